This is an optimization exercise on Yosys and OpenROAD, whose aim is small area, a short achievable clock period and few clock cycles, not a production implementation. RTL that was checked went through simulation tests only; none was proved equivalent to the original. Order is by start time. A run may have started before the one above it ended, and the first run may already hold edits. The series may have gaps, and a smaller design here may also do less where the tests do not look. Function not checked in runs 3, 4, 12 to 14 and 27 to 34: the RTL went through the layout flow alone.

==> design/flow/design.v <==
`timescale 1ns / 1ps
module dp_ram(
    input                         i_clk,
    input                         i_a_wr,
    input  [P_LOG2_RAM_DEPTH-1:0] i_a_addr,
    input          [P_DATA_W-1:0] i_a_data,
    output reg     [P_DATA_W-1:0] o_a_data,
    input                         i_b_wr,
    input  [P_LOG2_RAM_DEPTH-1:0] i_b_addr,
    input          [P_DATA_W-1:0] i_b_data,
    output reg     [P_DATA_W-1:0] o_b_data
    );
   function integer log2;
      input [31:0] value;
      begin
	 value = value-1;
	 for (log2=0; value>0; log2=log2+1)
	   value = value>>1;
      end
   endfunction
   parameter P_DATA_W    = 640;
   parameter P_LOG2_RAM_DEPTH = 9;
   reg [P_DATA_W-1:0] mem [0:2**P_LOG2_RAM_DEPTH-1];
   always @(posedge i_clk) 
   begin
      o_a_data         <= mem[i_a_addr];
      if(i_a_wr) begin
         o_a_data      <= i_a_data;
         mem[i_a_addr] <= i_a_data;
      end
   end
   always @(posedge i_clk) 
   begin
      o_b_data         <= mem[i_b_addr];
      if(i_b_wr) begin
         o_b_data      <= i_b_data;
         mem[i_b_addr] <= i_b_data;
      end
   end
endmodule
`timescale 1ns / 1ps
module fifo(
    input                 i_clk,
    input                 i_reset,
    input  [P_DATA_W-1:0] i_data,
    input                 i_read,
    input                 i_write,
    output [P_DATA_W-1:0] o_data,
    output                o_empty,
    output                o_full
    );
   parameter  P_DATA_W = 11;
   parameter  P_ADDR_W = 8;
   localparam P_DEPTH  = (1 << P_ADDR_W);
   reg  [P_ADDR_W-1:0] wr_addr;
   reg  [P_ADDR_W-1:0] rd_addr;
   reg  [P_DATA_W-1:0] output_data;
   wire [P_DATA_W-1:0] ram_data;
   reg  [P_ADDR_W-1:0] counter;
   assign o_full  = (counter == (P_DEPTH-1));
   assign o_empty = (counter == 0);
   assign o_data  = ram_data; 
   always @(posedge i_clk)
   begin
      if (i_reset) begin
         wr_addr <= 0;
      end else if (i_write) begin
         wr_addr <= wr_addr+1;
      end
   end
   always @(posedge i_clk)
   begin
      if (i_reset) begin
         rd_addr <= 0;
      end else if (i_read) begin
         rd_addr <= rd_addr+1;
      end
   end
   always @(posedge i_clk)
   begin
      if (i_reset) begin
         counter <= 0;
      end else if (i_read && !i_write) begin
         counter <= counter-1;
      end else if (i_write && !i_read) begin
         counter <= counter+1;
      end
   end
   dp_ram #(
      .P_DATA_W(P_DATA_W),
      .P_LOG2_RAM_DEPTH(P_ADDR_W)
      ) buffer (
         .i_clk(i_clk),
         .i_a_wr(i_write),
         .i_a_addr(wr_addr),
         .i_a_data(i_data),
         .o_a_data(),
         .i_b_wr(1'b0),
         .i_b_addr(rd_addr),
         .i_b_data(0),
         .o_b_data(ram_data)
    );
endmodule
`timescale 1ns / 1ps
module bresenham(
      input                        i_clk,
      input                        i_reset,
      input      [P_X_COORD_W-1:0] i_x0,
      input      [P_X_COORD_W-1:0] i_x1,
      input      [P_Y_COORD_W-1:0] i_y0,
      input      [P_Y_COORD_W-1:0] i_y1,
      input                        i_load_vals,
      output reg [P_X_COORD_W-1:0] o_x_val,
      output reg [P_Y_COORD_W-1:0] o_y_val,
      output                       o_vals_rdy,
      output                       o_waiting
    );
   parameter  P_X_COORD_W                 = 11;
   parameter  P_Y_COORD_W                 = 11;
   localparam P_ERROR_W                   = (P_X_COORD_W>P_Y_COORD_W) ? P_X_COORD_W : P_Y_COORD_W;
   localparam STATE__WAITING              = 0;
   localparam STATE__SETUP_IS_STEEP       = 1;
   localparam STATE__SETUP_REV_COORDS     = 2;
   localparam STATE__SETUP_ERROR_AND_STEP = 3;
   localparam STATE__DRAWING              = 4;
   reg                    [2:0] curr_state, next_state;
   reg signed [P_X_COORD_W-1:0] x, x0, x1;
   reg signed [P_Y_COORD_W-1:0] y, y0, y1;
   reg signed [P_X_COORD_W-1:0] delta_x;
   reg signed [P_X_COORD_W-1:0] delta_y;
   reg signed   [P_ERROR_W-1:0] error;
   reg signed             [1:0] ystep;
   reg                          steep;
   reg                          vals_rdy;
   reg                          waiting;
   assign o_vals_rdy   = vals_rdy;
   assign o_waiting    = (curr_state == STATE__WAITING) ? 1'b1 : 1'b0;
   always @(posedge i_clk)
   begin
      if (i_reset) begin
         x              <= 'b0;
         x0             <= 'b0;
         x1             <= 'b0;
         y              <= 'b0;
         y0             <= 'b0;
         y1             <= 'b0;
         error          <= 'b0;
         curr_state     <= STATE__WAITING;
      end else begin
         vals_rdy       <= 0;
         x0             <= x0;
         x1             <= x1;
         y0             <= y0;
         y1             <= y1;
         error          <= error;
         curr_state     <= next_state;
         case (curr_state)
            STATE__WAITING : begin
               if (i_load_vals) begin
                  x0    <= i_x0;
                  x1    <= i_x1;
                  y0    <= i_y0;
                  y1    <= i_y1;
                  error <= 'b0;
               end
            end
            STATE__SETUP_IS_STEEP : begin
               if (y1 > y0) begin
                  if (x1 > x0) begin 
                     steep <= (y1-y0) > (x1-x0);
                  end else begin
                     steep <= (y1-y0) > (x0-x1);
                  end
               end else begin
                  if (x1 > x0) begin 
                     steep <= (y0-y1) > (x1-x0);
                  end else begin
                     steep <= (y0-y1) > (x0-x1);
                  end
               end
            end
            STATE__SETUP_REV_COORDS : begin
               if (steep) begin
                  if (y0 > y1) begin
                     x0      <= y1;
                     x1      <= y0;
                     y0      <= x1;
                     y1      <= x0;
                     delta_x <= y0-y1;
                     delta_y <= (x1>x0 ? x1-x0 : x0-x1);
                  end else begin
                     x0      <= y0;
                     x1      <= y1;
                     y0      <= x0;
                     y1      <= x1;
                     delta_x <= y1-y0;
                     delta_y <= (x1>x0 ? x1-x0 : x0-x1);
                  end
               end else begin
                  if (x0 > x1) begin
                     x0      <= x1;
                     x1      <= x0;
                     y0      <= y1;
                     y1      <= y0;
                     delta_x <= x0-x1;
                     delta_y <= (y1>y0 ? y1-y0 : y0-y1);
                  end else begin
                     delta_x <= x1-x0;
                     delta_y <= (y1>y0 ? y1-y0 : y0-y1);
                  end
               end
            end
            STATE__SETUP_ERROR_AND_STEP : begin
               error <= delta_x >>> 1;
               ystep <= (y0<y1 ? 1 : -1);
               x     <= x0;
               y     <= y0;
            end
            STATE__DRAWING : begin
               if (steep) begin
                  o_x_val <= y;
                  o_y_val <= x;
               end else begin
                  o_x_val <= x;
                  o_y_val <= y;
               end
               x <= x+1;
               if (error-delta_y < 0) begin
                  error <= error-delta_y + delta_x;
                  y     <= y+ystep;
               end else begin
                  error <= error-delta_y;
               end
               vals_rdy <= 1;
            end
         endcase
      end
   end
   always @(curr_state, i_load_vals, x, x1)
   begin
      next_state = curr_state;
      case(curr_state)
         STATE__WAITING : begin
            if (i_load_vals) begin
               next_state = STATE__SETUP_IS_STEEP;
            end 
         end
         STATE__SETUP_IS_STEEP : begin
            next_state = STATE__SETUP_REV_COORDS;
         end
         STATE__SETUP_REV_COORDS : begin
            next_state = STATE__SETUP_ERROR_AND_STEP;
         end
         STATE__SETUP_ERROR_AND_STEP : begin
            next_state = STATE__DRAWING;
         end
         STATE__DRAWING : begin
            if (x == x1) begin
               next_state = STATE__WAITING;
            end 
         end         
      endcase
   end
endmodule
`timescale 1ns / 1ps
module draw_lines(
      input                                      i_clk,
      input                                      i_reset,
      input                    [P_X_COORD_W-1:0] i_x0,
      input                    [P_X_COORD_W-1:0] i_x1,
      input                    [P_Y_COORD_W-1:0] i_y0,
      input                    [P_Y_COORD_W-1:0] i_y1,
      input                                      i_start,
      input                                      i_load_fifo,
      output                                     o_waiting,
      output                                     o_fifo_full,
      output                                     o_wr,
      output                [P_LOG2_RAM_DEPTH-1:0] o_addr
    );
    parameter P_X_COORD_W = 11;
    parameter P_Y_COORD_W = 11;
    parameter P_SCREEN_W = 640;
    parameter P_SCREEN_H = 480;
    parameter P_DATA_W = 1;
    parameter P_LOG2_RAM_DEPTH = 19;
    parameter P_FIFO_ADDR_W = 4;
    localparam STATE__WAITING = 0;
    localparam STATE__CLEAR   = 1;
    localparam STATE__LOAD    = 2;
    localparam STATE__DRAW    = 3;
    reg [1:0] curr_state;
    reg [1:0] next_state;
    wire [P_LOG2_RAM_DEPTH-1:0] bres_addr;
    reg  [P_LOG2_RAM_DEPTH-1:0] buffer_addr;
    wire bres_wr;
    reg  buffer_wr;
    wire [P_DATA_W-1:0] bres_data;
    reg  [P_DATA_W-1:0] buffer_data;
    wire                   bres_waiting;
    wire                   load_vals;
    wire [P_X_COORD_W-1:0] fifo_x0;
    wire [P_X_COORD_W-1:0] fifo_x1;
    wire [P_Y_COORD_W-1:0] fifo_y0;
    wire [P_Y_COORD_W-1:0] fifo_y1;
    wire     [P_X_COORD_W-1:0] x_val;
    wire     [P_Y_COORD_W-1:0] y_val;
    wire fifo_empty;
    wire fifo_full;
    assign o_fifo_full = fifo_full;
    assign o_waiting  = (curr_state == STATE__WAITING) ? 1'b1 : 1'b0;
    fifo #(.P_DATA_W(P_X_COORD_W), .P_ADDR_W(P_FIFO_ADDR_W)) x0_in_buffer (
		.i_clk(i_clk), 
		.i_reset(i_reset), 
		.i_data(i_x0), 
		.i_read(load_vals), 
		.i_write(i_load_fifo), 
		.o_data(fifo_x0), 
		.o_empty(fifo_empty), 
		.o_full(fifo_full)
	 );
    fifo #(.P_DATA_W(P_X_COORD_W), .P_ADDR_W(P_FIFO_ADDR_W)) x1_in_buffer (
		.i_clk(i_clk), 
		.i_reset(i_reset), 
		.i_data(i_x1), 
		.i_read(load_vals), 
		.i_write(i_load_fifo), 
		.o_data(fifo_x1), 
		.o_empty(), 
		.o_full()
	 );
    fifo #(.P_DATA_W(P_Y_COORD_W), .P_ADDR_W(P_FIFO_ADDR_W)) y0_in_buffer (
		.i_clk(i_clk), 
		.i_reset(i_reset), 
		.i_data(i_y0), 
		.i_read(load_vals), 
		.i_write(i_load_fifo), 
		.o_data(fifo_y0), 
		.o_empty(), 
		.o_full()
	 );
    fifo #(.P_DATA_W(P_Y_COORD_W), .P_ADDR_W(P_FIFO_ADDR_W)) y1_in_buffer (
		.i_clk(i_clk), 
		.i_reset(i_reset), 
		.i_data(i_y1), 
		.i_read(load_vals), 
		.i_write(i_load_fifo), 
		.o_data(fifo_y1), 
		.o_empty(), 
		.o_full()
	 );
    always @(posedge i_clk) 
    begin
      if (i_reset) begin
         curr_state <= STATE__WAITING;
      end else begin
         curr_state <= next_state;
      end
    end
   always @(curr_state, i_start, bres_waiting, fifo_empty)
   begin
      next_state = curr_state;
      case(curr_state)
         STATE__WAITING : begin
            if (i_start == 1'b1) begin
               next_state = STATE__LOAD;
            end
         end
         STATE__LOAD : begin
            next_state = STATE__DRAW;
         end
         STATE__DRAW : begin
            if (bres_waiting && fifo_empty) begin
               next_state = STATE__WAITING;
            end else if (~fifo_empty && bres_waiting) begin
               next_state = STATE__LOAD;
            end
         end
      endcase
   end
	bresenham bres (
		.i_clk(i_clk), 
		.i_reset(i_reset), 
		.i_x0(fifo_x0), 
		.i_x1(fifo_x1), 
		.i_y0(fifo_y0), 
		.i_y1(fifo_y1), 
		.i_load_vals(load_vals), 
      .o_x_val(x_val),
      .o_y_val(y_val),
		.o_vals_rdy(bres_wr),
      .o_waiting(bres_waiting)
	);
   assign load_vals = (curr_state == STATE__LOAD) ? 1'b1 : 1'b0;
   assign o_wr   = buffer_wr;
   assign o_addr = buffer_addr;
   assign bres_addr  = P_SCREEN_W*y_val+x_val;
   assign bres_data  = 1;
   always @(bres_addr, 
            bres_wr, 
            bres_data, 
            curr_state)
   begin
      case (curr_state)
         STATE__DRAW : begin
            buffer_wr   = bres_wr;
            buffer_addr = bres_addr;
            buffer_data = bres_data;
         end
         default : begin
            buffer_wr   = 1'b0;
            buffer_addr = 0;
            buffer_data = 0;
         end
      endcase
   end
endmodule
==> design/flow/run.sh <==
#!/bin/bash
# synth_recipe.tcl (not shown) runs the flow's synth.tcl, then flattens the netlist and writes it again
# the make line also repeats each setting of config.mk as NAME=value (left out here)
make -C /OpenROAD-flow-scripts/flow DESIGN_CONFIG=/design/flow/config.mk WORK_HOME=/design/flow/orfs CLKGATE_MAP_FILE= SYNTH_SCRIPT=/design/flow/synth_recipe.tcl finish
==> design/flow/config.mk <==
export PLATFORM = sky130hd
export DESIGN_NAME = draw_lines
export DESIGN_NICKNAME = draw_lines
export VERILOG_FILES = /design/flow/design.v
export SDC_FILE = /design/flow/constraint.sdc
export NUM_CORES = 4
export LEC_CHECK = 0
export CAP_MARGIN = 20
export CORE_MARGIN = 2
export CORE_UTILIZATION = 40
export SLEW_MARGIN = 20
==> design/flow/constraint.sdc <==
create_clock -name core_clock -period 5.0 [get_ports {i_clk}]
set_input_delay 1.0000 -clock core_clock [delete_from_list [all_inputs] [get_ports {i_clk}]]
set_output_delay 1.0000 -clock core_clock [all_outputs]
set_load 0.01 [all_outputs]
==> results of run 1 <==
## cell families after synthesis
family                     after synthesis
DFF                                    913
and+or+nand+nor                        658
AOI/OAI and AO/OA                      489
buffers and inverters                  295
muxes                                  290
adders and majority gates              167
xor gates and xnor gates               109
## per-stage QoR
stage / instances / utilization (%) / hold WS [ps] / setup slack [ps] / cell area (um^2)
2_1_floorplan: 2921 / - / 436 / 1110 / 42000
3_3_place_gp: 4242 / 42.5 / 446 / 623 / 44100
3_5_place_dp: 4242 / 42.5 / 451 / 574 / 44100
4_1_cts: 4423 / 45.6 / 462 / 10.5 / 47300
5_1_grt: 4424 / 45.6 / 474 / 136 / 47300
6_report: 4424 / 45.6 / 440 / 330 / 47300
## synthesized netlist by cell type, drive strengths merged, types with 6 or more instances
library cell	count	share of area (%)
nand4	26	0.39
a31oi	56	0.87
fa	10	0.48
o21a	17	0.30
nand2b	7	0.10
nor3b	8	0.14
a21oi	132	1.6
a2111oi	12	0.25
a21o	23	0.42
dfxtp	162	7.7
a22oi	12	0.21
a221oi	7	0.15
o21ai	142	1.7
or3	11	0.18
nor2b	23	0.34
mux2i	39	0.93
clkbuf	101	0.90
nand3	102	1.2
xnor2	64	1.3
o31ai	6	0.11
xor2	45	0.94
and3	30	0.46
mux4	220	12
buf	58	0.62
nor4	6	0.089
inv	135	1.2
nor3	27	0.32
ha	156	4.6
a211oi	14	0.25
and2	71	1.1
mux2	31	0.84
edfxtp	751	54
o211ai	8	0.14
nand2	146	1.3
nor2	187	1.7
o21bai	6	0.11
## layer usage
| layer | routed length [um] | track usage [%] |
|---|---|---|
| met5 | 24 | 0 |
| met4 | 2830 | 6.53 |
| met3 | 5680 | 2.78 |
| met2 | 50700 | 32.0 |
| met1 | 44700 | 26.1 |
## registers in the layout (all words and copies together), names as in the netlist, 176 cells and up
| name | flops |
|---|---|
| x0_in_buffer.buffer.mem | 176 |
| x1_in_buffer.buffer.mem | 176 |
| y0_in_buffer.buffer.mem | 176 |
| y1_in_buffer.buffer.mem | 176 |
## final cells by class
cell class              count  area [um^2]
clock buffers             122         2620
fillers                  9038        56500
repair buffers            101          946
diodes                      1         2.50
flip-flops and latches    913        25800
well taps                1380         1730
inverters                 136          513
clock inverters            58          578
multi-input cells        1713        15100
## worst max-delay path, cell delays in order (launching register included)
cell,delay [ps]
edfxtp_1,410
ha_1,310
ha_1,150
inv_1,60
fa_1,450
nor2b_1,110
o21ai_0,100
a21boi_1,180
o21ai_0,110
nand2_1,130
xnor2_1,200
xnor2_1,110
nor2_1,100
clkdlybuf4s50_1,550
## final timing paths
check	from	endpoint	slack [ps]	depth (start not counted)
min reg2reg	y0_in_buffer.buffer.o_b_data[6]$_DFF_P_	bres.y0[6]$_SDFFE_PP0P_	440	2
max	bres.o_y_val[3]$_DFFE_PP_	o_addr[16]	330	13
min	y0_in_buffer.buffer.o_b_data[6]$_DFF_P_	bres.y0[6]$_SDFFE_PP0P_	440	2
max reg2reg	bres.x1[0]$_SDFFE_PP0P_	bres.steep$_DFFE_PP_	440	18
## what timing repair did
| item | 4_1_cts | 5_1_grt |
|---|---|---|
| pin swaps | 0 | 1 |
| setup endpoints to repair | 1 | 2 |
| buffers inserted | 1 | 0 |
| resized for setup | 1 | 6 |
==> out/qor.yml, run 1 <==
netlist_instances: 2921
cts_root_buf: "clkbuf_16"
async_flop_share_pct: 0
tightestPinTransition_ps: 1050
dp_hpwl_um: 67400
cp_max_fo: 2
finalHoldViolCount: 0
fp.dieW_um: 328
ios: 70
clk_latency_ps: 700
globalplace.congestion: 0.922
dr.first_iter.drc_count: 2402
die_h_um: 328
critPathCaptureType: "output port"
synth-warning-count: 5
relSlewSlack_pct: 29.7
synthFlopType: "edfxtp_1"
critPathLaunchType: "register"
synth-seq-cells: 913
clock_sinks: 913
cts_buffers: 95
grt_max_degree: 89
dieArea_um2: 108000
synth_cell_types: 85
final_layout_size_suffix_gt1_share_pct: 15.2
cp.required_ps: 4000
maxCapViolations: 0
critPathKind: "register to output port"
avgSynthCellArea_um2: 14.4
syn_nets: 3135
drc_errors: 0
cts_max_path_buffers: 3
h-tree-depth: 3
clk_pin_slew_ps: 60
overflow: 0
fp-row-count: 118
first_global_vias: 25300
synth_top_family_by_area: "multiplexers"
synth_edf_count: 751
synth.area.mux_share_pct: 13.6
ys_seq_area_share_pct: 61.4
synth_xor_area_share_pct: 2.27
drt_wl_total_um: 104000
wl_per_cell_um: 23.5
ant_nets: 0
outcome: "complete, no violations"
slew_violations: 0
core_area_um2: 104000
start_util_pct: 40.5
hold_buffers: 0
portBuffers: 69
synth_area_um2: 42000
layout_commonest_cell: "edfxtp_1"
fin_nets: 3174
grt_pass1_wl_um: 157000
clock_skew_ps: 43.0
synth_compound_area_share_pct: 7.33
vias: 25000
period_minus_slack_ps: 4670
viasPerCell: 5.66
setup_viol: 0
rsz0062_at_grt: "no"
antenna_found_initial: 5
synthAdderAreaFrac_pct: 5.15
period_share_pct: 93.4
final_cell_mix: "edfxtp_1, mux4_2, nor2_1, ha_1, dfxtp_1"
syn_to_final_growth_pct: 12.6
arrival_ps: 3670
synth-simple-area-share_pct: 7.55
fmax_ghz: 0.214
hold_path_class: "register to register"
grt_util_all_layers_pct: 19.3
setup_tns_ps: 0
first_pass_iters: 6
tritoncts: "built"
Testbench counts, summed over its fixed seeds: cycles 129,814.
Power of run 1 is not shown: the default activity estimate is doubtful for this run.
==> run 2: changes to the inputs <==
==> design/flow/design.v (replaced) <==
module draw_lines(
      input          i_clk,
      input          i_reset,
      input   [10:0] i_x0,
      input   [10:0] i_x1,
      input   [10:0] i_y0,
      input   [10:0] i_y1,
      input          i_start,
      input          i_load_fifo,
      output         o_waiting,
      output         o_fifo_full,
      output         o_wr,
      output  [18:0] o_addr
    );
   localparam NR = 12;           
   localparam RW = 38;           
   reg        drawing;           
   reg  [3:0] count;             
   reg        full;              
   reg  [NR-1:0] r_v;            
   reg           p1_v, p2_v, e_v;
   reg        e_last;            
   wire finish = drawing & e_v & e_last;       
   wire [NR+2:0] vall = {e_v, p2_v, p1_v, r_v};    
   wire [NR+2:0] take;
   genvar gi;
   generate
      for (gi = 1; gi <= NR+2; gi = gi + 1) begin : g_take
         assign take[gi] = vall[gi-1] & (~&vall[NR+2:gi] | finish);
      end
   endgenerate
   assign take[0] = i_load_fifo;
   always @(posedge i_clk) begin
      if (i_reset) begin
         drawing <= 1'b0;
         count   <= 4'd0;
         full    <= 1'b0;
         r_v     <= {NR{1'b0}};
         p1_v    <= 1'b0;
         p2_v    <= 1'b0;
         e_v     <= 1'b0;
      end else begin
         if (i_start & ~drawing)
            drawing <= 1'b1;
         else if (finish & (count == 4'd1))
            drawing <= 1'b0;
         count <= count + {3'd0, i_load_fifo} - {3'd0, finish};
         full  <= (count + {3'd0, i_load_fifo} - {3'd0, finish}) == 4'd15;
         r_v   <= (r_v & ~take[NR:1]) | take[NR-1:0];
         p1_v  <= (p1_v & ~take[NR+1]) | take[NR];
         p2_v  <= (p2_v & ~take[NR+2]) | take[NR+1];
         e_v   <= (e_v & ~finish) | take[NR+2];
      end
   end
   assign o_waiting   = ~drawing;
   assign o_fifo_full = full;
   reg [RW-1:0] r_d [0:NR-1];
   always @(posedge i_clk) begin
      if (take[0])
         r_d[0] <= {i_x0[9:0], i_y0[8:0], i_x1[9:0], i_y1[8:0]};
   end
   generate
      for (gi = 1; gi < NR; gi = gi + 1) begin : g_raw
         always @(posedge i_clk) begin
            if (take[gi])
               r_d[gi] <= r_d[gi-1];
         end
      end
   endgenerate
   wire [9:0] h_x0 = r_d[NR-1][37:28];
   wire [8:0] h_y0 = r_d[NR-1][27:19];
   wire [9:0] h_x1 = r_d[NR-1][18:9];
   wire [8:0] h_y1 = r_d[NR-1][8:0];
   wire [10:0] dxp = {1'b0, h_x1} - {1'b0, h_x0};
   wire [10:0] dxn = {1'b0, h_x0} - {1'b0, h_x1};
   wire  [9:0] dyp = {1'b0, h_y1} - {1'b0, h_y0};
   wire  [9:0] dyn = {1'b0, h_y0} - {1'b0, h_y1};
   wire [18:0] a0  = {h_y0, 9'd0} + {2'd0, h_y0, 7'd0} + {9'd0, h_x0};
   wire [18:0] a1  = {h_y1, 9'd0} + {2'd0, h_y1, 7'd0} + {9'd0, h_x1};
   reg  [9:0] p1_adx;
   reg  [8:0] p1_ady;
   reg        p1_sx, p1_sy;      
   reg [18:0] p1_a0, p1_a1;
   always @(posedge i_clk) begin
      if (take[NR]) begin
         p1_sx  <= dxp[10];
         p1_sy  <= dyp[9];
         p1_adx <= dxp[10] ? dxn[9:0] : dxp[9:0];
         p1_ady <= dyp[9]  ? dyn[8:0] : dyp[8:0];
         p1_a0  <= a0;
         p1_a1  <= a1;
      end
   end
   wire [10:0] t_xy  = {1'b0, p1_adx} - {2'b0, p1_ady};         
   wire [10:0] t_yx  = {2'b0, p1_ady} - {1'b0, p1_adx};         
   wire [10:0] e0_ns = {2'b0, p1_adx[9:1]} - {2'b0, p1_ady};    
   wire [10:0] e0_s  = {3'b0, p1_ady[8:1]} - {1'b0, p1_adx};    
   wire        steep = t_xy[10];
   wire        swap  = steep ? p1_sy : p1_sx;
   reg [18:0] p2_addr;
   reg [10:0] p2_e;
   reg  [9:0] p2_d1;             
   reg  [9:0] p2_db;
   reg  [9:0] p2_cnt;            
   reg        p2_last;           
   reg        p2_steep, p2_bpos;
   always @(posedge i_clk) begin
      if (take[NR+1]) begin
         p2_addr  <= swap ? p1_a1 : p1_a0;
         p2_e     <= steep ? e0_s : e0_ns;
         p2_d1    <= steep ? t_yx[9:0] : t_xy[9:0];
         p2_db    <= steep ? p1_adx : {1'b0, p1_ady};
         p2_cnt   <= steep ? {1'b0, p1_ady} : p1_adx;
         p2_last  <= steep ? 1'b0 : (p1_adx == 10'd0);
         p2_steep <= steep;
         p2_bpos  <= ~(p1_sx ^ p1_sy);
      end
   end
   reg [18:0] e_addr;
   reg [10:0] e_err;             
   reg  [9:0] e_d1;
   reg  [9:0] e_db;
   reg  [9:0] e_cnt;
   reg        e_steep, e_bpos;
   wire        e_step = e_err[10];
   wire [18:0] e_inc  = ~e_step ? (e_steep ? 19'd640 : 19'd1) :
                        e_steep ? (e_bpos ? 19'd641 : 19'd639) :
                                  (e_bpos ? 19'd641 : -19'd639);
   wire [10:0] e_err_s  = e_err + {1'b0, e_d1};
   wire [10:0] e_err_ns = e_err - {1'b0, e_db};
   always @(posedge i_clk) begin
      if (take[NR+2]) begin
         e_addr  <= p2_addr;
         e_err   <= p2_e;
         e_d1    <= p2_d1;
         e_db    <= p2_db;
         e_cnt   <= p2_cnt;
         e_last  <= p2_last;
         e_steep <= p2_steep;
         e_bpos  <= p2_bpos;
      end else if (drawing & e_v) begin
         e_addr  <= e_addr + e_inc;
         e_err   <= e_step ? e_err_s : e_err_ns;
         e_cnt   <= e_cnt - 10'd1;
         e_last  <= (e_cnt == 10'd1);
      end
   end
   assign o_wr   = drawing & e_v;
   assign o_addr = e_addr;
endmodule
==> out/qor.yml, run 2 <==
grt_max_degree: 64  # -28%
clock_skew_ps: 21.7  # -21.3 ps
overflow: 0  # unchanged
tritoncts: "built"
synth-seq-cells: 662  # -27%
dpl_worst_slack_ps: 1580  # +1010 ps
fp.dieW_um: 263  # -20%
async_flop_share_pct: 0  # unchanged
viasPerCell: 4.77  # -16%
synth_cell_types: 68  # -20%
synth-warning-count: 2  # -3
setup_tns_ps: 0  # unchanged
fp-row-count: 95  # -19%
hold_path_class: "register to register"
yosys-top-cells-area: "edfxtp_1, ha_1, xnor2_1"
netlist_instances: 1700  # -42%
fmax_ghz: 0.295  # +38%
clock_sinks: 662  # -27%
dieArea_um2: 69400  # -36%
period_minus_slack_ps: 3390  # -1280 ps
first_pass_iters: 5  # -1
cts_root_buf: "clkbuf_16"
finalHoldViolCount: 0  # unchanged
largest_reg_flops: 456
critPathCaptureType: "register"
ios: 70  # unchanged
outcome: "complete, no violations"
vias: 13100  # -48%
maxCapViolations: 0  # unchanged
hold_buffers: 0  # unchanged
critPathKind: "register to register"
cp.required_ps: 5340  # +1340 ps
diodes: 0  # -1
synth_top_cell_area_share_pct: 71.5  # +18 points
syn_nets: 1907  # -39%
slew_violations: 0  # unchanged
first_global_vias: 13000  # -49%
layout_commonest_cell: "edfxtp_1"
hold_ws_ps: 404  # -35.6 ps
ant_nets: 0  # unchanged
synth_edf_count: 641  # -15%
grt_pass1_wl_um: 65100  # -59%
final_cell_mix: "edfxtp_1, ha_1, nor2_1, inv_1, o21ai_0"
drc_errors: 0  # unchanged
synthTopCellsByCount: "edfxtp_1, ha_1, nor2_1"
cp_max_fo: 19  # +17
setup_viol: 0  # unchanged
yosys.area.top_type: "edfxtp_1"
clk_pin_slew_ps: 60  # about the same
globalplace.congestion: 0.821  # -11%
portBuffers: 63  # -8.7%
antenna_found_initial: 0  # -5
die_h_um: 263  # -20%
dr.first_iter.drc_count: 790  # -67%
h-tree-depth: 3  # unchanged
cts_buffers: 69  # -27%
final_layout_size_suffix_gt1_share_pct: 8.96  # -6.3 points
clk_latency_ps: 610  # -90 ps
tightestPinTransition_ps: 1000  # -50.3 ps
ys_seq_area_share_pct: 73.1  # +12 points
avgSynthCellArea_um2: 15.8  # +10%
synthFlopType: "edfxtp_1"
postCtsSetupBuffers: 0  # -1
top_register: "r_d"
period_share_pct: 67.9  # -26 points
synth.most_common_cell: "edfxtp_1"
core_area_um2: 66900  # -36%
setup_ws_ps: 1610  # +1280 ps
synth_area_um2: 26900  # -36%
grt_util_all_layers_pct: 11.6  # -7.7 points
relSlewSlack_pct: 33.0  # +3.3 points
final_util_pct: 46.6  # +1.0 points
start_util_pct: 40.2  # -0.25 points
syn_to_final_growth_pct: 15.8
fin_nets: 2026  # -36%
drt_wl_total_um: 39900  # -62%
dp_hpwl_um: 27700  # -59%
rsz0062_at_grt: "no"
postCtsResizedCells: 0  # -1
cts_max_path_buffers: 3  # unchanged
wl_per_cell_um: 14.5  # -38%
arrival_ps: 3740  # +70 ps
critPathLaunchType: "register"
run 2: changes by cell type in the layout (fill, tap and decap cells not counted), moves of 67 or more:
cell / previous run / this run
and2_1: 70 / 3
dfxtp_1: 154 / 21
edfxtp_1: 751 / 641
mux4_2: 220 / 0
nand3_1: 102 / 6
nor2_1: 185 / 100
run 2: stage by stage:
stage | cells | instance area [um^2]
floorplan | 1700 | 26900
detailed placement | 2616 | 28700
CTS | 2742 | 31000
global route | 2747 | 31200
finish | 2747 | 31200
global placement | 2615 | 28700
run 2: critical path, stage by stage, from the launching register on:
cell	delay (ps)
edfxtp_1	500
inv_1	180
fa_1	480
nor2b_1	150
o21a_1	190
o21ai_1	130
a21oi_4	250
mux2i_4	830
mux2_2	420
run 2: path summary, 6_finish.rpt:
kind                     endpoint  depth (start not counted)                start  slack (ps)
min           r_d[9][0]$_DFFE_PP_                          0  r_d[8][0]$_DFFE_PP_         400
max reg2reg  p2_addr[0]$_DFFE_PP_                          8  p1_adx[1]$_DFFE_PP_        1610
min reg2reg   r_d[9][0]$_DFFE_PP_                          0  r_d[8][0]$_DFFE_PP_         400
max          p2_addr[0]$_DFFE_PP_                          8  p1_adx[1]$_DFFE_PP_        1610
run 2: cell type report:
cell class,instances,area [um^2]
fill,5703,35700
sequential,662,19700
multi-input combinational,908,6860
clock buffer,87,1860
tap,873,1090
timing repair buffer,78,851
clock inverter,39,474
inverter,100,375
run 2: kinds of logic (layout without fill, tap and decap cells):
logic type	Yosys count	in the layout	share of synthesized area, %
flops	662	662	73.1
other cells	1	1	0.0139
compound gates	298	298	6.77
simple gates	317	317	5.59
xor+xnor	88	88	2.86
mux	45	45	1.99
fa+ha+maj	159	159	7.81
buf+inv	130	304	1.89
run 2: layer usage:
layer / global-route usage, % / vias up / wire [um]
met4: 4.09 / 0 / 1100
met3: 2.55 / 80 / 1500
met2: 19.9 / 218 / 19400
met5: 0 / - / 0
li1: - / 6594 / -
met1: 14.6 / 6218 / 17800
Testbench counts for the RTL of run 2, summed over its fixed seeds: cycles 117,814.
Power of run 2 is not shown: the default activity estimate is doubtful for this run.
==> run 3: changes to the inputs <==
==> design/flow/design.v (replaced) <==
module draw_lines(
      input          i_clk,
      input          i_reset,
      input   [10:0] i_x0,
      input   [10:0] i_x1,
      input   [10:0] i_y0,
      input   [10:0] i_y1,
      input          i_start,
      input          i_load_fifo,
      output         o_waiting,
      output         o_fifo_full,
      output         o_wr,
      output  [18:0] o_addr
    );
   localparam NR = 12;           
   localparam RW = 38;           
   reg        idle;              
   reg        wr;                
   reg  [3:0] count;             
   reg        full;              
   reg  [NR-1:0] r_v;            
   reg           x_v, y_v, e_v;
   reg        e_last;            
   wire finish = wr & e_last;    
   wire [NR+2:0] vall = {e_v, y_v, x_v, r_v};      
   wire [NR+2:0] take;
   genvar gi;
   generate
      for (gi = 1; gi <= NR+2; gi = gi + 1) begin : g_take
         assign take[gi] = vall[gi-1] & (~&vall[NR+2:gi] | finish);
      end
   endgenerate
   assign take[0] = i_load_fifo;
   wire       done       = finish & (count == 4'd1);
   wire       idle_nx    = idle ? ~i_start : done;
   wire       e_v_nx     = (e_v & ~finish) | take[NR+2];
   wire [3:0] count_nx   = count + {3'd0, i_load_fifo} - {3'd0, finish};
   always @(posedge i_clk) begin
      if (i_reset) begin
         idle    <= 1'b1;
         wr      <= 1'b0;
         count   <= 4'd0;
         full    <= 1'b0;
         r_v     <= {NR{1'b0}};
         x_v     <= 1'b0;
         y_v     <= 1'b0;
         e_v     <= 1'b0;
      end else begin
         idle  <= idle_nx;
         wr    <= ~idle_nx & e_v_nx;
         count <= count_nx;
         full  <= count_nx == 4'd15;
         r_v   <= (r_v & ~take[NR:1]) | take[NR-1:0];
         x_v   <= (x_v & ~take[NR+1]) | take[NR];
         y_v   <= (y_v & ~take[NR+2]) | take[NR+1];
         e_v   <= e_v_nx;
      end
   end
   assign o_waiting   = idle;
   assign o_fifo_full = full;
   assign o_wr        = wr;
   reg [RW-1:0] r_d [0:NR-1];
   always @(posedge i_clk) begin
      if (take[0])
         r_d[0] <= {i_x0[9:0], i_y0[8:0], i_x1[9:0], i_y1[8:0]};
   end
   generate
      for (gi = 1; gi < NR; gi = gi + 1) begin : g_raw
         always @(posedge i_clk) begin
            if (take[gi])
               r_d[gi] <= r_d[gi-1];
         end
      end
   endgenerate
   wire [9:0] h_x0 = r_d[NR-1][37:28];
   wire [8:0] h_y0 = r_d[NR-1][27:19];
   wire [9:0] h_x1 = r_d[NR-1][18:9];
   wire [8:0] h_y1 = r_d[NR-1][8:0];
   reg  [10:0] x_dx;             
   reg   [9:0] x_dy;             
   reg  [18:0] x_a0, x_a1;       
   always @(posedge i_clk) begin
      if (take[NR]) begin
         x_dx <= {1'b0, h_x1} - {1'b0, h_x0};
         x_dy <= {1'b0, h_y1} - {1'b0, h_y0};
         x_a0 <= {h_y0, 9'd0} + {2'd0, h_y0, 7'd0} + {9'd0, h_x0};
         x_a1 <= {h_y1, 9'd0} + {2'd0, h_y1, 7'd0} + {9'd0, h_x1};
      end
   end
   wire        sx  = x_dx[10];
   wire        sy  = x_dy[9];
   wire [11:0] dxe = {x_dx[10], x_dx};
   wire [11:0] dye = {{2{x_dy[9]}}, x_dy};
   wire [11:0] s1  = dye - dxe;
   wire [11:0] s2  = dye + dxe;
   wire        steep = (s1[11] & s2[11]) | (~s1[11] & ~s2[11] & (|s1) & (|s2));
   wire        swap  = steep ? sy : sx;
   wire [10:0] ndx   = -x_dx;
   wire  [9:0] ndy   = -x_dy;
   reg   [9:0] y_adx;
   reg   [8:0] y_ady;
   reg         y_steep, y_bpos;
   reg  [18:0] y_addr;
   always @(posedge i_clk) begin
      if (take[NR+1]) begin
         y_adx   <= sx ? ndx[9:0] : x_dx[9:0];
         y_ady   <= sy ? ndy[8:0] : x_dy[8:0];
         y_steep <= steep;
         y_bpos  <= ~(sx ^ sy);
         y_addr  <= swap ? x_a1 : x_a0;
      end
   end
   wire [10:0] t_xy  = {1'b0, y_adx} - {2'b0, y_ady};         
   wire [10:0] t_yx  = {2'b0, y_ady} - {1'b0, y_adx};         
   wire [10:0] e0_ns = {2'b0, y_adx[9:1]} - {2'b0, y_ady};    
   wire [10:0] e0_s  = {3'b0, y_ady[8:1]} - {1'b0, y_adx};    
   reg [18:0] e_addr;
   reg [10:0] e_err;             
   reg  [9:0] e_d1;              
   reg  [9:0] e_db;
   reg  [9:0] e_cnt;             
   reg        e_steep, e_bpos;
   wire        e_step = e_err[10];
   wire [18:0] e_inc  = ~e_step ? (e_steep ? 19'd640 : 19'd1) :
                        e_steep ? (e_bpos ? 19'd641 : 19'd639) :
                                  (e_bpos ? 19'd641 : -19'd639);
   wire [10:0] e_err_s  = e_err + {1'b0, e_d1};
   wire [10:0] e_err_ns = e_err - {1'b0, e_db};
   always @(posedge i_clk) begin
      if (take[NR+2]) begin
         e_addr  <= y_addr;
         e_err   <= y_steep ? e0_s : e0_ns;
         e_d1    <= y_steep ? t_yx[9:0] : t_xy[9:0];
         e_db    <= y_steep ? y_adx : {1'b0, y_ady};
         e_cnt   <= y_steep ? {1'b0, y_ady} : y_adx;
         e_last  <= y_steep ? 1'b0 : (y_adx == 10'd0);
         e_steep <= y_steep;
         e_bpos  <= y_bpos;
      end else if (wr) begin
         e_addr  <= e_addr + e_inc;
         e_err   <= e_step ? e_err_s : e_err_ns;
         e_cnt   <= e_cnt - 10'd1;
         e_last  <= (e_cnt == 10'd1);
      end
   end
   assign o_addr = e_addr;
endmodule
==> out/qor.yml, run 3 <==
yosys-top-cells-area: "edfxtp_1, ha_1, xnor2_1"
fp.dieW_um: 266  # +1.1%
first_global_vias: 15000  # +15%
synth_cell_types: 68  # unchanged
overflow: 0  # unchanged
synth_area_um2: 27500  # +2.2%
dr.first_iter.drc_count: 842  # +6.6%
syn_nets: 2089  # +9.5%
final_layout_size_suffix_gt1_share_pct: 6.81  # -2.1 points
antenna_found_initial: 0  # unchanged
fillCellCount: 5854  # +2.6%
critPathKind: "register to register"
die_h_um: 266  # +1.1%
top_register: "r_d"
dieArea_um2: 70900  # +2.2%
clk_pin_slew_ps: 60  # about the same
tightestPinTransition_ps: 981  # -21.9 ps
crit_buf_inv: 1  # unchanged
cts_buffers: 67  # -2.9%
synth_edf_count: 618  # -3.6%
viasPerCell: 5.06  # +6.1%
critPathLaunchType: "register"
fmax_ghz: 0.271  # -8.0%
grt_pass1_wl_um: 75000  # +15%
clock_sinks: 640  # -3.3%
period_share_pct: 73.8  # +5.9 points
rsz0062_at_grt: "no"
synthFlopType: "edfxtp_1"
cts_max_path_buffers: 3  # unchanged
grt_util_all_layers_pct: 13.2  # +1.6 points
hold_path_class: "register to register"
hold_buffers: 0  # unchanged
postCtsSetupBuffers: 0  # unchanged
layout_commonest_cell: "edfxtp_1"
finalHoldViolCount: 0  # unchanged
largest_reg_flops: 456  # unchanged
start_util_pct: 40.2  # about the same
slew_violations: 0  # unchanged
grt_max_degree: 60  # -6.3%
ant_nets: 0  # unchanged
final_cell_mix: "edfxtp_1, ha_1, inv_1, nor2_1, nand2_1"
critical_path.slowest_cell: "or4b_4"
hold_ws_ps: 402  # -1.71 ps
synth_top_cell_area_share_pct: 67.5  # -4.0 points
fp-row-count: 96  # +1.1%
yosys.area.top_type: "edfxtp_1"
vias: 14700  # +12%
async_flop_share_pct: 0  # unchanged
dp_hpwl_um: 32600  # +18%
ys_seq_area_share_pct: 69.1  # -4.0 points
globalplace.congestion: 0.811  # -1.3%
setup_tns_ps: 0  # unchanged
slowest_delay_ps: 770  # -60 ps
avgSynthCellArea_um2: 14.6  # -7.5%
setup_viol: 0  # unchanged
fin_nets: 2189  # +8.0%
synthTopCellsByCount: "edfxtp_1, ha_1, inv_1"
cts_root_buf: "clkbuf_16"
postCtsResizedCells: 0  # unchanged
period_minus_slack_ps: 3690  # +297 ps
maxCapViolations: 0  # unchanged
core_area_um2: 68300  # +2.1%
portBuffers: 63  # unchanged
cp.required_ps: 5310  # -30 ps
critPathCaptureType: "register"
h-tree-depth: 3  # unchanged
arrival_ps: 4000  # +260 ps
synth.most_common_cell: "edfxtp_1"
outcome: "complete, no violations"
crit_family: "compound AO/OA/AOI/OAI gates"
first_pass_iters: 5  # unchanged
syn_to_final_growth_pct: 14.1
diodes: 0  # unchanged
drt_wl_total_um: 46200  # +16%
relSlewSlack_pct: 34.4  # +1.5 points
ios: 70  # unchanged
synth-warning-count: 2  # unchanged
synth-seq-cells: 640  # -3.3%
tritoncts: "built"
clk_latency_ps: 600  # about the same
cp_max_fo: 38  # +19
wl_per_cell_um: 15.9  # +9.5%
clock_skew_ps: 30.3  # +8.57 ps
crit_chain: "inv_1, ha_1, fa_1, nand2b_1, a21oi_2, o2bb2ai_2, o311a_1, or4b_4, o2111ai_1, nand3_1"
drc_errors: 0  # unchanged
netlist_instances: 1878  # +10%
-- run 3: kinds of logic (layout without fill, tap and decap cells) --
kind of cell             count (synthesis)  in the layout  share of synthesized area [%]
AND/OR/NAND/NOR                        416            416                           7.68
XOR/XNOR                                93             93                           2.96
flip-flops                             640            640                           69.1
buffers and inverters                  176            323                           2.57
multiplexers                            19             19                          0.710
AO/OA/AOI/OAI                          371            371                           9.18
adder cells (fa/ha/maj)                163            163                           7.82
-- run 3: path summary, 6_finish.rpt --
kind,startpoint,end,slack (ps),cells past startpoint
worst max register to register,x_dy[0]$_DFFE_PP_,y_addr[10]$_DFFE_PP_,1310,10
worst min-delay path,r_d[9][15]$_DFFE_PP_,r_d[10][15]$_DFFE_PP_,400,0
worst min register to register,r_d[9][15]$_DFFE_PP_,r_d[10][15]$_DFFE_PP_,400,0
worst max-delay path,x_dy[0]$_DFFE_PP_,y_addr[10]$_DFFE_PP_,1310,10
-- run 3: stage by stage --
stage | cells | cell area [um^2] | setup WS, ps | utilization (%)
global route | 2907 | 31400 | 1070 | 45.9
detailed placement | 2786 | 29300 | 1350 | 42.8
floorplan | 1878 | 27500 | 533 | -
finish | 2907 | 31400 | 1310 | 45.9
CTS | 2902 | 31200 | 1330 | 45.7
global placement | 2786 | 29300 | 1330 | 42.8
-- run 3: layer usage --
layer,vias up,routed length [um],track usage (%)
met4,0,1310,4.98
met1,6994,20100,16.2
met5,-,0,0
met3,104,1840,2.74
met2,328,23000,23.0
li1,7294,-,-
-- run 3: final cells by class --
| type | instances | area (um^2) | share of cell area [%] |
|---|---|---|---|
| well taps | 882 | 1100 | 3.52 |
| inverters | 120 | 450 | 1.44 |
| clock inverters | 32 | 239 | 0.762 |
| multi-input cells | 1062 | 7950 | 25.3 |
| repair buffers | 87 | 898 | 2.86 |
| clock buffers | 84 | 1740 | 5.55 |
| flip-flops and latches | 640 | 19000 | 60.6 |
Power of run 3 is not shown: the default activity estimate is doubtful for this run.
==> run 4: changes to the inputs <==
--- a/design/flow/config.mk
+++ b/design/flow/config.mk
@@ -10,2 +10,3 @@
 export CORE_UTILIZATION = 40
+export SETUP_SLACK_MARGIN = 2.9
 export SLEW_MARGIN = 20
==> out/qor.yml, run 4 <==
outcome: "complete, no violations"
clk_latency_ps: 650  # +50 ps
h-tree-depth: 2  # -1
fillCellCount: 5551  # -5.2%
antenna_found_initial: 0  # unchanged
syn_nets: 2089  # unchanged
synth_top_cell_area_share_pct: 67.5  # unchanged
tritoncts: "built"
netlist_instances: 1878  # unchanged
synth_edf_count: 618  # unchanged
grt_util_all_layers_pct: 15.7  # +2.4 points
grt_pass1_wl_um: 86700  # +15%
globalplace.congestion: 0.924  # +14%
hp-start: "r_d[10][19]$_DFFE_PP_"
cp_max_fo: 6  # -84%
ys_seq_area_share_pct: 69.1  # unchanged
clk_pin_slew_ps: 70  # about the same
drc_errors: 0  # unchanged
grt_max_degree: 60  # unchanged
timing.critical_path.from: "x_dx[0]$_DFFE_PP_"
tightestPinTransition_ps: 884  # -97.7 ps
fp-row-count: 96  # unchanged
critical_path.slowest_cell: "or4b_4"
fp.dieW_um: 266  # unchanged
slew_violations: 0  # unchanged
overflow: 0  # unchanged
critPathKind: "register to register"
critPathLaunchType: "register"
fmax_ghz: 0.310  # +15%
setup_tns_ps: 0  # unchanged
first_pass_iters: 4  # -1
ios: 70  # unchanged
vias: 16100  # +9.4%
async_flop_share_pct: 0  # unchanged
largest_reg_flops: 456  # unchanged
cts_buffers: 59  # -12%
cts_root_buf: "clkbuf_16"
fin_nets: 2402  # +9.7%
diodes: 0  # unchanged
first_global_vias: 16300  # +8.7%
setup_viol: 0  # unchanged
synthTopCellsByCount: "edfxtp_1, ha_1, inv_1"
synth.most_common_cell: "edfxtp_1"
cts_max_path_buffers: 3  # unchanged
rrSetupSlack_ps: 1780  # +470 ps
syn_to_final_growth_pct: 27.3
portBuffers: 63  # unchanged
hold_path_class: "register to register"
maxCapViolations: 0  # unchanged
ant_nets: 0  # unchanged
arrival_ps: 3590  # -410 ps
clock_sinks: 640  # unchanged
synth-seq-cells: 640  # unchanged
final_cell_mix: "edfxtp_1, buf_4, ha_1, inv_1, nor2_1"
drt_wl_total_um: 57200  # +24%
slowest_delay_ps: 600  # -170 ps
yosys-top-cells-area: "edfxtp_1, ha_1, xnor2_1"
synth_area_um2: 27500  # unchanged
period_minus_slack_ps: 3220  # -469 ps
layout_commonest_cell: "edfxtp_1"
start_util_pct: 40.2  # unchanged
dieArea_um2: 70900  # unchanged
crit_chain: "buf_6, ha_4, fa_2, nand2b_4, a21oi_4, o2bb2ai_4, o21ai_2, mux2i_4, buf_6, or4b_4, o2111ai_1, nand3_1"
dp_hpwl_um: 34000  # +4.4%
hold_buffers: 0  # unchanged
synth-warning-count: 2  # unchanged
synth_cell_types: 68  # unchanged
critPathCaptureType: "register"
avgSynthCellArea_um2: 14.6  # unchanged
finalHoldViolCount: 0  # unchanged
core_area_um2: 68300  # unchanged
die_h_um: 266  # unchanged
final_layout_size_suffix_gt1_share_pct: 27.8  # +21 points
synthFlopType: "edfxtp_1"
path_common_cell: "buf_6"
top_register: "r_d"
viasPerCell: 5.16  # +1.8%
yosys.area.top_type: "edfxtp_1"
dr.first_iter.drc_count: 730  # -13%
wl_per_cell_um: 18.3  # +15%
rsz0062_at_grt: "yes"
relSlewSlack_pct: 40.9  # +6.5 points
worst_r2r_startpoint: "x_dx[0]$_DFFE_PP_"
cp.required_ps: 5360  # +50 ps
clock_skew_ps: 34.6  # +4.28 ps
period_share_pct: 64.5  # -9.4 points
==> run 4: cell counts after synthesis <==
No cell type changed its count.
==> run 4: worst max-delay path, delay by kind of cell, from the launching register on <==
kind	cells	cell delay (ps)
buffers and inverters	2	320
AND/OR/NAND/NOR	3	880
flip-flops	1	400
adder cells (fa/ha/maj)	2	510
multiplexers	1	160
AO/OA/AOI/OAI	4	680
==> run 4: kinds of logic (layout without fill, tap and decap cells) <==
kind of cell | Yosys count | in the layout | share of synthesized area [%]
simple gates | 416 | 435 | 7.68
xor+xnor | 93 | 93 | 2.96
buf+inv | 176 | 515 | 2.57
flops | 640 | 640 | 69.1
mux | 19 | 19 | 0.710
compound gates | 371 | 375 | 9.18
fa+ha+maj | 163 | 163 | 7.82
==> run 4: per-layer routing <==
| layer | routed length, um | vias up | global-route usage [%] |
|---|---|---|---|
| met5 | 0 | - | 0 |
| met4 | 2240 | 0 | 6.44 |
| met3 | 1800 | 120 | 2.20 |
| met2 | 31400 | 321 | 30.0 |
| met1 | 21700 | 7879 | 17.2 |
| li1 | - | 7779 | - |
==> run 4: area by class of cell <==
cell class                      instances  area, um^2  area share [%]
Clock inverter                         34         459            1.31
Timing Repair Buffer                  285        2690            7.68
Inverter                              120         462            1.32
Sequential cell                       640       19000            54.3
Multi-Input combinational cell       1085        9720            27.8
Tap cell                              882        1100            3.15
Clock buffer                           76        1570            4.49
==> run 4: worst paths after layout <==
kind,endpoint,cells past startpoint
worst max-delay path,y_addr[13]$_DFFE_PP_,12
worst min-delay path,r_d[11][19]$_DFFE_PP_,0
worst max register to register,y_addr[13]$_DFFE_PP_,12
worst min register to register,r_d[11][19]$_DFFE_PP_,0
==> run 4: metrics by stage <==
step	utilization, %	instance area [um^2]	worst slack [ps]	cells	hold slack [ps]
floorplan	-	27900	2020	1878	400
global placement	43.2	29500	1490	2781	400
detailed placement	43.2	29500	1430	2781	405
CTS	49.4	33800	1820	3068	396
global route	51.2	35000	1660	3122	404
finish	51.2	35000	1780	3122	399
==> run 4: timing repair <==
| action | CTS | global route |
|---|---|---|
| buffers inserted | 158 | 44 |
| resized for setup | 269 | 161 |
| pin swaps | 113 | 91 |
| endpoints found under the setup margin | 450 | 356 |
| cloned | 19 | 9 |
Power of run 4 is not shown: the default activity estimate is doubtful for this run.
==> run 5: changes to the inputs <==
--- a/design/flow/design.v
+++ b/design/flow/design.v
@@ -16,2 +16,21 @@
    localparam RW = 38;           
+   function [11:0] ks_add;
+      input [11:0] a, b;
+      input        ci;
+      reg   [11:0] p, g, pp, gg;
+      integer i, d;
+      begin
+         p = a ^ b;
+         g = a & b;
+         gg = {g[11:1], g[0] | (p[0] & ci)};
+         pp = p;
+         for (d = 1; d < 12; d = d * 2) begin
+            for (i = 11; i >= d; i = i - 1) begin
+               gg[i] = gg[i] | (pp[i] & gg[i-d]);
+               pp[i] = pp[i] & pp[i-d];
+            end
+         end
+         ks_add = p ^ {gg[10:0], ci};
+      end
+   endfunction
    reg        idle;              
@@ -23,3 +42,4 @@
    reg        e_last;            
-   wire finish = wr & e_last;    
+   wire emit   = ~idle & e_v;    
+   wire finish = emit & e_last;  
    wire [NR+2:0] vall = {e_v, y_v, x_v, r_v};      
@@ -33,6 +53,3 @@
    assign take[0] = i_load_fifo;
-   wire       done       = finish & (count == 4'd1);
-   wire       idle_nx    = idle ? ~i_start : done;
-   wire       e_v_nx     = (e_v & ~finish) | take[NR+2];
-   wire [3:0] count_nx   = count + {3'd0, i_load_fifo} - {3'd0, finish};
+   wire [3:0] count_nx = count + {3'd0, i_load_fifo} - {3'd0, finish};
    always @(posedge i_clk) begin
@@ -48,4 +65,4 @@
       end else begin
-         idle  <= idle_nx;
-         wr    <= ~idle_nx & e_v_nx;
+         idle  <= idle ? ~i_start : (count == 4'd0);
+         wr    <= emit;
          count <= count_nx;
@@ -55,3 +72,3 @@
          y_v   <= (y_v & ~take[NR+2]) | take[NR+1];
-         e_v   <= e_v_nx;
+         e_v   <= (e_v & ~finish) | take[NR+2];
       end
@@ -78,34 +95,32 @@
    wire [8:0] h_y1 = r_d[NR-1][8:0];
-   reg  [10:0] x_dx;             
-   reg   [9:0] x_dy;             
-   reg  [18:0] x_a0, x_a1;       
+   wire [10:0] dxp = {1'b0, h_x1} - {1'b0, h_x0};
+   wire [10:0] dxn = {1'b0, h_x0} - {1'b0, h_x1};
+   wire  [9:0] dyp = {1'b0, h_y1} - {1'b0, h_y0};
+   wire  [9:0] dyn = {1'b0, h_y0} - {1'b0, h_y1};
+   reg  [RW-1:0] x_pts;          
+   reg     [9:0] x_adx;
+   reg     [8:0] x_ady;
+   reg           x_sx, x_sy;     
    always @(posedge i_clk) begin
       if (take[NR]) begin
-         x_dx <= {1'b0, h_x1} - {1'b0, h_x0};
-         x_dy <= {1'b0, h_y1} - {1'b0, h_y0};
-         x_a0 <= {h_y0, 9'd0} + {2'd0, h_y0, 7'd0} + {9'd0, h_x0};
-         x_a1 <= {h_y1, 9'd0} + {2'd0, h_y1, 7'd0} + {9'd0, h_x1};
+         x_pts <= r_d[NR-1];
+         x_sx  <= dxp[10];
+         x_sy  <= dyp[9];
+         x_adx <= dxp[10] ? dxn[9:0] : dxp[9:0];
+         x_ady <= dyp[9]  ? dyn[8:0] : dyp[8:0];
       end
    end
-   wire        sx  = x_dx[10];
-   wire        sy  = x_dy[9];
-   wire [11:0] dxe = {x_dx[10], x_dx};
-   wire [11:0] dye = {{2{x_dy[9]}}, x_dy};
-   wire [11:0] s1  = dye - dxe;
-   wire [11:0] s2  = dye + dxe;
-   wire        steep = (s1[11] & s2[11]) | (~s1[11] & ~s2[11] & (|s1) & (|s2));
-   wire        swap  = steep ? sy : sx;
-   wire [10:0] ndx   = -x_dx;
-   wire  [9:0] ndy   = -x_dy;
-   reg   [9:0] y_adx;
-   reg   [8:0] y_ady;
-   reg         y_steep, y_bpos;
-   reg  [18:0] y_addr;
+   wire        steep = {1'b0, x_ady} > x_adx;
+   reg  [RW-1:0] y_pts;
+   reg     [9:0] y_adx;
+   reg     [8:0] y_ady;
+   reg           y_steep, y_bpos, y_swap;
    always @(posedge i_clk) begin
       if (take[NR+1]) begin
-         y_adx   <= sx ? ndx[9:0] : x_dx[9:0];
-         y_ady   <= sy ? ndy[8:0] : x_dy[8:0];
+         y_pts   <= x_pts;
+         y_adx   <= x_adx;
+         y_ady   <= x_ady;
          y_steep <= steep;
-         y_bpos  <= ~(sx ^ sy);
-         y_addr  <= swap ? x_a1 : x_a0;
+         y_bpos  <= ~(x_sx ^ x_sy);
+         y_swap  <= steep ? x_sy : x_sx;
       end
@@ -116,3 +131,4 @@
    wire [10:0] e0_s  = {3'b0, y_ady[8:1]} - {1'b0, y_adx};    
-   reg [18:0] e_addr;
+   reg  [9:0] e_x;
+   reg  [8:0] e_y;
    reg [10:0] e_err;             
@@ -122,11 +138,17 @@
    reg        e_steep, e_bpos;
-   wire        e_step = e_err[10];
-   wire [18:0] e_inc  = ~e_step ? (e_steep ? 19'd640 : 19'd1) :
-                        e_steep ? (e_bpos ? 19'd641 : 19'd639) :
-                                  (e_bpos ? 19'd641 : -19'd639);
-   wire [10:0] e_err_s  = e_err + {1'b0, e_d1};
-   wire [10:0] e_err_ns = e_err - {1'b0, e_db};
+   wire        e_step   = e_err[10];
+   wire [11:0] e_err_s_w  = ks_add({e_err[10], e_err}, {2'b0, e_d1}, 1'b0);
+   wire [11:0] e_err_ns_w = ks_add({e_err[10], e_err}, {2'b11, ~e_db}, 1'b1);
+   wire [10:0] e_err_s  = e_err_s_w[10:0];
+   wire [10:0] e_err_ns = e_err_ns_w[10:0];
+   wire        x_mv = ~e_steep | e_step;
+   wire        x_up = ~e_steep | e_bpos;
+   wire        y_mv =  e_steep | e_step;
+   wire        y_up =  e_steep | e_bpos;
+   wire  [9:0] e_x_nx = x_mv ? (x_up ? e_x + 10'd1 : e_x - 10'd1) : e_x;
+   wire  [8:0] e_y_nx = y_mv ? (y_up ? e_y + 9'd1 : e_y - 9'd1) : e_y;
    always @(posedge i_clk) begin
       if (take[NR+2]) begin
-         e_addr  <= y_addr;
+         e_x     <= y_swap ? y_pts[18:9] : y_pts[37:28];
+         e_y     <= y_swap ? y_pts[8:0]  : y_pts[27:19];
          e_err   <= y_steep ? e0_s : e0_ns;
@@ -138,4 +160,5 @@
          e_bpos  <= y_bpos;
-      end else if (wr) begin
-         e_addr  <= e_addr + e_inc;
+      end else if (emit) begin
+         e_x     <= e_x_nx;
+         e_y     <= e_y_nx;
          e_err   <= e_step ? e_err_s : e_err_ns;
@@ -145,3 +168,13 @@
    end
-   assign o_addr = e_addr;
+   reg [18:0] addr;
+   wire [11:0] s_a = {1'b0, e_y, 2'b0};
+   wire [11:0] s_b = {3'b0, e_y};
+   wire [11:0] s_c = {9'b0, e_x[9:7]};
+   wire [11:0] s_sum = s_a ^ s_b ^ s_c;
+   wire [11:0] s_cry = (s_a & s_b) | (s_a & s_c) | (s_b & s_c);
+   always @(posedge i_clk) begin
+      addr[6:0]  <= e_x[6:0];
+      addr[18:7] <= ks_add(s_sum, {s_cry[10:0], 1'b0}, 1'b0);
+   end
+   assign o_addr = addr;
 endmodule
--- a/design/flow/config.mk
+++ b/design/flow/config.mk
@@ -7,2 +7,3 @@
 export LEC_CHECK = 0
+export ABC_AREA = 1
 export CAP_MARGIN = 20
@@ -10,3 +11,3 @@
 export CORE_UTILIZATION = 40
-export SETUP_SLACK_MARGIN = 2.9
+export SETUP_SLACK_MARGIN = 3.5
 export SLEW_MARGIN = 20
==> out/qor.yml, run 5 <==
synth.most_common_cell: "edfxtp_1"
slew_violations: 0  # unchanged
synth_edf_count: 638  # +3.2%
critPathKind: "register to register"
wl_met2_um: 36800  # +17%
grt_util_all_layers_pct: 17.3  # +1.6 points
final_layout_size_suffix_gt1_share_pct: 36.8  # +9.0 points
dieArea_um2: 71300  # +0.53%
maxCapViolations: 0  # unchanged
layout_commonest_cell: "edfxtp_1"
final_util_pct: 56.9  # +5.7 points
slowest_delay_ps: 360  # -240 ps
critPathCaptureType: "register"
highest_layer: "met4"
antenna_found_initial: 0  # unchanged
viasPerCell: 4.87  # -5.5%
outcome: "complete, no violations"
grt_pass1_wl_um: 93300  # +7.7%
vias: 16700  # +3.7%
cp.required_ps: 5390  # +30 ps
synth_area_um2: 27700  # +0.54%
relSlewSlack_pct: 59.5  # +19 points
fmax_ghz: 0.427  # +38%
dp_hpwl_um: 32100  # -5.8%
overflow: 0  # unchanged
cts_max_path_buffers: 3  # unchanged
rsz0062_at_grt: "yes"
portBuffers: 63  # unchanged
synth-warning-count: 2  # unchanged
tightestPinTransition_ps: 608  # -276 ps
first_global_vias: 16900  # +3.9%
rrSetupSlack_ps: 2660  # +880 ps
synth_cell_types: 56  # -18%
synthTopCellsByCount: "edfxtp_1, nand2_1, inv_1"
drc_errors: 0  # unchanged
critical_path.slowest_cell: "dfxtp_4"
ys_seq_area_share_pct: 72.3  # +3.2 points
grt_max_degree: 43  # -28%
crit_chain: "buf_12, nand3_4, buf_6, buf_6, inv_8, buf_6, nor2_4, nand2_4, nor2_4, nand3_4, o21ai_4, clkinv_4, buf_12, buf_16"
cts_root_buf: "clkbuf_16"
cp_max_fo: 5  # -1
synthFlopType: "edfxtp_1"
setup_viol: 0  # unchanged
final_cell_mix: "edfxtp_1, nand2_1, inv_1, buf_4, buf_6"
top_register: "r_d"
fin_nets: 2681  # +12%
path_common_cell: "buf_6"
clk_latency_ps: 630  # -20 ps
syn_nets: 2207  # +5.6%
hold_buffers: 0  # unchanged
fp.dieW_um: 267  # +0.26%
fp-row-count: 96  # unchanged
placed_area_um2: 29900  # +1.2%
drt_wl_total_um: 65300  # +14%
ant_nets: 0  # unchanged
synth_top_cell_area_share_pct: 69.3  # +1.8 points
top_regs: "r_d: 456 flops, x_pts: 38 flops, y_pts: 38 flops"
arrival_ps: 2730  # -860 ps
wl_per_cell_um: 19.1  # +4.2%
design_area_um2: 39000  # +11%
clock_skew_ps: 40.3  # +5.75 ps
cts_buffers: 71  # +20%
finalHoldViolCount: 0  # unchanged
clk_pin_slew_ps: 70  # about the same
setup_tns_ps: 0  # unchanged
wl_met3_um: 2190  # +22%
yosys-top-cells-area: "edfxtp_1, ha_1, nand2_1"
period_share_pct: 46.8  # -18 points
tritoncts: "built"
ios: 70  # unchanged
largest_reg_flops: 456  # unchanged
h-tree-depth: 3  # +1
avgSynthCellArea_um2: 13.7  # -6.2%
synth-seq-cells: 679  # +6.1%
syn_to_final_growth_pct: 40.9
wl_met1_um: 24400  # +13%
clock_sinks: 679  # +6.1%
core_area_um2: 68500  # +0.18%
hold_path_class: "register to register"
netlist_instances: 2013  # +7.2%
async_flop_share_pct: 0  # unchanged
die_h_um: 267  # +0.26%
first_pass_iters: 5  # +1
critPathLaunchType: "register"
yosys.area.top_type: "edfxtp_1"
globalplace.congestion: 0.864  # -6.5%
start_util_pct: 40.4  # +0.15 points
dr.first_iter.drc_count: 882  # +21%
period_minus_slack_ps: 2340  # -880 ps
diodes: 0  # unchanged
run 5: metal layers:
layer	global-route usage (%)	up-vias
li1	-	8070
met1	18.9	8158
met2	32.9	351
met3	3.17	110
met4	6.80	0
met5	0	-
run 5: logic make-up after synthesis:
logic type | share of synthesized area, %
flops | 72.3
simple gates | 8.85
compound gates | 5.66
buf+inv | 3.89
fa+ha+maj | 6.99
xor+xnor | 2.28
mux | 0.0724
run 5: path summary, 6_finish.rpt:
| check | cells after the start | endpoint | from |
|---|---|---|---|
| worst max register to register | 14 | r_d[3][1]$_DFFE_PP_ | e_v$_SDFF_PP0_ |
| worst max-delay path | 14 | r_d[3][1]$_DFFE_PP_ | e_v$_SDFF_PP0_ |
| worst min-delay path | 0 | r_d[4][28]$_DFFE_PP_ | r_d[3][28]$_DFFE_PP_ |
| worst min register to register | 0 | r_d[4][28]$_DFFE_PP_ | r_d[3][28]$_DFFE_PP_ |
run 5: area by class of cell:
cell class,count,area (um^2)
Fill cell,5190,29500
Sequential cell,679,20000
Multi-Input combinational cell,1076,8820
Timing Repair Buffer,412,5480
Clock buffer,80,1810
Tap cell,882,1100
Inverter,231,986
Clock inverter,48,561
Timing Repair inverter,16,201
run 5: what timing repair did:
action | CTS | global route
endpoints found under the setup margin | 736 | 722
pin swaps | 132 | 118
gates resized for setup | 452 | 269
buffers inserted | 203 | 78
gates cloned | 55 | 34
run 5: stage by stage:
step	std cells	hold WS (ps)	setup slack (ps)
global placement	2926	401	2370
floorplan	2013	387	2910
detailed placement	2926	405	2350
CTS	3312	402	2770
global route	3424	417	2610
finish	3424	405	2660
run 5: critical path, delay by kind of cell (launching register included):
family,cells,cell delay [ps]
buf+inv,8,940
simple gates,5,550
flops,1,360
compound gates,1,240
Testbench counts for the RTL of run 5, summed over its fixed seeds: cycles 117,974.
Power of run 5 is not shown: the default activity estimate is doubtful for this run.
==> run 6: changes to the inputs <==
--- a/design/flow/config.mk
+++ b/design/flow/config.mk
@@ -11,3 +11,3 @@
 export CORE_UTILIZATION = 40
-export SETUP_SLACK_MARGIN = 3.5
+export SETUP_SLACK_MARGIN = 3.0
 export SLEW_MARGIN = 20
==> out/qor.yml, run 6 <==
outcome: "complete, no violations"
syn_nets: 2207  # unchanged
hp-start: "r_d[10][10]$_DFFE_PP_"
netlist_instances: 2013  # unchanged
tritoncts: "built"
layout_commonest_cell: "edfxtp_1"
antenna_found_initial: 1  # +1
setup_viol: 0  # unchanged
hold_path_class: "register to register"
ys_seq_area_share_pct: 72.3  # unchanged
grt_pass1_wl_um: 80700  # -14%
clk_latency_ps: 620  # about the same
first_pass_iters: 5  # unchanged
wl_per_cell_um: 15.9  # -17%
synth_top_cell_area_share_pct: 69.3  # unchanged
fin_nets: 2478  # -7.6%
dp.cells: 2932  # +0.21%
cts_root_buf: "clkbuf_16"
globalplace.congestion: 0.865  # +0.12%
wl_met1_um: 21200  # -13%
start_util_pct: 40.4  # unchanged
fillCellCount: 5698  # +9.8%
wl_met2_um: 26600  # -28%
period_minus_slack_ps: 2230  # -116 ps
clock_sinks: 679  # unchanged
final_layout_size_suffix_gt1_share_pct: 26.8  # -10 points
yosys.area.top_type: "edfxtp_1"
dieArea_um2: 71300  # unchanged
dr.first_iter.drc_count: 777  # -12%
tightestPinTransition_ps: 914  # +307 ps
ant_nets: 0  # unchanged
period_share_pct: 44.5  # -2.3 points
hold_ws_ps: 400  # -4.54 ps
critPathKind: "register to register"
r2r_cells: 11  # -3
synth_area_um2: 27700  # unchanged
h-tree-depth: 3  # unchanged
portBuffers: 63  # unchanged
core_area_um2: 68500  # unchanged
drc_errors: 0  # unchanged
final_cells: 3219  # -6.0%
rrSetupSlack_ps: 2770  # +120 ps
critPathCaptureType: "register"
synth_cell_types: 56  # unchanged
yosys-top-cells-area: "edfxtp_1, ha_1, nand2_1"
syn_to_final_growth_pct: 24.9
fmax_ghz: 0.449  # +5.2%
regArea_um2: 20000  # about the same
clock_skew_ps: 23.5  # -16.9 ps
cp.required_ps: 5340  # -50 ps
synthTopCellsByCount: "edfxtp_1, nand2_1, inv_1"
multi_input_area_um2: 8220  # -6.7%
timing.rr.end: "x_adx[8]$_DFFE_PP_"
finalHoldViolCount: 0  # unchanged
synthFlopType: "edfxtp_1"
async_flop_share_pct: 0  # unchanged
final_cell_mix: "edfxtp_1, nand2_1, inv_1, buf_4, ha_1"
avgSynthCellArea_um2: 13.7  # unchanged
overflow: 0  # unchanged
hold_buffers: 0  # unchanged
setup_tns_ps: 0  # unchanged
cts_max_path_buffers: 3  # unchanged
clk_pin_slew_ps: 60  # about the same
cp_max_fo: 9  # +4
relSlewSlack_pct: 38.9  # -21 points
fp-row-count: 96  # unchanged
largest_reg_flops: 456  # unchanged
worstHoldEndpoint: "r_d[11][10]$_DFFE_PP_"
dp_hpwl_um: 32200  # +0.44%
ios: 70  # unchanged
slew_violations: 0  # unchanged
first_global_vias: 15400  # -8.8%
vias: 15400  # -7.8%
top_regs: "r_d: 456 flops, x_pts: 38 flops, y_pts: 38 flops"
grt_max_degree: 71  # +65%
diodes: 0  # unchanged
wl_met3_um: 1910  # -13%
synth-seq-cells: 679  # unchanged
critPathLaunchType: "register"
arrival_ps: 2560  # -170 ps
synth-warning-count: 2  # unchanged
worst_r2r_startpoint: "r_d[11][28]$_DFFE_PP_"
drt_wl_total_um: 51100  # -22%
cts_buffers: 71  # unchanged
viasPerCell: 4.78  # -1.9%
holdPathStages: 0  # unchanged
rsz0062_at_grt: "yes"
fp.dieW_um: 267  # unchanged
synth_edf_count: 638  # unchanged
grt_util_all_layers_pct: 14.4  # -2.9 points
top_register: "r_d"
synth.most_common_cell: "edfxtp_1"
maxCapViolations: 0  # unchanged
die_h_um: 267  # unchanged
highest_layer: "met4"
## run 6: cell families (layout without fill, tap and decap cells)
logic type / Yosys count / count (layout) / share of synthesized area (%)
AOI/OAI and AO/OA: 271 / 273 / 5.66
buffers and inverters: 268 / 587 / 3.89
DFF: 679 / 679 / 72.3
and+or+nand+nor: 575 / 578 / 8.85
adders and majority gates: 146 / 146 / 6.99
xor gates and xnor gates: 72 / 72 / 2.28
muxes: 2 / 2 / 0.0724
## run 6: layout make-up
| type | count | share of cell area [%] |
|---|---|---|
| inverter | 231 | 2.68 |
| multi-input combinational | 1071 | 23.8 |
| timing repair buffer | 225 | 5.73 |
| sequential | 679 | 57.9 |
| clock buffer | 85 | 5.29 |
| timing repair inverter | 5 | 0.109 |
| clock inverter | 41 | 1.31 |
| tap | 882 | 3.19 |
## run 6: worst max-delay path by stage
stage / start / to / slack [ps] / depth (start not counted)
floorplan: e_x[9]$_DFFE_PP_ / addr[16]$_DFF_P_ / 2910 / 11
global placement: e_last$_DFFE_PP_ / e_err[0]$_DFFE_PP_ / 1990 / 6
detailed placement: e_last$_DFFE_PP_ / e_err[1]$_DFFE_PP_ / 1990 / 6
CTS: r_d[11][9]$_DFFE_PP_ / x_adx[8]$_DFFE_PP_ / 2760 / 12
global route: r_d[11][9]$_DFFE_PP_ / x_adx[8]$_DFFE_PP_ / 2660 / 12
finish: r_d[11][28]$_DFFE_PP_ / x_adx[8]$_DFFE_PP_ / 2770 / 11
## run 6: through the flow
| stage | setup slack [ps] | utilization, % | area [um^2] |
|---|---|---|---|
| 2_1_floorplan | 2910 | - | 27800 |
| 3_3_place_gp | 1990 | 43.0 | 29400 |
| 3_5_place_dp | 1990 | 43.0 | 29400 |
| 4_1_cts | 2760 | 48.1 | 32900 |
| 5_1_grt | 2660 | 50.5 | 34500 |
| 6_report | 2770 | 50.5 | 34500 |
## run 6: critical path, stage by stage (launching register included)
cell	delay (ps)
edfxtp_1	410
ha_2	210
fa_2	350
nand3b_1	180
nand2_2	130
a21oi_4	80
o21ai_2	160
nand2_2	80
nand2_4	120
inv_8	70
nand2_1	70
nand2_2	90
## run 6: what timing repair did
item	CTS	global route
endpoints found under the setup margin	517	362
hold endpoints to repair	0	0
buffers inserted	82	69
gates resized for setup	249	240
pin swaps	54	124
gates cloned	10	0
## run 6: per-layer routing
layer	vias to the layer above	track usage, %
li1	7636	-
met1	7362	17.3
met2	278	26.1
met3	108	2.80
met4	0	4.42
met5	-	0
Power of run 6 is not shown: the default activity estimate is doubtful for this run.
==> run 7: changes to the inputs <==
--- a/design/flow/design.v
+++ b/design/flow/design.v
@@ -113,20 +113,19 @@
    wire        steep = {1'b0, x_ady} > x_adx;
-   reg  [RW-1:0] y_pts;
-   reg     [9:0] y_adx;
-   reg     [8:0] y_ady;
-   reg           y_steep, y_bpos, y_swap;
+   wire        swap  = steep ? x_sy : x_sx;
+   reg   [9:0] y_xs;
+   reg   [8:0] y_ys;
+   reg   [9:0] y_da, y_db;
+   reg         y_steep, y_bpos;
    always @(posedge i_clk) begin
       if (take[NR+1]) begin
-         y_pts   <= x_pts;
-         y_adx   <= x_adx;
-         y_ady   <= x_ady;
+         y_xs    <= swap ? x_pts[18:9] : x_pts[37:28];
+         y_ys    <= swap ? x_pts[8:0]  : x_pts[27:19];
+         y_da    <= steep ? {1'b0, x_ady} : x_adx;
+         y_db    <= steep ? x_adx : {1'b0, x_ady};
          y_steep <= steep;
          y_bpos  <= ~(x_sx ^ x_sy);
-         y_swap  <= steep ? x_sy : x_sx;
       end
    end
-   wire [10:0] t_xy  = {1'b0, y_adx} - {2'b0, y_ady};         
-   wire [10:0] t_yx  = {2'b0, y_ady} - {1'b0, y_adx};         
-   wire [10:0] e0_ns = {2'b0, y_adx[9:1]} - {2'b0, y_ady};    
-   wire [10:0] e0_s  = {3'b0, y_ady[8:1]} - {1'b0, y_adx};    
+   wire [9:0]  d1 = y_da - y_db;                             
+   wire [10:0] e0 = {2'b0, y_da[9:1]} - {1'b0, y_db};        
    reg  [9:0] e_x;
@@ -151,9 +150,9 @@
       if (take[NR+2]) begin
-         e_x     <= y_swap ? y_pts[18:9] : y_pts[37:28];
-         e_y     <= y_swap ? y_pts[8:0]  : y_pts[27:19];
-         e_err   <= y_steep ? e0_s : e0_ns;
-         e_d1    <= y_steep ? t_yx[9:0] : t_xy[9:0];
-         e_db    <= y_steep ? y_adx : {1'b0, y_ady};
-         e_cnt   <= y_steep ? {1'b0, y_ady} : y_adx;
-         e_last  <= y_steep ? 1'b0 : (y_adx == 10'd0);
+         e_x     <= y_xs;
+         e_y     <= y_ys;
+         e_err   <= e0;
+         e_d1    <= d1;
+         e_db    <= y_db;
+         e_cnt   <= y_da;
+         e_last  <= (y_da == 10'd0);
          e_steep <= y_steep;
==> out/qor.yml, run 7 <==
outcome: "complete, no violations"
critPathKind: "register to register"
fmax_ghz: 0.463  # +3.2%
setup_tns_ps: 0  # unchanged
yosys.area.top_type: "edfxtp_1"
h-tree-depth: 3  # unchanged
period_share_pct: 43.2  # -1.4 points
drc_errors: 0  # unchanged
async_flop_share_pct: 0  # unchanged
dp_hpwl_um: 28700  # -11%
synth-warning-count: 2  # unchanged
top_regs: "r_d: 456 flops, x_pts: 38 flops, addr: 19 flops"
synth.most_common_cell: "edfxtp_1"
synth-seq-cells: 660  # -2.8%
cts_buffers: 68  # -4.2%
layout_commonest_cell: "edfxtp_1"
ant_nets: 0  # unchanged
slowest_delay_ps: 460  # +50 ps
first_global_vias: 14400  # -6.8%
clock_sinks: 660  # -2.8%
crit_family: "simple AND/OR/NAND/NOR gates"
fin_nets: 2316  # -6.5%
yosys-top-cells-area: "edfxtp_1, ha_1, nand2_1"
drt_wl_total_um: 48400  # -5.3%
highest_layer: "met4"
crit_chain: "ha_1, nand4_2, nor2_4, o21ai_2, nand3_4, buf_4, nand3_2, nand3_2, nand2_1"
maxCapViolations: 0  # unchanged
globalplace.congestion: 0.831  # -4.0%
start_util_pct: 40.2  # -0.21 points
wl_met3_um: 1590  # -17%
multi_input_area_um2: 8000  # -2.8%
fp.dieW_um: 261  # -2.4%
first_pass_iters: 5  # unchanged
fp-row-count: 94  # -2.1%
synth_edf_count: 619  # -3.0%
final_cell_mix: "edfxtp_1, nand2_1, inv_1, buf_4, clkbuf_16"
synthTopCellsByCount: "edfxtp_1, nand2_1, inv_1"
viasPerCell: 4.75  # -0.65%
fillCellCount: 5359  # -5.9%
clk_pin_slew_ps: 60  # about the same
top_register: "r_d"
slew_violations: 0  # unchanged
ys_seq_area_share_pct: 73.7  # +1.5 points
cts_root_buf: "clkbuf_16"
syn_nets: 2048  # -7.2%
final_layout_size_suffix_gt1_share_pct: 28.2  # +1.4 points
tritoncts: "built"
setup_viol: 0  # unchanged
dieArea_um2: 67900  # -4.7%
antenna_found_initial: 0  # -1
avgSynthCellArea_um2: 14.1  # +2.3%
cp.required_ps: 5340  # about the same
diodes: 0  # unchanged
synth_area_um2: 26300  # -4.8%
wl_met1_um: 18700  # -12%
period_minus_slack_ps: 2160  # -68.4 ps
cp_max_fo: 7  # -2
ios: 70  # unchanged
synth_top_cell_area_share_pct: 70.6  # +1.3 points
hold_path_class: "register to register"
finalHoldViolCount: 0  # unchanged
relSlewSlack_pct: 37.5  # -1.4 points
dr.first_iter.drc_count: 690  # -11%
critPathLaunchType: "register"
arrival_ps: 2500  # -60 ps
die_h_um: 261  # -2.4%
clock_skew_ps: 28.2  # +4.78 ps
tightestPinTransition_ps: 935  # +20.8 ps
regArea_um2: 19400  # -2.9%
largest_reg_flops: 456  # unchanged
vias: 14500  # -5.7%
grt_util_all_layers_pct: 13.8  # -0.63 points
wl_per_cell_um: 15.8  # -0.27%
rsz0062_at_grt: "yes"
portBuffers: 63  # unchanged
crit_buf_inv: 1  # unchanged
overflow: 0  # unchanged
hold_buffers: 0  # unchanged
grt_max_degree: 60  # -15%
core_area_um2: 65500  # -4.3%
critPathCaptureType: "register"
wl_met2_um: 26700  # +0.40%
synthFlopType: "edfxtp_1"
cts_max_path_buffers: 3  # unchanged
netlist_instances: 1873  # -7.0%
grt_pass1_wl_um: 73300  # -9.2%
syn_to_final_growth_pct: 27.3
critical_path.slowest_cell: "edfxtp_1"
clk_latency_ps: 610  # about the same
path_common_cell: "nand3_2"
synth_cell_types: 52  # -7.1%
## run 7: cell count changes in the layout (fill, tap and decap cells not counted), sizes merged, moves of 7 or more
cell and delta:
clkinv -7, ha -17, xor2 -9, clkinvlp -10
edfxtp -19, nand3 +35, buf -20, nand2 -43
nor2 +15, inv -18, a21oi -23
## run 7: cells by family after synthesis
| group | Yosys count | share of synthesized area, % |
|---|---|---|
| compound gates | 230 | 4.90 |
| xor+xnor | 60 | 2.00 |
| fa+ha+maj | 127 | 6.38 |
| buf+inv | 240 | 3.72 |
| flops | 660 | 73.7 |
| mux | 1 | 0.0380 |
| other cells | 1 | 0.0142 |
| simple gates | 554 | 9.22 |
## run 7: metal layers
layer	vias up	track usage [%]
li1	7197	-
met5	-	0
met1	6993	15.1
met4	0	5.35
met3	91	2.65
met2	229	26.1
## run 7: path summary, 6_finish.rpt
path,to,depth (start not counted),startpoint,slack [ps]
min reg2reg,r_d[4][36]$_DFFE_PP_,0,r_d[3][36]$_DFFE_PP_,410
max reg2reg,y_ys[3]$_DFFE_PP_,9,x_ady[6]$_DFFE_PP_,2840
max,y_ys[3]$_DFFE_PP_,9,x_ady[6]$_DFFE_PP_,2840
min,r_d[4][36]$_DFFE_PP_,0,r_d[3][36]$_DFFE_PP_,410
## run 7: per-stage QoR
step	cells	cell area, um^2	utilization, %	setup slack (ps)	hold slack (ps)
after global routing	3056	33500	51.1	2790	411
after floorplan	1873	26500	-	2920	371
final	3056	33500	51.1	2840	405
after CTS	2985	31800	48.5	2850	396
after global placement	2777	28000	42.8	2300	400
after detailed placement	2777	28000	42.8	2270	405
## run 7: area by class of cell
cell class / count / area share (%)
sequential: 660 / 58.0
multi-input combinational: 996 / 23.9
timing repair buffer: 206 / 5.79
clock buffer: 87 / 5.35
tap: 864 / 3.23
inverter: 208 / 2.48
clock inverter: 34 / 1.28
timing repair inverter: 1 / 0.0261
## run 7: worst register-to-register path: cells and delay by family (launching register included)
family	cells	cell delay, ps
buf+inv	1	170
flops	1	460
simple gates	6	840
fa+ha+maj	1	340
compound gates	1	90
## run 7: what timing repair did
| action | CTS | global route |
|---|---|---|
| buffers inserted | 69 | 61 |
| setup endpoints to repair | 402 | 306 |
| endpoints found under the hold margin | 0 | 0 |
| gates cloned | 18 | 8 |
| gates resized for setup | 294 | 247 |
| pin swaps | 42 | 82 |
Testbench counts for the RTL of run 7, summed over its fixed seeds: cycles 117,974.
Power of run 7 is not shown: the default activity estimate is doubtful for this run.
==> run 8: changes to the inputs <==
--- a/design/flow/config.mk
+++ b/design/flow/config.mk
@@ -11,2 +11,4 @@
 export CORE_UTILIZATION = 40
+export CTS_CLUSTER_DIAMETER = 100
+export CTS_CLUSTER_SIZE = 30
 export SETUP_SLACK_MARGIN = 3.0
==> out/qor.yml, run 8 <==
outcome: "complete, no violations"
synth_area_um2: 26300  # unchanged
slew_violations: 0  # unchanged
dr.first_iter.drc_count: 684  # -0.87%
grt_pass1_wl_um: 71800  # -2.0%
wl_per_cell_um: 15.4  # -2.5%
fillCellCount: 5531  # +3.2%
avgSynthCellArea_um2: 14.1  # unchanged
critPathKind: "register to register"
vias: 14300  # -1.4%
portBuffers: 63  # unchanged
layout_commonest_cell: "edfxtp_1"
synth-warning-count: 2  # unchanged
finalHoldViolCount: 0  # unchanged
core_area_um2: 65500  # unchanged
async_flop_share_pct: 0  # unchanged
ios: 70  # unchanged
cts_buffers: 27  # -60%
setup_viol: 0  # unchanged
first_pass_iters: 5  # unchanged
setup_tns_ps: 0  # unchanged
period_minus_slack_ps: 2200  # +42.7 ps
hold_path_class: "register to register"
final_layout_size_suffix_gt1_share_pct: 26.8  # -1.4 points
globalplace.congestion: 0.831  # unchanged
cts_root_buf: "clkbuf_16"
syn_to_final_growth_pct: 21.7
synth_edf_count: 619  # unchanged
antenna_found_initial: 0  # unchanged
arrival_ps: 2570  # +70 ps
synth-seq-cells: 660  # unchanged
final_cell_mix: "edfxtp_1, nand2_1, inv_1, buf_4, ha_1"
critPathCaptureType: "register"
viasPerCell: 4.76  # +0.26%
synthFlopType: "edfxtp_1"
netlist_instances: 1873  # unchanged
clock_sinks: 660  # unchanged
grt_util_all_layers_pct: 13.2  # -0.61 points
diodes: 0  # unchanged
rsz0062_at_grt: "yes"
grt_max_degree: 60  # unchanged
synth_top_cell_area_share_pct: 70.6  # unchanged
yosys.area.top_type: "edfxtp_1"
synth.most_common_cell: "edfxtp_1"
first_global_vias: 14000  # -2.3%
largest_reg_flops: 456  # unchanged
synth_cell_types: 52  # unchanged
fmax_ghz: 0.454  # -1.9%
fp-row-count: 94  # unchanged
critPathLaunchType: "register"
overflow: 0  # unchanged
clk_latency_ps: 610  # about the same
ys_seq_area_share_pct: 73.7  # unchanged
dieArea_um2: 67900  # unchanged
yosys-top-cells-area: "edfxtp_1, ha_1, nand2_1"
relSlewSlack_pct: 38.0  # +0.57 points
h-tree-depth: 1  # -2
dp_hpwl_um: 28700  # unchanged
drt_wl_total_um: 46400  # -4.2%
ant_nets: 0  # unchanged
top_regs: "r_d: 456 flops, x_pts: 38 flops, addr: 19 flops"
tritoncts: "built"
die_h_um: 261  # unchanged
cp_max_fo: 8  # +1
cts_max_path_buffers: 3  # unchanged
start_util_pct: 40.2  # unchanged
clock_skew_ps: 35.0  # +6.79 ps
drc_errors: 0  # unchanged
syn_nets: 2048  # unchanged
clk_pin_slew_ps: 110  # +50 ps
period_share_pct: 44.0  # +0.85 points
maxCapViolations: 0  # unchanged
fp.dieW_um: 261  # unchanged
tightestPinTransition_ps: 927  # -8.58 ps
fin_nets: 2295  # -0.91%
cp.required_ps: 5370  # +30 ps
synthTopCellsByCount: "edfxtp_1, nand2_1, inv_1"
top_register: "r_d"
==> run 8: cell counts after synthesis <==
No cell type changed its count.
==> run 8: kinds of logic after synthesis <==
group	share of synthesized area, %
other cells	0.0142
compound gates	4.90
flops	73.7
buf+inv	3.72
xor+xnor	2.00
simple gates	9.22
mux	0.0380
fa+ha+maj	6.38
==> run 8: layout make-up <==
| cell class | instances | area, um^2 | area share, % |
|---|---|---|---|
| timing repair buffer | 230 | 2100 | 6.56 |
| multi-input combinational | 990 | 7740 | 24.2 |
| clock buffer | 43 | 736 | 2.30 |
| tap | 864 | 1080 | 3.38 |
| inverter | 208 | 818 | 2.55 |
| clock inverter | 7 | 92.6 | 0.289 |
| timing repair inverter | 3 | 33.8 | 0.105 |
| sequential | 660 | 19400 | 60.7 |
==> run 8: critical path, cell delays in order (launching register included) <==
cell and delay (ps):
edfxtp_1 480, ha_4 290, nand2_1 80, inv_1 60, o21ai_2 110, a21o_1 200
nand3_4 160, nand2_8 180, buf_12 180, inv_12 50, nand2_1 70, o21ai_2 90
==> run 8: final timing paths <==
kind / slack, ps / depth (start not counted) / start / to
worst max-delay path: 2800 / 11 / x_ady[3]$_DFFE_PP_ / y_da[7]$_DFFE_PP_
worst min register to register: 400 / 0 / r_d[10][34]$_DFFE_PP_ / r_d[11][34]$_DFFE_PP_
worst min-delay path: 400 / 0 / r_d[10][34]$_DFFE_PP_ / r_d[11][34]$_DFFE_PP_
worst max register to register: 2800 / 11 / x_ady[3]$_DFFE_PP_ / y_da[7]$_DFFE_PP_
==> run 8: what timing repair did <==
| action | in CTS | in global routing |
|---|---|---|
| hold endpoints to repair | 0 | 0 |
| gates cloned | 19 | 2 |
| gates resized for setup | 301 | 212 |
| setup buffers | 87 | 68 |
| hold buffers | 0 | 0 |
| setup endpoints to repair | 387 | 347 |
| pin swaps | 55 | 103 |
==> run 8: routing by layer <==
metal | wire length (um) | part of all wire [%] | track usage [%] | vias up
met5 | 0 | 0 | 0 | -
met4 | 1360 | 2.9 | 3.75 | 0
met3 | 1270 | 2.7 | 1.55 | 85
met2 | 25400 | 55 | 25.2 | 223
met1 | 18300 | 39 | 15.4 | 6893
li1 | - | - | - | 7104
==> run 8: stage by stage <==
| stage | std cells | hold slack (ps) | worst slack, ps | area, um^2 | utilization, % |
|---|---|---|---|---|---|
| 2_1_floorplan | 1873 | 371 | 2920 | 26500 | - |
| 3_3_place_gp | 2777 | 400 | 2300 | 28000 | 42.8 |
| 3_5_place_dp | 2777 | 405 | 2270 | 28000 | 42.8 |
| 4_1_cts | 2933 | 398 | 2860 | 30400 | 46.5 |
| 5_1_grt | 3005 | 410 | 2760 | 32000 | 48.9 |
| 6_report | 3005 | 398 | 2800 | 32000 | 48.9 |
Power of run 8 is not shown: the default activity estimate is doubtful for this run.
==> run 9: changes to the inputs <==
--- a/design/flow/config.mk
+++ b/design/flow/config.mk
@@ -12,3 +12,3 @@
 export CTS_CLUSTER_DIAMETER = 100
-export CTS_CLUSTER_SIZE = 30
+export CTS_CLUSTER_SIZE = 20
 export SETUP_SLACK_MARGIN = 3.0
==> out/qor.yml, run 9 <==
outcome: "complete, no violations"
cts_max_path_buffers: 3  # unchanged
fillCellCount: 5507  # -0.43%
cts_buffers: 39  # +44%
synth-warning-count: 2  # unchanged
critPathLaunchType: "register"
finalHoldViolCount: 0  # unchanged
grt_util_all_layers_pct: 13.5  # +0.37 points
clock_sinks: 660  # unchanged
cts_root_buf: "clkbuf_16"
critPathKind: "register to register"
setup_viol: 0  # unchanged
synth_edf_count: 619  # unchanged
dp_hpwl_um: 28700  # unchanged
avgSynthCellArea_um2: 14.1  # unchanged
regArea_um2: 19400  # unchanged
slew_violations: 0  # unchanged
final_layout_size_suffix_gt1_share_pct: 25.8  # -0.97 points
final_cell_mix: "edfxtp_1, nand2_1, inv_1, buf_4, ha_1"
yosys.area.top_type: "edfxtp_1"
first_global_vias: 14000  # -0.42%
synthTopCellsByCount: "edfxtp_1, nand2_1, inv_1"
ys_seq_area_share_pct: 73.7  # unchanged
fp.dieW_um: 261  # unchanged
r2r_cells: 12  # +1
h-tree-depth: 2  # +1
critPathCaptureType: "register"
clock_skew_ps: 21.8  # -13.2 ps
setup_tns_ps: 0  # unchanged
yosys-top-cells-area: "edfxtp_1, ha_1, nand2_1"
drc_errors: 0  # unchanged
rrSetupSlack_ps: 2860  # +60 ps
hold_ws_ps: 409  # +10.7 ps
synth_area_um2: 26300  # unchanged
fin_nets: 2278  # -0.74%
synthFlopType: "edfxtp_1"
drt_wl_total_um: 47500  # +2.4%
die_h_um: 261  # unchanged
hold_path_class: "register to register"
timing.rr.end: "y_xs[2]$_DFFE_PP_"
grt_max_degree: 60  # unchanged
layout_commonest_cell: "edfxtp_1"
fmax_ghz: 0.468  # +2.9%
cp.required_ps: 5350  # -20 ps
dieArea_um2: 67900  # unchanged
slowest_delay_ps: 380  # -100 ps
wl_per_cell_um: 15.9  # +3.0%
worst_r2r_startpoint: "x_adx[3]$_DFFE_PP_"
crit_chain: "inv_2, ha_4, nand2_1, inv_1, o21ai_2, a21o_1, nand3_4, nand2_8, buf_12, nand2_8, nand3_2, nand2_2"
synth.most_common_cell: "edfxtp_1"
tightestPinTransition_ps: 944  # +17.3 ps
fp-row-count: 94  # unchanged
cp_max_fo: 6  # -2
overflow: 0  # unchanged
period_share_pct: 42.8  # -1.3 points
syn_nets: 2048  # unchanged
rsz0062_at_grt: "yes"
ant_nets: 0  # unchanged
relSlewSlack_pct: 37.0  # -1.1 points
timing.critical_path.from: "x_adx[3]$_DFFE_PP_"
design_area_um2: 32200  # +0.41%
placed_area_um2: 28000  # unchanged
dr.first_iter.drc_count: 617  # -9.8%
grt_pass1_wl_um: 72300  # +0.77%
crit_end: "y_xs[2]$_DFFE_PP_"
netlist_instances: 1873  # unchanged
synth-seq-cells: 660  # unchanged
syn_to_final_growth_pct: 22.2
diodes: 0  # unchanged
antenna_found_initial: 0  # unchanged
critical_path.slowest_cell: "edfxtp_1"
largest_reg_flops: 456  # unchanged
top_regs: "r_d: 456 flops, x_pts: 38 flops, addr: 19 flops"
viasPerCell: 4.76  # about the same
first_pass_iters: 5  # unchanged
start_util_pct: 40.2  # unchanged
globalplace.congestion: 0.831  # unchanged
clk_latency_ps: 590  # -20 ps
synth_top_cell_area_share_pct: 70.6  # unchanged
period_minus_slack_ps: 2140  # -62.7 ps
core_area_um2: 65500  # unchanged
portBuffers: 63  # unchanged
async_flop_share_pct: 0  # unchanged
hp-start: "r_d[10][34]$_DFFE_PP_"
arrival_ps: 2480  # -90 ps
clk_pin_slew_ps: 90  # -20 ps
maxCapViolations: 0  # unchanged
multi_input_area_um2: 7880  # +1.9%
synth_cell_types: 52  # unchanged
tritoncts: "built"
vias: 14200  # -0.70%
path_common_cell: "nand2_8"
ios: 70  # unchanged
top_register: "r_d"
[run 9: how the worst min path moves through the flow]
stage | end | cells after the start
floorplan | addr[1]$_DFF_P_ | 0
global placement | r_d[10][2]$_DFFE_PP_ | 0
detailed placement | e_steep$_DFFE_PP_ | 0
CTS | r_d[7][6]$_DFFE_PP_ | 0
global route | r_d[9][24]$_DFFE_PP_ | 0
finish | r_d[11][34]$_DFFE_PP_ | 0
[run 9: per-stage QoR]
step / utilization (%) / cells / setup slack [ps]
6_report: 49.1 / 2985 / 2860
3_5_place_dp: 42.8 / 2777 / 2270
2_1_floorplan: - / 1873 / 2920
4_1_cts: 46.8 / 2924 / 2840
3_3_place_gp: 42.8 / 2777 / 2300
5_1_grt: 49.1 / 2985 / 2810
[run 9: area by class of cell]
class | count | share of cell area, %
multi-input combinational | 996 | 24.5
clock buffer | 52 | 3.19
tap | 864 | 3.36
timing repair buffer | 198 | 5.69
inverter | 208 | 2.54
sequential | 660 | 60.4
clock inverter | 7 | 0.303
[run 9: what timing repair did]
action,4_1_cts,5_1_grt
pin swaps,55,84
gates resized for setup,297,202
hold buffers,0,0
gates cloned,20,4
setup buffers,68,55
endpoints found under the setup margin,384,380
[run 9: logic make-up after synthesis]
kind of cell,count (synthesis),share of synthesized area [%]
DFF,660,73.7
and+or+nand+nor,554,9.22
buffers and inverters,240,3.72
AOI/OAI and AO/OA,230,4.90
adders and majority gates,127,6.38
xor gates and xnor gates,60,2.00
other,1,0.0142
muxes,1,0.0380
[run 9: worst max-delay path, delay by kind of cell, from the launching register on]
family	cells	cell delay, ps
AOI/OAI and AO/OA	2	330
DFF	1	380
adders and majority gates	1	220
and+or+nand+nor	6	630
buffers and inverters	3	330
[run 9: layer usage]
metal	track usage [%]	routed length, um	vias up
met5	0	0	-
met4	4.44	1190	0
met3	1.84	1420	75
met2	26.2	26700	217
met1	15.2	18200	6822
li1	-	-	7091
Power of run 9 is not shown: the default activity estimate is doubtful for this run.
==> run 10: changes to the inputs <==
--- a/design/flow/config.mk
+++ b/design/flow/config.mk
@@ -13,3 +13,3 @@
 export CTS_CLUSTER_SIZE = 20
-export SETUP_SLACK_MARGIN = 3.0
+export SETUP_SLACK_MARGIN = 2.9
 export SLEW_MARGIN = 20
==> out/qor.yml, run 10 <==
synth-seq-cells: 660  # unchanged
synth_top_cell_area_share_pct: 70.6  # unchanged
clock_sinks: 660  # unchanged
drc_errors: 0  # unchanged
drt_wl_total_um: 45700  # -3.8%
grt_pass1_wl_um: 70200  # -2.9%
dp.cells: 2777  # unchanged
critical_path.slowest_cell: "edfxtp_1"
netlist_instances: 1873  # unchanged
first_global_vias: 13600  # -2.5%
diodes: 0  # unchanged
finalHoldViolCount: 0  # unchanged
dieArea_um2: 67900  # unchanged
relSlewSlack_pct: 41.3  # +4.4 points
timing.rr.end: "y_ys[6]$_DFFE_PP_"
grt_max_degree: 63  # +5.0%
core_area_um2: 65500  # unchanged
cts_root_buf: "clkbuf_16"
synth_cell_types: 52  # unchanged
placed_area_um2: 28000  # -0.11%
critPathCaptureType: "register"
tightestPinTransition_ps: 878  # -66.5 ps
ant_nets: 0  # unchanged
synthFlopType: "edfxtp_1"
avgSynthCellArea_um2: 14.1  # unchanged
clk_pin_slew_ps: 80  # about the same
tritoncts: "built"
period_share_pct: 44.8  # +2.1 points
layout_commonest_cell: "edfxtp_1"
final_layout_size_suffix_gt1_share_pct: 20.2  # -5.6 points
yosys-top-cells-area: "edfxtp_1, ha_1, nand2_1"
setup_tns_ps: 0  # unchanged
worstHoldEndpoint: "r_d[9][23]$_DFFE_PP_"
regArea_um2: 19400  # about the same
rrSetupSlack_ps: 2760  # -100 ps
crit_chain: "inv_2, ha_4, nand2_2, inv_2, nand3_4, nor2_4, buf_6, nand3_4, nand2_8, buf_12, nand2_8, nand3_2, nand2_2"
slew_violations: 0  # unchanged
hold_ws_ps: 404  # -4.62 ps
maxCapViolations: 0  # unchanged
first_pass_iters: 7  # +2
arrival_ps: 2580  # +100 ps
synth-warning-count: 2  # unchanged
cp.required_ps: 5340  # about the same
grt_util_all_layers_pct: 13.1  # -0.43 points
r2r_cells: 13  # +1
cp_max_fo: 5  # -1
holdPathStages: 0  # unchanged
synth_edf_count: 619  # unchanged
fillCellCount: 5566  # +1.1%
final_cells: 2957  # -0.94%
wl_per_cell_um: 15.4  # -2.9%
top_regs: "r_d: 456 flops, x_pts: 38 flops, addr: 19 flops"
yosys.area.top_type: "edfxtp_1"
dp_hpwl_um: 28500  # -0.79%
syn_nets: 2048  # unchanged
syn_to_final_growth_pct: 18.5
hp-start: "r_d[8][23]$_DFFE_PP_"
cts_buffers: 39  # unchanged
fmax_ghz: 0.446  # -4.6%
ios: 70  # unchanged
critPathKind: "register to register"
top_register: "r_d"
fp.dieW_um: 261  # unchanged
dr.first_iter.drc_count: 634  # +2.8%
hold_buffers: 0  # unchanged
critPathLaunchType: "register"
die_h_um: 261  # unchanged
fin_nets: 2252  # -1.1%
multi_input_area_um2: 7230  # -8.2%
clock_skew_ps: 23.5  # +1.68 ps
vias: 14000  # -1.4%
setup_viol: 0  # unchanged
final_cell_mix: "edfxtp_1, nand2_1, inv_1, buf_4, ha_1"
largest_reg_flops: 456  # unchanged
synth.most_common_cell: "edfxtp_1"
viasPerCell: 4.74  # -0.46%
outcome: "complete, no violations"
fp-row-count: 94  # unchanged
period_minus_slack_ps: 2240  # +104 ps
cts_max_path_buffers: 3  # unchanged
worst_r2r_startpoint: "x_adx[5]$_DFFE_PP_"
hold_path_class: "register to register"
antenna_found_initial: 0  # unchanged
overflow: 0  # unchanged
ys_seq_area_share_pct: 73.7  # unchanged
synth_area_um2: 26300  # unchanged
design_area_um2: 31200  # -3.0%
globalplace.congestion: 0.848  # +2.0%
clk_latency_ps: 600  # about the same
portBuffers: 63  # unchanged
synthTopCellsByCount: "edfxtp_1, nand2_1, inv_1"
h-tree-depth: 2  # unchanged
async_flop_share_pct: 0  # unchanged
slowest_delay_ps: 480  # +100 ps
rsz0062_at_grt: "yes"
start_util_pct: 40.2  # unchanged
[run 10: cell counts after synthesis]
No cell type changed its count.
[run 10: metal layers]
| layer | share of wire [%] | vias up | GRT usage (%) |
|---|---|---|---|
| met2 | 54 | 231 | 24.3 |
| met5 | 0 | - | 0 |
| met1 | 39 | 6674 | 15.1 |
| met3 | 3.0 | 79 | 1.79 |
| li1 | - | 7023 | - |
| met4 | 3.5 | 0 | 5.52 |
[run 10: cell families after synthesis]
group           after synthesis  share of synthesized area [%]
fa+ha+maj                   127                           6.38
flops                       660                           73.7
simple gates                554                           9.22
other cells                   1                         0.0142
compound gates              230                           4.90
mux                           1                         0.0380
xor+xnor                     60                           2.00
buf+inv                     240                           3.72
[run 10: worst max-delay path by stage]
stage	startpoint	end	slack, ps	cells past startpoint
after global routing	x_adx[5]$_DFFE_PP_	y_ys[6]$_DFFE_PP_	2710	13
after global placement	i_load_fifo	full$_SDFF_PP0_	2280	7
final	x_adx[5]$_DFFE_PP_	y_ys[6]$_DFFE_PP_	2760	13
after floorplan	idle$_SDFF_PP1_	x_adx[0]$_DFFE_PP_	2900	5
after detailed placement	i_load_fifo	full$_SDFF_PP0_	2200	7
after CTS	idle$_SDFF_PP1_	r_d[2][27]$_DFFE_PP_	2790	7
[run 10: final cells by class]
cell class                      count  share of cell area [%]
Clock inverter                      7                   0.317
Inverter                          208                    2.56
Tap cell                          864                    3.47
Multi-Input combinational cell    992                    23.2
Clock buffer                       50                    3.26
Timing Repair Buffer              176                    4.95
Sequential cell                   660                    62.3
[run 10: what timing repair did]
| item | 4_1_cts | 5_1_grt |
|---|---|---|
| pin swaps | 32 | 45 |
| hold endpoints to repair | 0 | 0 |
| gates cloned | 17 | 3 |
| resized for setup | 207 | 157 |
| setup buffers | 46 | 55 |
| endpoints found under the setup margin | 328 | 310 |
[run 10: stage by stage]
step,utilization (%),worst slack [ps]
detailed placement,42.8,2200
global route,47.6,2710
CTS,45.9,2790
global placement,42.8,2280
finish,47.6,2760
floorplan,-,2900
[run 10: worst max-delay path, delay by kind of cell (launching register included)]
family	cells	cell delay [ps]
and+or+nand+nor	8	770
DFF	1	480
buffers and inverters	4	460
adders and majority gates	1	280
Power of run 10 is not shown: the default activity estimate is doubtful for this run.
==> run 11: changes to the inputs <==
--- a/design/flow/config.mk
+++ b/design/flow/config.mk
@@ -13,3 +13,3 @@
 export CTS_CLUSTER_SIZE = 20
-export SETUP_SLACK_MARGIN = 2.9
+export SETUP_SLACK_MARGIN = 3.2
 export SLEW_MARGIN = 20
==> out/qor.yml, run 11 <==
outcome: "complete, no violations"
rsz0062_at_grt: "yes"
fmax_ghz: 0.443  # -0.80%
relSlewSlack_pct: 35.3  # -6.1 points
synth_edf_count: 619  # unchanged
largest_reg_flops: 456  # unchanged
cts_max_path_buffers: 3  # unchanged
period_share_pct: 45.2  # +0.36 points
ys_seq_area_share_pct: 73.7  # unchanged
critPathCaptureType: "register"
cts_root_buf: "clkbuf_16"
dieArea_um2: 67900  # unchanged
fp.dieW_um: 261  # unchanged
die_h_um: 261  # unchanged
wl_per_cell_um: 16.8  # +8.8%
period_minus_slack_ps: 2260  # +18.2 ps
top_register: "r_d"
cp.required_ps: 5340  # about the same
tightestPinTransition_ps: 969  # +92.0 ps
critPathLaunchType: "register"
cp_max_fo: 5  # unchanged
synth_area_um2: 26300  # unchanged
diodes: 0  # unchanged
dr.first_iter.drc_count: 653  # +3.0%
top_regs: "r_d: 456 flops, x_pts: 38 flops, addr: 19 flops"
yosys.area.top_type: "edfxtp_1"
hold_path_class: "register to register"
crit_chain: "ha_4, a21oi_2, nor2_1, a21oi_2, nand3_4, nand2_8, buf_12, buf_12, clkinv_8, nand2_2, o21ai_1"
setup_ws_ps: 2740  # -18.2 ps
yosys-top-cells-area: "edfxtp_1, ha_1, nand2_1"
synth_cell_types: 52  # unchanged
setup_viol: 0  # unchanged
fin_nets: 2384  # +5.9%
setup_tns_ps: 0  # unchanged
async_flop_share_pct: 0  # unchanged
synthTopCellsByCount: "edfxtp_1, nand2_1, inv_1"
synth-warning-count: 2  # unchanged
slew_violations: 0  # unchanged
drc_errors: 0  # unchanged
clock_sinks: 660  # unchanged
final_cell_mix: "edfxtp_1, nand2_1, inv_1, buf_4, nand2_2"
crit_buf_inv: 3  # -1
clk_pin_slew_ps: 80  # about the same
hold_buffers: 0  # unchanged
cts_buffers: 39  # unchanged
crit_family: "flip-flops"
synth.most_common_cell: "edfxtp_1"
overflow: 0  # unchanged
start_util_pct: 40.2  # unchanged
portBuffers: 63  # unchanged
globalplace.congestion: 0.849  # +0.11%
holdPathStages: 0  # unchanged
crit_cells: 11  # -2
final_layout_size_suffix_gt1_share_pct: 37.6  # +17 points
synth_top_cell_area_share_pct: 70.6  # unchanged
r2r_cells: 11  # -2
placed_area_um2: 28400  # +1.3%
avgSynthCellArea_um2: 14.1  # unchanged
ios: 70  # unchanged
grt_util_all_layers_pct: 14.8  # +1.7 points
first_global_vias: 15100  # +11%
fp-row-count: 94  # unchanged
h-tree-depth: 2  # unchanged
arrival_ps: 2600  # +20 ps
maxCapViolations: 0  # unchanged
dp_hpwl_um: 29300  # +2.8%
viasPerCell: 4.82  # +1.9%
dpl_worst_slack_ps: 2300  # +102 ps
finalHoldViolCount: 0  # unchanged
netlist_instances: 1873  # unchanged
critical_path.slowest_cell: "edfxtp_1"
core_area_um2: 65500  # unchanged
hold_ws_ps: 401  # -3.13 ps
antenna_found_initial: 0  # unchanged
drt_wl_total_um: 52000  # +14%
tritoncts: "built"
ant_nets: 0  # unchanged
synthFlopType: "edfxtp_1"
clk_latency_ps: 590  # about the same
design_area_um2: 34700  # +11%
slowest_delay_ps: 480  # about the same
grt_pass1_wl_um: 78700  # +12%
grt_max_degree: 60  # -4.8%
vias: 14900  # +6.5%
syn_to_final_growth_pct: 31.8
layout_commonest_cell: "edfxtp_1"
first_pass_iters: 5  # -2
critPathKind: "register to register"
synth-seq-cells: 660  # unchanged
syn_nets: 2048  # unchanged
clock_skew_ps: 31.2  # +7.73 ps
run 11: cell type report:
cell class	count	area, um^2
clock buffers	54	1030
clock inverters	7	100
flip-flops and latches	660	19400
inverters	208	856
fillers	5105	30800
repair inverters	5	65.1
multi-input cells	992	8880
well taps	864	1080
repair buffers	303	3240
run 11: path summary, 6_finish.rpt:
path / startpoint / endpoint / slack, ps
worst max-delay path: x_ady[7]$_DFFE_PP_ / y_da[1]$_DFFE_PP_ / 2740
worst min-delay path: r_d[10][3]$_DFFE_PP_ / r_d[11][3]$_DFFE_PP_ / 400
worst max register to register: x_ady[7]$_DFFE_PP_ / y_da[1]$_DFFE_PP_ / 2740
worst min register to register: r_d[10][3]$_DFFE_PP_ / r_d[11][3]$_DFFE_PP_ / 400
run 11: per-layer routing:
metal  global-route usage (%)  up-vias  part of all wire [%]  wire length [um]
met3                     2.28      142                   3.3              1740
met5                        0        -                     0                 0
li1                         -     7288                     -                 -
met4                     7.06        0                   4.5              2360
met1                     16.3     7194                    37             19500
met2                     27.9      299                    55             28400
run 11: cells by family (layout without fill, tap and decap cells):
kind of cell             count (synthesis)  after routing  synth area share, %
flip-flops                             660            660                 73.7
XOR/XNOR                                60             60                 2.00
AO/OA/AOI/OAI                          230            233                 4.90
multiplexers                             1              1               0.0380
adder cells (fa/ha/maj)                127            127                 6.38
other                                    1              1               0.0142
buffers and inverters                  240            577                 3.72
AND/OR/NAND/NOR                        554            570                 9.22
run 11: timing repair:
action	4_1_cts	5_1_grt
pin swaps	123	170
resized for setup	457	304
gates cloned	28	7
buffers inserted	146	77
endpoints found under the setup margin	629	517
run 11: stage by stage:
step | std cells | util (%)
2_1_floorplan | 1873 | -
6_report | 3093 | 53.0
4_1_cts | 3009 | 49.9
5_1_grt | 3093 | 53.0
3_5_place_dp | 2774 | 43.3
3_3_place_gp | 2774 | 43.3
run 11: worst reg2reg max path, cell delays in order, from the launching register on:
cell      delay, ps
edfxtp_1        480
ha_4            300
a21oi_2         160
nor2_1           80
a21oi_2         190
nand3_4         190
nand2_8         130
buf_12          170
buf_12          130
clkinv_8         70
nand2_2          60
o21ai_1          60
Power of run 11 is not shown: the default activity estimate is doubtful for this run.
==> run 12: changes to the inputs <==
--- a/design/flow/design.v
+++ b/design/flow/design.v
@@ -42,4 +42,4 @@
    reg        e_last;            
-   wire emit   = ~idle & e_v;    
-   wire finish = emit & e_last;  
+   wire emit   = e_v & (~idle | (i_start & ~e_last));
+   wire finish = ~idle & e_v & e_last;    
    wire [NR+2:0] vall = {e_v, y_v, x_v, r_v};      
--- a/design/flow/config.mk
+++ b/design/flow/config.mk
@@ -13,3 +13,3 @@
 export CTS_CLUSTER_SIZE = 20
-export SETUP_SLACK_MARGIN = 3.2
+export SETUP_SLACK_MARGIN = 3.0
 export SLEW_MARGIN = 20
==> out/qor.yml, run 12 <==
rsz0062_at_grt: "yes"
clk_pin_slew_ps: 90  # about the same
hold_buffers: 0  # unchanged
hold_path_class: "register to register"
ios: 70  # unchanged
ant_nets: 0  # unchanged
dp_hpwl_um: 28700  # -2.1%
clock_sinks: 660  # unchanged
critPathKind: "register to register"
synth_area_um2: 26300  # -0.15%
fin_nets: 2352  # -1.3%
grt_max_degree: 69  # +15%
critPathCaptureType: "register"
period_share_pct: 44.8  # -0.35 points
die_h_um: 260  # about the same
avgSynthCellArea_um2: 14.0  # about the same
portBuffers: 63  # unchanged
dr.first_iter.drc_count: 716  # +9.6%
final_cell_mix: "edfxtp_1, nand2_1, inv_1, buf_4, nand2_2"
top_regs: "r_d: 456 flops, x_pts: 38 flops, addr: 19 flops"
largest_reg_flops: 456  # unchanged
synth-warning-count: 2  # unchanged
cp_max_fo: 6  # +1
slew_violations: 0  # unchanged
fp.dieW_um: 260  # about the same
synth-seq-cells: 660  # unchanged
clk_latency_ps: 600  # about the same
finalHoldViolCount: 0  # unchanged
grt_pass1_wl_um: 75900  # -3.6%
synth.most_common_cell: "edfxtp_1"
synthFlopType: "edfxtp_1"
core_area_um2: 64700  # -1.2%
fillCellCount: 5291  # +3.6%
yosys-top-cells-area: "edfxtp_1, ha_1, nand2_1"
outcome: "complete, no violations"
tightestPinTransition_ps: 849  # -120 ps
overflow: 0  # unchanged
clock_skew_ps: 26.0  # -5.22 ps
fmax_ghz: 0.446  # +0.79%
globalplace.congestion: 0.856  # +0.81%
final_util_pct: 52.0  # -1.0 points
yosys.area.top_type: "edfxtp_1"
setup_tns_ps: 0  # unchanged
h-tree-depth: 2  # unchanged
vias: 14800  # -0.74%
cp.required_ps: 5340  # about the same
top_register: "r_d"
syn_nets: 2047  # -0.049%
grt_util_all_layers_pct: 14.3  # -0.55 points
drt_wl_total_um: 51700  # -0.63%
netlist_instances: 1872  # -0.053%
final_layout_size_suffix_gt1_share_pct: 30.9  # -6.6 points
viasPerCell: 4.86  # +0.69%
drc_errors: 0  # unchanged
setup_viol: 0  # unchanged
period_minus_slack_ps: 2240  # -17.7 ps
synth_edf_count: 619  # unchanged
synthTopCellsByCount: "edfxtp_1, nand2_1, inv_1"
syn_to_final_growth_pct: 27.9
first_global_vias: 14700  # -2.7%
antenna_found_initial: 0  # unchanged
fp-row-count: 93  # -1.1%
cts_buffers: 39  # unchanged
relSlewSlack_pct: 43.4  # +8.1 points
synth_cell_types: 56  # +7.7%
maxCapViolations: 0  # unchanged
tritoncts: "built"
dieArea_um2: 67800  # -0.15%
diodes: 0  # unchanged
layout_commonest_cell: "edfxtp_1"
synth_top_cell_area_share_pct: 70.7  # +0.11 points
holdPathStages: 0  # unchanged
cts_root_buf: "clkbuf_16"
arrival_ps: 2580  # -20 ps
start_util_pct: 40.6  # +0.44 points
r2r_cells: 11  # unchanged
ys_seq_area_share_pct: 73.8  # +0.11 points
async_flop_share_pct: 0  # unchanged
cts_max_path_buffers: 3  # unchanged
wl_per_cell_um: 16.9  # +0.80%
first_pass_iters: 8  # +3
critPathLaunchType: "register"
==> run 12: layout make-up <==
class | instances | area, um^2 | share of cell area [%]
multi-input cells | 1013 | 8370 | 24.9
flip-flops and latches | 660 | 19400 | 57.8
repair buffers | 261 | 2780 | 8.28
well taps | 855 | 1070 | 3.18
clock buffers | 51 | 1020 | 3.04
clock inverters | 7 | 131 | 0.391
inverters | 200 | 792 | 2.36
repair inverters | 2 | 18.8 | 0.0558
==> run 12: cells by family after synthesis <==
group | Yosys count | share of synthesized area, %
other | 1 | 0.0143
multiplexers | 1 | 0.0381
flip-flops | 660 | 73.8
AO/OA/AOI/OAI | 233 | 4.93
AND/OR/NAND/NOR | 561 | 9.20
buffers and inverters | 231 | 3.64
adder cells (fa/ha/maj) | 127 | 6.39
XOR/XNOR | 58 | 1.93
==> run 12: final timing paths <==
kind / from / end / slack [ps]
min: r_d[9][4]$_DFFE_PP_ / r_d[10][4]$_DFFE_PP_ / 400
max reg2reg: x_adx[1]$_DFFE_PP_ / y_xs[0]$_DFFE_PP_ / 2760
max: x_adx[1]$_DFFE_PP_ / y_xs[0]$_DFFE_PP_ / 2760
min reg2reg: r_d[9][4]$_DFFE_PP_ / r_d[10][4]$_DFFE_PP_ / 400
==> run 12: worst max-delay path, stage by stage, from the launching register on <==
cell	delay [ps]
edfxtp_1	440
inv_2	140
ha_4	230
inv_1	60
nor2_1	50
o21ai_2	220
nand3_4	240
buf_12	220
nand2_8	90
nand2_8	90
nand3_2	120
nand2_2	80
==> run 12: repair_timing <==
item	in CTS	in global routing
endpoints found under the setup margin	604	519
gates cloned	36	8
gates resized for setup	335	315
pin swaps	76	113
setup buffers	101	80
==> run 12: routing by layer <==
layer  GRT usage [%]  vias to the layer above  share of wire [%]
met2            27.5                      285                 55
met3            1.73                       99                3.1
li1                -                     7257                  -
met5               0                        -                  0
met4            5.16                        0                3.3
met1            16.0                     7171                 38
==> run 12: through the flow <==
step / std cells / hold slack (ps) / setup slack, ps / instance area, um^2
6_report: 3049 / 401 / 2760 / 33600
5_1_grt: 3049 / 414 / 2730 / 33600
4_1_cts: 2959 / 404 / 2730 / 31400
3_5_place_dp: 2764 / 405 / 1880 / 28000
3_3_place_gp: 2764 / 400 / 1920 / 28000
2_1_floorplan: 1872 / 371 / 2870 / 26400
Power of run 12 is not shown: the default activity estimate is doubtful for this run.
==> run 13: changes to the inputs <==
--- a/design/flow/design.v
+++ b/design/flow/design.v
@@ -46,2 +46,3 @@
    wire [NR+2:0] take;
+   reg  [NR+2:1] sfull;
    genvar gi;
@@ -49,3 +50,3 @@
       for (gi = 1; gi <= NR+2; gi = gi + 1) begin : g_take
-         assign take[gi] = vall[gi-1] & (~&vall[NR+2:gi] | finish);
+         assign take[gi] = vall[gi-1] & (~sfull[gi] | finish);
       end
@@ -54,2 +55,9 @@
    wire [3:0] count_nx = count + {3'd0, i_load_fifo} - {3'd0, finish};
+   wire [NR+2:0] vall_nx = (vall & ~{finish, take[NR+2:1]}) | take;
+   wire [NR+2:1] sfull_nx;
+   generate
+      for (gi = 1; gi <= NR+2; gi = gi + 1) begin : g_sfull
+         assign sfull_nx[gi] = &vall_nx[NR+2:gi];
+      end
+   endgenerate
    always @(posedge i_clk) begin
@@ -64,2 +72,3 @@
          e_v     <= 1'b0;
+         sfull   <= {(NR+2){1'b0}};
       end else begin
@@ -69,6 +78,7 @@
          full  <= count_nx == 4'd15;
-         r_v   <= (r_v & ~take[NR:1]) | take[NR-1:0];
-         x_v   <= (x_v & ~take[NR+1]) | take[NR];
-         y_v   <= (y_v & ~take[NR+2]) | take[NR+1];
-         e_v   <= (e_v & ~finish) | take[NR+2];
+         r_v   <= vall_nx[NR-1:0];
+         x_v   <= vall_nx[NR];
+         y_v   <= vall_nx[NR+1];
+         e_v   <= vall_nx[NR+2];
+         sfull <= sfull_nx;
       end
==> out/qor.yml, run 13 <==
h-tree-depth: 2  # unchanged
grt_max_degree: 60  # -13%
critPathCaptureType: "register"
dr.first_iter.drc_count: 627  # -12%
hold_path_class: "register to register"
viasPerCell: 4.77  # -1.8%
drt_wl_total_um: 47100  # -8.8%
vias: 14700  # -1.1%
synth_cell_types: 52  # -7.1%
synthTopCellsByCount: "edfxtp_1, nand2_1, inv_1"
globalplace.congestion: 0.852  # -0.40%
finalHoldViolCount: 0  # unchanged
clk_latency_ps: 590  # about the same
rsz0062_at_grt: "yes"
outcome: "complete, no violations"
synth_top_cell_area_share_pct: 69.4  # -1.4 points
slew_violations: 0  # unchanged
dieArea_um2: 69100  # +1.9%
critPathLaunchType: "register"
netlist_instances: 1947  # +4.0%
top_register: "r_d"
clk_pin_slew_ps: 80  # about the same
met3_usage_pct: 1.88  # +0.15 points
syn_to_final_growth_pct: 21.7
synth_area_um2: 26800  # +2.0%
design_area_um2: 32600  # -2.9%
use_met2_pct: 24.6  # -2.9 points
tightestPinTransition_ps: 812  # -37.0 ps
maxCapViolations: 0  # unchanged
final_cell_mix: "edfxtp_1, nand2_1, inv_1, buf_4, nand3_1"
period_share_pct: 43.7  # -1.1 points
slowest_delay_ps: 470  # +30 ps
diodes: 0  # unchanged
async_flop_share_pct: 0  # unchanged
gr-usage-met1_pct: 15.0  # -1.0 points
largest_reg_flops: 456  # unchanged
synth-seq-cells: 673  # +2.0%
synth_edf_count: 619  # unchanged
first_pass_iters: 4  # -4
core_area_um2: 66100  # +2.2%
synth-warning-count: 2  # unchanged
ios: 70  # unchanged
first_global_vias: 14500  # -0.99%
fin_nets: 2362  # +0.43%
clock_skew_ps: 19.4  # -6.58 ps
clock_sinks: 673  # +2.0%
synth.most_common_cell: "edfxtp_1"
period_minus_slack_ps: 2190  # -55.2 ps
die_h_um: 263  # +0.96%
start_util_pct: 40.5  # -0.083 points
crit_buf_inv: 2  # -1
cts_max_path_buffers: 3  # unchanged
final_util_pct: 49.4  # -2.6 points
cp.required_ps: 5340  # about the same
hold_ws_ps: 409  # +7.66 ps
wl_per_cell_um: 15.3  # -9.5%
synthFlopType: "edfxtp_1"
fmax_ghz: 0.457  # +2.5%
critical_path.slowest_cell: "edfxtp_1"
fp-row-count: 94  # +1.1%
crit_family: "simple AND/OR/NAND/NOR gates"
cp_max_fo: 8  # +2
yosys.area.top_type: "edfxtp_1"
placed_area_um2: 28500  # +1.8%
top_regs: "r_d: 456 flops, x_pts: 38 flops, addr: 19 flops"
fillCellCount: 5608  # +6.0%
setup_viol: 0  # unchanged
drc_errors: 0  # unchanged
final_layout_size_suffix_gt1_share_pct: 24.3  # -6.6 points
ys_seq_area_share_pct: 73.4  # -0.45 points
cts_buffers: 40  # +2.6%
ant_nets: 0  # unchanged
layout_commonest_cell: "edfxtp_1"
syn_nets: 2122  # +3.7%
grt_util_all_layers_pct: 13.2  # -1.1 points
critPathKind: "register to register"
portBuffers: 63  # unchanged
dp_hpwl_um: 30200  # +5.3%
overflow: 0  # unchanged
crit_chain: "ha_4, nand2_4, nor2_4, nand4_1, nand3_4, buf_6, nand3b_4, buf_12, nand3_2, nand2_2"
fp.dieW_um: 263  # +0.96%
relSlewSlack_pct: 45.9  # +2.5 points
grt_pass1_wl_um: 73500  # -3.1%
top_usage_layer: "met2"
antenna_found_initial: 0  # unchanged
avgSynthCellArea_um2: 13.8  # -2.0%
setup_tns_ps: 0  # unchanged
cts_root_buf: "clkbuf_16"
tritoncts: "built"
arrival_ps: 2530  # -50 ps
yosys-top-cells-area: "edfxtp_1, ha_1, nand2_1"
==> run 13: cell families (layout without fill, tap and decap cells) <==
logic type / count (synthesis) / after routing / synth area share (%)
AO/OA/AOI/OAI: 218 / 218 / 4.58
XOR/XNOR: 60 / 60 / 1.96
adder cells (fa/ha/maj): 127 / 127 / 6.27
buffers and inverters: 254 / 504 / 3.84
flip-flops: 673 / 673 / 73.4
multiplexers: 1 / 1 / 0.0374
other: 1 / 1 / 0.0140
AND/OR/NAND/NOR: 613 / 625 / 9.90
==> run 13: through the flow <==
step                cells  setup slack, ps
detailed placement   2857             1720
CTS                  3008             2860
finish               3073             2810
global placement     2857             1740
floorplan            1947             2870
global route         3073             2730
==> run 13: layout make-up <==
class / instances / area [um^2] / share of cell area (%)
Tap cell: 864 / 1080 / 3.31
Timing Repair Buffer: 218 / 2000 / 6.13
Multi-Input combinational cell: 1032 / 7800 / 23.9
Sequential cell: 673 / 19700 / 60.3
Inverter: 222 / 876 / 2.68
Clock buffer: 60 / 1110 / 3.39
Clock inverter: 4 / 75.1 / 0.230
==> run 13: final timing paths <==
| kind | startpoint | endpoint | slack, ps | cells after the start |
|---|---|---|---|---|
| worst max-delay path | x_ady[7]$_DFFE_PP_ | y_xs[1]$_DFFE_PP_ | 2810 | 10 |
| worst min register to register | r_d[6][18]$_DFFE_PP_ | r_d[7][18]$_DFFE_PP_ | 410 | 0 |
| worst max register to register | x_ady[7]$_DFFE_PP_ | y_xs[1]$_DFFE_PP_ | 2810 | 10 |
| worst min-delay path | r_d[6][18]$_DFFE_PP_ | r_d[7][18]$_DFFE_PP_ | 410 | 0 |
==> run 13: repair_timing <==
item	in CTS	in global routing
resized for setup	304	228
setup buffers	76	63
hold buffers	0	0
setup endpoints to repair	297	227
gates cloned	11	2
pin swaps	52	87
==> run 13: layer usage <==
| layer | routed length [um] | share of wire, % |
|---|---|---|
| met5 | 0 | 0 |
| met4 | 1890 | 4.0 |
| met3 | 1430 | 3.0 |
| met2 | 25100 | 53 |
| met1 | 18700 | 40 |
Power of run 13 is not shown: the default activity estimate is doubtful for this run.
==> run 14: changes to the inputs <==
--- a/design/flow/design.v
+++ b/design/flow/design.v
@@ -42,4 +42,4 @@
    reg        e_last;            
-   wire emit   = e_v & (~idle | (i_start & ~e_last));
-   wire finish = ~idle & e_v & e_last;    
+   wire emit   = ~idle & e_v;    
+   wire finish = emit & e_last;  
    wire [NR+2:0] vall = {e_v, y_v, x_v, r_v};      
==> out/qor.yml, run 14 <==
outcome: "complete, no violations"
crit_buf_inv: 5  # +3
netlist_instances: 1951  # +0.21%
arrival_ps: 2550  # +20 ps
synth-warning-count: 2  # unchanged
yosys.area.top_type: "edfxtp_1"
dieArea_um2: 69100  # about the same
synth-seq-cells: 673  # unchanged
start_util_pct: 40.6  # about the same
die_h_um: 263  # about the same
synth_compound_area_share_pct: 4.78  # +0.20 points
critPathKind: "register to register"
vias: 14700  # +0.096%
slowest_delay_ps: 440  # -30 ps
synth_cell_types: 50  # -3.8%
setup_viol: 0  # unchanged
fmax_ghz: 0.450  # -1.7%
ios: 70  # unchanged
fp-row-count: 94  # unchanged
ys_seq_area_share_pct: 73.4  # about the same
overflow: 0  # unchanged
top_regs: "r_d: 456 flops, x_pts: 38 flops, addr: 19 flops"
wl_per_cell_um: 15.6  # +1.8%
tightestPinTransition_ps: 841  # +29.1 ps
final_cell_mix: "edfxtp_1, nand2_1, inv_1, buf_4, ha_1"
core_area_um2: 66100  # unchanged
grt_pass1_wl_um: 74100  # +0.75%
top_register: "r_d"
cts_root_buf: "clkbuf_16"
synth-simple-area-share_pct: 9.55  # -0.35 points
critical_path.slowest_cell: "edfxtp_1"
hold_buffers: 0  # unchanged
synthTopCellsByCount: "edfxtp_1, nand2_1, inv_1"
synth_edf_count: 619  # unchanged
clock_skew_ps: 15.6  # -3.88 ps
relSlewSlack_pct: 43.9  # -1.9 points
cp_max_fo: 5  # -3
avgSynthCellArea_um2: 13.7  # -0.17%
drt_wl_total_um: 48100  # +2.1%
tritoncts: "built"
critPathLaunchType: "register"
fin_nets: 2372  # +0.42%
globalplace.congestion: 0.839  # -1.5%
synth.area.mux_share_pct: 0.0373  # about the same
viasPerCell: 4.76  # -0.23%
grt_util_all_layers_pct: 13.4  # +0.20 points
hold_path_class: "register to register"
synth_top_cell_area_share_pct: 69.3  # about the same
diodes: 0  # unchanged
clock_sinks: 673  # unchanged
dr.first_iter.drc_count: 766  # +22%
layout_commonest_cell: "edfxtp_1"
ant_nets: 0  # unchanged
h-tree-depth: 2  # unchanged
slew_violations: 0  # unchanged
first_pass_iters: 5  # +1
fp.dieW_um: 263  # about the same
largest_reg_flops: 456  # unchanged
yosys-top-cells-area: "edfxtp_1, ha_1, nand2_1"
period_minus_slack_ps: 2220  # +36.8 ps
critPathCaptureType: "register"
cp.required_ps: 5330  # about the same
crit_family: "buffers and inverters"
first_global_vias: 14400  # -0.75%
drc_errors: 0  # unchanged
synthFlopType: "edfxtp_1"
setup_tns_ps: 0  # unchanged
rsz0062_at_grt: "yes"
crit_chain: "buf_6, nor2_4, buf_6, ha_4, a21oi_4, nand2_2, buf_4, buf_6, buf_6, xnor2_2, o21ai_1"
synth.most_common_cell: "edfxtp_1"
maxCapViolations: 0  # unchanged
period_share_pct: 44.5  # +0.74 points
grt_max_degree: 60  # unchanged
path_common_cell: "buf_6"
async_flop_share_pct: 0  # unchanged
synth_area_um2: 26800  # about the same
syn_nets: 2126  # +0.19%
synthAdderAreaFrac_pct: 6.26  # about the same
antenna_found_initial: 0  # unchanged
finalHoldViolCount: 0  # unchanged
synth_xor_area_share_pct: 1.93  # -0.033 points
cts_max_path_buffers: 3  # unchanged
clk_latency_ps: 570  # -20 ps
dp_hpwl_um: 29400  # -2.6%
portBuffers: 63  # unchanged
clk_pin_slew_ps: 90  # about the same
syn_to_final_growth_pct: 21.3
cts_buffers: 39  # -2.5%
synth_top_family_by_area: "simple AND/OR/NAND/NOR gates"
final_layout_size_suffix_gt1_share_pct: 24.2  # -0.064 points
run 14: changes by cell type after synthesis, moves of 2 or more:
cell	change
a21oi_1	-5
o22ai_1	+4
inv_1	+16
nand2_2	-3
nand3_1	-8
nand2_1	-12
o21bai_1	-2
o211ai_1	+3
a211oi_1	+2
a21o_1	-2
o21ai_0	+3
o21ai_2	+3
o21ai_1	+5
run 14: what timing repair did:
action | 4_1_cts | 5_1_grt
endpoints found under the hold margin | 0 | 0
gates resized for setup | 319 | 208
buffers inserted | 69 | 71
pin swaps | 64 | 78
gates cloned | 22 | 2
endpoints found under the setup margin | 620 | 302
run 14: kinds of logic after synthesis:
group,count (synthesis)
other cells,1
mux,1
compound gates,228
flops,673
fa+ha+maj,127
xor+xnor,59
buf+inv,270
simple gates,592
run 14: path summary, 6_finish.rpt:
kind                                           start              endpoint  slack [ps]  depth (start not counted)
worst max-delay path                e_bpos$_DFFE_PP_      e_y[4]$_DFFE_PP_        2780                         11
worst min register to register  r_d[8][24]$_DFFE_PP_  r_d[9][24]$_DFFE_PP_         410                          0
worst min-delay path            r_d[8][24]$_DFFE_PP_  r_d[9][24]$_DFFE_PP_         410                          0
worst max register to register      e_bpos$_DFFE_PP_      e_y[4]$_DFFE_PP_        2780                         11
run 14: routing by layer:
metal	vias up	global-route usage, %	share of wire (%)
met2	250	25.3	54
met4	0	5.16	3.1
met1	7005	15.1	40
met3	79	1.88	3.0
met5	-	0	0
li1	7333	-	-
run 14: final cells by class:
| class | count | area [um^2] |
|---|---|---|
| Timing Repair Buffer | 213 | 2040 |
| Tap cell | 864 | 1080 |
| Multi-Input combinational cell | 1029 | 7650 |
| Clock inverter | 4 | 67.6 |
| Fill cell | 5642 | 33600 |
| Sequential cell | 673 | 19700 |
| Inverter | 239 | 921 |
| Timing Repair inverter | 2 | 20.0 |
| Clock buffer | 59 | 1050 |
run 14: per-stage QoR:
stage	utilization, %	area (um^2)	instances	hold WS, ps	setup WS [ps]
finish	49.2	32500	3083	414	2780
global route	49.2	32500	3083	423	2690
CTS	47.1	31100	3010	417	2820
detailed placement	43.1	28500	2856	405	1990
global placement	43.1	28500	2855	401	2070
floorplan	-	26900	1951	371	2970
Power of run 14 is not shown: the default activity estimate is doubtful for this run.
==> run 15: changes to the inputs <==
--- a/design/flow/design.v
+++ b/design/flow/design.v
@@ -46,3 +46,2 @@
    wire [NR+2:0] take;
-   reg  [NR+2:1] sfull;
    genvar gi;
@@ -50,3 +49,3 @@
       for (gi = 1; gi <= NR+2; gi = gi + 1) begin : g_take
-         assign take[gi] = vall[gi-1] & (~sfull[gi] | finish);
+         assign take[gi] = vall[gi-1] & (~&vall[NR+2:gi] | finish);
       end
@@ -55,9 +54,2 @@
    wire [3:0] count_nx = count + {3'd0, i_load_fifo} - {3'd0, finish};
-   wire [NR+2:0] vall_nx = (vall & ~{finish, take[NR+2:1]}) | take;
-   wire [NR+2:1] sfull_nx;
-   generate
-      for (gi = 1; gi <= NR+2; gi = gi + 1) begin : g_sfull
-         assign sfull_nx[gi] = &vall_nx[NR+2:gi];
-      end
-   endgenerate
    always @(posedge i_clk) begin
@@ -72,3 +64,2 @@
          e_v     <= 1'b0;
-         sfull   <= {(NR+2){1'b0}};
       end else begin
@@ -78,7 +69,6 @@
          full  <= count_nx == 4'd15;
-         r_v   <= vall_nx[NR-1:0];
-         x_v   <= vall_nx[NR];
-         y_v   <= vall_nx[NR+1];
-         e_v   <= vall_nx[NR+2];
-         sfull <= sfull_nx;
+         r_v   <= (r_v & ~take[NR:1]) | take[NR-1:0];
+         x_v   <= (x_v & ~take[NR+1]) | take[NR];
+         y_v   <= (y_v & ~take[NR+2]) | take[NR+1];
+         e_v   <= (e_v & ~finish) | take[NR+2];
       end
--- a/design/flow/config.mk
+++ b/design/flow/config.mk
@@ -11,4 +11,5 @@
 export CORE_UTILIZATION = 40
+export CTS_BUF_LIST = sky130_fd_sc_hd__clkbuf_8
 export CTS_CLUSTER_DIAMETER = 100
-export CTS_CLUSTER_SIZE = 20
+export CTS_CLUSTER_SIZE = 15
 export SETUP_SLACK_MARGIN = 3.0
==> out/qor.yml, run 15 <==
outcome: "complete, no violations"
fmax_ghz: 0.461  # +2.5%
synth-simple-area-share_pct: 9.22  # -0.33 points
overflow: 0  # unchanged
clock_sinks: 660  # -1.9%
crit_cells: 11  # unchanged
critical_path.slowest_cell: "edfxtp_1"
critPathKind: "register to register"
clock_skew_ps: 31.2  # +15.6 ps
grt_util_all_layers_pct: 13.6  # +0.20 points
dr.first_iter.drc_count: 662  # -14%
relSlewSlack_pct: 38.0  # -5.9 points
async_flop_share_pct: 0  # unchanged
first_pass_iters: 4  # -1
rrSetupSlack_ps: 2830  # +50 ps
largest_reg_flops: 456  # unchanged
crit_buf_inv: 3  # -2
period_minus_slack_ps: 2170  # -54.7 ps
synth_compound_area_share_pct: 4.90  # +0.12 points
portBuffers: 63  # unchanged
syn_nets: 2048  # -3.7%
wl_per_cell_um: 15.9  # +1.9%
ant_nets: 0  # unchanged
vias: 14400  # -1.7%
fp.dieW_um: 261  # -0.89%
synth.most_common_cell: "edfxtp_1"
netlist_instances: 1873  # -4.0%
setup_ws_ps: 2830  # +54.7 ps
slew_violations: 0  # unchanged
setup_viol: 0  # unchanged
synth-warning-count: 2  # unchanged
gr-usage-met1_pct: 15.0  # -0.096 points
rsz0062_at_grt: "yes"
first_global_vias: 14300  # -1.0%
met3_usage_pct: 2.10  # +0.21 points
fin_nets: 2319  # -2.2%
core_area_um2: 65500  # -0.89%
fp-row-count: 94  # unchanged
yosys-top-cells-area: "edfxtp_1, ha_1, nand2_1"
critPathLaunchType: "register"
cts_root_buf: "clkbuf_8"
drc_errors: 0  # unchanged
grt_pass1_wl_um: 72600  # -2.0%
final_layout_size_suffix_gt1_share_pct: 28.7  # +4.4 points
synthAdderAreaFrac_pct: 6.38  # +0.12 points
crit_chain: "inv_2, ha_4, nand4_4, nor2_4, o21ai_2, nand3_4, buf_12, buf_6, nand3b_4, nand3_2, nand2_2"
globalplace.congestion: 0.831  # -1.0%
synth-seq-cells: 660  # -1.9%
crit_family: "simple AND/OR/NAND/NOR gates"
arrival_ps: 2570  # +20 ps
finalHoldViolCount: 0  # unchanged
synth_xor_area_share_pct: 2.00  # +0.069 points
final_util_pct: 49.5  # +0.30 points
final_cell_mix: "edfxtp_1, nand2_1, inv_1, buf_4, nor2_1"
grt_max_degree: 60  # unchanged
cp_max_fo: 5  # unchanged
synthTopCellsByCount: "edfxtp_1, nand2_1, inv_1"
avgSynthCellArea_um2: 14.1  # +2.3%
synth_top_family_by_area: "simple AND/OR/NAND/NOR gates"
cts_max_path_buffers: 3  # unchanged
ys_seq_area_share_pct: 73.7  # +0.36 points
dpl_worst_slack_ps: 2270  # +279 ps
holdPathStages: 0  # unchanged
synthFlopType: "edfxtp_1"
yosys.area.top_type: "edfxtp_1"
tightestPinTransition_ps: 927  # +86.2 ps
die_h_um: 261  # -0.89%
dieArea_um2: 67900  # -1.8%
period_share_pct: 43.4  # -1.1 points
start_util_pct: 40.2  # -0.38 points
antenna_found_initial: 1  # +1
synth_cell_types: 52  # +4.0%
layout_commonest_cell: "edfxtp_1"
hold_path_class: "register to register"
dp_hpwl_um: 28700  # -2.4%
syn_to_final_growth_pct: 23.2
synth.area.mux_share_pct: 0.0380  # +0.00069 points
clk_pin_slew_ps: 110  # +20 ps
synth_top_cell_area_share_pct: 70.6  # +1.3 points
tritoncts: "built"
setup_tns_ps: 0  # unchanged
viasPerCell: 4.75  # -0.16%
cp.required_ps: 5410  # +80 ps
use_met2_pct: 25.9  # +0.58 points
top_register: "r_d"
r2r_cells: 11  # unchanged
maxCapViolations: 0  # unchanged
synth_edf_count: 619  # unchanged
cts_buffers: 49  # +26%
drt_wl_total_um: 48300  # +0.31%
slowest_delay_ps: 440  # about the same
critPathCaptureType: "register"
top_usage_layer: "met2"
synth_area_um2: 26300  # -1.8%
ios: 70  # unchanged
h-tree-depth: 2  # unchanged
top_regs: "r_d: 456 flops, x_pts: 38 flops, addr: 19 flops"
clk_latency_ps: 660  # +90 ps
run 15: cell types whose count changed after synthesis, moves of 5 or more:
cell | before | now
nor2_1 | 87 | 80
nor3_1 | 5 | 10
dfxtp_1 | 54 | 41
inv_1 | 232 | 199
nand3_1 | 117 | 99
o22ai_1 | 6 | 1
a21oi_1 | 79 | 85
nand2_1 | 339 | 320
o21ai_2 | 7 | 1
run 15: timing repair:
action                                  CTS  global route
resized for setup                       311           253
hold buffers                              0             0
pin swaps                                69           107
endpoints found under the setup margin  386           321
gates cloned                             17             8
setup buffers                            82            70
run 15: worst paths after layout:
path                                           start                    to
worst max-delay path              x_adx[8]$_DFFE_PP_     y_ys[2]$_DFFE_PP_
worst min-delay path            r_d[5][23]$_DFFE_PP_  r_d[6][23]$_DFFE_PP_
worst max register to register    x_adx[8]$_DFFE_PP_     y_ys[2]$_DFFE_PP_
worst min register to register  r_d[5][23]$_DFFE_PP_  r_d[6][23]$_DFFE_PP_
run 15: kinds of logic (layout without fill, tap and decap cells):
kind of cell / after synthesis / after routing
buffers and inverters: 240 / 518
DFF: 660 / 660
AOI/OAI and AO/OA: 230 / 231
adders and majority gates: 127 / 127
muxes: 1 / 1
and+or+nand+nor: 554 / 573
xor gates and xnor gates: 60 / 60
other: 1 / 2
run 15: final cells by class:
cell class              instances  area, um^2
fillers                      5493       33100
flip-flops and latches        660       19400
multi-input cells             993        8060
repair buffers                229        2200
well taps                     864        1080
inverters                     208         813
clock buffers                  49         674
clock inverters                29         141
repair inverters                3        36.3
diodes                          1        2.50
run 15: metal layers:
metal / vias to the layer above / routed length [um]
met5: - / 0
met4: 0 / 1470
met3: 90 / 1650
met2: 244 / 26700
met1: 6927 / 18500
li1: 7160 / -
run 15: through the flow:
step | hold WS (ps) | cells | instance area, um^2
after floorplan | 371 | 1873 | 26500
after global placement | 400 | 2777 | 28000
after detailed placement | 405 | 2777 | 28000
after CTS | 403 | 2954 | 30500
after global routing | 411 | 3036 | 32400
final | 409 | 3036 | 32400
run 15: worst register-to-register path, stage by stage, from the launching register on:
cell,delay (ps)
edfxtp_1,440
inv_2,90
ha_4,280
nand4_4,120
nor2_4,150
o21ai_2,90
nand3_4,160
buf_12,160
buf_6,100
nand3b_4,150
nand3_2,110
nand2_2,70
Testbench counts for the RTL of run 15, summed over its fixed seeds: cycles 117,974.
Power of run 15 is not shown: the default activity estimate is doubtful for this run.
==> run 16: changes to the inputs <==
--- a/design/flow/config.mk
+++ b/design/flow/config.mk
@@ -11,5 +11,5 @@
 export CORE_UTILIZATION = 40
-export CTS_BUF_LIST = sky130_fd_sc_hd__clkbuf_8
+export CTS_BUF_LIST = sky130_fd_sc_hd__clkbuf_8 sky130_fd_sc_hd__clkbuf_16
 export CTS_CLUSTER_DIAMETER = 100
-export CTS_CLUSTER_SIZE = 15
+export CTS_CLUSTER_SIZE = 20
 export SETUP_SLACK_MARGIN = 3.0
==> out/qor.yml, run 16 <==
portBuffers: 63  # unchanged
synthFlopType: "edfxtp_1"
hold_path_class: "register to register"
ys_seq_area_share_pct: 73.7  # unchanged
period_minus_slack_ps: 2120  # -47.3 ps
first_pass_iters: 6  # +2
arrival_ps: 2510  # -60 ps
top_regs: "r_d: 456 flops, x_pts: 38 flops, addr: 19 flops"
clk_latency_ps: 590  # -70 ps
hold_buffers: 0  # unchanged
final_layout_size_suffix_gt1_share_pct: 25.0  # -3.6 points
layout_commonest_cell: "edfxtp_1"
maxCapViolations: 0  # unchanged
synth-seq-cells: 660  # unchanged
globalplace.congestion: 0.831  # unchanged
top_register: "r_d"
core_area_um2: 65500  # unchanged
syn_nets: 2048  # unchanged
cp_max_fo: 9  # +4
synth.most_common_cell: "edfxtp_1"
critPathCaptureType: "register"
netlist_instances: 1873  # unchanged
rsz0062_at_grt: "yes"
antenna_found_initial: 0  # -1
finalHoldViolCount: 0  # unchanged
async_flop_share_pct: 0  # unchanged
synth-warning-count: 2  # unchanged
first_global_vias: 13900  # -2.6%
drc_errors: 0  # unchanged
final_cells: 2984  # -1.7%
cp.required_ps: 5390  # -20 ps
grt_pass1_wl_um: 71500  # -1.5%
synthTopCellsByCount: "edfxtp_1, nand2_1, inv_1"
setup_viol: 0  # unchanged
yosys.area.top_type: "edfxtp_1"
fin_nets: 2277  # -1.8%
diodes: 0  # -1
vias: 14200  # -1.4%
die_h_um: 261  # unchanged
drt_wl_total_um: 47200  # -2.1%
start_util_pct: 40.2  # unchanged
grt_max_degree: 60  # unchanged
clock_skew_ps: 20.1  # -11.1 ps
worstHoldEndpoint: "r_d[11][34]$_DFFE_PP_"
clk_pin_slew_ps: 90  # -20 ps
syn_to_final_growth_pct: 21.7
rrSetupSlack_ps: 2880  # +50 ps
fmax_ghz: 0.471  # +2.2%
yosys-top-cells-area: "edfxtp_1, ha_1, nand2_1"
wl_per_cell_um: 15.8  # -0.38%
hp-start: "r_d[10][34]$_DFFE_PP_"
synth_edf_count: 619  # unchanged
viasPerCell: 4.77  # +0.36%
setup_tns_ps: 0  # unchanged
dp_hpwl_um: 28700  # unchanged
dieArea_um2: 67900  # unchanged
outcome: "complete, no violations"
avgSynthCellArea_um2: 14.1  # unchanged
cts_buffers: 39  # -20%
tritoncts: "built"
clock_sinks: 660  # unchanged
relSlewSlack_pct: 38.0  # about the same
dp.cells: 2777  # unchanged
cts_max_path_buffers: 3  # unchanged
period_share_pct: 42.4  # -0.94 points
overflow: 0  # unchanged
ios: 70  # unchanged
timing.rr.end: "y_da[7]$_DFFE_PP_"
tightestPinTransition_ps: 928  # +0.854 ps
dr.first_iter.drc_count: 673  # +1.7%
synth_area_um2: 26300  # unchanged
final_cell_mix: "edfxtp_1, nand2_1, inv_1, buf_4"
critPathLaunchType: "register"
fp.dieW_um: 261  # unchanged
largest_reg_flops: 456  # unchanged
grt_util_all_layers_pct: 13.4  # -0.20 points
slew_violations: 0  # unchanged
synth_top_cell_area_share_pct: 70.6  # unchanged
synth_cell_types: 52  # unchanged
r2r_cells: 10  # -1
critPathKind: "register to register"
cts_root_buf: "clkbuf_16"
fp-row-count: 94  # unchanged
h-tree-depth: 2  # unchanged
holdPathStages: 0  # unchanged
ant_nets: 0  # unchanged
worst_r2r_startpoint: "x_adx[1]$_DFFE_PP_"
[run 16: worst max-delay path, stage by stage (launching register included)]
cell and delay, ps:
edfxtp_1 380, inv_1 140, ha_1 300, inv_1 90, nor2_1 60, o21ai_2 180, nand3_4 150, nand2_8 170
buf_12 170, inv_6 70, o21ai_2 210
[run 16: logic make-up (layout without fill, tap and decap cells)]
family / count (synthesis) / in the layout / synth area share (%)
flip-flops: 660 / 660 / 73.7
AND/OR/NAND/NOR: 554 / 573 / 9.22
buffers and inverters: 240 / 466 / 3.72
AO/OA/AOI/OAI: 230 / 232 / 4.90
adder cells (fa/ha/maj): 127 / 127 / 6.38
XOR/XNOR: 60 / 60 / 2.00
other: 1 / 1 / 0.0142
multiplexers: 1 / 1 / 0.0380
[run 16: area by class of cell]
class	instances	area, um^2
Clock buffer	39	976
Clock inverter	20	146
Fill cell	5534	33500
Inverter	208	820
Multi-Input combinational cell	994	7770
Sequential cell	660	19400
Tap cell	864	1080
Timing Repair Buffer	197	1800
Timing Repair inverter	2	17.5
[run 16: worst max-delay path by stage]
stage | slack (ps) | start | endpoint | cells after the start
after global placement | 2300 | i_load_fifo | full$_SDFF_PP0_ | 5
after detailed placement | 2270 | i_load_fifo | full$_SDFF_PP0_ | 7
after CTS | 2850 | r_d[11][28]$_DFFE_PP_ | x_adx[5]$_DFFE_PP_ | 10
final | 2880 | x_adx[1]$_DFFE_PP_ | y_da[7]$_DFFE_PP_ | 10
after floorplan | 2920 | idle$_SDFF_PP1_ | x_adx[0]$_DFFE_PP_ | 5
after global routing | 2820 | x_adx[7]$_DFFE_PP_ | y_xs[5]$_DFFE_PP_ | 11
[run 16: per-layer routing]
layer | vias up | share of wire, % | track usage (%)
met5 | - | 0 | 0
met4 | 0 | 2.7 | 4.60
li1 | 7085 | - | -
met3 | 75 | 2.9 | 1.75
met1 | 6829 | 39 | 14.9
met2 | 236 | 56 | 25.8
[run 16: per-stage QoR]
| step | area [um^2] | setup WS (ps) | hold WS, ps | utilization (%) |
|---|---|---|---|---|
| 2_1_floorplan | 26500 | 2920 | 371 | - |
| 3_3_place_gp | 28000 | 2300 | 400 | 42.8 |
| 3_5_place_dp | 28000 | 2270 | 405 | 42.8 |
| 4_1_cts | 30400 | 2850 | 407 | 46.4 |
| 5_1_grt | 32000 | 2820 | 420 | 48.9 |
| 6_report | 32000 | 2880 | 410 | 48.9 |
[run 16: what timing repair did]
item                                    CTS  global route
buffers inserted                         66            56
pin swaps                                43            83
endpoints found under the setup margin  384           380
cloned                                   15             9
resized for setup                       268           223
Power of run 16 is not shown: the default activity estimate is doubtful for this run.
==> run 17: changes to the inputs <==
--- a/design/flow/config.mk
+++ b/design/flow/config.mk
@@ -10,3 +10,3 @@
 export CORE_MARGIN = 2
-export CORE_UTILIZATION = 40
+export CORE_UTILIZATION = 55
 export CTS_BUF_LIST = sky130_fd_sc_hd__clkbuf_8 sky130_fd_sc_hd__clkbuf_16
==> out/qor.yml, run 17 <==
clk_pin_slew_ps: 90  # about the same
arrival_ps: 2600  # +90 ps
setup_viol: 0  # unchanged
rsz0062_at_grt: "yes"
cts_root_buf: "clkbuf_16"
dp_hpwl_um: 28200  # -1.8%
start_util_pct: 55.5  # +15 points
synth_edf_count: 619  # unchanged
antenna_found_initial: 0  # unchanged
hold_buffers: 0  # unchanged
diodes: 0  # unchanged
ant_nets: 0  # unchanged
async_flop_share_pct: 0  # unchanged
finalHoldViolCount: 0  # unchanged
tightestPinTransition_ps: 1010  # +81.6 ps
wl_per_cell_um: 17.3  # +9.4%
core_area_um2: 47400  # -28%
period_minus_slack_ps: 2280  # +155 ps
ios: 70  # unchanged
overflow: 0  # unchanged
vias: 14500  # +1.8%
regArea_um2: 19400  # about the same
cts_max_path_buffers: 3  # unchanged
syn_to_final_growth_pct: 22.7
critPathLaunchType: "register"
h-tree-depth: 2  # unchanged
synth_top_cell_area_share_pct: 70.6  # unchanged
clk_latency_ps: 580  # about the same
fp.dieW_um: 223  # -14%
hold_path_class: "register to register"
multi_input_area_um2: 7990  # +2.8%
drt_wl_total_um: 47900  # +1.5%
viasPerCell: 5.23  # +9.7%
cp.required_ps: 5320  # -70 ps
critical_path.slowest_cell: "edfxtp_1"
netlist_instances: 1873  # unchanged
largest_reg_flops: 456  # unchanged
dr.first_iter.drc_count: 831  # +23%
grt_pass1_wl_um: 72700  # +1.7%
ys_seq_area_share_pct: 73.7  # unchanged
final_layout_size_suffix_gt1_share_pct: 27.5  # +2.4 points
synth_cell_types: 52  # unchanged
yosys.area.top_type: "edfxtp_1"
grt_max_degree: 68  # +13%
first_global_vias: 14100  # +1.3%
fin_nets: 2306  # +1.3%
clock_skew_ps: 33.5  # +13.5 ps
critPathKind: "register to register"
globalplace.congestion: 0.899  # +8.1%
synth-seq-cells: 660  # unchanged
fillCellCount: 3307  # -40%
slowest_delay_ps: 460  # +80 ps
outcome: "complete, no violations"
die_h_um: 223  # -14%
synth_area_um2: 26300  # unchanged
maxCapViolations: 0  # unchanged
drc_errors: 0  # unchanged
top_regs: "r_d: 456 flops, x_pts: 38 flops, addr: 19 flops"
synthFlopType: "edfxtp_1"
cp_max_fo: 10  # +1
setup_tns_ps: 0  # unchanged
grt_util_all_layers_pct: 18.7  # +5.4 points
synth-warning-count: 2  # unchanged
relSlewSlack_pct: 32.5  # -5.5 points
top_register: "r_d"
syn_nets: 2048  # unchanged
slew_violations: 0  # unchanged
first_pass_iters: 5  # -1
avgSynthCellArea_um2: 14.1  # unchanged
tritoncts: "built"
fp-row-count: 80  # -15%
dieArea_um2: 49600  # -27%
crit_chain: "inv_2, ha_4, nand2_4, inv_2, o21ai_2, a21o_1, buf_6, nand3_4, buf_4, buf_6, nand2_8, o21ai_0"
final_cell_mix: "edfxtp_1, nand2_1, inv_1, buf_4, nor2_1"
portBuffers: 63  # unchanged
synth.most_common_cell: "edfxtp_1"
fmax_ghz: 0.439  # -6.8%
critPathCaptureType: "register"
period_share_pct: 45.5  # +3.1 points
cts_buffers: 39  # unchanged
clock_sinks: 660  # unchanged
yosys-top-cells-area: "edfxtp_1, ha_1, nand2_1"
layout_commonest_cell: "edfxtp_1"
synthTopCellsByCount: "edfxtp_1, nand2_1, inv_1"
-- run 17: cell count changes in the layout (fill, tap and decap cells not counted), sizes merged, moves of 2 or more --
cell | previous run | this run
buf | 156 | 184
clkbuf | 39 | 41
clkinv | 4 | 2
inv | 226 | 230
nand2 | 333 | 337
nor2 | 96 | 94
-- run 17: cell families (layout without fill, tap and decap cells) --
logic type / after synthesis / after routing / share of synthesized area [%]
AND/OR/NAND/NOR: 554 / 576 / 9.22
buffers and inverters: 240 / 497 / 3.72
flip-flops: 660 / 660 / 73.7
AO/OA/AOI/OAI: 230 / 231 / 4.90
XOR/XNOR: 60 / 60 / 2.00
other: 1 / 1 / 0.0142
multiplexers: 1 / 1 / 0.0380
adder cells (fa/ha/maj): 127 / 127 / 6.38
-- run 17: final cells by class --
type                    count  share of cell area, %
flip-flops and latches    660                   60.2
multi-input cells         996                   24.7
repair buffers            224                   6.57
clock buffers              41                   3.18
inverters                 208                   2.52
well taps                 615                   2.38
clock inverters            22                  0.414
repair inverters            2                 0.0697
-- run 17: worst max-delay path: cells and delay by family (launching register included) --
kind	cells	cell delay [ps]
DFF	1	460
and+or+nand+nor	3	300
buffers and inverters	5	630
AOI/OAI and AO/OA	3	400
adders and majority gates	1	230
-- run 17: final timing paths --
check | depth (start not counted) | endpoint | slack [ps] | from
max | 12 | y_db[4]$_DFFE_PP_ | 2720 | x_adx[3]$_DFFE_PP_
min reg2reg | 0 | r_d[1][12]$_DFFE_PP_ | 410 | r_d[0][12]$_DFFE_PP_
min | 0 | r_d[1][12]$_DFFE_PP_ | 410 | r_d[0][12]$_DFFE_PP_
max reg2reg | 12 | y_db[4]$_DFFE_PP_ | 2720 | x_adx[3]$_DFFE_PP_
-- run 17: through the flow --
| step | utilization [%] | setup slack (ps) | hold slack [ps] | std cells | instance area, um^2 |
|---|---|---|---|---|---|
| 5_1_grt | 68.1 | 2680 | 412 | 2768 | 32300 |
| 4_1_cts | 64.4 | 2830 | 405 | 2697 | 30600 |
| 3_5_place_dp | 58.5 | 2220 | 405 | 2529 | 27700 |
| 2_1_floorplan | - | 2920 | 371 | 1873 | 26500 |
| 6_report | 68.1 | 2720 | 406 | 2768 | 32300 |
| 3_3_place_gp | 58.4 | 2290 | 400 | 2528 | 27700 |
-- run 17: layer usage --
| metal | vias up | global-route usage (%) | routed length [um] |
|---|---|---|---|
| li1 | 7134 | - | - |
| met5 | - | 0 | 0 |
| met3 | 105 | 2.95 | 1820 |
| met4 | 0 | 7.06 | 1740 |
| met1 | 6962 | 20.7 | 17600 |
| met2 | 279 | 36.0 | 26800 |
-- run 17: what timing repair did --
item | 4_1_cts | 5_1_grt
resized for setup | 302 | 247
buffers inserted | 79 | 69
gates cloned | 26 | 1
pin swaps | 61 | 93
setup endpoints to repair | 347 | 339
Power of run 17 is not shown: the default activity estimate is doubtful for this run.
==> run 18: changes to the inputs <==
--- a/design/flow/config.mk
+++ b/design/flow/config.mk
@@ -10,3 +10,3 @@
 export CORE_MARGIN = 2
-export CORE_UTILIZATION = 55
+export CORE_UTILIZATION = 40
 export CTS_BUF_LIST = sky130_fd_sc_hd__clkbuf_8 sky130_fd_sc_hd__clkbuf_16
@@ -14,2 +14,3 @@
 export CTS_CLUSTER_SIZE = 20
+export PLACE_DENSITY = 0.7
 export SETUP_SLACK_MARGIN = 3.0
==> out/qor.yml, run 18 <==
syn_nets: 2048  # unchanged
ys_seq_area_share_pct: 73.7  # unchanged
avgSynthCellArea_um2: 14.1  # unchanged
regArea_um2: 19400  # about the same
clock_sinks: 660  # unchanged
slew_violations: 0  # unchanged
synth_xor_area_share_pct: 2.00  # unchanged
holdPathStages: 0  # unchanged
die_h_um: 261  # +17%
dr.first_iter.drc_count: 845  # +1.7%
fin_nets: 2307  # +0.043%
first_global_vias: 14400  # +2.5%
final_cell_mix: "edfxtp_1, nand2_1, inv_1, buf_4, nor2_1"
critical_path.slowest_cell: "edfxtp_1"
cts_buffers: 39  # unchanged
finalHoldViolCount: 0  # unchanged
globalplace.congestion: 0.884  # -1.6%
wl_per_cell_um: 16.2  # -6.4%
cts_root_buf: "clkbuf_16"
hold_path_class: "register to register"
slowest_delay_ps: 460  # about the same
period_share_pct: 47.0  # +1.4 points
first_pass_iters: 5  # unchanged
clk_pin_slew_ps: 80  # about the same
synth-warning-count: 2  # unchanged
cp.required_ps: 5320  # about the same
largest_reg_flops: 456  # unchanged
final_layout_size_suffix_gt1_share_pct: 26.8  # -0.65 points
setup_viol: 0  # unchanged
synth_compound_area_share_pct: 4.90  # unchanged
cts_max_path_buffers: 3  # unchanged
rsz0062_at_grt: "yes"
core_area_um2: 65500  # +38%
synthTopCellsByCount: "edfxtp_1, nand2_1, inv_1"
layout_commonest_cell: "edfxtp_1"
critPathKind: "register to register"
vias: 14600  # +1.0%
cp_max_fo: 6  # -4
synth_edf_count: 619  # unchanged
outcome: "complete, no violations"
maxCapViolations: 0  # unchanged
overflow: 0  # unchanged
placed_area_um2: 28000  # +1.1%
synthAdderAreaFrac_pct: 6.38  # unchanged
design_area_um2: 32400  # +0.44%
top_regs: "r_d: 456 flops, x_pts: 38 flops, addr: 19 flops"
grt_max_degree: 41  # -40%
final_util_pct: 49.5  # -19 points
viasPerCell: 4.86  # -7.2%
hold_buffers: 0  # unchanged
drt_wl_total_um: 48800  # +1.9%
synth_top_cell_area_share_pct: 70.6  # unchanged
antenna_found_initial: 0  # unchanged
ant_nets: 0  # unchanged
clock_skew_ps: 20.8  # -12.7 ps
portBuffers: 63  # unchanged
relSlewSlack_pct: 36.7  # +4.2 points
critPathLaunchType: "register"
synth-simple-area-share_pct: 9.22  # unchanged
clk_latency_ps: 570  # about the same
syn_to_final_growth_pct: 23.3
top_register: "r_d"
start_util_pct: 40.2  # -15 points
ios: 70  # unchanged
h-tree-depth: 2  # unchanged
diodes: 0  # unchanged
synth_cell_types: 52  # unchanged
synth-seq-cells: 660  # unchanged
synth.most_common_cell: "edfxtp_1"
fp.dieW_um: 261  # +17%
arrival_ps: 2670  # +70 ps
yosys-top-cells-area: "edfxtp_1, ha_1, nand2_1"
grt_util_all_layers_pct: 13.6  # -5.2 points
fmax_ghz: 0.426  # -3.0%
grt_pass1_wl_um: 73400  # +0.91%
fp-row-count: 94  # +18%
tritoncts: "built"
async_flop_share_pct: 0  # unchanged
hold_ws_ps: 403  # -2.67 ps
tightestPinTransition_ps: 946  # -63.2 ps
synthFlopType: "edfxtp_1"
critPathCaptureType: "register"
setup_tns_ps: 0  # unchanged
r2r_cells: 11  # -1
synth_top_family_by_area: "simple AND/OR/NAND/NOR gates"
multi_input_area_um2: 7780  # -2.6%
synth_area_um2: 26300  # unchanged
yosys.area.top_type: "edfxtp_1"
dieArea_um2: 67900  # +37%
crit_chain: "ha_4, a21oi_2, nor2_1, a21oi_2, nand3_4, buf_12, nand2_8, buf_12, inv_8, nand2_1, o21ai_1"
synth.area.mux_share_pct: 0.0380  # unchanged
drc_errors: 0  # unchanged
period_minus_slack_ps: 2350  # +71.4 ps
fillCellCount: 5340  # +61%
netlist_instances: 1873  # unchanged
dp_hpwl_um: 28300  # +0.21%
-- run 18: layer usage --
layer	share of wire (%)	routed length, um	global-route usage, %
met4	4.0	1970	5.25
met2	54	26300	25.4
met3	3.9	1910	2.26
met5	0	0	0
met1	38	18600	15.3
-- run 18: what timing repair did --
item                       CTS  global route
pin swaps                   65            90
gates resized for setup    297           222
setup endpoints to repair  456           369
setup buffers               73            78
cloned                      18             8
-- run 18: worst paths after layout --
| kind | start | endpoint | slack (ps) |
|---|---|---|---|
| worst min-delay path | r_d[5][36]$_DFFE_PP_ | r_d[6][36]$_DFFE_PP_ | 400 |
| worst max-delay path | x_ady[7]$_DFFE_PP_ | y_da[4]$_DFFE_PP_ | 2650 |
| worst min register to register | r_d[5][36]$_DFFE_PP_ | r_d[6][36]$_DFFE_PP_ | 400 |
| worst max register to register | x_ady[7]$_DFFE_PP_ | y_da[4]$_DFFE_PP_ | 2650 |
-- run 18: final cells by class --
cell class                 count  area share (%)
tap                          864            3.33
timing repair buffer         230            6.85
clock buffer                  39            3.01
sequential                   660            59.9
clock inverter                19           0.382
multi-input combinational    991            24.0
timing repair inverter         2          0.0617
inverter                     208            2.49
-- run 18: worst max-delay path: cells and delay by family, from the launching register on --
family                     cells  cell delay [ps]
AOI/OAI and AO/OA              3              450
adders and majority gates      1              290
buffers and inverters          3              370
DFF                            1              460
and+or+nand+nor                4              510
-- run 18: cell families after synthesis --
kind of cell,Yosys count
adder cells (fa/ha/maj),127
flip-flops,660
AND/OR/NAND/NOR,554
other,1
multiplexers,1
buffers and inverters,240
XOR/XNOR,60
AO/OA/AOI/OAI,230
-- run 18: metrics by stage --
step	setup slack (ps)	std cells
floorplan	2920	1873
global placement	2310	2777
detailed placement	2270	2777
CTS	2710	2926
global route	2600	3013
finish	2650	3013
Power of run 18 is not shown: the default activity estimate is doubtful for this run.
==> run 19: changes to the inputs <==
--- a/design/flow/design.v
+++ b/design/flow/design.v
@@ -14,3 +14,3 @@
     );
-   localparam NR = 12;           
+   localparam NR = 11;           
    localparam RW = 38;           
@@ -40,3 +40,3 @@
    reg  [NR-1:0] r_v;            
-   reg           x_v, y_v, e_v;
+   reg           x_v, y_v, z_v, e_v;
    reg        e_last;            
@@ -44,8 +44,8 @@
    wire finish = emit & e_last;  
-   wire [NR+2:0] vall = {e_v, y_v, x_v, r_v};      
-   wire [NR+2:0] take;
+   wire [NR+3:0] vall = {e_v, z_v, y_v, x_v, r_v};      
+   wire [NR+3:0] take;
    genvar gi;
    generate
-      for (gi = 1; gi <= NR+2; gi = gi + 1) begin : g_take
-         assign take[gi] = vall[gi-1] & (~&vall[NR+2:gi] | finish);
+      for (gi = 1; gi <= NR+3; gi = gi + 1) begin : g_take
+         assign take[gi] = vall[gi-1] & (~&vall[NR+3:gi] | finish);
       end
@@ -63,2 +63,3 @@
          y_v     <= 1'b0;
+         z_v     <= 1'b0;
          e_v     <= 1'b0;
@@ -72,3 +73,4 @@
          y_v   <= (y_v & ~take[NR+2]) | take[NR+1];
-         e_v   <= (e_v & ~finish) | take[NR+2];
+         z_v   <= (z_v & ~take[NR+3]) | take[NR+2];
+         e_v   <= (e_v & ~finish) | take[NR+3];
       end
@@ -112,20 +114,33 @@
    end
-   wire        steep = {1'b0, x_ady} > x_adx;
-   wire        swap  = steep ? x_sy : x_sx;
-   reg   [9:0] y_xs;
-   reg   [8:0] y_ys;
-   reg   [9:0] y_da, y_db;
-   reg         y_steep, y_bpos;
+   reg  [RW-1:0] y_pts;
+   reg     [9:0] y_adx;
+   reg     [8:0] y_ady;
+   reg           y_sx, y_sy, y_steep;
    always @(posedge i_clk) begin
       if (take[NR+1]) begin
-         y_xs    <= swap ? x_pts[18:9] : x_pts[37:28];
-         y_ys    <= swap ? x_pts[8:0]  : x_pts[27:19];
-         y_da    <= steep ? {1'b0, x_ady} : x_adx;
-         y_db    <= steep ? x_adx : {1'b0, x_ady};
-         y_steep <= steep;
-         y_bpos  <= ~(x_sx ^ x_sy);
+         y_pts   <= x_pts;
+         y_adx   <= x_adx;
+         y_ady   <= x_ady;
+         y_sx    <= x_sx;
+         y_sy    <= x_sy;
+         y_steep <= {1'b0, x_ady} > x_adx;
       end
    end
-   wire [9:0]  d1 = y_da - y_db;                             
-   wire [10:0] e0 = {2'b0, y_da[9:1]} - {1'b0, y_db};        
+   wire        swap  = y_steep ? y_sy : y_sx;
+   reg   [9:0] z_xs;
+   reg   [8:0] z_ys;
+   reg   [9:0] z_da, z_db;
+   reg         z_steep, z_bpos;
+   always @(posedge i_clk) begin
+      if (take[NR+2]) begin
+         z_xs    <= swap ? y_pts[18:9] : y_pts[37:28];
+         z_ys    <= swap ? y_pts[8:0]  : y_pts[27:19];
+         z_da    <= y_steep ? {1'b0, y_ady} : y_adx;
+         z_db    <= y_steep ? y_adx : {1'b0, y_ady};
+         z_steep <= y_steep;
+         z_bpos  <= ~(y_sx ^ y_sy);
+      end
+   end
+   wire [9:0]  d1 = z_da - z_db;                             
+   wire [10:0] e0 = {2'b0, z_da[9:1]} - {1'b0, z_db};        
    reg  [9:0] e_x;
@@ -149,12 +164,12 @@
    always @(posedge i_clk) begin
-      if (take[NR+2]) begin
-         e_x     <= y_xs;
-         e_y     <= y_ys;
+      if (take[NR+3]) begin
+         e_x     <= z_xs;
+         e_y     <= z_ys;
          e_err   <= e0;
          e_d1    <= d1;
-         e_db    <= y_db;
-         e_cnt   <= y_da;
-         e_last  <= (y_da == 10'd0);
-         e_steep <= y_steep;
-         e_bpos  <= y_bpos;
+         e_db    <= z_db;
+         e_cnt   <= z_da;
+         e_last  <= (z_da == 10'd0);
+         e_steep <= z_steep;
+         e_bpos  <= z_bpos;
       end else if (emit) begin
--- a/design/flow/config.mk
+++ b/design/flow/config.mk
@@ -14,3 +14,2 @@
 export CTS_CLUSTER_SIZE = 20
-export PLACE_DENSITY = 0.7
 export SETUP_SLACK_MARGIN = 3.0
==> out/qor.yml, run 19 <==
outcome: "complete, no violations"
diodes: 0  # unchanged
clock_sinks: 682  # +3.3%
top_register: "r_d"
rsz0062_at_grt: "yes"
setup_tns_ps: 0  # unchanged
met3_usage_pct: 1.92  # -0.34 points
grt_pass1_wl_um: 70800  # -3.6%
synth_top_cell_area_share_pct: 71.3  # +0.73 points
ios: 70  # unchanged
yosys.area.top_type: "edfxtp_1"
yosys-top-cells-area: "edfxtp_1, ha_1, nand2_1"
use_met2_pct: 24.7  # -0.76 points
synth_edf_count: 641  # +3.6%
fmax_ghz: 0.487  # +14%
synth-warning-count: 2  # unchanged
layout_commonest_cell: "edfxtp_1"
fp-row-count: 95  # +1.1%
ant_nets: 0  # unchanged
portBuffers: 63  # unchanged
grt_max_degree: 47  # +15%
arrival_ps: 2520  # -150 ps
largest_reg_flops: 418  # -8.3%
dieArea_um2: 69500  # +2.5%
synth_cell_types: 49  # -5.8%
critPathCaptureType: "register"
relSlewSlack_pct: 42.3  # +5.6 points
finalHoldViolCount: 0  # unchanged
cts_root_buf: "clkbuf_16"
h-tree-depth: 2  # unchanged
tightestPinTransition_ps: 862  # -84.2 ps
wl_per_cell_um: 15.0  # -7.5%
first_pass_iters: 5  # unchanged
hold_path_class: "register to register"
synth-seq-cells: 682  # +3.3%
critPathLaunchType: "register"
period_share_pct: 41.1  # -5.9 points
drc_errors: 0  # unchanged
dp_hpwl_um: 28900  # +2.3%
cp_max_fo: 3  # -3
synth.most_common_cell: "edfxtp_1"
placed_area_um2: 28800  # +2.6%
maxCapViolations: 0  # unchanged
setup_viol: 0  # unchanged
clk_latency_ps: 580  # about the same
gr-usage-met1_pct: 14.1  # -1.2 points
design_area_um2: 32100  # -1.1%
syn_nets: 2073  # +1.2%
core_area_um2: 66900  # +2.2%
critical_path.slowest_cell: "fa_1"
cts_max_path_buffers: 3  # unchanged
synthTopCellsByCount: "edfxtp_1, nand2_1, inv_1"
avgSynthCellArea_um2: 14.2  # +1.1%
crit_chain: "inv_2, fa_1, inv_2, fa_2, nand2_1, nand2_1, o21ai_2, o221ai_2, a21oi_2, nor2_1"
final_util_pct: 47.9  # -1.6 points
antenna_found_initial: 1  # +1
slew_violations: 0  # unchanged
netlist_instances: 1898  # +1.3%
cp.required_ps: 5470  # +150 ps
tritoncts: "built"
synthFlopType: "edfxtp_1"
syn_to_final_growth_pct: 18.9
vias: 14100  # -3.7%
viasPerCell: 4.69  # -3.4%
start_util_pct: 40.3  # +0.13 points
top_regs: "r_d: 418 flops, x_pts: 38 flops, y_pts: 38 flops"
fp.dieW_um: 264  # +1.2%
slowest_delay_ps: 520  # +60 ps
synth_area_um2: 27000  # +2.5%
dr.first_iter.drc_count: 589  # -30%
final_layout_size_suffix_gt1_share_pct: 21.1  # -5.8 points
overflow: 0  # unchanged
final_cell_mix: "edfxtp_1, nand2_1, inv_1, buf_4, ha_1"
globalplace.congestion: 0.809  # -8.4%
clk_pin_slew_ps: 90  # about the same
drt_wl_total_um: 45100  # -7.7%
timing.critical_path.from: "e_y[0]$_DFFE_PP_"
critPathKind: "register to register"
async_flop_share_pct: 0  # unchanged
top_usage_layer: "met2"
ys_seq_area_share_pct: 74.4  # +0.65 points
worst_r2r_startpoint: "e_y[0]$_DFFE_PP_"
die_h_um: 264  # +1.2%
clock_skew_ps: 23.2  # +2.41 ps
hp-start: "r_d[9][7]$_DFFE_PP_"
first_global_vias: 14100  # -2.3%
cts_buffers: 40  # +2.6%
period_minus_slack_ps: 2050  # -294 ps
grt_util_all_layers_pct: 12.7  # -0.85 points
fin_nets: 2287  # -0.87%
-- run 19: cell types whose count changed after synthesis, moves of 5 or more --
cell and delta:
nand3b_1 +6, nand3_2 -5, nor2_1 -5, clkbuf_2 +5, o21ai_0 -6, nand2_1 +18, mux2_2 +19, a21oi_1 +12
o211ai_1 -8, edfxtp_1 +22, nor3_1 -5, inv_1 +18, nand3_1 -25
-- run 19: through the flow --
step | instances | setup slack, ps | hold slack [ps]
finish | 3006 | 2950 | 413
global route | 3006 | 2850 | 424
CTS | 2952 | 2910 | 417
detailed placement | 2818 | 2260 | 405
global placement | 2818 | 2310 | 400
floorplan | 1898 | 2710 | 370
-- run 19: final cells by class --
| cell class | instances | area, um^2 |
|---|---|---|
| Clock inverter | 23 | 139 |
| Inverter | 223 | 870 |
| Multi-Input combinational cell | 976 | 7110 |
| Tap cell | 873 | 1090 |
| Sequential cell | 682 | 20100 |
| Clock buffer | 40 | 1000 |
| Fill cell | 5718 | 34800 |
| Timing Repair inverter | 3 | 21.3 |
| Timing Repair Buffer | 186 | 1750 |
-- run 19: worst max-delay path: cells and delay by family (launching register included) --
kind / cells / cell delay (ps)
AO/OA/AOI/OAI: 3 / 380
flip-flops: 1 / 400
adder cells (fa/ha/maj): 2 / 860
AND/OR/NAND/NOR: 3 / 180
buffers and inverters: 2 / 120
-- run 19: layer usage --
layer	share of wire (%)	vias to the layer above
met1	40	6709
met2	54	222
met5	0.029	-
met4	2.7	2
li1	-	7086
met3	3.0	74
-- run 19: cells by family (layout without fill, tap and decap cells) --
| group | after synthesis | after routing | synth area share, % |
|---|---|---|---|
| muxes | 19 | 19 | 0.793 |
| and+or+nand+nor | 534 | 538 | 8.32 |
| xor gates and xnor gates | 65 | 65 | 2.11 |
| DFF | 682 | 682 | 74.4 |
| adders and majority gates | 127 | 127 | 6.22 |
| buffers and inverters | 249 | 475 | 3.59 |
| AOI/OAI and AO/OA | 222 | 227 | 4.57 |
-- run 19: worst paths after layout --
check / endpoint / slack [ps] / cells after the start
setup / recovery: addr[18]$_DFF_P_ / 2950 / 10
hold / removal: r_d[10][7]$_DFFE_PP_ / 410 / 0
setup reg to reg: addr[18]$_DFF_P_ / 2950 / 10
hold reg to reg: r_d[10][7]$_DFFE_PP_ / 410 / 0
-- run 19: repair_timing --
item                                    in CTS  in global routing
setup buffers                               59                 53
endpoints found under the hold margin        0                  0
gates resized for setup                    209                168
cloned                                      12                  1
hold buffers                                 0                  0
pin swaps                                   35                 70
endpoints found under the setup margin     692                437
Testbench counts for the RTL of run 19, summed over its fixed seeds: cycles 117,974.
Power of run 19 is not shown: the default activity estimate is doubtful for this run.
==> run 20: changes to the inputs <==
--- a/design/flow/config.mk
+++ b/design/flow/config.mk
@@ -11,3 +11,2 @@
 export CORE_UTILIZATION = 40
-export CTS_BUF_LIST = sky130_fd_sc_hd__clkbuf_8 sky130_fd_sc_hd__clkbuf_16
 export CTS_CLUSTER_DIAMETER = 100
==> out/qor.yml, run 20 <==
ys_seq_area_share_pct: 74.4  # unchanged
final_layout_size_suffix_gt1_share_pct: 21.1  # +0.037 points
largest_reg_flops: 418  # unchanged
cp.required_ps: 5470  # about the same
arrival_ps: 2510  # about the same
synth_top_cell_area_share_pct: 71.3  # unchanged
worst_r2r_startpoint: "e_y[0]$_DFFE_PP_"
dieArea_um2: 69500  # unchanged
clk_pin_slew_ps: 90  # about the same
critPathKind: "register to register"
yosys.area.top_type: "edfxtp_1"
start_util_pct: 40.3  # unchanged
r2r_cells: 10  # unchanged
antenna_found_initial: 1  # unchanged
top_register: "r_d"
dp_hpwl_um: 28900  # unchanged
fmax_ghz: 0.489  # +0.32%
portBuffers: 63  # unchanged
overflow: 0  # unchanged
critPathLaunchType: "register"
synth_cell_types: 49  # unchanged
top_regs: "r_d: 418 flops, x_pts: 38 flops, y_pts: 38 flops"
critical_path.slowest_cell: "fa_1"
crit_buf_inv: 2  # unchanged
ant_nets: 0  # unchanged
hp-start: "r_d[9][7]$_DFFE_PP_"
synthFlopType: "edfxtp_1"
fp-row-count: 95  # unchanged
synth_area_um2: 27000  # unchanged
timing.rr.end: "addr[18]$_DFF_P_"
crit_family: "adder cells"
rsz0062_at_grt: "yes"
holdPathStages: 0  # unchanged
grt_pass1_wl_um: 70700  # about the same
cts_root_buf: "clkbuf_16"
cts_max_path_buffers: 3  # unchanged
drt_wl_total_um: 45200  # +0.14%
globalplace.congestion: 0.809  # unchanged
relSlewSlack_pct: 42.5  # +0.12 points
hold_path_class: "register to register"
drc_errors: 0  # unchanged
synth.most_common_cell: "edfxtp_1"
wl_per_cell_um: 15.0  # +0.11%
clock_skew_ps: 24.7  # +1.54 ps
slew_violations: 0  # unchanged
period_minus_slack_ps: 2050  # -6.56 ps
finalHoldViolCount: 0  # unchanged
dr.first_iter.drc_count: 613  # +4.1%
layout_commonest_cell: "edfxtp_1"
synth-seq-cells: 682  # unchanged
outcome: "complete, no violations"
synth-warning-count: 2  # unchanged
syn_to_final_growth_pct: 18.9  # about the same
tightestPinTransition_ps: 860  # -1.85 ps
h-tree-depth: 2  # unchanged
viasPerCell: 4.69  # about the same
synth_edf_count: 641  # unchanged
syn_nets: 2073  # unchanged
slowest_delay_ps: 520  # about the same
critPathCaptureType: "register"
clk_latency_ps: 580  # about the same
yosys-top-cells-area: "edfxtp_1, ha_1, nand2_1"
maxCapViolations: 0  # unchanged
synthTopCellsByCount: "edfxtp_1, nand2_1, inv_1"
final_cell_mix: "edfxtp_1, nand2_1, inv_1, buf_4, ha_1"
avgSynthCellArea_um2: 14.2  # unchanged
setup_viol: 0  # unchanged
tritoncts: "built"
vias: 14100  # +0.043%
rrSetupSlack_ps: 2950  # about the same
core_area_um2: 66900  # unchanged
fin_nets: 2288  # +0.044%
async_flop_share_pct: 0  # unchanged
cts_buffers: 40  # unchanged
period_share_pct: 40.9  # -0.13 points
worstHoldEndpoint: "r_d[10][7]$_DFFE_PP_"
crit_chain: "inv_2, fa_1, inv_2, fa_2, nand2_1, nand2_1, o21ai_2, o221ai_2, a21oi_2, nor2_1"
fp.dieW_um: 264  # unchanged
cp_max_fo: 3  # unchanged
grt_max_degree: 47  # unchanged
setup_tns_ps: 0  # unchanged
ios: 70  # unchanged
diodes: 0  # unchanged
fillCellCount: 5715  # -0.052%
die_h_um: 264  # unchanged
first_global_vias: 14100  # +0.014%
netlist_instances: 1898  # unchanged
clock_sinks: 682  # unchanged
grt_util_all_layers_pct: 12.7  # about the same
first_pass_iters: 5  # unchanged
-- run 20: cell counts after synthesis --
Identical to the previous run, type by type.
-- run 20: kinds of logic (layout without fill, tap and decap cells) --
logic type	count (synthesis)	after routing	share of synthesized area [%]
XOR/XNOR	65	65	2.11
AND/OR/NAND/NOR	534	538	8.32
AO/OA/AOI/OAI	222	227	4.57
multiplexers	19	19	0.793
adder cells (fa/ha/maj)	127	127	6.22
flip-flops	682	682	74.4
buffers and inverters	249	476	3.59
-- run 20: layout make-up --
type | instances | area (um^2) | area share [%]
flip-flops and latches | 682 | 20100 | 62.6
multi-input cells | 976 | 7110 | 22.2
repair buffers | 187 | 1750 | 5.47
well taps | 873 | 1090 | 3.40
clock buffers | 56 | 1060 | 3.31
inverters | 223 | 870 | 2.71
clock inverters | 7 | 78.8 | 0.246
repair inverters | 3 | 21.3 | 0.0663
-- run 20: metrics by stage --
stage	area (um^2)	util (%)	cells	hold WS [ps]	setup WS [ps]
final	32100	47.9	3007	413	2950
after global routing	32100	47.9	3007	424	2860
after CTS	30900	46.2	2952	417	2910
after detailed placement	28800	43.0	2818	405	2260
after global placement	28800	43.0	2818	400	2310
after floorplan	27100	-	1898	370	2710
-- run 20: worst max path at each step --
stage	start	end	cells past startpoint
2_1_floorplan	e_v$_SDFF_PP0_	r_d[1][0]$_DFFE_PP_	6
3_3_place_gp	i_load_fifo	full$_SDFF_PP0_	8
3_5_place_dp	idle$_SDFF_PP1_	r_d[2][33]$_DFFE_PP_	7
4_1_cts	idle$_SDFF_PP1_	o_waiting	1
5_1_grt	e_y[0]$_DFFE_PP_	addr[18]$_DFF_P_	10
6_report	e_y[0]$_DFFE_PP_	addr[18]$_DFF_P_	10
-- run 20: worst register-to-register path: stages (launching register included) --
cell and delay, ps:
edfxtp_1 390, inv_2 60, fa_1 520, inv_2 60
fa_2 340, nand2_1 70, nand2_1 70, o21ai_2 90
o221ai_2 150, a21oi_2 140, nor2_1 40
-- run 20: timing repair --
action	CTS	global route
endpoints found under the setup margin	692	437
buffers inserted	59	54
pin swaps	35	70
gates cloned	12	1
hold buffers	0	0
resized for setup	209	168
-- run 20: layer usage --
metal,vias up,global-route usage (%),wire length [um]
met4,2,4.05,1190
li1,7090,-,-
met1,6720,14.1,18000
met5,-,0,13
met3,72,1.92,1380
met2,215,24.7,24600
Power of run 20 is not shown: the default activity estimate is doubtful for this run.
==> run 21: changes to the inputs <==
--- a/design/flow/config.mk
+++ b/design/flow/config.mk
@@ -13,3 +13,3 @@
 export CTS_CLUSTER_SIZE = 20
-export SETUP_SLACK_MARGIN = 3.0
+export SETUP_SLACK_MARGIN = 3.1
 export SLEW_MARGIN = 20
==> out/qor.yml, run 21 <==
vias: 14600  # +3.7%
fp-row-count: 95  # unchanged
grt_max_degree: 61  # +30%
avgSynthCellArea_um2: 14.2  # unchanged
slowest_delay_ps: 370  # -150 ps
clk_latency_ps: 600  # +20 ps
first_pass_iters: 5  # unchanged
syn_nets: 2073  # unchanged
crit_buf_inv: 1  # -1
crit_family: "flip-flops"
globalplace.congestion: 0.852  # +5.3%
ant_nets: 0  # unchanged
dieArea_um2: 69500  # unchanged
async_flop_share_pct: 0  # unchanged
first_global_vias: 14600  # +3.3%
period_minus_slack_ps: 2070  # +26.0 ps
grt_pass1_wl_um: 75000  # +6.0%
synth_area_um2: 27000  # unchanged
setup_viol: 0  # unchanged
critPathKind: "register to output port"
hold_path_class: "register to register"
tritoncts: "built"
outcome: "complete, no violations"
finalHoldViolCount: 0  # unchanged
syn_to_final_growth_pct: 25.4
core_area_um2: 66900  # unchanged
ios: 70  # unchanged
top_register: "r_d"
clock_skew_ps: 40.7  # +16.0 ps
die_h_um: 264  # unchanged
wl_per_cell_um: 16.2  # +7.7%
yosys-top-cells-area: "edfxtp_1, ha_1, nand2_1"
final_layout_size_suffix_gt1_share_pct: 29.0  # +7.9 points
synth_cell_types: 49  # unchanged
yosys.area.top_type: "edfxtp_1"
maxCapViolations: 0  # unchanged
fin_nets: 2374  # +3.8%
fillCellCount: 5564  # -2.6%
fmax_ghz: 0.482  # -1.3%
cp.required_ps: 4000  # -1470 ps
ys_seq_area_share_pct: 74.4  # unchanged
rsz0062_at_grt: "yes"
drc_errors: 0  # unchanged
placed_area_um2: 28800  # +0.19%
dp_hpwl_um: 28800  # -0.61%
largest_reg_flops: 418  # unchanged
relSlewSlack_pct: 42.4  # -0.091 points
fp.dieW_um: 264  # unchanged
final_cell_mix: "edfxtp_1, nand2_1, inv_1, buf_4, a21oi_1"
diodes: 0  # unchanged
clk_pin_slew_ps: 80  # about the same
drt_wl_total_um: 50000  # +11%
synthFlopType: "edfxtp_1"
crit_chain: "buf_6"
clock_sinks: 682  # unchanged
cts_buffers: 40  # unchanged
antenna_found_initial: 0  # -1
layout_commonest_cell: "edfxtp_1"
grt_util_all_layers_pct: 13.6  # +0.93 points
synth-warning-count: 2  # unchanged
slew_violations: 0  # unchanged
arrival_ps: 1070  # -1440 ps
tightestPinTransition_ps: 862  # +1.36 ps
setup_tns_ps: 0  # unchanged
critical_path.slowest_cell: "dfxtp_4"
synthTopCellsByCount: "edfxtp_1, nand2_1, inv_1"
top_regs: "r_d: 418 flops, x_pts: 38 flops, y_pts: 38 flops"
cp_max_fo: 4  # +1
cts_max_path_buffers: 3  # unchanged
period_share_pct: 41.5  # +0.52 points
critPathLaunchType: "register"
synth_top_cell_area_share_pct: 71.3  # unchanged
viasPerCell: 4.73  # +0.86%
start_util_pct: 40.3  # unchanged
critPathCaptureType: "output port"
hold_buffers: 0  # unchanged
synth-seq-cells: 682  # unchanged
portBuffers: 63  # unchanged
dr.first_iter.drc_count: 711  # +16%
cts_root_buf: "clkbuf_16"
h-tree-depth: 2  # unchanged
design_area_um2: 33800  # +5.4%
netlist_instances: 1898  # unchanged
synth.most_common_cell: "edfxtp_1"
synth_edf_count: 641  # unchanged
overflow: 0  # unchanged
-- run 21: cell counts after synthesis --
No cell type changed its count.
-- run 21: through the flow --
step / hold WS (ps) / worst slack [ps] / util (%) / instances
after floorplan: 370 / 2830 / - / 1898
after global routing: 394 / 2860 / 50.5 / 3093
final: 405 / 2930 / 50.5 / 3093
after global placement: 400 / 2360 / 43.1 / 2816
after detailed placement: 405 / 2300 / 43.1 / 2816
after CTS: 394 / 2880 / 47.6 / 3005
-- run 21: cell families (layout without fill, tap and decap cells) --
group           count (synthesis)  after routing  synth area share, %
buf+inv                       249            563                 3.59
fa+ha+maj                     127            127                 6.22
xor+xnor                       65             65                 2.11
compound gates                222            226                 4.57
flops                         682            682                 74.4
mux                            19             19                0.793
simple gates                  534            538                 8.32
-- run 21: final timing paths --
path / depth (start not counted) / slack, ps / endpoint / startpoint
min reg2reg: 0 / 410 / y_pts[21]$_DFFE_PP_ / x_pts[21]$_DFFE_PP_
max reg2reg: 10 / 2950 / addr[18]$_DFF_P_ / e_y[0]$_DFFE_PP_
max: 1 / 2930 / o_waiting / idle$_SDFF_PP1_
min: 0 / 410 / y_pts[21]$_DFFE_PP_ / x_pts[21]$_DFFE_PP_
-- run 21: metal layers --
| metal | part of all wire [%] | global-route usage, % | up-vias |
|---|---|---|---|
| li1 | - | - | 7250 |
| met1 | 38 | 14.6 | 7113 |
| met2 | 57 | 27.3 | 195 |
| met3 | 2.6 | 1.91 | 69 |
| met4 | 2.2 | 4.20 | 0 |
| met5 | 0 | 0 | - |
-- run 21: final cells by class --
cell class | count | area (um^2) | share of cell area, %
Inverter | 223 | 913 | 2.70
Clock inverter | 4 | 96.3 | 0.285
Timing Repair inverter | 5 | 38.8 | 0.115
Timing Repair Buffer | 272 | 2770 | 8.18
Multi-Input combinational cell | 975 | 7720 | 22.8
Sequential cell | 682 | 20100 | 59.4
Clock buffer | 59 | 1090 | 3.23
Tap cell | 873 | 1090 | 3.23
-- run 21: timing repair --
| item | 4_1_cts | 5_1_grt |
|---|---|---|
| setup endpoints to repair | 712 | 460 |
| cloned | 13 | 15 |
| buffers inserted | 113 | 73 |
| pin swaps | 70 | 121 |
| resized for setup | 277 | 258 |
Power of run 21 is not shown: the default activity estimate is doubtful for this run.
==> run 22: changes to the inputs <==
--- a/design/flow/config.mk
+++ b/design/flow/config.mk
@@ -13,3 +13,3 @@
 export CTS_CLUSTER_SIZE = 20
-export SETUP_SLACK_MARGIN = 3.1
+export SETUP_SLACK_MARGIN = 2.9
 export SLEW_MARGIN = 20
==> out/qor.yml, run 22 <==
outcome: "complete, no violations"
drt_wl_total_um: 44100  # -12%
critPathCaptureType: "register"
clk_pin_slew_ps: 80  # about the same
fillCellCount: 5845  # +5.1%
dieArea_um2: 69500  # unchanged
dr.first_iter.drc_count: 714  # +0.42%
tightestPinTransition_ps: 990  # +129 ps
slew_violations: 0  # unchanged
cts_max_path_buffers: 3  # unchanged
multi_input_area_um2: 6560  # -15%
fmax_ghz: 0.482  # about the same
rsz0062_at_grt: "yes"
core_area_um2: 66900  # unchanged
final_cell_mix: "edfxtp_1, nand2_1, inv_1, ha_1, a21oi_1"
synthTopCellsByCount: "edfxtp_1, nand2_1, inv_1"
setup_tns_ps: 0  # unchanged
avgSynthCellArea_um2: 14.2  # unchanged
relSlewSlack_pct: 34.0  # -8.4 points
ys_seq_area_share_pct: 74.4  # unchanged
critPathKind: "register to register"
yosys.area.top_type: "edfxtp_1"
layout_commonest_cell: "edfxtp_1"
netlist_instances: 1898  # unchanged
cts_root_buf: "clkbuf_16"
crit_buf_inv: 2  # +1
ant_nets: 0  # unchanged
cts_buffers: 40  # unchanged
synth_cell_types: 49  # unchanged
cp_max_fo: 19  # +15
start_util_pct: 40.3  # unchanged
clock_skew_ps: 41.9  # +1.16 ps
critical_path.slowest_cell: "a21oi_2"
slowest_delay_ps: 750  # +380 ps
crit_family: "compound AO/OA/AOI/OAI gates"
fp.dieW_um: 264  # unchanged
critPathLaunchType: "register"
fp-row-count: 95  # unchanged
final_layout_size_suffix_gt1_share_pct: 14.7  # -14 points
viasPerCell: 4.68  # -1.1%
first_global_vias: 13800  # -5.5%
diodes: 0  # unchanged
setup_viol: 0  # unchanged
die_h_um: 264  # unchanged
syn_nets: 2073  # unchanged
maxCapViolations: 0  # unchanged
drc_errors: 0  # unchanged
cp.required_ps: 5230  # +1230 ps
syn_to_final_growth_pct: 15.0
vias: 13800  # -5.6%
antenna_found_initial: 0  # unchanged
async_flop_share_pct: 0  # unchanged
synth-warning-count: 2  # unchanged
ios: 70  # unchanged
grt_pass1_wl_um: 70500  # -5.9%
clk_latency_ps: 610  # about the same
synth.most_common_cell: "edfxtp_1"
regArea_um2: 20100  # about the same
synthFlopType: "edfxtp_1"
synth_top_cell_area_share_pct: 71.3  # unchanged
grt_util_all_layers_pct: 12.7  # -0.90 points
clock_sinks: 682  # unchanged
fin_nets: 2232  # -6.0%
crit_chain: "inv_2, nor2_4, nand2_4, nand2_2, nor4_4, buf_12, a21oi_2"
synth_area_um2: 27000  # unchanged
portBuffers: 63  # unchanged
synth-seq-cells: 682  # unchanged
largest_reg_flops: 418  # unchanged
yosys-top-cells-area: "edfxtp_1, ha_1, nand2_1"
globalplace.congestion: 0.872  # +2.4%
first_pass_iters: 5  # unchanged
tritoncts: "built"
period_minus_slack_ps: 2070  # +0.0600 ps
hold_path_class: "register to register"
top_regs: "r_d: 418 flops, x_pts: 38 flops, y_pts: 38 flops"
grt_max_degree: 61  # unchanged
finalHoldViolCount: 0  # unchanged
period_share_pct: 41.5  # about the same
h-tree-depth: 2  # unchanged
wl_per_cell_um: 15.0  # -7.5%
synth_edf_count: 641  # unchanged
top_register: "r_d"
dp_hpwl_um: 28700  # -0.20%
arrival_ps: 2300  # +1230 ps
overflow: 0  # unchanged
==> run 22: cell count changes in the layout (fill, tap and decap cells not counted), sizes merged <==
| cell | change |
|---|---|
| buf | -128 |
| clkbuf | -13 |
| inv | +2 |
| clkinv | -1 |
| clkinvlp | -1 |
| nor2 | -1 |
==> run 22: metal layers <==
| layer | part of all wire, % | global-route usage [%] | vias to the layer above |
|---|---|---|---|
| li1 | - | - | 6981 |
| met2 | 54 | 24.3 | 182 |
| met5 | 0 | 0 | - |
| met3 | 2.8 | 1.89 | 68 |
| met4 | 2.5 | 3.94 | 0 |
| met1 | 41 | 14.5 | 6573 |
==> run 22: final timing paths <==
check | endpoint | cells after the start | from | slack, ps
min | r_d[10][22]$_DFFE_PP_ | 0 | r_d[9][22]$_DFFE_PP_ | 410
max reg2reg | r_d[1][18]$_DFFE_PP_ | 7 | e_v$_SDFF_PP0_ | 2930
max | r_d[1][18]$_DFFE_PP_ | 7 | e_v$_SDFF_PP0_ | 2930
min reg2reg | r_d[10][22]$_DFFE_PP_ | 0 | r_d[9][22]$_DFFE_PP_ | 410
==> run 22: kinds of logic (layout without fill, tap and decap cells) <==
family          count (synthesis)  after routing  synth area share (%)
flops                         682            682                  74.4
fa+ha+maj                     127            127                  6.22
mux                            19             19                 0.793
simple gates                  534            537                  8.32
xor+xnor                       65             65                  2.11
buf+inv                       249            422                  3.59
compound gates                222            226                  4.57
==> run 22: through the flow <==
step | setup WS, ps | hold WS, ps | cell area [um^2] | std cells | util, %
final | 2930 | 407 | 31000 | 2951 | 46.4
after global routing | 2800 | 422 | 31000 | 2951 | 46.4
after CTS | 2810 | 407 | 30400 | 2920 | 45.4
after detailed placement | 2200 | 405 | 28700 | 2817 | 43.0
after global placement | 2240 | 400 | 28700 | 2817 | 43.0
after floorplan | 2680 | 370 | 27100 | 1898 | -
==> run 22: layout make-up <==
class	count	area share (%)
clock inverter	7	0.335
inverter	223	2.79
sequential	682	64.7
timing repair buffer	134	3.98
multi-input combinational	974	21.1
timing repair inverter	2	0.0484
tap	873	3.52
clock buffer	56	3.45
==> run 22: repair_timing <==
action | CTS | global route
pin swaps | 19 | 35
resized for setup | 144 | 93
endpoints found under the setup margin | 621 | 382
gates cloned | 9 | 0
endpoints found under the hold margin | 0 | 0
hold buffers | 0 | 0
setup buffers | 31 | 30
==> run 22: worst register-to-register path, stage by stage, from the launching register on <==
cell and delay (ps):
dfxtp_2 350, inv_2 40, nor2_4 130, nand2_4 70, nand2_2 160, nor4_4 60, buf_12 160, a21oi_2 760
Power of run 22 is not shown: the default activity estimate is doubtful for this run.
==> run 23: changes to the inputs <==
--- a/design/flow/config.mk
+++ b/design/flow/config.mk
@@ -13,3 +13,3 @@
 export CTS_CLUSTER_SIZE = 20
-export SETUP_SLACK_MARGIN = 2.9
+export SETUP_SLACK_MARGIN = 2.7
 export SLEW_MARGIN = 20
==> out/qor.yml, run 23 <==
outcome: "complete, no violations"
die_h_um: 264  # unchanged
period_minus_slack_ps: 2230  # +155 ps
ant_nets: 0  # unchanged
final_util_pct: 45.4  # -0.99 points
first_pass_iters: 5  # unchanged
cp.required_ps: 4000  # -1230 ps
yosys.area.top_type: "edfxtp_1"
cts_max_path_buffers: 3  # unchanged
clk_pin_slew_ps: 80  # about the same
dpl_worst_slack_ps: 2060  # -145 ps
highest_layer: "met5"
syn_nets: 2073  # unchanged
layout_commonest_cell: "edfxtp_1"
hold_ws_ps: 412  # +5.35 ps
final_cell_mix: "edfxtp_1, nand2_1, inv_1, ha_1, a21oi_1"
fp-row-count: 95  # unchanged
clk_latency_ps: 590  # -20 ps
hold_path_class: "register to register"
crit_buf_inv: 1  # -1
grt_pass1_wl_um: 67300  # -4.6%
overflow: 0  # unchanged
fmax_ghz: 0.449  # -7.0%
async_flop_share_pct: 0  # unchanged
fp.dieW_um: 264  # unchanged
syn_to_final_growth_pct: 12.5
portBuffers: 63  # unchanged
largest_reg_flops: 418  # unchanged
critPathCaptureType: "output port"
antenna_found_initial: 2  # +2
slew_violations: 0  # unchanged
wl_met1_um: 16900  # -5.4%
wl_met3_um: 1360  # +8.5%
maxCapViolations: 0  # unchanged
synth_top_cell_area_share_pct: 71.3  # unchanged
globalplace.congestion: 0.835  # -4.3%
critPathLaunchType: "register"
ios: 70  # unchanged
top_register: "r_d"
first_global_vias: 13800  # -0.19%
setup_tns_ps: 0  # unchanged
avgSynthCellArea_um2: 14.2  # unchanged
critPathKind: "register to output port"
dr.first_iter.drc_count: 655  # -8.3%
tightestPinTransition_ps: 974  # -16.2 ps
core_area_um2: 66900  # unchanged
synth_cell_types: 49  # unchanged
grt_max_degree: 61  # unchanged
dieArea_um2: 69500  # unchanged
cp_max_fo: 4  # -15
synthTopCellsByCount: "edfxtp_1, nand2_1, inv_1"
crit_chain: "clkdlybuf4s15_1"
synth-warning-count: 2  # unchanged
top_regs: "r_d: 418 flops, x_pts: 38 flops, y_pts: 38 flops"
setup_viol: 0  # unchanged
slowest_delay_ps: 380  # -370 ps
synth.most_common_cell: "edfxtp_1"
viasPerCell: 4.67  # -0.22%
tritoncts: "built"
grt_util_all_layers_pct: 12.0  # -0.75 points
critical_path.slowest_cell: "dfxtp_2"
synth-seq-cells: 682  # unchanged
drt_wl_total_um: 41400  # -6.2%
h-tree-depth: 2  # unchanged
synthFlopType: "edfxtp_1"
synth_area_um2: 27000  # unchanged
netlist_instances: 1898  # unchanged
start_util_pct: 40.3  # unchanged
period_share_pct: 44.6  # +3.1 points
dp_hpwl_um: 27800  # -3.1%
setup_ws_ps: 2770  # -155 ps
vias: 13600  # -1.6%
cts_buffers: 40  # unchanged
yosys-top-cells-area: "edfxtp_1, ha_1, nand2_1"
ys_seq_area_share_pct: 74.4  # unchanged
finalHoldViolCount: 0  # unchanged
relSlewSlack_pct: 34.9  # +0.92 points
wl_met2_um: 22000  # -7.9%
crit_family: "flip-flops"
clock_sinks: 682  # unchanged
arrival_ps: 1230  # -1070 ps
synth_edf_count: 641  # unchanged
diodes: 0  # unchanged
cts_root_buf: "clkbuf_16"
fin_nets: 2193  # -1.7%
clock_skew_ps: 23.4  # -18.5 ps
hold_buffers: 0  # unchanged
final_layout_size_suffix_gt1_share_pct: 7.85  # -6.9 points
drc_errors: 0  # unchanged
wl_per_cell_um: 14.2  # -4.9%
rsz0062_at_grt: "yes"
## run 23: cell types whose count changed in the layout (fill, tap and decap cells not counted), moves of 10 or more
cell,change
a21oi_1,+12
a21oi_2,-12
buf_2,-21
buf_4,-34
dlygate4sd2_1,+21
ha_1,+15
ha_4,-10
inv_1,+12
nand2_1,+14
nand2_2,-10
o21ai_0,+10
## run 23: routing by layer
| layer | vias to the layer above | track usage [%] |
|---|---|---|
| li1 | 6873 | - |
| met1 | 6427 | 13.5 |
| met2 | 209 | 22.8 |
| met3 | 69 | 1.91 |
| met4 | 4 | 4.22 |
| met5 | - | 0 |
## run 23: metrics by stage
stage                     instances  area [um^2]
after floorplan                1898        27000
after global placement         2818        28700
after detailed placement       2818        28700
after CTS                      2900        30200
after global routing           2910        30400
final                          2910        30400
## run 23: final timing paths
check	startpoint	endpoint	slack [ps]	depth (start not counted)
setup / recovery	idle$_SDFF_PP1_	o_waiting	2770	1
hold / removal	r_d[6][1]$_DFFE_PP_	r_d[7][1]$_DFFE_PP_	410	0
setup reg to reg	e_v$_SDFF_PP0_	r_d[6][31]$_DFFE_PP_	2800	10
hold reg to reg	r_d[6][1]$_DFFE_PP_	r_d[7][1]$_DFFE_PP_	410	0
## run 23: repair_timing
action,4_1_cts,5_1_grt
gates resized for setup,50,16
buffers inserted,15,8
setup endpoints to repair,589,144
cloned,6,1
pin swaps,12,3
## run 23: cell type report
type	instances	area, um^2
Inverter	223	850
Clock inverter	7	92.6
Fill cell	5811	36600
Multi-Input combinational cell	974	6180
Clock buffer	54	1060
Tap cell	873	1090
Sequential cell	682	20100
Timing Repair Buffer	97	1010
## run 23: cells by family (layout without fill, tap and decap cells)
kind of cell    Yosys count  count (layout)  synth area share (%)
fa+ha+maj               127             127                  6.22
simple gates            534             537                  8.32
mux                      19              19                 0.793
buf+inv                 249             381                  3.59
flops                   682             682                  74.4
compound gates          222             226                  4.57
xor+xnor                 65              65                  2.11
Power of run 23 is not shown: the default activity estimate is doubtful for this run.
==> run 24: changes to the inputs <==
--- a/design/flow/config.mk
+++ b/design/flow/config.mk
@@ -13,3 +13,3 @@
 export CTS_CLUSTER_SIZE = 20
-export SETUP_SLACK_MARGIN = 2.7
+export SETUP_SLACK_MARGIN = 2.8
 export SLEW_MARGIN = 20
==> out/qor.yml, run 24 <==
outcome: "complete, no violations"
antenna_found_initial: 0  # -2
met3_usage_pct: 1.84  # -0.075 points
vias: 13700  # +1.1%
cts_root_buf: "clkbuf_16"
synth_edf_count: 641  # unchanged
ys_seq_area_share_pct: 74.4  # unchanged
rsz0062_at_grt: "yes"
clk_pin_slew_ps: 80  # about the same
yosys-top-cells-area: "edfxtp_1, ha_1, nand2_1"
synthFlopType: "edfxtp_1"
netlist_instances: 1898  # unchanged
use_met2_pct: 24.3  # +1.4 points
arrival_ps: 1140  # -90 ps
worstHoldEndpoint: "r_d[9][7]$_DFFE_PP_"
synth_area_um2: 27000  # unchanged
yosys.area.top_type: "edfxtp_1"
critPathKind: "register to output port"
crit_chain: "dlygate4sd2_1"
holdPathStages: 0  # unchanged
grt_util_all_layers_pct: 12.5  # +0.55 points
timing.rr.end: "e_err[8]$_DFFE_PP_"
largest_reg_flops: 418  # unchanged
top_usage_layer: "met2"
synth_top_cell_area_share_pct: 71.3  # unchanged
dp_hpwl_um: 28600  # +2.7%
viasPerCell: 4.68  # +0.26%
syn_nets: 2073  # unchanged
fmax_ghz: 0.468  # +4.3%
cts_buffers: 40  # unchanged
setup_viol: 0  # unchanged
drt_wl_total_um: 43700  # +5.7%
drc_errors: 0  # unchanged
r2r_cells: 8  # -2
hold_ws_ps: 414  # +1.92 ps
period_minus_slack_ps: 2140  # -91.5 ps
setup_tns_ps: 0  # unchanged
slew_violations: 0  # unchanged
start_util_pct: 40.3  # unchanged
crit_family: "flip-flops"
clock_sinks: 682  # unchanged
cts_max_path_buffers: 3  # unchanged
grt_pass1_wl_um: 69900  # +3.9%
finalHoldViolCount: 0  # unchanged
layout_commonest_cell: "edfxtp_1"
first_pass_iters: 7  # +2
first_global_vias: 13700  # -0.43%
slowest_delay_ps: 300  # -80 ps
portBuffers: 63  # unchanged
final_layout_size_suffix_gt1_share_pct: 10.8  # +2.9 points
ios: 70  # unchanged
h-tree-depth: 2  # unchanged
rrSetupSlack_ps: 2880  # +80 ps
worst_r2r_startpoint: "z_da[6]$_DFFE_PP_"
critPathLaunchType: "register"
syn_to_final_growth_pct: 13.6
overflow: 0  # unchanged
core_area_um2: 66900  # unchanged
hp-start: "r_d[8][7]$_DFFE_PP_"
critical_path.slowest_cell: "dfxtp_1"
maxCapViolations: 0  # unchanged
cp.required_ps: 4000  # about the same
synth-seq-cells: 682  # unchanged
fp.dieW_um: 264  # unchanged
tritoncts: "built"
synth.most_common_cell: "edfxtp_1"
hold_path_class: "register to register"
gr-usage-met1_pct: 14.1  # +0.60 points
ant_nets: 0  # unchanged
final_cell_mix: "edfxtp_1, nand2_1, inv_1, ha_1, a21oi_1"
top_register: "r_d"
synth-warning-count: 2  # unchanged
grt_max_degree: 50  # -18%
die_h_um: 264  # unchanged
fp-row-count: 95  # unchanged
synth_cell_types: 49  # unchanged
period_share_pct: 42.7  # -1.8 points
globalplace.congestion: 0.823  # -1.4%
wl_per_cell_um: 14.9  # +4.9%
async_flop_share_pct: 0  # unchanged
clock_skew_ps: 17.6  # -5.80 ps
diodes: 0  # unchanged
crit_buf_inv: 1  # unchanged
dr.first_iter.drc_count: 751  # +15%
avgSynthCellArea_um2: 14.2  # unchanged
clk_latency_ps: 590  # about the same
relSlewSlack_pct: 38.4  # +3.5 points
critPathCaptureType: "output port"
fin_nets: 2213  # +0.91%
tightestPinTransition_ps: 921  # -52.9 ps
cp_max_fo: 1  # -3
dieArea_um2: 69500  # unchanged
hold_buffers: 0  # unchanged
top_regs: "r_d: 418 flops, x_pts: 38 flops, y_pts: 38 flops"
synthTopCellsByCount: "edfxtp_1, nand2_1, inv_1"
-- run 24: logic make-up after synthesis --
logic type | synth area share, %
fa+ha+maj | 6.22
compound gates | 4.57
simple gates | 8.32
buf+inv | 3.59
xor+xnor | 2.11
flops | 74.4
mux | 0.793
-- run 24: worst max-delay path by stage --
stage	startpoint	end	cells past startpoint
global placement	e_v$_SDFF_PP0_	x_pts[14]$_DFFE_PP_	7
detailed placement	e_v$_SDFF_PP0_	x_pts[13]$_DFFE_PP_	7
floorplan	idle$_SDFF_PP1_	r_d[1][0]$_DFFE_PP_	5
global route	e_y[0]$_DFFE_PP_	addr[15]$_DFF_P_	10
CTS	e_y[0]$_DFFE_PP_	addr[18]$_DFF_P_	10
finish	addr[18]$_DFF_P_	o_addr[18]	1
-- run 24: metrics by stage --
| stage | setup WS, ps | area [um^2] | cells | util, % |
|---|---|---|---|---|
| after CTS | 2800 | 30300 | 2912 | 45.3 |
| after floorplan | 2620 | 27000 | 1898 | - |
| final | 2860 | 30600 | 2933 | 45.8 |
| after global placement | 2120 | 28700 | 2818 | 42.9 |
| after detailed placement | 2040 | 28700 | 2818 | 42.9 |
| after global routing | 2720 | 30600 | 2933 | 45.8 |
-- run 24: per-layer routing --
layer | part of all wire [%] | up-vias
li1 | - | 6942
met1 | 40 | 6545
met2 | 55 | 172
met3 | 2.8 | 66
met4 | 2.2 | 0
met5 | 0 | -
-- run 24: final cells by class --
type / count / area, um^2
Fill cell: 5857 / 36300
Inverter: 223 / 855
Clock inverter: 6 / 90.1
Tap cell: 873 / 1090
Timing Repair Buffer: 116 / 1130
Multi-Input combinational cell: 974 / 6310
Timing Repair inverter: 1 / 7.51
Clock buffer: 58 / 1080
Sequential cell: 682 / 20100
-- run 24: what timing repair did --
item                       in CTS  in global routing
setup endpoints to repair     650                441
setup buffers                  23                 19
pin swaps                      14                 12
resized for setup              80                 58
gates cloned                    7                  1
Power of run 24 is not shown: the default activity estimate is doubtful for this run.
==> run 25: changes to the inputs <==
--- a/design/flow/config.mk
+++ b/design/flow/config.mk
@@ -11,5 +11,6 @@
 export CORE_UTILIZATION = 40
+export CTS_BUF_LIST = sky130_fd_sc_hd__clkbuf_8 sky130_fd_sc_hd__clkbuf_16
 export CTS_CLUSTER_DIAMETER = 100
 export CTS_CLUSTER_SIZE = 20
-export SETUP_SLACK_MARGIN = 2.8
+export SETUP_SLACK_MARGIN = 2.9
 export SLEW_MARGIN = 20
==> out/qor.yml, run 25 <==
wl_per_cell_um: 14.9  # +0.28%
diodes: 0  # unchanged
hold_path_class: "register to register"
dr.first_iter.drc_count: 693  # -7.7%
clock_skew_ps: 41.9  # +24.3 ps
critPathKind: "register to register"
fp.dieW_um: 264  # unchanged
synth-warning-count: 2  # unchanged
yosys-top-cells-area: "edfxtp_1, ha_1, nand2_1"
final_cell_mix: "edfxtp_1, nand2_1, inv_1, ha_1, a21oi_1"
fp-row-count: 95  # unchanged
yosys.area.top_type: "edfxtp_1"
globalplace.congestion: 0.872  # +6.0%
largest_reg_flops: 418  # unchanged
avgSynthCellArea_um2: 14.2  # unchanged
drc_errors: 0  # unchanged
fin_nets: 2232  # +0.86%
cts_root_buf: "clkbuf_16"
syn_to_final_growth_pct: 15.0
drt_wl_total_um: 44100  # +0.89%
synth-seq-cells: 682  # unchanged
tightestPinTransition_ps: 979  # +58.0 ps
synth_top_cell_area_share_pct: 71.3  # unchanged
critPathCaptureType: "register"
critPathLaunchType: "register"
async_flop_share_pct: 0  # unchanged
first_pass_iters: 5  # -2
top_register: "r_d"
viasPerCell: 4.67  # -0.18%
clk_pin_slew_ps: 80  # about the same
hold_buffers: 0  # unchanged
design_area_um2: 31000  # +1.2%
h-tree-depth: 2  # unchanged
synth_cell_types: 49  # unchanged
start_util_pct: 40.3  # unchanged
cp.required_ps: 5230  # +1230 ps
synth.most_common_cell: "edfxtp_1"
ios: 70  # unchanged
clock_sinks: 682  # unchanged
setup_viol: 0  # unchanged
arrival_ps: 2300  # +1160 ps
slew_violations: 0  # unchanged
overflow: 0  # unchanged
fmax_ghz: 0.485  # +3.5%
netlist_instances: 1898  # unchanged
tritoncts: "built"
maxCapViolations: 0  # unchanged
first_global_vias: 13800  # +0.62%
cts_buffers: 40  # unchanged
cp_max_fo: 19  # +18
grt_util_all_layers_pct: 12.7  # +0.20 points
vias: 13800  # +0.43%
finalHoldViolCount: 0  # unchanged
period_share_pct: 41.3  # -1.5 points
final_layout_size_suffix_gt1_share_pct: 14.7  # +3.9 points
clk_latency_ps: 610  # +20 ps
die_h_um: 264  # unchanged
dp_hpwl_um: 28700  # +0.46%
portBuffers: 63  # unchanged
rsz0062_at_grt: "yes"
synth_edf_count: 641  # unchanged
placed_area_um2: 28700  # about the same
grt_pass1_wl_um: 70600  # +0.91%
outcome: "complete, no violations"
core_area_um2: 66900  # unchanged
cts_max_path_buffers: 3  # unchanged
relSlewSlack_pct: 34.7  # -3.7 points
final_cells: 2951  # +0.61%
dp.cells: 2817  # -0.035%
antenna_found_initial: 0  # unchanged
ant_nets: 0  # unchanged
top_regs: "r_d: 418 flops, x_pts: 38 flops, y_pts: 38 flops"
synthFlopType: "edfxtp_1"
synthTopCellsByCount: "edfxtp_1, nand2_1, inv_1"
setup_tns_ps: 0  # unchanged
grt_max_degree: 61  # +22%
dieArea_um2: 69500  # unchanged
syn_nets: 2073  # unchanged
period_minus_slack_ps: 2060  # -73.0 ps
layout_commonest_cell: "edfxtp_1"
final_util_pct: 46.4  # +0.57 points
ys_seq_area_share_pct: 74.4  # unchanged
synth_area_um2: 27000  # unchanged
[run 25: cell types whose count changed in the layout (fill, tap and decap cells not counted), moves of 9 or more]
cell / delta
buf_4: +15
ha_1: -10
clkbuf_1: -17
clkdlybuf4s15_1: -10
buf_2: +20
nand2_1: -9
ha_4: +9
[run 25: repair_timing]
action | CTS | global route
pin swaps | 19 | 35
setup endpoints to repair | 620 | 382
setup buffers | 31 | 30
gates cloned | 9 | 0
gates resized for setup | 144 | 93
[run 25: worst paths after layout]
| check | from | to | slack, ps | cells past startpoint |
|---|---|---|---|---|
| setup reg to reg | e_v$_SDFF_PP0_ | r_d[1][18]$_DFFE_PP_ | 2940 | 7 |
| hold / removal | r_d[9][22]$_DFFE_PP_ | r_d[10][22]$_DFFE_PP_ | 410 | 0 |
| hold reg to reg | r_d[9][22]$_DFFE_PP_ | r_d[10][22]$_DFFE_PP_ | 410 | 0 |
| setup / recovery | e_v$_SDFF_PP0_ | r_d[1][18]$_DFFE_PP_ | 2940 | 7 |
[run 25: layout make-up]
class,count,area [um^2]
clock buffer,41,1010
clock inverter,22,160
fill,5845,35900
timing repair buffer,134,1240
tap,873,1090
multi-input combinational,974,6560
sequential,682,20100
inverter,223,866
timing repair inverter,2,15.0
[run 25: kinds of logic (layout without fill, tap and decap cells)]
logic type | Yosys count | in the layout | share of synthesized area, %
AOI/OAI and AO/OA | 222 | 226 | 4.57
xor gates and xnor gates | 65 | 65 | 2.11
adders and majority gates | 127 | 127 | 6.22
buffers and inverters | 249 | 422 | 3.59
DFF | 682 | 682 | 74.4
muxes | 19 | 19 | 0.793
and+or+nand+nor | 534 | 537 | 8.32
[run 25: layer usage]
layer	up-vias	global-route usage, %	share of wire (%)
li1	6982	-	-
met1	6551	14.5	41
met2	185	24.4	54
met3	66	1.89	2.9
met4	0	3.94	2.4
met5	-	0	0
[run 25: critical path, cell delays in order, from the launching register on]
cell	delay [ps]
dfxtp_2	350
inv_2	40
nor2_4	130
nand2_4	70
nand2_2	160
nor4_4	60
buf_12	160
a21oi_2	740
[run 25: through the flow]
| stage | worst slack [ps] | hold slack, ps |
|---|---|---|
| after floorplan | 2680 | 370 |
| after global placement | 2240 | 400 |
| after detailed placement | 2200 | 405 |
| after CTS | 2810 | 407 |
| after global routing | 2800 | 422 |
| final | 2940 | 406 |
Power of run 25 is not shown: the default activity estimate is doubtful for this run.
==> run 26: changes to the inputs <==
--- a/design/flow/config.mk
+++ b/design/flow/config.mk
@@ -11,5 +11,4 @@
 export CORE_UTILIZATION = 40
-export CTS_BUF_LIST = sky130_fd_sc_hd__clkbuf_8 sky130_fd_sc_hd__clkbuf_16
 export CTS_CLUSTER_DIAMETER = 100
-export CTS_CLUSTER_SIZE = 20
+export CTS_CLUSTER_SIZE = 25
 export SETUP_SLACK_MARGIN = 2.9
==> out/qor.yml, run 26 <==
outcome: "complete, no violations"
r2r_cells: 10  # +3
synth_cell_types: 49  # unchanged
worst_r2r_startpoint: "e_x[9]$_DFFE_PP_"
relSlewSlack_pct: 41.2  # +6.4 points
clock_skew_ps: 13.6  # -28.3 ps
synth_edf_count: 641  # unchanged
cp.required_ps: 4000  # -1230 ps
avgSynthCellArea_um2: 14.2  # unchanged
grt_max_degree: 61  # unchanged
start_util_pct: 40.3  # unchanged
timing.critical_path.from: "idle$_SDFF_PP1_"
wl_per_cell_um: 14.3  # -4.1%
ios: 70  # unchanged
regArea_um2: 20100  # about the same
cts_max_path_buffers: 3  # unchanged
top_register: "r_d"
dp.cells: 2817  # unchanged
critPathKind: "register to output port"
hold_buffers: 0  # unchanged
antenna_found_initial: 0  # unchanged
viasPerCell: 4.65  # -0.48%
globalplace.congestion: 0.872  # unchanged
final_cells: 2955  # +0.14%
critPathLaunchType: "register"
worstHoldEndpoint: "r_d[9][3]$_DFFE_PP_"
rsz0062_at_grt: "yes"
hold_path_class: "register to register"
setup_tns_ps: 0  # unchanged
first_global_vias: 13600  # -1.1%
portBuffers: 63  # unchanged
syn_nets: 2073  # unchanged
synth-seq-cells: 682  # unchanged
final_layout_size_suffix_gt1_share_pct: 14.9  # +0.16 points
h-tree-depth: 1  # -1
clk_latency_ps: 630  # +20 ps
crit_family: "flip-flops"
hp-start: "r_d[8][3]$_DFFE_PP_"
fin_nets: 2232  # unchanged
dr.first_iter.drc_count: 652  # -5.9%
tightestPinTransition_ps: 882  # -97.7 ps
synth_top_cell_area_share_pct: 71.3  # unchanged
top_regs: "r_d: 418 flops, x_pts: 38 flops, y_pts: 38 flops"
yosys.area.top_type: "edfxtp_1"
timing.rr.end: "addr[18]$_DFF_P_"
tritoncts: "built"
core_area_um2: 66900  # unchanged
slew_violations: 0  # unchanged
maxCapViolations: 0  # unchanged
synthTopCellsByCount: "edfxtp_1, nand2_1, inv_1"
clk_pin_slew_ps: 100  # +20 ps
final_cell_mix: "edfxtp_1, nand2_1, inv_1, ha_1, a21oi_1"
synthFlopType: "edfxtp_1"
cp_max_fo: 2  # -17
fillCellCount: 5851  # +0.10%
largest_reg_flops: 418  # unchanged
critPathCaptureType: "output port"
arrival_ps: 1090  # -1210 ps
holdPathStages: 0  # unchanged
first_pass_iters: 5  # unchanged
netlist_instances: 1898  # unchanged
period_minus_slack_ps: 2090  # +30.1 ps
fmax_ghz: 0.478  # -1.4%
critical_path.slowest_cell: "dfxtp_4"
period_share_pct: 41.9  # +0.60 points
fp.dieW_um: 264  # unchanged
ant_nets: 0  # unchanged
synth.most_common_cell: "edfxtp_1"
final_util_pct: 46.2  # -0.14 points
overflow: 0  # unchanged
cts_buffers: 31  # -23%
fp-row-count: 95  # unchanged
clock_sinks: 682  # unchanged
hold_ws_ps: 414  # +7.20 ps
synth_area_um2: 27000  # unchanged
die_h_um: 264  # unchanged
grt_util_all_layers_pct: 12.1  # -0.62 points
dieArea_um2: 69500  # unchanged
rrSetupSlack_ps: 2950  # about the same
slowest_delay_ps: 360  # -380 ps
syn_to_final_growth_pct: 14.6
setup_viol: 0  # unchanged
synth-warning-count: 2  # unchanged
layout_commonest_cell: "edfxtp_1"
yosys-top-cells-area: "edfxtp_1, ha_1, nand2_1"
cts_root_buf: "clkbuf_16"
finalHoldViolCount: 0  # unchanged
crit_chain: "buf_6"
async_flop_share_pct: 0  # unchanged
drc_errors: 0  # unchanged
ys_seq_area_share_pct: 74.4  # unchanged
dp_hpwl_um: 28700  # unchanged
drt_wl_total_um: 42400  # -3.9%
crit_buf_inv: 1  # -1
multi_input_area_um2: 6590  # +0.40%
grt_pass1_wl_um: 68600  # -2.8%
diodes: 0  # unchanged
vias: 13700  # -0.34%
## run 26: cell families after synthesis
| kind of cell | count (synthesis) | synth area share (%) |
|---|---|---|
| flops | 682 | 74.4 |
| simple gates | 534 | 8.32 |
| buf+inv | 249 | 3.59 |
| compound gates | 222 | 4.57 |
| fa+ha+maj | 127 | 6.22 |
| xor+xnor | 65 | 2.11 |
| mux | 19 | 0.793 |
## run 26: repair_timing
item / CTS / global route
pin swaps: 24 / 31
buffers inserted: 35 / 35
cloned: 9 / 0
setup endpoints to repair: 668 / 405
resized for setup: 158 / 104
## run 26: stage by stage
| stage | cell area (um^2) | setup WS (ps) |
|---|---|---|
| finish | 30900 | 2910 |
| detailed placement | 28700 | 2200 |
| floorplan | 27100 | 2680 |
| CTS | 30200 | 2800 |
| global placement | 28700 | 2240 |
| global route | 30900 | 2840 |
## run 26: how the worst max path moves through the flow
stage                     slack [ps]  cells after the start                   end
after floorplan                 2680                      6   r_d[1][0]$_DFFE_PP_
after global placement          2240                      8       full$_SDFF_PP0_
after detailed placement        2200                      8       full$_SDFF_PP0_
after CTS                       2800                      7  r_d[4][27]$_DFFE_PP_
after global routing            2840                      1             o_waiting
final                           2910                      1             o_waiting
## run 26: layout make-up
cell class,instances,area share [%]
Clock buffer,55,2.90
Timing Repair Buffer,143,4.36
Timing Repair inverter,2,0.0485
Multi-Input combinational cell,974,21.3
Tap cell,873,3.53
Clock inverter,3,0.113
Inverter,223,2.80
Sequential cell,682,64.9
## run 26: per-layer routing
layer	part of all wire [%]	GRT usage, %	wire length (um)	vias up
met5	0	0	0	-
met4	2.1	2.75	874	0
met3	2.7	1.58	1150	62
met2	54	23.2	22800	172
met1	42	14.3	17600	6525
li1	-	-	-	6978
Power of run 26 is not shown: the default activity estimate is doubtful for this run.
==> run 27: changes to the inputs <==
--- a/design/flow/design.v
+++ b/design/flow/design.v
@@ -14,3 +14,3 @@
     );
-   localparam NR = 11;           
+   localparam NR = 12;           
    localparam RW = 38;           
@@ -40,3 +40,3 @@
    reg  [NR-1:0] r_v;            
-   reg           x_v, y_v, z_v, e_v;
+   reg           x_v, y_v, e_v;
    reg        e_last;            
@@ -44,8 +44,8 @@
    wire finish = emit & e_last;  
-   wire [NR+3:0] vall = {e_v, z_v, y_v, x_v, r_v};      
-   wire [NR+3:0] take;
+   wire [NR+2:0] vall = {e_v, y_v, x_v, r_v};      
+   wire [NR+2:0] take;
    genvar gi;
    generate
-      for (gi = 1; gi <= NR+3; gi = gi + 1) begin : g_take
-         assign take[gi] = vall[gi-1] & (~&vall[NR+3:gi] | finish);
+      for (gi = 1; gi <= NR+2; gi = gi + 1) begin : g_take
+         assign take[gi] = vall[gi-1] & (~&vall[NR+2:gi] | finish);
       end
@@ -63,3 +63,2 @@
          y_v     <= 1'b0;
-         z_v     <= 1'b0;
          e_v     <= 1'b0;
@@ -73,4 +72,3 @@
          y_v   <= (y_v & ~take[NR+2]) | take[NR+1];
-         z_v   <= (z_v & ~take[NR+3]) | take[NR+2];
-         e_v   <= (e_v & ~finish) | take[NR+3];
+         e_v   <= (e_v & ~finish) | take[NR+2];
       end
@@ -114,33 +112,23 @@
    end
-   reg  [RW-1:0] y_pts;
-   reg     [9:0] y_adx;
-   reg     [8:0] y_ady;
-   reg           y_sx, y_sy, y_steep;
+   wire        steep = {1'b0, x_ady} > x_adx;
+   wire  [9:0] xs_s = x_sy ? x_pts[18:9] : x_pts[37:28];
+   wire  [8:0] ys_s = x_sy ? x_pts[8:0]  : x_pts[27:19];
+   wire  [9:0] xs_n = x_sx ? x_pts[18:9] : x_pts[37:28];
+   wire  [8:0] ys_n = x_sx ? x_pts[8:0]  : x_pts[27:19];
+   reg   [9:0] y_xs;
+   reg   [8:0] y_ys;
+   reg   [9:0] y_da, y_db;
+   reg         y_steep, y_bpos;
    always @(posedge i_clk) begin
       if (take[NR+1]) begin
-         y_pts   <= x_pts;
-         y_adx   <= x_adx;
-         y_ady   <= x_ady;
-         y_sx    <= x_sx;
-         y_sy    <= x_sy;
-         y_steep <= {1'b0, x_ady} > x_adx;
+         y_xs    <= steep ? xs_s : xs_n;
+         y_ys    <= steep ? ys_s : ys_n;
+         y_da    <= steep ? {1'b0, x_ady} : x_adx;
+         y_db    <= steep ? x_adx : {1'b0, x_ady};
+         y_steep <= steep;
+         y_bpos  <= ~(x_sx ^ x_sy);
       end
    end
-   wire        swap  = y_steep ? y_sy : y_sx;
-   reg   [9:0] z_xs;
-   reg   [8:0] z_ys;
-   reg   [9:0] z_da, z_db;
-   reg         z_steep, z_bpos;
-   always @(posedge i_clk) begin
-      if (take[NR+2]) begin
-         z_xs    <= swap ? y_pts[18:9] : y_pts[37:28];
-         z_ys    <= swap ? y_pts[8:0]  : y_pts[27:19];
-         z_da    <= y_steep ? {1'b0, y_ady} : y_adx;
-         z_db    <= y_steep ? y_adx : {1'b0, y_ady};
-         z_steep <= y_steep;
-         z_bpos  <= ~(y_sx ^ y_sy);
-      end
-   end
-   wire [9:0]  d1 = z_da - z_db;                             
-   wire [10:0] e0 = {2'b0, z_da[9:1]} - {1'b0, z_db};        
+   wire [9:0]  d1 = y_da - y_db;                             
+   wire [10:0] e0 = {2'b0, y_da[9:1]} - {1'b0, y_db};        
    reg  [9:0] e_x;
@@ -164,12 +152,12 @@
    always @(posedge i_clk) begin
-      if (take[NR+3]) begin
-         e_x     <= z_xs;
-         e_y     <= z_ys;
+      if (take[NR+2]) begin
+         e_x     <= y_xs;
+         e_y     <= y_ys;
          e_err   <= e0;
          e_d1    <= d1;
-         e_db    <= z_db;
-         e_cnt   <= z_da;
-         e_last  <= (z_da == 10'd0);
-         e_steep <= z_steep;
-         e_bpos  <= z_bpos;
+         e_db    <= y_db;
+         e_cnt   <= y_da;
+         e_last  <= (y_da == 10'd0);
+         e_steep <= y_steep;
+         e_bpos  <= y_bpos;
       end else if (emit) begin
==> out/qor.yml, run 27 <==
viasPerCell: 4.70  # +1.1%
setup_ws_ps: 2760  # -146 ps
hold_path_class: "register to register"
synth-warning-count: 2  # unchanged
die_h_um: 262  # -0.58%
grt_util_all_layers_pct: 12.5  # +0.38 points
dieArea_um2: 68700  # -1.2%
clk_latency_ps: 620  # about the same
grt_pass1_wl_um: 69000  # +0.58%
crit_end: "y_db[2]$_DFFE_PP_"
dpl_worst_slack_ps: 2280  # +78.3 ps
ys_seq_area_share_pct: 72.8  # -1.6 points
grt_max_degree: 69  # +13%
clock_skew_ps: 15.8  # +2.25 ps
worst_r2r_startpoint: "x_adx[5]$_DFFE_PP_"
clock_sinks: 660  # -3.2%
antenna_found_initial: 0  # unchanged
top_register: "r_d"
synth.most_common_cell: "edfxtp_1"
async_flop_share_pct: 0  # unchanged
synth_cell_types: 52  # +6.1%
dp_hpwl_um: 29100  # +1.6%
overflow: 0  # unchanged
cp.required_ps: 5370  # +1370 ps
slew_violations: 0  # unchanged
setup_tns_ps: 0  # unchanged
drt_wl_total_um: 43600  # +3.0%
first_global_vias: 13900  # +2.1%
wl_per_cell_um: 14.5  # +1.1%
dr.first_iter.drc_count: 785  # +20%
yosys.area.top_type: "edfxtp_1"
portBuffers: 63  # unchanged
globalplace.congestion: 0.833  # -4.5%
finalHoldViolCount: 0  # unchanged
timing.rr.end: "y_db[2]$_DFFE_PP_"
r2r_cells: 10  # unchanged
critPathLaunchType: "register"
ios: 70  # unchanged
slowest_delay_ps: 450  # +90 ps
cp_max_fo: 18  # +16
synth-seq-cells: 660  # -3.2%
period_minus_slack_ps: 2240  # +146 ps
tightestPinTransition_ps: 948  # +65.9 ps
rsz0062_at_grt: "yes"
synth_top_cell_area_share_pct: 69.7  # -1.6 points
timing.critical_path.from: "x_adx[5]$_DFFE_PP_"
diodes: 0  # unchanged
rrSetupSlack_ps: 2760  # -190 ps
synthFlopType: "edfxtp_1"
fin_nets: 2301  # +3.1%
cts_buffers: 31  # unchanged
final_cell_mix: "edfxtp_1, nand2_1, inv_1, o21ai_0, ha_1"
setup_viol: 0  # unchanged
netlist_instances: 1968  # +3.7%
start_util_pct: 40.5  # +0.17 points
largest_reg_flops: 456  # +9.1%
cts_root_buf: "clkbuf_16"
synth_area_um2: 26700  # -1.2%
synthTopCellsByCount: "edfxtp_1, nand2_1, inv_1"
crit_chain: "inv_1, ha_1, nand2_1, nor3_2, o21ai_1, o211ai_1, nand2_4, bufbuf_16, nand2_1, o21ai_1"
use_met2_pct: 23.4  # +0.14 points
hold_buffers: 0  # unchanged
ant_nets: 0  # unchanged
critPathCaptureType: "register"
syn_to_final_growth_pct: 15.7
relSlewSlack_pct: 36.7  # -4.5 points
maxCapViolations: 0  # unchanged
arrival_ps: 2610  # +1520 ps
drc_errors: 0  # unchanged
fp.dieW_um: 262  # -0.58%
fmax_ghz: 0.446  # -6.5%
met3_usage_pct: 1.71  # +0.12 points
top_regs: "r_d: 456 flops, x_pts: 38 flops, addr: 19 flops"
core_area_um2: 65900  # -1.6%
syn_nets: 2143  # +3.4%
yosys-top-cells-area: "edfxtp_1, nand2_1, ha_1"
period_share_pct: 44.8  # +2.9 points
vias: 14100  # +3.0%
avgSynthCellArea_um2: 13.5  # -4.7%
tritoncts: "built"
top_usage_layer: "met2"
fp-row-count: 94  # -1.1%
synth_edf_count: 619  # -3.4%
layout_commonest_cell: "edfxtp_1"
critical_path.slowest_cell: "edfxtp_1"
first_pass_iters: 5  # unchanged
gr-usage-met1_pct: 14.6  # +0.23 points
critPathKind: "register to register"
clk_pin_slew_ps: 100  # about the same
cts_max_path_buffers: 3  # unchanged
final_layout_size_suffix_gt1_share_pct: 17.2  # +2.3 points
outcome: "complete, no violations"
h-tree-depth: 1  # unchanged
[run 27: cell count changes in the layout (fill, tap and decap cells not counted), moves of 9 or more]
| cell | change |
|---|---|
| a21oi_1 | -23 |
| a21oi_2 | +14 |
| buf_4 | +15 |
| edfxtp_1 | -22 |
| mux2_2 | -19 |
| nand2_1 | +29 |
| nand2_2 | +24 |
| nand3_1 | -13 |
| o211ai_1 | +9 |
| o21ai_0 | +27 |
| o21ai_1 | +12 |
[run 27: what timing repair did]
action                     CTS  global route
pin swaps                   24            43
resized for setup          178           142
cloned                       9             2
setup endpoints to repair  320           298
buffers inserted            29            48
[run 27: layer usage]
layer	wire length, um	vias to the layer above
li1	-	7167
met1	17800	6688
met2	23000	217
met3	1300	75
met4	1560	0
met5	0	-
[run 27: worst min path at each step]
stage                    startpoint                    end  slack, ps  cells after the start
4_1_cts        r_d[7][19]$_DFFE_PP_   r_d[8][19]$_DFFE_PP_        420                      0
3_5_place_dp   r_d[9][37]$_DFFE_PP_  r_d[10][37]$_DFFE_PP_        400                      0
5_1_grt        r_d[4][33]$_DFFE_PP_   r_d[5][33]$_DFFE_PP_        430                      0
2_1_floorplan      e_x[1]$_DFFE_PP_        addr[1]$_DFF_P_        370                      0
3_3_place_gp    r_d[6][3]$_DFFE_PP_    r_d[7][3]$_DFFE_PP_        400                      0
6_report       r_d[9][15]$_DFFE_PP_  r_d[10][15]$_DFFE_PP_        410                      0
[run 27: logic make-up after synthesis]
group / synth area share, %
simple gates: 9.41
compound gates: 5.61
xor+xnor: 1.91
fa+ha+maj: 6.30
flops: 72.8
mux: 0.0375
buf+inv: 3.93
other cells: 0.0141
[run 27: layout make-up]
type / count / area, um^2
clock buffer: 46 / 832
timing repair buffer: 158 / 1520
tap: 864 / 1080
multi-input combinational: 1051 / 7020
clock inverter: 6 / 68.8
inverter: 221 / 875
fill: 5702 / 35000
sequential: 660 / 19400
timing repair inverter: 3 / 26.3
[run 27: critical path: cells and delay by family, from the launching register on]
| family | cells | cell delay [ps] |
|---|---|---|
| DFF | 1 | 450 |
| AOI/OAI and AO/OA | 3 | 290 |
| adders and majority gates | 1 | 310 |
| buffers and inverters | 2 | 430 |
| and+or+nand+nor | 4 | 500 |
[run 27: through the flow]
stage          cells  hold slack, ps  util [%]  cell area (um^2)
6_report        3009             410      46.8             30900
5_1_grt         3009             425      46.8             30900
4_1_cts         2955             417      45.3             29800
3_5_place_dp    2865             405      43.0             28300
3_3_place_gp    2865             401      43.0             28300
2_1_floorplan   1968             371         -             26700
Power of run 27 is not shown: the default activity estimate is doubtful for this run.
==> run 28: changes to the inputs <==
--- a/design/flow/config.mk
+++ b/design/flow/config.mk
@@ -13,3 +13,3 @@
 export CTS_CLUSTER_SIZE = 25
-export SETUP_SLACK_MARGIN = 2.9
+export SETUP_SLACK_MARGIN = 3.0
 export SLEW_MARGIN = 20
==> out/qor.yml, run 28 <==
cts_root_buf: "clkbuf_16"
final_cell_mix: "edfxtp_1, nand2_1, inv_1, buf_4, ha_1"
die_h_um: 262  # unchanged
drc_errors: 0  # unchanged
wl_per_cell_um: 14.8  # +1.9%
vias: 14500  # +2.8%
fin_nets: 2337  # +1.6%
arrival_ps: 2570  # -40 ps
layout_commonest_cell: "edfxtp_1"
timing.rr.end: "x_adx[6]$_DFFE_PP_"
grt_max_degree: 69  # unchanged
dr.first_iter.drc_count: 777  # -1.0%
overflow: 0  # unchanged
portBuffers: 63  # unchanged
synth_xor_area_share_pct: 1.91  # unchanged
critPathKind: "register to register"
setup_viol: 0  # unchanged
async_flop_share_pct: 0  # unchanged
globalplace.congestion: 0.848  # +1.8%
avgSynthCellArea_um2: 13.5  # unchanged
synth_top_cell_area_share_pct: 69.7  # unchanged
syn_to_final_growth_pct: 19.6
synth_edf_count: 619  # unchanged
finalHoldViolCount: 0  # unchanged
core_area_um2: 65900  # unchanged
setup_tns_ps: 0  # unchanged
antenna_found_initial: 0  # unchanged
h-tree-depth: 1  # unchanged
worstHoldEndpoint: "r_d[11][9]$_DFFE_PP_"
top_register: "r_d"
synth-warning-count: 2  # unchanged
grt_pass1_wl_um: 70200  # +1.8%
largest_reg_flops: 456  # unchanged
synth_top_family_by_area: "simple AND/OR/NAND/NOR gates"
cp.required_ps: 5390  # +20 ps
first_global_vias: 14100  # +1.2%
maxCapViolations: 0  # unchanged
clk_latency_ps: 640  # +20 ps
ios: 70  # unchanged
cp_max_fo: 8  # -10
synth_compound_area_share_pct: 5.61  # unchanged
yosys.area.top_type: "edfxtp_1"
dieArea_um2: 68700  # unchanged
hp-start: "r_d[10][9]$_DFFE_PP_"
fmax_ghz: 0.458  # +2.6%
synthFlopType: "edfxtp_1"
drt_wl_total_um: 45100  # +3.4%
diodes: 0  # unchanged
top_regs: "r_d: 456 flops, x_pts: 38 flops, addr: 19 flops"
synthTopCellsByCount: "edfxtp_1, nand2_1, inv_1"
yosys-top-cells-area: "edfxtp_1, nand2_1, ha_1"
rsz0062_at_grt: "yes"
synth_cell_types: 52  # unchanged
tritoncts: "built"
synth.most_common_cell: "edfxtp_1"
synth-seq-cells: 660  # unchanged
synthAdderAreaFrac_pct: 6.30  # unchanged
synth-simple-area-share_pct: 9.41  # unchanged
cts_max_path_buffers: 3  # unchanged
cts_buffers: 31  # unchanged
period_minus_slack_ps: 2180  # -57.5 ps
holdPathStages: 0  # unchanged
ys_seq_area_share_pct: 72.8  # unchanged
clk_pin_slew_ps: 100  # about the same
syn_nets: 2143  # unchanged
hold_path_class: "register to register"
final_layout_size_suffix_gt1_share_pct: 21.8  # +4.6 points
slew_violations: 0  # unchanged
first_pass_iters: 5  # unchanged
netlist_instances: 1968  # unchanged
grt_util_all_layers_pct: 12.7  # +0.19 points
dp_hpwl_um: 28800  # -1.2%
worst_r2r_startpoint: "r_d[11][28]$_DFFE_PP_"
period_share_pct: 43.6  # -1.1 points
critPathCaptureType: "register"
synth.area.mux_share_pct: 0.0375  # unchanged
rrSetupSlack_ps: 2820  # +60 ps
outcome: "complete, no violations"
clock_sinks: 660  # unchanged
hold_buffers: 0  # unchanged
critPathLaunchType: "register"
fp.dieW_um: 262  # unchanged
synth_area_um2: 26700  # unchanged
relSlewSlack_pct: 38.6  # +2.0 points
clock_skew_ps: 30.3  # +14.4 ps
r2r_cells: 10  # unchanged
fp-row-count: 94  # unchanged
tightestPinTransition_ps: 918  # -29.9 ps
viasPerCell: 4.77  # +1.4%
start_util_pct: 40.5  # unchanged
ant_nets: 0  # unchanged
==> run 28: worst max-delay path: stages, from the launching register on <==
cell	delay, ps
edfxtp_1	440
ha_4	190
fa_2	370
o21ai_4	210
a21oi_4	90
o21ai_2	150
nand2_2	120
nand2_8	120
inv_8	60
nand2_1	80
nand2_2	90
==> run 28: worst max-delay path by stage <==
| stage | cells after the start | to | slack (ps) | from |
|---|---|---|---|---|
| 2_1_floorplan | 5 | r_d[8][0]$_DFFE_PP_ | 2820 | x_v$_SDFF_PP0_ |
| 3_3_place_gp | 6 | e_err[1]$_DFFE_PP_ | 2220 | e_last$_DFFE_PP_ |
| 3_5_place_dp | 6 | e_err[3]$_DFFE_PP_ | 2190 | e_last$_DFFE_PP_ |
| 4_1_cts | 10 | x_adx[6]$_DFFE_PP_ | 2790 | r_d[11][28]$_DFFE_PP_ |
| 5_1_grt | 11 | x_adx[8]$_DFFE_PP_ | 2770 | r_d[11][28]$_DFFE_PP_ |
| 6_report | 10 | x_adx[6]$_DFFE_PP_ | 2820 | r_d[11][28]$_DFFE_PP_ |
==> run 28: kinds of logic after synthesis <==
family                     after synthesis
DFF                                    660
and+or+nand+nor                        593
AOI/OAI and AO/OA                      267
buffers and inverters                  261
adders and majority gates              127
xor gates and xnor gates                58
other                                    1
muxes                                    1
==> run 28: stage by stage <==
stage / hold slack (ps) / worst slack, ps / cells / util [%] / area (um^2)
final: 403 / 2820 / 3051 / 48.4 / 31900
after global routing: 418 / 2770 / 3051 / 48.4 / 31900
after CTS: 415 / 2790 / 3001 / 46.3 / 30500
after detailed placement: 405 / 2190 / 2864 / 43.0 / 28400
after global placement: 401 / 2220 / 2864 / 43.0 / 28400
after floorplan: 371 / 2820 / 1968 / - / 26800
==> run 28: cell type report <==
class,instances,area (um^2)
Timing Repair Buffer,186,1770
Clock buffer,54,903
Multi-Input combinational cell,1056,7680
Clock inverter,4,61.3
Timing Repair inverter,6,85.1
Tap cell,864,1080
Sequential cell,660,19400
Fill cell,5574,34000
Inverter,221,883
==> run 28: what timing repair did <==
item / CTS / global route
cloned: 10 / 6
pin swaps: 53 / 81
resized for setup: 233 / 221
endpoints found under the setup margin: 406 / 345
buffers inserted: 69 / 40
==> run 28: layer usage <==
layer  global-route usage, %  up-vias  wire (um)  part of all wire [%]
li1                        -     7272          -                     -
met1                    14.9     6939      18400                    41
met2                    23.6      246      23800                    53
met3                    1.67       85       1360                   3.0
met4                    4.66        0       1580                   3.5
met5                       0        -          0                     0
Power of run 28 is not shown: the default activity estimate is doubtful for this run.
==> run 29: changes to the inputs <==
--- a/design/flow/design.v
+++ b/design/flow/design.v
@@ -14,3 +14,3 @@
     );
-   localparam NR = 12;           
+   localparam NR = 11;           
    localparam RW = 38;           
@@ -40,3 +40,3 @@
    reg  [NR-1:0] r_v;            
-   reg           x_v, y_v, e_v;
+   reg           x_v, y_v, z_v, e_v;
    reg        e_last;            
@@ -44,8 +44,8 @@
    wire finish = emit & e_last;  
-   wire [NR+2:0] vall = {e_v, y_v, x_v, r_v};      
-   wire [NR+2:0] take;
+   wire [NR+3:0] vall = {e_v, z_v, y_v, x_v, r_v};      
+   wire [NR+3:0] take;
    genvar gi;
    generate
-      for (gi = 1; gi <= NR+2; gi = gi + 1) begin : g_take
-         assign take[gi] = vall[gi-1] & (~&vall[NR+2:gi] | finish);
+      for (gi = 1; gi <= NR+3; gi = gi + 1) begin : g_take
+         assign take[gi] = vall[gi-1] & (~&vall[NR+3:gi] | finish);
       end
@@ -63,2 +63,3 @@
          y_v     <= 1'b0;
+         z_v     <= 1'b0;
          e_v     <= 1'b0;
@@ -72,3 +73,4 @@
          y_v   <= (y_v & ~take[NR+2]) | take[NR+1];
-         e_v   <= (e_v & ~finish) | take[NR+2];
+         z_v   <= (z_v & ~take[NR+3]) | take[NR+2];
+         e_v   <= (e_v & ~finish) | take[NR+3];
       end
@@ -99,3 +101,4 @@
    wire  [9:0] dyn = {1'b0, h_y0} - {1'b0, h_y1};
-   reg  [RW-1:0] x_pts;          
+   reg     [9:0] x_x0;           
+   reg     [8:0] x_y0;
    reg     [9:0] x_adx;
@@ -105,3 +108,4 @@
       if (take[NR]) begin
-         x_pts <= r_d[NR-1];
+         x_x0  <= h_x0;
+         x_y0  <= h_y0;
          x_sx  <= dxp[10];
@@ -112,23 +116,35 @@
    end
-   wire        steep = {1'b0, x_ady} > x_adx;
-   wire  [9:0] xs_s = x_sy ? x_pts[18:9] : x_pts[37:28];
-   wire  [8:0] ys_s = x_sy ? x_pts[8:0]  : x_pts[27:19];
-   wire  [9:0] xs_n = x_sx ? x_pts[18:9] : x_pts[37:28];
-   wire  [8:0] ys_n = x_sx ? x_pts[8:0]  : x_pts[27:19];
-   reg   [9:0] y_xs;
-   reg   [8:0] y_ys;
-   reg   [9:0] y_da, y_db;
-   reg         y_steep, y_bpos;
+   wire  [9:0] x_x1 = x_sx ? x_x0 - x_adx : x_x0 + x_adx;
+   wire  [8:0] x_y1 = x_sy ? x_y0 - x_ady : x_y0 + x_ady;
+   reg  [RW-1:0] y_pts;
+   reg     [9:0] y_adx;
+   reg     [8:0] y_ady;
+   reg           y_sx, y_sy, y_steep;
    always @(posedge i_clk) begin
       if (take[NR+1]) begin
-         y_xs    <= steep ? xs_s : xs_n;
-         y_ys    <= steep ? ys_s : ys_n;
-         y_da    <= steep ? {1'b0, x_ady} : x_adx;
-         y_db    <= steep ? x_adx : {1'b0, x_ady};
-         y_steep <= steep;
-         y_bpos  <= ~(x_sx ^ x_sy);
+         y_pts   <= {x_x0, x_y0, x_x1, x_y1};
+         y_adx   <= x_adx;
+         y_ady   <= x_ady;
+         y_sx    <= x_sx;
+         y_sy    <= x_sy;
+         y_steep <= {1'b0, x_ady} > x_adx;
       end
    end
-   wire [9:0]  d1 = y_da - y_db;                             
-   wire [10:0] e0 = {2'b0, y_da[9:1]} - {1'b0, y_db};        
+   wire        swap  = y_steep ? y_sy : y_sx;
+   reg   [9:0] z_xs;
+   reg   [8:0] z_ys;
+   reg   [9:0] z_da, z_db;
+   reg         z_steep, z_bpos;
+   always @(posedge i_clk) begin
+      if (take[NR+2]) begin
+         z_xs    <= swap ? y_pts[18:9] : y_pts[37:28];
+         z_ys    <= swap ? y_pts[8:0]  : y_pts[27:19];
+         z_da    <= y_steep ? {1'b0, y_ady} : y_adx;
+         z_db    <= y_steep ? y_adx : {1'b0, y_ady};
+         z_steep <= y_steep;
+         z_bpos  <= ~(y_sx ^ y_sy);
+      end
+   end
+   wire [9:0]  d1 = z_da - z_db;                             
+   wire [10:0] e0 = {2'b0, z_da[9:1]} - {1'b0, z_db};        
    reg  [9:0] e_x;
@@ -152,12 +168,12 @@
    always @(posedge i_clk) begin
-      if (take[NR+2]) begin
-         e_x     <= y_xs;
-         e_y     <= y_ys;
+      if (take[NR+3]) begin
+         e_x     <= z_xs;
+         e_y     <= z_ys;
          e_err   <= e0;
          e_d1    <= d1;
-         e_db    <= y_db;
-         e_cnt   <= y_da;
-         e_last  <= (y_da == 10'd0);
-         e_steep <= y_steep;
-         e_bpos  <= y_bpos;
+         e_db    <= z_db;
+         e_cnt   <= z_da;
+         e_last  <= (z_da == 10'd0);
+         e_steep <= z_steep;
+         e_bpos  <= z_bpos;
       end else if (emit) begin
--- a/design/flow/config.mk
+++ b/design/flow/config.mk
@@ -13,3 +13,3 @@
 export CTS_CLUSTER_SIZE = 25
-export SETUP_SLACK_MARGIN = 3.0
+export SETUP_SLACK_MARGIN = 2.9
 export SLEW_MARGIN = 20
==> out/qor.yml, run 29 <==
outcome: "complete, no violations"
r2r_cells: 14  # +4
synth_compound_area_share_pct: 5.41  # -0.20 points
path_common_cell: "nand2_1"
die_h_um: 266  # +1.6%
dr.first_iter.drc_count: 852  # +9.7%
fin_nets: 2432  # +4.1%
holdPathStages: 0  # unchanged
drc_errors: 0  # unchanged
synth-warning-count: 2  # unchanged
netlist_instances: 2041  # +3.7%
portBuffers: 63  # unchanged
placed_area_um2: 29400  # +3.8%
setup_tns_ps: 0  # unchanged
critPathLaunchType: "register"
setup_viol: 0  # unchanged
slowest_delay_ps: 440  # about the same
ys_seq_area_share_pct: 70.8  # -2.0 points
period_share_pct: 50.1  # +6.4 points
viasPerCell: 4.76  # -0.18%
design_area_um2: 32400  # +1.6%
grt_util_all_layers_pct: 12.9  # +0.19 points
hold_path_class: "register to register"
cp_max_fo: 5  # -3
synth_top_family_by_area: "simple AND/OR/NAND/NOR gates"
critical_path.slowest_cell: "edfxtp_1"
cts_root_buf: "clkbuf_16"
fp.dieW_um: 266  # +1.6%
fillCellCount: 5837  # +4.7%
largest_reg_flops: 418  # -8.3%
core_area_um2: 68300  # +3.8%
clk_pin_slew_ps: 100  # about the same
critPathCaptureType: "register"
synth_xor_area_share_pct: 2.96  # +1.1 points
h-tree-depth: 1  # unchanged
fmax_ghz: 0.399  # -13%
tritoncts: "built"
synth_top_cell_area_share_pct: 67.9  # -1.9 points
clock_sinks: 663  # +0.45%
antenna_found_initial: 0  # unchanged
synth.area.mux_share_pct: 0.777  # +0.74 points
synth_edf_count: 622  # +0.48%
drt_wl_total_um: 46400  # +3.0%
vias: 14900  # +2.6%
globalplace.congestion: 0.845  # -0.37%
arrival_ps: 2890  # +320 ps
final_cell_mix: "edfxtp_1, nand2_1, inv_1, ha_1, a21oi_1"
first_pass_iters: 6  # +1
slew_violations: 0  # unchanged
syn_nets: 2245  # +4.8%
yosys-top-cells-area: "edfxtp_1, ha_1, nand2_1"
diodes: 0  # unchanged
finalHoldViolCount: 0  # unchanged
synth-seq-cells: 663  # +0.45%
wl_per_cell_um: 14.8  # +0.22%
start_util_pct: 40.3  # -0.21 points
synthFlopType: "edfxtp_1"
synth-simple-area-share_pct: 8.53  # -0.88 points
layout_commonest_cell: "edfxtp_1"
avgSynthCellArea_um2: 13.5  # -0.46%
syn_to_final_growth_pct: 17.6
synthAdderAreaFrac_pct: 7.50  # +1.2 points
ios: 70  # unchanged
maxCapViolations: 0  # unchanged
dieArea_um2: 70900  # +3.2%
synth_area_um2: 27500  # +3.2%
ant_nets: 0  # unchanged
synthTopCellsByCount: "edfxtp_1, nand2_1, inv_1"
cp.required_ps: 5390  # about the same
crit_chain: "buf_4, nor3_4, nand2_2, nor2_2, a21oi_1, xor2_1, inv_1, ha_4, nand2_1, inv_2, a221oi_2, nand2_1, nand2_1, nand2_1"
synth.most_common_cell: "edfxtp_1"
regArea_um2: 19500  # +0.48%
yosys.area.top_type: "edfxtp_1"
dp_hpwl_um: 30600  # +6.1%
top_regs: "r_d: 418 flops, y_pts: 38 flops, addr: 19 flops"
synth_cell_types: 48  # -7.7%
relSlewSlack_pct: 42.4  # +3.7 points
rsz0062_at_grt: "yes"
clock_skew_ps: 19.2  # -11.1 ps
period_minus_slack_ps: 2500  # +322 ps
final_layout_size_suffix_gt1_share_pct: 19.0  # -2.7 points
fp-row-count: 96  # +2.1%
top_register: "r_d"
grt_max_degree: 71  # +2.9%
tightestPinTransition_ps: 862  # -55.9 ps
first_global_vias: 15100  # +6.9%
overflow: 0  # unchanged
async_flop_share_pct: 0  # unchanged
grt_pass1_wl_um: 74200  # +5.6%
clk_latency_ps: 630  # about the same
cts_max_path_buffers: 3  # unchanged
critPathKind: "register to register"
multi_input_area_um2: 8220  # +7.1%
cts_buffers: 31  # unchanged
[run 29: path summary, 6_finish.rpt]
check / startpoint / endpoint / slack (ps)
setup / recovery: x_adx[0]$_DFFE_PP_ / y_pts[17]$_DFFE_PP_ / 2500
hold / removal: r_d[5][30]$_DFFE_PP_ / r_d[6][30]$_DFFE_PP_ / 410
setup reg to reg: x_adx[0]$_DFFE_PP_ / y_pts[17]$_DFFE_PP_ / 2500
hold reg to reg: r_d[5][30]$_DFFE_PP_ / r_d[6][30]$_DFFE_PP_ / 410
[run 29: cell type report]
cell class                      instances  area share [%]
Tap cell                              882            3.41
Multi-Input combinational cell       1105            25.4
Sequential cell                       663            60.3
Clock inverter                          4           0.174
Clock buffer                           54            2.79
Inverter                              257            3.07
Timing Repair Buffer                  168            4.84
Timing Repair inverter                  2          0.0464
[run 29: kinds of logic after synthesis]
kind of cell,after synthesis
DFF,663
and+or+nand+nor,562
buffers and inverters,282
AOI/OAI and AO/OA,266
adders and majority gates,156
xor gates and xnor gates,93
muxes,19
[run 29: worst max-delay path, delay by kind of cell (launching register included)]
family | cells | cell delay (ps)
xor gates and xnor gates | 1 | 190
DFF | 1 | 440
AOI/OAI and AO/OA | 2 | 370
buffers and inverters | 3 | 320
adders and majority gates | 1 | 260
and+or+nand+nor | 7 | 690
[run 29: per-layer routing]
metal  vias to the layer above  track usage (%)  share of wire, %
li1                       7529                -                 -
met1                      7082             14.1                39
met2                       225             25.5                55
met3                        80             1.58               2.6
met4                         0             4.01               3.2
met5                         -                0                 0
[run 29: repair_timing]
item,in CTS,in global routing
gates resized for setup,200,181
gates cloned,10,1
hold buffers,0,0
pin swaps,49,73
setup endpoints to repair,505,189
hold endpoints to repair,0,0
setup buffers,57,39
[run 29: per-stage QoR]
stage                     setup WS (ps)  instances  util [%]  hold slack, ps
after CTS                          2550       3095      45.8             396
after detailed placement           2330       2970      43.0             369
after global routing               2380       3135      47.4             423
after floorplan                    2570       2041         -             355
final                              2500       3135      47.4             409
after global placement             2450       2970      43.0             372
Power of run 29 is not shown: the default activity estimate is doubtful for this run.
==> run 30: changes to the inputs <==
--- a/design/flow/design.v
+++ b/design/flow/design.v
@@ -116,5 +116,4 @@
    end
-   wire  [9:0] x_x1 = x_sx ? x_x0 - x_adx : x_x0 + x_adx;
-   wire  [8:0] x_y1 = x_sy ? x_y0 - x_ady : x_y0 + x_ady;
-   reg  [RW-1:0] y_pts;
+   reg     [9:0] y_x0;
+   reg     [8:0] y_y0;
    reg     [9:0] y_adx;
@@ -124,3 +123,4 @@
       if (take[NR+1]) begin
-         y_pts   <= {x_x0, x_y0, x_x1, x_y1};
+         y_x0    <= x_x0;
+         y_y0    <= x_y0;
          y_adx   <= x_adx;
@@ -133,2 +133,4 @@
    wire        swap  = y_steep ? y_sy : y_sx;
+   wire  [9:0] y_x1  = y_sx ? y_x0 - y_adx : y_x0 + y_adx;
+   wire  [8:0] y_y1  = y_sy ? y_y0 - y_ady : y_y0 + y_ady;
    reg   [9:0] z_xs;
@@ -139,4 +141,4 @@
       if (take[NR+2]) begin
-         z_xs    <= swap ? y_pts[18:9] : y_pts[37:28];
-         z_ys    <= swap ? y_pts[8:0]  : y_pts[27:19];
+         z_xs    <= swap ? y_x1 : y_x0;
+         z_ys    <= swap ? y_y1 : y_y0;
          z_da    <= y_steep ? {1'b0, y_ady} : y_adx;
==> out/qor.yml, run 30 <==
outcome: "complete, no violations"
slew_violations: 0  # unchanged
h-tree-depth: 1  # unchanged
synth_top_cell_area_share_pct: 67.3  # -0.55 points
critical_path.slowest_cell: "edfxtp_1"
synthFlopType: "edfxtp_1"
drc_errors: 0  # unchanged
relSlewSlack_pct: 40.4  # -2.0 points
vias: 14700  # -1.3%
final_layout_size_suffix_gt1_share_pct: 18.1  # -0.94 points
fillCellCount: 5812  # -0.43%
rrSetupSlack_ps: 2510  # +20 ps
layout_commonest_cell: "edfxtp_1"
fin_nets: 2428  # -0.16%
tightestPinTransition_ps: 892  # +30.2 ps
critPathCaptureType: "register"
grt_util_all_layers_pct: 12.8  # -0.11 points
avgSynthCellArea_um2: 13.1  # -2.6%
synth_edf_count: 603  # -3.1%
finalHoldViolCount: 0  # unchanged
hold_path_class: "register to register"
grt_pass1_wl_um: 72400  # -2.4%
fp-row-count: 95  # -1.0%
top_register: "r_d"
viasPerCell: 4.72  # -0.87%
crit_family: "simple AND/OR/NAND/NOR gates"
arrival_ps: 2880  # about the same
cp.required_ps: 5390  # about the same
synth_cell_types: 44  # -8.3%
critPathLaunchType: "register"
start_util_pct: 40.2  # -0.072 points
synth-seq-cells: 644  # -2.9%
cp_max_fo: 4  # -1
fp.dieW_um: 263  # -1.1%
cts_root_buf: "clkbuf_16"
async_flop_share_pct: 0  # unchanged
top_regs: "r_d: 418 flops, addr: 19 flops"
timing.rr.end: "z_xs[9]$_DFFE_PP_"
crit_chain: "inv_2, ha_4, nand2_4, nor3_4, a31oi_1, xor2_1, inv_1, ha_4, nand2_4, inv_1, a21oi_2, nand3_4, nand3_4, nand3_2, nand2_1, nand2_1"
clk_latency_ps: 630  # about the same
final_cell_mix: "edfxtp_1, nand2_1, inv_1, ha_1, a21oi_1"
portBuffers: 63  # unchanged
hold_buffers: 0  # unchanged
placed_area_um2: 28700  # -2.3%
crit_buf_inv: 3  # unchanged
hp-start: "r_d[7][7]$_DFFE_PP_"
setup_ws_ps: 2510  # +15.8 ps
wl_per_cell_um: 14.5  # -2.4%
synthTopCellsByCount: "edfxtp_1, nand2_1, inv_1"
tritoncts: "built"
design_area_um2: 31700  # -2.2%
largest_reg_flops: 418  # unchanged
yosys.area.top_type: "edfxtp_1"
setup_viol: 0  # unchanged
diodes: 0  # unchanged
first_global_vias: 14700  # -2.5%
drt_wl_total_um: 45100  # -2.8%
clock_sinks: 644  # -2.9%
die_h_um: 263  # -1.1%
setup_tns_ps: 0  # unchanged
dieArea_um2: 69300  # -2.2%
cts_buffers: 31  # unchanged
worstHoldEndpoint: "r_d[8][7]$_DFFE_PP_"
maxCapViolations: 0  # unchanged
first_pass_iters: 4  # -2
yosys-top-cells-area: "edfxtp_1, ha_1, nand2_1"
globalplace.congestion: 0.881  # +4.3%
synth.most_common_cell: "edfxtp_1"
period_minus_slack_ps: 2490  # -15.8 ps
clk_pin_slew_ps: 100  # about the same
rsz0062_at_grt: "yes"
slowest_delay_ps: 430  # about the same
worst_r2r_startpoint: "y_adx[0]$_DFFE_PP_"
clock_skew_ps: 31.5  # +12.4 ps
syn_nets: 2253  # +0.36%
dpl_worst_slack_ps: 2280  # -54.4 ps
dr.first_iter.drc_count: 674  # -21%
ant_nets: 0  # unchanged
cts_max_path_buffers: 3  # unchanged
antenna_found_initial: 0  # unchanged
hold_ws_ps: 398  # -10.3 ps
grt_max_degree: 52  # -27%
ios: 70  # unchanged
synth-warning-count: 2  # unchanged
netlist_instances: 2049  # +0.39%
holdPathStages: 0  # unchanged
fmax_ghz: 0.402  # +0.64%
core_area_um2: 66900  # -2.1%
syn_to_final_growth_pct: 17.8
synth_area_um2: 26900  # -2.3%
r2r_cells: 16  # +2
dp_hpwl_um: 30300  # -0.66%
overflow: 0  # unchanged
critPathKind: "register to register"
ys_seq_area_share_pct: 70.4  # -0.48 points
period_share_pct: 49.8  # -0.32 points
[run 30: kinds of logic (layout without fill, tap and decap cells)]
kind of cell	after synthesis	count (layout)	synth area share, %
adder cells (fa/ha/maj)	156	156	7.67
AND/OR/NAND/NOR	614	615	9.52
AO/OA/AOI/OAI	265	271	5.44
flip-flops	644	644	70.4
buffers and inverters	284	477	4.20
XOR/XNOR	86	86	2.80
[run 30: worst max-delay path by stage]
| stage | start | to | slack [ps] | cells after the start |
|---|---|---|---|---|
| floorplan | e_v$_SDFF_PP0_ | r_d[1][0]$_DFFE_PP_ | 2500 | 9 |
| global placement | i_load_fifo | full$_SDFF_PP0_ | 2380 | 8 |
| detailed placement | i_load_fifo | full$_SDFF_PP0_ | 2280 | 8 |
| CTS | y_adx[1]$_DFFE_PP_ | z_xs[9]$_DFFE_PP_ | 2590 | 17 |
| global route | y_adx[1]$_DFFE_PP_ | z_xs[9]$_DFFE_PP_ | 2370 | 17 |
| finish | y_adx[0]$_DFFE_PP_ | z_xs[9]$_DFFE_PP_ | 2510 | 16 |
[run 30: worst register-to-register path, cell delays in order (launching register included)]
cell,delay (ps)
edfxtp_1,430
inv_2,110
ha_4,160
nand2_4,60
nor3_4,200
a31oi_1,120
xor2_1,140
inv_1,90
ha_4,270
nand2_4,70
inv_1,50
a21oi_2,170
nand3_4,120
nand3_4,80
nand3_2,80
nand2_1,80
nand2_1,50
[run 30: area by class of cell]
cell class,instances,area (um^2),share of cell area [%]
Clock buffer,50,847,2.67
Tap cell,873,1090,3.45
Clock inverter,8,92.6,0.292
Timing Repair Buffer,168,1620,5.12
Inverter,251,963,3.04
Sequential cell,644,18900,59.8
Multi-Input combinational cell,1128,8120,25.6
[run 30: repair_timing]
| item | CTS | global route |
|---|---|---|
| cloned | 7 | 1 |
| resized for setup | 197 | 181 |
| buffers inserted | 59 | 35 |
| pin swaps | 49 | 85 |
| endpoints found under the hold margin | 0 | 0 |
| setup endpoints to repair | 476 | 330 |
[run 30: stage by stage]
| stage | utilization (%) | std cells |
|---|---|---|
| floorplan | - | 2049 |
| global placement | 42.9 | 2961 |
| detailed placement | 42.9 | 2961 |
| CTS | 45.9 | 3085 |
| global route | 47.3 | 3122 |
| finish | 47.3 | 3122 |
[run 30: per-layer routing]
metal	routed length, um	GRT usage (%)	vias up	share of wire, %
li1	-	-	7489	-
met1	18400	14.7	6976	41
met2	24200	24.6	191	54
met3	1150	1.55	69	2.5
met4	1350	3.91	0	3.0
met5	0	0	-	0
Power of run 30 is not shown: the default activity estimate is doubtful for this run.
==> run 31: changes to the inputs <==
--- a/design/flow/design.v
+++ b/design/flow/design.v
@@ -133,4 +133,6 @@
    wire        swap  = y_steep ? y_sy : y_sx;
-   wire  [9:0] y_x1  = y_sx ? y_x0 - y_adx : y_x0 + y_adx;
-   wire  [8:0] y_y1  = y_sy ? y_y0 - y_ady : y_y0 + y_ady;
+   wire [11:0] y_x1_w = ks_add({2'b0, y_x0}, {2'b0, y_adx ^ {10{y_sx}}}, y_sx);
+   wire [11:0] y_y1_w = ks_add({3'b0, y_y0}, {3'b0, y_ady ^ {9{y_sy}}}, y_sy);
+   wire  [9:0] y_x1  = y_x1_w[9:0];
+   wire  [8:0] y_y1  = y_y1_w[8:0];
    reg   [9:0] z_xs;
==> out/qor.yml, run 31 <==
setup_viol: 0  # unchanged
crit_chain: "buf_6, inv_2, o21ai_4, inv_2, fa_2, inv_2, nand3_2, nand2_2, nand3_2, nand2_2, a21oi_2, xnor2_1, nand2_1, nand2_1"
synthFlopType: "edfxtp_1"
arrival_ps: 2510  # -370 ps
first_global_vias: 14400  # -2.3%
largest_reg_flops: 418  # unchanged
grt_util_all_layers_pct: 12.7  # -0.063 points
diodes: 0  # unchanged
synth_edf_count: 603  # unchanged
synth-warning-count: 2  # unchanged
outcome: "complete, no violations"
yosys.area.top_type: "edfxtp_1"
wl_met1_um: 17300  # -5.9%
worstHoldEndpoint: "r_d[3][31]$_DFFE_PP_"
fp.dieW_um: 262  # -0.54%
slew_violations: 0  # unchanged
drc_errors: 0  # unchanged
synth.most_common_cell: "edfxtp_1"
cts_max_path_buffers: 3  # unchanged
netlist_instances: 1976  # -3.6%
fillCellCount: 5778  # -0.58%
globalplace.congestion: 0.859  # -2.5%
antenna_found_initial: 0  # unchanged
finalHoldViolCount: 0  # unchanged
clk_latency_ps: 620  # about the same
slowest_delay_ps: 420  # about the same
ios: 70  # unchanged
drt_wl_total_um: 43700  # -3.1%
portBuffers: 63  # unchanged
synth_cell_types: 51  # +16%
crit_cells: 14  # -2
fin_nets: 2333  # -3.9%
dp_hpwl_um: 29400  # -3.1%
highest_layer: "met4"
fp-row-count: 94  # -1.1%
clk_pin_slew_ps: 100  # about the same
period_share_pct: 42.5  # -7.2 points
critPathCaptureType: "register"
core_area_um2: 65900  # -1.6%
synth-seq-cells: 644  # unchanged
top_regs: "r_d: 418 flops, addr: 19 flops"
multi_input_area_um2: 7500  # -7.7%
critPathKind: "register to register"
syn_to_final_growth_pct: 16.2
ys_seq_area_share_pct: 71.1  # +0.77 points
critical_path.slowest_cell: "edfxtp_1"
final_cell_mix: "edfxtp_1, nand2_1, inv_1, ha_1, o21ai_0"
wl_met3_um: 1070  # -7.0%
rsz0062_at_grt: "yes"
wl_per_cell_um: 14.4  # about the same
crit_family: "simple AND/OR/NAND/NOR gates"
hold_buffers: 0  # unchanged
top_register: "r_d"
tightestPinTransition_ps: 831  # -60.6 ps
syn_nets: 2168  # -3.8%
cp_max_fo: 4  # unchanged
h-tree-depth: 1  # unchanged
grt_pass1_wl_um: 70000  # -3.4%
tritoncts: "built"
overflow: 0  # unchanged
clock_sinks: 644  # unchanged
r2r_cells: 14  # -2
async_flop_share_pct: 0  # unchanged
cts_buffers: 30  # -3.2%
critPathLaunchType: "register"
hp-start: "r_d[2][31]$_DFFE_PP_"
hold_path_class: "register to register"
dr.first_iter.drc_count: 651  # -3.4%
maxCapViolations: 0  # unchanged
grt_max_degree: 43  # -17%
path_common_cell: "inv_2"
holdPathStages: 0  # unchanged
fmax_ghz: 0.470  # +17%
yosys-top-cells-area: "edfxtp_1, ha_1, nand2_1"
crit_buf_inv: 4  # +1
worst_r2r_startpoint: "y_sx$_DFFE_PP_"
layout_commonest_cell: "edfxtp_1"
vias: 14200  # -3.5%
synth_area_um2: 26600  # -1.1%
relSlewSlack_pct: 44.4  # +4.1 points
rrSetupSlack_ps: 2870  # +360 ps
final_layout_size_suffix_gt1_share_pct: 17.0  # -1.1 points
cts_root_buf: "clkbuf_16"
regArea_um2: 18900  # unchanged
first_pass_iters: 5  # +1
viasPerCell: 4.69  # -0.47%
die_h_um: 262  # -0.54%
synth_top_cell_area_share_pct: 68.0  # +0.74 points
cp.required_ps: 5380  # about the same
timing.rr.end: "z_xs[8]$_DFFE_PP_"
synthTopCellsByCount: "edfxtp_1, nand2_1, inv_1"
avgSynthCellArea_um2: 13.5  # +2.6%
dieArea_um2: 68600  # -1.1%
ant_nets: 0  # unchanged
start_util_pct: 40.4  # +0.20 points
clock_skew_ps: 17.5  # -14.1 ps
setup_tns_ps: 0  # unchanged
period_minus_slack_ps: 2130  # -361 ps
wl_met2_um: 23800  # -1.8%
## run 31: changes by cell type in the layout (fill, tap and decap cells not counted), moves of 8 or more
cell      before  now
a21oi_1       88   71
a21oi_2       20   31
buf_4         73   63
buf_6         27   17
ha_4          24   15
inv_1        227  208
nand2_1      342  326
nand3_1       74   63
nand3_2       21    5
o211ai_1       4   12
o21ai_0       59   81
o21ai_1       27   18
## run 31: routing by layer
metal | GRT usage (%) | vias to the layer above
met1 | 13.8 | 6716
met5 | 0 | -
li1 | - | 7226
met3 | 1.48 | 75
met2 | 25.1 | 198
met4 | 4.57 | 0
## run 31: logic make-up after synthesis
family,Yosys count,share of synthesized area [%]
compound gates,279,5.86
xor+xnor,89,2.93
fa+ha+maj,144,7.17
buf+inv,266,4.02
flops,644,71.1
mux,1,0.0376
simple gates,553,8.86
## run 31: cell type report
class	count	share of cell area [%]
flip-flops and latches	644	61.3
multi-input cells	1073	24.3
repair buffers	152	4.95
well taps	864	3.50
inverters	235	3.00
clock buffers	49	2.66
clock inverters	6	0.219
repair inverters	5	0.125
## run 31: what timing repair did
item	4_1_cts	5_1_grt
setup endpoints to repair	571	102
gates cloned	11	1
setup buffers	54	28
pin swaps	36	46
hold endpoints to repair	0	0
gates resized for setup	182	144
## run 31: worst max path at each step
stage                          from  slack (ps)             endpoint
floorplan           idle$_SDFF_PP1_        2590  r_d[1][0]$_DFFE_PP_
global placement     y_sx$_DFFE_PP_        2210    z_xs[8]$_DFFE_PP_
detailed placement   y_sx$_DFFE_PP_        2190    z_xs[8]$_DFFE_PP_
CTS                  e_v$_SDFF_PP0_        2820     e_last$_DFFE_PP_
global route         y_sx$_DFFE_PP_        2740    z_xs[8]$_DFFE_PP_
finish               y_sx$_DFFE_PP_        2870    z_xs[8]$_DFFE_PP_
## run 31: through the flow
stage,hold slack [ps],cells,worst slack [ps],area (um^2),utilization [%]
floorplan,371,1976,2590,26700,-
global placement,400,2877,2210,28300,43.0
detailed placement,405,2877,2190,28300,43.0
CTS,403,2997,2820,30100,45.7
global route,406,3028,2740,30900,46.9
finish,409,3028,2870,30900,46.9
Power of run 31 is not shown: the default activity estimate is doubtful for this run.
==> run 32: changes to the inputs <==
--- a/design/flow/design.v
+++ b/design/flow/design.v
@@ -42,4 +42,4 @@
    reg        e_last;            
-   wire emit   = ~idle & e_v;    
-   wire finish = emit & e_last;  
+   wire emit   = e_v & (~idle | (i_start & ~e_last));
+   wire finish = ~idle & e_v & e_last;    
    wire [NR+3:0] vall = {e_v, z_v, y_v, x_v, r_v};      
@@ -101,4 +101,3 @@
    wire  [9:0] dyn = {1'b0, h_y0} - {1'b0, h_y1};
-   reg     [9:0] x_x0;           
-   reg     [8:0] x_y0;
+   reg  [RW-1:0] x_pts;          
    reg     [9:0] x_adx;
@@ -108,4 +107,3 @@
       if (take[NR]) begin
-         x_x0  <= h_x0;
-         x_y0  <= h_y0;
+         x_pts <= r_d[NR-1];
          x_sx  <= dxp[10];
@@ -116,4 +114,3 @@
    end
-   reg     [9:0] y_x0;
-   reg     [8:0] y_y0;
+   reg  [RW-1:0] y_pts;
    reg     [9:0] y_adx;
@@ -123,4 +120,3 @@
       if (take[NR+1]) begin
-         y_x0    <= x_x0;
-         y_y0    <= x_y0;
+         y_pts   <= x_pts;
          y_adx   <= x_adx;
@@ -133,6 +129,2 @@
    wire        swap  = y_steep ? y_sy : y_sx;
-   wire [11:0] y_x1_w = ks_add({2'b0, y_x0}, {2'b0, y_adx ^ {10{y_sx}}}, y_sx);
-   wire [11:0] y_y1_w = ks_add({3'b0, y_y0}, {3'b0, y_ady ^ {9{y_sy}}}, y_sy);
-   wire  [9:0] y_x1  = y_x1_w[9:0];
-   wire  [8:0] y_y1  = y_y1_w[8:0];
    reg   [9:0] z_xs;
@@ -143,4 +135,4 @@
       if (take[NR+2]) begin
-         z_xs    <= swap ? y_x1 : y_x0;
-         z_ys    <= swap ? y_y1 : y_y0;
+         z_xs    <= swap ? y_pts[18:9] : y_pts[37:28];
+         z_ys    <= swap ? y_pts[8:0]  : y_pts[27:19];
          z_da    <= y_steep ? {1'b0, y_ady} : y_adx;
==> out/qor.yml, run 32 <==
ys_seq_area_share_pct: 74.5  # +3.4 points
clk_pin_slew_ps: 100  # about the same
synth_area_um2: 26900  # +1.2%
yosys-top-cells-area: "edfxtp_1, ha_1, nand2_1"
grt_util_all_layers_pct: 12.1  # -0.56 points
portBuffers: 63  # unchanged
synth_edf_count: 641  # +6.3%
period_minus_slack_ps: 2140  # +12.7 ps
fmax_ghz: 0.467  # -0.59%
slew_violations: 0  # unchanged
synthFlopType: "edfxtp_1"
synth_top_cell_area_share_pct: 71.5  # +3.4 points
critPathCaptureType: "register"
clk_latency_ps: 630  # about the same
synth.most_common_cell: "edfxtp_1"
overflow: 0  # unchanged
holdPathStages: 0  # unchanged
hold_path_class: "register to register"
clock_sinks: 682  # +5.9%
synth_cell_types: 49  # -3.9%
period_share_pct: 42.8  # +0.25 points
largest_reg_flops: 418  # unchanged
final_cell_mix: "edfxtp_1, nand2_1, inv_1, ha_1, a21oi_1"
first_pass_iters: 5  # unchanged
drt_wl_total_um: 42700  # -2.3%
antenna_found_initial: 0  # unchanged
dp.cells: 2806  # -2.5%
fp.dieW_um: 263  # +0.58%
grt_pass1_wl_um: 69300  # -0.92%
final_layout_size_suffix_gt1_share_pct: 15.1  # -1.9 points
final_cells: 2947  # -2.7%
worstHoldEndpoint: "addr[6]$_DFF_P_"
netlist_instances: 1889  # -4.4%
synth-warning-count: 2  # unchanged
dp_hpwl_um: 28500  # -3.0%
diodes: 0  # unchanged
top_register: "r_d"
core_area_um2: 66900  # +1.6%
worst_r2r_startpoint: "e_steep$_DFFE_PP_"
grt_max_degree: 67  # +56%
fin_nets: 2224  # -4.7%
synthTopCellsByCount: "edfxtp_1, nand2_1, inv_1"
arrival_ps: 2510  # about the same
hold_buffers: 0  # unchanged
finalHoldViolCount: 0  # unchanged
tritoncts: "built"
critPathKind: "register to register"
start_util_pct: 40.2  # -0.17 points
top_regs: "r_d: 418 flops, x_pts: 38 flops, y_pts: 38 flops"
rrSetupSlack_ps: 2860  # about the same
timing.rr.end: "e_y[8]$_DFFE_PP_"
syn_to_final_growth_pct: 14.6
syn_nets: 2064  # -4.8%
setup_tns_ps: 0  # unchanged
cp.required_ps: 5370  # about the same
viasPerCell: 4.64  # -1.1%
clock_skew_ps: 25.0  # +7.55 ps
r2r_cells: 10  # -4
rsz0062_at_grt: "yes"
cts_root_buf: "clkbuf_16"
avgSynthCellArea_um2: 14.3  # +5.8%
cts_buffers: 31  # +3.3%
h-tree-depth: 1  # unchanged
fp-row-count: 95  # +1.1%
vias: 13700  # -3.7%
die_h_um: 263  # +0.58%
ant_nets: 0  # unchanged
fillCellCount: 5829  # +0.88%
dieArea_um2: 69400  # +1.2%
cts_max_path_buffers: 3  # unchanged
relSlewSlack_pct: 38.8  # -5.6 points
outcome: "complete, no violations"
hp-start: "e_x[6]$_DFFE_PP_"
async_flop_share_pct: 0  # unchanged
synth-seq-cells: 682  # +5.9%
layout_commonest_cell: "edfxtp_1"
dr.first_iter.drc_count: 702  # +7.8%
globalplace.congestion: 0.857  # -0.20%
drc_errors: 0  # unchanged
critPathLaunchType: "register"
first_global_vias: 14000  # -2.7%
multi_input_area_um2: 6590  # -12%
regArea_um2: 20100  # +6.0%
hold_ws_ps: 412  # +2.94 ps
setup_viol: 0  # unchanged
tightestPinTransition_ps: 917  # +86.0 ps
cp_max_fo: 5  # +1
yosys.area.top_type: "edfxtp_1"
maxCapViolations: 0  # unchanged
wl_per_cell_um: 14.5  # +0.37%
ios: 70  # unchanged
## run 32: cell types whose count changed in the layout (fill, tap and decap cells not counted), sizes merged, moves of 12 or more
cell / before / now
mux2: 0 / 19
inv: 232 / 212
xnor2: 27 / 15
ha: 130 / 115
o21ai: 118 / 88
a21oi: 112 / 98
edfxtp: 603 / 641
nand2: 365 / 334
## run 32: worst max path at each step
stage / startpoint / end / slack, ps / cells past startpoint
after floorplan: y_v$_SDFF_PP0_ / r_d[2][0]$_DFFE_PP_ / 2830 / 7
after global placement: i_start / e_x[6]$_DFFE_PP_ / 1770 / 4
after detailed placement: i_start / e_x[5]$_DFFE_PP_ / 1740 / 4
after CTS: r_v[6]$_SDFF_PP0_ / r_d[2][12]$_DFFE_PP_ / 2800 / 6
after global routing: e_steep$_DFFE_PP_ / e_y[8]$_DFFE_PP_ / 2780 / 10
final: e_steep$_DFFE_PP_ / e_y[8]$_DFFE_PP_ / 2860 / 10
## run 32: critical path, cell delays in order, from the launching register on
cell and delay [ps]:
edfxtp_1 510, nor2_4 250, inv_2 70, fa_2 360
nand3b_1 180, nand2_2 110, nand4_1 130, nand3_2 110
xor2_1 70, nand2_1 60, nand2_1 50
## run 32: layout make-up
class	instances	share of cell area, %
well taps	873	3.54
clock buffers	54	2.79
repair inverters	2	0.0487
flip-flops and latches	682	65.1
multi-input cells	972	21.4
repair buffers	147	4.36
inverters	213	2.65
clock inverters	4	0.142
## run 32: cell families (layout without fill, tap and decap cells)
| group | count (synthesis) | after routing | share of synthesized area (%) |
|---|---|---|---|
| buf+inv | 240 | 420 | 3.41 |
| fa+ha+maj | 127 | 127 | 6.24 |
| simple gates | 536 | 539 | 8.37 |
| mux | 19 | 19 | 0.795 |
| xor+xnor | 66 | 66 | 2.15 |
| flops | 682 | 682 | 74.5 |
| compound gates | 219 | 221 | 4.51 |
## run 32: stage by stage
step	worst slack, ps	instance area [um^2]	utilization [%]
2_1_floorplan	2830	27100	-
3_3_place_gp	1770	28700	42.9
3_5_place_dp	1740	28700	42.9
4_1_cts	2800	30000	44.8
5_1_grt	2780	30900	46.1
6_report	2860	30900	46.1
## run 32: timing repair
item,in CTS,in global routing
setup buffers,28,42
resized for setup,135,110
endpoints found under the setup margin,454,303
pin swaps,13,43
gates cloned,6,4
## run 32: layer usage
layer	GRT usage, %	part of all wire (%)
met4	3.41	2.6
met5	0	0
met3	1.67	2.5
met1	13.9	41
met2	23.4	54
Power of run 32 is not shown: the default activity estimate is doubtful for this run.
==> run 33: changes to the inputs <==
--- a/design/flow/design.v
+++ b/design/flow/design.v
@@ -161,4 +161,6 @@
    wire        y_up =  e_steep | e_bpos;
-   wire  [9:0] e_x_nx = x_mv ? (x_up ? e_x + 10'd1 : e_x - 10'd1) : e_x;
-   wire  [8:0] e_y_nx = y_mv ? (y_up ? e_y + 9'd1 : e_y - 9'd1) : e_y;
+   wire [11:0] e_x_nx_w = ks_add({2'b0, e_x}, {{11{x_mv & ~x_up}}, x_mv}, 1'b0);
+   wire [11:0] e_y_nx_w = ks_add({3'b0, e_y}, {{11{y_mv & ~y_up}}, y_mv}, 1'b0);
+   wire  [9:0] e_x_nx = e_x_nx_w[9:0];
+   wire  [8:0] e_y_nx = e_y_nx_w[8:0];
    always @(posedge i_clk) begin
==> out/qor.yml, run 33 <==
yosys-top-cells-area: "edfxtp_1, ha_1, nand2_1"
critical_path.slowest_cell: "edfxtp_1"
setup_viol: 0  # unchanged
grt_pass1_wl_um: 70500  # +1.7%
synthTopCellsByCount: "edfxtp_1, nand2_1, inv_1"
clk_latency_ps: 580  # -50 ps
fp.dieW_um: 263  # about the same
first_pass_iters: 5  # unchanged
clock_skew_ps: 18.4  # -6.60 ps
synth_edf_count: 641  # unchanged
cp.required_ps: 5340  # -30 ps
period_minus_slack_ps: 2240  # +97.3 ps
synth.most_common_cell: "edfxtp_1"
cp_max_fo: 3  # -2
synth_area_um2: 26900  # about the same
top_regs: "r_d: 418 flops, x_pts: 38 flops, y_pts: 38 flops"
dr.first_iter.drc_count: 702  # unchanged
finalHoldViolCount: 0  # unchanged
ios: 70  # unchanged
tightestPinTransition_ps: 791  # -126 ps
fin_nets: 2228  # +0.18%
hold_path_class: "register to register"
fillCellCount: 5785  # -0.75%
start_util_pct: 40.2  # about the same
core_area_um2: 66900  # unchanged
cts_max_path_buffers: 3  # unchanged
overflow: 0  # unchanged
period_share_pct: 44.7  # +1.9 points
holdPathStages: 0  # unchanged
final_cell_mix: "edfxtp_1, nand2_1, inv_1, buf_4, ha_1"
cts_root_buf: "clkbuf_16"
wl_met2_um: 23700  # +2.4%
antenna_found_initial: 0  # unchanged
grt_util_all_layers_pct: 12.6  # +0.42 points
tritoncts: "built"
viasPerCell: 4.65  # about the same
vias: 13700  # -0.13%
dpl_worst_slack_ps: 1820  # +74.2 ps
avgSynthCellArea_um2: 14.5  # +1.7%
portBuffers: 63  # unchanged
outcome: "complete, no violations"
ys_seq_area_share_pct: 74.5  # about the same
dieArea_um2: 69400  # about the same
slowest_delay_ps: 440  # -70 ps
yosys.area.top_type: "edfxtp_1"
h-tree-depth: 2  # +1
highest_layer: "met4"
largest_reg_flops: 418  # unchanged
grt_max_degree: 63  # -6.0%
clock_sinks: 682  # unchanged
drt_wl_total_um: 44000  # +3.1%
synth-warning-count: 2  # unchanged
rsz0062_at_grt: "yes"
regArea_um2: 20100  # about the same
syn_nets: 2034  # -1.5%
diodes: 0  # unchanged
netlist_instances: 1857  # -1.7%
crit_chain: "buf_8, or2_4, ha_4, fa_2, nand3_2, nand2_2, nand4_1, o211ai_1, or2_4, nand3_2, nand2_1"
ant_nets: 0  # unchanged
critPathKind: "register to register"
wl_met3_um: 1190  # +10%
synth-seq-cells: 682  # unchanged
globalplace.congestion: 0.849  # -1.0%
fp-row-count: 95  # unchanged
fmax_ghz: 0.447  # -4.3%
die_h_um: 263  # about the same
setup_ws_ps: 2760  # -97.3 ps
synth_top_cell_area_share_pct: 71.5  # about the same
synthFlopType: "edfxtp_1"
top_register: "r_d"
dp_hpwl_um: 28300  # -0.69%
drc_errors: 0  # unchanged
critPathCaptureType: "register"
layout_commonest_cell: "edfxtp_1"
r2r_cells: 11  # +1
maxCapViolations: 0  # unchanged
relSlewSlack_pct: 47.1  # +8.3 points
final_layout_size_suffix_gt1_share_pct: 19.9  # +4.8 points
multi_input_area_um2: 6770  # +2.6%
hold_ws_ps: 413  # +1.21 ps
syn_to_final_growth_pct: 16.8
critPathLaunchType: "register"
first_global_vias: 13800  # -0.95%
clk_pin_slew_ps: 100  # about the same
final_util_pct: 47.0  # +0.90 points
hp-start: "x_pts[17]$_DFFE_PP_"
async_flop_share_pct: 0  # unchanged
wl_per_cell_um: 15.0  # +3.2%
arrival_ps: 2580  # +70 ps
worst_r2r_startpoint: "e_err[10]$_DFFE_PP_"
slew_violations: 0  # unchanged
setup_tns_ps: 0  # unchanged
crit_family: "simple AND/OR/NAND/NOR gates"
crit_buf_inv: 1  # unchanged
timing.critical_path.from: "e_err[10]$_DFFE_PP_"
cts_buffers: 35  # +13%
crit_cells: 11  # +1
synth_cell_types: 55  # +12%
wl_met1_um: 18000  # +3.4%
-- run 33: changes by cell type after synthesis, sizes merged, moves of 4 or more --
| cell | previous run | this run |
|---|---|---|
| buf | 8 | 18 |
| clkbuf | 19 | 14 |
| inv | 211 | 215 |
| nand2 | 334 | 313 |
| nand3 | 75 | 57 |
| nand3b | 10 | 3 |
| nand4 | 12 | 16 |
| nor2 | 87 | 66 |
| nor3 | 5 | 11 |
| or2 | 11 | 4 |
-- run 33: final timing paths --
check                                           end  slack, ps
worst max register to register     e_y[8]$_DFFE_PP_       2760
worst max-delay path               e_y[8]$_DFFE_PP_       2760
worst min-delay path            y_pts[17]$_DFFE_PP_        410
worst min register to register  y_pts[17]$_DFFE_PP_        410
-- run 33: cell families (layout without fill, tap and decap cells) --
kind of cell,count (synthesis),after routing,share of synthesized area [%]
xor+xnor,69,69,2.27
mux,19,19,0.795
simple gates,476,479,7.51
buf+inv,249,455,3.68
compound gates,233,236,4.88
fa+ha+maj,129,129,6.33
flops,682,682,74.5
-- run 33: metal layers --
layer	vias up	GRT usage, %
met5	-	0
met4	0	3.91
met3	65	1.82
met2	161	24.1
met1	6527	14.3
li1	6916	-
-- run 33: metrics by stage --
step | cell area [um^2] | cells
after detailed placement | 28700 | 2769
after global placement | 28700 | 2769
final | 31500 | 2942
after CTS | 30700 | 2892
after global routing | 31500 | 2942
after floorplan | 27100 | 1857
-- run 33: what timing repair did --
action / CTS / global route
pin swaps: 52 / 67
hold buffers: 0 / 0
setup endpoints to repair: 395 / 203
gates resized for setup: 220 / 93
gates cloned: 7 / 1
setup buffers: 61 / 48
-- run 33: worst register-to-register path, delay by kind of cell, from the launching register on --
| family | cells | cell delay (ps) |
|---|---|---|
| AO/OA/AOI/OAI | 1 | 100 |
| adder cells (fa/ha/maj) | 2 | 530 |
| buffers and inverters | 1 | 150 |
| flip-flops | 1 | 440 |
| AND/OR/NAND/NOR | 7 | 790 |
-- run 33: layout make-up --
cell class                 instances  area share (%)
clock buffer                      43            2.88
clock inverter                    12           0.497
inverter                         217            2.65
multi-input combinational        932            21.5
sequential                       682            63.8
tap                              873            3.47
timing repair buffer             182            5.13
timing repair inverter             1          0.0239
Power of run 33 is not shown: the default activity estimate is doubtful for this run.
==> run 34: changes to the inputs <==
--- a/design/flow/design.v
+++ b/design/flow/design.v
@@ -42,4 +42,4 @@
    reg        e_last;            
-   wire emit   = e_v & (~idle | (i_start & ~e_last));
-   wire finish = ~idle & e_v & e_last;    
+   wire emit   = ~idle & e_v;    
+   wire finish = emit & e_last;  
    wire [NR+3:0] vall = {e_v, z_v, y_v, x_v, r_v};      
==> out/qor.yml, run 34 <==
ant_nets: 0  # unchanged
slew_violations: 0  # unchanged
critPathCaptureType: "register"
yosys-top-cells-area: "edfxtp_1, ha_1, nand2_1"
clock_sinks: 682  # unchanged
clock_skew_ps: 16.3  # -2.07 ps
h-tree-depth: 1  # -1
fp.dieW_um: 264  # about the same
cts_buffers: 31  # -11%
fmax_ghz: 0.435  # -2.6%
yosys.area.top_type: "edfxtp_1"
synth_edf_count: 641  # unchanged
clk_latency_ps: 620  # +40 ps
clk_pin_slew_ps: 110  # about the same
first_global_vias: 13700  # -0.88%
dr.first_iter.drc_count: 770  # +9.7%
synth-warning-count: 2  # unchanged
critPathKind: "register to register"
largest_reg_flops: 418  # unchanged
synth-simple-area-share_pct: 7.56  # +0.049 points
rsz0062_at_grt: "yes"
relSlewSlack_pct: 42.8  # -4.3 points
core_area_um2: 66900  # unchanged
viasPerCell: 4.65  # about the same
synth.most_common_cell: "edfxtp_1"
synthTopCellsByCount: "edfxtp_1, nand2_1, inv_1"
hold_buffers: 0  # unchanged
crit_chain: "buf_8, or2_4, ha_4, fa_2, nand3_2, nand2_2, nand4_1, o211ai_1, or2_4, nand3_2, nand2_1"
synth-seq-cells: 682  # unchanged
grt_max_degree: 61  # -3.2%
cp.required_ps: 5390  # +50 ps
period_share_pct: 45.9  # +1.2 points
critical_path.slowest_cell: "edfxtp_1"
vias: 13800  # +0.64%
portBuffers: 63  # unchanged
outcome: "complete, no violations"
finalHoldViolCount: 0  # unchanged
maxCapViolations: 0  # unchanged
avgSynthCellArea_um2: 14.5  # -0.12%
tightestPinTransition_ps: 855  # +64.0 ps
top_register: "r_d"
fin_nets: 2237  # +0.40%
syn_nets: 2038  # +0.20%
overflow: 0  # unchanged
globalplace.congestion: 0.847  # -0.21%
first_pass_iters: 5  # unchanged
synthAdderAreaFrac_pct: 6.32  # about the same
syn_to_final_growth_pct: 16.7
fillCellCount: 5802  # +0.29%
fp-row-count: 95  # unchanged
dp_hpwl_um: 28800  # +1.5%
synth_area_um2: 26900  # about the same
synth_xor_area_share_pct: 2.27  # about the same
arrival_ps: 2690  # +110 ps
die_h_um: 264  # about the same
netlist_instances: 1861  # +0.22%
top_regs: "r_d: 418 flops, x_pts: 38 flops, y_pts: 38 flops"
setup_viol: 0  # unchanged
diodes: 0  # unchanged
synth_top_cell_area_share_pct: 71.4  # about the same
hold_path_class: "register to register"
final_layout_size_suffix_gt1_share_pct: 18.7  # -1.2 points
tritoncts: "built"
synth.area.mux_share_pct: 0.794  # about the same
synth_top_family_by_area: "simple AND/OR/NAND/NOR gates"
drt_wl_total_um: 44100  # +0.14%
ios: 70  # unchanged
ys_seq_area_share_pct: 74.5  # about the same
period_minus_slack_ps: 2300  # +59.4 ps
hp-start: "r_d[2][14]$_DFFE_PP_"
final_cell_mix: "edfxtp_1, nand2_1, inv_1, buf_4, ha_1"
cts_root_buf: "clkbuf_16"
antenna_found_initial: 0  # unchanged
grt_pass1_wl_um: 69200  # -1.8%
worst_r2r_startpoint: "e_err[10]$_DFFE_PP_"
cts_max_path_buffers: 3  # unchanged
layout_commonest_cell: "edfxtp_1"
synthFlopType: "edfxtp_1"
grt_util_all_layers_pct: 12.3  # -0.23 points
drc_errors: 0  # unchanged
wl_per_cell_um: 14.9  # -0.40%
critPathLaunchType: "register"
async_flop_share_pct: 0  # unchanged
synth_cell_types: 56  # +1.8%
timing.critical_path.from: "e_err[10]$_DFFE_PP_"
setup_tns_ps: 0  # unchanged
cp_max_fo: 3  # unchanged
slowest_delay_ps: 440  # about the same
synth_compound_area_share_pct: 4.81  # -0.065 points
dieArea_um2: 69500  # about the same
start_util_pct: 40.3  # about the same
## run 34: cell count changes in the layout (fill, tap and decap cells not counted), sizes merged, moves of 2 or more
cell    previous run  this run
a31oi              6        11
buf              141       149
clkbuf            44        54
clkinv             8         2
inv              218       221
nand3             57        59
nor2              69        71
nor3              11        13
o21ai             90        86
## run 34: worst paths after layout
kind | to | slack [ps] | depth (start not counted)
setup / recovery | e_y[8]$_DFFE_PP_ | 2700 | 11
hold / removal | r_d[3][14]$_DFFE_PP_ | 410 | 0
setup reg to reg | e_y[8]$_DFFE_PP_ | 2700 | 11
hold reg to reg | r_d[3][14]$_DFFE_PP_ | 410 | 0
## run 34: critical path: cells and delay by family, from the launching register on
kind            cells  cell delay (ps)
simple gates        7              820
fa+ha+maj           2              520
buf+inv             1              150
compound gates      1              130
flops               1              440
## run 34: cell families (layout without fill, tap and decap cells)
group                    after synthesis  after routing
buffers and inverters                256            471
XOR/XNOR                              69             69
AND/OR/NAND/NOR                      476            481
adder cells (fa/ha/maj)              129            129
AO/OA/AOI/OAI                        230            234
flip-flops                           682            682
multiplexers                          19             19
## run 34: repair_timing
action | in CTS | in global routing
buffers inserted | 32 | 84
endpoints found under the hold margin | 0 | 0
cloned | 7 | 3
pin swaps | 34 | 57
gates resized for setup | 180 | 123
endpoints found under the setup margin | 426 | 224
## run 34: area by class of cell
type	count	area, um^2	share of cell area [%]
inverter	223	860	2.73
sequential	682	20100	63.9
clock buffer	54	862	2.74
tap	873	1090	3.47
timing repair buffer	189	1700	5.41
timing repair inverter	1	7.51	0.0239
clock inverter	4	66.3	0.211
multi-input combinational	932	6760	21.5
## run 34: metal layers
metal,vias up,global-route usage (%),share of wire (%)
met5,-,0,0
li1,6965,-,-
met2,142,24.3,56
met1,6599,14.0,40
met3,50,1.52,2.2
met4,0,3.17,2.2
## run 34: metrics by stage
step | util [%] | area, um^2 | hold WS (ps) | setup WS (ps) | instances
2_1_floorplan | - | 27100 | 355 | 2690 | 1861
3_3_place_gp | 42.9 | 28700 | 379 | 1720 | 2773
3_5_place_dp | 42.9 | 28700 | 377 | 1680 | 2774
4_1_cts | 45.2 | 30300 | 401 | 2700 | 2871
5_1_grt | 47.0 | 31400 | 417 | 2540 | 2958
6_report | 47.0 | 31400 | 407 | 2700 | 2958
Power of run 34 is not shown: the default activity estimate is doubtful for this run.

-- static timing again, ports no longer ideal --
How much do the figures lean on ideal ports? The routed layouts below were timed once more, with nothing changed but the port constraints.
Step 1, drivers: a clkbuf_16 drives i_clk and a buf_2 each remaining input, both assumed.
Step 2 also shifts input and output timing later by t, the mid clock arrival at the registers, as if the neighbouring blocks saw the same clock.
Three values: no drivers, after step 1, after step 2; two values: the first two.
| run | shift t [ns] | slack for setup (ns) | worst slew at a driven data input, ns |
|---|---|---|---|
| run 1 | 0.745 | 0.330 / 0.260 / 0.443 | 0.08 |
| run 2 | 0.661 | 1.605 / 1.605 / 1.605 | 0.04 |
| run 3 | 0.640 | 1.309 / 1.309 / 1.309 | 0.03 |
| run 4 | 0.685 | 1.777 / 1.777 / 1.777 | 0.05 |
| run 5 | 0.673 | 2.658 / 2.658 / 2.599 | 0.04 |
| run 6 | 0.669 | 2.774 / 2.774 / 2.470 | 0.06 |
| run 7 | 0.654 | 2.842 / 2.842 / 2.457 | 0.04 |
| run 8 | 0.662 | 2.800 / 2.800 / 2.470 | 0.04 |
| run 9 | 0.635 | 2.862 / 2.862 / 2.584 | 0.04 |
| run 10 | 0.639 | 2.758 / 2.758 / 2.497 | 0.04 |
| run 11 | 0.640 | 2.740 / 2.740 / 2.569 | 0.05 |
| run 12 | 0.639 | 2.758 / 2.758 / 2.408 | 0.05 |
| run 13 | 0.635 | 2.813 / 2.813 / 2.482 | 0.04 |
| run 14 | 0.619 | 2.777 / 2.777 / 2.476 | 0.03 |
| run 15 | 0.702 | 2.831 / 2.831 / 2.455 | 0.04 |
| run 16 | 0.632 | 2.878 / 2.878 / 2.586 | 0.04 |
| run 17 | 0.624 | 2.724 / 2.724 / 2.420 | 0.04 |
| run 18 | 0.615 | 2.652 / 2.652 / 2.473 | 0.04 |
| run 19 | 0.630 | 2.947 / 2.898 / 2.430 | 0.04 |
| run 20 | 0.630 | 2.953 / 2.898 / 2.431 | 0.04 |
| run 21 | 0.638 | 2.927 / 2.869 / 2.509 | 0.03 |
| run 22 | 0.648 | 2.927 / 2.884 / 2.440 | 0.03 |
| run 23 | 0.635 | 2.772 / 2.714 / 2.269 | 0.03 |
| run 24 | 0.634 | 2.863 / 2.806 / 2.463 | 0.03 |
| run 25 | 0.647 | 2.937 / 2.884 / 2.441 | 0.03 |
| run 26 | 0.673 | 2.906 / 2.852 / 2.433 | 0.03 |
| run 27 | 0.669 | 2.760 / 2.758 / 2.477 | 0.04 |
| run 28 | 0.678 | 2.818 / 2.818 / 2.444 | 0.04 |
| run 29 | 0.675 | 2.496 / 2.496 / 2.496 | 0.03 |
| run 30 | 0.673 | 2.512 / 2.512 / 2.409 | 0.04 |
| run 31 | 0.669 | 2.873 / 2.839 / 2.443 | 0.04 |
| run 32 | 0.671 | 2.860 / 2.841 / 2.370 | 0.03 |
| run 33 | 0.627 | 2.763 / 2.763 / 2.386 | 0.04 |
| run 34 | 0.675 | 2.703 / 2.703 / 2.504 | 0.03 |
After both steps every run listed still meets setup and hold. The setup slack of run 20, which loses most, moves by -0.055 ns with the drivers and by -0.522 ns with both steps.
